What follows belongs to an exercise in optimizing a design on an open flow for small area, a short achievable clock period and few clock cycles; a production flow would make more cautious choices. Where RTL was checked, it was by simulation tests only, not by an equivalence proof against the original. Runs are listed by start time; runs that overlapped did not see each other's results, and the first one shown may already differ from the original design. The series may have gaps, and a smaller design here may also do less where the tests do not look. Function not checked in runs 7, 8, 13, 15, 16 and 18: the RTL went through the layout flow alone.

<file path="flow/design.v">
module relu_32b4 (a, b);
input [31:0] a;
output [31:0] b;
wire signed [31:0] a;
wire signed [31:0] b;
reg signed [31:0] f;
always @(*) begin
    if (a < 0) begin
      f <= 32'd0;
    end
    else begin
      f <= a;
    end
end
assign b = f;
endmodule
module neuron_4input_baseline (x1, x2, x3, x4,
                               w1, w2, w3, w4,
                               b, f);
input [31:0] x1, x2, x3, x4, w1, w2, w3, w4, b;
output [31:0] f;
wire signed [31:0] x1, x2, x3, x4, w1, w2, w3, w4, b;
wire signed [31:0] f;
wire signed [31:0] w1x1, w2x2, w3x3, w4x4;
assign w1x1 = w1 * x1;
assign w2x2 = w2 * x2; 
assign w3x3 = w3 * x3; 
assign w4x4 = w4 * x4;
wire signed [31:0] output_x1x2, output_x3x4;
assign output_x1x2 = w1x1 + w2x2;
assign output_x3x4 = w3x3 + w4x4;
wire signed [31:0] output_before_bias;
assign output_before_bias = output_x1x2 + output_x3x4;
wire signed [31:0] output_bias;
assign output_bias = output_before_bias + b;
wire signed [31:0] output_relu;
relu_32b4 RELU (output_bias, output_relu);
assign f = output_relu;
endmodule
module mux2to1_128b (a0, b1, s, out);
parameter bitsize = 128;
input [bitsize-1:0] a0, b1;
input s;
output [bitsize-1:0] out;
wire [bitsize-1:0] a0, b1;
wire s;
reg [bitsize-1:0] out;
always @(*)
begin
    if (s == 1'b0) begin
      out <= a0;
    end
    else begin
      out <= b1;
    end
end
endmodule
module weight_mem (En_w_mem, Addr_mem_w, Res, Clock, 
                   w_l1_11, w_l1_12, w_l1_13, w_l1_14, w_l1_21, w_l1_22, w_l1_23, w_l1_24, w_l1_31, w_l1_32, w_l1_33, w_l1_34, w_l1_41, w_l1_42, w_l1_43, w_l1_44,
                   w_l2_11, w_l2_12, w_l2_21, w_l2_22, w_l2_31, w_l2_32, w_l2_41, w_l2_42,
                   w_l3_11, w_l3_21,
                   w_l4_11,
                   w_l5_11,
                   w_l6_11, w_l6_12, b_l6_1, b_l6_2,
                   w_l7_11, w_l7_12, w_l7_13, w_l7_14, w_l7_21, w_l7_22, w_l7_23, w_l7_24,
                   w_l8_11, w_l8_12, w_l8_13, w_l8_14, w_l8_21, w_l8_22, w_l8_23, w_l8_24, w_l8_31, w_l8_32, w_l8_33, w_l8_34, w_l8_41, w_l8_42, w_l8_43, w_l8_44,
                   mem_out);
input En_w_mem, Res, Clock;
input [4:0] Addr_mem_w;
input [31:0] w_l1_11, w_l1_12, w_l1_13, w_l1_14, w_l1_21, w_l1_22, w_l1_23, w_l1_24, w_l1_31, w_l1_32, w_l1_33, w_l1_34, w_l1_41, w_l1_42, w_l1_43, w_l1_44,
             w_l2_11, w_l2_12, w_l2_21, w_l2_22, w_l2_31, w_l2_32, w_l2_41, w_l2_42,
             w_l3_11, w_l3_21,
             w_l4_11,
             w_l5_11,
             w_l6_11, w_l6_12, b_l6_1, b_l6_2,
             w_l7_11, w_l7_12, w_l7_13, w_l7_14, w_l7_21, w_l7_22, w_l7_23, w_l7_24,
             w_l8_11, w_l8_12, w_l8_13, w_l8_14, w_l8_21, w_l8_22, w_l8_23, w_l8_24, w_l8_31, w_l8_32, w_l8_33, w_l8_34, w_l8_41, w_l8_42, w_l8_43, w_l8_44;
output [127:0] mem_out;
wire En_w_mem, Res, Clock;
wire [4:0] Addr_mem_w;
wire signed [31:0] w_l1_11, w_l1_12, w_l1_13, w_l1_14, w_l1_21, w_l1_22, w_l1_23, w_l1_24, w_l1_31, w_l1_32, w_l1_33, w_l1_34, w_l1_41, w_l1_42, w_l1_43, w_l1_44,
             w_l2_11, w_l2_12, w_l2_21, w_l2_22, w_l2_31, w_l2_32, w_l2_41, w_l2_42,
             w_l3_11, w_l3_21,
             w_l4_11,
             w_l5_11,
             w_l6_11, w_l6_12, b_l6_1, b_l6_2,
             w_l7_11, w_l7_12, w_l7_13, w_l7_14, w_l7_21, w_l7_22, w_l7_23, w_l7_24,
             w_l8_11, w_l8_12, w_l8_13, w_l8_14, w_l8_21, w_l8_22, w_l8_23, w_l8_24, w_l8_31, w_l8_32, w_l8_33, w_l8_34, w_l8_41, w_l8_42, w_l8_43, w_l8_44;
wire [127:0] mem_out;
reg [127:0] mem_block [0:18];
integer i;
always @(posedge Clock) begin
    if(!Res) begin
      for (i=0; i<19; i=i+1) begin  
        mem_block[i] <= 128'd0;
      end
    end
    else begin
      if (En_w_mem) begin  
        mem_block[0] <= {w_l1_11, w_l1_21, w_l1_31, w_l1_41};  
        mem_block[1] <= {w_l1_12, w_l1_22, w_l1_32, w_l1_42};
        mem_block[2] <= {w_l1_13, w_l1_23, w_l1_33, w_l1_43};
        mem_block[3] <= {w_l1_14, w_l1_24, w_l1_34, w_l1_44};
        mem_block[4] <= {w_l2_11, w_l2_21, w_l2_31, w_l2_41};  
        mem_block[5] <= {w_l2_12, w_l2_22, w_l2_32, w_l2_42};
        mem_block[6] <= {w_l3_11, w_l3_21, 32'd0, 32'd0};  
        mem_block[7] <= {w_l4_11, 32'd0, 32'd0, 32'd0};  
        mem_block[8] <= {w_l5_11, 32'd0, 32'd0, 32'd0};  
        mem_block[9] <= {w_l6_11, 32'd0, 32'd0, 32'd0};  
        mem_block[10] <= {w_l6_12, 32'd0, 32'd0, 32'd0}; 
        mem_block[11] <= {w_l7_11, w_l7_21, 32'd0, 32'd0};  
        mem_block[12] <= {w_l7_12, w_l7_22, 32'd0, 32'd0};
        mem_block[13] <= {w_l7_13, w_l7_23, 32'd0, 32'd0};
        mem_block[14] <= {w_l7_14, w_l7_24, 32'd0, 32'd0};
        mem_block[15] <= {w_l8_11, w_l8_21, w_l8_31, w_l8_41};  
        mem_block[16] <= {w_l8_12, w_l8_22, w_l8_32, w_l8_42};
        mem_block[17] <= {w_l8_13, w_l8_23, w_l8_33, w_l8_43};
        mem_block[18] <= {w_l8_14, w_l8_24, w_l8_34, w_l8_44};
      end
      else begin
        mem_block[0] <= mem_block[0];  
        mem_block[1] <= mem_block[1];
        mem_block[2] <= mem_block[2];
        mem_block[3] <= mem_block[3];
        mem_block[4] <= mem_block[4];  
        mem_block[5] <= mem_block[5];
        mem_block[6] <= mem_block[6];  
        mem_block[7] <= mem_block[7];  
        mem_block[8] <= mem_block[8];  
        mem_block[9] <= mem_block[9];  
        mem_block[10] <= mem_block[10]; 
        mem_block[11] <= mem_block[11];  
        mem_block[12] <= mem_block[12];
        mem_block[13] <= mem_block[13];
        mem_block[14] <= mem_block[14];
        mem_block[15] <= mem_block[15];  
        mem_block[16] <= mem_block[16];
        mem_block[17] <= mem_block[17];
        mem_block[18] <= mem_block[18];
      end
    end
end
assign mem_out = mem_block[Addr_mem_w];
endmodule
module bias_mem (En_b_mem, Addr_mem_b, Res, Clock,
                 b_l1_1, b_l1_2, b_l1_3, b_l1_4,
                 b_l2_1, b_l2_2,
                 b_l3_1,
                 b_l4_1,
                 b_l5_1,
                 b_l6_1, b_l6_2,
                 b_l7_1, b_l7_2, b_l7_3, b_l7_4,
                 b_l8_1, b_l8_2, b_l8_3, b_l8_4,
                 mem_out);
input En_b_mem, Res, Clock;
input [4:0] Addr_mem_b;
input [31:0] b_l1_1, b_l1_2, b_l1_3, b_l1_4,
             b_l2_1, b_l2_2,
             b_l3_1,
             b_l4_1,
             b_l5_1,
             b_l6_1, b_l6_2,
             b_l7_1, b_l7_2, b_l7_3, b_l7_4,
             b_l8_1, b_l8_2, b_l8_3, b_l8_4;
output [31:0] mem_out;
wire En_b_mem, Res, Clock;
wire [4:0] Addr_mem_b;
wire signed [31:0] b_l1_1, b_l1_2, b_l1_3, b_l1_4,
                   b_l2_1, b_l2_2,
                   b_l3_1,
                   b_l4_1,
                   b_l5_1,
                   b_l6_1, b_l6_2,
                   b_l7_1, b_l7_2, b_l7_3, b_l7_4,
                   b_l8_1, b_l8_2, b_l8_3, b_l8_4;
wire [31:0] mem_out;
reg [31:0] mem_block [0:18];
integer i;
always @(posedge Clock) begin
    if(!Res) begin
      for (i=0; i<19; i=i+1) begin  
        mem_block[i] <= 32'd0;
      end
    end
    else begin
      if (En_b_mem) begin  
        mem_block[0] <= b_l1_1;  
        mem_block[1] <= b_l1_2;
        mem_block[2] <= b_l1_3;
        mem_block[3] <= b_l1_4;
        mem_block[4] <= b_l2_1;  
        mem_block[5] <= b_l2_2;
        mem_block[6] <= b_l3_1;  
        mem_block[7] <= b_l4_1;  
        mem_block[8] <= b_l5_1;  
        mem_block[9] <= b_l6_1;  
        mem_block[10] <= b_l6_2; 
        mem_block[11] <= b_l7_1;  
        mem_block[12] <= b_l7_2;
        mem_block[13] <= b_l7_3;
        mem_block[14] <= b_l7_4;
        mem_block[15] <= b_l8_1;  
        mem_block[16] <= b_l8_2;
        mem_block[17] <= b_l8_3;
        mem_block[18] <= b_l8_4;
      end
      else begin
        mem_block[0] <= mem_block[0];  
        mem_block[1] <= mem_block[1];
        mem_block[2] <= mem_block[2];
        mem_block[3] <= mem_block[3];
        mem_block[4] <= mem_block[4];  
        mem_block[5] <= mem_block[5];
        mem_block[6] <= mem_block[6];  
        mem_block[7] <= mem_block[7];  
        mem_block[8] <= mem_block[8];  
        mem_block[9] <= mem_block[9];  
        mem_block[10] <= mem_block[10]; 
        mem_block[11] <= mem_block[11];  
        mem_block[12] <= mem_block[12];
        mem_block[13] <= mem_block[13];
        mem_block[14] <= mem_block[14];
        mem_block[15] <= mem_block[15];  
        mem_block[16] <= mem_block[16];
        mem_block[17] <= mem_block[17];
        mem_block[18] <= mem_block[18];
      end
    end
end
assign mem_out = mem_block[Addr_mem_b];
endmodule
module output_mem (En_out_mem, Addr_mem_o, Res, Clock,
                   in_data, out_data);
input En_out_mem, Res, Clock;
input [2:0] Addr_mem_o;
input [31:0] in_data;
output [127:0] out_data;
wire En_out_mem, Res, Clock;
wire [2:0] Addr_mem_o;
wire [31:0] in_data;
wire [127:0] out_data;
reg [31:0] mem_block [0:3];
integer i;
always @(posedge Clock) begin
    if(!Res) begin
      for (i=0; i<4; i=i+1) begin
        mem_block[i] <= 32'd0;
      end
    end
    else begin
      if (En_out_mem) begin
        mem_block[Addr_mem_o] <= in_data;
      end
      else begin
        mem_block[Addr_mem_o] <= mem_block[Addr_mem_o];
      end
    end
end
wire [127:0] mem_out;
assign mem_out = {mem_block[0], mem_block[1], mem_block[2], mem_block[3]};
assign out_data = mem_out;
endmodule
module wb_counter (En_wb_count, Res_wb_count, Clock, wb_count_out);
input En_wb_count, Res_wb_count, Clock;
output [4:0] wb_count_out;
wire En_wb_count, Res_wb_count, Clock;
reg [4:0] wb_count_out;
always @(posedge Clock) begin
    if (!Res_wb_count) begin
      wb_count_out <= 5'd0;
    end
    else begin
      if (En_wb_count) begin
        wb_count_out <= wb_count_out + 1;
      end
      else begin
        wb_count_out <= wb_count_out;
      end
    end
end
endmodule
module output_counter (En_o_count, Res_o_count, Clock, o_count_out);
input En_o_count, Res_o_count, Clock;
output [2:0] o_count_out;
wire En_o_count, Res_o_count, Clock;
reg [2:0] o_count_out;
always @(posedge Clock) begin
    if (!Res_o_count) begin
      o_count_out <= 3'd0;
    end
    else begin
      if (En_o_count) begin
        o_count_out <= o_count_out + 1;
      end
      else begin
        o_count_out <= o_count_out;
      end
    end
end
endmodule
module GAN_control_unit (Reset, Start, Wb_count, Clock,
                         Output, Done);
input Reset, Start, Clock;
input [4:0] Wb_count;
output [9:0] Output;
output Done;
wire Reset, Start, Clock;
wire [4:0] Wb_count;
reg [9:0] Output;
parameter state_size = 3;
parameter S1 = 3'b000;
parameter S2 = 3'b001;
parameter S3 = 3'b010;
parameter S4 = 3'b011;
parameter S5 = 3'b100;
parameter S6 = 3'b101;
reg [state_size-1:0] state;
assign Done = (state == S6);
always @(posedge Clock) begin
    if(!Reset) begin
      state <= S1;
    end
    else begin
      case (state)
      S1: begin
        if (Start) begin
          state <= S2;
        end
        else begin
          state <= S1;
        end
      end
      S2: begin
        state <= S3;
      end
      S3: begin
        state <= S4;
      end
      S4: begin
        case (Wb_count)
            3, 5, 6, 7, 8, 10, 14: begin
              state <= S5;
            end
            18: begin
              state <= S6;
            end
            default: begin
              state <= S4;
            end
        endcase   
      end
      S5: begin
        state <= S4;
      end
      S6: begin
        state <= S6;
      end
      default: begin
        state <= S1;
      end
      endcase
    end
end
always @(state) begin
    case (state)
      S1: begin
        Output <= 10'b1000000000;
      end
      S2: begin
        Output <= 10'b1111110011;
      end
      S3: begin
        Output <= 10'b0100011111;
      end
      S4: begin
        Output <= 10'b0100011111;
      end
      S5: begin
        Output <= 10'b0110010110;
      end
      S6: begin
        Output <= 10'b0100000011;
      end
      default:
        Output <= 10'b0000000000;
    endcase
end
endmodule
module GAN_shared_hw (x1, x2, x3, x4,
                     w_l1_11, w_l1_12, w_l1_13, w_l1_14, w_l1_21, w_l1_22, w_l1_23, w_l1_24, w_l1_31, w_l1_32, w_l1_33, w_l1_34, w_l1_41, w_l1_42, w_l1_43, w_l1_44, b_l1_1, b_l1_2, b_l1_3, b_l1_4,
                     w_l2_11, w_l2_12, w_l2_21, w_l2_22, w_l2_31, w_l2_32, w_l2_41, w_l2_42, b_l2_1, b_l2_2,
                     w_l3_11, w_l3_21, b_l3_1,
                     w_l4_11, b_l4_1,
                     w_l5_11, b_l5_1,
                     w_l6_11, w_l6_12, b_l6_1, b_l6_2,
                     w_l7_11, w_l7_12, w_l7_13, w_l7_14, w_l7_21, w_l7_22, w_l7_23, w_l7_24, b_l7_1, b_l7_2, b_l7_3, b_l7_4,
                     w_l8_11, w_l8_12, w_l8_13, w_l8_14, w_l8_21, w_l8_22, w_l8_23, w_l8_24, w_l8_31, w_l8_32, w_l8_33, w_l8_34, w_l8_41, w_l8_42, w_l8_43, w_l8_44, b_l8_1, b_l8_2, b_l8_3, b_l8_4,
                     f1, f2, f3, f4, Done, Start, Reset, Clock);
input Start, Reset, Clock;
input [5:0] x1, x2, x3, x4,
            w_l1_11, w_l1_12, w_l1_13, w_l1_14, w_l1_21, w_l1_22, w_l1_23, w_l1_24, w_l1_31, w_l1_32, w_l1_33, w_l1_34, w_l1_41, w_l1_42, w_l1_43, w_l1_44, b_l1_1, b_l1_2, b_l1_3, b_l1_4,
            w_l2_11, w_l2_12, w_l2_21, w_l2_22, w_l2_31, w_l2_32, w_l2_41, w_l2_42, b_l2_1, b_l2_2,
            w_l3_11, w_l3_21, b_l3_1,
            w_l4_11, b_l4_1,
            w_l5_11, b_l5_1,
            w_l6_11, w_l6_12, b_l6_1, b_l6_2,
            w_l7_11, w_l7_12, w_l7_13, w_l7_14, w_l7_21, w_l7_22, w_l7_23, w_l7_24, b_l7_1, b_l7_2, b_l7_3, b_l7_4,
            w_l8_11, w_l8_12, w_l8_13, w_l8_14, w_l8_21, w_l8_22, w_l8_23, w_l8_24, w_l8_31, w_l8_32, w_l8_33, w_l8_34, w_l8_41, w_l8_42, w_l8_43, w_l8_44, b_l8_1, b_l8_2, b_l8_3, b_l8_4;
output [31:0] f1, f2, f3, f4;
output Done;
wire Start, Reset, Clock;
wire signed [5:0] x1, x2, x3, x4,
            w_l1_11, w_l1_12, w_l1_13, w_l1_14, w_l1_21, w_l1_22, w_l1_23, w_l1_24, w_l1_31, w_l1_32, w_l1_33, w_l1_34, w_l1_41, w_l1_42, w_l1_43, w_l1_44, b_l1_1, b_l1_2, b_l1_3, b_l1_4,
            w_l2_11, w_l2_12, w_l2_21, w_l2_22, w_l2_31, w_l2_32, w_l2_41, w_l2_42, b_l2_1, b_l2_2,
            w_l3_11, w_l3_21, b_l3_1,
            w_l4_11, b_l4_1,
            w_l5_11, b_l5_1,
            w_l6_11, w_l6_12, b_l6_1, b_l6_2,
            w_l7_11, w_l7_12, w_l7_13, w_l7_14, w_l7_21, w_l7_22, w_l7_23, w_l7_24, b_l7_1, b_l7_2, b_l7_3, b_l7_4,
            w_l8_11, w_l8_12, w_l8_13, w_l8_14, w_l8_21, w_l8_22, w_l8_23, w_l8_24, w_l8_31, w_l8_32, w_l8_33, w_l8_34, w_l8_41, w_l8_42, w_l8_43, w_l8_44, b_l8_1, b_l8_2, b_l8_3, b_l8_4;
wire signed [31:0] f1, f2, f3, f4;
wire [9:0] control_signals;
GAN_control_unit CONTROL (
    .Reset(Reset),
    .Start(Start),
    .Clock(Clock),
    .Wb_count(wb_count_out),
    .Output(control_signals),
    .Done(Done)
);
wire [4:0] wb_count_out;
wb_counter WB_COUNT (
    .En_wb_count(control_signals[3]),
    .Res_wb_count(control_signals[1]),
    .Clock(Clock),
    .wb_count_out(wb_count_out)
);
wire [2:0] o_count_out;
output_counter OUTPUT_COUNTER (
    .En_o_count(control_signals[2]),
    .Res_o_count(control_signals[0]),
    .Clock(Clock),
    .o_count_out(o_count_out)
);
wire signed [31:0] x1_concat, x2_concat, x3_concat, x4_concat;
assign x1_concat = x1;
assign x2_concat = x2;
assign x3_concat = x3;
assign x4_concat = x4;
wire signed [127:0] input_concat;
assign input_concat = {x1_concat, x2_concat, x3_concat, x4_concat};
wire [127:0] mux_out;
mux2to1_128b mux_input (
    .a0(output_mem_out),
    .b1(input_concat),
    .s(control_signals[9]),  
    .out(mux_out)
);
reg [127:0] input_reg;
always @(posedge Clock) begin
    if(!control_signals[8]) begin  
      input_reg <= 128'd0;
    end
    else begin
      if (control_signals[7]) begin  
        input_reg <= mux_out;
      end
      else begin
        input_reg <= input_reg;
      end
    end
end
wire [127:0] weight_mem_out;
weight_mem WEIGHT_MEM (
    .En_w_mem(control_signals[6]),
    .Addr_mem_w(wb_count_out),
    .Res(control_signals[8]),
    .Clock(Clock),
    .w_l1_11(w_l1_11), .w_l1_12(w_l1_12), .w_l1_13(w_l1_13), .w_l1_14(w_l1_14), .w_l1_21(w_l1_21), .w_l1_22(w_l1_22), .w_l1_23(w_l1_23), .w_l1_24(w_l1_24), .w_l1_31(w_l1_31), .w_l1_32(w_l1_32), .w_l1_33(w_l1_33), .w_l1_34(w_l1_34), .w_l1_41(w_l1_41), .w_l1_42(w_l1_42), .w_l1_43(w_l1_43), .w_l1_44(w_l1_44),
    .w_l2_11(w_l2_11), .w_l2_12(w_l2_12), .w_l2_21(w_l2_21), .w_l2_22(w_l2_22), .w_l2_31(w_l2_31), .w_l2_32(w_l2_32), .w_l2_41(w_l2_41), .w_l2_42(w_l2_42),
    .w_l3_11(w_l3_11), .w_l3_21(w_l3_21),
    .w_l4_11(w_l4_11),
    .w_l5_11(w_l5_11),
    .w_l6_11(w_l6_11), .w_l6_12(w_l6_12),
    .w_l7_11(w_l7_11), .w_l7_12(w_l7_12), .w_l7_13(w_l7_13), .w_l7_14(w_l7_14), .w_l7_21(w_l7_21), .w_l7_22(w_l7_22), .w_l7_23(w_l7_23), .w_l7_24(w_l7_24),
    .w_l8_11(w_l8_11), .w_l8_12(w_l8_12), .w_l8_13(w_l8_13), .w_l8_14(w_l8_14), .w_l8_21(w_l8_21), .w_l8_22(w_l8_22), .w_l8_23(w_l8_23), .w_l8_24(w_l8_24), .w_l8_31(w_l8_31), .w_l8_32(w_l8_32), .w_l8_33(w_l8_33), .w_l8_34(w_l8_34), .w_l8_41(w_l8_41), .w_l8_42(w_l8_42), .w_l8_43(w_l8_43), .w_l8_44(w_l8_44),
    .mem_out(weight_mem_out)
);
wire [31:0] bias_mem_out;
bias_mem BIAS_MEM (
    .En_b_mem(control_signals[5]),
    .Addr_mem_b(wb_count_out),
    .Res(control_signals[8]),
    .Clock(Clock),
    .b_l1_1(b_l1_1), .b_l1_2(b_l1_2), .b_l1_3(b_l1_3), .b_l1_4(b_l1_4),
    .b_l2_1(b_l2_1), .b_l2_2(b_l2_2),
    .b_l3_1(b_l3_1),
    .b_l4_1(b_l4_1),
    .b_l5_1(b_l5_1),
    .b_l6_1(b_l6_1), .b_l6_2(b_l6_2),
    .b_l7_1(b_l7_1), .b_l7_2(b_l7_2), .b_l7_3(b_l7_3), .b_l7_4(b_l7_4),
    .b_l8_1(b_l8_1), .b_l8_2(b_l8_2), .b_l8_3(b_l8_3), .b_l8_4(b_l8_4),
    .mem_out(bias_mem_out)
);
wire [127:0] output_mem_out;
output_mem OUTPUT_MEM(
    .En_out_mem(control_signals[4]),
    .Addr_mem_o(o_count_out),
    .Res(control_signals[8]),
    .Clock(Clock),
    .in_data(neuron_out),
    .out_data(output_mem_out)
);
wire signed [31:0] neuron_out;
neuron_4input_baseline NEURON (
    .x1(input_reg[127:96]),
    .x2(input_reg[95:64]),
    .x3(input_reg[63:32]),
    .x4(input_reg[31:0]),
    .w1(weight_mem_out[127:96]),
    .w2(weight_mem_out[95:64]),
    .w3(weight_mem_out[63:32]),
    .w4(weight_mem_out[31:0]),
    .b(bias_mem_out),
    .f(neuron_out)
);
assign f1 = output_mem_out[127:96];
assign f2 = output_mem_out[95:64];
assign f3 = output_mem_out[63:32];
assign f4 = output_mem_out[31:0];
endmodule
</file>
<file path="flow/run.sh">
#!/bin/bash
# synth_recipe.tcl (not shown) runs the flow's synth.tcl, then flattens the netlist and writes it again
# the make line also repeats each setting of config.mk as NAME=value (left out here)
make -C /OpenROAD-flow-scripts/flow DESIGN_CONFIG=/design/flow/config.mk WORK_HOME=/design/flow/orfs CLKGATE_MAP_FILE= SYNTH_SCRIPT=/design/flow/synth_recipe.tcl finish
</file>
<file path="flow/config.mk">
export PLATFORM = sky130hd
export DESIGN_NAME = GAN_shared_hw
export DESIGN_NICKNAME = GAN_shared_hw
export VERILOG_FILES = /design/flow/design.v
export SDC_FILE = /design/flow/constraint.sdc
export NUM_CORES = 4
export LEC_CHECK = 0
export CAP_MARGIN = 20
export CORE_MARGIN = 2
export CORE_UTILIZATION = 40
export SLEW_MARGIN = 20
</file>
<file path="flow/constraint.sdc">
create_clock -name core_clock -period 12.5 [get_ports {Clock}]
set_input_delay 2.5000 -clock core_clock [delete_from_list [all_inputs] [get_ports {Clock}]]
set_output_delay 2.5000 -clock core_clock [all_outputs]
set_load 0.01 [all_outputs]
</file>
==> flow_summary_export.csv, run 1 <==
group,metric,value,unit
outcome,status,"complete, no violations",
timing,period_needed,12040,ps
critical_path,r2r-end,"OUTPUT_MEM.mem_block[1][16]",
logic_synthesis,synth_top_area_share,32.1,%
floorplanning,core,169000,sq um
logic_synthesis,synth_cells,7367,
routing,viasPerCell,5.25,
floorplanning,fp.dieH,416,um
logic_synthesis,synthTopCellsByArea,"fa_1, dfxtp_1, ha_1",
critical_path,crit_path_start_kind,"flop",
critical_path,crit_type,"flop to flop",
placed_design,gp_congestion,0.974,
critical_path,crit_path_end,"OUTPUT_MEM.mem_block[1][16]",
cts,clk_pin_slew_worst_paths,60,ps
grt,track_usage,29.8,%
logic_synthesis,ys.flop_type,"dfxtp_1",
critical_path,r2r_slack,460,ps
logic_synthesis,synth-seq-cells,703,
cts,cts_tree,"yes",
placed_design,place.port_buffers,589,
critical_path,slowest_delay,580,ps
routing,via_count,53400,
logic_synthesis,postSynthAreaPerCell,9.23,sq um
critical_path,critPathBufInv,11,
logic_synthesis,synth_top_cells_by_count,"inv_1, nand2_1, fa_1, a21oi_1, dfxtp_1",
critical_path,r2r-start,"WB_COUNT.wb_count_out[0]",
critical_path,cp.required,12890,ps
logic_synthesis,seq_area_frac_synth,22.5,%
routing,ant_nets,0,
grt,antenna_found_initial,24,
timing,rsz0062_at_grt,"no",
critical_path,path_depth,39,
timing,slew_violations,0,
cts,cts_buffers,82,
timing,skew,94.1,ps
min_path,holdCritPathClass,"flop to flop",
grt,grt_overflow,0,
routing,wl,257000,um
timing,setup_viol,0,
routing,first_pass_iters,6,
grt,grt_pass1_vias,55800,
routing,drc_errors,0,
grt,grt_max_degree,227,
logic_synthesis,synth-edff-count,124,
timing,setup_tns,0,ps
critical_path,cp_slowest_cell,"nor4bb_4",
timing,fmax,83.1,MHz
floorplanning,start_util,40.2,%
final_layout,drive_gt1_share,4.99,%
critical_path,critical_path.endpoint_type,"flop",
critical_path,crit_family,"adder cells",
cts,clock_tree.root_cell,"clkbuf_16",
routing,post_drt_wl_per_cell,25.3,um
logic_synthesis,ys_warn_count,84,
logic_synthesis,async_reset_ff_share,0,%
cts,clk_path_buf_depth,3,
timing,max-slew-margin-rel,11.9,%
critical_path,cp.arrival,12430,ps
floorplanning,die_w,416,um
cts,h-tree-depth,3,
timing,worstMarginPinSlew,1320,ps
floorplanning,rows,151,
cts,insertion_delay,770,ps
cts,ctsHoldBuffers,0,
routing,drtIter0Drc,4405,
final_layout,largest_reg_flops,324,
critical_path,critPathLaunch,"WB_COUNT.wb_count_out[0]",
critical_path,path_max_fanout,35,
critical_path,reg2reg_depth,39,
grt,grt_pass1_wl,376000,um
logic_synthesis,yosys.area.top_type,"fa_1",
logic_synthesis,synthMostInstantiatedCell,"inv_1",
final_layout,layout-area-overhead-vs-synth,17.4,%
critical_path,cp_common_cell,"fa_1",
floorplanning,pin_count,594,
timing,period_share,96.3,%
placed_design,hpwl,214000,um
logic_synthesis,netlist_area,68000,sq um
floorplanning,dieArea,173000,sq um
logic_synthesis,synth.distinct_cells,91,
timing,hold_violations,0,
final_layout,num-nets-final,9934,
cts,cts_sinks,703,
job,cap_violations,0,
## per-layer routing
| metal | vias up | part of all wire, % | routed length (um) | track usage (%) |
|---|---|---|---|---|
| met5 | - | 0.047 | 121 | 0 |
| met4 | 18 | 6.1 | 15700 | 15.3 |
| met3 | 469 | 6.4 | 16500 | 4.93 |
| met2 | 1974 | 48 | 122000 | 49.7 |
| met1 | 27000 | 40 | 102000 | 37.1 |
| li1 | 23900 | - | - | - |
## placed cells by master (no fill, tap or decap), drive strengths merged, types with 25 or more instances in the layout
master and count:
inv 1386, nand2 1358, fa 1092, clkdlybuf4s50 589
a21oi 586, dfxtp 579, ha 506, and2 384
buf 198, o21ai 153, nor3 138, edfxtp 124
clkbuf 121, xnor2 113, a22oi 73, nor2 47
mux2i 35, a22o 31, a21o 27, xor2 25
## worst min-delay path: cells and delay by family (launching register included)
| family | cells | cell delay [ps] |
|---|---|---|
| flip-flops | 1 | 310 |
| AND/OR/NAND/NOR | 1 | 50 |
| AO/OA/AOI/OAI | 1 | 50 |
## worst min path at each step
| stage | end | slack, ps | from | cells after the start |
|---|---|---|---|---|
| floorplan | input_reg[30] | 430 | input_reg[30] | 2 |
| global placement | WEIGHT_MEM.mem_block[9][98] | 440 | WEIGHT_MEM.mem_block[9][98] | 2 |
| detailed placement | WEIGHT_MEM.mem_block[9][98] | 440 | WEIGHT_MEM.mem_block[9][98] | 2 |
| CTS | WEIGHT_MEM.mem_block[9][98] | 450 | WEIGHT_MEM.mem_block[9][98] | 2 |
| global route | BIAS_MEM.mem_block[9][3] | 460 | BIAS_MEM.mem_block[9][3] | 2 |
| finish | WEIGHT_MEM.mem_block[9][98] | 450 | WEIGHT_MEM.mem_block[9][98] | 2 |
## layout make-up
class | count | area (sq um)
diodes | 14 | 35.0
clock buffers | 121 | 2340
clock inverters | 26 | 314
fillers | 16200 | 89300
inverters | 1381 | 5180
multi-input cells | 4916 | 46200
flip-flops and latches | 703 | 15300
well taps | 2218 | 2780
repair buffers | 787 | 7670
## cells by family after synthesis
family                     Yosys count  synth area share (%)
AOI/OAI and AO/OA                 1028                  9.03
DFF                                703                  22.5
and+or+nand+nor                   2089                  14.1
other                                1               0.00551
buffers and inverters             1751                  9.93
xor gates and xnor gates           154                  2.34
adders and majority gates         1599                  41.5
muxes                               42                 0.631
## what timing repair did
item | in CTS | in global routing
buffers inserted | 0 | 1
setup endpoints to repair | 0 | 124
gates resized for setup | 0 | 4
## metrics by stage
step	setup WS (ps)	area, sq um	instances	utilization, %	hold WS [ps]
2_1_floorplan	108	68000	7370	-	431
5_1_grt	8.69	79800	10200	47.2	465
3_3_place_gp	330	77100	10000	45.6	440
3_5_place_dp	195	77100	10000	45.6	445
4_1_cts	121	79800	10200	47.2	453
6_report	460	79800	10200	47.2	452
Testbench counts, summed over its fixed seeds: cycles 9,280.
Power of run 1 is not shown: default switching activity piles up to over one toggle a cycle in this logic, so the estimate is an artifact.
## Run 2: large edit since run 1, in outline
flow/design.v: 531 -> 1634 lines; modules unchanged: 0
  booth_pp: new, 5 lines
  csa_fa: new, 6 lines
  csa_ha: new, 6 lines
  gan_nu: new, 1417 lines, shown in part
  GAN_shared_hw: edited, 143 -> 200 lines
  removed: relu_32b4, neuron_4input_baseline, mux2to1_128b, weight_mem, bias_mem, output_mem, wb_counter, output_counter, GAN_control_unit
==> module booth_pp as of run 2 <==
module booth_pp (one, two, neg, a, am1, pp);
input one, two, neg, a, am1;
output pp;
assign pp = ((one & a) | (two & am1)) ^ neg;
endmodule
==> module csa_fa as of run 2 <==
module csa_fa (a, b, c, s, co);
input a, b, c;
output s, co;
assign s = a ^ b ^ c;
assign co = (a & b) | (a & c) | (b & c);
endmodule
==> module csa_ha as of run 2 <==
module csa_ha (a, b, s, co);
input a, b;
output s, co;
assign s = a ^ b;
assign co = a & b;
endmodule
==> module gan_nu as of run 2, first 22 of 1417 lines <==
module gan_nu (a0, a1, a2, a3, e0, e1, e2, e3, k, r);
input [31:0] a0, a1, a2, a3;
input [8:0] e0, e1, e2, e3;
input [7:0] k;
output [30:0] r;
wire [31:0] pp0_0;
booth_pp b0_0_0 (.one(e0[0]), .two(e0[3]), .neg(e0[6]), .a(a0[0]), .am1(1'b0), .pp(pp0_0[0]));
booth_pp b0_0_1 (.one(e0[0]), .two(e0[3]), .neg(e0[6]), .a(a0[1]), .am1(a0[0]), .pp(pp0_0[1]));
booth_pp b0_0_2 (.one(e0[0]), .two(e0[3]), .neg(e0[6]), .a(a0[2]), .am1(a0[1]), .pp(pp0_0[2]));
booth_pp b0_0_3 (.one(e0[0]), .two(e0[3]), .neg(e0[6]), .a(a0[3]), .am1(a0[2]), .pp(pp0_0[3]));
booth_pp b0_0_4 (.one(e0[0]), .two(e0[3]), .neg(e0[6]), .a(a0[4]), .am1(a0[3]), .pp(pp0_0[4]));
booth_pp b0_0_5 (.one(e0[0]), .two(e0[3]), .neg(e0[6]), .a(a0[5]), .am1(a0[4]), .pp(pp0_0[5]));
booth_pp b0_0_6 (.one(e0[0]), .two(e0[3]), .neg(e0[6]), .a(a0[6]), .am1(a0[5]), .pp(pp0_0[6]));
booth_pp b0_0_7 (.one(e0[0]), .two(e0[3]), .neg(e0[6]), .a(a0[7]), .am1(a0[6]), .pp(pp0_0[7]));
booth_pp b0_0_8 (.one(e0[0]), .two(e0[3]), .neg(e0[6]), .a(a0[8]), .am1(a0[7]), .pp(pp0_0[8]));
booth_pp b0_0_9 (.one(e0[0]), .two(e0[3]), .neg(e0[6]), .a(a0[9]), .am1(a0[8]), .pp(pp0_0[9]));
booth_pp b0_0_10 (.one(e0[0]), .two(e0[3]), .neg(e0[6]), .a(a0[10]), .am1(a0[9]), .pp(pp0_0[10]));
booth_pp b0_0_11 (.one(e0[0]), .two(e0[3]), .neg(e0[6]), .a(a0[11]), .am1(a0[10]), .pp(pp0_0[11]));
booth_pp b0_0_12 (.one(e0[0]), .two(e0[3]), .neg(e0[6]), .a(a0[12]), .am1(a0[11]), .pp(pp0_0[12]));
booth_pp b0_0_13 (.one(e0[0]), .two(e0[3]), .neg(e0[6]), .a(a0[13]), .am1(a0[12]), .pp(pp0_0[13]));
booth_pp b0_0_14 (.one(e0[0]), .two(e0[3]), .neg(e0[6]), .a(a0[14]), .am1(a0[13]), .pp(pp0_0[14]));
booth_pp b0_0_15 (.one(e0[0]), .two(e0[3]), .neg(e0[6]), .a(a0[15]), .am1(a0[14]), .pp(pp0_0[15]));
==> module GAN_shared_hw as of run 2 <==
module GAN_shared_hw (x1, x2, x3, x4,
                     w_l1_11, w_l1_12, w_l1_13, w_l1_14, w_l1_21, w_l1_22, w_l1_23, w_l1_24, w_l1_31, w_l1_32, w_l1_33, w_l1_34, w_l1_41, w_l1_42, w_l1_43, w_l1_44, b_l1_1, b_l1_2, b_l1_3, b_l1_4,
                     w_l2_11, w_l2_12, w_l2_21, w_l2_22, w_l2_31, w_l2_32, w_l2_41, w_l2_42, b_l2_1, b_l2_2,
                     w_l3_11, w_l3_21, b_l3_1,
                     w_l4_11, b_l4_1,
                     w_l5_11, b_l5_1,
                     w_l6_11, w_l6_12, b_l6_1, b_l6_2,
                     w_l7_11, w_l7_12, w_l7_13, w_l7_14, w_l7_21, w_l7_22, w_l7_23, w_l7_24, b_l7_1, b_l7_2, b_l7_3, b_l7_4,
                     w_l8_11, w_l8_12, w_l8_13, w_l8_14, w_l8_21, w_l8_22, w_l8_23, w_l8_24, w_l8_31, w_l8_32, w_l8_33, w_l8_34, w_l8_41, w_l8_42, w_l8_43, w_l8_44, b_l8_1, b_l8_2, b_l8_3, b_l8_4,
                     f1, f2, f3, f4, Done, Start, Reset, Clock);
input Start, Reset, Clock;
input [5:0] x1, x2, x3, x4,
            w_l1_11, w_l1_12, w_l1_13, w_l1_14, w_l1_21, w_l1_22, w_l1_23, w_l1_24, w_l1_31, w_l1_32, w_l1_33, w_l1_34, w_l1_41, w_l1_42, w_l1_43, w_l1_44, b_l1_1, b_l1_2, b_l1_3, b_l1_4,
            w_l2_11, w_l2_12, w_l2_21, w_l2_22, w_l2_31, w_l2_32, w_l2_41, w_l2_42, b_l2_1, b_l2_2,
            w_l3_11, w_l3_21, b_l3_1,
            w_l4_11, b_l4_1,
            w_l5_11, b_l5_1,
            w_l6_11, w_l6_12, b_l6_1, b_l6_2,
            w_l7_11, w_l7_12, w_l7_13, w_l7_14, w_l7_21, w_l7_22, w_l7_23, w_l7_24, b_l7_1, b_l7_2, b_l7_3, b_l7_4,
            w_l8_11, w_l8_12, w_l8_13, w_l8_14, w_l8_21, w_l8_22, w_l8_23, w_l8_24, w_l8_31, w_l8_32, w_l8_33, w_l8_34, w_l8_41, w_l8_42, w_l8_43, w_l8_44, b_l8_1, b_l8_2, b_l8_3, b_l8_4;
output [31:0] f1, f2, f3, f4;
output Done;
wire Start, Reset, Clock;
wire [5:0] x1, x2, x3, x4,
            w_l1_11, w_l1_12, w_l1_13, w_l1_14, w_l1_21, w_l1_22, w_l1_23, w_l1_24, w_l1_31, w_l1_32, w_l1_33, w_l1_34, w_l1_41, w_l1_42, w_l1_43, w_l1_44, b_l1_1, b_l1_2, b_l1_3, b_l1_4,
            w_l2_11, w_l2_12, w_l2_21, w_l2_22, w_l2_31, w_l2_32, w_l2_41, w_l2_42, b_l2_1, b_l2_2,
            w_l3_11, w_l3_21, b_l3_1,
            w_l4_11, b_l4_1,
            w_l5_11, b_l5_1,
            w_l6_11, w_l6_12, b_l6_1, b_l6_2,
            w_l7_11, w_l7_12, w_l7_13, w_l7_14, w_l7_21, w_l7_22, w_l7_23, w_l7_24, b_l7_1, b_l7_2, b_l7_3, b_l7_4,
            w_l8_11, w_l8_12, w_l8_13, w_l8_14, w_l8_21, w_l8_22, w_l8_23, w_l8_24, w_l8_31, w_l8_32, w_l8_33, w_l8_34, w_l8_41, w_l8_42, w_l8_43, w_l8_44, b_l8_1, b_l8_2, b_l8_3, b_l8_4;
wire [31:0] f1, f2, f3, f4;
reg [3:0] cyc;      
reg done_r;
wire idle = (cyc == 4'd0) & ~done_r;
assign Done = done_r;
always @(posedge Clock) begin
  if (!Reset) begin
    cyc <= 4'd0;
    done_r <= 1'b0;
  end else if (idle) begin
    if (Start) cyc <= 4'd1;
  end else if (cyc == 4'd11) begin
    cyc <= 4'd0;
    done_r <= 1'b1;
  end else if (cyc != 4'd0) begin
    cyc <= cyc + 4'd1;
  end
end
reg [5:0] s_w2_11, s_w2_12, s_w2_21, s_w2_22, s_w2_31, s_w2_32, s_w2_41, s_w2_42, s_b2_1, s_b2_2;
reg [5:0] s_w3_11, s_w3_21, s_b3_1, s_w4_11, s_b4_1, s_w5_11, s_b5_1;
reg [5:0] s_w6_11, s_w6_12, s_b6_1, s_b6_2;
reg [5:0] s_w7_11, s_w7_12, s_w7_13, s_w7_14, s_w7_21, s_w7_22, s_w7_23, s_w7_24;
reg [5:0] s_b7_1, s_b7_2, s_b7_3, s_b7_4;
reg [5:0] s_w8_11, s_w8_12, s_w8_13, s_w8_14, s_w8_21, s_w8_22, s_w8_23, s_w8_24;
reg [5:0] s_w8_31, s_w8_32, s_w8_33, s_w8_34, s_w8_41, s_w8_42, s_w8_43, s_w8_44;
reg [5:0] s_b8_1, s_b8_2, s_b8_3, s_b8_4;
always @(posedge Clock) begin
  if (idle) begin
    s_w2_11 <= w_l2_11; s_w2_12 <= w_l2_12; s_w2_21 <= w_l2_21; s_w2_22 <= w_l2_22;
    s_w2_31 <= w_l2_31; s_w2_32 <= w_l2_32; s_w2_41 <= w_l2_41; s_w2_42 <= w_l2_42;
    s_b2_1 <= b_l2_1; s_b2_2 <= b_l2_2;
    s_w3_11 <= w_l3_11; s_w3_21 <= w_l3_21; s_b3_1 <= b_l3_1;
    s_w4_11 <= w_l4_11; s_b4_1 <= b_l4_1; s_w5_11 <= w_l5_11; s_b5_1 <= b_l5_1;
    s_w6_11 <= w_l6_11; s_w6_12 <= w_l6_12; s_b6_1 <= b_l6_1; s_b6_2 <= b_l6_2;
    s_w7_11 <= w_l7_11; s_w7_12 <= w_l7_12; s_w7_13 <= w_l7_13; s_w7_14 <= w_l7_14;
    s_w7_21 <= w_l7_21; s_w7_22 <= w_l7_22; s_w7_23 <= w_l7_23; s_w7_24 <= w_l7_24;
    s_b7_1 <= b_l7_1; s_b7_2 <= b_l7_2; s_b7_3 <= b_l7_3; s_b7_4 <= b_l7_4;
    s_w8_11 <= w_l8_11; s_w8_12 <= w_l8_12; s_w8_13 <= w_l8_13; s_w8_14 <= w_l8_14;
    s_w8_21 <= w_l8_21; s_w8_22 <= w_l8_22; s_w8_23 <= w_l8_23; s_w8_24 <= w_l8_24;
    s_w8_31 <= w_l8_31; s_w8_32 <= w_l8_32; s_w8_33 <= w_l8_33; s_w8_34 <= w_l8_34;
    s_w8_41 <= w_l8_41; s_w8_42 <= w_l8_42; s_w8_43 <= w_l8_43; s_w8_44 <= w_l8_44;
    s_b8_1 <= b_l8_1; s_b8_2 <= b_l8_2; s_b8_3 <= b_l8_3; s_b8_4 <= b_l8_4;
  end
end
reg [5:0] n00, n01, n02, n03, nb0, n10, n11, n12, n13, nb1;
always @(*) begin
  case (cyc)
    4'd1: begin  
      n00 = w_l1_13; n01 = w_l1_23; n02 = w_l1_33; n03 = w_l1_43; nb0 = b_l1_3;
      n10 = w_l1_14; n11 = w_l1_24; n12 = w_l1_34; n13 = w_l1_44; nb1 = b_l1_4;
    end
    4'd2: begin  
      n00 = s_w2_11; n01 = s_w2_21; n02 = s_w2_31; n03 = s_w2_41; nb0 = s_b2_1;
      n10 = s_w2_12; n11 = s_w2_22; n12 = s_w2_32; n13 = s_w2_42; nb1 = s_b2_2;
    end
    4'd3: begin  
      n00 = s_w3_11; n01 = s_w3_21; n02 = s_w8_31; n03 = s_w8_41; nb0 = s_b3_1;
      n10 = s_w6_12; n11 = s_w7_22; n12 = s_w8_32; n13 = s_w8_42; nb1 = s_b6_2;
    end
    4'd4: begin  
      n00 = s_w4_11; n01 = s_w7_21; n02 = s_w8_31; n03 = s_w8_41; nb0 = s_b4_1;
      n10 = s_w6_12; n11 = s_w7_22; n12 = s_w8_32; n13 = s_w8_42; nb1 = s_b6_2;
    end
    4'd5: begin  
      n00 = s_w5_11; n01 = s_w7_21; n02 = s_w8_31; n03 = s_w8_41; nb0 = s_b5_1;
      n10 = s_w6_12; n11 = s_w7_22; n12 = s_w8_32; n13 = s_w8_42; nb1 = s_b6_2;
    end
    4'd6: begin  
      n00 = s_w6_11; n01 = s_w7_21; n02 = s_w8_31; n03 = s_w8_41; nb0 = s_b6_1;
      n10 = s_w6_12; n11 = s_w7_22; n12 = s_w8_32; n13 = s_w8_42; nb1 = s_b6_2;
    end
    4'd7: begin  
      n00 = s_w7_11; n01 = s_w7_21; n02 = s_w8_31; n03 = s_w8_41; nb0 = s_b7_1;
      n10 = s_w7_12; n11 = s_w7_22; n12 = s_w8_32; n13 = s_w8_42; nb1 = s_b7_2;
    end
    4'd8: begin  
      n00 = s_w7_13; n01 = s_w7_23; n02 = s_w8_31; n03 = s_w8_41; nb0 = s_b7_3;
      n10 = s_w7_14; n11 = s_w7_24; n12 = s_w8_32; n13 = s_w8_42; nb1 = s_b7_4;
    end
    4'd9: begin  
      n00 = s_w8_11; n01 = s_w8_21; n02 = s_w8_31; n03 = s_w8_41; nb0 = s_b8_1;
      n10 = s_w8_12; n11 = s_w8_22; n12 = s_w8_32; n13 = s_w8_42; nb1 = s_b8_2;
    end
    4'd10: begin  
      n00 = s_w8_13; n01 = s_w8_23; n02 = s_w8_33; n03 = s_w8_43; nb0 = s_b8_3;
      n10 = s_w8_14; n11 = s_w8_24; n12 = s_w8_34; n13 = s_w8_44; nb1 = s_b8_4;
    end
    default: begin  
      n00 = w_l1_11; n01 = w_l1_21; n02 = w_l1_31; n03 = w_l1_41; nb0 = b_l1_1;
      n10 = w_l1_12; n11 = w_l1_22; n12 = w_l1_32; n13 = w_l1_42; nb1 = b_l1_2;
    end
  endcase
end
function [8:0] benc;
  input [5:0] w;
  reg [6:0] x;
  integer d;
  begin
    x = {w, 1'b0};
    for (d = 0; d < 3; d = d + 1) begin
      benc[d]     = x[2*d+1] ^ x[2*d];
      benc[3 + d] = (x[2*d+2] & ~x[2*d+1] & ~x[2*d]) | (~x[2*d+2] & x[2*d+1] & x[2*d]);
      benc[6 + d] = x[2*d+2];
    end
  end
endfunction
function [7:0] negs;
  input [8:0] e;
  begin
    negs = {7'd0, e[6]} + {5'd0, e[7], 2'd0} + {3'd0, e[8], 4'd0};
  end
endfunction
wire [8:0] q00 = benc(n00), q01 = benc(n01), q02 = benc(n02), q03 = benc(n03);
wire [8:0] q10 = benc(n10), q11 = benc(n11), q12 = benc(n12), q13 = benc(n13);
wire [7:0] qk0 = {{2{nb0[5]}}, nb0} + negs(q00) + negs(q01) + negs(q02) + negs(q03);
wire [7:0] qk1 = {{2{nb1[5]}}, nb1} + negs(q10) + negs(q11) + negs(q12) + negs(q13);
reg [8:0] e00, e01, e02, e03, e10, e11, e12, e13;
reg [7:0] k0, k1;
always @(posedge Clock) begin
  e00 <= q00; e01 <= q01; e02 <= q02; e03 <= q03;
  e10 <= q10; e11 <= q11; e12 <= q12; e13 <= q13;
  k0 <= qk0; k1 <= qk1;
end
reg [31:0] act0, act1, act2, act3;
reg [30:0] o0, o1;
wire [30:0] r0, r1;
gan_nu NU0 (.a0(act0), .a1(act1), .a2(act2), .a3(act3),
            .e0(e00), .e1(e01), .e2(e02), .e3(e03), .k(k0), .r(r0));
gan_nu NU1 (.a0(act0), .a1(act1), .a2(act2), .a3(act3),
            .e0(e10), .e1(e11), .e2(e12), .e3(e13), .k(k1), .r(r1));
always @(posedge Clock) begin
  if (idle) begin
    act0 <= {{26{x1[5]}}, x1};
    act1 <= {{26{x2[5]}}, x2};
    act2 <= {{26{x3[5]}}, x3};
    act3 <= {{26{x4[5]}}, x4};
  end else begin
    case (cyc)
      4'd2, 4'd9: begin
        act0 <= {1'b0, o0}; act1 <= {1'b0, o1}; act2 <= {1'b0, r0}; act3 <= {1'b0, r1};
      end
      4'd3: begin
        act0 <= {1'b0, r0}; act1 <= {1'b0, r1}; act2 <= 32'd0; act3 <= 32'd0;
      end
      4'd4: begin
        act0 <= {1'b0, r0}; act1 <= 32'd0;
      end
      4'd5, 4'd6: begin
        act0 <= {1'b0, r0};
      end
      4'd7, 4'd11: begin
        act0 <= {1'b0, r0}; act1 <= {1'b0, r1};
      end
      default: ;
    endcase
  end
end
always @(posedge Clock) begin
  if (cyc == 4'd1 || cyc == 4'd8 || cyc == 4'd10) begin
    o0 <= r0;
    o1 <= r1;
  end
end
assign f1 = {1'b0, o0};
assign f2 = {1'b0, o1};
assign f3 = act0;
assign f4 = act1;
endmodule
--- a/flow/config.mk
+++ b/flow/config.mk
@@ -9,3 +9,4 @@
 export CORE_MARGIN = 2
 export CORE_UTILIZATION = 40
 export SLEW_MARGIN = 20
+export SYNTH_HIERARCHICAL = 1
==> run 2 against run 1 <==
Effect of this change: still clean; worst hold slack improved by 94 ps; register-to-register slack better by 4100 ps; clock skew down 47 ps; synthesized cell count is 43% lower; maximum frequency rose by 52%; via count shrank 24%; non-clock buffer count is 90 lower; final cell count down 34%; core utilization is 1.1 points higher; first-iteration DRC count fell by 17%; critical endpoint is now act0[24].
==> flow_summary_export.csv, run 2 <==
group,metric,value,unit
logic_synthesis,ys.flop_type,"edfxtp_1",
routing,drc_errors,0,
routing,drtIter0Drc,3645,
grt,grt-busiest-layer,"met2",
cts,clk_path_buf_depth,3,
logic_synthesis,netlist_area,55700,sq um
cts,cts_buffers,71,
grt,grt_pass1_vias,41900,
floorplanning,pin_count,594,
min_path,holdCritPathClass,"flop to flop",
grt,antenna_found_initial,36,
critical_path,slowest_delay,1040,ps
logic_synthesis,seq_area_frac_synth,30.7,%
critical_path,path_cells,"a22oi_2 > xnor2_1 > fa_1 > fa_1 > fa_1 > fa_1 > fa_1 > ha_1 > and2_1 > nand3_1 > nor3_1 > o211ai_1 > a21oi_1 > o211ai_4 > nor3b_1 > nand2_1 > a31oi_1",
cts,clk_pin_slew_worst_paths,60,ps
floorplanning,core,138000,sq um
critical_path,crit_type,"flop to flop",
routing,first_pass_iters,6,
cts,cts_sinks,601,
logic_synthesis,synth_cells,4217,
outcome,status,"complete, no violations",
timing,max-slew-margin-rel,15.2,%
job,cap_violations,0,
cts,cts_tree,"yes",
timing,period_share,63.4,%
placed_design,hpwl,160000,um
timing,skew,47.5,ps
floorplanning,rows,136,
final_layout,layout-area-overhead-vs-synth,19.6,%
cts,cts_resized,0,
grt,track_usage,29.3,%
final_layout,num-nets-final,6108,
placed_design,place.port_buffers,591,
final_layout,most-common-layout-cells,"xnor2_1, a22oi_2, fa_1, clkdlybuf4s50_1, edfxtp_1",
logic_synthesis,ys_warn_count,7,
grt,grt_overflow,0,
floorplanning,start_util,40.4,%
timing,slew_violations,0,
final_layout,drive_gt1_share,21.5,%
critical_path,r2r_slack,4580,ps
grt,grt_use_met1,35.8,%
critical_path,crit_path_start_kind,"flop",
grt,grt_pass1_wl,305000,um
floorplanning,dieArea,142000,sq um
routing,wl,209000,um
logic_synthesis,postSynthAreaPerCell,13.2,sq um
floorplanning,fp.dieH,377,um
critical_path,cp.required,13020,ps
routing,viasPerCell,5.99,
timing,rsz0062_at_grt,"no",
logic_synthesis,synth_top_cells_by_count,"xnor2_1, a22oi_2, fa_1, edfxtp_1, nand2_1",
logic_synthesis,synth-seq-cells,601,
cts,ctsHoldBuffers,0,
critical_path,path_max_fanout,32,
cts,cts_setup_buffers,0,
logic_synthesis,synth-edff-count,508,
cts,clock_tree.root_cell,"clkbuf_16",
timing,period_needed,7920,ps
routing,ant_nets,0,
critical_path,critPathBufInv,0,
final_layout,final_common_cell,"xnor2_1",
logic_synthesis,synth.distinct_cells,87,
timing,setup_viol,0,
timing,hold_violations,0,
critical_path,crit_family,"adder cells",
logic_synthesis,synth_top_area_share,27.4,%
timing,fmax,126,MHz
cts,h-tree-depth,3,
grt,use_met2,51.2,%
grt,grt_use_met3,4.79,%
critical_path,critical_path.endpoint_type,"flop",
logic_synthesis,synthMostInstantiatedCell,"xnor2_1",
floorplanning,die_w,377,um
critical_path,cp.arrival,8450,ps
grt,grt_max_degree,175,
critical_path,cp_slowest_cell,"dfxtp_2",
logic_synthesis,async_reset_ff_share,0,%
placed_design,gp_congestion,0.920,
timing,setup_tns,0,ps
logic_synthesis,synthTopCellsByArea,"edfxtp_1, fa_1, a22oi_2",
cts,insertion_delay,690,ps
logic_synthesis,yosys.area.top_type,"edfxtp_1",
critical_path,cp_common_cell,"fa_1",
routing,post_drt_wl_per_cell,31.0,um
timing,worstMarginPinSlew,1260,ps
routing,via_count,40400,
[run 2: per-module statistics from Yosys (local to each module, per instance)]
module,copies in the design,cells inside
csa_fa,634,1
booth_pp,720,2
csa_ha,14,1
gan_nu,2,303
GAN_shared_hw,1,1523
[run 2: worst paths after layout]
check          from  endpoint  cells after the start
max reg2reg  e01[0]  act0[24]                     17
max          e01[0]  act0[24]                     17
min          done_r    done_r                      2
min reg2reg  done_r    done_r                      2
[run 2: worst register-to-register path, stage by stage, from the launching register on]
cell	delay, ps
dfxtp_2	1040
a22oi_2	260
xnor2_1	200
fa_1	680
fa_1	470
fa_1	550
fa_1	600
fa_1	440
ha_1	470
and2_1	210
nand3_1	160
nor3_1	480
o211ai_1	380
a21oi_1	350
o211ai_4	360
nor3b_1	830
nand2_1	110
a31oi_1	190
[run 2: cell type report]
cell class,instances,area [sq um]
fillers,12400,71300
flip-flops and latches,601,17200
multi-input cells,3461,37800
inverters,51,199
clock buffers,81,1860
repair buffers,697,6740
well taps,1794,2240
diodes,15,37.5
clock inverters,47,529
[run 2: metrics by stage]
| step | cell area (sq um) | std cells | hold WS [ps] | setup slack [ps] | util, % |
|---|---|---|---|---|---|
| after floorplan | 55800 | 4240 | 473 | 5850 | - |
| after CTS | 66500 | 6732 | 542 | 4710 | 48.3 |
| after detailed placement | 64200 | 6604 | 522 | 4800 | 46.5 |
| final | 66600 | 6747 | 546 | 4580 | 48.3 |
| after global routing | 66600 | 6741 | 571 | 4270 | 48.3 |
| after global placement | 64100 | 6603 | 507 | 4700 | 46.5 |
[run 2: cells by family (layout without fill, tap and decap cells)]
group	Yosys count	count (layout)	synth area share, %
xor+xnor	782	782	12.3
mux	14	14	0.258
fa+ha+maj	760	760	25.8
flops	601	601	30.7
buf+inv	178	876	1.64
simple gates	544	544	4.47
other cells	3	41	0.0202
compound gates	1335	1335	24.8
[run 2: metal layers]
metal	vias to the layer above	wire [um]	share of wire (%)
met1	21100	79700	38
met4	26	8610	4.1
li1	17300	-	-
met5	-	158	0.076
met2	1691	107000	51
met3	325	13200	6.3
Testbench counts for the RTL of run 2, summed over its fixed seeds: cycles 4,160.
Power of run 2 is left out for the same reason.
==> run 3, diff against run 2 <==
--- a/flow/config.mk
+++ b/flow/config.mk
@@ -9,4 +9,3 @@
 export CORE_MARGIN = 2
 export CORE_UTILIZATION = 40
 export SLEW_MARGIN = 20
-export SYNTH_HIERARCHICAL = 1
==> run 3 against run 2 <==
Effect of this change: sequential share of layout area rose by 1.3 points; critical path depth grew 5; cell area is 5.1% lower; maximum frequency is 2.9% lower; clock skew up 13 ps; non-clock buffer count down 9; via count increased by 2.6%; register-to-register slack lost 240 ps; count of clock-buffer cells in the layout decreased by 2; worst hold slack better by 18 ps; critical endpoint is now act3[30]; largest cell class unchanged; highest routed layer unchanged.
==> flow_summary_export.csv, run 3 <==
group,metric,value,unit
critical_path,r2r-start,"e10[2]",
logic_synthesis,synthXorXnorAreaFrac,13.7,%
outcome,status,"complete, no violations",
timing,setup_viol,0,
final_layout,num-nets-final,6506,
cts,insertion_delay,670,ps
logic_synthesis,seq_area_frac_synth,31.5,%
timing,period_share,65.3,%
final_layout,drive_gt1_share,4.87,%
logic_synthesis,synth.distinct_cells,71,
placed_design,placed_cells,7022,
timing,worstMarginPinSlew,1180,ps
cts,cts_resized,0,
floorplanning,pin_count,594,
logic_synthesis,synth_compound_area_share,17.1,%
cts,cts_sinks,601,
cts,ctsHoldBuffers,0,
cts,h-tree-depth,2,
cts,clk_path_buf_depth,3,
critical_path,cp.arrival,8490,ps
logic_synthesis,synth_top_area_share,28.0,%
timing,skew,60.4,ps
cts,cts_tree,"yes",
routing,first_pass_iters,7,
critical_path,crit_type,"flop to flop",
min_path,holdPathEnd,"act0[23]",
routing,wl,202000,um
critical_path,r2r-end,"act3[30]",
cts,cts_setup_buffers,0,
final_layout,final_common_cell,"a22oi_1",
logic_synthesis,yosys.area.top_type,"edfxtp_1",
cts,cts_buffers,60,
routing,drtIter0Drc,4576,
routing,viasPerCell,5.81,
critical_path,critPathLaunch,"e10[2]",
timing,max-slew-margin-rel,21.0,%
timing,rsz0062_at_grt,"no",
grt,grt_pass1_wl,294000,um
grt,grt_max_degree,155,
final_layout,most-common-layout-cells,"a22oi_1, fa_1, inv_1, clkdlybuf4s50_1, edfxtp_1",
floorplanning,fp.dieH,373,um
routing,post_drt_wl_per_cell,28.3,um
critical_path,reg2reg_depth,22,
grt,antenna_found_initial,27,
final_layout,layout-area-overhead-vs-synth,16.1,%
min_path,min_from,"o0[23]",
critical_path,critical_path.endpoint_type,"flop",
logic_synthesis,synthSimpleGateAreaFrac,3.82,%
timing,hold_ws,564,ps
floorplanning,die_w,373,um
timing,period_needed,8160,ps
placed_design,hpwl,151000,um
final_layout,layout.cells.non_filler,7142,
logic_synthesis,synth_cells,5071,
floorplanning,rows,135,
timing,hold_violations,0,
logic_synthesis,muxShareOfSynthArea,0.0966,%
logic_synthesis,synth_fa_ha_area_share,25.5,%
critical_path,cp_common_cell,"fa_1",
job,cap_violations,0,
grt,grt_pass1_vias,42600,
min_path,holdCritPathClass,"flop to flop",
logic_synthesis,netlist_area,54400,sq um
grt,grt_overflow,0,
logic_synthesis,synthTopCellsByArea,"edfxtp_1, fa_1, a22oi_1",
cts,clk_pin_slew_worst_paths,70,ps
critical_path,cp.required,12830,ps
placed_design,place.port_buffers,591,
placed_design,gp_congestion,0.921,
logic_synthesis,synthMostInstantiatedCell,"a22oi_1",
critical_path,crit_path_start_kind,"flop",
grt,track_usage,28.5,%
critical_path,slowest_delay,1100,ps
timing,slew_violations,0,
logic_synthesis,ys_warn_count,1,
logic_synthesis,postSynthAreaPerCell,10.7,sq um
critical_path,r2r_slack,4340,ps
critical_path,path_max_fanout,40,
routing,ant_nets,0,
logic_synthesis,ys.flop_type,"edfxtp_1",
final_layout,fill_cells,12500,
cts,clock_tree.root_cell,"clkbuf_16",
logic_synthesis,synth_top_cells_by_count,"a22oi_1, fa_1, inv_1, edfxtp_1, xor2_1",
routing,via_count,41500,
final_layout,multi_input_area,32900,sq um
logic_synthesis,synth_top_family_by_area,"adder cells",
critical_path,cp_slowest_cell,"dfxtp_1",
logic_synthesis,async_reset_ff_share,0,%
final_layout,ff_latch_area,17200,sq um
floorplanning,start_util,40.2,%
timing,fmax,123,MHz
logic_synthesis,synth-edff-count,508,
routing,drc_errors,0,
min_path,hold_path_depth,2,
floorplanning,dieArea,139000,sq um
critical_path,path_cells,"a22oi_1 > xnor2_1 > fa_1 > inv_1 > fa_1 > inv_1 > fa_1 > inv_1 > fa_1 > inv_1 > fa_1 > ha_1 > a211oi_1 > o211ai_1 > a31oi_1 > o211ai_1 > nand2_1 > o21ai_0 > xnor2_2 > buf_4 > nand2b_1 > o21ai_0",
timing,setup_tns,0,ps
logic_synthesis,synth-seq-cells,601,
floorplanning,core,135000,sq um
-- run 3: changes by cell type after synthesis, sizes merged, moves of 28 or more --
| cell | change |
|---|---|
| a21o | -64 |
| a21oi | +57 |
| a221oi | -39 |
| a31oi | -36 |
| buf | +89 |
| clkbuf | +303 |
| fa | -28 |
| inv | +546 |
| nand2 | -49 |
| nor2 | -29 |
| o21ai | +136 |
| xnor2 | -396 |
| xor2 | +467 |
-- run 3: cells by family after synthesis --
logic type	count (synthesis)
AO/OA/AOI/OAI	1314
buffers and inverters	1114
XOR/XNOR	853
adder cells (fa/ha/maj)	738
flip-flops	601
AND/OR/NAND/NOR	446
multiplexers	4
other	1
-- run 3: how the worst max path moves through the flow --
| stage | slack [ps] | cells after the start | to |
|---|---|---|---|
| 6_report | 4340 | 22 | act3[30] |
| 5_1_grt | 3820 | 22 | act3[14] |
| 4_1_cts | 4350 | 19 | act2[17] |
| 3_5_place_dp | 4390 | 19 | act2[17] |
| 3_3_place_gp | 4520 | 22 | act3[18] |
| 2_1_floorplan | 1560 | 7 | s_b2_1[0] |
-- run 3: cell type report --
cell class / instances / share of cell area [%]
clock buffers: 79 / 2.69
flip-flops and latches: 601 / 27.1
multi-input cells: 3357 / 52.0
repair buffers: 688 / 10.5
clock inverters: 35 / 0.523
diodes: 6 / 0.0238
well taps: 1781 / 3.53
inverters: 595 / 3.55
-- run 3: worst max-delay path: cells and delay by family (launching register included) --
kind	cells	cell delay, ps
AOI/OAI and AO/OA	7	1700
xor gates and xnor gates	2	380
adders and majority gates	6	2930
buffers and inverters	5	650
DFF	1	1100
and+or+nand+nor	2	980
-- run 3: metrics by stage --
step | setup slack (ps) | area, sq um | util, %
final | 4340 | 63200 | 46.7
after global routing | 3820 | 63200 | 46.7
after CTS | 4350 | 63200 | 46.7
after detailed placement | 4390 | 61100 | 45.2
after global placement | 4520 | 61100 | 45.2
after floorplan | 1560 | 54400 | -
-- run 3: layer usage --
metal | vias up | wire length [um] | track usage, %
li1 | 17800 | - | -
met1 | 20800 | 71800 | 33.6
met2 | 2328 | 101000 | 48.8
met3 | 512 | 15600 | 4.90
met4 | 30 | 13800 | 16.6
met5 | - | 207 | 0
Power of run 3 is left out for the same reason.
==> run 4, diff against run 3 <==
--- a/flow/config.mk
+++ b/flow/config.mk
@@ -5,7 +5,9 @@
 export SDC_FILE = /design/flow/constraint.sdc
 export NUM_CORES = 4
 export LEC_CHECK = 0
+export ABC_CLOCK_PERIOD_IN_PS = 4000
 export CAP_MARGIN = 20
 export CORE_MARGIN = 2
 export CORE_UTILIZATION = 40
-export SLEW_MARGIN = 20
+export SETUP_SLACK_MARGIN = 5
+export SLEW_MARGIN = 60
==> run 4 against run 3 <==
Effect of this change: highest routed layer unchanged; synthesized area stayed put; cell area rose by 2.7%; global-route usage increased by 0.33 points; still clean on timing, DRC and antenna; die area unchanged; final cell count increased by 2.2%; critical path depth is 1 lower; critical endpoint is now act2[5]; non-clock buffer count increased by 147.
==> flow_summary_export.csv, run 4 <==
group,metric,value,unit
outcome,status,"complete, no violations",
grt,antenna_found_initial,29,
critical_path,critical_path.endpoint_type,"flop",
logic_synthesis,synth-edff-count,508,
critical_path,critPathBufInv,4,
logic_synthesis,ys_warn_count,1,
logic_synthesis,seq_area_frac_synth,31.5,%
grt,track_usage,28.8,%
timing,period_share,56.9,%
placed_design,place.port_buffers,591,
timing,skew,36.0,ps
timing,slew_violations,0,
timing,hold_violations,0,
cts,clock_tree.root_cell,"clkbuf_16",
routing,drc_errors,0,
cts,cts_tree,"yes",
final_layout,final_common_cell,"a22oi_1",
logic_synthesis,synth_top_cells_by_count,"a22oi_1, fa_1, inv_1, edfxtp_1, xor2_1",
final_layout,fill_cells,12300,
critical_path,crit_path_start_kind,"flop",
logic_synthesis,synth_top_area_share,28.0,%
routing,viasPerCell,5.78,
grt,grt_overflow,0,
critical_path,cp.arrival,7460,ps
cts,ctsHoldBuffers,0,
critical_path,path_cells,"buf_4 > buf_4 > a22oi_1 > xor2_1 > fa_1 > inv_1 > fa_1 > fa_1 > fa_1 > fa_1 > ha_1 > and3_1 > and3_1 > nand4_1 > a21oi_1 > a31oi_1 > o41a_1 > xnor2_2 > buf_6 > nand2b_4 > o21ai_0",
grt,grt_pass1_vias,43300,
floorplanning,start_util,40.2,%
final_layout,num-nets-final,6659,
logic_synthesis,yosys.area.top_type,"edfxtp_1",
placed_design,dp_slack,5040,ps
routing,drtIter0Drc,4662,
logic_synthesis,synth_cells,5071,
logic_synthesis,synthMostInstantiatedCell,"a22oi_1",
cts,h-tree-depth,3,
timing,setup_tns,0,ps
critical_path,crit_family,"adder cells",
cts,cts_sinks,601,
timing,hold_ws,552,ps
critical_path,slowest_delay,590,ps
routing,first_pass_iters,7,
timing,setup_viol,0,
job,cap_violations,0,
floorplanning,fp.dieH,373,um
floorplanning,rows,135,
timing,period_needed,7120,ps
final_layout,layout-area-overhead-vs-synth,19.2,%
timing,fin_ws,5380,ps
final_layout,utilization,47.9,%
critical_path,cp_slowest_cell,"fa_1",
logic_synthesis,ys.flop_type,"edfxtp_1",
floorplanning,dieArea,139000,sq um
grt,grt_max_degree,73,
logic_synthesis,netlist_area,54400,sq um
timing,rsz0062_at_grt,"no",
placed_design,hpwl,157000,um
critical_path,cp.required,12840,ps
cts,clk_path_buf_depth,3,
timing,max-slew-margin-rel,58.4,%
placed_design,gp_congestion,0.921,
critical_path,path_max_fanout,38,
floorplanning,pin_count,594,
cts,cts_setup_buffers,0,
routing,via_count,42200,
routing,post_drt_wl_per_cell,27.9,um
logic_synthesis,postSynthAreaPerCell,10.7,sq um
cts,cts_buffers,66,
final_layout,most-common-layout-cells,"a22oi_1, fa_1, inv_1, clkdlybuf4s50_1, edfxtp_1",
logic_synthesis,async_reset_ff_share,0,%
routing,wl,204000,um
cts,insertion_delay,650,ps
logic_synthesis,synth.distinct_cells,71,
critical_path,cp_common_cell,"fa_1",
floorplanning,die_w,373,um
routing,ant_nets,0,
critical_path,crit_type,"flop to flop",
timing,fmax,141,MHz
cts,clk_pin_slew_worst_paths,60,ps
logic_synthesis,synthTopCellsByArea,"edfxtp_1, fa_1, a22oi_1",
timing,worstMarginPinSlew,624,ps
final_layout,drive_gt1_share,8.01,%
grt,grt_pass1_wl,297000,um
logic_synthesis,synth-seq-cells,601,
min_path,holdCritPathClass,"flop to flop",
floorplanning,core,135000,sq um
[run 4: cell counts after synthesis]
Identical to the previous run, type by type.
[run 4: path summary, 6_finish.rpt]
check	slack [ps]	to	from	cells past startpoint
setup / recovery	5380	act2[5]	act1[9]	21
hold / removal	550	e02[0]	s_w8_31[0]	1
setup reg to reg	5380	act2[5]	act1[9]	21
hold reg to reg	550	e02[0]	s_w8_31[0]	1
[run 4: timing repair]
item | 4_1_cts | 5_1_grt
endpoints found under the setup margin | 2 | 76
endpoints found under the hold margin | 0 | 0
cloned | 0 | 0
pin swaps | 0 | 1
gates resized for setup | 1 | 3
[run 4: final cells by class]
class	instances	area, sq um	share of cell area [%]
timing repair buffer	835	7970	12.3
antenna	9	22.5	0.0347
multi-input combinational	3357	33000	50.9
inverter	595	2240	3.45
tap	1781	2230	3.44
clock buffer	84	1760	2.71
sequential	601	17200	26.5
clock inverter	37	430	0.664
[run 4: cell families after synthesis]
| group | after synthesis | share of synthesized area (%) |
|---|---|---|
| mux | 4 | 0.0966 |
| simple gates | 446 | 3.82 |
| flops | 601 | 31.5 |
| xor+xnor | 853 | 13.7 |
| fa+ha+maj | 738 | 25.5 |
| buf+inv | 1114 | 8.26 |
| other cells | 1 | 0.00689 |
| compound gates | 1314 | 17.1 |
[run 4: metal layers]
| metal | part of all wire (%) | global-route usage (%) | up-vias |
|---|---|---|---|
| met5 | 0.061 | 0 | - |
| met4 | 6.4 | 15.4 | 18 |
| met3 | 8.0 | 4.82 | 478 |
| met2 | 50 | 49.7 | 2430 |
| met1 | 36 | 34.4 | 21200 |
| li1 | - | - | 18100 |
[run 4: per-stage QoR]
step	instance area, sq um	instances
after CTS	64600	7281
after global routing	64900	7296
after global placement	61100	7023
final	64900	7299
after floorplan	54400	5072
after detailed placement	62400	7160
Power of run 4 is left out for the same reason.
==> run 5, diff against run 4 <==
--- a/flow/config.mk
+++ b/flow/config.mk
@@ -5,7 +5,6 @@
 export SDC_FILE = /design/flow/constraint.sdc
 export NUM_CORES = 4
 export LEC_CHECK = 0
-export ABC_CLOCK_PERIOD_IN_PS = 4000
 export CAP_MARGIN = 20
 export CORE_MARGIN = 2
 export CORE_UTILIZATION = 40
==> run 5 against run 4 <==
Effect of this change: sequential share of layout area stayed put; critical path depth stayed put; cell area stayed put; global-route usage stayed put; register-to-register slack hardly changed; largest cell class unchanged; sequential cell count stayed put; routed wire length stayed put; critical endpoint unchanged.
==> flow_summary_export.csv, run 5 <==
group,metric,value,unit
critical_path,crit_path_start_kind,"flop",
grt,track_usage,28.8,%
critical_path,cp_common_cell,"fa_1",
placed_design,hpwl,157000,um
job,cap_violations,0,
cts,cts_buffers,66,
logic_synthesis,async_reset_ff_share,0,%
final_layout,final_common_cell,"a22oi_1",
final_layout,most-common-layout-cells,"a22oi_1, fa_1, inv_1, clkdlybuf4s50_1, edfxtp_1",
timing,fmax,141,MHz
floorplanning,fp.dieH,373,um
floorplanning,core,135000,sq um
timing,slew_violations,0,
floorplanning,rows,135,
floorplanning,die_w,373,um
final_layout,fill_cells,12300,
cts,cts_tree,"yes",
timing,rsz0062_at_grt,"no",
cts,h-tree-depth,3,
routing,viasPerCell,5.78,
timing,setup_viol,0,
timing,period_share,56.9,%
routing,via_count,42200,
floorplanning,start_util,40.2,%
critical_path,critical_path.endpoint_type,"flop",
timing,hold_ws,552,ps
logic_synthesis,synth.distinct_cells,71,
timing,fin_ws,5380,ps
outcome,status,"complete, no violations",
critical_path,path_max_fanout,38,
final_layout,num-nets-final,6659,
routing,first_pass_iters,7,
cts,insertion_delay,650,ps
grt,grt_pass1_vias,43300,
timing,skew,36.0,ps
logic_synthesis,ys.flop_type,"edfxtp_1",
timing,worstMarginPinSlew,624,ps
final_layout,drive_gt1_share,8.01,%
cts,clk_path_buf_depth,3,
grt,grt_max_degree,73,
floorplanning,pin_count,594,
critical_path,cp_slowest_cell,"fa_1",
critical_path,crit_family,"adder cells",
logic_synthesis,synthTopCellsByArea,"edfxtp_1, fa_1, a22oi_1",
final_layout,layout-area-overhead-vs-synth,19.2,%
cts,clock_tree.root_cell,"clkbuf_16",
timing,setup_tns,0,ps
logic_synthesis,synth-edff-count,508,
timing,period_needed,7120,ps
logic_synthesis,synth-seq-cells,601,
final_layout,ff_latch_area,17200,sq um
min_path,holdCritPathClass,"flop to flop",
timing,hold_violations,0,
critical_path,cp.arrival,7460,ps
routing,ant_nets,0,
critical_path,path_cells,"buf_4 > buf_4 > a22oi_1 > xor2_1 > fa_1 > inv_1 > fa_1 > fa_1 > fa_1 > fa_1 > ha_1 > and3_1 > and3_1 > nand4_1 > a21oi_1 > a31oi_1 > o41a_1 > xnor2_2 > buf_6 > nand2b_4 > o21ai_0",
routing,drc_errors,0,
timing,max-slew-margin-rel,58.4,%
logic_synthesis,synth_top_cells_by_count,"a22oi_1, fa_1, inv_1, edfxtp_1, xor2_1",
placed_design,gp_congestion,0.921,
logic_synthesis,netlist_area,54400,sq um
placed_design,dp_slack,5040,ps
critical_path,crit_type,"flop to flop",
grt,antenna_found_initial,29,
floorplanning,dieArea,139000,sq um
logic_synthesis,synth_cells,5071,
routing,post_drt_wl_per_cell,27.9,um
critical_path,critPathBufInv,4,
logic_synthesis,ys_warn_count,1,
placed_design,placed_cells,7160,
final_layout,layout.cells.non_filler,7299,
routing,drtIter0Drc,4662,
logic_synthesis,synthMostInstantiatedCell,"a22oi_1",
critical_path,slowest_delay,590,ps
routing,wl,204000,um
grt,grt_pass1_wl,297000,um
logic_synthesis,yosys.area.top_type,"edfxtp_1",
critical_path,cp.required,12840,ps
final_layout,multi_input_area,33000,sq um
logic_synthesis,synth_top_area_share,28.0,%
logic_synthesis,seq_area_frac_synth,31.5,%
placed_design,place.port_buffers,591,
logic_synthesis,postSynthAreaPerCell,10.7,sq um
cts,cts_sinks,601,
cts,clk_pin_slew_worst_paths,60,ps
grt,grt_overflow,0,
## run 5: area by class of cell
cell class	count	share of cell area (%)
multi-input combinational	3357	50.9
sequential	601	26.5
timing repair buffer	835	12.3
inverter	595	3.45
tap	1781	3.44
clock buffer	84	2.71
clock inverter	37	0.664
antenna	9	0.0347
## run 5: metrics by stage
stage | cell area, sq um | utilization, %
after global placement | 61100 | 45.2
final | 64900 | 47.9
after CTS | 64600 | 47.8
after floorplan | 54400 | -
after global routing | 64900 | 47.9
after detailed placement | 62400 | 46.1
## run 5: metal layers
| layer | GRT usage [%] | wire length [um] |
|---|---|---|
| met1 | 34.4 | 72300 |
| met2 | 49.7 | 102000 |
| met5 | 0 | 124 |
| met4 | 15.4 | 12900 |
| met3 | 4.82 | 16300 |
## run 5: cells by family after synthesis
| logic type | Yosys count | share of synthesized area (%) |
|---|---|---|
| AO/OA/AOI/OAI | 1314 | 17.1 |
| buffers and inverters | 1114 | 8.26 |
| XOR/XNOR | 853 | 13.7 |
| adder cells (fa/ha/maj) | 738 | 25.5 |
| flip-flops | 601 | 31.5 |
| AND/OR/NAND/NOR | 446 | 3.82 |
| multiplexers | 4 | 0.0966 |
| other | 1 | 0.00689 |
## run 5: worst paths after layout
check                           cells past startpoint  endpoint        from  slack [ps]
worst max register to register                     21   act2[5]     act1[9]        5380
worst min-delay path                                1    e02[0]  s_w8_31[0]         550
worst max-delay path                               21   act2[5]     act1[9]        5380
worst min register to register                      1    e02[0]  s_w8_31[0]         550
## run 5: what timing repair did
item,in CTS,in global routing
setup endpoints to repair,2,76
resized for setup,1,3
hold buffers,0,0
setup buffers,0,0
pin swaps,0,1
Power of run 5 is left out for the same reason.
==> run 6, diff against run 5 <==
==> flow/flow/run.sh (new file) <==
#!/bin/bash
set -euo pipefail
bash standard.sh SETUP_SLACK_MARGIN=7 finish > standard_flow.log 2>&1
==> flow/standard.sh (new file) <==
#!/bin/bash
# synth_recipe.tcl (not shown) runs the flow's synth.tcl, then flattens the netlist and writes it again
# the make line also repeats each setting of config.mk as NAME=value (left out here)
make -C /OpenROAD-flow-scripts/flow DESIGN_CONFIG=/design/flow/config.mk WORK_HOME=/design/flow/orfs CLKGATE_MAP_FILE= SYNTH_SCRIPT=/design/flow/synth_recipe.tcl "${@:-finish}"
--- a/flow/config.mk
+++ b/flow/config.mk
@@ -8,5 +8,4 @@
 export CAP_MARGIN = 20
 export CORE_MARGIN = 2
 export CORE_UTILIZATION = 40
-export SETUP_SLACK_MARGIN = 5
 export SLEW_MARGIN = 60
removed: flow/run.sh
==> run 6 against run 5 <==
Effect of this change: first-iteration DRC count rose by 4.0%; worst setup slack improved by 570 ps; core utilization rose by 3.8 points; global-route usage rose by 1.6 points; die area did not move; synthesized area did not move; maximum frequency rose by 8.7%; critical endpoint is now act2[24]; non-clock buffer count rose by 241; sequential cell count did not move.
==> flow_summary_export.csv, run 6 <==
group,metric,value,unit
floorplanning,rows,135,
timing,hold_violations,0,
grt,antenna_found_initial,19,
critical_path,cp.arrival,6960,ps
routing,post_drt_wl_per_cell,28.7,um
critical_path,r2r-end,"act2[24]",
job,cap_violations,0,
cts,h-tree-depth,2,
final_layout,most-common-layout-cells,"a22oi_1, fa_1, clkdlybuf4s50_1, inv_1, edfxtp_1",
cts,cts_buffers,60,
timing,period_share,52.4,%
min_path,holdCritPathClass,"flop to flop",
cts,cts_tree,"yes",
timing,max-slew-margin-rel,54.7,%
routing,drtIter0Drc,4849,
floorplanning,die_w,373,um
logic_synthesis,async_reset_ff_share,0,%
grt,grt_max_degree,76,
final_layout,num-nets-final,6908,
outcome,status,"complete, no violations",
floorplanning,start_util,40.2,%
placed_design,dp_slack,5400,ps
floorplanning,core,135000,sq um
cts,clk_path_buf_depth,3,
logic_synthesis,synth_top_cells_by_count,"a22oi_1, fa_1, inv_1, edfxtp_1, xor2_1",
critical_path,crit_type,"flop to flop",
logic_synthesis,synth_top_area_share,28.0,%
routing,via_count,44000,
floorplanning,pin_count,594,
critical_path,critical_path.endpoint_type,"flop",
logic_synthesis,synth-edff-count,508,
timing,fin_ws,5950,ps
grt,grt_pass1_vias,45500,
final_layout,final_common_cell,"a22oi_1",
logic_synthesis,synth-seq-cells,601,
min_path,min_from,"s_w8_31[0]",
placed_design,place.port_buffers,591,
logic_synthesis,yosys.area.top_type,"edfxtp_1",
cts,cts_sinks,601,
timing,setup_viol,0,
critical_path,r2r_slack,5950,ps
floorplanning,dieArea,139000,sq um
critical_path,r2r-start,"act1[14]",
grt,grt_pass1_wl,313000,um
critical_path,cp.required,12910,ps
logic_synthesis,netlist_area,54400,sq um
logic_synthesis,synth.distinct_cells,71,
grt,track_usage,30.5,%
floorplanning,fp.dieH,373,um
final_layout,drive_gt1_share,18.6,%
timing,fmax,153,MHz
min_path,hold_path_depth,1,
cts,ctsHoldBuffers,0,
placed_design,hpwl,157000,um
routing,wl,217000,um
placed_design,placed_cells,7159,
timing,period_needed,6550,ps
cts,clk_pin_slew_worst_paths,60,ps
timing,worstMarginPinSlew,679,ps
routing,drc_errors,0,
critical_path,path_max_fanout,8,
logic_synthesis,seq_area_frac_synth,31.5,%
routing,viasPerCell,5.83,
placed_design,gp_congestion,0.911,
logic_synthesis,synthTopCellsByArea,"edfxtp_1, fa_1, a22oi_1",
routing,ant_nets,0,
logic_synthesis,ys_warn_count,1,
logic_synthesis,postSynthAreaPerCell,10.7,sq um
logic_synthesis,ys.flop_type,"edfxtp_1",
final_layout,layout-area-overhead-vs-synth,28.6,%
logic_synthesis,synth_cells,5071,
cts,clock_tree.root_cell,"clkbuf_16",
logic_synthesis,synthMostInstantiatedCell,"a22oi_1",
timing,slew_violations,0,
routing,first_pass_iters,7,
grt,grt_overflow,0,
timing,hold_ws,542,ps
timing,rsz0062_at_grt,"yes",
timing,skew,63.8,ps
critical_path,crit_path_start_kind,"flop",
critical_path,reg2reg_depth,21,
timing,setup_tns,0,ps
final_layout,layout.cells.non_filler,7543,
cts,insertion_delay,690,ps
min_path,holdPathEnd,"e02[0]",
[run 6: cell types whose count changed in the layout (fill, tap and decap cells not counted), sizes merged, moves of 3 or more]
cell	change
buf	+233
diode	-3
clkinvlp	+4
dlymetal6s2s	+4
clkdlybuf4s50	-8
clkinv	+6
inv	-6
clkbuf	-8
dlygate4sd2	+3
or3	+7
nand2b	+6
[run 6: repair_timing]
| action | 4_1_cts | 5_1_grt |
|---|---|---|
| buffers inserted | 183 | 46 |
| pin swaps | 149 | 131 |
| gates resized for setup | 376 | 192 |
| setup endpoints to repair | 199 | 192 |
| cloned | 25 | 3 |
[run 6: worst max path at each step]
stage | from | end | slack [ps]
floorplan | act2[5] | act0[23] | 6660
global placement | act1[14] | act0[19] | 4970
detailed placement | act1[14] | act0[9] | 5400
CTS | act3[6] | act2[23] | 6060
global route | act0[2] | act3[25] | 5790
finish | act1[14] | act2[24] | 5950
[run 6: cell type report]
| class | count | area [sq um] |
|---|---|---|
| tap | 1781 | 2230 |
| multi-input combinational | 3371 | 35400 |
| inverter | 595 | 2250 |
| clock inverter | 43 | 483 |
| antenna | 6 | 15.0 |
| clock buffer | 70 | 1560 |
| fill | 11900 | 65300 |
| sequential | 601 | 17200 |
| timing repair buffer | 1076 | 10800 |
[run 6: per-layer routing]
metal,track usage (%),wire [um],vias up
li1,-,-,18600
met2,52.0,106000,2587
met5,0,126,-
met1,35.6,76100,22100
met3,5.41,17700,628
met4,18.9,17300,20
[run 6: cell families (layout without fill, tap and decap cells)]
family                     Yosys count  after routing  share of synthesized area [%]
AOI/OAI and AO/OA                 1314           1315                           17.1
xor gates and xnor gates           853            853                           13.7
adders and majority gates          738            738                           25.5
buffers and inverters             1114           1784                           8.26
DFF                                601            601                           31.5
muxes                                4              4                         0.0966
other                                1              8                        0.00689
and+or+nand+nor                    446            459                           3.82
[run 6: critical path, cell delays in order (launching register included)]
cell      delay (ps)
edfxtp_1         440
buf_6            180
buf_4            200
a22oi_2          220
xor2_1           220
fa_1             450
inv_1            100
fa_1             480
fa_1             590
fa_1             480
fa_1             550
ha_4             300
and2_4           170
nand4_1          200
a21oi_4          260
a31oi_4          120
o41a_1           400
xnor2_4          330
buf_6            180
buf_16           110
nand2b_4         250
o21ai_2           90
[run 6: per-stage QoR]
step / util (%) / cell area (sq um)
floorplan: - / 55800
global placement: 45.5 / 61600
detailed placement: 46.5 / 62900
CTS: 50.6 / 68500
global route: 51.7 / 70000
finish: 51.7 / 70000
Power of run 6 is left out for the same reason.
==> run 7, diff against run 6 <==
--- a/flow/design.v
+++ b/flow/design.v
@@ -19,7 +19,7 @@
 input [31:0] a0, a1, a2, a3;
 input [8:0] e0, e1, e2, e3;
 input [7:0] k;
-output [30:0] r;
+output [31:0] r;
 wire [31:0] pp0_0;
 booth_pp b0_0_0 (.one(e0[0]), .two(e0[3]), .neg(e0[6]), .a(a0[0]), .am1(1'b0), .pp(pp0_0[0]));
 booth_pp b0_0_1 (.one(e0[0]), .two(e0[3]), .neg(e0[6]), .a(a0[1]), .am1(a0[0]), .pp(pp0_0[1]));
@@ -1429,8 +1429,7 @@
 assign s1[30] = t644;
 assign s0[31] = t647;
 assign s1[31] = t646;
-wire [31:0] sum = s0 + s1;
-assign r = sum[31] ? 31'd0 : sum[30:0];
+assign r = s0 + s1;
 endmodule
 module GAN_shared_hw (x1, x2, x3, x4,
                      w_l1_11, w_l1_12, w_l1_13, w_l1_14, w_l1_21, w_l1_22, w_l1_23, w_l1_24, w_l1_31, w_l1_32, w_l1_33, w_l1_34, w_l1_41, w_l1_42, w_l1_43, w_l1_44, b_l1_1, b_l1_2, b_l1_3, b_l1_4,
@@ -1582,40 +1581,53 @@
 wire [7:0] qk1 = {{2{nb1[5]}}, nb1} + negs(q10) + negs(q11) + negs(q12) + negs(q13);
 reg [8:0] e00, e01, e02, e03, e10, e11, e12, e13;
 reg [7:0] k0, k1;
+reg rmode;    
 always @(posedge Clock) begin
   e00 <= q00; e01 <= q01; e02 <= q02; e03 <= q03;
   e10 <= q10; e11 <= q11; e12 <= q12; e13 <= q13;
   k0 <= qk0; k1 <= qk1;
+  if (idle) rmode <= 1'b0;
+  else if (cyc == 4'd2) rmode <= 1'b1;
 end
-reg [31:0] act0, act1, act2, act3;
-reg [30:0] o0, o1;
-wire [30:0] r0, r1;
+wire [31:0] act0, act1, act2, act3;
+wire z0 = rmode & act0[31], z1 = rmode & act1[31], z2 = rmode & act2[31], z3 = rmode & act3[31];
+wire [8:0] d00 = {e00[8:6], e00[5:0] & {6{~z0}}}, d01 = {e01[8:6], e01[5:0] & {6{~z1}}};
+wire [8:0] d02 = {e02[8:6], e02[5:0] & {6{~z2}}}, d03 = {e03[8:6], e03[5:0] & {6{~z3}}};
+wire [8:0] d10 = {e10[8:6], e10[5:0] & {6{~z0}}}, d11 = {e11[8:6], e11[5:0] & {6{~z1}}};
+wire [8:0] d12 = {e12[8:6], e12[5:0] & {6{~z2}}}, d13 = {e13[8:6], e13[5:0] & {6{~z3}}};
+reg [31:0] a0_r, a1_r, a2_r, a3_r;
+reg [31:0] o0, o1;
+wire [31:0] r0, r1;
+assign act0 = a0_r;
+assign act1 = a1_r;
+assign act2 = a2_r;
+assign act3 = a3_r;
 gan_nu NU0 (.a0(act0), .a1(act1), .a2(act2), .a3(act3),
-            .e0(e00), .e1(e01), .e2(e02), .e3(e03), .k(k0), .r(r0));
+            .e0(d00), .e1(d01), .e2(d02), .e3(d03), .k(k0), .r(r0));
 gan_nu NU1 (.a0(act0), .a1(act1), .a2(act2), .a3(act3),
-            .e0(e10), .e1(e11), .e2(e12), .e3(e13), .k(k1), .r(r1));
+            .e0(d10), .e1(d11), .e2(d12), .e3(d13), .k(k1), .r(r1));
 always @(posedge Clock) begin
   if (idle) begin
-    act0 <= {{26{x1[5]}}, x1};
-    act1 <= {{26{x2[5]}}, x2};
-    act2 <= {{26{x3[5]}}, x3};
-    act3 <= {{26{x4[5]}}, x4};
+    a0_r <= {{26{x1[5]}}, x1};
+    a1_r <= {{26{x2[5]}}, x2};
+    a2_r <= {{26{x3[5]}}, x3};
+    a3_r <= {{26{x4[5]}}, x4};
   end else begin
     case (cyc)
       4'd2, 4'd9: begin
-        act0 <= {1'b0, o0}; act1 <= {1'b0, o1}; act2 <= {1'b0, r0}; act3 <= {1'b0, r1};
+        a0_r <= o0; a1_r <= o1; a2_r <= r0; a3_r <= r1;
       end
       4'd3: begin
-        act0 <= {1'b0, r0}; act1 <= {1'b0, r1}; act2 <= 32'd0; act3 <= 32'd0;
+        a0_r <= r0; a1_r <= r1; a2_r <= 32'd0; a3_r <= 32'd0;
       end
       4'd4: begin
-        act0 <= {1'b0, r0}; act1 <= 32'd0;
+        a0_r <= r0; a1_r <= 32'd0;
       end
       4'd5, 4'd6: begin
-        act0 <= {1'b0, r0};
+        a0_r <= r0;
       end
       4'd7, 4'd11: begin
-        act0 <= {1'b0, r0}; act1 <= {1'b0, r1};
+        a0_r <= r0; a1_r <= r1;
       end
       default: ;
     endcase
@@ -1627,8 +1639,8 @@
     o1 <= r1;
   end
 end
-assign f1 = {1'b0, o0};
-assign f2 = {1'b0, o1};
-assign f3 = act0;
-assign f4 = act1;
+assign f1 = {1'b0, o0[30:0] & {31{~o0[31]}}};
+assign f2 = {1'b0, o1[30:0] & {31{~o1[31]}}};
+assign f3 = {1'b0, act0[30:0] & {31{~act0[31]}}};
+assign f4 = {1'b0, act1[30:0] & {31{~act1[31]}}};
 endmodule
==> flow/run.sh (new file) <==
#!/bin/bash
# synth_recipe.tcl (not shown) runs the flow's synth.tcl, then flattens the netlist and writes it again
# the make line also repeats each setting of config.mk as NAME=value (left out here)
make -C /OpenROAD-flow-scripts/flow DESIGN_CONFIG=/design/flow/config.mk WORK_HOME=/design/flow/orfs CLKGATE_MAP_FILE= SYNTH_SCRIPT=/design/flow/synth_recipe.tcl finish
--- a/flow/config.mk
+++ b/flow/config.mk
@@ -8,4 +8,5 @@
 export CAP_MARGIN = 20
 export CORE_MARGIN = 2
 export CORE_UTILIZATION = 40
+export SETUP_SLACK_MARGIN = 5
 export SLEW_MARGIN = 60
removed: flow/flow/run.sh
removed: flow/standard.sh
==> run 7 against run 6 <==
Effect of this change: synthesized cell count is 2.1% higher; final cell count is 0.38% lower; first-iteration DRC count is 0.72% lower; critical path type unchanged; critical endpoint is now a1_r[20]; highest routed layer unchanged.
==> flow_summary_export.csv, run 7 <==
group,metric,value,unit
cts,clk_pin_slew_worst_paths,60,ps
cts,insertion_delay,670,ps
critical_path,slowest_delay,630,ps
timing,setup_viol,0,
logic_synthesis,seq_area_frac_synth,31.3,%
cts,clk_path_buf_depth,3,
min_path,holdCritPathClass,"flop to flop",
final_layout,drive_gt1_share,8.22,%
cts,h-tree-depth,3,
logic_synthesis,ys_warn_count,1,
floorplanning,die_w,375,um
floorplanning,rows,136,
final_layout,layout-area-overhead-vs-synth,21.2,%
logic_synthesis,yosys.area.top_type,"edfxtp_1",
critical_path,crit_family,"adder cells",
floorplanning,fp.dieH,375,um
timing,skew,36.2,ps
logic_synthesis,synth_top_cells_by_count,"a22oi_1, inv_1, fa_1, edfxtp_1, xor2_1",
min_path,min_from,"s_w8_31[5]",
logic_synthesis,synth_top_area_share,27.9,%
logic_synthesis,synth.distinct_cells,65,
cts,cts_tree,"yes",
routing,via_count,43200,
timing,rsz0062_at_grt,"no",
logic_synthesis,netlist_area,55000,sq um
routing,post_drt_wl_per_cell,28.0,um
placed_design,place.port_buffers,589,
timing,worstMarginPinSlew,628,ps
critical_path,r2r_slack,5170,ps
critical_path,reg2reg_depth,22,
min_path,holdPathEnd,"e02[8]",
logic_synthesis,async_reset_ff_share,0,%
cts,cts_buffers,67,
final_layout,most-common-layout-cells,"a22oi_1, inv_1, fa_1, clkdlybuf4s50_1, edfxtp_1",
logic_synthesis,synth-edff-count,510,
critical_path,r2r-start,"a0_r[31]",
routing,drc_errors,0,
timing,slew_violations,0,
timing,period_needed,7330,ps
critical_path,cp.arrival,7740,ps
critical_path,crit_path_start_kind,"flop",
cts,cts_sinks,604,
grt,grt_overflow,0,
routing,ant_nets,0,
critical_path,path_cells,"nand2_4 > and2_1 > buf_6 > a22oi_1 > xor2_1 > fa_1 > inv_1 > fa_1 > fa_1 > fa_1 > inv_1 > fa_1 > inv_1 > ha_1 > or4_1 > o32a_4 > a21oi_4 > o211ai_1 > a31o_2 > a21oi_1 > xnor2_2 > a221o_1",
timing,max-slew-margin-rel,58.1,%
job,cap_violations,0,
grt,grt_pass1_wl,304000,um
logic_synthesis,synthMostInstantiatedCell,"a22oi_1",
routing,wl,210000,um
routing,viasPerCell,5.75,
timing,hold_violations,0,
routing,first_pass_iters,9,
grt,antenna_found_initial,22,
logic_synthesis,synth_cells,5179,
logic_synthesis,synth-seq-cells,604,
logic_synthesis,synthTopCellsByArea,"edfxtp_1, fa_1, a22oi_1",
grt,grt_pass1_vias,43700,
floorplanning,dieArea,140000,sq um
min_path,hold_path_depth,1,
critical_path,cp.required,12910,ps
critical_path,r2r-end,"a1_r[20]",
floorplanning,pin_count,594,
critical_path,cp_slowest_cell,"fa_1",
critical_path,critPathBufInv,4,
timing,setup_tns,0,ps
critical_path,critical_path.endpoint_type,"flop",
final_layout,num-nets-final,6858,
routing,drtIter0Drc,4814,
final_layout,final_common_cell,"a22oi_1",
critical_path,path_max_fanout,28,
grt,track_usage,29.6,%
critical_path,cp_common_cell,"fa_1",
timing,period_share,58.6,%
floorplanning,core,137000,sq um
floorplanning,start_util,40.1,%
timing,fmax,136,MHz
grt,grt_max_degree,73,
logic_synthesis,ys.flop_type,"edfxtp_1",
placed_design,hpwl,164000,um
outcome,status,"complete, no violations",
critical_path,crit_type,"flop to flop",
placed_design,gp_congestion,0.922,
logic_synthesis,postSynthAreaPerCell,10.6,sq um
cts,clock_tree.root_cell,"clkbuf_16",
run 7: repair_timing:
action / CTS / global route
setup endpoints to repair: 35 / 35
hold buffers: 0 / 0
resized for setup: 15 / 55
pin swaps: 0 / 4
setup buffers: 2 / 7
run 7: worst max-delay path by stage:
stage / start / end / cells past startpoint
floorplan: a1_r[31] / a1_r[31] / 25
detailed placement: rmode / a1_r[31] / 21
finish: a0_r[31] / a1_r[20] / 22
global route: a2_r[31] / a1_r[31] / 22
global placement: rmode / a2_r[30] / 25
CTS: a1_r[31] / a1_r[31] / 21
run 7: cell families after synthesis:
group                    count (synthesis)  synth area share, %
multiplexers                             3               0.0546
adder cells (fa/ha/maj)                738                 25.3
flip-flops                             604                 31.3
AO/OA/AOI/OAI                         1215                 16.4
other                                    1              0.00682
AND/OR/NAND/NOR                        661                 5.81
XOR/XNOR                               852                 13.6
buffers and inverters                 1105                 7.65
run 7: stage by stage:
stage	cell area, sq um	setup WS, ps	util (%)	std cells	hold slack (ps)
global route	66600	4990	48.6	7509	556
detailed placement	63700	4530	46.5	7362	520
finish	66600	5170	48.6	7514	537
floorplan	55000	5300	-	5182	467
CTS	66100	5000	48.3	7485	528
global placement	62300	4380	45.5	7218	513
run 7: layout make-up:
class / count / area (sq um)
Timing Repair Buffer: 880 / 8500
Multi-Input combinational cell: 3473 / 34000
Antenna cell: 13 / 32.5
Sequential cell: 604 / 17200
Inverter: 629 / 2370
Clock buffer: 78 / 1750
Fill cell: 12500 / 70400
Tap cell: 1794 / 2240
Clock inverter: 43 / 551
run 7: per-layer routing:
layer	global-route usage (%)	vias to the layer above	routed length (um)
met3	5.04	526	16700
met1	36.3	21600	77400
met4	16.5	16	13900
li1	-	18600	-
met5	0	-	103
met2	49.4	2454	102000
run 7: worst register-to-register path, cell delays in order, from the launching register on:
cell      delay (ps)
edfxtp_1         530
nand2_4          210
and2_1           160
buf_6            260
a22oi_1          190
xor2_1           180
fa_1             540
inv_1             70
fa_1             500
fa_1             550
fa_1             630
inv_1             90
fa_1             510
inv_1             40
ha_1             270
or4_1            580
o32a_4           390
a21oi_4          220
o211ai_1         180
a31o_2           270
a21oi_1          220
xnor2_2          170
a221o_1          340
Power of run 7 is left out for the same reason.
==> run 8, diff against run 7 <==
==> flow/flow/run.sh (new file) <==
#!/bin/bash
# The standard layout (synthesis included), with the port buffers made
# of the smallest buffer cell.
set -euo pipefail
export BUFFER_PORTS_ARGS="-buffer_cell sky130_fd_sc_hd__buf_1"
bash standard.sh finish > standard_flow.log 2>&1
==> flow/standard.sh (new file) <==
#!/bin/bash
# synth_recipe.tcl (not shown) runs the flow's synth.tcl, then flattens the netlist and writes it again
# the make line also repeats each setting of config.mk as NAME=value (left out here)
make -C /OpenROAD-flow-scripts/flow DESIGN_CONFIG=/design/flow/config.mk WORK_HOME=/design/flow/orfs CLKGATE_MAP_FILE= SYNTH_SCRIPT=/design/flow/synth_recipe.tcl "${@:-finish}"
removed: flow/run.sh
==> run 8 against run 7 <==
Effect of this change: critical path depth stayed put; worst setup slack better by 26 ps; register-to-register slack better by 30 ps; worst hold slack worse by 11 ps; core utilization is 2.8 points lower; synthesized cell count stayed put; critical path type unchanged.
==> flow_summary_export.csv, run 8 <==
group,metric,value,unit
floorplanning,core,137000,sq um
logic_synthesis,ys_warn_count,1,
routing,post_drt_wl_per_cell,27.7,um
cts,clock_tree.root_cell,"clkbuf_16",
floorplanning,die_w,375,um
cts,cts_buffers,67,
placed_design,hpwl,162000,um
grt,grt_overflow,0,
floorplanning,fp.dieH,375,um
critical_path,path_max_fanout,32,
critical_path,cp.arrival,7690,ps
timing,setup_tns,0,ps
floorplanning,rows,136,
grt,grt_max_degree,71,
timing,worstMarginPinSlew,627,ps
placed_design,gp_congestion,0.917,
final_layout,drive_gt1_share,8.13,%
logic_synthesis,seq_area_frac_synth,31.3,%
routing,first_pass_iters,6,
logic_synthesis,synth_top_area_share,27.9,%
cts,cts_sinks,604,
logic_synthesis,netlist_area,55000,sq um
final_layout,utilization,45.8,%
logic_synthesis,async_reset_ff_share,0,%
critical_path,cp_slowest_cell,"fa_1",
logic_synthesis,yosys.area.top_type,"edfxtp_1",
timing,period_share,58.4,%
logic_synthesis,synthTopCellsByArea,"edfxtp_1, fa_1, a22oi_1",
final_layout,num-nets-final,6848,
routing,viasPerCell,5.75,
final_layout,most-common-layout-cells,"a22oi_1, inv_1, fa_1, buf_1, edfxtp_1",
critical_path,crit_family,"adder cells",
cts,ctsHoldBuffers,0,
timing,fmax,137,MHz
cts,clk_pin_slew_worst_paths,60,ps
critical_path,path_cells,"nand2_4 > and2_1 > buf_8 > a22oi_1 > xnor2_1 > fa_1 > inv_1 > fa_1 > inv_1 > fa_1 > fa_1 > fa_1 > ha_2 > nand4_1 > or3_1 > or3_4 > a211oi_4 > nor2_1 > o211ai_1 > a21oi_1 > xnor2_1 > a221o_1",
final_layout,final_common_cell,"a22oi_1",
critical_path,critPathBufInv,3,
grt,antenna_found_initial,14,
job,cap_violations,0,
timing,period_needed,7300,ps
grt,use_met2,48.1,%
cts,clk_path_buf_depth,3,
routing,via_count,43100,
outcome,status,"complete, no violations",
critical_path,slowest_delay,640,ps
grt,grt_pass1_vias,43800,
timing,hold_violations,0,
critical_path,critical_path.endpoint_type,"flop",
routing,wl,208000,um
min_path,holdCritPathClass,"flop to flop",
final_layout,layout-area-overhead-vs-synth,14.2,%
final_layout,fill_cells,12900,
timing,rsz0062_at_grt,"no",
logic_synthesis,synth_cells,5179,
grt,grt_use_met1,35.5,%
logic_synthesis,synth_top_cells_by_count,"a22oi_1, inv_1, fa_1, edfxtp_1, xor2_1",
critical_path,cp_common_cell,"fa_1",
logic_synthesis,synth-edff-count,510,
logic_synthesis,synth-seq-cells,604,
routing,drc_errors,0,
grt,track_usage,29.2,%
floorplanning,dieArea,140000,sq um
timing,skew,68.1,ps
grt,grt_use_met3,5.42,%
routing,drtIter0Drc,4470,
critical_path,cp.required,12890,ps
floorplanning,start_util,40.1,%
grt,grt_pass1_wl,301000,um
cts,cts_tree,"yes",
timing,slew_violations,0,
cts,h-tree-depth,3,
floorplanning,pin_count,594,
cts,insertion_delay,700,ps
critical_path,crit_type,"flop to flop",
routing,ant_nets,0,
logic_synthesis,synthMostInstantiatedCell,"a22oi_1",
timing,setup_viol,0,
critical_path,crit_path_start_kind,"flop",
placed_design,place.port_buffers,589,
logic_synthesis,postSynthAreaPerCell,10.6,sq um
logic_synthesis,ys.flop_type,"edfxtp_1",
grt,grt-busiest-layer,"met2",
timing,max-slew-margin-rel,58.0,%
logic_synthesis,synth.distinct_cells,65,
## run 8: cell counts after synthesis
Identical to the previous run, type by type.
## run 8: routing by layer
metal / part of all wire [%] / vias to the layer above
li1: - / 18600
met1: 37 / 21500
met2: 48 / 2516
met3: 8.0 / 560
met4: 7.2 / 18
met5: 0.063 / -
## run 8: kinds of logic after synthesis
| family | Yosys count | synth area share [%] |
|---|---|---|
| and+or+nand+nor | 661 | 5.81 |
| adders and majority gates | 738 | 25.3 |
| DFF | 604 | 31.3 |
| buffers and inverters | 1105 | 7.65 |
| xor gates and xnor gates | 852 | 13.6 |
| AOI/OAI and AO/OA | 1215 | 16.4 |
| other | 1 | 0.00682 |
| muxes | 3 | 0.0546 |
## run 8: timing repair
| item | 4_1_cts | 5_1_grt |
|---|---|---|
| endpoints found under the setup margin | 47 | 38 |
| pin swaps | 0 | 3 |
| gates cloned | 0 | 1 |
| gates resized for setup | 20 | 67 |
| buffers inserted | 2 | 7 |
## run 8: stage by stage
step	worst slack, ps	hold WS, ps	std cells	instance area, sq um
6_report	5200	526	7498	62800
5_1_grt	4980	557	7493	62800
4_1_cts	4990	530	7477	62300
3_5_place_dp	4410	510	7355	60000
3_3_place_gp	4280	507	7215	58600
2_1_floorplan	5300	467	5182	55000
## run 8: final cells by class
| cell class | count | area, sq um | share of cell area, % |
|---|---|---|---|
| tap | 1794 | 2240 | 3.57 |
| clock buffer | 87 | 1760 | 2.81 |
| clock inverter | 33 | 398 | 0.634 |
| timing repair buffer | 870 | 4780 | 7.61 |
| antenna | 8 | 20.0 | 0.0319 |
| multi-input combinational | 3473 | 34000 | 54.2 |
| inverter | 629 | 2370 | 3.77 |
| sequential | 604 | 17200 | 27.4 |
## run 8: final timing paths
path	startpoint	end	slack (ps)	depth (start not counted)
max	a2_r[31]	a1_r[31]	5200	22
min	s_w8_31[5]	e02[8]	530	1
max reg2reg	a2_r[31]	a1_r[31]	5200	22
min reg2reg	s_w8_31[5]	e02[8]	530	1
Power of run 8 is left out for the same reason.
==> run 9, diff against run 8 <==
==> flow/design.v: back to that of run 2 <==
==> run 9 against run 8 <==
Effect of this change: clock skew down 7.8 ps; count of clock-buffer cells in the layout down 5; final cell count shrank 2.7%; non-clock buffer count decreased by 24; critical path depth up 1; sequential share of layout area grew 0.73 points; register-to-register slack improved by 120 ps; critical endpoint is now act1[13]; maximum frequency increased by 1.6%; still clean; worst hold slack improved by 53 ps; sequential cell count decreased by 3; synthesized area down 1.0%; highest routed layer unchanged.
==> flow_summary_export.csv, run 9 <==
group,metric,value,unit
final_layout,drive_gt1_share,7.81,%
final_layout,fill_cells,12700,
logic_synthesis,synth.distinct_cells,71,
final_layout,most-common-layout-cells,"a22oi_1, fa_1, inv_1, buf_1, edfxtp_1",
critical_path,crit_family,"adder cells",
logic_synthesis,synth_cells,5071,
timing,fin_ws,5310,ps
floorplanning,start_util,40.2,%
grt,antenna_found_initial,9,
routing,wl,205000,um
logic_synthesis,ys_warn_count,1,
critical_path,r2r_slack,5310,ps
final_layout,ff_latch_area,17200,sq um
logic_synthesis,async_reset_ff_share,0,%
logic_synthesis,synth_top_cells_by_count,"a22oi_1, fa_1, inv_1, edfxtp_1, xor2_1",
routing,first_pass_iters,9,
critical_path,cp_slowest_cell,"fa_1",
critical_path,cp.arrival,7620,ps
critical_path,crit_path_start_kind,"flop",
final_layout,multi_input_area,33000,sq um
floorplanning,core,135000,sq um
cts,ctsHoldBuffers,0,
timing,period_needed,7190,ps
logic_synthesis,seq_area_frac_synth,31.5,%
critical_path,path_max_fanout,40,
placed_design,gp_congestion,0.934,
grt,grt_max_degree,71,
critical_path,r2r-start,"act0[5]",
logic_synthesis,postSynthAreaPerCell,10.7,sq um
logic_synthesis,synth-edff-count,508,
logic_synthesis,synthMostInstantiatedCell,"a22oi_1",
timing,fmax,139,MHz
outcome,status,"complete, no violations",
grt,grt_pass1_vias,43600,
grt,track_usage,28.8,%
timing,rsz0062_at_grt,"no",
logic_synthesis,ys.flop_type,"edfxtp_1",
floorplanning,pin_count,594,
logic_synthesis,synthTopCellsByArea,"edfxtp_1, fa_1, a22oi_1",
logic_synthesis,yosys.area.top_type,"edfxtp_1",
cts,clk_pin_slew_worst_paths,70,ps
logic_synthesis,synth_top_area_share,28.0,%
timing,slew_violations,0,
critical_path,critical_path.endpoint_type,"flop",
final_layout,num-nets-final,6663,
routing,via_count,42500,
timing,setup_viol,0,
grt,grt_pass1_wl,298000,um
cts,clk_path_buf_depth,3,
timing,skew,60.3,ps
routing,ant_nets,0,
timing,hold_violations,0,
grt,grt_overflow,0,
logic_synthesis,synth-seq-cells,601,
critical_path,reg2reg_depth,23,
critical_path,cp_common_cell,"fa_1",
final_layout,layout-area-overhead-vs-synth,12.1,%
routing,viasPerCell,5.83,
job,cap_violations,0,
logic_synthesis,netlist_area,54400,sq um
timing,max-slew-margin-rel,58.0,%
placed_design,hpwl,158000,um
critical_path,critPathLaunch,"act0[5]",
cts,cts_buffers,58,
critical_path,path_depth,23,
cts,insertion_delay,690,ps
floorplanning,die_w,373,um
placed_design,dp_slack,4980,ps
critical_path,critPathBufInv,6,
critical_path,crit_type,"flop to flop",
critical_path,slowest_delay,590,ps
critical_path,cp.required,12940,ps
timing,setup_tns,0,ps
floorplanning,rows,135,
routing,drtIter0Drc,4766,
routing,post_drt_wl_per_cell,28.0,um
cts,cts_sinks,601,
cts,cts_tree,"yes",
critical_path,crit_path_end,"act1[13]",
final_layout,final_common_cell,"a22oi_1",
min_path,hold_path_depth,2,
timing,worstMarginPinSlew,630,ps
critical_path,path_cells,"buf_4 > a22oi_1 > xnor2_1 > fa_1 > inv_1 > fa_1 > inv_1 > fa_1 > inv_1 > fa_1 > inv_1 > fa_1 > ha_1 > a211oi_1 > o211ai_1 > a31oi_2 > o211ai_1 > nand2_1 > o21ai_0 > xnor2_2 > buf_4 > or3_4 > o21ai_0",
cts,h-tree-depth,2,
min_path,holdCritPathClass,"flop to flop",
cts,clock_tree.root_cell,"clkbuf_16",
placed_design,place.port_buffers,591,
critical_path,r2r-end,"act1[13]",
timing,period_share,57.5,%
floorplanning,fp.dieH,373,um
floorplanning,dieArea,139000,sq um
routing,drc_errors,0,
[run 9: cell count changes after synthesis, moves of 20 or more]
cell / change
a21oi_1: +48
a221o_1: -36
a22o_1: -20
and2_1: -39
buf_1: +29
buf_4: +62
clkbuf_1: -57
inv_1: -33
nand2_1: -123
nor2_1: +45
nor2b_1: -115
o21ai_0: +105
[run 9: tightest hold or removal path: stages, from the launching register on]
cell and delay [ps]:
edfxtp_1 340, a21oi_1 70, o21ai_0 60
[run 9: cells by family (layout without fill, tap and decap cells)]
kind of cell,after synthesis,after routing,synth area share (%)
AOI/OAI and AO/OA,1314,1314,17.1
buffers and inverters,1114,1550,8.26
xor gates and xnor gates,853,853,13.7
adders and majority gates,738,738,25.5
DFF,601,601,31.5
and+or+nand+nor,446,447,3.82
muxes,4,4,0.0966
other,1,6,0.00689
[run 9: per-stage QoR]
step / hold WS (ps) / std cells / util, % / cell area [sq um]
floorplan: 472 / 5072 / - / 54400
global placement: 544 / 7028 / 42.5 / 57500
detailed placement: 547 / 7164 / 43.4 / 58800
CTS: 574 / 7277 / 44.9 / 60700
global route: 605 / 7291 / 45.1 / 61000
finish: 579 / 7294 / 45.1 / 61000
[run 9: cell type report]
cell class                      count  area share [%]
Multi-Input combinational cell   3358            54.2
Sequential cell                   601            28.1
Timing Repair Buffer              846            7.19
Inverter                          595            3.68
Tap cell                         1781            3.65
Clock buffer                       82            2.62
Clock inverter                     27           0.521
Antenna cell                        4          0.0164
[run 9: how the worst min path moves through the flow]
stage	endpoint	startpoint
final	act1[15]	o1[15]
after global routing	e11[6]	s_w7_22[1]
after CTS	act1[15]	o1[15]
after detailed placement	e02[0]	s_w8_31[0]
after global placement	act0[26]	o0[26]
after floorplan	e11[6]	s_w7_22[1]
[run 9: routing by layer]
metal / global-route usage, % / up-vias / wire length (um)
li1: - / 18100 / -
met1: 34.2 / 21400 / 72800
met2: 49.8 / 2423 / 102000
met3: 3.96 / 569 / 14800
met4: 17.1 / 10 / 15100
met5: 0 / - / 58
[run 9: timing repair]
action	in CTS	in global routing
endpoints found under the hold margin	0	0
gates resized for setup	1	7
setup buffers	4	0
cloned	0	1
endpoints found under the setup margin	16	84
Testbench counts for the RTL of run 9, summed over its fixed seeds: cycles 4,160.
Power of run 9 is left out for the same reason.
==> run 10, diff against run 9 <==
--- a/flow/config.mk
+++ b/flow/config.mk
@@ -5,6 +5,7 @@
 export SDC_FILE = /design/flow/constraint.sdc
 export NUM_CORES = 4
 export LEC_CHECK = 0
+export ABC_AREA = 1
 export CAP_MARGIN = 20
 export CORE_MARGIN = 2
 export CORE_UTILIZATION = 40
==> run 10 against run 9 <==
Effect of this change: synthesized cell count increased by 19%; largest cell class unchanged; core utilization decreased by 0.71 points; cell area increased by 2.6%; critical path type unchanged; final cell count increased by 13%; still clean; clock skew increased by 5.0 ps; global-route usage increased by 0.42 points; count of clock-buffer cells in the layout unchanged; sequential cell count unchanged; critical path depth unchanged; critical endpoint is now act3[26].
==> flow_summary_export.csv, run 10 <==
group,metric,value,unit
grt,grt_max_degree,77,
floorplanning,die_w,380,um
logic_synthesis,synth.distinct_cells,61,
timing,hold_ws,540,ps
final_layout,layout-area-overhead-vs-synth,10.5,%
logic_synthesis,synthMostInstantiatedCell,"inv_1",
logic_synthesis,synth-seq-cells,601,
critical_path,cp_slowest_cell,"fa_1",
final_layout,ff_latch_area,17100,sq um
routing,first_pass_iters,8,
timing,period_share,58.5,%
timing,max-slew-margin-rel,57.5,%
timing,hold_violations,0,
logic_synthesis,synth_cells,6019,
timing,rsz0062_at_grt,"yes",
routing,viasPerCell,5.57,
final_layout,fill_cells,13700,
cts,insertion_delay,690,ps
cts,cts_tree,"yes",
timing,period_needed,7320,ps
grt,grt_pass1_wl,313000,um
critical_path,slowest_delay,550,ps
final_layout,most-common-layout-cells,"inv_1, nand2_1, xor2_1, o22ai_1, fa_1",
timing,worstMarginPinSlew,636,ps
routing,drtIter0Drc,5128,
routing,drc_errors,0,
routing,wl_met2,103000,um
cts,clk_pin_slew_worst_paths,60,ps
cts,clk_path_buf_depth,3,
routing,via_count,46100,
logic_synthesis,async_reset_ff_share,0,%
critical_path,cp.required,13010,ps
routing,wl_met1,79200,um
routing,post_drt_wl_per_cell,26.0,um
timing,setup_tns,0,ps
floorplanning,start_util,40.1,%
critical_path,crit_path_start_kind,"flop",
logic_synthesis,netlist_area,56600,sq um
job,cap_violations,0,
logic_synthesis,synth-edff-count,508,
grt,track_usage,29.2,%
final_layout,layout.cells.non_filler,8265,
logic_synthesis,ys_warn_count,1,
logic_synthesis,synth_top_cells_by_count,"inv_1, nand2_1, xor2_1, o22ai_1, fa_1",
floorplanning,dieArea,145000,sq um
routing,route.met3.wl,16500,um
floorplanning,core,141000,sq um
critical_path,path_cells,"clkinv_1 > o22ai_1 > xor2_1 > fa_1 > inv_1 > fa_1 > inv_1 > fa_1 > fa_1 > fa_1 > ha_1 > a21oi_1 > nor2_1 > nor2_1 > o21ai_0 > a21o_1 > a21oi_1 > inv_1 > nand2_4 > nand2_8 > a21oi_1 > nand2_1 > nand2_1",
logic_synthesis,postSynthAreaPerCell,9.41,sq um
timing,setup_viol,0,
placed_design,place.port_buffers,591,
placed_design,gp_congestion,0.947,
cts,cts_setup_buffers,0,
grt,grt_overflow,0,
min_path,holdCritPathClass,"flop to flop",
floorplanning,fp.dieH,380,um
final_layout,final_common_cell,"inv_1",
critical_path,critical_path.endpoint_type,"flop",
final_layout,utilization,44.4,%
cts,h-tree-depth,3,
timing,fmax,137,MHz
floorplanning,pin_count,594,
logic_synthesis,yosys.area.top_type,"edfxtp_1",
critical_path,cp.arrival,7820,ps
placed_design,hpwl,166000,um
routing,highest_layer,"met5",
cts,cts_buffers,67,
cts,ctsHoldBuffers,0,
logic_synthesis,synth_top_area_share,26.9,%
timing,slew_violations,0,
grt,grt_pass1_vias,46100,
routing,ant_nets,0,
final_layout,multi_input_area,33600,sq um
grt,antenna_found_initial,9,
cts,clock_tree.root_cell,"clkbuf_16",
routing,wl,215000,um
final_layout,drive_gt1_share,6.47,%
logic_synthesis,ys.flop_type,"edfxtp_1",
final_layout,num-nets-final,7520,
cts,cts_resized,0,
critical_path,cp_common_cell,"fa_1",
critical_path,crit_type,"flop to flop",
cts,cts_sinks,601,
timing,skew,65.3,ps
placed_design,placed_cells,8131,
critical_path,path_max_fanout,36,
logic_synthesis,seq_area_frac_synth,30.2,%
outcome,status,"complete, no violations",
logic_synthesis,synthTopCellsByArea,"edfxtp_1, fa_1, xor2_1",
floorplanning,rows,138,
## run 10: changes by cell type in the layout (fill, tap and decap cells not counted), sizes merged, moves of 272 or more
cell / change
inv: +457
o22ai: +670
a22oi: -760
xnor2: -332
nand2: +631
xor2: +272
## run 10: routing by layer
metal  up-vias  track usage, %
met5         -               0
met4         8            18.0
met3       526            4.46
met2      2703            48.5
met1     22600            35.8
li1      20200               -
## run 10: logic make-up after synthesis
kind of cell / synth area share [%]
fa+ha+maj: 24.5
flops: 30.2
simple gates: 9.55
xor+xnor: 12.3
mux: 0.0707
compound gates: 12.5
other cells: 0.00662
buf+inv: 10.9
## run 10: worst paths after layout
kind         slack, ps  cells after the start        from       end
max               5180                     23    act2[11]  act3[26]
min                540                      2  s_w8_33[5]    e02[8]
max reg2reg       5180                     23    act2[11]  act3[26]
min reg2reg        540                      2  s_w8_33[5]    e02[8]
## run 10: area by class of cell
| cell class | count | area share (%) |
|---|---|---|
| clock inverter | 38 | 0.888 |
| sequential | 601 | 27.4 |
| multi-input combinational | 3882 | 53.6 |
| tap | 1890 | 3.78 |
| clock buffer | 82 | 2.84 |
| antenna | 7 | 0.0280 |
| timing repair buffer | 675 | 4.79 |
| inverter | 1090 | 6.68 |
## run 10: worst max-delay path: cells and delay by family (launching register included)
family	cells	cell delay [ps]
buf+inv	4	800
fa+ha+maj	6	2970
flops	1	390
compound gates	6	1740
xor+xnor	1	130
simple gates	6	1050
## run 10: metrics by stage
stage	instance area [sq um]	setup WS, ps
floorplan	56600	6380
global placement	59700	4430
detailed placement	60100	5250
CTS	62400	5220
global route	62600	5010
finish	62600	5180
Power of run 10 is left out for the same reason.
==> run 11, diff against run 10 <==
--- a/flow/design.v
+++ b/flow/design.v
@@ -1,8 +1,3 @@
-module booth_pp (one, two, neg, a, am1, pp);
-input one, two, neg, a, am1;
-output pp;
-assign pp = ((one & a) | (two & am1)) ^ neg;
-endmodule
 module csa_fa (a, b, c, s, co);
 input a, b, c;
 output s, co;
@@ -21,377 +16,377 @@
 input [7:0] k;
 output [30:0] r;
 wire [31:0] pp0_0;
-booth_pp b0_0_0 (.one(e0[0]), .two(e0[3]), .neg(e0[6]), .a(a0[0]), .am1(1'b0), .pp(pp0_0[0]));
-booth_pp b0_0_1 (.one(e0[0]), .two(e0[3]), .neg(e0[6]), .a(a0[1]), .am1(a0[0]), .pp(pp0_0[1]));
-booth_pp b0_0_2 (.one(e0[0]), .two(e0[3]), .neg(e0[6]), .a(a0[2]), .am1(a0[1]), .pp(pp0_0[2]));
-booth_pp b0_0_3 (.one(e0[0]), .two(e0[3]), .neg(e0[6]), .a(a0[3]), .am1(a0[2]), .pp(pp0_0[3]));
-booth_pp b0_0_4 (.one(e0[0]), .two(e0[3]), .neg(e0[6]), .a(a0[4]), .am1(a0[3]), .pp(pp0_0[4]));
-booth_pp b0_0_5 (.one(e0[0]), .two(e0[3]), .neg(e0[6]), .a(a0[5]), .am1(a0[4]), .pp(pp0_0[5]));
-booth_pp b0_0_6 (.one(e0[0]), .two(e0[3]), .neg(e0[6]), .a(a0[6]), .am1(a0[5]), .pp(pp0_0[6]));
-booth_pp b0_0_7 (.one(e0[0]), .two(e0[3]), .neg(e0[6]), .a(a0[7]), .am1(a0[6]), .pp(pp0_0[7]));
-booth_pp b0_0_8 (.one(e0[0]), .two(e0[3]), .neg(e0[6]), .a(a0[8]), .am1(a0[7]), .pp(pp0_0[8]));
-booth_pp b0_0_9 (.one(e0[0]), .two(e0[3]), .neg(e0[6]), .a(a0[9]), .am1(a0[8]), .pp(pp0_0[9]));
-booth_pp b0_0_10 (.one(e0[0]), .two(e0[3]), .neg(e0[6]), .a(a0[10]), .am1(a0[9]), .pp(pp0_0[10]));
-booth_pp b0_0_11 (.one(e0[0]), .two(e0[3]), .neg(e0[6]), .a(a0[11]), .am1(a0[10]), .pp(pp0_0[11]));
-booth_pp b0_0_12 (.one(e0[0]), .two(e0[3]), .neg(e0[6]), .a(a0[12]), .am1(a0[11]), .pp(pp0_0[12]));
-booth_pp b0_0_13 (.one(e0[0]), .two(e0[3]), .neg(e0[6]), .a(a0[13]), .am1(a0[12]), .pp(pp0_0[13]));
-booth_pp b0_0_14 (.one(e0[0]), .two(e0[3]), .neg(e0[6]), .a(a0[14]), .am1(a0[13]), .pp(pp0_0[14]));
-booth_pp b0_0_15 (.one(e0[0]), .two(e0[3]), .neg(e0[6]), .a(a0[15]), .am1(a0[14]), .pp(pp0_0[15]));
-booth_pp b0_0_16 (.one(e0[0]), .two(e0[3]), .neg(e0[6]), .a(a0[16]), .am1(a0[15]), .pp(pp0_0[16]));
-booth_pp b0_0_17 (.one(e0[0]), .two(e0[3]), .neg(e0[6]), .a(a0[17]), .am1(a0[16]), .pp(pp0_0[17]));
-booth_pp b0_0_18 (.one(e0[0]), .two(e0[3]), .neg(e0[6]), .a(a0[18]), .am1(a0[17]), .pp(pp0_0[18]));
-booth_pp b0_0_19 (.one(e0[0]), .two(e0[3]), .neg(e0[6]), .a(a0[19]), .am1(a0[18]), .pp(pp0_0[19]));
-booth_pp b0_0_20 (.one(e0[0]), .two(e0[3]), .neg(e0[6]), .a(a0[20]), .am1(a0[19]), .pp(pp0_0[20]));
-booth_pp b0_0_21 (.one(e0[0]), .two(e0[3]), .neg(e0[6]), .a(a0[21]), .am1(a0[20]), .pp(pp0_0[21]));
-booth_pp b0_0_22 (.one(e0[0]), .two(e0[3]), .neg(e0[6]), .a(a0[22]), .am1(a0[21]), .pp(pp0_0[22]));
-booth_pp b0_0_23 (.one(e0[0]), .two(e0[3]), .neg(e0[6]), .a(a0[23]), .am1(a0[22]), .pp(pp0_0[23]));
-booth_pp b0_0_24 (.one(e0[0]), .two(e0[3]), .neg(e0[6]), .a(a0[24]), .am1(a0[23]), .pp(pp0_0[24]));
-booth_pp b0_0_25 (.one(e0[0]), .two(e0[3]), .neg(e0[6]), .a(a0[25]), .am1(a0[24]), .pp(pp0_0[25]));
-booth_pp b0_0_26 (.one(e0[0]), .two(e0[3]), .neg(e0[6]), .a(a0[26]), .am1(a0[25]), .pp(pp0_0[26]));
-booth_pp b0_0_27 (.one(e0[0]), .two(e0[3]), .neg(e0[6]), .a(a0[27]), .am1(a0[26]), .pp(pp0_0[27]));
-booth_pp b0_0_28 (.one(e0[0]), .two(e0[3]), .neg(e0[6]), .a(a0[28]), .am1(a0[27]), .pp(pp0_0[28]));
-booth_pp b0_0_29 (.one(e0[0]), .two(e0[3]), .neg(e0[6]), .a(a0[29]), .am1(a0[28]), .pp(pp0_0[29]));
-booth_pp b0_0_30 (.one(e0[0]), .two(e0[3]), .neg(e0[6]), .a(a0[30]), .am1(a0[29]), .pp(pp0_0[30]));
-booth_pp b0_0_31 (.one(e0[0]), .two(e0[3]), .neg(e0[6]), .a(a0[31]), .am1(a0[30]), .pp(pp0_0[31]));
+assign pp0_0[0] = ((e0[0] & a0[0]) | (e0[3] & 1'b0)) ^ e0[6];
+assign pp0_0[1] = ((e0[0] & a0[1]) | (e0[3] & a0[0])) ^ e0[6];
+assign pp0_0[2] = ((e0[0] & a0[2]) | (e0[3] & a0[1])) ^ e0[6];
+assign pp0_0[3] = ((e0[0] & a0[3]) | (e0[3] & a0[2])) ^ e0[6];
+assign pp0_0[4] = ((e0[0] & a0[4]) | (e0[3] & a0[3])) ^ e0[6];
+assign pp0_0[5] = ((e0[0] & a0[5]) | (e0[3] & a0[4])) ^ e0[6];
+assign pp0_0[6] = ((e0[0] & a0[6]) | (e0[3] & a0[5])) ^ e0[6];
+assign pp0_0[7] = ((e0[0] & a0[7]) | (e0[3] & a0[6])) ^ e0[6];
+assign pp0_0[8] = ((e0[0] & a0[8]) | (e0[3] & a0[7])) ^ e0[6];
+assign pp0_0[9] = ((e0[0] & a0[9]) | (e0[3] & a0[8])) ^ e0[6];
+assign pp0_0[10] = ((e0[0] & a0[10]) | (e0[3] & a0[9])) ^ e0[6];
+assign pp0_0[11] = ((e0[0] & a0[11]) | (e0[3] & a0[10])) ^ e0[6];
+assign pp0_0[12] = ((e0[0] & a0[12]) | (e0[3] & a0[11])) ^ e0[6];
+assign pp0_0[13] = ((e0[0] & a0[13]) | (e0[3] & a0[12])) ^ e0[6];
+assign pp0_0[14] = ((e0[0] & a0[14]) | (e0[3] & a0[13])) ^ e0[6];
+assign pp0_0[15] = ((e0[0] & a0[15]) | (e0[3] & a0[14])) ^ e0[6];
+assign pp0_0[16] = ((e0[0] & a0[16]) | (e0[3] & a0[15])) ^ e0[6];
+assign pp0_0[17] = ((e0[0] & a0[17]) | (e0[3] & a0[16])) ^ e0[6];
+assign pp0_0[18] = ((e0[0] & a0[18]) | (e0[3] & a0[17])) ^ e0[6];
+assign pp0_0[19] = ((e0[0] & a0[19]) | (e0[3] & a0[18])) ^ e0[6];
+assign pp0_0[20] = ((e0[0] & a0[20]) | (e0[3] & a0[19])) ^ e0[6];
+assign pp0_0[21] = ((e0[0] & a0[21]) | (e0[3] & a0[20])) ^ e0[6];
+assign pp0_0[22] = ((e0[0] & a0[22]) | (e0[3] & a0[21])) ^ e0[6];
+assign pp0_0[23] = ((e0[0] & a0[23]) | (e0[3] & a0[22])) ^ e0[6];
+assign pp0_0[24] = ((e0[0] & a0[24]) | (e0[3] & a0[23])) ^ e0[6];
+assign pp0_0[25] = ((e0[0] & a0[25]) | (e0[3] & a0[24])) ^ e0[6];
+assign pp0_0[26] = ((e0[0] & a0[26]) | (e0[3] & a0[25])) ^ e0[6];
+assign pp0_0[27] = ((e0[0] & a0[27]) | (e0[3] & a0[26])) ^ e0[6];
+assign pp0_0[28] = ((e0[0] & a0[28]) | (e0[3] & a0[27])) ^ e0[6];
+assign pp0_0[29] = ((e0[0] & a0[29]) | (e0[3] & a0[28])) ^ e0[6];
+assign pp0_0[30] = ((e0[0] & a0[30]) | (e0[3] & a0[29])) ^ e0[6];
+assign pp0_0[31] = ((e0[0] & a0[31]) | (e0[3] & a0[30])) ^ e0[6];
 wire [29:0] pp0_1;
-booth_pp b0_1_0 (.one(e0[1]), .two(e0[4]), .neg(e0[7]), .a(a0[0]), .am1(1'b0), .pp(pp0_1[0]));
-booth_pp b0_1_1 (.one(e0[1]), .two(e0[4]), .neg(e0[7]), .a(a0[1]), .am1(a0[0]), .pp(pp0_1[1]));
-booth_pp b0_1_2 (.one(e0[1]), .two(e0[4]), .neg(e0[7]), .a(a0[2]), .am1(a0[1]), .pp(pp0_1[2]));
-booth_pp b0_1_3 (.one(e0[1]), .two(e0[4]), .neg(e0[7]), .a(a0[3]), .am1(a0[2]), .pp(pp0_1[3]));
-booth_pp b0_1_4 (.one(e0[1]), .two(e0[4]), .neg(e0[7]), .a(a0[4]), .am1(a0[3]), .pp(pp0_1[4]));
-booth_pp b0_1_5 (.one(e0[1]), .two(e0[4]), .neg(e0[7]), .a(a0[5]), .am1(a0[4]), .pp(pp0_1[5]));
-booth_pp b0_1_6 (.one(e0[1]), .two(e0[4]), .neg(e0[7]), .a(a0[6]), .am1(a0[5]), .pp(pp0_1[6]));
-booth_pp b0_1_7 (.one(e0[1]), .two(e0[4]), .neg(e0[7]), .a(a0[7]), .am1(a0[6]), .pp(pp0_1[7]));
-booth_pp b0_1_8 (.one(e0[1]), .two(e0[4]), .neg(e0[7]), .a(a0[8]), .am1(a0[7]), .pp(pp0_1[8]));
-booth_pp b0_1_9 (.one(e0[1]), .two(e0[4]), .neg(e0[7]), .a(a0[9]), .am1(a0[8]), .pp(pp0_1[9]));
-booth_pp b0_1_10 (.one(e0[1]), .two(e0[4]), .neg(e0[7]), .a(a0[10]), .am1(a0[9]), .pp(pp0_1[10]));
-booth_pp b0_1_11 (.one(e0[1]), .two(e0[4]), .neg(e0[7]), .a(a0[11]), .am1(a0[10]), .pp(pp0_1[11]));
-booth_pp b0_1_12 (.one(e0[1]), .two(e0[4]), .neg(e0[7]), .a(a0[12]), .am1(a0[11]), .pp(pp0_1[12]));
-booth_pp b0_1_13 (.one(e0[1]), .two(e0[4]), .neg(e0[7]), .a(a0[13]), .am1(a0[12]), .pp(pp0_1[13]));
-booth_pp b0_1_14 (.one(e0[1]), .two(e0[4]), .neg(e0[7]), .a(a0[14]), .am1(a0[13]), .pp(pp0_1[14]));
-booth_pp b0_1_15 (.one(e0[1]), .two(e0[4]), .neg(e0[7]), .a(a0[15]), .am1(a0[14]), .pp(pp0_1[15]));
-booth_pp b0_1_16 (.one(e0[1]), .two(e0[4]), .neg(e0[7]), .a(a0[16]), .am1(a0[15]), .pp(pp0_1[16]));
-booth_pp b0_1_17 (.one(e0[1]), .two(e0[4]), .neg(e0[7]), .a(a0[17]), .am1(a0[16]), .pp(pp0_1[17]));
-booth_pp b0_1_18 (.one(e0[1]), .two(e0[4]), .neg(e0[7]), .a(a0[18]), .am1(a0[17]), .pp(pp0_1[18]));
-booth_pp b0_1_19 (.one(e0[1]), .two(e0[4]), .neg(e0[7]), .a(a0[19]), .am1(a0[18]), .pp(pp0_1[19]));
-booth_pp b0_1_20 (.one(e0[1]), .two(e0[4]), .neg(e0[7]), .a(a0[20]), .am1(a0[19]), .pp(pp0_1[20]));
-booth_pp b0_1_21 (.one(e0[1]), .two(e0[4]), .neg(e0[7]), .a(a0[21]), .am1(a0[20]), .pp(pp0_1[21]));
-booth_pp b0_1_22 (.one(e0[1]), .two(e0[4]), .neg(e0[7]), .a(a0[22]), .am1(a0[21]), .pp(pp0_1[22]));
-booth_pp b0_1_23 (.one(e0[1]), .two(e0[4]), .neg(e0[7]), .a(a0[23]), .am1(a0[22]), .pp(pp0_1[23]));
-booth_pp b0_1_24 (.one(e0[1]), .two(e0[4]), .neg(e0[7]), .a(a0[24]), .am1(a0[23]), .pp(pp0_1[24]));
-booth_pp b0_1_25 (.one(e0[1]), .two(e0[4]), .neg(e0[7]), .a(a0[25]), .am1(a0[24]), .pp(pp0_1[25]));
-booth_pp b0_1_26 (.one(e0[1]), .two(e0[4]), .neg(e0[7]), .a(a0[26]), .am1(a0[25]), .pp(pp0_1[26]));
-booth_pp b0_1_27 (.one(e0[1]), .two(e0[4]), .neg(e0[7]), .a(a0[27]), .am1(a0[26]), .pp(pp0_1[27]));
-booth_pp b0_1_28 (.one(e0[1]), .two(e0[4]), .neg(e0[7]), .a(a0[28]), .am1(a0[27]), .pp(pp0_1[28]));
-booth_pp b0_1_29 (.one(e0[1]), .two(e0[4]), .neg(e0[7]), .a(a0[29]), .am1(a0[28]), .pp(pp0_1[29]));
+assign pp0_1[0] = ((e0[1] & a0[0]) | (e0[4] & 1'b0)) ^ e0[7];
+assign pp0_1[1] = ((e0[1] & a0[1]) | (e0[4] & a0[0])) ^ e0[7];
+assign pp0_1[2] = ((e0[1] & a0[2]) | (e0[4] & a0[1])) ^ e0[7];
+assign pp0_1[3] = ((e0[1] & a0[3]) | (e0[4] & a0[2])) ^ e0[7];
+assign pp0_1[4] = ((e0[1] & a0[4]) | (e0[4] & a0[3])) ^ e0[7];
+assign pp0_1[5] = ((e0[1] & a0[5]) | (e0[4] & a0[4])) ^ e0[7];
+assign pp0_1[6] = ((e0[1] & a0[6]) | (e0[4] & a0[5])) ^ e0[7];
+assign pp0_1[7] = ((e0[1] & a0[7]) | (e0[4] & a0[6])) ^ e0[7];
+assign pp0_1[8] = ((e0[1] & a0[8]) | (e0[4] & a0[7])) ^ e0[7];
+assign pp0_1[9] = ((e0[1] & a0[9]) | (e0[4] & a0[8])) ^ e0[7];
+assign pp0_1[10] = ((e0[1] & a0[10]) | (e0[4] & a0[9])) ^ e0[7];
+assign pp0_1[11] = ((e0[1] & a0[11]) | (e0[4] & a0[10])) ^ e0[7];
+assign pp0_1[12] = ((e0[1] & a0[12]) | (e0[4] & a0[11])) ^ e0[7];
+assign pp0_1[13] = ((e0[1] & a0[13]) | (e0[4] & a0[12])) ^ e0[7];
+assign pp0_1[14] = ((e0[1] & a0[14]) | (e0[4] & a0[13])) ^ e0[7];
+assign pp0_1[15] = ((e0[1] & a0[15]) | (e0[4] & a0[14])) ^ e0[7];
+assign pp0_1[16] = ((e0[1] & a0[16]) | (e0[4] & a0[15])) ^ e0[7];
+assign pp0_1[17] = ((e0[1] & a0[17]) | (e0[4] & a0[16])) ^ e0[7];
+assign pp0_1[18] = ((e0[1] & a0[18]) | (e0[4] & a0[17])) ^ e0[7];
+assign pp0_1[19] = ((e0[1] & a0[19]) | (e0[4] & a0[18])) ^ e0[7];
+assign pp0_1[20] = ((e0[1] & a0[20]) | (e0[4] & a0[19])) ^ e0[7];
+assign pp0_1[21] = ((e0[1] & a0[21]) | (e0[4] & a0[20])) ^ e0[7];
+assign pp0_1[22] = ((e0[1] & a0[22]) | (e0[4] & a0[21])) ^ e0[7];
+assign pp0_1[23] = ((e0[1] & a0[23]) | (e0[4] & a0[22])) ^ e0[7];
+assign pp0_1[24] = ((e0[1] & a0[24]) | (e0[4] & a0[23])) ^ e0[7];
+assign pp0_1[25] = ((e0[1] & a0[25]) | (e0[4] & a0[24])) ^ e0[7];
+assign pp0_1[26] = ((e0[1] & a0[26]) | (e0[4] & a0[25])) ^ e0[7];
+assign pp0_1[27] = ((e0[1] & a0[27]) | (e0[4] & a0[26])) ^ e0[7];
+assign pp0_1[28] = ((e0[1] & a0[28]) | (e0[4] & a0[27])) ^ e0[7];
+assign pp0_1[29] = ((e0[1] & a0[29]) | (e0[4] & a0[28])) ^ e0[7];
 wire [27:0] pp0_2;
-booth_pp b0_2_0 (.one(e0[2]), .two(e0[5]), .neg(e0[8]), .a(a0[0]), .am1(1'b0), .pp(pp0_2[0]));
-booth_pp b0_2_1 (.one(e0[2]), .two(e0[5]), .neg(e0[8]), .a(a0[1]), .am1(a0[0]), .pp(pp0_2[1]));
-booth_pp b0_2_2 (.one(e0[2]), .two(e0[5]), .neg(e0[8]), .a(a0[2]), .am1(a0[1]), .pp(pp0_2[2]));
-booth_pp b0_2_3 (.one(e0[2]), .two(e0[5]), .neg(e0[8]), .a(a0[3]), .am1(a0[2]), .pp(pp0_2[3]));
-booth_pp b0_2_4 (.one(e0[2]), .two(e0[5]), .neg(e0[8]), .a(a0[4]), .am1(a0[3]), .pp(pp0_2[4]));
-booth_pp b0_2_5 (.one(e0[2]), .two(e0[5]), .neg(e0[8]), .a(a0[5]), .am1(a0[4]), .pp(pp0_2[5]));
-booth_pp b0_2_6 (.one(e0[2]), .two(e0[5]), .neg(e0[8]), .a(a0[6]), .am1(a0[5]), .pp(pp0_2[6]));
-booth_pp b0_2_7 (.one(e0[2]), .two(e0[5]), .neg(e0[8]), .a(a0[7]), .am1(a0[6]), .pp(pp0_2[7]));
-booth_pp b0_2_8 (.one(e0[2]), .two(e0[5]), .neg(e0[8]), .a(a0[8]), .am1(a0[7]), .pp(pp0_2[8]));
-booth_pp b0_2_9 (.one(e0[2]), .two(e0[5]), .neg(e0[8]), .a(a0[9]), .am1(a0[8]), .pp(pp0_2[9]));
-booth_pp b0_2_10 (.one(e0[2]), .two(e0[5]), .neg(e0[8]), .a(a0[10]), .am1(a0[9]), .pp(pp0_2[10]));
-booth_pp b0_2_11 (.one(e0[2]), .two(e0[5]), .neg(e0[8]), .a(a0[11]), .am1(a0[10]), .pp(pp0_2[11]));
-booth_pp b0_2_12 (.one(e0[2]), .two(e0[5]), .neg(e0[8]), .a(a0[12]), .am1(a0[11]), .pp(pp0_2[12]));
-booth_pp b0_2_13 (.one(e0[2]), .two(e0[5]), .neg(e0[8]), .a(a0[13]), .am1(a0[12]), .pp(pp0_2[13]));
-booth_pp b0_2_14 (.one(e0[2]), .two(e0[5]), .neg(e0[8]), .a(a0[14]), .am1(a0[13]), .pp(pp0_2[14]));
-booth_pp b0_2_15 (.one(e0[2]), .two(e0[5]), .neg(e0[8]), .a(a0[15]), .am1(a0[14]), .pp(pp0_2[15]));
-booth_pp b0_2_16 (.one(e0[2]), .two(e0[5]), .neg(e0[8]), .a(a0[16]), .am1(a0[15]), .pp(pp0_2[16]));
-booth_pp b0_2_17 (.one(e0[2]), .two(e0[5]), .neg(e0[8]), .a(a0[17]), .am1(a0[16]), .pp(pp0_2[17]));
-booth_pp b0_2_18 (.one(e0[2]), .two(e0[5]), .neg(e0[8]), .a(a0[18]), .am1(a0[17]), .pp(pp0_2[18]));
-booth_pp b0_2_19 (.one(e0[2]), .two(e0[5]), .neg(e0[8]), .a(a0[19]), .am1(a0[18]), .pp(pp0_2[19]));
-booth_pp b0_2_20 (.one(e0[2]), .two(e0[5]), .neg(e0[8]), .a(a0[20]), .am1(a0[19]), .pp(pp0_2[20]));
-booth_pp b0_2_21 (.one(e0[2]), .two(e0[5]), .neg(e0[8]), .a(a0[21]), .am1(a0[20]), .pp(pp0_2[21]));
-booth_pp b0_2_22 (.one(e0[2]), .two(e0[5]), .neg(e0[8]), .a(a0[22]), .am1(a0[21]), .pp(pp0_2[22]));
-booth_pp b0_2_23 (.one(e0[2]), .two(e0[5]), .neg(e0[8]), .a(a0[23]), .am1(a0[22]), .pp(pp0_2[23]));
-booth_pp b0_2_24 (.one(e0[2]), .two(e0[5]), .neg(e0[8]), .a(a0[24]), .am1(a0[23]), .pp(pp0_2[24]));
-booth_pp b0_2_25 (.one(e0[2]), .two(e0[5]), .neg(e0[8]), .a(a0[25]), .am1(a0[24]), .pp(pp0_2[25]));
-booth_pp b0_2_26 (.one(e0[2]), .two(e0[5]), .neg(e0[8]), .a(a0[26]), .am1(a0[25]), .pp(pp0_2[26]));
-booth_pp b0_2_27 (.one(e0[2]), .two(e0[5]), .neg(e0[8]), .a(a0[27]), .am1(a0[26]), .pp(pp0_2[27]));
+assign pp0_2[0] = ((e0[2] & a0[0]) | (e0[5] & 1'b0)) ^ e0[8];
+assign pp0_2[1] = ((e0[2] & a0[1]) | (e0[5] & a0[0])) ^ e0[8];
+assign pp0_2[2] = ((e0[2] & a0[2]) | (e0[5] & a0[1])) ^ e0[8];
+assign pp0_2[3] = ((e0[2] & a0[3]) | (e0[5] & a0[2])) ^ e0[8];
+assign pp0_2[4] = ((e0[2] & a0[4]) | (e0[5] & a0[3])) ^ e0[8];
+assign pp0_2[5] = ((e0[2] & a0[5]) | (e0[5] & a0[4])) ^ e0[8];
+assign pp0_2[6] = ((e0[2] & a0[6]) | (e0[5] & a0[5])) ^ e0[8];
+assign pp0_2[7] = ((e0[2] & a0[7]) | (e0[5] & a0[6])) ^ e0[8];
+assign pp0_2[8] = ((e0[2] & a0[8]) | (e0[5] & a0[7])) ^ e0[8];
+assign pp0_2[9] = ((e0[2] & a0[9]) | (e0[5] & a0[8])) ^ e0[8];
+assign pp0_2[10] = ((e0[2] & a0[10]) | (e0[5] & a0[9])) ^ e0[8];
+assign pp0_2[11] = ((e0[2] & a0[11]) | (e0[5] & a0[10])) ^ e0[8];
+assign pp0_2[12] = ((e0[2] & a0[12]) | (e0[5] & a0[11])) ^ e0[8];
+assign pp0_2[13] = ((e0[2] & a0[13]) | (e0[5] & a0[12])) ^ e0[8];
+assign pp0_2[14] = ((e0[2] & a0[14]) | (e0[5] & a0[13])) ^ e0[8];
+assign pp0_2[15] = ((e0[2] & a0[15]) | (e0[5] & a0[14])) ^ e0[8];
+assign pp0_2[16] = ((e0[2] & a0[16]) | (e0[5] & a0[15])) ^ e0[8];
+assign pp0_2[17] = ((e0[2] & a0[17]) | (e0[5] & a0[16])) ^ e0[8];
+assign pp0_2[18] = ((e0[2] & a0[18]) | (e0[5] & a0[17])) ^ e0[8];
+assign pp0_2[19] = ((e0[2] & a0[19]) | (e0[5] & a0[18])) ^ e0[8];
+assign pp0_2[20] = ((e0[2] & a0[20]) | (e0[5] & a0[19])) ^ e0[8];
+assign pp0_2[21] = ((e0[2] & a0[21]) | (e0[5] & a0[20])) ^ e0[8];
+assign pp0_2[22] = ((e0[2] & a0[22]) | (e0[5] & a0[21])) ^ e0[8];
+assign pp0_2[23] = ((e0[2] & a0[23]) | (e0[5] & a0[22])) ^ e0[8];
+assign pp0_2[24] = ((e0[2] & a0[24]) | (e0[5] & a0[23])) ^ e0[8];
+assign pp0_2[25] = ((e0[2] & a0[25]) | (e0[5] & a0[24])) ^ e0[8];
+assign pp0_2[26] = ((e0[2] & a0[26]) | (e0[5] & a0[25])) ^ e0[8];
+assign pp0_2[27] = ((e0[2] & a0[27]) | (e0[5] & a0[26])) ^ e0[8];
 wire [31:0] pp1_0;
-booth_pp b1_0_0 (.one(e1[0]), .two(e1[3]), .neg(e1[6]), .a(a1[0]), .am1(1'b0), .pp(pp1_0[0]));
-booth_pp b1_0_1 (.one(e1[0]), .two(e1[3]), .neg(e1[6]), .a(a1[1]), .am1(a1[0]), .pp(pp1_0[1]));
-booth_pp b1_0_2 (.one(e1[0]), .two(e1[3]), .neg(e1[6]), .a(a1[2]), .am1(a1[1]), .pp(pp1_0[2]));
-booth_pp b1_0_3 (.one(e1[0]), .two(e1[3]), .neg(e1[6]), .a(a1[3]), .am1(a1[2]), .pp(pp1_0[3]));
-booth_pp b1_0_4 (.one(e1[0]), .two(e1[3]), .neg(e1[6]), .a(a1[4]), .am1(a1[3]), .pp(pp1_0[4]));
-booth_pp b1_0_5 (.one(e1[0]), .two(e1[3]), .neg(e1[6]), .a(a1[5]), .am1(a1[4]), .pp(pp1_0[5]));
-booth_pp b1_0_6 (.one(e1[0]), .two(e1[3]), .neg(e1[6]), .a(a1[6]), .am1(a1[5]), .pp(pp1_0[6]));
-booth_pp b1_0_7 (.one(e1[0]), .two(e1[3]), .neg(e1[6]), .a(a1[7]), .am1(a1[6]), .pp(pp1_0[7]));
-booth_pp b1_0_8 (.one(e1[0]), .two(e1[3]), .neg(e1[6]), .a(a1[8]), .am1(a1[7]), .pp(pp1_0[8]));
-booth_pp b1_0_9 (.one(e1[0]), .two(e1[3]), .neg(e1[6]), .a(a1[9]), .am1(a1[8]), .pp(pp1_0[9]));
-booth_pp b1_0_10 (.one(e1[0]), .two(e1[3]), .neg(e1[6]), .a(a1[10]), .am1(a1[9]), .pp(pp1_0[10]));
-booth_pp b1_0_11 (.one(e1[0]), .two(e1[3]), .neg(e1[6]), .a(a1[11]), .am1(a1[10]), .pp(pp1_0[11]));
-booth_pp b1_0_12 (.one(e1[0]), .two(e1[3]), .neg(e1[6]), .a(a1[12]), .am1(a1[11]), .pp(pp1_0[12]));
-booth_pp b1_0_13 (.one(e1[0]), .two(e1[3]), .neg(e1[6]), .a(a1[13]), .am1(a1[12]), .pp(pp1_0[13]));
-booth_pp b1_0_14 (.one(e1[0]), .two(e1[3]), .neg(e1[6]), .a(a1[14]), .am1(a1[13]), .pp(pp1_0[14]));
-booth_pp b1_0_15 (.one(e1[0]), .two(e1[3]), .neg(e1[6]), .a(a1[15]), .am1(a1[14]), .pp(pp1_0[15]));
-booth_pp b1_0_16 (.one(e1[0]), .two(e1[3]), .neg(e1[6]), .a(a1[16]), .am1(a1[15]), .pp(pp1_0[16]));
-booth_pp b1_0_17 (.one(e1[0]), .two(e1[3]), .neg(e1[6]), .a(a1[17]), .am1(a1[16]), .pp(pp1_0[17]));
-booth_pp b1_0_18 (.one(e1[0]), .two(e1[3]), .neg(e1[6]), .a(a1[18]), .am1(a1[17]), .pp(pp1_0[18]));
-booth_pp b1_0_19 (.one(e1[0]), .two(e1[3]), .neg(e1[6]), .a(a1[19]), .am1(a1[18]), .pp(pp1_0[19]));
-booth_pp b1_0_20 (.one(e1[0]), .two(e1[3]), .neg(e1[6]), .a(a1[20]), .am1(a1[19]), .pp(pp1_0[20]));
-booth_pp b1_0_21 (.one(e1[0]), .two(e1[3]), .neg(e1[6]), .a(a1[21]), .am1(a1[20]), .pp(pp1_0[21]));
-booth_pp b1_0_22 (.one(e1[0]), .two(e1[3]), .neg(e1[6]), .a(a1[22]), .am1(a1[21]), .pp(pp1_0[22]));
-booth_pp b1_0_23 (.one(e1[0]), .two(e1[3]), .neg(e1[6]), .a(a1[23]), .am1(a1[22]), .pp(pp1_0[23]));
-booth_pp b1_0_24 (.one(e1[0]), .two(e1[3]), .neg(e1[6]), .a(a1[24]), .am1(a1[23]), .pp(pp1_0[24]));
-booth_pp b1_0_25 (.one(e1[0]), .two(e1[3]), .neg(e1[6]), .a(a1[25]), .am1(a1[24]), .pp(pp1_0[25]));
-booth_pp b1_0_26 (.one(e1[0]), .two(e1[3]), .neg(e1[6]), .a(a1[26]), .am1(a1[25]), .pp(pp1_0[26]));
-booth_pp b1_0_27 (.one(e1[0]), .two(e1[3]), .neg(e1[6]), .a(a1[27]), .am1(a1[26]), .pp(pp1_0[27]));
-booth_pp b1_0_28 (.one(e1[0]), .two(e1[3]), .neg(e1[6]), .a(a1[28]), .am1(a1[27]), .pp(pp1_0[28]));
-booth_pp b1_0_29 (.one(e1[0]), .two(e1[3]), .neg(e1[6]), .a(a1[29]), .am1(a1[28]), .pp(pp1_0[29]));
-booth_pp b1_0_30 (.one(e1[0]), .two(e1[3]), .neg(e1[6]), .a(a1[30]), .am1(a1[29]), .pp(pp1_0[30]));
-booth_pp b1_0_31 (.one(e1[0]), .two(e1[3]), .neg(e1[6]), .a(a1[31]), .am1(a1[30]), .pp(pp1_0[31]));
+assign pp1_0[0] = ((e1[0] & a1[0]) | (e1[3] & 1'b0)) ^ e1[6];
+assign pp1_0[1] = ((e1[0] & a1[1]) | (e1[3] & a1[0])) ^ e1[6];
+assign pp1_0[2] = ((e1[0] & a1[2]) | (e1[3] & a1[1])) ^ e1[6];
+assign pp1_0[3] = ((e1[0] & a1[3]) | (e1[3] & a1[2])) ^ e1[6];
+assign pp1_0[4] = ((e1[0] & a1[4]) | (e1[3] & a1[3])) ^ e1[6];
+assign pp1_0[5] = ((e1[0] & a1[5]) | (e1[3] & a1[4])) ^ e1[6];
+assign pp1_0[6] = ((e1[0] & a1[6]) | (e1[3] & a1[5])) ^ e1[6];
+assign pp1_0[7] = ((e1[0] & a1[7]) | (e1[3] & a1[6])) ^ e1[6];
+assign pp1_0[8] = ((e1[0] & a1[8]) | (e1[3] & a1[7])) ^ e1[6];
+assign pp1_0[9] = ((e1[0] & a1[9]) | (e1[3] & a1[8])) ^ e1[6];
+assign pp1_0[10] = ((e1[0] & a1[10]) | (e1[3] & a1[9])) ^ e1[6];
+assign pp1_0[11] = ((e1[0] & a1[11]) | (e1[3] & a1[10])) ^ e1[6];
+assign pp1_0[12] = ((e1[0] & a1[12]) | (e1[3] & a1[11])) ^ e1[6];
+assign pp1_0[13] = ((e1[0] & a1[13]) | (e1[3] & a1[12])) ^ e1[6];
+assign pp1_0[14] = ((e1[0] & a1[14]) | (e1[3] & a1[13])) ^ e1[6];
+assign pp1_0[15] = ((e1[0] & a1[15]) | (e1[3] & a1[14])) ^ e1[6];
+assign pp1_0[16] = ((e1[0] & a1[16]) | (e1[3] & a1[15])) ^ e1[6];
+assign pp1_0[17] = ((e1[0] & a1[17]) | (e1[3] & a1[16])) ^ e1[6];
+assign pp1_0[18] = ((e1[0] & a1[18]) | (e1[3] & a1[17])) ^ e1[6];
+assign pp1_0[19] = ((e1[0] & a1[19]) | (e1[3] & a1[18])) ^ e1[6];
+assign pp1_0[20] = ((e1[0] & a1[20]) | (e1[3] & a1[19])) ^ e1[6];
+assign pp1_0[21] = ((e1[0] & a1[21]) | (e1[3] & a1[20])) ^ e1[6];
+assign pp1_0[22] = ((e1[0] & a1[22]) | (e1[3] & a1[21])) ^ e1[6];
+assign pp1_0[23] = ((e1[0] & a1[23]) | (e1[3] & a1[22])) ^ e1[6];
+assign pp1_0[24] = ((e1[0] & a1[24]) | (e1[3] & a1[23])) ^ e1[6];
+assign pp1_0[25] = ((e1[0] & a1[25]) | (e1[3] & a1[24])) ^ e1[6];
+assign pp1_0[26] = ((e1[0] & a1[26]) | (e1[3] & a1[25])) ^ e1[6];
+assign pp1_0[27] = ((e1[0] & a1[27]) | (e1[3] & a1[26])) ^ e1[6];
+assign pp1_0[28] = ((e1[0] & a1[28]) | (e1[3] & a1[27])) ^ e1[6];
+assign pp1_0[29] = ((e1[0] & a1[29]) | (e1[3] & a1[28])) ^ e1[6];
+assign pp1_0[30] = ((e1[0] & a1[30]) | (e1[3] & a1[29])) ^ e1[6];
+assign pp1_0[31] = ((e1[0] & a1[31]) | (e1[3] & a1[30])) ^ e1[6];
 wire [29:0] pp1_1;
-booth_pp b1_1_0 (.one(e1[1]), .two(e1[4]), .neg(e1[7]), .a(a1[0]), .am1(1'b0), .pp(pp1_1[0]));
-booth_pp b1_1_1 (.one(e1[1]), .two(e1[4]), .neg(e1[7]), .a(a1[1]), .am1(a1[0]), .pp(pp1_1[1]));
-booth_pp b1_1_2 (.one(e1[1]), .two(e1[4]), .neg(e1[7]), .a(a1[2]), .am1(a1[1]), .pp(pp1_1[2]));
-booth_pp b1_1_3 (.one(e1[1]), .two(e1[4]), .neg(e1[7]), .a(a1[3]), .am1(a1[2]), .pp(pp1_1[3]));
-booth_pp b1_1_4 (.one(e1[1]), .two(e1[4]), .neg(e1[7]), .a(a1[4]), .am1(a1[3]), .pp(pp1_1[4]));
-booth_pp b1_1_5 (.one(e1[1]), .two(e1[4]), .neg(e1[7]), .a(a1[5]), .am1(a1[4]), .pp(pp1_1[5]));
-booth_pp b1_1_6 (.one(e1[1]), .two(e1[4]), .neg(e1[7]), .a(a1[6]), .am1(a1[5]), .pp(pp1_1[6]));
-booth_pp b1_1_7 (.one(e1[1]), .two(e1[4]), .neg(e1[7]), .a(a1[7]), .am1(a1[6]), .pp(pp1_1[7]));
-booth_pp b1_1_8 (.one(e1[1]), .two(e1[4]), .neg(e1[7]), .a(a1[8]), .am1(a1[7]), .pp(pp1_1[8]));
-booth_pp b1_1_9 (.one(e1[1]), .two(e1[4]), .neg(e1[7]), .a(a1[9]), .am1(a1[8]), .pp(pp1_1[9]));
-booth_pp b1_1_10 (.one(e1[1]), .two(e1[4]), .neg(e1[7]), .a(a1[10]), .am1(a1[9]), .pp(pp1_1[10]));
-booth_pp b1_1_11 (.one(e1[1]), .two(e1[4]), .neg(e1[7]), .a(a1[11]), .am1(a1[10]), .pp(pp1_1[11]));
-booth_pp b1_1_12 (.one(e1[1]), .two(e1[4]), .neg(e1[7]), .a(a1[12]), .am1(a1[11]), .pp(pp1_1[12]));
-booth_pp b1_1_13 (.one(e1[1]), .two(e1[4]), .neg(e1[7]), .a(a1[13]), .am1(a1[12]), .pp(pp1_1[13]));
-booth_pp b1_1_14 (.one(e1[1]), .two(e1[4]), .neg(e1[7]), .a(a1[14]), .am1(a1[13]), .pp(pp1_1[14]));
-booth_pp b1_1_15 (.one(e1[1]), .two(e1[4]), .neg(e1[7]), .a(a1[15]), .am1(a1[14]), .pp(pp1_1[15]));
-booth_pp b1_1_16 (.one(e1[1]), .two(e1[4]), .neg(e1[7]), .a(a1[16]), .am1(a1[15]), .pp(pp1_1[16]));
-booth_pp b1_1_17 (.one(e1[1]), .two(e1[4]), .neg(e1[7]), .a(a1[17]), .am1(a1[16]), .pp(pp1_1[17]));
-booth_pp b1_1_18 (.one(e1[1]), .two(e1[4]), .neg(e1[7]), .a(a1[18]), .am1(a1[17]), .pp(pp1_1[18]));
-booth_pp b1_1_19 (.one(e1[1]), .two(e1[4]), .neg(e1[7]), .a(a1[19]), .am1(a1[18]), .pp(pp1_1[19]));
-booth_pp b1_1_20 (.one(e1[1]), .two(e1[4]), .neg(e1[7]), .a(a1[20]), .am1(a1[19]), .pp(pp1_1[20]));
-booth_pp b1_1_21 (.one(e1[1]), .two(e1[4]), .neg(e1[7]), .a(a1[21]), .am1(a1[20]), .pp(pp1_1[21]));
-booth_pp b1_1_22 (.one(e1[1]), .two(e1[4]), .neg(e1[7]), .a(a1[22]), .am1(a1[21]), .pp(pp1_1[22]));
-booth_pp b1_1_23 (.one(e1[1]), .two(e1[4]), .neg(e1[7]), .a(a1[23]), .am1(a1[22]), .pp(pp1_1[23]));
-booth_pp b1_1_24 (.one(e1[1]), .two(e1[4]), .neg(e1[7]), .a(a1[24]), .am1(a1[23]), .pp(pp1_1[24]));
-booth_pp b1_1_25 (.one(e1[1]), .two(e1[4]), .neg(e1[7]), .a(a1[25]), .am1(a1[24]), .pp(pp1_1[25]));
-booth_pp b1_1_26 (.one(e1[1]), .two(e1[4]), .neg(e1[7]), .a(a1[26]), .am1(a1[25]), .pp(pp1_1[26]));
-booth_pp b1_1_27 (.one(e1[1]), .two(e1[4]), .neg(e1[7]), .a(a1[27]), .am1(a1[26]), .pp(pp1_1[27]));
-booth_pp b1_1_28 (.one(e1[1]), .two(e1[4]), .neg(e1[7]), .a(a1[28]), .am1(a1[27]), .pp(pp1_1[28]));
-booth_pp b1_1_29 (.one(e1[1]), .two(e1[4]), .neg(e1[7]), .a(a1[29]), .am1(a1[28]), .pp(pp1_1[29]));
+assign pp1_1[0] = ((e1[1] & a1[0]) | (e1[4] & 1'b0)) ^ e1[7];
+assign pp1_1[1] = ((e1[1] & a1[1]) | (e1[4] & a1[0])) ^ e1[7];
+assign pp1_1[2] = ((e1[1] & a1[2]) | (e1[4] & a1[1])) ^ e1[7];
+assign pp1_1[3] = ((e1[1] & a1[3]) | (e1[4] & a1[2])) ^ e1[7];
+assign pp1_1[4] = ((e1[1] & a1[4]) | (e1[4] & a1[3])) ^ e1[7];
+assign pp1_1[5] = ((e1[1] & a1[5]) | (e1[4] & a1[4])) ^ e1[7];
+assign pp1_1[6] = ((e1[1] & a1[6]) | (e1[4] & a1[5])) ^ e1[7];
+assign pp1_1[7] = ((e1[1] & a1[7]) | (e1[4] & a1[6])) ^ e1[7];
+assign pp1_1[8] = ((e1[1] & a1[8]) | (e1[4] & a1[7])) ^ e1[7];
+assign pp1_1[9] = ((e1[1] & a1[9]) | (e1[4] & a1[8])) ^ e1[7];
+assign pp1_1[10] = ((e1[1] & a1[10]) | (e1[4] & a1[9])) ^ e1[7];
+assign pp1_1[11] = ((e1[1] & a1[11]) | (e1[4] & a1[10])) ^ e1[7];
+assign pp1_1[12] = ((e1[1] & a1[12]) | (e1[4] & a1[11])) ^ e1[7];
+assign pp1_1[13] = ((e1[1] & a1[13]) | (e1[4] & a1[12])) ^ e1[7];
+assign pp1_1[14] = ((e1[1] & a1[14]) | (e1[4] & a1[13])) ^ e1[7];
+assign pp1_1[15] = ((e1[1] & a1[15]) | (e1[4] & a1[14])) ^ e1[7];
+assign pp1_1[16] = ((e1[1] & a1[16]) | (e1[4] & a1[15])) ^ e1[7];
+assign pp1_1[17] = ((e1[1] & a1[17]) | (e1[4] & a1[16])) ^ e1[7];
+assign pp1_1[18] = ((e1[1] & a1[18]) | (e1[4] & a1[17])) ^ e1[7];
+assign pp1_1[19] = ((e1[1] & a1[19]) | (e1[4] & a1[18])) ^ e1[7];
+assign pp1_1[20] = ((e1[1] & a1[20]) | (e1[4] & a1[19])) ^ e1[7];
+assign pp1_1[21] = ((e1[1] & a1[21]) | (e1[4] & a1[20])) ^ e1[7];
+assign pp1_1[22] = ((e1[1] & a1[22]) | (e1[4] & a1[21])) ^ e1[7];
+assign pp1_1[23] = ((e1[1] & a1[23]) | (e1[4] & a1[22])) ^ e1[7];
+assign pp1_1[24] = ((e1[1] & a1[24]) | (e1[4] & a1[23])) ^ e1[7];
+assign pp1_1[25] = ((e1[1] & a1[25]) | (e1[4] & a1[24])) ^ e1[7];
+assign pp1_1[26] = ((e1[1] & a1[26]) | (e1[4] & a1[25])) ^ e1[7];
+assign pp1_1[27] = ((e1[1] & a1[27]) | (e1[4] & a1[26])) ^ e1[7];
+assign pp1_1[28] = ((e1[1] & a1[28]) | (e1[4] & a1[27])) ^ e1[7];
+assign pp1_1[29] = ((e1[1] & a1[29]) | (e1[4] & a1[28])) ^ e1[7];
 wire [27:0] pp1_2;
-booth_pp b1_2_0 (.one(e1[2]), .two(e1[5]), .neg(e1[8]), .a(a1[0]), .am1(1'b0), .pp(pp1_2[0]));
-booth_pp b1_2_1 (.one(e1[2]), .two(e1[5]), .neg(e1[8]), .a(a1[1]), .am1(a1[0]), .pp(pp1_2[1]));
-booth_pp b1_2_2 (.one(e1[2]), .two(e1[5]), .neg(e1[8]), .a(a1[2]), .am1(a1[1]), .pp(pp1_2[2]));
-booth_pp b1_2_3 (.one(e1[2]), .two(e1[5]), .neg(e1[8]), .a(a1[3]), .am1(a1[2]), .pp(pp1_2[3]));
-booth_pp b1_2_4 (.one(e1[2]), .two(e1[5]), .neg(e1[8]), .a(a1[4]), .am1(a1[3]), .pp(pp1_2[4]));
-booth_pp b1_2_5 (.one(e1[2]), .two(e1[5]), .neg(e1[8]), .a(a1[5]), .am1(a1[4]), .pp(pp1_2[5]));
-booth_pp b1_2_6 (.one(e1[2]), .two(e1[5]), .neg(e1[8]), .a(a1[6]), .am1(a1[5]), .pp(pp1_2[6]));
-booth_pp b1_2_7 (.one(e1[2]), .two(e1[5]), .neg(e1[8]), .a(a1[7]), .am1(a1[6]), .pp(pp1_2[7]));
-booth_pp b1_2_8 (.one(e1[2]), .two(e1[5]), .neg(e1[8]), .a(a1[8]), .am1(a1[7]), .pp(pp1_2[8]));
-booth_pp b1_2_9 (.one(e1[2]), .two(e1[5]), .neg(e1[8]), .a(a1[9]), .am1(a1[8]), .pp(pp1_2[9]));
-booth_pp b1_2_10 (.one(e1[2]), .two(e1[5]), .neg(e1[8]), .a(a1[10]), .am1(a1[9]), .pp(pp1_2[10]));
-booth_pp b1_2_11 (.one(e1[2]), .two(e1[5]), .neg(e1[8]), .a(a1[11]), .am1(a1[10]), .pp(pp1_2[11]));
-booth_pp b1_2_12 (.one(e1[2]), .two(e1[5]), .neg(e1[8]), .a(a1[12]), .am1(a1[11]), .pp(pp1_2[12]));
-booth_pp b1_2_13 (.one(e1[2]), .two(e1[5]), .neg(e1[8]), .a(a1[13]), .am1(a1[12]), .pp(pp1_2[13]));
-booth_pp b1_2_14 (.one(e1[2]), .two(e1[5]), .neg(e1[8]), .a(a1[14]), .am1(a1[13]), .pp(pp1_2[14]));
-booth_pp b1_2_15 (.one(e1[2]), .two(e1[5]), .neg(e1[8]), .a(a1[15]), .am1(a1[14]), .pp(pp1_2[15]));
-booth_pp b1_2_16 (.one(e1[2]), .two(e1[5]), .neg(e1[8]), .a(a1[16]), .am1(a1[15]), .pp(pp1_2[16]));
-booth_pp b1_2_17 (.one(e1[2]), .two(e1[5]), .neg(e1[8]), .a(a1[17]), .am1(a1[16]), .pp(pp1_2[17]));
-booth_pp b1_2_18 (.one(e1[2]), .two(e1[5]), .neg(e1[8]), .a(a1[18]), .am1(a1[17]), .pp(pp1_2[18]));
-booth_pp b1_2_19 (.one(e1[2]), .two(e1[5]), .neg(e1[8]), .a(a1[19]), .am1(a1[18]), .pp(pp1_2[19]));
-booth_pp b1_2_20 (.one(e1[2]), .two(e1[5]), .neg(e1[8]), .a(a1[20]), .am1(a1[19]), .pp(pp1_2[20]));
-booth_pp b1_2_21 (.one(e1[2]), .two(e1[5]), .neg(e1[8]), .a(a1[21]), .am1(a1[20]), .pp(pp1_2[21]));
-booth_pp b1_2_22 (.one(e1[2]), .two(e1[5]), .neg(e1[8]), .a(a1[22]), .am1(a1[21]), .pp(pp1_2[22]));
-booth_pp b1_2_23 (.one(e1[2]), .two(e1[5]), .neg(e1[8]), .a(a1[23]), .am1(a1[22]), .pp(pp1_2[23]));
-booth_pp b1_2_24 (.one(e1[2]), .two(e1[5]), .neg(e1[8]), .a(a1[24]), .am1(a1[23]), .pp(pp1_2[24]));
-booth_pp b1_2_25 (.one(e1[2]), .two(e1[5]), .neg(e1[8]), .a(a1[25]), .am1(a1[24]), .pp(pp1_2[25]));
-booth_pp b1_2_26 (.one(e1[2]), .two(e1[5]), .neg(e1[8]), .a(a1[26]), .am1(a1[25]), .pp(pp1_2[26]));
-booth_pp b1_2_27 (.one(e1[2]), .two(e1[5]), .neg(e1[8]), .a(a1[27]), .am1(a1[26]), .pp(pp1_2[27]));
+assign pp1_2[0] = ((e1[2] & a1[0]) | (e1[5] & 1'b0)) ^ e1[8];
+assign pp1_2[1] = ((e1[2] & a1[1]) | (e1[5] & a1[0])) ^ e1[8];
+assign pp1_2[2] = ((e1[2] & a1[2]) | (e1[5] & a1[1])) ^ e1[8];
+assign pp1_2[3] = ((e1[2] & a1[3]) | (e1[5] & a1[2])) ^ e1[8];
+assign pp1_2[4] = ((e1[2] & a1[4]) | (e1[5] & a1[3])) ^ e1[8];
+assign pp1_2[5] = ((e1[2] & a1[5]) | (e1[5] & a1[4])) ^ e1[8];
+assign pp1_2[6] = ((e1[2] & a1[6]) | (e1[5] & a1[5])) ^ e1[8];
+assign pp1_2[7] = ((e1[2] & a1[7]) | (e1[5] & a1[6])) ^ e1[8];
+assign pp1_2[8] = ((e1[2] & a1[8]) | (e1[5] & a1[7])) ^ e1[8];
+assign pp1_2[9] = ((e1[2] & a1[9]) | (e1[5] & a1[8])) ^ e1[8];
+assign pp1_2[10] = ((e1[2] & a1[10]) | (e1[5] & a1[9])) ^ e1[8];
+assign pp1_2[11] = ((e1[2] & a1[11]) | (e1[5] & a1[10])) ^ e1[8];
+assign pp1_2[12] = ((e1[2] & a1[12]) | (e1[5] & a1[11])) ^ e1[8];
+assign pp1_2[13] = ((e1[2] & a1[13]) | (e1[5] & a1[12])) ^ e1[8];
+assign pp1_2[14] = ((e1[2] & a1[14]) | (e1[5] & a1[13])) ^ e1[8];
+assign pp1_2[15] = ((e1[2] & a1[15]) | (e1[5] & a1[14])) ^ e1[8];
+assign pp1_2[16] = ((e1[2] & a1[16]) | (e1[5] & a1[15])) ^ e1[8];
+assign pp1_2[17] = ((e1[2] & a1[17]) | (e1[5] & a1[16])) ^ e1[8];
+assign pp1_2[18] = ((e1[2] & a1[18]) | (e1[5] & a1[17])) ^ e1[8];
+assign pp1_2[19] = ((e1[2] & a1[19]) | (e1[5] & a1[18])) ^ e1[8];
+assign pp1_2[20] = ((e1[2] & a1[20]) | (e1[5] & a1[19])) ^ e1[8];
+assign pp1_2[21] = ((e1[2] & a1[21]) | (e1[5] & a1[20])) ^ e1[8];
+assign pp1_2[22] = ((e1[2] & a1[22]) | (e1[5] & a1[21])) ^ e1[8];
+assign pp1_2[23] = ((e1[2] & a1[23]) | (e1[5] & a1[22])) ^ e1[8];
+assign pp1_2[24] = ((e1[2] & a1[24]) | (e1[5] & a1[23])) ^ e1[8];
+assign pp1_2[25] = ((e1[2] & a1[25]) | (e1[5] & a1[24])) ^ e1[8];
+assign pp1_2[26] = ((e1[2] & a1[26]) | (e1[5] & a1[25])) ^ e1[8];
+assign pp1_2[27] = ((e1[2] & a1[27]) | (e1[5] & a1[26])) ^ e1[8];
 wire [31:0] pp2_0;
-booth_pp b2_0_0 (.one(e2[0]), .two(e2[3]), .neg(e2[6]), .a(a2[0]), .am1(1'b0), .pp(pp2_0[0]));
-booth_pp b2_0_1 (.one(e2[0]), .two(e2[3]), .neg(e2[6]), .a(a2[1]), .am1(a2[0]), .pp(pp2_0[1]));
-booth_pp b2_0_2 (.one(e2[0]), .two(e2[3]), .neg(e2[6]), .a(a2[2]), .am1(a2[1]), .pp(pp2_0[2]));
-booth_pp b2_0_3 (.one(e2[0]), .two(e2[3]), .neg(e2[6]), .a(a2[3]), .am1(a2[2]), .pp(pp2_0[3]));
-booth_pp b2_0_4 (.one(e2[0]), .two(e2[3]), .neg(e2[6]), .a(a2[4]), .am1(a2[3]), .pp(pp2_0[4]));
-booth_pp b2_0_5 (.one(e2[0]), .two(e2[3]), .neg(e2[6]), .a(a2[5]), .am1(a2[4]), .pp(pp2_0[5]));
-booth_pp b2_0_6 (.one(e2[0]), .two(e2[3]), .neg(e2[6]), .a(a2[6]), .am1(a2[5]), .pp(pp2_0[6]));
-booth_pp b2_0_7 (.one(e2[0]), .two(e2[3]), .neg(e2[6]), .a(a2[7]), .am1(a2[6]), .pp(pp2_0[7]));
-booth_pp b2_0_8 (.one(e2[0]), .two(e2[3]), .neg(e2[6]), .a(a2[8]), .am1(a2[7]), .pp(pp2_0[8]));
-booth_pp b2_0_9 (.one(e2[0]), .two(e2[3]), .neg(e2[6]), .a(a2[9]), .am1(a2[8]), .pp(pp2_0[9]));
-booth_pp b2_0_10 (.one(e2[0]), .two(e2[3]), .neg(e2[6]), .a(a2[10]), .am1(a2[9]), .pp(pp2_0[10]));
-booth_pp b2_0_11 (.one(e2[0]), .two(e2[3]), .neg(e2[6]), .a(a2[11]), .am1(a2[10]), .pp(pp2_0[11]));
-booth_pp b2_0_12 (.one(e2[0]), .two(e2[3]), .neg(e2[6]), .a(a2[12]), .am1(a2[11]), .pp(pp2_0[12]));
-booth_pp b2_0_13 (.one(e2[0]), .two(e2[3]), .neg(e2[6]), .a(a2[13]), .am1(a2[12]), .pp(pp2_0[13]));
-booth_pp b2_0_14 (.one(e2[0]), .two(e2[3]), .neg(e2[6]), .a(a2[14]), .am1(a2[13]), .pp(pp2_0[14]));
-booth_pp b2_0_15 (.one(e2[0]), .two(e2[3]), .neg(e2[6]), .a(a2[15]), .am1(a2[14]), .pp(pp2_0[15]));
-booth_pp b2_0_16 (.one(e2[0]), .two(e2[3]), .neg(e2[6]), .a(a2[16]), .am1(a2[15]), .pp(pp2_0[16]));
-booth_pp b2_0_17 (.one(e2[0]), .two(e2[3]), .neg(e2[6]), .a(a2[17]), .am1(a2[16]), .pp(pp2_0[17]));
-booth_pp b2_0_18 (.one(e2[0]), .two(e2[3]), .neg(e2[6]), .a(a2[18]), .am1(a2[17]), .pp(pp2_0[18]));
-booth_pp b2_0_19 (.one(e2[0]), .two(e2[3]), .neg(e2[6]), .a(a2[19]), .am1(a2[18]), .pp(pp2_0[19]));
-booth_pp b2_0_20 (.one(e2[0]), .two(e2[3]), .neg(e2[6]), .a(a2[20]), .am1(a2[19]), .pp(pp2_0[20]));
-booth_pp b2_0_21 (.one(e2[0]), .two(e2[3]), .neg(e2[6]), .a(a2[21]), .am1(a2[20]), .pp(pp2_0[21]));
-booth_pp b2_0_22 (.one(e2[0]), .two(e2[3]), .neg(e2[6]), .a(a2[22]), .am1(a2[21]), .pp(pp2_0[22]));
-booth_pp b2_0_23 (.one(e2[0]), .two(e2[3]), .neg(e2[6]), .a(a2[23]), .am1(a2[22]), .pp(pp2_0[23]));
-booth_pp b2_0_24 (.one(e2[0]), .two(e2[3]), .neg(e2[6]), .a(a2[24]), .am1(a2[23]), .pp(pp2_0[24]));
-booth_pp b2_0_25 (.one(e2[0]), .two(e2[3]), .neg(e2[6]), .a(a2[25]), .am1(a2[24]), .pp(pp2_0[25]));
-booth_pp b2_0_26 (.one(e2[0]), .two(e2[3]), .neg(e2[6]), .a(a2[26]), .am1(a2[25]), .pp(pp2_0[26]));
-booth_pp b2_0_27 (.one(e2[0]), .two(e2[3]), .neg(e2[6]), .a(a2[27]), .am1(a2[26]), .pp(pp2_0[27]));
-booth_pp b2_0_28 (.one(e2[0]), .two(e2[3]), .neg(e2[6]), .a(a2[28]), .am1(a2[27]), .pp(pp2_0[28]));
-booth_pp b2_0_29 (.one(e2[0]), .two(e2[3]), .neg(e2[6]), .a(a2[29]), .am1(a2[28]), .pp(pp2_0[29]));
-booth_pp b2_0_30 (.one(e2[0]), .two(e2[3]), .neg(e2[6]), .a(a2[30]), .am1(a2[29]), .pp(pp2_0[30]));
-booth_pp b2_0_31 (.one(e2[0]), .two(e2[3]), .neg(e2[6]), .a(a2[31]), .am1(a2[30]), .pp(pp2_0[31]));
+assign pp2_0[0] = ((e2[0] & a2[0]) | (e2[3] & 1'b0)) ^ e2[6];
+assign pp2_0[1] = ((e2[0] & a2[1]) | (e2[3] & a2[0])) ^ e2[6];
+assign pp2_0[2] = ((e2[0] & a2[2]) | (e2[3] & a2[1])) ^ e2[6];
+assign pp2_0[3] = ((e2[0] & a2[3]) | (e2[3] & a2[2])) ^ e2[6];
+assign pp2_0[4] = ((e2[0] & a2[4]) | (e2[3] & a2[3])) ^ e2[6];
+assign pp2_0[5] = ((e2[0] & a2[5]) | (e2[3] & a2[4])) ^ e2[6];
+assign pp2_0[6] = ((e2[0] & a2[6]) | (e2[3] & a2[5])) ^ e2[6];
+assign pp2_0[7] = ((e2[0] & a2[7]) | (e2[3] & a2[6])) ^ e2[6];
+assign pp2_0[8] = ((e2[0] & a2[8]) | (e2[3] & a2[7])) ^ e2[6];
+assign pp2_0[9] = ((e2[0] & a2[9]) | (e2[3] & a2[8])) ^ e2[6];
+assign pp2_0[10] = ((e2[0] & a2[10]) | (e2[3] & a2[9])) ^ e2[6];
+assign pp2_0[11] = ((e2[0] & a2[11]) | (e2[3] & a2[10])) ^ e2[6];
+assign pp2_0[12] = ((e2[0] & a2[12]) | (e2[3] & a2[11])) ^ e2[6];
+assign pp2_0[13] = ((e2[0] & a2[13]) | (e2[3] & a2[12])) ^ e2[6];
+assign pp2_0[14] = ((e2[0] & a2[14]) | (e2[3] & a2[13])) ^ e2[6];
+assign pp2_0[15] = ((e2[0] & a2[15]) | (e2[3] & a2[14])) ^ e2[6];
+assign pp2_0[16] = ((e2[0] & a2[16]) | (e2[3] & a2[15])) ^ e2[6];
+assign pp2_0[17] = ((e2[0] & a2[17]) | (e2[3] & a2[16])) ^ e2[6];
+assign pp2_0[18] = ((e2[0] & a2[18]) | (e2[3] & a2[17])) ^ e2[6];
+assign pp2_0[19] = ((e2[0] & a2[19]) | (e2[3] & a2[18])) ^ e2[6];
+assign pp2_0[20] = ((e2[0] & a2[20]) | (e2[3] & a2[19])) ^ e2[6];
+assign pp2_0[21] = ((e2[0] & a2[21]) | (e2[3] & a2[20])) ^ e2[6];
+assign pp2_0[22] = ((e2[0] & a2[22]) | (e2[3] & a2[21])) ^ e2[6];
+assign pp2_0[23] = ((e2[0] & a2[23]) | (e2[3] & a2[22])) ^ e2[6];
+assign pp2_0[24] = ((e2[0] & a2[24]) | (e2[3] & a2[23])) ^ e2[6];
+assign pp2_0[25] = ((e2[0] & a2[25]) | (e2[3] & a2[24])) ^ e2[6];
+assign pp2_0[26] = ((e2[0] & a2[26]) | (e2[3] & a2[25])) ^ e2[6];
+assign pp2_0[27] = ((e2[0] & a2[27]) | (e2[3] & a2[26])) ^ e2[6];
+assign pp2_0[28] = ((e2[0] & a2[28]) | (e2[3] & a2[27])) ^ e2[6];
+assign pp2_0[29] = ((e2[0] & a2[29]) | (e2[3] & a2[28])) ^ e2[6];
+assign pp2_0[30] = ((e2[0] & a2[30]) | (e2[3] & a2[29])) ^ e2[6];
+assign pp2_0[31] = ((e2[0] & a2[31]) | (e2[3] & a2[30])) ^ e2[6];
 wire [29:0] pp2_1;
-booth_pp b2_1_0 (.one(e2[1]), .two(e2[4]), .neg(e2[7]), .a(a2[0]), .am1(1'b0), .pp(pp2_1[0]));
-booth_pp b2_1_1 (.one(e2[1]), .two(e2[4]), .neg(e2[7]), .a(a2[1]), .am1(a2[0]), .pp(pp2_1[1]));
-booth_pp b2_1_2 (.one(e2[1]), .two(e2[4]), .neg(e2[7]), .a(a2[2]), .am1(a2[1]), .pp(pp2_1[2]));
-booth_pp b2_1_3 (.one(e2[1]), .two(e2[4]), .neg(e2[7]), .a(a2[3]), .am1(a2[2]), .pp(pp2_1[3]));
-booth_pp b2_1_4 (.one(e2[1]), .two(e2[4]), .neg(e2[7]), .a(a2[4]), .am1(a2[3]), .pp(pp2_1[4]));
-booth_pp b2_1_5 (.one(e2[1]), .two(e2[4]), .neg(e2[7]), .a(a2[5]), .am1(a2[4]), .pp(pp2_1[5]));
-booth_pp b2_1_6 (.one(e2[1]), .two(e2[4]), .neg(e2[7]), .a(a2[6]), .am1(a2[5]), .pp(pp2_1[6]));
-booth_pp b2_1_7 (.one(e2[1]), .two(e2[4]), .neg(e2[7]), .a(a2[7]), .am1(a2[6]), .pp(pp2_1[7]));
-booth_pp b2_1_8 (.one(e2[1]), .two(e2[4]), .neg(e2[7]), .a(a2[8]), .am1(a2[7]), .pp(pp2_1[8]));
-booth_pp b2_1_9 (.one(e2[1]), .two(e2[4]), .neg(e2[7]), .a(a2[9]), .am1(a2[8]), .pp(pp2_1[9]));
-booth_pp b2_1_10 (.one(e2[1]), .two(e2[4]), .neg(e2[7]), .a(a2[10]), .am1(a2[9]), .pp(pp2_1[10]));
-booth_pp b2_1_11 (.one(e2[1]), .two(e2[4]), .neg(e2[7]), .a(a2[11]), .am1(a2[10]), .pp(pp2_1[11]));
-booth_pp b2_1_12 (.one(e2[1]), .two(e2[4]), .neg(e2[7]), .a(a2[12]), .am1(a2[11]), .pp(pp2_1[12]));
-booth_pp b2_1_13 (.one(e2[1]), .two(e2[4]), .neg(e2[7]), .a(a2[13]), .am1(a2[12]), .pp(pp2_1[13]));
-booth_pp b2_1_14 (.one(e2[1]), .two(e2[4]), .neg(e2[7]), .a(a2[14]), .am1(a2[13]), .pp(pp2_1[14]));
-booth_pp b2_1_15 (.one(e2[1]), .two(e2[4]), .neg(e2[7]), .a(a2[15]), .am1(a2[14]), .pp(pp2_1[15]));
-booth_pp b2_1_16 (.one(e2[1]), .two(e2[4]), .neg(e2[7]), .a(a2[16]), .am1(a2[15]), .pp(pp2_1[16]));
-booth_pp b2_1_17 (.one(e2[1]), .two(e2[4]), .neg(e2[7]), .a(a2[17]), .am1(a2[16]), .pp(pp2_1[17]));
-booth_pp b2_1_18 (.one(e2[1]), .two(e2[4]), .neg(e2[7]), .a(a2[18]), .am1(a2[17]), .pp(pp2_1[18]));
-booth_pp b2_1_19 (.one(e2[1]), .two(e2[4]), .neg(e2[7]), .a(a2[19]), .am1(a2[18]), .pp(pp2_1[19]));
-booth_pp b2_1_20 (.one(e2[1]), .two(e2[4]), .neg(e2[7]), .a(a2[20]), .am1(a2[19]), .pp(pp2_1[20]));
-booth_pp b2_1_21 (.one(e2[1]), .two(e2[4]), .neg(e2[7]), .a(a2[21]), .am1(a2[20]), .pp(pp2_1[21]));
-booth_pp b2_1_22 (.one(e2[1]), .two(e2[4]), .neg(e2[7]), .a(a2[22]), .am1(a2[21]), .pp(pp2_1[22]));
-booth_pp b2_1_23 (.one(e2[1]), .two(e2[4]), .neg(e2[7]), .a(a2[23]), .am1(a2[22]), .pp(pp2_1[23]));
-booth_pp b2_1_24 (.one(e2[1]), .two(e2[4]), .neg(e2[7]), .a(a2[24]), .am1(a2[23]), .pp(pp2_1[24]));
-booth_pp b2_1_25 (.one(e2[1]), .two(e2[4]), .neg(e2[7]), .a(a2[25]), .am1(a2[24]), .pp(pp2_1[25]));
-booth_pp b2_1_26 (.one(e2[1]), .two(e2[4]), .neg(e2[7]), .a(a2[26]), .am1(a2[25]), .pp(pp2_1[26]));
-booth_pp b2_1_27 (.one(e2[1]), .two(e2[4]), .neg(e2[7]), .a(a2[27]), .am1(a2[26]), .pp(pp2_1[27]));
-booth_pp b2_1_28 (.one(e2[1]), .two(e2[4]), .neg(e2[7]), .a(a2[28]), .am1(a2[27]), .pp(pp2_1[28]));
-booth_pp b2_1_29 (.one(e2[1]), .two(e2[4]), .neg(e2[7]), .a(a2[29]), .am1(a2[28]), .pp(pp2_1[29]));
+assign pp2_1[0] = ((e2[1] & a2[0]) | (e2[4] & 1'b0)) ^ e2[7];
+assign pp2_1[1] = ((e2[1] & a2[1]) | (e2[4] & a2[0])) ^ e2[7];
+assign pp2_1[2] = ((e2[1] & a2[2]) | (e2[4] & a2[1])) ^ e2[7];
+assign pp2_1[3] = ((e2[1] & a2[3]) | (e2[4] & a2[2])) ^ e2[7];
+assign pp2_1[4] = ((e2[1] & a2[4]) | (e2[4] & a2[3])) ^ e2[7];
+assign pp2_1[5] = ((e2[1] & a2[5]) | (e2[4] & a2[4])) ^ e2[7];
+assign pp2_1[6] = ((e2[1] & a2[6]) | (e2[4] & a2[5])) ^ e2[7];
+assign pp2_1[7] = ((e2[1] & a2[7]) | (e2[4] & a2[6])) ^ e2[7];
+assign pp2_1[8] = ((e2[1] & a2[8]) | (e2[4] & a2[7])) ^ e2[7];
+assign pp2_1[9] = ((e2[1] & a2[9]) | (e2[4] & a2[8])) ^ e2[7];
+assign pp2_1[10] = ((e2[1] & a2[10]) | (e2[4] & a2[9])) ^ e2[7];
+assign pp2_1[11] = ((e2[1] & a2[11]) | (e2[4] & a2[10])) ^ e2[7];
+assign pp2_1[12] = ((e2[1] & a2[12]) | (e2[4] & a2[11])) ^ e2[7];
+assign pp2_1[13] = ((e2[1] & a2[13]) | (e2[4] & a2[12])) ^ e2[7];
+assign pp2_1[14] = ((e2[1] & a2[14]) | (e2[4] & a2[13])) ^ e2[7];
+assign pp2_1[15] = ((e2[1] & a2[15]) | (e2[4] & a2[14])) ^ e2[7];
+assign pp2_1[16] = ((e2[1] & a2[16]) | (e2[4] & a2[15])) ^ e2[7];
+assign pp2_1[17] = ((e2[1] & a2[17]) | (e2[4] & a2[16])) ^ e2[7];
+assign pp2_1[18] = ((e2[1] & a2[18]) | (e2[4] & a2[17])) ^ e2[7];
+assign pp2_1[19] = ((e2[1] & a2[19]) | (e2[4] & a2[18])) ^ e2[7];
+assign pp2_1[20] = ((e2[1] & a2[20]) | (e2[4] & a2[19])) ^ e2[7];
+assign pp2_1[21] = ((e2[1] & a2[21]) | (e2[4] & a2[20])) ^ e2[7];
+assign pp2_1[22] = ((e2[1] & a2[22]) | (e2[4] & a2[21])) ^ e2[7];
+assign pp2_1[23] = ((e2[1] & a2[23]) | (e2[4] & a2[22])) ^ e2[7];
+assign pp2_1[24] = ((e2[1] & a2[24]) | (e2[4] & a2[23])) ^ e2[7];
+assign pp2_1[25] = ((e2[1] & a2[25]) | (e2[4] & a2[24])) ^ e2[7];
+assign pp2_1[26] = ((e2[1] & a2[26]) | (e2[4] & a2[25])) ^ e2[7];
+assign pp2_1[27] = ((e2[1] & a2[27]) | (e2[4] & a2[26])) ^ e2[7];
+assign pp2_1[28] = ((e2[1] & a2[28]) | (e2[4] & a2[27])) ^ e2[7];
+assign pp2_1[29] = ((e2[1] & a2[29]) | (e2[4] & a2[28])) ^ e2[7];
 wire [27:0] pp2_2;
-booth_pp b2_2_0 (.one(e2[2]), .two(e2[5]), .neg(e2[8]), .a(a2[0]), .am1(1'b0), .pp(pp2_2[0]));
-booth_pp b2_2_1 (.one(e2[2]), .two(e2[5]), .neg(e2[8]), .a(a2[1]), .am1(a2[0]), .pp(pp2_2[1]));
-booth_pp b2_2_2 (.one(e2[2]), .two(e2[5]), .neg(e2[8]), .a(a2[2]), .am1(a2[1]), .pp(pp2_2[2]));
-booth_pp b2_2_3 (.one(e2[2]), .two(e2[5]), .neg(e2[8]), .a(a2[3]), .am1(a2[2]), .pp(pp2_2[3]));
-booth_pp b2_2_4 (.one(e2[2]), .two(e2[5]), .neg(e2[8]), .a(a2[4]), .am1(a2[3]), .pp(pp2_2[4]));
-booth_pp b2_2_5 (.one(e2[2]), .two(e2[5]), .neg(e2[8]), .a(a2[5]), .am1(a2[4]), .pp(pp2_2[5]));
-booth_pp b2_2_6 (.one(e2[2]), .two(e2[5]), .neg(e2[8]), .a(a2[6]), .am1(a2[5]), .pp(pp2_2[6]));
-booth_pp b2_2_7 (.one(e2[2]), .two(e2[5]), .neg(e2[8]), .a(a2[7]), .am1(a2[6]), .pp(pp2_2[7]));
-booth_pp b2_2_8 (.one(e2[2]), .two(e2[5]), .neg(e2[8]), .a(a2[8]), .am1(a2[7]), .pp(pp2_2[8]));
-booth_pp b2_2_9 (.one(e2[2]), .two(e2[5]), .neg(e2[8]), .a(a2[9]), .am1(a2[8]), .pp(pp2_2[9]));
-booth_pp b2_2_10 (.one(e2[2]), .two(e2[5]), .neg(e2[8]), .a(a2[10]), .am1(a2[9]), .pp(pp2_2[10]));
-booth_pp b2_2_11 (.one(e2[2]), .two(e2[5]), .neg(e2[8]), .a(a2[11]), .am1(a2[10]), .pp(pp2_2[11]));
-booth_pp b2_2_12 (.one(e2[2]), .two(e2[5]), .neg(e2[8]), .a(a2[12]), .am1(a2[11]), .pp(pp2_2[12]));
-booth_pp b2_2_13 (.one(e2[2]), .two(e2[5]), .neg(e2[8]), .a(a2[13]), .am1(a2[12]), .pp(pp2_2[13]));
-booth_pp b2_2_14 (.one(e2[2]), .two(e2[5]), .neg(e2[8]), .a(a2[14]), .am1(a2[13]), .pp(pp2_2[14]));
-booth_pp b2_2_15 (.one(e2[2]), .two(e2[5]), .neg(e2[8]), .a(a2[15]), .am1(a2[14]), .pp(pp2_2[15]));
-booth_pp b2_2_16 (.one(e2[2]), .two(e2[5]), .neg(e2[8]), .a(a2[16]), .am1(a2[15]), .pp(pp2_2[16]));
-booth_pp b2_2_17 (.one(e2[2]), .two(e2[5]), .neg(e2[8]), .a(a2[17]), .am1(a2[16]), .pp(pp2_2[17]));
-booth_pp b2_2_18 (.one(e2[2]), .two(e2[5]), .neg(e2[8]), .a(a2[18]), .am1(a2[17]), .pp(pp2_2[18]));
-booth_pp b2_2_19 (.one(e2[2]), .two(e2[5]), .neg(e2[8]), .a(a2[19]), .am1(a2[18]), .pp(pp2_2[19]));
-booth_pp b2_2_20 (.one(e2[2]), .two(e2[5]), .neg(e2[8]), .a(a2[20]), .am1(a2[19]), .pp(pp2_2[20]));
-booth_pp b2_2_21 (.one(e2[2]), .two(e2[5]), .neg(e2[8]), .a(a2[21]), .am1(a2[20]), .pp(pp2_2[21]));
-booth_pp b2_2_22 (.one(e2[2]), .two(e2[5]), .neg(e2[8]), .a(a2[22]), .am1(a2[21]), .pp(pp2_2[22]));
-booth_pp b2_2_23 (.one(e2[2]), .two(e2[5]), .neg(e2[8]), .a(a2[23]), .am1(a2[22]), .pp(pp2_2[23]));
-booth_pp b2_2_24 (.one(e2[2]), .two(e2[5]), .neg(e2[8]), .a(a2[24]), .am1(a2[23]), .pp(pp2_2[24]));
-booth_pp b2_2_25 (.one(e2[2]), .two(e2[5]), .neg(e2[8]), .a(a2[25]), .am1(a2[24]), .pp(pp2_2[25]));
-booth_pp b2_2_26 (.one(e2[2]), .two(e2[5]), .neg(e2[8]), .a(a2[26]), .am1(a2[25]), .pp(pp2_2[26]));
-booth_pp b2_2_27 (.one(e2[2]), .two(e2[5]), .neg(e2[8]), .a(a2[27]), .am1(a2[26]), .pp(pp2_2[27]));
+assign pp2_2[0] = ((e2[2] & a2[0]) | (e2[5] & 1'b0)) ^ e2[8];
+assign pp2_2[1] = ((e2[2] & a2[1]) | (e2[5] & a2[0])) ^ e2[8];
+assign pp2_2[2] = ((e2[2] & a2[2]) | (e2[5] & a2[1])) ^ e2[8];
+assign pp2_2[3] = ((e2[2] & a2[3]) | (e2[5] & a2[2])) ^ e2[8];
+assign pp2_2[4] = ((e2[2] & a2[4]) | (e2[5] & a2[3])) ^ e2[8];
+assign pp2_2[5] = ((e2[2] & a2[5]) | (e2[5] & a2[4])) ^ e2[8];
+assign pp2_2[6] = ((e2[2] & a2[6]) | (e2[5] & a2[5])) ^ e2[8];
+assign pp2_2[7] = ((e2[2] & a2[7]) | (e2[5] & a2[6])) ^ e2[8];
+assign pp2_2[8] = ((e2[2] & a2[8]) | (e2[5] & a2[7])) ^ e2[8];
+assign pp2_2[9] = ((e2[2] & a2[9]) | (e2[5] & a2[8])) ^ e2[8];
+assign pp2_2[10] = ((e2[2] & a2[10]) | (e2[5] & a2[9])) ^ e2[8];
+assign pp2_2[11] = ((e2[2] & a2[11]) | (e2[5] & a2[10])) ^ e2[8];
+assign pp2_2[12] = ((e2[2] & a2[12]) | (e2[5] & a2[11])) ^ e2[8];
+assign pp2_2[13] = ((e2[2] & a2[13]) | (e2[5] & a2[12])) ^ e2[8];
+assign pp2_2[14] = ((e2[2] & a2[14]) | (e2[5] & a2[13])) ^ e2[8];
+assign pp2_2[15] = ((e2[2] & a2[15]) | (e2[5] & a2[14])) ^ e2[8];
+assign pp2_2[16] = ((e2[2] & a2[16]) | (e2[5] & a2[15])) ^ e2[8];
+assign pp2_2[17] = ((e2[2] & a2[17]) | (e2[5] & a2[16])) ^ e2[8];
+assign pp2_2[18] = ((e2[2] & a2[18]) | (e2[5] & a2[17])) ^ e2[8];
+assign pp2_2[19] = ((e2[2] & a2[19]) | (e2[5] & a2[18])) ^ e2[8];
+assign pp2_2[20] = ((e2[2] & a2[20]) | (e2[5] & a2[19])) ^ e2[8];
+assign pp2_2[21] = ((e2[2] & a2[21]) | (e2[5] & a2[20])) ^ e2[8];
+assign pp2_2[22] = ((e2[2] & a2[22]) | (e2[5] & a2[21])) ^ e2[8];
+assign pp2_2[23] = ((e2[2] & a2[23]) | (e2[5] & a2[22])) ^ e2[8];
+assign pp2_2[24] = ((e2[2] & a2[24]) | (e2[5] & a2[23])) ^ e2[8];
+assign pp2_2[25] = ((e2[2] & a2[25]) | (e2[5] & a2[24])) ^ e2[8];
+assign pp2_2[26] = ((e2[2] & a2[26]) | (e2[5] & a2[25])) ^ e2[8];
+assign pp2_2[27] = ((e2[2] & a2[27]) | (e2[5] & a2[26])) ^ e2[8];
 wire [31:0] pp3_0;
-booth_pp b3_0_0 (.one(e3[0]), .two(e3[3]), .neg(e3[6]), .a(a3[0]), .am1(1'b0), .pp(pp3_0[0]));
-booth_pp b3_0_1 (.one(e3[0]), .two(e3[3]), .neg(e3[6]), .a(a3[1]), .am1(a3[0]), .pp(pp3_0[1]));
-booth_pp b3_0_2 (.one(e3[0]), .two(e3[3]), .neg(e3[6]), .a(a3[2]), .am1(a3[1]), .pp(pp3_0[2]));
-booth_pp b3_0_3 (.one(e3[0]), .two(e3[3]), .neg(e3[6]), .a(a3[3]), .am1(a3[2]), .pp(pp3_0[3]));
-booth_pp b3_0_4 (.one(e3[0]), .two(e3[3]), .neg(e3[6]), .a(a3[4]), .am1(a3[3]), .pp(pp3_0[4]));
-booth_pp b3_0_5 (.one(e3[0]), .two(e3[3]), .neg(e3[6]), .a(a3[5]), .am1(a3[4]), .pp(pp3_0[5]));
-booth_pp b3_0_6 (.one(e3[0]), .two(e3[3]), .neg(e3[6]), .a(a3[6]), .am1(a3[5]), .pp(pp3_0[6]));
-booth_pp b3_0_7 (.one(e3[0]), .two(e3[3]), .neg(e3[6]), .a(a3[7]), .am1(a3[6]), .pp(pp3_0[7]));
-booth_pp b3_0_8 (.one(e3[0]), .two(e3[3]), .neg(e3[6]), .a(a3[8]), .am1(a3[7]), .pp(pp3_0[8]));
-booth_pp b3_0_9 (.one(e3[0]), .two(e3[3]), .neg(e3[6]), .a(a3[9]), .am1(a3[8]), .pp(pp3_0[9]));
-booth_pp b3_0_10 (.one(e3[0]), .two(e3[3]), .neg(e3[6]), .a(a3[10]), .am1(a3[9]), .pp(pp3_0[10]));
-booth_pp b3_0_11 (.one(e3[0]), .two(e3[3]), .neg(e3[6]), .a(a3[11]), .am1(a3[10]), .pp(pp3_0[11]));
-booth_pp b3_0_12 (.one(e3[0]), .two(e3[3]), .neg(e3[6]), .a(a3[12]), .am1(a3[11]), .pp(pp3_0[12]));
-booth_pp b3_0_13 (.one(e3[0]), .two(e3[3]), .neg(e3[6]), .a(a3[13]), .am1(a3[12]), .pp(pp3_0[13]));
-booth_pp b3_0_14 (.one(e3[0]), .two(e3[3]), .neg(e3[6]), .a(a3[14]), .am1(a3[13]), .pp(pp3_0[14]));
-booth_pp b3_0_15 (.one(e3[0]), .two(e3[3]), .neg(e3[6]), .a(a3[15]), .am1(a3[14]), .pp(pp3_0[15]));
-booth_pp b3_0_16 (.one(e3[0]), .two(e3[3]), .neg(e3[6]), .a(a3[16]), .am1(a3[15]), .pp(pp3_0[16]));
-booth_pp b3_0_17 (.one(e3[0]), .two(e3[3]), .neg(e3[6]), .a(a3[17]), .am1(a3[16]), .pp(pp3_0[17]));
-booth_pp b3_0_18 (.one(e3[0]), .two(e3[3]), .neg(e3[6]), .a(a3[18]), .am1(a3[17]), .pp(pp3_0[18]));
-booth_pp b3_0_19 (.one(e3[0]), .two(e3[3]), .neg(e3[6]), .a(a3[19]), .am1(a3[18]), .pp(pp3_0[19]));
-booth_pp b3_0_20 (.one(e3[0]), .two(e3[3]), .neg(e3[6]), .a(a3[20]), .am1(a3[19]), .pp(pp3_0[20]));
-booth_pp b3_0_21 (.one(e3[0]), .two(e3[3]), .neg(e3[6]), .a(a3[21]), .am1(a3[20]), .pp(pp3_0[21]));
-booth_pp b3_0_22 (.one(e3[0]), .two(e3[3]), .neg(e3[6]), .a(a3[22]), .am1(a3[21]), .pp(pp3_0[22]));
-booth_pp b3_0_23 (.one(e3[0]), .two(e3[3]), .neg(e3[6]), .a(a3[23]), .am1(a3[22]), .pp(pp3_0[23]));
-booth_pp b3_0_24 (.one(e3[0]), .two(e3[3]), .neg(e3[6]), .a(a3[24]), .am1(a3[23]), .pp(pp3_0[24]));
-booth_pp b3_0_25 (.one(e3[0]), .two(e3[3]), .neg(e3[6]), .a(a3[25]), .am1(a3[24]), .pp(pp3_0[25]));
-booth_pp b3_0_26 (.one(e3[0]), .two(e3[3]), .neg(e3[6]), .a(a3[26]), .am1(a3[25]), .pp(pp3_0[26]));
-booth_pp b3_0_27 (.one(e3[0]), .two(e3[3]), .neg(e3[6]), .a(a3[27]), .am1(a3[26]), .pp(pp3_0[27]));
-booth_pp b3_0_28 (.one(e3[0]), .two(e3[3]), .neg(e3[6]), .a(a3[28]), .am1(a3[27]), .pp(pp3_0[28]));
-booth_pp b3_0_29 (.one(e3[0]), .two(e3[3]), .neg(e3[6]), .a(a3[29]), .am1(a3[28]), .pp(pp3_0[29]));
-booth_pp b3_0_30 (.one(e3[0]), .two(e3[3]), .neg(e3[6]), .a(a3[30]), .am1(a3[29]), .pp(pp3_0[30]));
-booth_pp b3_0_31 (.one(e3[0]), .two(e3[3]), .neg(e3[6]), .a(a3[31]), .am1(a3[30]), .pp(pp3_0[31]));
+assign pp3_0[0] = ((e3[0] & a3[0]) | (e3[3] & 1'b0)) ^ e3[6];
+assign pp3_0[1] = ((e3[0] & a3[1]) | (e3[3] & a3[0])) ^ e3[6];
+assign pp3_0[2] = ((e3[0] & a3[2]) | (e3[3] & a3[1])) ^ e3[6];
+assign pp3_0[3] = ((e3[0] & a3[3]) | (e3[3] & a3[2])) ^ e3[6];
+assign pp3_0[4] = ((e3[0] & a3[4]) | (e3[3] & a3[3])) ^ e3[6];
+assign pp3_0[5] = ((e3[0] & a3[5]) | (e3[3] & a3[4])) ^ e3[6];
+assign pp3_0[6] = ((e3[0] & a3[6]) | (e3[3] & a3[5])) ^ e3[6];
+assign pp3_0[7] = ((e3[0] & a3[7]) | (e3[3] & a3[6])) ^ e3[6];
+assign pp3_0[8] = ((e3[0] & a3[8]) | (e3[3] & a3[7])) ^ e3[6];
+assign pp3_0[9] = ((e3[0] & a3[9]) | (e3[3] & a3[8])) ^ e3[6];
+assign pp3_0[10] = ((e3[0] & a3[10]) | (e3[3] & a3[9])) ^ e3[6];
+assign pp3_0[11] = ((e3[0] & a3[11]) | (e3[3] & a3[10])) ^ e3[6];
+assign pp3_0[12] = ((e3[0] & a3[12]) | (e3[3] & a3[11])) ^ e3[6];
+assign pp3_0[13] = ((e3[0] & a3[13]) | (e3[3] & a3[12])) ^ e3[6];
+assign pp3_0[14] = ((e3[0] & a3[14]) | (e3[3] & a3[13])) ^ e3[6];
+assign pp3_0[15] = ((e3[0] & a3[15]) | (e3[3] & a3[14])) ^ e3[6];
+assign pp3_0[16] = ((e3[0] & a3[16]) | (e3[3] & a3[15])) ^ e3[6];
+assign pp3_0[17] = ((e3[0] & a3[17]) | (e3[3] & a3[16])) ^ e3[6];
+assign pp3_0[18] = ((e3[0] & a3[18]) | (e3[3] & a3[17])) ^ e3[6];
+assign pp3_0[19] = ((e3[0] & a3[19]) | (e3[3] & a3[18])) ^ e3[6];
+assign pp3_0[20] = ((e3[0] & a3[20]) | (e3[3] & a3[19])) ^ e3[6];
+assign pp3_0[21] = ((e3[0] & a3[21]) | (e3[3] & a3[20])) ^ e3[6];
+assign pp3_0[22] = ((e3[0] & a3[22]) | (e3[3] & a3[21])) ^ e3[6];
+assign pp3_0[23] = ((e3[0] & a3[23]) | (e3[3] & a3[22])) ^ e3[6];
+assign pp3_0[24] = ((e3[0] & a3[24]) | (e3[3] & a3[23])) ^ e3[6];
+assign pp3_0[25] = ((e3[0] & a3[25]) | (e3[3] & a3[24])) ^ e3[6];
+assign pp3_0[26] = ((e3[0] & a3[26]) | (e3[3] & a3[25])) ^ e3[6];
+assign pp3_0[27] = ((e3[0] & a3[27]) | (e3[3] & a3[26])) ^ e3[6];
+assign pp3_0[28] = ((e3[0] & a3[28]) | (e3[3] & a3[27])) ^ e3[6];
+assign pp3_0[29] = ((e3[0] & a3[29]) | (e3[3] & a3[28])) ^ e3[6];
+assign pp3_0[30] = ((e3[0] & a3[30]) | (e3[3] & a3[29])) ^ e3[6];
+assign pp3_0[31] = ((e3[0] & a3[31]) | (e3[3] & a3[30])) ^ e3[6];
 wire [29:0] pp3_1;
-booth_pp b3_1_0 (.one(e3[1]), .two(e3[4]), .neg(e3[7]), .a(a3[0]), .am1(1'b0), .pp(pp3_1[0]));
-booth_pp b3_1_1 (.one(e3[1]), .two(e3[4]), .neg(e3[7]), .a(a3[1]), .am1(a3[0]), .pp(pp3_1[1]));
-booth_pp b3_1_2 (.one(e3[1]), .two(e3[4]), .neg(e3[7]), .a(a3[2]), .am1(a3[1]), .pp(pp3_1[2]));
-booth_pp b3_1_3 (.one(e3[1]), .two(e3[4]), .neg(e3[7]), .a(a3[3]), .am1(a3[2]), .pp(pp3_1[3]));
-booth_pp b3_1_4 (.one(e3[1]), .two(e3[4]), .neg(e3[7]), .a(a3[4]), .am1(a3[3]), .pp(pp3_1[4]));
-booth_pp b3_1_5 (.one(e3[1]), .two(e3[4]), .neg(e3[7]), .a(a3[5]), .am1(a3[4]), .pp(pp3_1[5]));
-booth_pp b3_1_6 (.one(e3[1]), .two(e3[4]), .neg(e3[7]), .a(a3[6]), .am1(a3[5]), .pp(pp3_1[6]));
-booth_pp b3_1_7 (.one(e3[1]), .two(e3[4]), .neg(e3[7]), .a(a3[7]), .am1(a3[6]), .pp(pp3_1[7]));
-booth_pp b3_1_8 (.one(e3[1]), .two(e3[4]), .neg(e3[7]), .a(a3[8]), .am1(a3[7]), .pp(pp3_1[8]));
-booth_pp b3_1_9 (.one(e3[1]), .two(e3[4]), .neg(e3[7]), .a(a3[9]), .am1(a3[8]), .pp(pp3_1[9]));
-booth_pp b3_1_10 (.one(e3[1]), .two(e3[4]), .neg(e3[7]), .a(a3[10]), .am1(a3[9]), .pp(pp3_1[10]));
-booth_pp b3_1_11 (.one(e3[1]), .two(e3[4]), .neg(e3[7]), .a(a3[11]), .am1(a3[10]), .pp(pp3_1[11]));
-booth_pp b3_1_12 (.one(e3[1]), .two(e3[4]), .neg(e3[7]), .a(a3[12]), .am1(a3[11]), .pp(pp3_1[12]));
-booth_pp b3_1_13 (.one(e3[1]), .two(e3[4]), .neg(e3[7]), .a(a3[13]), .am1(a3[12]), .pp(pp3_1[13]));
-booth_pp b3_1_14 (.one(e3[1]), .two(e3[4]), .neg(e3[7]), .a(a3[14]), .am1(a3[13]), .pp(pp3_1[14]));
-booth_pp b3_1_15 (.one(e3[1]), .two(e3[4]), .neg(e3[7]), .a(a3[15]), .am1(a3[14]), .pp(pp3_1[15]));
-booth_pp b3_1_16 (.one(e3[1]), .two(e3[4]), .neg(e3[7]), .a(a3[16]), .am1(a3[15]), .pp(pp3_1[16]));
-booth_pp b3_1_17 (.one(e3[1]), .two(e3[4]), .neg(e3[7]), .a(a3[17]), .am1(a3[16]), .pp(pp3_1[17]));
-booth_pp b3_1_18 (.one(e3[1]), .two(e3[4]), .neg(e3[7]), .a(a3[18]), .am1(a3[17]), .pp(pp3_1[18]));
-booth_pp b3_1_19 (.one(e3[1]), .two(e3[4]), .neg(e3[7]), .a(a3[19]), .am1(a3[18]), .pp(pp3_1[19]));
-booth_pp b3_1_20 (.one(e3[1]), .two(e3[4]), .neg(e3[7]), .a(a3[20]), .am1(a3[19]), .pp(pp3_1[20]));
-booth_pp b3_1_21 (.one(e3[1]), .two(e3[4]), .neg(e3[7]), .a(a3[21]), .am1(a3[20]), .pp(pp3_1[21]));
-booth_pp b3_1_22 (.one(e3[1]), .two(e3[4]), .neg(e3[7]), .a(a3[22]), .am1(a3[21]), .pp(pp3_1[22]));
-booth_pp b3_1_23 (.one(e3[1]), .two(e3[4]), .neg(e3[7]), .a(a3[23]), .am1(a3[22]), .pp(pp3_1[23]));
-booth_pp b3_1_24 (.one(e3[1]), .two(e3[4]), .neg(e3[7]), .a(a3[24]), .am1(a3[23]), .pp(pp3_1[24]));
-booth_pp b3_1_25 (.one(e3[1]), .two(e3[4]), .neg(e3[7]), .a(a3[25]), .am1(a3[24]), .pp(pp3_1[25]));
-booth_pp b3_1_26 (.one(e3[1]), .two(e3[4]), .neg(e3[7]), .a(a3[26]), .am1(a3[25]), .pp(pp3_1[26]));
-booth_pp b3_1_27 (.one(e3[1]), .two(e3[4]), .neg(e3[7]), .a(a3[27]), .am1(a3[26]), .pp(pp3_1[27]));
-booth_pp b3_1_28 (.one(e3[1]), .two(e3[4]), .neg(e3[7]), .a(a3[28]), .am1(a3[27]), .pp(pp3_1[28]));
-booth_pp b3_1_29 (.one(e3[1]), .two(e3[4]), .neg(e3[7]), .a(a3[29]), .am1(a3[28]), .pp(pp3_1[29]));
+assign pp3_1[0] = ((e3[1] & a3[0]) | (e3[4] & 1'b0)) ^ e3[7];
+assign pp3_1[1] = ((e3[1] & a3[1]) | (e3[4] & a3[0])) ^ e3[7];
+assign pp3_1[2] = ((e3[1] & a3[2]) | (e3[4] & a3[1])) ^ e3[7];
+assign pp3_1[3] = ((e3[1] & a3[3]) | (e3[4] & a3[2])) ^ e3[7];
+assign pp3_1[4] = ((e3[1] & a3[4]) | (e3[4] & a3[3])) ^ e3[7];
+assign pp3_1[5] = ((e3[1] & a3[5]) | (e3[4] & a3[4])) ^ e3[7];
+assign pp3_1[6] = ((e3[1] & a3[6]) | (e3[4] & a3[5])) ^ e3[7];
+assign pp3_1[7] = ((e3[1] & a3[7]) | (e3[4] & a3[6])) ^ e3[7];
+assign pp3_1[8] = ((e3[1] & a3[8]) | (e3[4] & a3[7])) ^ e3[7];
+assign pp3_1[9] = ((e3[1] & a3[9]) | (e3[4] & a3[8])) ^ e3[7];
+assign pp3_1[10] = ((e3[1] & a3[10]) | (e3[4] & a3[9])) ^ e3[7];
+assign pp3_1[11] = ((e3[1] & a3[11]) | (e3[4] & a3[10])) ^ e3[7];
+assign pp3_1[12] = ((e3[1] & a3[12]) | (e3[4] & a3[11])) ^ e3[7];
+assign pp3_1[13] = ((e3[1] & a3[13]) | (e3[4] & a3[12])) ^ e3[7];
+assign pp3_1[14] = ((e3[1] & a3[14]) | (e3[4] & a3[13])) ^ e3[7];
+assign pp3_1[15] = ((e3[1] & a3[15]) | (e3[4] & a3[14])) ^ e3[7];
+assign pp3_1[16] = ((e3[1] & a3[16]) | (e3[4] & a3[15])) ^ e3[7];
+assign pp3_1[17] = ((e3[1] & a3[17]) | (e3[4] & a3[16])) ^ e3[7];
+assign pp3_1[18] = ((e3[1] & a3[18]) | (e3[4] & a3[17])) ^ e3[7];
+assign pp3_1[19] = ((e3[1] & a3[19]) | (e3[4] & a3[18])) ^ e3[7];
+assign pp3_1[20] = ((e3[1] & a3[20]) | (e3[4] & a3[19])) ^ e3[7];
+assign pp3_1[21] = ((e3[1] & a3[21]) | (e3[4] & a3[20])) ^ e3[7];
+assign pp3_1[22] = ((e3[1] & a3[22]) | (e3[4] & a3[21])) ^ e3[7];
+assign pp3_1[23] = ((e3[1] & a3[23]) | (e3[4] & a3[22])) ^ e3[7];
+assign pp3_1[24] = ((e3[1] & a3[24]) | (e3[4] & a3[23])) ^ e3[7];
+assign pp3_1[25] = ((e3[1] & a3[25]) | (e3[4] & a3[24])) ^ e3[7];
+assign pp3_1[26] = ((e3[1] & a3[26]) | (e3[4] & a3[25])) ^ e3[7];
+assign pp3_1[27] = ((e3[1] & a3[27]) | (e3[4] & a3[26])) ^ e3[7];
+assign pp3_1[28] = ((e3[1] & a3[28]) | (e3[4] & a3[27])) ^ e3[7];
+assign pp3_1[29] = ((e3[1] & a3[29]) | (e3[4] & a3[28])) ^ e3[7];
 wire [27:0] pp3_2;
-booth_pp b3_2_0 (.one(e3[2]), .two(e3[5]), .neg(e3[8]), .a(a3[0]), .am1(1'b0), .pp(pp3_2[0]));
-booth_pp b3_2_1 (.one(e3[2]), .two(e3[5]), .neg(e3[8]), .a(a3[1]), .am1(a3[0]), .pp(pp3_2[1]));
-booth_pp b3_2_2 (.one(e3[2]), .two(e3[5]), .neg(e3[8]), .a(a3[2]), .am1(a3[1]), .pp(pp3_2[2]));
-booth_pp b3_2_3 (.one(e3[2]), .two(e3[5]), .neg(e3[8]), .a(a3[3]), .am1(a3[2]), .pp(pp3_2[3]));
-booth_pp b3_2_4 (.one(e3[2]), .two(e3[5]), .neg(e3[8]), .a(a3[4]), .am1(a3[3]), .pp(pp3_2[4]));
-booth_pp b3_2_5 (.one(e3[2]), .two(e3[5]), .neg(e3[8]), .a(a3[5]), .am1(a3[4]), .pp(pp3_2[5]));
-booth_pp b3_2_6 (.one(e3[2]), .two(e3[5]), .neg(e3[8]), .a(a3[6]), .am1(a3[5]), .pp(pp3_2[6]));
-booth_pp b3_2_7 (.one(e3[2]), .two(e3[5]), .neg(e3[8]), .a(a3[7]), .am1(a3[6]), .pp(pp3_2[7]));
-booth_pp b3_2_8 (.one(e3[2]), .two(e3[5]), .neg(e3[8]), .a(a3[8]), .am1(a3[7]), .pp(pp3_2[8]));
-booth_pp b3_2_9 (.one(e3[2]), .two(e3[5]), .neg(e3[8]), .a(a3[9]), .am1(a3[8]), .pp(pp3_2[9]));
-booth_pp b3_2_10 (.one(e3[2]), .two(e3[5]), .neg(e3[8]), .a(a3[10]), .am1(a3[9]), .pp(pp3_2[10]));
-booth_pp b3_2_11 (.one(e3[2]), .two(e3[5]), .neg(e3[8]), .a(a3[11]), .am1(a3[10]), .pp(pp3_2[11]));
-booth_pp b3_2_12 (.one(e3[2]), .two(e3[5]), .neg(e3[8]), .a(a3[12]), .am1(a3[11]), .pp(pp3_2[12]));
-booth_pp b3_2_13 (.one(e3[2]), .two(e3[5]), .neg(e3[8]), .a(a3[13]), .am1(a3[12]), .pp(pp3_2[13]));
-booth_pp b3_2_14 (.one(e3[2]), .two(e3[5]), .neg(e3[8]), .a(a3[14]), .am1(a3[13]), .pp(pp3_2[14]));
-booth_pp b3_2_15 (.one(e3[2]), .two(e3[5]), .neg(e3[8]), .a(a3[15]), .am1(a3[14]), .pp(pp3_2[15]));
-booth_pp b3_2_16 (.one(e3[2]), .two(e3[5]), .neg(e3[8]), .a(a3[16]), .am1(a3[15]), .pp(pp3_2[16]));
-booth_pp b3_2_17 (.one(e3[2]), .two(e3[5]), .neg(e3[8]), .a(a3[17]), .am1(a3[16]), .pp(pp3_2[17]));
-booth_pp b3_2_18 (.one(e3[2]), .two(e3[5]), .neg(e3[8]), .a(a3[18]), .am1(a3[17]), .pp(pp3_2[18]));
-booth_pp b3_2_19 (.one(e3[2]), .two(e3[5]), .neg(e3[8]), .a(a3[19]), .am1(a3[18]), .pp(pp3_2[19]));
-booth_pp b3_2_20 (.one(e3[2]), .two(e3[5]), .neg(e3[8]), .a(a3[20]), .am1(a3[19]), .pp(pp3_2[20]));
-booth_pp b3_2_21 (.one(e3[2]), .two(e3[5]), .neg(e3[8]), .a(a3[21]), .am1(a3[20]), .pp(pp3_2[21]));
-booth_pp b3_2_22 (.one(e3[2]), .two(e3[5]), .neg(e3[8]), .a(a3[22]), .am1(a3[21]), .pp(pp3_2[22]));
-booth_pp b3_2_23 (.one(e3[2]), .two(e3[5]), .neg(e3[8]), .a(a3[23]), .am1(a3[22]), .pp(pp3_2[23]));
-booth_pp b3_2_24 (.one(e3[2]), .two(e3[5]), .neg(e3[8]), .a(a3[24]), .am1(a3[23]), .pp(pp3_2[24]));
-booth_pp b3_2_25 (.one(e3[2]), .two(e3[5]), .neg(e3[8]), .a(a3[25]), .am1(a3[24]), .pp(pp3_2[25]));
-booth_pp b3_2_26 (.one(e3[2]), .two(e3[5]), .neg(e3[8]), .a(a3[26]), .am1(a3[25]), .pp(pp3_2[26]));
-booth_pp b3_2_27 (.one(e3[2]), .two(e3[5]), .neg(e3[8]), .a(a3[27]), .am1(a3[26]), .pp(pp3_2[27]));
+assign pp3_2[0] = ((e3[2] & a3[0]) | (e3[5] & 1'b0)) ^ e3[8];
+assign pp3_2[1] = ((e3[2] & a3[1]) | (e3[5] & a3[0])) ^ e3[8];
+assign pp3_2[2] = ((e3[2] & a3[2]) | (e3[5] & a3[1])) ^ e3[8];
+assign pp3_2[3] = ((e3[2] & a3[3]) | (e3[5] & a3[2])) ^ e3[8];
+assign pp3_2[4] = ((e3[2] & a3[4]) | (e3[5] & a3[3])) ^ e3[8];
+assign pp3_2[5] = ((e3[2] & a3[5]) | (e3[5] & a3[4])) ^ e3[8];
+assign pp3_2[6] = ((e3[2] & a3[6]) | (e3[5] & a3[5])) ^ e3[8];
+assign pp3_2[7] = ((e3[2] & a3[7]) | (e3[5] & a3[6])) ^ e3[8];
+assign pp3_2[8] = ((e3[2] & a3[8]) | (e3[5] & a3[7])) ^ e3[8];
+assign pp3_2[9] = ((e3[2] & a3[9]) | (e3[5] & a3[8])) ^ e3[8];
+assign pp3_2[10] = ((e3[2] & a3[10]) | (e3[5] & a3[9])) ^ e3[8];
+assign pp3_2[11] = ((e3[2] & a3[11]) | (e3[5] & a3[10])) ^ e3[8];
+assign pp3_2[12] = ((e3[2] & a3[12]) | (e3[5] & a3[11])) ^ e3[8];
+assign pp3_2[13] = ((e3[2] & a3[13]) | (e3[5] & a3[12])) ^ e3[8];
+assign pp3_2[14] = ((e3[2] & a3[14]) | (e3[5] & a3[13])) ^ e3[8];
+assign pp3_2[15] = ((e3[2] & a3[15]) | (e3[5] & a3[14])) ^ e3[8];
+assign pp3_2[16] = ((e3[2] & a3[16]) | (e3[5] & a3[15])) ^ e3[8];
+assign pp3_2[17] = ((e3[2] & a3[17]) | (e3[5] & a3[16])) ^ e3[8];
+assign pp3_2[18] = ((e3[2] & a3[18]) | (e3[5] & a3[17])) ^ e3[8];
+assign pp3_2[19] = ((e3[2] & a3[19]) | (e3[5] & a3[18])) ^ e3[8];
+assign pp3_2[20] = ((e3[2] & a3[20]) | (e3[5] & a3[19])) ^ e3[8];
+assign pp3_2[21] = ((e3[2] & a3[21]) | (e3[5] & a3[20])) ^ e3[8];
+assign pp3_2[22] = ((e3[2] & a3[22]) | (e3[5] & a3[21])) ^ e3[8];
+assign pp3_2[23] = ((e3[2] & a3[23]) | (e3[5] & a3[22])) ^ e3[8];
+assign pp3_2[24] = ((e3[2] & a3[24]) | (e3[5] & a3[23])) ^ e3[8];
+assign pp3_2[25] = ((e3[2] & a3[25]) | (e3[5] & a3[24])) ^ e3[8];
+assign pp3_2[26] = ((e3[2] & a3[26]) | (e3[5] & a3[25])) ^ e3[8];
+assign pp3_2[27] = ((e3[2] & a3[27]) | (e3[5] & a3[26])) ^ e3[8];
 wire t1;
 wire t2;
 csa_fa ft1 (.a(pp0_0[4]), .b(pp0_1[2]), .c(pp0_2[0]), .s(t1), .co(t2));
--- a/flow/config.mk
+++ b/flow/config.mk
@@ -5,9 +5,9 @@
 export SDC_FILE = /design/flow/constraint.sdc
 export NUM_CORES = 4
 export LEC_CHECK = 0
-export ABC_AREA = 1
 export CAP_MARGIN = 20
 export CORE_MARGIN = 2
 export CORE_UTILIZATION = 40
 export SETUP_SLACK_MARGIN = 5
 export SLEW_MARGIN = 60
+export SYNTH_HIERARCHICAL = 1
==> run 11 against run 10 <==
Effect of this change: die area shrank 7.2%; highest routed layer unchanged; via count shrank 10%; synthesized area shrank 7.3%; sequential cell count is the same.
==> flow_summary_export.csv, run 11 <==
group,metric,value,unit
routing,first_pass_iters,7,
placed_design,gp_congestion,0.916,
logic_synthesis,seq_area_frac_synth,32.6,%
critical_path,crit_path_start_kind,"flop",
logic_synthesis,synth.distinct_cells,81,
critical_path,critical_path.endpoint_type,"flop",
cts,ctsHoldBuffers,0,
routing,wl,197000,um
logic_synthesis,synthSimpleGateAreaFrac,4.76,%
cts,clk_path_buf_depth,3,
logic_synthesis,yosys.area.top_type,"edfxtp_1",
timing,period_share,57.3,%
placed_design,dp_slack,5340,ps
floorplanning,core,130000,sq um
logic_synthesis,synth_compound_area_share,18.7,%
logic_synthesis,synth_top_family_by_area,"adder cells",
placed_design,place.port_buffers,591,
final_layout,layout.cells.non_filler,6803,
final_layout,utilization,46.4,%
grt,grt_pass1_vias,42200,
timing,max-slew-margin-rel,60.2,%
timing,setup_viol,0,
grt,grt_max_degree,92,
cts,h-tree-depth,3,
routing,via_count,41300,
logic_synthesis,synth-edff-count,508,
timing,skew,68.0,ps
routing,drtIter0Drc,4601,
critical_path,cp.required,12890,ps
routing,viasPerCell,6.07,
logic_synthesis,synth_top_area_share,29.1,%
cts,clock_tree.root_cell,"clkbuf_16",
final_layout,drive_gt1_share,9.55,%
logic_synthesis,synth_cells,4425,
placed_design,placed_cells,6647,
cts,clk_pin_slew_worst_paths,60,ps
cts,cts_setup_buffers,0,
logic_synthesis,postSynthAreaPerCell,11.9,sq um
critical_path,cp.arrival,7550,ps
logic_synthesis,netlist_area,52500,sq um
timing,fmax,140,MHz
cts,cts_sinks,601,
floorplanning,fp.dieH,366,um
logic_synthesis,synthXorXnorAreaFrac,13.1,%
grt,grt_pass1_wl,289000,um
final_layout,layout-area-overhead-vs-synth,14.9,%
logic_synthesis,synthMostInstantiatedCell,"a22oi_1",
timing,rsz0062_at_grt,"no",
timing,worstMarginPinSlew,596,ps
job,cap_violations,0,
final_layout,fill_cells,12200,
floorplanning,dieArea,134000,sq um
grt,grt_overflow,0,
placed_design,hpwl,156000,um
logic_synthesis,muxShareOfSynthArea,0.319,%
logic_synthesis,synth_top_cells_by_count,"a22oi_1, xnor2_1, fa_1, edfxtp_1, nand2_1",
timing,hold_violations,0,
final_layout,num-nets-final,6225,
timing,fin_ws,5340,ps
cts,cts_buffers,72,
final_layout,final_common_cell,"a22oi_1",
floorplanning,rows,132,
timing,slew_violations,0,
final_layout,most-common-layout-cells,"a22oi_1, xnor2_1, fa_1, buf_1, edfxtp_1",
cts,cts_tree,"yes",
routing,post_drt_wl_per_cell,29.0,um
logic_synthesis,synth-seq-cells,601,
critical_path,path_max_fanout,12,
logic_synthesis,ys_warn_count,7,
critical_path,crit_type,"flop to flop",
routing,ant_nets,0,
logic_synthesis,ys.flop_type,"edfxtp_1",
floorplanning,die_w,366,um
min_path,holdCritPathClass,"flop to flop",
logic_synthesis,async_reset_ff_share,0,%
routing,drc_errors,0,
cts,insertion_delay,710,ps
grt,antenna_found_initial,23,
outcome,status,"complete, no violations",
timing,setup_tns,0,ps
floorplanning,start_util,40.4,%
floorplanning,pin_count,594,
grt,track_usage,29.1,%
logic_synthesis,synth_fa_ha_area_share,27.4,%
logic_synthesis,synthTopCellsByArea,"edfxtp_1, fa_1, xnor2_1",
timing,period_needed,7160,ps
run 11: cell types whose count changed after synthesis, moves of 46 or more:
cell	before	now
nand2_1	781	220
inv_1	1029	50
o22ai_1	672	13
nand4_1	78	2
nand3_1	121	50
a21o_1	11	79
a21oi_1	136	89
a31oi_1	2	48
xor2_1	764	26
o21ai_0	113	34
buf_4	76	6
a22oi_1	20	776
xnor2_1	29	757
run 11: cell families (layout without fill, tap and decap cells):
group,count (synthesis),count (layout)
AO/OA/AOI/OAI,1308,1308
XOR/XNOR,783,783
adder cells (fa/ha/maj),760,760
buffers and inverters,406,1038
flip-flops,601,601
multiplexers,15,15
other,1,5
AND/OR/NAND/NOR,551,551
run 11: timing repair:
action / CTS / global route
gates resized for setup: 0 / 2
hold endpoints to repair: 0 / 0
setup endpoints to repair: 0 / 12
run 11: worst max-delay path: stages (launching register included):
cell,delay (ps)
edfxtp_1,460
buf_4,210
buf_4,180
a22oi_1,210
xnor2_1,120
fa_1,590
fa_1,450
fa_1,520
fa_1,570
fa_1,450
ha_1,480
and2_1,210
nand3_1,170
nor3_2,350
o211ai_1,320
a211o_1,410
o211ai_4,190
buf_6,230
buf_4,230
nor3_1,100
a221oi_1,290
nor2_1,70
run 11: cell type report:
cell class | count | area [sq um] | share of cell area (%)
repair buffers | 852 | 4360 | 7.23
multi-input cells | 3419 | 34000 | 56.3
inverters | 54 | 215 | 0.357
flip-flops and latches | 601 | 17100 | 28.4
clock inverters | 42 | 469 | 0.778
well taps | 1742 | 2180 | 3.61
clock buffers | 90 | 1960 | 3.24
diodes | 3 | 7.51 | 0.0124
run 11: stage by stage:
stage	cell area, sq um	hold WS [ps]
finish	60300	544
global route	60300	595
CTS	60000	551
detailed placement	57600	538
global placement	56400	533
floorplan	52500	473
run 11: Yosys stat by module, one instance, submodules excluded:
module,cell area (sq um),times used
csa_fa,20.0,634
GAN_shared_hw,23100,1
gan_nu,8280,2
csa_ha,12.5,14
run 11: routing by layer:
| layer | wire (um) | up-vias | GRT usage, % |
|---|---|---|---|
| met3 | 14200 | 435 | 4.86 |
| li1 | - | 17400 | - |
| met1 | 73100 | 21200 | 36.1 |
| met5 | 198 | - | 0 |
| met4 | 9970 | 28 | 12.4 |
| met2 | 99700 | 2227 | 50.1 |
run 11: final timing paths:
| kind | from | end | slack [ps] | cells after the start |
|---|---|---|---|---|
| max | act0[25] | act1[5] | 5340 | 21 |
| min | s_w8_42[0] | e13[0] | 540 | 2 |
| max reg2reg | act0[25] | act1[5] | 5340 | 21 |
| min reg2reg | s_w8_42[0] | e13[0] | 540 | 2 |
Testbench counts for the RTL of run 11, summed over its fixed seeds: cycles 4,160.
Power of run 11 is left out for the same reason.
==> run 12, diff against run 11 <==
==> flow/design.v: back to that of run 2 <==
--- a/flow/config.mk
+++ b/flow/config.mk
@@ -7,7 +7,7 @@
 export LEC_CHECK = 0
 export CAP_MARGIN = 20
 export CORE_MARGIN = 2
-export CORE_UTILIZATION = 40
+export CORE_UTILIZATION = 60
+export CTS_BUF_LIST = sky130_fd_sc_hd__clkbuf_8
 export SETUP_SLACK_MARGIN = 5
 export SLEW_MARGIN = 60
-export SYNTH_HIERARCHICAL = 1
==> run 12 against run 11 <==
Effect of this change: cell area decreased by 0.56%; critical endpoint is now act2[6]; routed wire length fell by 3.3%; maximum frequency increased by 0.57%; largest cell class unchanged; register-to-register slack gained 40 ps; worst hold slack worse by 13 ps; critical path depth is the same; count of clock-buffer cells in the layout increased by 18; still clean.
==> flow_summary_export.csv, run 12 <==
group,metric,value,unit
outcome,status,"complete, no violations",
grt,grt_overflow,0,
cts,clock_tree.root_cell,"clkbuf_8",
final_layout,most-common-layout-cells,"a22oi_1, fa_1, inv_1, buf_1, edfxtp_1",
timing,period_share,57.0,%
timing,setup_viol,0,
final_layout,final_common_cell,"a22oi_1",
floorplanning,start_util,60.5,%
min_path,holdCritPathClass,"flop to flop",
min_path,holdPathEnd,"e03[0]",
critical_path,slowest_delay,590,ps
critical_path,path_cells,"buf_4 > a22oi_1 > xnor2_1 > fa_1 > inv_1 > fa_1 > inv_1 > fa_1 > fa_1 > fa_1 > ha_1 > and3_1 > and3_1 > nand4_1 > a21oi_1 > a31oi_1 > o41a_1 > xnor2_2 > buf_6 > nand2b_2 > o21ai_0",
timing,fin_ws,5380,ps
grt,grt_pass1_wl,282000,um
critical_path,r2r-end,"act2[6]",
grt,track_usage,40.9,%
logic_synthesis,synthMostInstantiatedCell,"a22oi_1",
logic_synthesis,synthTopCellsByArea,"edfxtp_1, fa_1, a22oi_1",
timing,max-slew-margin-rel,59.1,%
routing,ant_nets,0,
final_layout,drive_gt1_share,7.94,%
final_layout,final_area,60000,sq um
critical_path,cp.required,12940,ps
timing,hold_violations,0,
cts,cts_tree,"yes",
job,cap_violations,0,
floorplanning,core,89900,sq um
timing,setup_tns,0,ps
timing,fmax,140,MHz
floorplanning,pin_count,594,
cts,clk_pin_slew_worst_paths,60,ps
grt,grt_max_degree,79,
logic_synthesis,synth-seq-cells,601,
placed_design,dpl_cell_area,57700,sq um
timing,period_needed,7120,ps
final_layout,layout.cells.non_filler,6731,
critical_path,critPathLaunch,"e02[1]",
critical_path,crit_path_start_kind,"flop",
critical_path,crit_family,"adder cells",
routing,viasPerCell,6.35,
placed_design,place.port_buffers,591,
logic_synthesis,synth_cells,5071,
logic_synthesis,synth.distinct_cells,71,
routing,via_count,42800,
placed_design,gp_congestion,0.965,
grt,grt_pass1_vias,43100,
placed_design,placed_cells,6523,
logic_synthesis,seq_area_frac_synth,31.5,%
cts,cts_buffers,99,
timing,slew_violations,0,
floorplanning,rows,110,
routing,drtIter0Drc,5446,
critical_path,critPathBufInv,4,
routing,drc_errors,0,
grt,antenna_found_initial,18,
logic_synthesis,synth_top_area_share,28.0,%
cts,clk_path_buf_depth,3,
placed_design,dp_slack,5140,ps
critical_path,critical_path.endpoint_type,"flop",
final_layout,num-nets-final,6665,
logic_synthesis,yosys.area.top_type,"edfxtp_1",
logic_synthesis,synth-edff-count,508,
floorplanning,fp.dieH,305,um
min_path,min_from,"s_w8_41[0]",
timing,skew,73.1,ps
logic_synthesis,async_reset_ff_share,0,%
routing,first_pass_iters,8,
logic_synthesis,ys_warn_count,1,
placed_design,hpwl,144000,um
floorplanning,die_w,305,um
timing,worstMarginPinSlew,613,ps
min_path,hold_path_depth,1,
timing,rsz0062_at_grt,"yes",
logic_synthesis,netlist_area,54400,sq um
critical_path,cp_common_cell,"fa_1",
cts,h-tree-depth,3,
critical_path,r2r_slack,5380,ps
critical_path,crit_type,"flop to flop",
logic_synthesis,postSynthAreaPerCell,10.7,sq um
cts,cts_sinks,601,
critical_path,reg2reg_depth,21,
logic_synthesis,ys.flop_type,"edfxtp_1",
final_layout,layout-area-overhead-vs-synth,10.3,%
critical_path,path_max_fanout,39,
critical_path,r2r-start,"e02[1]",
logic_synthesis,synth_top_cells_by_count,"a22oi_1, fa_1, inv_1, edfxtp_1, xor2_1",
critical_path,cp_slowest_cell,"fa_1",
cts,ctsHoldBuffers,0,
routing,wl,191000,um
floorplanning,dieArea,93100,sq um
routing,post_drt_wl_per_cell,28.3,um
cts,insertion_delay,790,ps
critical_path,cp.arrival,7560,ps
## run 12: how the worst max path moves through the flow
stage	slack (ps)	depth (start not counted)	to
after floorplan	5750	21	act1[22]
after global placement	4700	20	act2[14]
after detailed placement	5140	20	act0[21]
after CTS	5080	23	act1[6]
after global routing	4950	23	act1[6]
final	5380	21	act2[6]
## run 12: layout make-up
| class | instances | area [sq um] |
|---|---|---|
| antenna | 15 | 37.5 |
| clock buffer | 108 | 1490 |
| clock inverter | 71 | 474 |
| fill | 7279 | 29900 |
| inverter | 595 | 2250 |
| multi-input combinational | 3358 | 33000 |
| sequential | 601 | 17200 |
| tap | 1176 | 1470 |
| timing repair buffer | 807 | 4100 |
## run 12: routing by layer
metal	GRT usage, %	vias up	part of all wire, %
met1	52.4	21100	36
met2	64.9	2966	47
met3	7.27	598	9.6
met4	25.5	4	7.6
met5	0	-	0.014
li1	-	18100	-
## run 12: kinds of logic (layout without fill, tap and decap cells)
group | Yosys count | count (layout) | share of synthesized area (%)
buffers and inverters | 1114 | 1581 | 8.26
xor gates and xnor gates | 853 | 853 | 13.7
and+or+nand+nor | 446 | 447 | 3.82
AOI/OAI and AO/OA | 1314 | 1314 | 17.1
other | 1 | 17 | 0.00689
muxes | 4 | 4 | 0.0966
adders and majority gates | 738 | 738 | 25.5
DFF | 601 | 601 | 31.5
## run 12: metrics by stage
step | util [%] | hold WS, ps
2_1_floorplan | - | 472
3_3_place_gp | 63.2 | 531
3_5_place_dp | 64.2 | 519
4_1_cts | 66.4 | 528
5_1_grt | 66.7 | 537
6_report | 66.8 | 532
## run 12: what timing repair did
action                     CTS  global route
gates resized for setup      0             4
setup endpoints to repair    0            82
setup buffers                0             0
Testbench counts for the RTL of run 12, summed over its fixed seeds: cycles 4,160.
Power of run 12 is left out for the same reason.
==> run 13: too many edits to list; what changed since run 12 <==
flow/design.v: 1634 -> 1641 lines; modules unchanged: 2
  gan_nu: edited, 1417 -> 1416 lines, shown in part
  GAN_shared_hw: edited, 200 -> 213 lines
  removed: booth_pp
==> module gan_nu as of run 13, first 31 of 1416 lines <==
module gan_nu (a0, a1, a2, a3, e0, e1, e2, e3, k, r);
input [31:0] a0, a1, a2, a3;
input [8:0] e0, e1, e2, e3;
input [7:0] k;
output [31:0] r;
wire [31:0] pp0_0;
assign pp0_0[0] = ((e0[0] & a0[0]) | (e0[3] & 1'b0)) ^ e0[6];
assign pp0_0[1] = ((e0[0] & a0[1]) | (e0[3] & a0[0])) ^ e0[6];
assign pp0_0[2] = ((e0[0] & a0[2]) | (e0[3] & a0[1])) ^ e0[6];
assign pp0_0[3] = ((e0[0] & a0[3]) | (e0[3] & a0[2])) ^ e0[6];
assign pp0_0[4] = ((e0[0] & a0[4]) | (e0[3] & a0[3])) ^ e0[6];
assign pp0_0[5] = ((e0[0] & a0[5]) | (e0[3] & a0[4])) ^ e0[6];
assign pp0_0[6] = ((e0[0] & a0[6]) | (e0[3] & a0[5])) ^ e0[6];
assign pp0_0[7] = ((e0[0] & a0[7]) | (e0[3] & a0[6])) ^ e0[6];
assign pp0_0[8] = ((e0[0] & a0[8]) | (e0[3] & a0[7])) ^ e0[6];
assign pp0_0[9] = ((e0[0] & a0[9]) | (e0[3] & a0[8])) ^ e0[6];
assign pp0_0[10] = ((e0[0] & a0[10]) | (e0[3] & a0[9])) ^ e0[6];
assign pp0_0[11] = ((e0[0] & a0[11]) | (e0[3] & a0[10])) ^ e0[6];
assign pp0_0[12] = ((e0[0] & a0[12]) | (e0[3] & a0[11])) ^ e0[6];
assign pp0_0[13] = ((e0[0] & a0[13]) | (e0[3] & a0[12])) ^ e0[6];
assign pp0_0[14] = ((e0[0] & a0[14]) | (e0[3] & a0[13])) ^ e0[6];
assign pp0_0[15] = ((e0[0] & a0[15]) | (e0[3] & a0[14])) ^ e0[6];
assign pp0_0[16] = ((e0[0] & a0[16]) | (e0[3] & a0[15])) ^ e0[6];
assign pp0_0[17] = ((e0[0] & a0[17]) | (e0[3] & a0[16])) ^ e0[6];
assign pp0_0[18] = ((e0[0] & a0[18]) | (e0[3] & a0[17])) ^ e0[6];
assign pp0_0[19] = ((e0[0] & a0[19]) | (e0[3] & a0[18])) ^ e0[6];
assign pp0_0[20] = ((e0[0] & a0[20]) | (e0[3] & a0[19])) ^ e0[6];
assign pp0_0[21] = ((e0[0] & a0[21]) | (e0[3] & a0[20])) ^ e0[6];
assign pp0_0[22] = ((e0[0] & a0[22]) | (e0[3] & a0[21])) ^ e0[6];
assign pp0_0[23] = ((e0[0] & a0[23]) | (e0[3] & a0[22])) ^ e0[6];
assign pp0_0[24] = ((e0[0] & a0[24]) | (e0[3] & a0[23])) ^ e0[6];
==> module GAN_shared_hw, changes in run 13 <==
@@ -148,40 +148,53 @@
 wire [7:0] qk1 = {{2{nb1[5]}}, nb1} + negs(q10) + negs(q11) + negs(q12) + negs(q13);
 reg [8:0] e00, e01, e02, e03, e10, e11, e12, e13;
 reg [7:0] k0, k1;
+reg rmode;    
 always @(posedge Clock) begin
   e00 <= q00; e01 <= q01; e02 <= q02; e03 <= q03;
   e10 <= q10; e11 <= q11; e12 <= q12; e13 <= q13;
   k0 <= qk0; k1 <= qk1;
-end
-reg [31:0] act0, act1, act2, act3;
-reg [30:0] o0, o1;
-wire [30:0] r0, r1;
+  if (idle) rmode <= 1'b0;
+  else if (cyc == 4'd2) rmode <= 1'b1;
+end
+wire [31:0] act0, act1, act2, act3;
+wire z0 = rmode & act0[31], z1 = rmode & act1[31], z2 = rmode & act2[31], z3 = rmode & act3[31];
+wire [8:0] d00 = {e00[8:6], e00[5:0] & {6{~z0}}}, d01 = {e01[8:6], e01[5:0] & {6{~z1}}};
+wire [8:0] d02 = {e02[8:6], e02[5:0] & {6{~z2}}}, d03 = {e03[8:6], e03[5:0] & {6{~z3}}};
+wire [8:0] d10 = {e10[8:6], e10[5:0] & {6{~z0}}}, d11 = {e11[8:6], e11[5:0] & {6{~z1}}};
+wire [8:0] d12 = {e12[8:6], e12[5:0] & {6{~z2}}}, d13 = {e13[8:6], e13[5:0] & {6{~z3}}};
+reg [31:0] a0_r, a1_r, a2_r, a3_r;
+reg [31:0] o0, o1;
+wire [31:0] r0, r1;
+assign act0 = a0_r;
+assign act1 = a1_r;
+assign act2 = a2_r;
+assign act3 = a3_r;
 gan_nu NU0 (.a0(act0), .a1(act1), .a2(act2), .a3(act3),
-            .e0(e00), .e1(e01), .e2(e02), .e3(e03), .k(k0), .r(r0));
+            .e0(d00), .e1(d01), .e2(d02), .e3(d03), .k(k0), .r(r0));
 gan_nu NU1 (.a0(act0), .a1(act1), .a2(act2), .a3(act3),
-            .e0(e10), .e1(e11), .e2(e12), .e3(e13), .k(k1), .r(r1));
+            .e0(d10), .e1(d11), .e2(d12), .e3(d13), .k(k1), .r(r1));
 always @(posedge Clock) begin
   if (idle) begin
-    act0 <= {{26{x1[5]}}, x1};
-    act1 <= {{26{x2[5]}}, x2};
-    act2 <= {{26{x3[5]}}, x3};
-    act3 <= {{26{x4[5]}}, x4};
+    a0_r <= {{26{x1[5]}}, x1};
+    a1_r <= {{26{x2[5]}}, x2};
+    a2_r <= {{26{x3[5]}}, x3};
+    a3_r <= {{26{x4[5]}}, x4};
   end else begin
     case (cyc)
       4'd2, 4'd9: begin
-        act0 <= {1'b0, o0}; act1 <= {1'b0, o1}; act2 <= {1'b0, r0}; act3 <= {1'b0, r1};
+        a0_r <= o0; a1_r <= o1; a2_r <= r0; a3_r <= r1;
       end
       4'd3: begin
-        act0 <= {1'b0, r0}; act1 <= {1'b0, r1}; act2 <= 32'd0; act3 <= 32'd0;
+        a0_r <= r0; a1_r <= r1; a2_r <= 32'd0; a3_r <= 32'd0;
       end
       4'd4: begin
-        act0 <= {1'b0, r0}; act1 <= 32'd0;
+        a0_r <= r0; a1_r <= 32'd0;
       end
       4'd5, 4'd6: begin
-        act0 <= {1'b0, r0};
+        a0_r <= r0;
       end
       4'd7, 4'd11: begin
-        act0 <= {1'b0, r0}; act1 <= {1'b0, r1};
+        a0_r <= r0; a1_r <= r1;
       end
       default: ;
     endcase
@@ -193,8 +206,8 @@
     o1 <= r1;
   end
 end
-assign f1 = {1'b0, o0};
-assign f2 = {1'b0, o1};
-assign f3 = act0;
-assign f4 = act1;
+assign f1 = {1'b0, o0[30:0] & {31{~o0[31]}}};
+assign f2 = {1'b0, o1[30:0] & {31{~o1[31]}}};
+assign f3 = {1'b0, act0[30:0] & {31{~act0[31]}}};
+assign f4 = {1'b0, act1[30:0] & {31{~act1[31]}}};
 endmodule
--- a/flow/config.mk
+++ b/flow/config.mk
@@ -7,7 +7,7 @@
 export LEC_CHECK = 0
 export CAP_MARGIN = 20
 export CORE_MARGIN = 2
-export CORE_UTILIZATION = 60
-export CTS_BUF_LIST = sky130_fd_sc_hd__clkbuf_8
+export CORE_UTILIZATION = 40
 export SETUP_SLACK_MARGIN = 5
 export SLEW_MARGIN = 60
+export SYNTH_HIERARCHICAL = 1
==> run 13 against run 12 <==
Effect of this change: register-to-register slack got worse by 100 ps; sequential cell count rose by 3; highest routed layer unchanged; cell area rose by 2.0%; critical path depth fell by 2; sequential share of layout area fell by 0.47 points; final cell count rose by 3.0%.
==> flow_summary_export.csv, run 13 <==
group,metric,value,unit
timing,period_needed,7230,ps
cts,cts_setup_buffers,0,
logic_synthesis,synth-seq-cells,604,
logic_synthesis,netlist_area,53400,sq um
critical_path,critical_path.endpoint_type,"flop",
logic_synthesis,synth_top_cells_by_count,"xnor2_1, a22oi_1, fa_1, edfxtp_1, nand2_1",
logic_synthesis,synth.distinct_cells,91,
cts,cts_sinks,604,
grt,grt_pass1_wl,304000,um
routing,wl,211000,um
placed_design,hpwl,162000,um
routing,via_count,42300,
floorplanning,pin_count,594,
logic_synthesis,synthMostInstantiatedCell,"xnor2_1",
cts,ctsHoldBuffers,0,
cts,clk_path_buf_depth,3,
grt,grt_use_met1,37.6,%
logic_synthesis,synth-edff-count,510,
placed_design,place.port_buffers,589,
grt,grt_use_met3,6.15,%
floorplanning,core,133000,sq um
critical_path,cp.required,12910,ps
final_layout,layout.cells.non_filler,6932,
final_layout,most-common-layout-cells,"xnor2_1, a22oi_1, fa_1, buf_1, edfxtp_1",
critical_path,crit_type,"flop to flop",
floorplanning,dieArea,137000,sq um
final_layout,drive_gt1_share,9.82,%
final_layout,final_common_cell,"xnor2_1",
critical_path,cp.arrival,7630,ps
outcome,status,"complete, no violations",
logic_synthesis,synth_cells,4512,
routing,ant_nets,0,
placed_design,placed_cells,6779,
logic_synthesis,synthTopCellsByArea,"edfxtp_1, fa_1, xnor2_1",
min_path,holdCritPathClass,"flop to flop",
grt,track_usage,30.5,%
final_layout,num-nets-final,6314,
routing,viasPerCell,6.10,
routing,drc_errors,0,
cts,clk_pin_slew_worst_paths,70,ps
cts,cts_buffers,66,
routing,post_drt_wl_per_cell,30.4,um
cts,cts_tree,"yes",
logic_synthesis,async_reset_ff_share,0,%
routing,drtIter0Drc,5272,
timing,slew_violations,0,
grt,grt_pass1_vias,42500,
floorplanning,start_util,40.2,%
timing,fmax,138,MHz
critical_path,crit_path_start_kind,"flop",
critical_path,path_max_fanout,31,
placed_design,gp_congestion,0.946,
logic_synthesis,synth_top_area_share,28.7,%
job,cap_violations,0,
cts,insertion_delay,690,ps
grt,use_met2,49.6,%
routing,first_pass_iters,7,
floorplanning,die_w,370,um
cts,h-tree-depth,3,
cts,clock_tree.root_cell,"clkbuf_16",
timing,max-slew-margin-rel,55.4,%
logic_synthesis,ys_warn_count,7,
timing,skew,57.0,ps
cts,cts_resized,0,
grt,grt_overflow,0,
timing,worstMarginPinSlew,665,ps
timing,setup_viol,0,
grt,antenna_found_initial,28,
timing,period_share,57.8,%
final_layout,layout-area-overhead-vs-synth,14.5,%
timing,setup_tns,0,ps
logic_synthesis,postSynthAreaPerCell,11.8,sq um
grt,grt-busiest-layer,"met2",
logic_synthesis,yosys.area.top_type,"edfxtp_1",
grt,grt_max_degree,70,
logic_synthesis,ys.flop_type,"edfxtp_1",
logic_synthesis,seq_area_frac_synth,32.2,%
timing,rsz0062_at_grt,"no",
floorplanning,rows,134,
timing,hold_violations,0,
floorplanning,fp.dieH,370,um
-- run 13: logic make-up (layout without fill, tap and decap cells) --
group / after synthesis / in the layout / synth area share, %
adder cells (fa/ha/maj): 760 / 760 / 26.9
flip-flops: 604 / 604 / 32.2
AND/OR/NAND/NOR: 642 / 642 / 5.99
buffers and inverters: 419 / 1046 / 3.36
AO/OA/AOI/OAI: 1275 / 1275 / 18.2
multiplexers: 11 / 11 / 0.218
other: 1 / 26 / 0.00702
XOR/XNOR: 800 / 800 / 13.1
-- run 13: worst paths after layout --
check / startpoint / endpoint / slack [ps] / depth (start not counted)
worst max register to register: a0_r[31] / a1_r[25] / 5270 / 19
worst min-delay path: rmode / rmode / 540 / 2
worst min register to register: rmode / rmode / 540 / 2
worst max-delay path: a0_r[31] / a1_r[25] / 5270 / 19
-- run 13: layout make-up --
class / instances / area [sq um]
clock buffers: 76 / 1730
repair buffers: 866 / 4560
well taps: 1768 / 2210
multi-input cells: 3492 / 34600
fillers: 12300 / 71800
flip-flops and latches: 604 / 17200
clock inverters: 45 / 547
inverters: 59 / 229
diodes: 22 / 55.1
-- run 13: routing by layer --
| layer | part of all wire, % | vias up |
|---|---|---|
| met3 | 9.4 | 511 |
| met2 | 47 | 2914 |
| met5 | 0.032 | - |
| li1 | - | 17600 |
| met1 | 36 | 21200 |
| met4 | 7.0 | 10 |
-- run 13: worst max-delay path, stage by stage, from the launching register on --
cell	delay [ps]
edfxtp_1	560
nand2_1	470
and2_1	200
buf_4	390
a22oi_1	200
xnor2_1	180
fa_1	630
fa_1	470
fa_1	550
fa_1	580
fa_1	470
ha_1	390
a21oi_1	190
o21ai_0	160
a2bb2oi_1	310
o311ai_4	210
o2bb2ai_2	290
o21ai_0	160
xor2_1	200
a221o_1	350
-- run 13: Yosys stat by module (local to each module, per instance) --
module	times used	cell area, sq um	flops+latches
GAN_shared_hw	1	24600	604
gan_nu	2	8000	0
csa_fa	634	20.0	0
csa_ha	14	12.5	0
-- run 13: through the flow --
stage | cell area, sq um | worst slack, ps | util, % | hold WS, ps
4_1_cts | 61000 | 5350 | 45.9 | 535
5_1_grt | 61100 | 5040 | 46.0 | 566
3_5_place_dp | 58700 | 5380 | 44.2 | 528
6_report | 61200 | 5270 | 46.0 | 537
2_1_floorplan | 53500 | 6150 | - | 454
3_3_place_gp | 57200 | 5270 | 43.0 | 517
Power of run 13 is left out for the same reason.
==> run 14, diff against run 13 <==
==> flow/design.v: back to that of run 11 <==
--- a/flow/config.mk
+++ b/flow/config.mk
@@ -7,7 +7,8 @@
 export LEC_CHECK = 0
 export CAP_MARGIN = 20
 export CORE_MARGIN = 2
-export CORE_UTILIZATION = 40
+export CORE_UTILIZATION = 60
+export CTS_BUF_LIST = sky130_fd_sc_hd__clkbuf_8
 export SETUP_SLACK_MARGIN = 5
 export SLEW_MARGIN = 60
 export SYNTH_HIERARCHICAL = 1
==> run 14 against run 13 <==
Effect of this change: cell area is 2.9% lower; final cell count decreased by 9.1%; worst setup slack got worse by 130 ps; clock skew decreased by 3.9 ps; via count rose by 0.55%; synthesized area shrank 1.7%; sequential cell count is 3 lower; routed wire length decreased by 6.4%; sequential share of layout area up 0.74 points; maximum frequency down 1.8%.
==> flow_summary_export.csv, run 14 <==
group,metric,value,unit
logic_synthesis,postSynthAreaPerCell,11.9,sq um
grt,track_usage,44.0,%
timing,rsz0062_at_grt,"no",
logic_synthesis,synth_compound_area_share,18.7,%
routing,via_count,42500,
placed_design,gp_congestion,0.983,
cts,h-tree-depth,3,
logic_synthesis,synth_fa_ha_area_share,27.4,%
routing,viasPerCell,6.75,
logic_synthesis,async_reset_ff_share,0,%
routing,drtIter0Drc,6010,
cts,clk_path_buf_depth,3,
logic_synthesis,synth-edff-count,508,
floorplanning,fp.dieH,300,um
critical_path,path_max_fanout,32,
grt,antenna_found_initial,19,
floorplanning,dieArea,89900,sq um
final_layout,fill_cells,6670,
placed_design,place.port_buffers,591,
outcome,status,"complete, no violations",
logic_synthesis,ys.flop_type,"edfxtp_1",
job,cap_violations,0,
logic_synthesis,synthTopCellsByArea,"edfxtp_1, fa_1, xnor2_1",
logic_synthesis,yosys.area.top_type,"edfxtp_1",
timing,period_share,58.8,%
critical_path,cp.required,13120,ps
logic_synthesis,synth-seq-cells,601,
cts,clk_pin_slew_worst_paths,70,ps
logic_synthesis,synthMostInstantiatedCell,"a22oi_1",
timing,setup_viol,0,
timing,period_needed,7360,ps
final_layout,num-nets-final,6266,
timing,hold_violations,0,
critical_path,crit_type,"flop to flop",
placed_design,hpwl,149000,um
cts,cts_buffers,100,
logic_synthesis,synth_top_family_by_area,"adder cells",
routing,wl,198000,um
critical_path,crit_path_start_kind,"flop",
timing,worstMarginPinSlew,614,ps
logic_synthesis,ys_warn_count,7,
logic_synthesis,synth.distinct_cells,81,
timing,setup_tns,0,ps
critical_path,cp.arrival,7970,ps
timing,max-slew-margin-rel,58.7,%
timing,slew_violations,0,
logic_synthesis,muxShareOfSynthArea,0.319,%
cts,cts_tree,"yes",
logic_synthesis,synth_cells,4425,
grt,grt_overflow,0,
logic_synthesis,synthXorXnorAreaFrac,13.1,%
logic_synthesis,synth_top_cells_by_count,"a22oi_1, xnor2_1, fa_1, edfxtp_1, nand2_1",
final_layout,most-common-layout-cells,"a22oi_1, xnor2_1, fa_1, buf_1, edfxtp_1",
cts,insertion_delay,790,ps
critical_path,critical_path.endpoint_type,"flop",
grt,grt_max_degree,96,
routing,ant_nets,0,
floorplanning,die_w,300,um
grt,grt_pass1_wl,289000,um
logic_synthesis,netlist_area,52500,sq um
grt,grt_pass1_vias,42900,
cts,cts_setup_buffers,0,
final_layout,final_common_cell,"a22oi_1",
floorplanning,core,86800,sq um
floorplanning,start_util,60.5,%
min_path,holdCritPathClass,"flop to flop",
routing,drc_errors,0,
logic_synthesis,synth_top_area_share,29.1,%
final_layout,ff_latch_area,17200,sq um
logic_synthesis,synthSimpleGateAreaFrac,4.76,%
floorplanning,pin_count,594,
final_layout,multi_input_area,34000,sq um
cts,clock_tree.root_cell,"clkbuf_8",
floorplanning,rows,108,
final_layout,layout-area-overhead-vs-synth,13.2,%
final_layout,drive_gt1_share,9.99,%
timing,fmax,136,MHz
timing,skew,53.1,ps
cts,cts_sinks,601,
routing,post_drt_wl_per_cell,31.4,um
cts,ctsHoldBuffers,0,
logic_synthesis,seq_area_frac_synth,32.6,%
routing,first_pass_iters,12,
-- run 14: cell count changes in the layout (fill, tap and decap cells not counted), moves of 27 or more --
| cell | previous run | this run |
|---|---|---|
| nor2b_1 | 137 | 11 |
| clkbuf_8 | 1 | 112 |
| nor2_1 | 76 | 147 |
| clkbuf_16 | 67 | 0 |
| inv_1 | 54 | 85 |
| a221oi_1 | 20 | 47 |
-- run 14: repair_timing --
action	in CTS	in global routing
hold endpoints to repair	0	0
gates resized for setup	0	1
endpoints found under the setup margin	0	1
-- run 14: per-layer routing --
metal | vias up | wire length (um) | GRT usage (%)
met5 | - | 46 | 0
met4 | 8 | 13700 | 25.1
met3 | 665 | 23800 | 11.9
met2 | 3358 | 90700 | 67.8
met1 | 20900 | 69300 | 56.5
li1 | 17500 | - | -
-- run 14: worst paths after layout --
| kind | from | endpoint | slack [ps] | cells past startpoint |
|---|---|---|---|---|
| setup / recovery | e00[0] | act0[15] | 5150 | 20 |
| hold / removal | s_w6_12[0] | e10[0] | 520 | 1 |
| setup reg to reg | e00[0] | act0[15] | 5150 | 20 |
| hold reg to reg | s_w6_12[0] | e10[0] | 520 | 1 |
-- run 14: stage by stage --
step	cell area, sq um	hold WS, ps	worst slack [ps]	util, %	cells
6_report	59400	525	5150	68.5	6299
2_1_floorplan	52500	473	5250	-	4426
3_5_place_dp	57100	511	5430	65.8	6073
4_1_cts	59000	519	5380	68.0	6260
3_3_place_gp	55700	507	5290	64.2	5934
5_1_grt	59400	531	5010	68.5	6294
-- run 14: cell families (layout without fill, tap and decap cells) --
group                      count (synthesis)  in the layout
xor gates and xnor gates                 783            783
DFF                                      601            601
and+or+nand+nor                          551            551
muxes                                     15             15
AOI/OAI and AO/OA                       1308           1308
other                                      1             20
adders and majority gates                760            760
buffers and inverters                    406           1106
-- run 14: final cells by class --
| type | instances | area share (%) |
|---|---|---|
| clock inverters | 77 | 0.718 |
| repair buffers | 865 | 7.78 |
| well taps | 1155 | 2.43 |
| clock buffers | 110 | 2.55 |
| inverters | 54 | 0.362 |
| multi-input cells | 3419 | 57.2 |
| flip-flops and latches | 601 | 28.9 |
| diodes | 18 | 0.0758 |
-- run 14: critical path: stages (launching register included) --
cell,delay [ps]
dfxtp_1,310
buf_4,500
a22oi_1,210
xnor2_1,190
fa_1,720
fa_1,490
fa_1,520
fa_1,510
fa_1,540
ha_1,460
a21o_1,230
o21bai_1,210
a211oi_2,360
a2bb2oi_1,380
a211o_1,230
o211ai_4,150
buf_6,190
buf_4,200
nor3_1,510
nand2_1,110
a31oi_1,170
-- run 14: Yosys stat by module, one instance, submodules excluded --
module / times used / cells inside
csa_fa: 634 / 1
gan_nu: 2 / 1138
GAN_shared_hw: 1 / 1501
csa_ha: 14 / 1
Testbench counts for the RTL of run 14, summed over its fixed seeds: cycles 4,160.
Power of run 14 is left out for the same reason.
==> run 15, diff against run 14 <==
--- a/flow/design.v
+++ b/flow/design.v
@@ -14,7 +14,7 @@
 input [31:0] a0, a1, a2, a3;
 input [8:0] e0, e1, e2, e3;
 input [7:0] k;
-output [30:0] r;
+output [31:0] r;
 wire [31:0] pp0_0;
 assign pp0_0[0] = ((e0[0] & a0[0]) | (e0[3] & 1'b0)) ^ e0[6];
 assign pp0_0[1] = ((e0[0] & a0[1]) | (e0[3] & a0[0])) ^ e0[6];
@@ -1424,8 +1424,7 @@
 assign s1[30] = t644;
 assign s0[31] = t647;
 assign s1[31] = t646;
-wire [31:0] sum = s0 + s1;
-assign r = sum[31] ? 31'd0 : sum[30:0];
+assign r = s0 + s1;
 endmodule
 module GAN_shared_hw (x1, x2, x3, x4,
                      w_l1_11, w_l1_12, w_l1_13, w_l1_14, w_l1_21, w_l1_22, w_l1_23, w_l1_24, w_l1_31, w_l1_32, w_l1_33, w_l1_34, w_l1_41, w_l1_42, w_l1_43, w_l1_44, b_l1_1, b_l1_2, b_l1_3, b_l1_4,
@@ -1575,55 +1574,62 @@
 wire [8:0] q10 = benc(n10), q11 = benc(n11), q12 = benc(n12), q13 = benc(n13);
 wire [7:0] qk0 = {{2{nb0[5]}}, nb0} + negs(q00) + negs(q01) + negs(q02) + negs(q03);
 wire [7:0] qk1 = {{2{nb1[5]}}, nb1} + negs(q10) + negs(q11) + negs(q12) + negs(q13);
-reg [8:0] e00, e01, e02, e03, e10, e11, e12, e13;
-reg [7:0] k0, k1;
-always @(posedge Clock) begin
-  e00 <= q00; e01 <= q01; e02 <= q02; e03 <= q03;
-  e10 <= q10; e11 <= q11; e12 <= q12; e13 <= q13;
-  k0 <= qk0; k1 <= qk1;
-end
 reg [31:0] act0, act1, act2, act3;
-reg [30:0] o0, o1;
-wire [30:0] r0, r1;
+reg [31:0] o0, o1;
+wire [31:0] r0, r1;
 gan_nu NU0 (.a0(act0), .a1(act1), .a2(act2), .a3(act3),
             .e0(e00), .e1(e01), .e2(e02), .e3(e03), .k(k0), .r(r0));
 gan_nu NU1 (.a0(act0), .a1(act1), .a2(act2), .a3(act3),
             .e0(e10), .e1(e11), .e2(e12), .e3(e13), .k(k1), .r(r1));
-always @(posedge Clock) begin
+reg [31:0] an0, an1, an2, an3;    
+always @(*) begin
+  an0 = act0; an1 = act1; an2 = act2; an3 = act3;
   if (idle) begin
-    act0 <= {{26{x1[5]}}, x1};
-    act1 <= {{26{x2[5]}}, x2};
-    act2 <= {{26{x3[5]}}, x3};
-    act3 <= {{26{x4[5]}}, x4};
+    an0 = {{26{x1[5]}}, x1};
+    an1 = {{26{x2[5]}}, x2};
+    an2 = {{26{x3[5]}}, x3};
+    an3 = {{26{x4[5]}}, x4};
   end else begin
     case (cyc)
       4'd2, 4'd9: begin
-        act0 <= {1'b0, o0}; act1 <= {1'b0, o1}; act2 <= {1'b0, r0}; act3 <= {1'b0, r1};
+        an0 = o0; an1 = o1; an2 = r0; an3 = r1;
       end
       4'd3: begin
-        act0 <= {1'b0, r0}; act1 <= {1'b0, r1}; act2 <= 32'd0; act3 <= 32'd0;
+        an0 = r0; an1 = r1; an2 = 32'd0; an3 = 32'd0;
       end
       4'd4: begin
-        act0 <= {1'b0, r0}; act1 <= 32'd0;
+        an0 = r0; an1 = 32'd0;
       end
       4'd5, 4'd6: begin
-        act0 <= {1'b0, r0};
+        an0 = r0;
       end
       4'd7, 4'd11: begin
-        act0 <= {1'b0, r0}; act1 <= {1'b0, r1};
+        an0 = r0; an1 = r1;
       end
       default: ;
     endcase
   end
 end
+wire sums = (cyc >= 4'd2);
+wire zn0 = sums & an0[31], zn1 = sums & an1[31], zn2 = sums & an2[31], zn3 = sums & an3[31];
+reg [8:0] e00, e01, e02, e03, e10, e11, e12, e13;
+reg [7:0] k0, k1;
+always @(posedge Clock) begin
+  act0 <= an0; act1 <= an1; act2 <= an2; act3 <= an3;
+  e00 <= {q00[8:6], q00[5:0] & {6{~zn0}}}; e01 <= {q01[8:6], q01[5:0] & {6{~zn1}}};
+  e02 <= {q02[8:6], q02[5:0] & {6{~zn2}}}; e03 <= {q03[8:6], q03[5:0] & {6{~zn3}}};
+  e10 <= {q10[8:6], q10[5:0] & {6{~zn0}}}; e11 <= {q11[8:6], q11[5:0] & {6{~zn1}}};
+  e12 <= {q12[8:6], q12[5:0] & {6{~zn2}}}; e13 <= {q13[8:6], q13[5:0] & {6{~zn3}}};
+  k0 <= qk0; k1 <= qk1;
+end
 always @(posedge Clock) begin
   if (cyc == 4'd1 || cyc == 4'd8 || cyc == 4'd10) begin
     o0 <= r0;
     o1 <= r1;
   end
 end
-assign f1 = {1'b0, o0};
-assign f2 = {1'b0, o1};
-assign f3 = act0;
-assign f4 = act1;
+assign f1 = {1'b0, o0[30:0] & {31{~o0[31]}}};
+assign f2 = {1'b0, o1[30:0] & {31{~o1[31]}}};
+assign f3 = {1'b0, act0[30:0] & {31{~act0[31]}}};
+assign f4 = {1'b0, act1[30:0] & {31{~act1[31]}}};
 endmodule
--- a/flow/config.mk
+++ b/flow/config.mk
@@ -7,8 +7,7 @@
 export LEC_CHECK = 0
 export CAP_MARGIN = 20
 export CORE_MARGIN = 2
-export CORE_UTILIZATION = 60
-export CTS_BUF_LIST = sky130_fd_sc_hd__clkbuf_8
+export CORE_UTILIZATION = 40
 export SETUP_SLACK_MARGIN = 5
 export SLEW_MARGIN = 60
 export SYNTH_HIERARCHICAL = 1
==> run 15 against run 14 <==
Effect of this change: clock skew is 2.7 ps lower; maximum frequency is 1.5% higher; sequential share of layout area is 0.92 points lower; count of clock-buffer cells in the layout is 22 lower; routed wire length is 2.2% higher; via count is 0.93% lower; core utilization is 22 points lower; critical endpoint is now e00[5]; highest routed layer unchanged.
==> flow_summary_export.csv, run 15 <==
group,metric,value,unit
routing,drc_errors,0,
timing,period_needed,7250,ps
timing,max-slew-margin-rel,57.7,%
logic_synthesis,netlist_area,53300,sq um
routing,drtIter0Drc,4349,
critical_path,path_max_fanout,32,
timing,fmax,138,MHz
grt,grt-busiest-layer,"met2",
timing,slew_violations,0,
floorplanning,core,132000,sq um
placed_design,hpwl,156000,um
cts,h-tree-depth,3,
routing,viasPerCell,6.08,
logic_synthesis,synth_top_area_share,28.5,%
placed_design,gp_congestion,0.934,
logic_synthesis,seq_area_frac_synth,32.1,%
timing,hold_violations,0,
critical_path,cp.arrival,7840,ps
grt,grt_use_met3,5.71,%
logic_synthesis,synth_cells,4544,
timing,skew,50.4,ps
logic_synthesis,ys_warn_count,7,
timing,worstMarginPinSlew,634,ps
floorplanning,dieArea,136000,sq um
grt,track_usage,29.4,%
grt,grt_max_degree,126,
timing,rsz0062_at_grt,"no",
grt,grt_overflow,0,
timing,setup_viol,0,
logic_synthesis,postSynthAreaPerCell,11.7,sq um
final_layout,most-common-layout-cells,"xnor2_1, a22oi_1, fa_1, buf_1, edfxtp_1",
logic_synthesis,synthMostInstantiatedCell,"xnor2_1",
final_layout,final_common_cell,"xnor2_1",
cts,clk_path_buf_depth,3,
routing,via_count,42100,
floorplanning,rows,133,
floorplanning,start_util,40.4,%
logic_synthesis,ys.flop_type,"edfxtp_1",
placed_design,place.port_buffers,589,
final_layout,drive_gt1_share,9.45,%
cts,clock_tree.root_cell,"clkbuf_16",
cts,clk_pin_slew_worst_paths,60,ps
logic_synthesis,async_reset_ff_share,0,%
floorplanning,die_w,369,um
logic_synthesis,synth_top_cells_by_count,"xnor2_1, a22oi_1, fa_1, edfxtp_1, clkbuf_1",
floorplanning,fp.dieH,369,um
floorplanning,pin_count,594,
logic_synthesis,yosys.area.top_type,"edfxtp_1",
routing,first_pass_iters,11,
timing,period_share,58.0,%
min_path,holdCritPathClass,"flop to flop",
grt,grt_pass1_vias,43200,
grt,antenna_found_initial,23,
logic_synthesis,synth.distinct_cells,84,
cts,cts_tree,"yes",
cts,insertion_delay,710,ps
critical_path,crit_path_start_kind,"flop",
logic_synthesis,synthTopCellsByArea,"edfxtp_1, fa_1, xnor2_1",
final_layout,num-nets-final,6333,
critical_path,cp.required,13090,ps
logic_synthesis,synth-seq-cells,603,
critical_path,crit_type,"flop to flop",
cts,ctsHoldBuffers,0,
outcome,status,"complete, no violations",
grt,use_met2,50.6,%
critical_path,critical_path.endpoint_type,"flop",
grt,grt_use_met1,35.0,%
cts,cts_buffers,72,
routing,wl,202000,um
routing,ant_nets,0,
timing,setup_tns,0,ps
cts,cts_sinks,603,
logic_synthesis,synth-edff-count,506,
grt,grt_pass1_wl,295000,um
job,cap_violations,0,
routing,post_drt_wl_per_cell,29.1,um
final_layout,layout-area-overhead-vs-synth,15.4,%
[run 15: changes by cell type in the layout (fill, tap and decap cells not counted), sizes merged, moves of 25 or more]
cell,delta
nor2b,+132
nand2,-70
a21oi,+51
inv,-35
a31oi,-31
a221oi,+26
a22oi,-25
[run 15: what timing repair did]
action                     4_1_cts  5_1_grt
hold endpoints to repair         0        0
setup buffers                    0        0
resized for setup                0        2
setup endpoints to repair        0        6
[run 15: critical path, cell delays in order (launching register included)]
cell	delay (ps)
dfxtp_1	310
buf_4	460
a22oi_1	220
xnor2_1	200
fa_1	600
fa_1	450
fa_1	540
fa_1	580
fa_1	450
ha_1	450
nand4_1	400
nor4_4	520
nand2_1	120
o21bai_2	310
o311ai_2	270
a221oi_2	490
a211oi_4	200
or4b_1	490
o31ai_1	80
[run 15: cell families (layout without fill, tap and decap cells)]
kind of cell               count (synthesis)  count (layout)  share of synthesized area, %
AOI/OAI and AO/OA                       1326            1326                          18.6
xor gates and xnor gates                 802             802                          13.2
adders and majority gates                763             763                          27.0
and+or+nand+nor                          616             616                          5.67
DFF                                      603             603                          32.1
buffers and inverters                    421            1037                          3.15
muxes                                     12              12                         0.244
other                                      1              17                       0.00703
[run 15: layout make-up]
type	instances	area (sq um)
repair buffers	854	4490
clock inverters	44	634
flip-flops and latches	603	17200
clock buffers	88	1890
diodes	13	32.5
well taps	1755	2200
multi-input cells	3523	34900
inverters	51	218
fillers	12200	70400
[run 15: routing by layer]
metal | wire, um | up-vias | part of all wire, %
met4 | 12100 | 12 | 6.0
met5 | 81 | - | 0.040
met1 | 72700 | 21500 | 36
met3 | 15900 | 483 | 7.9
li1 | - | 17800 | -
met2 | 101000 | 2329 | 50
[run 15: modules after synthesis, one instance, submodules excluded]
module | times used | cell area (sq um) | flip-flops and latches | cells
csa_fa | 634 | 20.0 | 0 | 1
gan_nu | 2 | 8000 | 0 | 1079
GAN_shared_hw | 1 | 24500 | 603 | 1738
csa_ha | 14 | 12.5 | 0 | 1
[run 15: metrics by stage]
| stage | util (%) | cell area [sq um] | std cells | setup slack, ps | hold slack [ps] |
|---|---|---|---|---|---|
| floorplan | - | 53400 | 4547 | 6300 | 495 |
| finish | 46.6 | 61600 | 6931 | 5250 | 551 |
| global route | 46.6 | 61500 | 6926 | 5080 | 620 |
| CTS | 46.4 | 61300 | 6907 | 5110 | 544 |
| detailed placement | 44.5 | 58700 | 6775 | 5160 | 531 |
| global placement | 43.4 | 57200 | 6630 | 4280 | 515 |
[run 15: final timing paths]
| check | start | end | slack, ps | cells past startpoint |
|---|---|---|---|---|
| max reg2reg | e00[0] | e00[5] | 5250 | 18 |
| max | e00[0] | e00[5] | 5250 | 18 |
| min | done_r | done_r | 550 | 2 |
| min reg2reg | done_r | done_r | 550 | 2 |
Power of run 15 is left out for the same reason.
==> run 16, diff against run 15 <==
==> flow/flow/run.sh (replaced) <==
#!/bin/bash
set -euo pipefail
export BUFFER_PORTS_ARGS="-buffer_cell sky130_fd_sc_hd__buf_1"
bash standard.sh SETUP_SLACK_MARGIN=8 finish > standard_flow.log 2>&1
--- a/flow/config.mk
+++ b/flow/config.mk
@@ -7,7 +7,7 @@
 export LEC_CHECK = 0
 export CAP_MARGIN = 20
 export CORE_MARGIN = 2
-export CORE_UTILIZATION = 40
-export SETUP_SLACK_MARGIN = 5
+export CORE_UTILIZATION = 60
+export CTS_BUF_LIST = sky130_fd_sc_hd__clkbuf_8
 export SLEW_MARGIN = 60
 export SYNTH_HIERARCHICAL = 1
==> run 16 against run 15 <==
Effect of this change: non-clock buffer count increased by 456; critical path type unchanged; final cell count decreased by 1.1%; still clean on timing, DRC and antenna; sequential share of layout area shrank 3.4 points.
==> flow_summary_export.csv, run 16 <==
group,metric,value,unit
logic_synthesis,synthMostInstantiatedCell,"xnor2_1",
timing,setup_tns,0,ps
grt,grt_use_met3,11.4,%
floorplanning,die_w,302,um
grt,grt_pass1_vias,46400,
logic_synthesis,async_reset_ff_share,0,%
timing,rsz0062_at_grt,"yes",
critical_path,crit_path_end,"e00[5]",
critical_path,critical_path.endpoint_type,"flop",
logic_synthesis,yosys.area.top_type,"edfxtp_1",
floorplanning,start_util,60.5,%
logic_synthesis,synth-edff-count,506,
cts,cts_tree,"yes",
grt,use_met2,70.7,%
final_layout,drive_gt1_share,29.8,%
routing,via_count,46700,
logic_synthesis,ys.flop_type,"edfxtp_1",
grt,grt_max_degree,67,
job,cap_violations,0,
timing,hold_violations,0,
grt,grt_overflow,0,
timing,fin_ws,5990,ps
critical_path,path_max_fanout,7,
logic_synthesis,postSynthAreaPerCell,11.7,sq um
cts,clock_tree.root_cell,"clkbuf_8",
cts,clk_pin_slew_worst_paths,70,ps
logic_synthesis,seq_area_frac_synth,32.1,%
critical_path,r2r-start,"act1[14]",
logic_synthesis,netlist_area,53300,sq um
placed_design,hpwl,146000,um
critical_path,crit_path_start_kind,"flop",
critical_path,r2r_slack,5990,ps
grt,track_usage,45.0,%
floorplanning,fp.dieH,302,um
final_layout,most-common-layout-cells,"xnor2_1, fa_1, buf_1, a22oi_1, edfxtp_1",
final_layout,layout-area-overhead-vs-synth,31.6,%
min_path,hold_path_depth,2,
logic_synthesis,synthTopCellsByArea,"edfxtp_1, fa_1, xnor2_1",
placed_design,place.port_buffers,589,
logic_synthesis,synth.distinct_cells,84,
routing,post_drt_wl_per_cell,31.2,um
grt,grt_use_met1,52.3,%
routing,drtIter0Drc,6069,
placed_design,dp_slack,5660,ps
logic_synthesis,ys_warn_count,7,
critical_path,crit_type,"flop to flop",
floorplanning,rows,109,
critical_path,critPathLaunch,"act1[14]",
cts,insertion_delay,830,ps
timing,setup_viol,0,
timing,period_needed,6510,ps
timing,fmax,154,MHz
placed_design,gp_congestion,0.953,
logic_synthesis,synth_cells,4544,
timing,slew_violations,0,
critical_path,reg2reg_depth,21,
outcome,status,"complete, no violations",
cts,h-tree-depth,3,
routing,wl,214000,um
cts,cts_buffers,101,
cts,ctsHoldBuffers,0,
floorplanning,pin_count,594,
floorplanning,core,88200,sq um
floorplanning,dieArea,91300,sq um
cts,cts_sinks,603,
grt,grt_pass1_wl,300000,um
grt,grt-busiest-layer,"met2",
cts,clk_path_buf_depth,3,
timing,max-slew-margin-rel,41.2,%
routing,drc_errors,0,
routing,first_pass_iters,8,
critical_path,cp.required,13200,ps
final_layout,final_common_cell,"xnor2_1",
routing,ant_nets,0,
routing,viasPerCell,6.82,
timing,worstMarginPinSlew,877,ps
final_layout,num-nets-final,6819,
critical_path,cp.arrival,7210,ps
min_path,holdCritPathClass,"flop to flop",
logic_synthesis,synth_top_cells_by_count,"xnor2_1, a22oi_1, fa_1, edfxtp_1, clkbuf_1",
timing,skew,90.3,ps
grt,antenna_found_initial,19,
critical_path,r2r-end,"e00[5]",
logic_synthesis,synth_top_area_share,28.5,%
logic_synthesis,synth-seq-cells,603,
timing,period_share,52.0,%
run 16: metrics by stage:
step                      util, %  instances  hold slack (ps)  instance area, sq um
after floorplan                 -       4547              495                 55700
after global routing         79.5       6846              614                 70200
final                        79.6       6852              593                 70200
after global placement       65.9       6033              544                 58100
after detailed placement     67.3       6160              580                 59400
after CTS                    76.0       6670              565                 67000
run 16: worst min-delay path by stage:
| stage | from | to |
|---|---|---|
| after floorplan | s_w8_31[3] | e02[7] |
| after global placement | s_w8_31[3] | e02[7] |
| after detailed placement | s_w7_22[0] | e11[3] |
| after CTS | s_w7_22[0] | e11[3] |
| after global routing | o0[18] | act0[18] |
| final | o0[18] | act0[18] |
run 16: layout make-up:
class	instances	area [sq um]
diodes	17	42.5
clock buffers	106	1460
clock inverters	76	549
fillers	5378	18000
inverters	51	208
multi-input cells	3524	39700
flip-flops and latches	603	17200
well taps	1165	1460
repair buffers	1310	9500
run 16: per-layer routing:
| metal | wire length (um) | share of wire (%) |
|---|---|---|
| met1 | 69000 | 32 |
| met2 | 99600 | 47 |
| met3 | 23200 | 11 |
| met4 | 22100 | 10 |
| met5 | 18 | 0.0084 |
run 16: critical path, stage by stage, from the launching register on:
cell and delay, ps:
edfxtp_1 480, buf_4 240, a22oi_1 230, xnor2_1 220
fa_2 530, fa_1 500, fa_2 580, fa_1 420
fa_1 510, ha_4 310, nand4_1 210, nor4_4 340
buf_4 170, and3_4 160, o21bai_4 160, o311ai_4 140
buf_12 170, a221oi_4 240, a211oi_2 110, buf_4 170
or4b_1 460, o31ai_1 80
run 16: cells by family after synthesis:
logic type	after synthesis	synth area share [%]
multiplexers	12	0.244
buffers and inverters	421	3.15
adder cells (fa/ha/maj)	763	27.0
other	1	0.00703
flip-flops	603	32.1
AO/OA/AOI/OAI	1326	18.6
XOR/XNOR	802	13.2
AND/OR/NAND/NOR	616	5.67
run 16: what timing repair did:
| action | CTS | global route |
|---|---|---|
| hold endpoints to repair | 0 | 0 |
| endpoints found under the setup margin | 399 | 304 |
| buffers inserted | 324 | 159 |
| gates resized for setup | 536 | 336 |
| pin swaps | 292 | 305 |
| cloned | 4 | 3 |
run 16: modules after synthesis, one instance, submodules excluded:
module         cell area (sq um)  times used  cells  flip-flops and latches
gan_nu                      8000           2   1079                       0
csa_fa                      20.0         634      1                       0
GAN_shared_hw              24500           1   1738                     603
csa_ha                      12.5          14      1                       0
Power of run 16 is left out for the same reason.
==> run 17, diff against run 16 <==
==> flow/design.v: back to that of run 11 <==
==> flow/flow/run.sh (replaced) <==
#!/bin/bash
set -euo pipefail
export BUFFER_PORTS_ARGS="-buffer_cell sky130_fd_sc_hd__buf_1"
bash standard.sh SETUP_SLACK_MARGIN=9 finish > standard_flow.log 2>&1
==> run 17 against run 16 <==
Effect of this change: count of clock-buffer cells in the layout decreased by 4; worst setup slack better by 120 ps; final cell count shrank 3.1%; die area shrank 1.5%; maximum frequency rose by 1.9%; register-to-register slack better by 120 ps; routed wire length fell by 3.4%; cell area shrank 4.9%; non-clock buffer count is 95 lower; global-route usage about the same.
==> flow_summary_export.csv, run 17 <==
group,metric,value,unit
outcome,status,"complete, no violations",
routing,drc_errors,0,
logic_synthesis,postSynthAreaPerCell,11.9,sq um
logic_synthesis,ys_warn_count,7,
cts,cts_buffers,95,
routing,post_drt_wl_per_cell,31.1,um
final_layout,drive_gt1_share,26.2,%
grt,grt_max_degree,78,
logic_synthesis,synthMostInstantiatedCell,"a22oi_1",
floorplanning,pin_count,594,
logic_synthesis,synth_top_cells_by_count,"a22oi_1, xnor2_1, fa_1, edfxtp_1, nand2_1",
cts,cts_tree,"yes",
grt,grt_use_met1,57.8,%
floorplanning,die_w,300,um
logic_synthesis,synth.distinct_cells,81,
grt,grt_pass1_wl,299000,um
timing,period_share,51.1,%
logic_synthesis,netlist_area,52500,sq um
timing,period_needed,6390,ps
grt,grt_use_met3,8.52,%
timing,fmax,157,MHz
floorplanning,start_util,60.5,%
grt,track_usage,45.1,%
placed_design,gp_congestion,0.969,
timing,skew,63.7,ps
final_layout,most-common-layout-cells,"xnor2_1, a22oi_1, fa_1, edfxtp_1, buf_1",
final_layout,final_common_cell,"xnor2_1",
grt,grt-busiest-layer,"met2",
placed_design,place.port_buffers,591,
min_path,holdCritPathClass,"flop to flop",
routing,ant_nets,0,
floorplanning,core,86800,sq um
routing,drtIter0Drc,6375,
placed_design,hpwl,145000,um
logic_synthesis,synthTopCellsByArea,"edfxtp_1, fa_1, xnor2_1",
critical_path,critical_path.endpoint_type,"flop",
routing,via_count,45500,
logic_synthesis,seq_area_frac_synth,32.6,%
timing,hold_violations,0,
critical_path,cp.arrival,6850,ps
logic_synthesis,synth-seq-cells,601,
logic_synthesis,synth_top_area_share,29.1,%
logic_synthesis,async_reset_ff_share,0,%
critical_path,crit_type,"flop to flop",
cts,cts_sinks,601,
grt,grt_overflow,0,
logic_synthesis,ys.flop_type,"edfxtp_1",
grt,use_met2,69.9,%
grt,grt_pass1_vias,45500,
timing,slew_violations,0,
timing,setup_tns,0,ps
logic_synthesis,yosys.area.top_type,"edfxtp_1",
timing,worstMarginPinSlew,628,ps
cts,h-tree-depth,3,
final_layout,layout-area-overhead-vs-synth,27.1,%
logic_synthesis,synth-edff-count,508,
routing,first_pass_iters,8,
final_layout,num-nets-final,6611,
placed_design,placed_cells,6071,
floorplanning,fp.dieH,300,um
job,cap_violations,0,
final_layout,layout.cells.non_filler,6643,
timing,max-slew-margin-rel,58.1,%
timing,rsz0062_at_grt,"yes",
floorplanning,rows,108,
floorplanning,dieArea,89900,sq um
grt,antenna_found_initial,24,
cts,clk_path_buf_depth,3,
cts,clk_pin_slew_worst_paths,60,ps
timing,setup_viol,0,
logic_synthesis,synth_cells,4425,
routing,wl,207000,um
routing,viasPerCell,6.85,
cts,clock_tree.root_cell,"clkbuf_8",
final_layout,utilization,76.9,%
cts,insertion_delay,780,ps
critical_path,path_max_fanout,8,
critical_path,cp.required,12970,ps
critical_path,crit_path_start_kind,"flop",
-- run 17: cell types whose count changed after synthesis, sizes merged, moves of 9 or more --
cell and delta:
or3 -10, xnor2 -15, nand3 +9, nor2 -19
a221oi -26, nor2b -132, a22oi +25, a31oi +31
and2 +15, buf -14, o21bai -13, nand4 -13
a21oi -51, nand2 +70
-- run 17: Yosys stat by module (local to each module, per instance) --
| module | times used | flops+latches | cells inside | cell area (sq um) |
|---|---|---|---|---|
| csa_fa | 634 | 0 | 1 | 20.0 |
| GAN_shared_hw | 1 | 601 | 1501 | 23100 |
| gan_nu | 2 | 0 | 1138 | 8280 |
| csa_ha | 14 | 0 | 1 | 12.5 |
-- run 17: routing by layer --
metal	routed length [um]	vias to the layer above	share of wire [%]
met5	65	-	0.031
met4	18100	10	8.7
met3	23000	925	11
met2	95000	3868	46
met1	70500	22400	34
li1	-	18300	-
-- run 17: final cells by class --
| cell class | instances | area, sq um |
|---|---|---|
| Antenna cell | 23 | 57.6 |
| Clock buffer | 102 | 1400 |
| Clock inverter | 74 | 478 |
| Fill cell | 5719 | 20000 |
| Inverter | 54 | 234 |
| Multi-Input combinational cell | 3419 | 37000 |
| Sequential cell | 601 | 17200 |
| Tap cell | 1155 | 1450 |
| Timing Repair Buffer | 1215 | 9010 |
-- run 17: worst max-delay path, cell delays in order (launching register included) --
cell and delay (ps):
edfxtp_1 480, buf_6 190, a22oi_1 260, xnor2_1 190, fa_1 500, fa_1 590, fa_2 470, fa_1 580
fa_2 480, ha_4 330, and3_4 220, nand2_4 60, nor3_4 220, buf_6 130, a2bb2oi_4 60, a211o_1 350
o211ai_4 120, buf_12 160, buf_12 100, buf_16 160, nor2_4 70, a221oi_2 290, nor2_1 80
-- run 17: final timing paths --
check	startpoint	endpoint	slack [ps]	cells past startpoint
worst min-delay path	s_w8_42[0]	e13[0]	540	2
worst max-delay path	act3[15]	act1[6]	6110	22
worst max register to register	act3[15]	act1[6]	6110	22
worst min register to register	s_w8_42[0]	e13[0]	540	2
-- run 17: logic make-up (layout without fill, tap and decap cells) --
kind of cell / Yosys count / in the layout / share of synthesized area [%]
AOI/OAI and AO/OA: 1308 / 1308 / 18.7
xor gates and xnor gates: 783 / 783 / 13.1
adders and majority gates: 760 / 760 / 27.4
buffers and inverters: 406 / 1445 / 3.18
DFF: 601 / 601 / 32.6
muxes: 15 / 15 / 0.319
other: 1 / 25 / 0.00714
and+or+nand+nor: 551 / 551 / 4.76
-- run 17: timing repair --
action                                  4_1_cts  5_1_grt
hold endpoints to repair                      0        0
buffers inserted                            272       88
pin swaps                                   265      142
cloned                                        7        1
endpoints found under the setup margin      565      415
resized for setup                           687      256
hold buffers                                  0        0
-- run 17: per-stage QoR --
| stage | hold slack (ps) | area (sq um) | setup slack (ps) |
|---|---|---|---|
| global placement | 531 | 56400 | 5420 |
| detailed placement | 500 | 57700 | 5630 |
| global route | 582 | 66700 | 5970 |
| floorplan | 473 | 53600 | 6760 |
| finish | 543 | 66800 | 6110 |
| CTS | 535 | 64900 | 6260 |
Testbench counts for the RTL of run 17, summed over its fixed seeds: cycles 4,160.
Power of run 17 is left out for the same reason.
==> run 18, diff against run 17 <==
==> flow/design.v (replaced) <==
module csa_fa (a, b, c, s, co);
input a, b, c;
output s, co;
assign s = a ^ b ^ c;
assign co = (a & b) | (a & c) | (b & c);
endmodule
module csa_ha (a, b, s, co);
input a, b;
output s, co;
assign s = a ^ b;
assign co = a & b;
endmodule
module gan_nu (a0, a1, a2, a3, e0, e1, e2, e3, h0, h1, h2, h3, k, kh, simd, r);
input [31:0] a0, a1, a2, a3;
input [8:0] e0, e1, e2, e3, h0, h1, h2, h3;
input [7:0] k, kh;
input simd;
output [31:0] r;
wire ns = ~simd;
wire a0_15g = a0[15] & ns;
wire [8:0] g0_1 = h0 & {9{ns}};
wire [8:0] g0_2 = h0 & {9{ns}};
wire [31:0] pp0_0;
assign pp0_0[0] = ((e0[0] & a0[0]) | (e0[3] & 1'b0)) ^ e0[6];
assign pp0_0[1] = ((e0[0] & a0[1]) | (e0[3] & a0[0])) ^ e0[6];
assign pp0_0[2] = ((e0[0] & a0[2]) | (e0[3] & a0[1])) ^ e0[6];
assign pp0_0[3] = ((e0[0] & a0[3]) | (e0[3] & a0[2])) ^ e0[6];
assign pp0_0[4] = ((e0[0] & a0[4]) | (e0[3] & a0[3])) ^ e0[6];
assign pp0_0[5] = ((e0[0] & a0[5]) | (e0[3] & a0[4])) ^ e0[6];
assign pp0_0[6] = ((e0[0] & a0[6]) | (e0[3] & a0[5])) ^ e0[6];
assign pp0_0[7] = ((e0[0] & a0[7]) | (e0[3] & a0[6])) ^ e0[6];
assign pp0_0[8] = ((e0[0] & a0[8]) | (e0[3] & a0[7])) ^ e0[6];
assign pp0_0[9] = ((e0[0] & a0[9]) | (e0[3] & a0[8])) ^ e0[6];
assign pp0_0[10] = ((e0[0] & a0[10]) | (e0[3] & a0[9])) ^ e0[6];
assign pp0_0[11] = ((e0[0] & a0[11]) | (e0[3] & a0[10])) ^ e0[6];
assign pp0_0[12] = ((e0[0] & a0[12]) | (e0[3] & a0[11])) ^ e0[6];
assign pp0_0[13] = ((e0[0] & a0[13]) | (e0[3] & a0[12])) ^ e0[6];
assign pp0_0[14] = ((e0[0] & a0[14]) | (e0[3] & a0[13])) ^ e0[6];
assign pp0_0[15] = ((e0[0] & a0[15]) | (e0[3] & a0[14])) ^ e0[6];
assign pp0_0[16] = ((h0[0] & a0[16]) | (h0[3] & a0_15g)) ^ h0[6];
assign pp0_0[17] = ((h0[0] & a0[17]) | (h0[3] & a0[16])) ^ h0[6];
assign pp0_0[18] = ((h0[0] & a0[18]) | (h0[3] & a0[17])) ^ h0[6];
assign pp0_0[19] = ((h0[0] & a0[19]) | (h0[3] & a0[18])) ^ h0[6];
assign pp0_0[20] = ((h0[0] & a0[20]) | (h0[3] & a0[19])) ^ h0[6];
assign pp0_0[21] = ((h0[0] & a0[21]) | (h0[3] & a0[20])) ^ h0[6];
assign pp0_0[22] = ((h0[0] & a0[22]) | (h0[3] & a0[21])) ^ h0[6];
assign pp0_0[23] = ((h0[0] & a0[23]) | (h0[3] & a0[22])) ^ h0[6];
assign pp0_0[24] = ((h0[0] & a0[24]) | (h0[3] & a0[23])) ^ h0[6];
assign pp0_0[25] = ((h0[0] & a0[25]) | (h0[3] & a0[24])) ^ h0[6];
assign pp0_0[26] = ((h0[0] & a0[26]) | (h0[3] & a0[25])) ^ h0[6];
assign pp0_0[27] = ((h0[0] & a0[27]) | (h0[3] & a0[26])) ^ h0[6];
assign pp0_0[28] = ((h0[0] & a0[28]) | (h0[3] & a0[27])) ^ h0[6];
assign pp0_0[29] = ((h0[0] & a0[29]) | (h0[3] & a0[28])) ^ h0[6];
assign pp0_0[30] = ((h0[0] & a0[30]) | (h0[3] & a0[29])) ^ h0[6];
assign pp0_0[31] = ((h0[0] & a0[31]) | (h0[3] & a0[30])) ^ h0[6];
wire [29:0] pp0_1;
assign pp0_1[0] = ((e0[1] & a0[0]) | (e0[4] & 1'b0)) ^ e0[7];
assign pp0_1[1] = ((e0[1] & a0[1]) | (e0[4] & a0[0])) ^ e0[7];
assign pp0_1[2] = ((e0[1] & a0[2]) | (e0[4] & a0[1])) ^ e0[7];
assign pp0_1[3] = ((e0[1] & a0[3]) | (e0[4] & a0[2])) ^ e0[7];
assign pp0_1[4] = ((e0[1] & a0[4]) | (e0[4] & a0[3])) ^ e0[7];
assign pp0_1[5] = ((e0[1] & a0[5]) | (e0[4] & a0[4])) ^ e0[7];
assign pp0_1[6] = ((e0[1] & a0[6]) | (e0[4] & a0[5])) ^ e0[7];
assign pp0_1[7] = ((e0[1] & a0[7]) | (e0[4] & a0[6])) ^ e0[7];
assign pp0_1[8] = ((e0[1] & a0[8]) | (e0[4] & a0[7])) ^ e0[7];
assign pp0_1[9] = ((e0[1] & a0[9]) | (e0[4] & a0[8])) ^ e0[7];
assign pp0_1[10] = ((e0[1] & a0[10]) | (e0[4] & a0[9])) ^ e0[7];
assign pp0_1[11] = ((e0[1] & a0[11]) | (e0[4] & a0[10])) ^ e0[7];
assign pp0_1[12] = ((e0[1] & a0[12]) | (e0[4] & a0[11])) ^ e0[7];
assign pp0_1[13] = ((e0[1] & a0[13]) | (e0[4] & a0[12])) ^ e0[7];
assign pp0_1[14] = ((g0_1[1] & a0[14]) | (g0_1[4] & a0[13])) ^ g0_1[7];
assign pp0_1[15] = ((g0_1[1] & a0[15]) | (g0_1[4] & a0[14])) ^ g0_1[7];
assign pp0_1[16] = ((h0[1] & a0[16]) | (h0[4] & a0_15g)) ^ h0[7];
assign pp0_1[17] = ((h0[1] & a0[17]) | (h0[4] & a0[16])) ^ h0[7];
assign pp0_1[18] = ((h0[1] & a0[18]) | (h0[4] & a0[17])) ^ h0[7];
assign pp0_1[19] = ((h0[1] & a0[19]) | (h0[4] & a0[18])) ^ h0[7];
assign pp0_1[20] = ((h0[1] & a0[20]) | (h0[4] & a0[19])) ^ h0[7];
assign pp0_1[21] = ((h0[1] & a0[21]) | (h0[4] & a0[20])) ^ h0[7];
assign pp0_1[22] = ((h0[1] & a0[22]) | (h0[4] & a0[21])) ^ h0[7];
assign pp0_1[23] = ((h0[1] & a0[23]) | (h0[4] & a0[22])) ^ h0[7];
assign pp0_1[24] = ((h0[1] & a0[24]) | (h0[4] & a0[23])) ^ h0[7];
assign pp0_1[25] = ((h0[1] & a0[25]) | (h0[4] & a0[24])) ^ h0[7];
assign pp0_1[26] = ((h0[1] & a0[26]) | (h0[4] & a0[25])) ^ h0[7];
assign pp0_1[27] = ((h0[1] & a0[27]) | (h0[4] & a0[26])) ^ h0[7];
assign pp0_1[28] = ((h0[1] & a0[28]) | (h0[4] & a0[27])) ^ h0[7];
assign pp0_1[29] = ((h0[1] & a0[29]) | (h0[4] & a0[28])) ^ h0[7];
wire [27:0] pp0_2;
assign pp0_2[0] = ((e0[2] & a0[0]) | (e0[5] & 1'b0)) ^ e0[8];
assign pp0_2[1] = ((e0[2] & a0[1]) | (e0[5] & a0[0])) ^ e0[8];
assign pp0_2[2] = ((e0[2] & a0[2]) | (e0[5] & a0[1])) ^ e0[8];
assign pp0_2[3] = ((e0[2] & a0[3]) | (e0[5] & a0[2])) ^ e0[8];
assign pp0_2[4] = ((e0[2] & a0[4]) | (e0[5] & a0[3])) ^ e0[8];
assign pp0_2[5] = ((e0[2] & a0[5]) | (e0[5] & a0[4])) ^ e0[8];
assign pp0_2[6] = ((e0[2] & a0[6]) | (e0[5] & a0[5])) ^ e0[8];
assign pp0_2[7] = ((e0[2] & a0[7]) | (e0[5] & a0[6])) ^ e0[8];
assign pp0_2[8] = ((e0[2] & a0[8]) | (e0[5] & a0[7])) ^ e0[8];
assign pp0_2[9] = ((e0[2] & a0[9]) | (e0[5] & a0[8])) ^ e0[8];
assign pp0_2[10] = ((e0[2] & a0[10]) | (e0[5] & a0[9])) ^ e0[8];
assign pp0_2[11] = ((e0[2] & a0[11]) | (e0[5] & a0[10])) ^ e0[8];
assign pp0_2[12] = ((g0_2[2] & a0[12]) | (g0_2[5] & a0[11])) ^ g0_2[8];
assign pp0_2[13] = ((g0_2[2] & a0[13]) | (g0_2[5] & a0[12])) ^ g0_2[8];
assign pp0_2[14] = ((g0_2[2] & a0[14]) | (g0_2[5] & a0[13])) ^ g0_2[8];
assign pp0_2[15] = ((g0_2[2] & a0[15]) | (g0_2[5] & a0[14])) ^ g0_2[8];
assign pp0_2[16] = ((h0[2] & a0[16]) | (h0[5] & a0_15g)) ^ h0[8];
assign pp0_2[17] = ((h0[2] & a0[17]) | (h0[5] & a0[16])) ^ h0[8];
assign pp0_2[18] = ((h0[2] & a0[18]) | (h0[5] & a0[17])) ^ h0[8];
assign pp0_2[19] = ((h0[2] & a0[19]) | (h0[5] & a0[18])) ^ h0[8];
assign pp0_2[20] = ((h0[2] & a0[20]) | (h0[5] & a0[19])) ^ h0[8];
assign pp0_2[21] = ((h0[2] & a0[21]) | (h0[5] & a0[20])) ^ h0[8];
assign pp0_2[22] = ((h0[2] & a0[22]) | (h0[5] & a0[21])) ^ h0[8];
assign pp0_2[23] = ((h0[2] & a0[23]) | (h0[5] & a0[22])) ^ h0[8];
assign pp0_2[24] = ((h0[2] & a0[24]) | (h0[5] & a0[23])) ^ h0[8];
assign pp0_2[25] = ((h0[2] & a0[25]) | (h0[5] & a0[24])) ^ h0[8];
assign pp0_2[26] = ((h0[2] & a0[26]) | (h0[5] & a0[25])) ^ h0[8];
assign pp0_2[27] = ((h0[2] & a0[27]) | (h0[5] & a0[26])) ^ h0[8];
wire a1_15g = a1[15] & ns;
wire [8:0] g1_1 = h1 & {9{ns}};
wire [8:0] g1_2 = h1 & {9{ns}};
wire [31:0] pp1_0;
assign pp1_0[0] = ((e1[0] & a1[0]) | (e1[3] & 1'b0)) ^ e1[6];
assign pp1_0[1] = ((e1[0] & a1[1]) | (e1[3] & a1[0])) ^ e1[6];
assign pp1_0[2] = ((e1[0] & a1[2]) | (e1[3] & a1[1])) ^ e1[6];
assign pp1_0[3] = ((e1[0] & a1[3]) | (e1[3] & a1[2])) ^ e1[6];
assign pp1_0[4] = ((e1[0] & a1[4]) | (e1[3] & a1[3])) ^ e1[6];
assign pp1_0[5] = ((e1[0] & a1[5]) | (e1[3] & a1[4])) ^ e1[6];
assign pp1_0[6] = ((e1[0] & a1[6]) | (e1[3] & a1[5])) ^ e1[6];
assign pp1_0[7] = ((e1[0] & a1[7]) | (e1[3] & a1[6])) ^ e1[6];
assign pp1_0[8] = ((e1[0] & a1[8]) | (e1[3] & a1[7])) ^ e1[6];
assign pp1_0[9] = ((e1[0] & a1[9]) | (e1[3] & a1[8])) ^ e1[6];
assign pp1_0[10] = ((e1[0] & a1[10]) | (e1[3] & a1[9])) ^ e1[6];
assign pp1_0[11] = ((e1[0] & a1[11]) | (e1[3] & a1[10])) ^ e1[6];
assign pp1_0[12] = ((e1[0] & a1[12]) | (e1[3] & a1[11])) ^ e1[6];
assign pp1_0[13] = ((e1[0] & a1[13]) | (e1[3] & a1[12])) ^ e1[6];
assign pp1_0[14] = ((e1[0] & a1[14]) | (e1[3] & a1[13])) ^ e1[6];
assign pp1_0[15] = ((e1[0] & a1[15]) | (e1[3] & a1[14])) ^ e1[6];
assign pp1_0[16] = ((h1[0] & a1[16]) | (h1[3] & a1_15g)) ^ h1[6];
assign pp1_0[17] = ((h1[0] & a1[17]) | (h1[3] & a1[16])) ^ h1[6];
assign pp1_0[18] = ((h1[0] & a1[18]) | (h1[3] & a1[17])) ^ h1[6];
assign pp1_0[19] = ((h1[0] & a1[19]) | (h1[3] & a1[18])) ^ h1[6];
assign pp1_0[20] = ((h1[0] & a1[20]) | (h1[3] & a1[19])) ^ h1[6];
assign pp1_0[21] = ((h1[0] & a1[21]) | (h1[3] & a1[20])) ^ h1[6];
assign pp1_0[22] = ((h1[0] & a1[22]) | (h1[3] & a1[21])) ^ h1[6];
assign pp1_0[23] = ((h1[0] & a1[23]) | (h1[3] & a1[22])) ^ h1[6];
assign pp1_0[24] = ((h1[0] & a1[24]) | (h1[3] & a1[23])) ^ h1[6];
assign pp1_0[25] = ((h1[0] & a1[25]) | (h1[3] & a1[24])) ^ h1[6];
assign pp1_0[26] = ((h1[0] & a1[26]) | (h1[3] & a1[25])) ^ h1[6];
assign pp1_0[27] = ((h1[0] & a1[27]) | (h1[3] & a1[26])) ^ h1[6];
assign pp1_0[28] = ((h1[0] & a1[28]) | (h1[3] & a1[27])) ^ h1[6];
assign pp1_0[29] = ((h1[0] & a1[29]) | (h1[3] & a1[28])) ^ h1[6];
assign pp1_0[30] = ((h1[0] & a1[30]) | (h1[3] & a1[29])) ^ h1[6];
assign pp1_0[31] = ((h1[0] & a1[31]) | (h1[3] & a1[30])) ^ h1[6];
wire [29:0] pp1_1;
assign pp1_1[0] = ((e1[1] & a1[0]) | (e1[4] & 1'b0)) ^ e1[7];
assign pp1_1[1] = ((e1[1] & a1[1]) | (e1[4] & a1[0])) ^ e1[7];
assign pp1_1[2] = ((e1[1] & a1[2]) | (e1[4] & a1[1])) ^ e1[7];
assign pp1_1[3] = ((e1[1] & a1[3]) | (e1[4] & a1[2])) ^ e1[7];
assign pp1_1[4] = ((e1[1] & a1[4]) | (e1[4] & a1[3])) ^ e1[7];
assign pp1_1[5] = ((e1[1] & a1[5]) | (e1[4] & a1[4])) ^ e1[7];
assign pp1_1[6] = ((e1[1] & a1[6]) | (e1[4] & a1[5])) ^ e1[7];
assign pp1_1[7] = ((e1[1] & a1[7]) | (e1[4] & a1[6])) ^ e1[7];
assign pp1_1[8] = ((e1[1] & a1[8]) | (e1[4] & a1[7])) ^ e1[7];
assign pp1_1[9] = ((e1[1] & a1[9]) | (e1[4] & a1[8])) ^ e1[7];
assign pp1_1[10] = ((e1[1] & a1[10]) | (e1[4] & a1[9])) ^ e1[7];
assign pp1_1[11] = ((e1[1] & a1[11]) | (e1[4] & a1[10])) ^ e1[7];
assign pp1_1[12] = ((e1[1] & a1[12]) | (e1[4] & a1[11])) ^ e1[7];
assign pp1_1[13] = ((e1[1] & a1[13]) | (e1[4] & a1[12])) ^ e1[7];
assign pp1_1[14] = ((g1_1[1] & a1[14]) | (g1_1[4] & a1[13])) ^ g1_1[7];
assign pp1_1[15] = ((g1_1[1] & a1[15]) | (g1_1[4] & a1[14])) ^ g1_1[7];
assign pp1_1[16] = ((h1[1] & a1[16]) | (h1[4] & a1_15g)) ^ h1[7];
assign pp1_1[17] = ((h1[1] & a1[17]) | (h1[4] & a1[16])) ^ h1[7];
assign pp1_1[18] = ((h1[1] & a1[18]) | (h1[4] & a1[17])) ^ h1[7];
assign pp1_1[19] = ((h1[1] & a1[19]) | (h1[4] & a1[18])) ^ h1[7];
assign pp1_1[20] = ((h1[1] & a1[20]) | (h1[4] & a1[19])) ^ h1[7];
assign pp1_1[21] = ((h1[1] & a1[21]) | (h1[4] & a1[20])) ^ h1[7];
assign pp1_1[22] = ((h1[1] & a1[22]) | (h1[4] & a1[21])) ^ h1[7];
assign pp1_1[23] = ((h1[1] & a1[23]) | (h1[4] & a1[22])) ^ h1[7];
assign pp1_1[24] = ((h1[1] & a1[24]) | (h1[4] & a1[23])) ^ h1[7];
assign pp1_1[25] = ((h1[1] & a1[25]) | (h1[4] & a1[24])) ^ h1[7];
assign pp1_1[26] = ((h1[1] & a1[26]) | (h1[4] & a1[25])) ^ h1[7];
assign pp1_1[27] = ((h1[1] & a1[27]) | (h1[4] & a1[26])) ^ h1[7];
assign pp1_1[28] = ((h1[1] & a1[28]) | (h1[4] & a1[27])) ^ h1[7];
assign pp1_1[29] = ((h1[1] & a1[29]) | (h1[4] & a1[28])) ^ h1[7];
wire [27:0] pp1_2;
assign pp1_2[0] = ((e1[2] & a1[0]) | (e1[5] & 1'b0)) ^ e1[8];
assign pp1_2[1] = ((e1[2] & a1[1]) | (e1[5] & a1[0])) ^ e1[8];
assign pp1_2[2] = ((e1[2] & a1[2]) | (e1[5] & a1[1])) ^ e1[8];
assign pp1_2[3] = ((e1[2] & a1[3]) | (e1[5] & a1[2])) ^ e1[8];
assign pp1_2[4] = ((e1[2] & a1[4]) | (e1[5] & a1[3])) ^ e1[8];
assign pp1_2[5] = ((e1[2] & a1[5]) | (e1[5] & a1[4])) ^ e1[8];
assign pp1_2[6] = ((e1[2] & a1[6]) | (e1[5] & a1[5])) ^ e1[8];
assign pp1_2[7] = ((e1[2] & a1[7]) | (e1[5] & a1[6])) ^ e1[8];
assign pp1_2[8] = ((e1[2] & a1[8]) | (e1[5] & a1[7])) ^ e1[8];
assign pp1_2[9] = ((e1[2] & a1[9]) | (e1[5] & a1[8])) ^ e1[8];
assign pp1_2[10] = ((e1[2] & a1[10]) | (e1[5] & a1[9])) ^ e1[8];
assign pp1_2[11] = ((e1[2] & a1[11]) | (e1[5] & a1[10])) ^ e1[8];
assign pp1_2[12] = ((g1_2[2] & a1[12]) | (g1_2[5] & a1[11])) ^ g1_2[8];
assign pp1_2[13] = ((g1_2[2] & a1[13]) | (g1_2[5] & a1[12])) ^ g1_2[8];
assign pp1_2[14] = ((g1_2[2] & a1[14]) | (g1_2[5] & a1[13])) ^ g1_2[8];
assign pp1_2[15] = ((g1_2[2] & a1[15]) | (g1_2[5] & a1[14])) ^ g1_2[8];
assign pp1_2[16] = ((h1[2] & a1[16]) | (h1[5] & a1_15g)) ^ h1[8];
assign pp1_2[17] = ((h1[2] & a1[17]) | (h1[5] & a1[16])) ^ h1[8];
assign pp1_2[18] = ((h1[2] & a1[18]) | (h1[5] & a1[17])) ^ h1[8];
assign pp1_2[19] = ((h1[2] & a1[19]) | (h1[5] & a1[18])) ^ h1[8];
assign pp1_2[20] = ((h1[2] & a1[20]) | (h1[5] & a1[19])) ^ h1[8];
assign pp1_2[21] = ((h1[2] & a1[21]) | (h1[5] & a1[20])) ^ h1[8];
assign pp1_2[22] = ((h1[2] & a1[22]) | (h1[5] & a1[21])) ^ h1[8];
assign pp1_2[23] = ((h1[2] & a1[23]) | (h1[5] & a1[22])) ^ h1[8];
assign pp1_2[24] = ((h1[2] & a1[24]) | (h1[5] & a1[23])) ^ h1[8];
assign pp1_2[25] = ((h1[2] & a1[25]) | (h1[5] & a1[24])) ^ h1[8];
assign pp1_2[26] = ((h1[2] & a1[26]) | (h1[5] & a1[25])) ^ h1[8];
assign pp1_2[27] = ((h1[2] & a1[27]) | (h1[5] & a1[26])) ^ h1[8];
wire a2_15g = a2[15] & ns;
wire [8:0] g2_1 = h2 & {9{ns}};
wire [8:0] g2_2 = h2 & {9{ns}};
wire [31:0] pp2_0;
assign pp2_0[0] = ((e2[0] & a2[0]) | (e2[3] & 1'b0)) ^ e2[6];
assign pp2_0[1] = ((e2[0] & a2[1]) | (e2[3] & a2[0])) ^ e2[6];
assign pp2_0[2] = ((e2[0] & a2[2]) | (e2[3] & a2[1])) ^ e2[6];
assign pp2_0[3] = ((e2[0] & a2[3]) | (e2[3] & a2[2])) ^ e2[6];
assign pp2_0[4] = ((e2[0] & a2[4]) | (e2[3] & a2[3])) ^ e2[6];
assign pp2_0[5] = ((e2[0] & a2[5]) | (e2[3] & a2[4])) ^ e2[6];
assign pp2_0[6] = ((e2[0] & a2[6]) | (e2[3] & a2[5])) ^ e2[6];
assign pp2_0[7] = ((e2[0] & a2[7]) | (e2[3] & a2[6])) ^ e2[6];
assign pp2_0[8] = ((e2[0] & a2[8]) | (e2[3] & a2[7])) ^ e2[6];
assign pp2_0[9] = ((e2[0] & a2[9]) | (e2[3] & a2[8])) ^ e2[6];
assign pp2_0[10] = ((e2[0] & a2[10]) | (e2[3] & a2[9])) ^ e2[6];
assign pp2_0[11] = ((e2[0] & a2[11]) | (e2[3] & a2[10])) ^ e2[6];
assign pp2_0[12] = ((e2[0] & a2[12]) | (e2[3] & a2[11])) ^ e2[6];
assign pp2_0[13] = ((e2[0] & a2[13]) | (e2[3] & a2[12])) ^ e2[6];
assign pp2_0[14] = ((e2[0] & a2[14]) | (e2[3] & a2[13])) ^ e2[6];
assign pp2_0[15] = ((e2[0] & a2[15]) | (e2[3] & a2[14])) ^ e2[6];
assign pp2_0[16] = ((h2[0] & a2[16]) | (h2[3] & a2_15g)) ^ h2[6];
assign pp2_0[17] = ((h2[0] & a2[17]) | (h2[3] & a2[16])) ^ h2[6];
assign pp2_0[18] = ((h2[0] & a2[18]) | (h2[3] & a2[17])) ^ h2[6];
assign pp2_0[19] = ((h2[0] & a2[19]) | (h2[3] & a2[18])) ^ h2[6];
assign pp2_0[20] = ((h2[0] & a2[20]) | (h2[3] & a2[19])) ^ h2[6];
assign pp2_0[21] = ((h2[0] & a2[21]) | (h2[3] & a2[20])) ^ h2[6];
assign pp2_0[22] = ((h2[0] & a2[22]) | (h2[3] & a2[21])) ^ h2[6];
assign pp2_0[23] = ((h2[0] & a2[23]) | (h2[3] & a2[22])) ^ h2[6];
assign pp2_0[24] = ((h2[0] & a2[24]) | (h2[3] & a2[23])) ^ h2[6];
assign pp2_0[25] = ((h2[0] & a2[25]) | (h2[3] & a2[24])) ^ h2[6];
assign pp2_0[26] = ((h2[0] & a2[26]) | (h2[3] & a2[25])) ^ h2[6];
assign pp2_0[27] = ((h2[0] & a2[27]) | (h2[3] & a2[26])) ^ h2[6];
assign pp2_0[28] = ((h2[0] & a2[28]) | (h2[3] & a2[27])) ^ h2[6];
assign pp2_0[29] = ((h2[0] & a2[29]) | (h2[3] & a2[28])) ^ h2[6];
assign pp2_0[30] = ((h2[0] & a2[30]) | (h2[3] & a2[29])) ^ h2[6];
assign pp2_0[31] = ((h2[0] & a2[31]) | (h2[3] & a2[30])) ^ h2[6];
wire [29:0] pp2_1;
assign pp2_1[0] = ((e2[1] & a2[0]) | (e2[4] & 1'b0)) ^ e2[7];
assign pp2_1[1] = ((e2[1] & a2[1]) | (e2[4] & a2[0])) ^ e2[7];
assign pp2_1[2] = ((e2[1] & a2[2]) | (e2[4] & a2[1])) ^ e2[7];
assign pp2_1[3] = ((e2[1] & a2[3]) | (e2[4] & a2[2])) ^ e2[7];
assign pp2_1[4] = ((e2[1] & a2[4]) | (e2[4] & a2[3])) ^ e2[7];
assign pp2_1[5] = ((e2[1] & a2[5]) | (e2[4] & a2[4])) ^ e2[7];
assign pp2_1[6] = ((e2[1] & a2[6]) | (e2[4] & a2[5])) ^ e2[7];
assign pp2_1[7] = ((e2[1] & a2[7]) | (e2[4] & a2[6])) ^ e2[7];
assign pp2_1[8] = ((e2[1] & a2[8]) | (e2[4] & a2[7])) ^ e2[7];
assign pp2_1[9] = ((e2[1] & a2[9]) | (e2[4] & a2[8])) ^ e2[7];
assign pp2_1[10] = ((e2[1] & a2[10]) | (e2[4] & a2[9])) ^ e2[7];
assign pp2_1[11] = ((e2[1] & a2[11]) | (e2[4] & a2[10])) ^ e2[7];
assign pp2_1[12] = ((e2[1] & a2[12]) | (e2[4] & a2[11])) ^ e2[7];
assign pp2_1[13] = ((e2[1] & a2[13]) | (e2[4] & a2[12])) ^ e2[7];
assign pp2_1[14] = ((g2_1[1] & a2[14]) | (g2_1[4] & a2[13])) ^ g2_1[7];
assign pp2_1[15] = ((g2_1[1] & a2[15]) | (g2_1[4] & a2[14])) ^ g2_1[7];
assign pp2_1[16] = ((h2[1] & a2[16]) | (h2[4] & a2_15g)) ^ h2[7];
assign pp2_1[17] = ((h2[1] & a2[17]) | (h2[4] & a2[16])) ^ h2[7];
assign pp2_1[18] = ((h2[1] & a2[18]) | (h2[4] & a2[17])) ^ h2[7];
assign pp2_1[19] = ((h2[1] & a2[19]) | (h2[4] & a2[18])) ^ h2[7];
assign pp2_1[20] = ((h2[1] & a2[20]) | (h2[4] & a2[19])) ^ h2[7];
assign pp2_1[21] = ((h2[1] & a2[21]) | (h2[4] & a2[20])) ^ h2[7];
assign pp2_1[22] = ((h2[1] & a2[22]) | (h2[4] & a2[21])) ^ h2[7];
assign pp2_1[23] = ((h2[1] & a2[23]) | (h2[4] & a2[22])) ^ h2[7];
assign pp2_1[24] = ((h2[1] & a2[24]) | (h2[4] & a2[23])) ^ h2[7];
assign pp2_1[25] = ((h2[1] & a2[25]) | (h2[4] & a2[24])) ^ h2[7];
assign pp2_1[26] = ((h2[1] & a2[26]) | (h2[4] & a2[25])) ^ h2[7];
assign pp2_1[27] = ((h2[1] & a2[27]) | (h2[4] & a2[26])) ^ h2[7];
assign pp2_1[28] = ((h2[1] & a2[28]) | (h2[4] & a2[27])) ^ h2[7];
assign pp2_1[29] = ((h2[1] & a2[29]) | (h2[4] & a2[28])) ^ h2[7];
wire [27:0] pp2_2;
assign pp2_2[0] = ((e2[2] & a2[0]) | (e2[5] & 1'b0)) ^ e2[8];
assign pp2_2[1] = ((e2[2] & a2[1]) | (e2[5] & a2[0])) ^ e2[8];
assign pp2_2[2] = ((e2[2] & a2[2]) | (e2[5] & a2[1])) ^ e2[8];
assign pp2_2[3] = ((e2[2] & a2[3]) | (e2[5] & a2[2])) ^ e2[8];
assign pp2_2[4] = ((e2[2] & a2[4]) | (e2[5] & a2[3])) ^ e2[8];
assign pp2_2[5] = ((e2[2] & a2[5]) | (e2[5] & a2[4])) ^ e2[8];
assign pp2_2[6] = ((e2[2] & a2[6]) | (e2[5] & a2[5])) ^ e2[8];
assign pp2_2[7] = ((e2[2] & a2[7]) | (e2[5] & a2[6])) ^ e2[8];
assign pp2_2[8] = ((e2[2] & a2[8]) | (e2[5] & a2[7])) ^ e2[8];
assign pp2_2[9] = ((e2[2] & a2[9]) | (e2[5] & a2[8])) ^ e2[8];
assign pp2_2[10] = ((e2[2] & a2[10]) | (e2[5] & a2[9])) ^ e2[8];
assign pp2_2[11] = ((e2[2] & a2[11]) | (e2[5] & a2[10])) ^ e2[8];
assign pp2_2[12] = ((g2_2[2] & a2[12]) | (g2_2[5] & a2[11])) ^ g2_2[8];
assign pp2_2[13] = ((g2_2[2] & a2[13]) | (g2_2[5] & a2[12])) ^ g2_2[8];
assign pp2_2[14] = ((g2_2[2] & a2[14]) | (g2_2[5] & a2[13])) ^ g2_2[8];
assign pp2_2[15] = ((g2_2[2] & a2[15]) | (g2_2[5] & a2[14])) ^ g2_2[8];
assign pp2_2[16] = ((h2[2] & a2[16]) | (h2[5] & a2_15g)) ^ h2[8];
assign pp2_2[17] = ((h2[2] & a2[17]) | (h2[5] & a2[16])) ^ h2[8];
assign pp2_2[18] = ((h2[2] & a2[18]) | (h2[5] & a2[17])) ^ h2[8];
assign pp2_2[19] = ((h2[2] & a2[19]) | (h2[5] & a2[18])) ^ h2[8];
assign pp2_2[20] = ((h2[2] & a2[20]) | (h2[5] & a2[19])) ^ h2[8];
assign pp2_2[21] = ((h2[2] & a2[21]) | (h2[5] & a2[20])) ^ h2[8];
assign pp2_2[22] = ((h2[2] & a2[22]) | (h2[5] & a2[21])) ^ h2[8];
assign pp2_2[23] = ((h2[2] & a2[23]) | (h2[5] & a2[22])) ^ h2[8];
assign pp2_2[24] = ((h2[2] & a2[24]) | (h2[5] & a2[23])) ^ h2[8];
assign pp2_2[25] = ((h2[2] & a2[25]) | (h2[5] & a2[24])) ^ h2[8];
assign pp2_2[26] = ((h2[2] & a2[26]) | (h2[5] & a2[25])) ^ h2[8];
assign pp2_2[27] = ((h2[2] & a2[27]) | (h2[5] & a2[26])) ^ h2[8];
wire a3_15g = a3[15] & ns;
wire [8:0] g3_1 = h3 & {9{ns}};
wire [8:0] g3_2 = h3 & {9{ns}};
wire [31:0] pp3_0;
assign pp3_0[0] = ((e3[0] & a3[0]) | (e3[3] & 1'b0)) ^ e3[6];
assign pp3_0[1] = ((e3[0] & a3[1]) | (e3[3] & a3[0])) ^ e3[6];
assign pp3_0[2] = ((e3[0] & a3[2]) | (e3[3] & a3[1])) ^ e3[6];
assign pp3_0[3] = ((e3[0] & a3[3]) | (e3[3] & a3[2])) ^ e3[6];
assign pp3_0[4] = ((e3[0] & a3[4]) | (e3[3] & a3[3])) ^ e3[6];
assign pp3_0[5] = ((e3[0] & a3[5]) | (e3[3] & a3[4])) ^ e3[6];
assign pp3_0[6] = ((e3[0] & a3[6]) | (e3[3] & a3[5])) ^ e3[6];
assign pp3_0[7] = ((e3[0] & a3[7]) | (e3[3] & a3[6])) ^ e3[6];
assign pp3_0[8] = ((e3[0] & a3[8]) | (e3[3] & a3[7])) ^ e3[6];
assign pp3_0[9] = ((e3[0] & a3[9]) | (e3[3] & a3[8])) ^ e3[6];
assign pp3_0[10] = ((e3[0] & a3[10]) | (e3[3] & a3[9])) ^ e3[6];
assign pp3_0[11] = ((e3[0] & a3[11]) | (e3[3] & a3[10])) ^ e3[6];
assign pp3_0[12] = ((e3[0] & a3[12]) | (e3[3] & a3[11])) ^ e3[6];
assign pp3_0[13] = ((e3[0] & a3[13]) | (e3[3] & a3[12])) ^ e3[6];
assign pp3_0[14] = ((e3[0] & a3[14]) | (e3[3] & a3[13])) ^ e3[6];
assign pp3_0[15] = ((e3[0] & a3[15]) | (e3[3] & a3[14])) ^ e3[6];
assign pp3_0[16] = ((h3[0] & a3[16]) | (h3[3] & a3_15g)) ^ h3[6];
assign pp3_0[17] = ((h3[0] & a3[17]) | (h3[3] & a3[16])) ^ h3[6];
assign pp3_0[18] = ((h3[0] & a3[18]) | (h3[3] & a3[17])) ^ h3[6];
assign pp3_0[19] = ((h3[0] & a3[19]) | (h3[3] & a3[18])) ^ h3[6];
assign pp3_0[20] = ((h3[0] & a3[20]) | (h3[3] & a3[19])) ^ h3[6];
assign pp3_0[21] = ((h3[0] & a3[21]) | (h3[3] & a3[20])) ^ h3[6];
assign pp3_0[22] = ((h3[0] & a3[22]) | (h3[3] & a3[21])) ^ h3[6];
assign pp3_0[23] = ((h3[0] & a3[23]) | (h3[3] & a3[22])) ^ h3[6];
assign pp3_0[24] = ((h3[0] & a3[24]) | (h3[3] & a3[23])) ^ h3[6];
assign pp3_0[25] = ((h3[0] & a3[25]) | (h3[3] & a3[24])) ^ h3[6];
assign pp3_0[26] = ((h3[0] & a3[26]) | (h3[3] & a3[25])) ^ h3[6];
assign pp3_0[27] = ((h3[0] & a3[27]) | (h3[3] & a3[26])) ^ h3[6];
assign pp3_0[28] = ((h3[0] & a3[28]) | (h3[3] & a3[27])) ^ h3[6];
assign pp3_0[29] = ((h3[0] & a3[29]) | (h3[3] & a3[28])) ^ h3[6];
assign pp3_0[30] = ((h3[0] & a3[30]) | (h3[3] & a3[29])) ^ h3[6];
assign pp3_0[31] = ((h3[0] & a3[31]) | (h3[3] & a3[30])) ^ h3[6];
wire [29:0] pp3_1;
assign pp3_1[0] = ((e3[1] & a3[0]) | (e3[4] & 1'b0)) ^ e3[7];
assign pp3_1[1] = ((e3[1] & a3[1]) | (e3[4] & a3[0])) ^ e3[7];
assign pp3_1[2] = ((e3[1] & a3[2]) | (e3[4] & a3[1])) ^ e3[7];
assign pp3_1[3] = ((e3[1] & a3[3]) | (e3[4] & a3[2])) ^ e3[7];
assign pp3_1[4] = ((e3[1] & a3[4]) | (e3[4] & a3[3])) ^ e3[7];
assign pp3_1[5] = ((e3[1] & a3[5]) | (e3[4] & a3[4])) ^ e3[7];
assign pp3_1[6] = ((e3[1] & a3[6]) | (e3[4] & a3[5])) ^ e3[7];
assign pp3_1[7] = ((e3[1] & a3[7]) | (e3[4] & a3[6])) ^ e3[7];
assign pp3_1[8] = ((e3[1] & a3[8]) | (e3[4] & a3[7])) ^ e3[7];
assign pp3_1[9] = ((e3[1] & a3[9]) | (e3[4] & a3[8])) ^ e3[7];
assign pp3_1[10] = ((e3[1] & a3[10]) | (e3[4] & a3[9])) ^ e3[7];
assign pp3_1[11] = ((e3[1] & a3[11]) | (e3[4] & a3[10])) ^ e3[7];
assign pp3_1[12] = ((e3[1] & a3[12]) | (e3[4] & a3[11])) ^ e3[7];
assign pp3_1[13] = ((e3[1] & a3[13]) | (e3[4] & a3[12])) ^ e3[7];
assign pp3_1[14] = ((g3_1[1] & a3[14]) | (g3_1[4] & a3[13])) ^ g3_1[7];
assign pp3_1[15] = ((g3_1[1] & a3[15]) | (g3_1[4] & a3[14])) ^ g3_1[7];
assign pp3_1[16] = ((h3[1] & a3[16]) | (h3[4] & a3_15g)) ^ h3[7];
assign pp3_1[17] = ((h3[1] & a3[17]) | (h3[4] & a3[16])) ^ h3[7];
assign pp3_1[18] = ((h3[1] & a3[18]) | (h3[4] & a3[17])) ^ h3[7];
assign pp3_1[19] = ((h3[1] & a3[19]) | (h3[4] & a3[18])) ^ h3[7];
assign pp3_1[20] = ((h3[1] & a3[20]) | (h3[4] & a3[19])) ^ h3[7];
assign pp3_1[21] = ((h3[1] & a3[21]) | (h3[4] & a3[20])) ^ h3[7];
assign pp3_1[22] = ((h3[1] & a3[22]) | (h3[4] & a3[21])) ^ h3[7];
assign pp3_1[23] = ((h3[1] & a3[23]) | (h3[4] & a3[22])) ^ h3[7];
assign pp3_1[24] = ((h3[1] & a3[24]) | (h3[4] & a3[23])) ^ h3[7];
assign pp3_1[25] = ((h3[1] & a3[25]) | (h3[4] & a3[24])) ^ h3[7];
assign pp3_1[26] = ((h3[1] & a3[26]) | (h3[4] & a3[25])) ^ h3[7];
assign pp3_1[27] = ((h3[1] & a3[27]) | (h3[4] & a3[26])) ^ h3[7];
assign pp3_1[28] = ((h3[1] & a3[28]) | (h3[4] & a3[27])) ^ h3[7];
assign pp3_1[29] = ((h3[1] & a3[29]) | (h3[4] & a3[28])) ^ h3[7];
wire [27:0] pp3_2;
assign pp3_2[0] = ((e3[2] & a3[0]) | (e3[5] & 1'b0)) ^ e3[8];
assign pp3_2[1] = ((e3[2] & a3[1]) | (e3[5] & a3[0])) ^ e3[8];
assign pp3_2[2] = ((e3[2] & a3[2]) | (e3[5] & a3[1])) ^ e3[8];
assign pp3_2[3] = ((e3[2] & a3[3]) | (e3[5] & a3[2])) ^ e3[8];
assign pp3_2[4] = ((e3[2] & a3[4]) | (e3[5] & a3[3])) ^ e3[8];
assign pp3_2[5] = ((e3[2] & a3[5]) | (e3[5] & a3[4])) ^ e3[8];
assign pp3_2[6] = ((e3[2] & a3[6]) | (e3[5] & a3[5])) ^ e3[8];
assign pp3_2[7] = ((e3[2] & a3[7]) | (e3[5] & a3[6])) ^ e3[8];
assign pp3_2[8] = ((e3[2] & a3[8]) | (e3[5] & a3[7])) ^ e3[8];
assign pp3_2[9] = ((e3[2] & a3[9]) | (e3[5] & a3[8])) ^ e3[8];
assign pp3_2[10] = ((e3[2] & a3[10]) | (e3[5] & a3[9])) ^ e3[8];
assign pp3_2[11] = ((e3[2] & a3[11]) | (e3[5] & a3[10])) ^ e3[8];
assign pp3_2[12] = ((g3_2[2] & a3[12]) | (g3_2[5] & a3[11])) ^ g3_2[8];
assign pp3_2[13] = ((g3_2[2] & a3[13]) | (g3_2[5] & a3[12])) ^ g3_2[8];
assign pp3_2[14] = ((g3_2[2] & a3[14]) | (g3_2[5] & a3[13])) ^ g3_2[8];
assign pp3_2[15] = ((g3_2[2] & a3[15]) | (g3_2[5] & a3[14])) ^ g3_2[8];
assign pp3_2[16] = ((h3[2] & a3[16]) | (h3[5] & a3_15g)) ^ h3[8];
assign pp3_2[17] = ((h3[2] & a3[17]) | (h3[5] & a3[16])) ^ h3[8];
assign pp3_2[18] = ((h3[2] & a3[18]) | (h3[5] & a3[17])) ^ h3[8];
assign pp3_2[19] = ((h3[2] & a3[19]) | (h3[5] & a3[18])) ^ h3[8];
assign pp3_2[20] = ((h3[2] & a3[20]) | (h3[5] & a3[19])) ^ h3[8];
assign pp3_2[21] = ((h3[2] & a3[21]) | (h3[5] & a3[20])) ^ h3[8];
assign pp3_2[22] = ((h3[2] & a3[22]) | (h3[5] & a3[21])) ^ h3[8];
assign pp3_2[23] = ((h3[2] & a3[23]) | (h3[5] & a3[22])) ^ h3[8];
assign pp3_2[24] = ((h3[2] & a3[24]) | (h3[5] & a3[23])) ^ h3[8];
assign pp3_2[25] = ((h3[2] & a3[25]) | (h3[5] & a3[24])) ^ h3[8];
assign pp3_2[26] = ((h3[2] & a3[26]) | (h3[5] & a3[25])) ^ h3[8];
assign pp3_2[27] = ((h3[2] & a3[27]) | (h3[5] & a3[26])) ^ h3[8];
wire t1;
wire t2;
csa_fa ft1 (.a(pp0_0[4]), .b(pp0_1[2]), .c(pp0_2[0]), .s(t1), .co(t2));
wire t3;
wire t4;
csa_fa ft3 (.a(pp1_0[4]), .b(pp1_1[2]), .c(pp1_2[0]), .s(t3), .co(t4));
wire t5;
wire t6;
csa_fa ft5 (.a(pp0_0[5]), .b(pp0_1[3]), .c(pp0_2[1]), .s(t5), .co(t6));
wire t7;
wire t8;
csa_fa ft7 (.a(pp1_0[5]), .b(pp1_1[3]), .c(pp1_2[1]), .s(t7), .co(t8));
wire t9;
wire t10;
csa_fa ft9 (.a(pp2_0[5]), .b(pp2_1[3]), .c(pp2_2[1]), .s(t9), .co(t10));
wire t11;
wire t12;
csa_fa ft11 (.a(pp0_0[6]), .b(pp0_1[4]), .c(pp0_2[2]), .s(t11), .co(t12));
wire t13;
wire t14;
csa_fa ft13 (.a(pp1_0[6]), .b(pp1_1[4]), .c(pp1_2[2]), .s(t13), .co(t14));
wire t15;
wire t16;
csa_fa ft15 (.a(pp2_0[6]), .b(pp2_1[4]), .c(pp2_2[2]), .s(t15), .co(t16));
wire t17;
wire t18;
csa_ha ht17 (.a(pp3_0[6]), .b(pp3_1[4]), .s(t17), .co(t18));
wire t19;
wire t20;
csa_fa ft19 (.a(pp0_0[7]), .b(pp0_1[5]), .c(pp0_2[3]), .s(t19), .co(t20));
wire t21;
wire t22;
csa_fa ft21 (.a(pp1_0[7]), .b(pp1_1[5]), .c(pp1_2[3]), .s(t21), .co(t22));
wire t23;
wire t24;
csa_fa ft23 (.a(pp2_0[7]), .b(pp2_1[5]), .c(pp2_2[3]), .s(t23), .co(t24));
wire t25;
wire t26;
csa_fa ft25 (.a(pp3_0[7]), .b(pp3_1[5]), .c(pp3_2[3]), .s(t25), .co(t26));
wire t27;
wire t28;
csa_fa ft27 (.a(pp0_0[8]), .b(pp0_1[6]), .c(pp0_2[4]), .s(t27), .co(t28));
wire t29;
wire t30;
csa_fa ft29 (.a(pp1_0[8]), .b(pp1_1[6]), .c(pp1_2[4]), .s(t29), .co(t30));
wire t31;
wire t32;
csa_fa ft31 (.a(pp2_0[8]), .b(pp2_1[6]), .c(pp2_2[4]), .s(t31), .co(t32));
wire t33;
wire t34;
csa_fa ft33 (.a(pp3_0[8]), .b(pp3_1[6]), .c(pp3_2[4]), .s(t33), .co(t34));
wire t35;
wire t36;
csa_fa ft35 (.a(pp0_0[9]), .b(pp0_1[7]), .c(pp0_2[5]), .s(t35), .co(t36));
wire t37;
wire t38;
csa_fa ft37 (.a(pp1_0[9]), .b(pp1_1[7]), .c(pp1_2[5]), .s(t37), .co(t38));
wire t39;
wire t40;
csa_fa ft39 (.a(pp2_0[9]), .b(pp2_1[7]), .c(pp2_2[5]), .s(t39), .co(t40));
wire t41;
wire t42;
csa_fa ft41 (.a(pp3_0[9]), .b(pp3_1[7]), .c(pp3_2[5]), .s(t41), .co(t42));
wire t43;
wire t44;
csa_fa ft43 (.a(pp0_0[10]), .b(pp0_1[8]), .c(pp0_2[6]), .s(t43), .co(t44));
wire t45;
wire t46;
csa_fa ft45 (.a(pp1_0[10]), .b(pp1_1[8]), .c(pp1_2[6]), .s(t45), .co(t46));
wire t47;
wire t48;
csa_fa ft47 (.a(pp2_0[10]), .b(pp2_1[8]), .c(pp2_2[6]), .s(t47), .co(t48));
wire t49;
wire t50;
csa_fa ft49 (.a(pp3_0[10]), .b(pp3_1[8]), .c(pp3_2[6]), .s(t49), .co(t50));
wire t51;
wire t52;
csa_fa ft51 (.a(pp0_0[11]), .b(pp0_1[9]), .c(pp0_2[7]), .s(t51), .co(t52));
wire t53;
wire t54;
csa_fa ft53 (.a(pp1_0[11]), .b(pp1_1[9]), .c(pp1_2[7]), .s(t53), .co(t54));
wire t55;
wire t56;
csa_fa ft55 (.a(pp2_0[11]), .b(pp2_1[9]), .c(pp2_2[7]), .s(t55), .co(t56));
wire t57;
wire t58;
csa_fa ft57 (.a(pp3_0[11]), .b(pp3_1[9]), .c(pp3_2[7]), .s(t57), .co(t58));
wire t59;
wire t60;
csa_fa ft59 (.a(pp0_0[12]), .b(pp0_1[10]), .c(pp0_2[8]), .s(t59), .co(t60));
wire t61;
wire t62;
csa_fa ft61 (.a(pp1_0[12]), .b(pp1_1[10]), .c(pp1_2[8]), .s(t61), .co(t62));
wire t63;
wire t64;
csa_fa ft63 (.a(pp2_0[12]), .b(pp2_1[10]), .c(pp2_2[8]), .s(t63), .co(t64));
wire t65;
wire t66;
csa_fa ft65 (.a(pp3_0[12]), .b(pp3_1[10]), .c(pp3_2[8]), .s(t65), .co(t66));
wire t67;
wire t68;
csa_fa ft67 (.a(pp0_0[13]), .b(pp0_1[11]), .c(pp0_2[9]), .s(t67), .co(t68));
wire t69;
wire t70;
csa_fa ft69 (.a(pp1_0[13]), .b(pp1_1[11]), .c(pp1_2[9]), .s(t69), .co(t70));
wire t71;
wire t72;
csa_fa ft71 (.a(pp2_0[13]), .b(pp2_1[11]), .c(pp2_2[9]), .s(t71), .co(t72));
wire t73;
wire t74;
csa_fa ft73 (.a(pp3_0[13]), .b(pp3_1[11]), .c(pp3_2[9]), .s(t73), .co(t74));
wire t75;
wire t76;
csa_fa ft75 (.a(pp0_0[14]), .b(pp0_1[12]), .c(pp0_2[10]), .s(t75), .co(t76));
wire t77;
wire t78;
csa_fa ft77 (.a(pp1_0[14]), .b(pp1_1[12]), .c(pp1_2[10]), .s(t77), .co(t78));
wire t79;
wire t80;
csa_fa ft79 (.a(pp2_0[14]), .b(pp2_1[12]), .c(pp2_2[10]), .s(t79), .co(t80));
wire t81;
wire t82;
csa_fa ft81 (.a(pp3_0[14]), .b(pp3_1[12]), .c(pp3_2[10]), .s(t81), .co(t82));
wire t83;
wire t84;
csa_fa ft83 (.a(pp0_0[15]), .b(pp0_1[13]), .c(pp0_2[11]), .s(t83), .co(t84));
wire t85;
assign t85 = t84 & ns;
wire t86;
wire t87;
csa_fa ft86 (.a(pp1_0[15]), .b(pp1_1[13]), .c(pp1_2[11]), .s(t86), .co(t87));
wire t88;
assign t88 = t87 & ns;
wire t89;
wire t90;
csa_fa ft89 (.a(pp2_0[15]), .b(pp2_1[13]), .c(pp2_2[11]), .s(t89), .co(t90));
wire t91;
assign t91 = t90 & ns;
wire t92;
wire t93;
csa_fa ft92 (.a(pp3_0[15]), .b(pp3_1[13]), .c(pp3_2[11]), .s(t92), .co(t93));
wire t94;
assign t94 = t93 & ns;
wire t95;
wire t96;
csa_fa ft95 (.a(pp0_0[16]), .b(pp0_1[14]), .c(pp0_2[12]), .s(t95), .co(t96));
wire t97;
wire t98;
csa_fa ft97 (.a(pp1_0[16]), .b(pp1_1[14]), .c(pp1_2[12]), .s(t97), .co(t98));
wire t99;
wire t100;
csa_fa ft99 (.a(pp2_0[16]), .b(pp2_1[14]), .c(pp2_2[12]), .s(t99), .co(t100));
wire t101;
wire t102;
csa_fa ft101 (.a(pp3_0[16]), .b(pp3_1[14]), .c(pp3_2[12]), .s(t101), .co(t102));
wire t103;
wire t104;
csa_fa ft103 (.a(pp0_0[17]), .b(pp0_1[15]), .c(pp0_2[13]), .s(t103), .co(t104));
wire t105;
wire t106;
csa_fa ft105 (.a(pp1_0[17]), .b(pp1_1[15]), .c(pp1_2[13]), .s(t105), .co(t106));
wire t107;
wire t108;
csa_fa ft107 (.a(pp2_0[17]), .b(pp2_1[15]), .c(pp2_2[13]), .s(t107), .co(t108));
wire t109;
wire t110;
csa_fa ft109 (.a(pp3_0[17]), .b(pp3_1[15]), .c(pp3_2[13]), .s(t109), .co(t110));
wire t111;
wire t112;
csa_fa ft111 (.a(pp0_0[18]), .b(pp0_1[16]), .c(pp0_2[14]), .s(t111), .co(t112));
wire t113;
wire t114;
csa_fa ft113 (.a(pp1_0[18]), .b(pp1_1[16]), .c(pp1_2[14]), .s(t113), .co(t114));
wire t115;
wire t116;
csa_fa ft115 (.a(pp2_0[18]), .b(pp2_1[16]), .c(pp2_2[14]), .s(t115), .co(t116));
wire t117;
wire t118;
csa_fa ft117 (.a(pp3_0[18]), .b(pp3_1[16]), .c(pp3_2[14]), .s(t117), .co(t118));
wire t119;
wire t120;
csa_fa ft119 (.a(pp0_0[19]), .b(pp0_1[17]), .c(pp0_2[15]), .s(t119), .co(t120));
wire t121;
wire t122;
csa_fa ft121 (.a(pp1_0[19]), .b(pp1_1[17]), .c(pp1_2[15]), .s(t121), .co(t122));
wire t123;
wire t124;
csa_fa ft123 (.a(pp2_0[19]), .b(pp2_1[17]), .c(pp2_2[15]), .s(t123), .co(t124));
wire t125;
wire t126;
csa_fa ft125 (.a(pp3_0[19]), .b(pp3_1[17]), .c(pp3_2[15]), .s(t125), .co(t126));
wire t127;
wire t128;
csa_fa ft127 (.a(pp0_0[20]), .b(pp0_1[18]), .c(pp0_2[16]), .s(t127), .co(t128));
wire t129;
wire t130;
csa_fa ft129 (.a(pp1_0[20]), .b(pp1_1[18]), .c(pp1_2[16]), .s(t129), .co(t130));
wire t131;
wire t132;
csa_fa ft131 (.a(pp2_0[20]), .b(pp2_1[18]), .c(pp2_2[16]), .s(t131), .co(t132));
wire t133;
wire t134;
csa_fa ft133 (.a(pp3_0[20]), .b(pp3_1[18]), .c(pp3_2[16]), .s(t133), .co(t134));
wire t135;
wire t136;
csa_fa ft135 (.a(pp0_0[21]), .b(pp0_1[19]), .c(pp0_2[17]), .s(t135), .co(t136));
wire t137;
wire t138;
csa_fa ft137 (.a(pp1_0[21]), .b(pp1_1[19]), .c(pp1_2[17]), .s(t137), .co(t138));
wire t139;
wire t140;
csa_fa ft139 (.a(pp2_0[21]), .b(pp2_1[19]), .c(pp2_2[17]), .s(t139), .co(t140));
wire t141;
wire t142;
csa_fa ft141 (.a(pp3_0[21]), .b(pp3_1[19]), .c(pp3_2[17]), .s(t141), .co(t142));
wire t143;
wire t144;
csa_fa ft143 (.a(pp0_0[22]), .b(pp0_1[20]), .c(pp0_2[18]), .s(t143), .co(t144));
wire t145;
wire t146;
csa_fa ft145 (.a(pp1_0[22]), .b(pp1_1[20]), .c(pp1_2[18]), .s(t145), .co(t146));
wire t147;
wire t148;
csa_fa ft147 (.a(pp2_0[22]), .b(pp2_1[20]), .c(pp2_2[18]), .s(t147), .co(t148));
wire t149;
wire t150;
csa_fa ft149 (.a(pp3_0[22]), .b(pp3_1[20]), .c(pp3_2[18]), .s(t149), .co(t150));
wire t151;
wire t152;
csa_fa ft151 (.a(pp0_0[23]), .b(pp0_1[21]), .c(pp0_2[19]), .s(t151), .co(t152));
wire t153;
wire t154;
csa_fa ft153 (.a(pp1_0[23]), .b(pp1_1[21]), .c(pp1_2[19]), .s(t153), .co(t154));
wire t155;
wire t156;
csa_fa ft155 (.a(pp2_0[23]), .b(pp2_1[21]), .c(pp2_2[19]), .s(t155), .co(t156));
wire t157;
wire t158;
csa_fa ft157 (.a(pp3_0[23]), .b(pp3_1[21]), .c(pp3_2[19]), .s(t157), .co(t158));
wire t159;
wire t160;
csa_fa ft159 (.a(pp0_0[24]), .b(pp0_1[22]), .c(pp0_2[20]), .s(t159), .co(t160));
wire t161;
wire t162;
csa_fa ft161 (.a(pp1_0[24]), .b(pp1_1[22]), .c(pp1_2[20]), .s(t161), .co(t162));
wire t163;
wire t164;
csa_fa ft163 (.a(pp2_0[24]), .b(pp2_1[22]), .c(pp2_2[20]), .s(t163), .co(t164));
wire t165;
wire t166;
csa_fa ft165 (.a(pp3_0[24]), .b(pp3_1[22]), .c(pp3_2[20]), .s(t165), .co(t166));
wire t167;
wire t168;
csa_fa ft167 (.a(pp0_0[25]), .b(pp0_1[23]), .c(pp0_2[21]), .s(t167), .co(t168));
wire t169;
wire t170;
csa_fa ft169 (.a(pp1_0[25]), .b(pp1_1[23]), .c(pp1_2[21]), .s(t169), .co(t170));
wire t171;
wire t172;
csa_fa ft171 (.a(pp2_0[25]), .b(pp2_1[23]), .c(pp2_2[21]), .s(t171), .co(t172));
wire t173;
wire t174;
csa_fa ft173 (.a(pp3_0[25]), .b(pp3_1[23]), .c(pp3_2[21]), .s(t173), .co(t174));
wire t175;
wire t176;
csa_fa ft175 (.a(pp0_0[26]), .b(pp0_1[24]), .c(pp0_2[22]), .s(t175), .co(t176));
wire t177;
wire t178;
csa_fa ft177 (.a(pp1_0[26]), .b(pp1_1[24]), .c(pp1_2[22]), .s(t177), .co(t178));
wire t179;
wire t180;
csa_fa ft179 (.a(pp2_0[26]), .b(pp2_1[24]), .c(pp2_2[22]), .s(t179), .co(t180));
wire t181;
wire t182;
csa_fa ft181 (.a(pp3_0[26]), .b(pp3_1[24]), .c(pp3_2[22]), .s(t181), .co(t182));
wire t183;
wire t184;
csa_fa ft183 (.a(pp0_0[27]), .b(pp0_1[25]), .c(pp0_2[23]), .s(t183), .co(t184));
wire t185;
wire t186;
csa_fa ft185 (.a(pp1_0[27]), .b(pp1_1[25]), .c(pp1_2[23]), .s(t185), .co(t186));
wire t187;
wire t188;
csa_fa ft187 (.a(pp2_0[27]), .b(pp2_1[25]), .c(pp2_2[23]), .s(t187), .co(t188));
wire t189;
wire t190;
csa_fa ft189 (.a(pp3_0[27]), .b(pp3_1[25]), .c(pp3_2[23]), .s(t189), .co(t190));
wire t191;
wire t192;
csa_fa ft191 (.a(pp0_0[28]), .b(pp0_1[26]), .c(pp0_2[24]), .s(t191), .co(t192));
wire t193;
wire t194;
csa_fa ft193 (.a(pp1_0[28]), .b(pp1_1[26]), .c(pp1_2[24]), .s(t193), .co(t194));
wire t195;
wire t196;
csa_fa ft195 (.a(pp2_0[28]), .b(pp2_1[26]), .c(pp2_2[24]), .s(t195), .co(t196));
wire t197;
wire t198;
csa_fa ft197 (.a(pp3_0[28]), .b(pp3_1[26]), .c(pp3_2[24]), .s(t197), .co(t198));
wire t199;
wire t200;
csa_fa ft199 (.a(pp0_0[29]), .b(pp0_1[27]), .c(pp0_2[25]), .s(t199), .co(t200));
wire t201;
wire t202;
csa_fa ft201 (.a(pp1_0[29]), .b(pp1_1[27]), .c(pp1_2[25]), .s(t201), .co(t202));
wire t203;
wire t204;
csa_fa ft203 (.a(pp2_0[29]), .b(pp2_1[27]), .c(pp2_2[25]), .s(t203), .co(t204));
wire t205;
wire t206;
csa_fa ft205 (.a(pp3_0[29]), .b(pp3_1[27]), .c(pp3_2[25]), .s(t205), .co(t206));
wire t207;
wire t208;
csa_fa ft207 (.a(pp0_0[30]), .b(pp0_1[28]), .c(pp0_2[26]), .s(t207), .co(t208));
wire t209;
wire t210;
csa_fa ft209 (.a(pp1_0[30]), .b(pp1_1[28]), .c(pp1_2[26]), .s(t209), .co(t210));
wire t211;
wire t212;
csa_fa ft211 (.a(pp2_0[30]), .b(pp2_1[28]), .c(pp2_2[26]), .s(t211), .co(t212));
wire t213;
wire t214;
csa_fa ft213 (.a(pp3_0[30]), .b(pp3_1[28]), .c(pp3_2[26]), .s(t213), .co(t214));
wire t215;
wire t216;
csa_fa ft215 (.a(pp0_0[31]), .b(pp0_1[29]), .c(pp0_2[27]), .s(t215), .co(t216));
wire t217;
wire t218;
csa_fa ft217 (.a(pp1_0[31]), .b(pp1_1[29]), .c(pp1_2[27]), .s(t217), .co(t218));
wire t219;
wire t220;
csa_fa ft219 (.a(pp2_0[31]), .b(pp2_1[29]), .c(pp2_2[27]), .s(t219), .co(t220));
wire t221;
wire t222;
csa_fa ft221 (.a(pp3_0[31]), .b(pp3_1[29]), .c(pp3_2[27]), .s(t221), .co(t222));
wire t223;
wire t224;
csa_fa ft223 (.a(pp0_0[2]), .b(pp0_1[0]), .c(pp1_0[2]), .s(t223), .co(t224));
wire t225;
wire t226;
csa_ha ht225 (.a(pp1_1[0]), .b(pp2_0[2]), .s(t225), .co(t226));
wire t227;
wire t228;
csa_fa ft227 (.a(pp0_0[3]), .b(pp0_1[1]), .c(pp1_0[3]), .s(t227), .co(t228));
wire t229;
wire t230;
csa_fa ft229 (.a(pp1_1[1]), .b(pp2_0[3]), .c(pp2_1[1]), .s(t229), .co(t230));
wire t231;
wire t232;
csa_ha ht231 (.a(pp3_0[3]), .b(pp3_1[1]), .s(t231), .co(t232));
wire t233;
wire t234;
csa_fa ft233 (.a(pp2_0[4]), .b(pp2_1[2]), .c(pp2_2[0]), .s(t233), .co(t234));
wire t235;
wire t236;
csa_fa ft235 (.a(pp3_0[4]), .b(pp3_1[2]), .c(pp3_2[0]), .s(t235), .co(t236));
wire t237;
wire t238;
csa_fa ft237 (.a(k[4]), .b(t1), .c(t3), .s(t237), .co(t238));
wire t239;
wire t240;
csa_fa ft239 (.a(pp3_0[5]), .b(pp3_1[3]), .c(pp3_2[1]), .s(t239), .co(t240));
wire t241;
wire t242;
csa_fa ft241 (.a(k[5]), .b(t5), .c(t7), .s(t241), .co(t242));
wire t243;
wire t244;
csa_fa ft243 (.a(t9), .b(t2), .c(t4), .s(t243), .co(t244));
wire t245;
wire t246;
csa_fa ft245 (.a(pp3_2[2]), .b(k[6]), .c(t11), .s(t245), .co(t246));
wire t247;
wire t248;
csa_fa ft247 (.a(t13), .b(t15), .c(t17), .s(t247), .co(t248));
wire t249;
wire t250;
csa_fa ft249 (.a(t6), .b(t8), .c(t10), .s(t249), .co(t250));
wire t251;
wire t252;
csa_fa ft251 (.a(k[7]), .b(t19), .c(t21), .s(t251), .co(t252));
wire t253;
wire t254;
csa_fa ft253 (.a(t23), .b(t25), .c(t12), .s(t253), .co(t254));
wire t255;
wire t256;
csa_fa ft255 (.a(t14), .b(t16), .c(t18), .s(t255), .co(t256));
wire t257;
wire t258;
csa_fa ft257 (.a(k[7]), .b(t27), .c(t29), .s(t257), .co(t258));
wire t259;
wire t260;
csa_fa ft259 (.a(t31), .b(t33), .c(t20), .s(t259), .co(t260));
wire t261;
wire t262;
csa_fa ft261 (.a(t22), .b(t24), .c(t26), .s(t261), .co(t262));
wire t263;
wire t264;
csa_fa ft263 (.a(k[7]), .b(t35), .c(t37), .s(t263), .co(t264));
wire t265;
wire t266;
csa_fa ft265 (.a(t39), .b(t41), .c(t28), .s(t265), .co(t266));
wire t267;
wire t268;
csa_fa ft267 (.a(t30), .b(t32), .c(t34), .s(t267), .co(t268));
wire t269;
wire t270;
csa_fa ft269 (.a(k[7]), .b(t43), .c(t45), .s(t269), .co(t270));
wire t271;
wire t272;
csa_fa ft271 (.a(t47), .b(t49), .c(t36), .s(t271), .co(t272));
wire t273;
wire t274;
csa_fa ft273 (.a(t38), .b(t40), .c(t42), .s(t273), .co(t274));
wire t275;
wire t276;
csa_fa ft275 (.a(k[7]), .b(t51), .c(t53), .s(t275), .co(t276));
wire t277;
wire t278;
csa_fa ft277 (.a(t55), .b(t57), .c(t44), .s(t277), .co(t278));
wire t279;
wire t280;
csa_fa ft279 (.a(t46), .b(t48), .c(t50), .s(t279), .co(t280));
wire t281;
wire t282;
csa_fa ft281 (.a(k[7]), .b(t59), .c(t61), .s(t281), .co(t282));
wire t283;
wire t284;
csa_fa ft283 (.a(t63), .b(t65), .c(t52), .s(t283), .co(t284));
wire t285;
wire t286;
csa_fa ft285 (.a(t54), .b(t56), .c(t58), .s(t285), .co(t286));
wire t287;
wire t288;
csa_fa ft287 (.a(k[7]), .b(t67), .c(t69), .s(t287), .co(t288));
wire t289;
wire t290;
csa_fa ft289 (.a(t71), .b(t73), .c(t60), .s(t289), .co(t290));
wire t291;
wire t292;
csa_fa ft291 (.a(t62), .b(t64), .c(t66), .s(t291), .co(t292));
wire t293;
wire t294;
csa_fa ft293 (.a(k[7]), .b(t75), .c(t77), .s(t293), .co(t294));
wire t295;
wire t296;
csa_fa ft295 (.a(t79), .b(t81), .c(t68), .s(t295), .co(t296));
wire t297;
wire t298;
csa_fa ft297 (.a(t70), .b(t72), .c(t74), .s(t297), .co(t298));
wire t299;
wire t300;
csa_fa ft299 (.a(k[7]), .b(t83), .c(t86), .s(t299), .co(t300));
wire t301;
assign t301 = t300 & ns;
wire t302;
wire t303;
csa_fa ft302 (.a(t89), .b(t92), .c(t76), .s(t302), .co(t303));
wire t304;
assign t304 = t303 & ns;
wire t305;
wire t306;
csa_fa ft305 (.a(t78), .b(t80), .c(t82), .s(t305), .co(t306));
wire t307;
assign t307 = t306 & ns;
wire t308;
wire t309;
csa_fa ft308 (.a(kh[0]), .b(t95), .c(t97), .s(t308), .co(t309));
wire t310;
wire t311;
csa_fa ft310 (.a(t99), .b(t101), .c(t85), .s(t310), .co(t311));
wire t312;
wire t313;
csa_fa ft312 (.a(t88), .b(t91), .c(t94), .s(t312), .co(t313));
wire t314;
wire t315;
csa_fa ft314 (.a(kh[1]), .b(t103), .c(t105), .s(t314), .co(t315));
wire t316;
wire t317;
csa_fa ft316 (.a(t107), .b(t109), .c(t96), .s(t316), .co(t317));
wire t318;
wire t319;
csa_fa ft318 (.a(t98), .b(t100), .c(t102), .s(t318), .co(t319));
wire t320;
wire t321;
csa_fa ft320 (.a(kh[2]), .b(t111), .c(t113), .s(t320), .co(t321));
wire t322;
wire t323;
csa_fa ft322 (.a(t115), .b(t117), .c(t104), .s(t322), .co(t323));
wire t324;
wire t325;
csa_fa ft324 (.a(t106), .b(t108), .c(t110), .s(t324), .co(t325));
wire t326;
wire t327;
csa_fa ft326 (.a(kh[3]), .b(t119), .c(t121), .s(t326), .co(t327));
wire t328;
wire t329;
csa_fa ft328 (.a(t123), .b(t125), .c(t112), .s(t328), .co(t329));
wire t330;
wire t331;
csa_fa ft330 (.a(t114), .b(t116), .c(t118), .s(t330), .co(t331));
wire t332;
wire t333;
csa_fa ft332 (.a(kh[4]), .b(t127), .c(t129), .s(t332), .co(t333));
wire t334;
wire t335;
csa_fa ft334 (.a(t131), .b(t133), .c(t120), .s(t334), .co(t335));
wire t336;
wire t337;
csa_fa ft336 (.a(t122), .b(t124), .c(t126), .s(t336), .co(t337));
wire t338;
wire t339;
csa_fa ft338 (.a(kh[5]), .b(t135), .c(t137), .s(t338), .co(t339));
wire t340;
wire t341;
csa_fa ft340 (.a(t139), .b(t141), .c(t128), .s(t340), .co(t341));
wire t342;
wire t343;
csa_fa ft342 (.a(t130), .b(t132), .c(t134), .s(t342), .co(t343));
wire t344;
wire t345;
csa_fa ft344 (.a(kh[6]), .b(t143), .c(t145), .s(t344), .co(t345));
wire t346;
wire t347;
csa_fa ft346 (.a(t147), .b(t149), .c(t136), .s(t346), .co(t347));
wire t348;
wire t349;
csa_fa ft348 (.a(t138), .b(t140), .c(t142), .s(t348), .co(t349));
wire t350;
wire t351;
csa_fa ft350 (.a(kh[7]), .b(t151), .c(t153), .s(t350), .co(t351));
wire t352;
wire t353;
csa_fa ft352 (.a(t155), .b(t157), .c(t144), .s(t352), .co(t353));
wire t354;
wire t355;
csa_fa ft354 (.a(t146), .b(t148), .c(t150), .s(t354), .co(t355));
wire t356;
wire t357;
csa_fa ft356 (.a(kh[7]), .b(t159), .c(t161), .s(t356), .co(t357));
wire t358;
wire t359;
csa_fa ft358 (.a(t163), .b(t165), .c(t152), .s(t358), .co(t359));
wire t360;
wire t361;
csa_fa ft360 (.a(t154), .b(t156), .c(t158), .s(t360), .co(t361));
wire t362;
wire t363;
csa_fa ft362 (.a(kh[7]), .b(t167), .c(t169), .s(t362), .co(t363));
wire t364;
wire t365;
csa_fa ft364 (.a(t171), .b(t173), .c(t160), .s(t364), .co(t365));
wire t366;
wire t367;
csa_fa ft366 (.a(t162), .b(t164), .c(t166), .s(t366), .co(t367));
wire t368;
wire t369;
csa_fa ft368 (.a(kh[7]), .b(t175), .c(t177), .s(t368), .co(t369));
wire t370;
wire t371;
csa_fa ft370 (.a(t179), .b(t181), .c(t168), .s(t370), .co(t371));
wire t372;
wire t373;
csa_fa ft372 (.a(t170), .b(t172), .c(t174), .s(t372), .co(t373));
wire t374;
wire t375;
csa_fa ft374 (.a(kh[7]), .b(t183), .c(t185), .s(t374), .co(t375));
wire t376;
wire t377;
csa_fa ft376 (.a(t187), .b(t189), .c(t176), .s(t376), .co(t377));
wire t378;
wire t379;
csa_fa ft378 (.a(t178), .b(t180), .c(t182), .s(t378), .co(t379));
wire t380;
wire t381;
csa_fa ft380 (.a(kh[7]), .b(t191), .c(t193), .s(t380), .co(t381));
wire t382;
wire t383;
csa_fa ft382 (.a(t195), .b(t197), .c(t184), .s(t382), .co(t383));
wire t384;
wire t385;
csa_fa ft384 (.a(t186), .b(t188), .c(t190), .s(t384), .co(t385));
wire t386;
wire t387;
csa_fa ft386 (.a(kh[7]), .b(t199), .c(t201), .s(t386), .co(t387));
wire t388;
wire t389;
csa_fa ft388 (.a(t203), .b(t205), .c(t192), .s(t388), .co(t389));
wire t390;
wire t391;
csa_fa ft390 (.a(t194), .b(t196), .c(t198), .s(t390), .co(t391));
wire t392;
wire t393;
csa_fa ft392 (.a(kh[7]), .b(t207), .c(t209), .s(t392), .co(t393));
wire t394;
wire t395;
csa_fa ft394 (.a(t211), .b(t213), .c(t200), .s(t394), .co(t395));
wire t396;
wire t397;
csa_fa ft396 (.a(t202), .b(t204), .c(t206), .s(t396), .co(t397));
wire t398;
wire t399;
csa_fa ft398 (.a(kh[7]), .b(t215), .c(t217), .s(t398), .co(t399));
wire t400;
wire t401;
csa_fa ft400 (.a(t219), .b(t221), .c(t208), .s(t400), .co(t401));
wire t402;
wire t403;
csa_fa ft402 (.a(t210), .b(t212), .c(t214), .s(t402), .co(t403));
wire t404;
wire t405;
csa_ha ht404 (.a(pp0_0[0]), .b(pp1_0[0]), .s(t404), .co(t405));
wire t406;
wire t407;
csa_fa ft406 (.a(pp0_0[1]), .b(pp1_0[1]), .c(pp2_0[1]), .s(t406), .co(t407));
wire t408;
wire t409;
csa_fa ft408 (.a(pp2_1[0]), .b(pp3_0[2]), .c(pp3_1[0]), .s(t408), .co(t409));
wire t410;
wire t411;
csa_ha ht410 (.a(k[2]), .b(t223), .s(t410), .co(t411));
wire t412;
wire t413;
csa_fa ft412 (.a(k[3]), .b(t227), .c(t229), .s(t412), .co(t413));
wire t414;
wire t415;
csa_fa ft414 (.a(t231), .b(t224), .c(t226), .s(t414), .co(t415));
wire t416;
wire t417;
csa_fa ft416 (.a(t233), .b(t235), .c(t237), .s(t416), .co(t417));
wire t418;
wire t419;
csa_fa ft418 (.a(t228), .b(t230), .c(t232), .s(t418), .co(t419));
wire t420;
wire t421;
csa_fa ft420 (.a(t239), .b(t241), .c(t243), .s(t420), .co(t421));
wire t422;
wire t423;
csa_fa ft422 (.a(t234), .b(t236), .c(t238), .s(t422), .co(t423));
wire t424;
wire t425;
csa_fa ft424 (.a(t245), .b(t247), .c(t249), .s(t424), .co(t425));
wire t426;
wire t427;
csa_fa ft426 (.a(t240), .b(t242), .c(t244), .s(t426), .co(t427));
wire t428;
wire t429;
csa_fa ft428 (.a(t251), .b(t253), .c(t255), .s(t428), .co(t429));
wire t430;
wire t431;
csa_fa ft430 (.a(t246), .b(t248), .c(t250), .s(t430), .co(t431));
wire t432;
wire t433;
csa_fa ft432 (.a(t257), .b(t259), .c(t261), .s(t432), .co(t433));
wire t434;
wire t435;
csa_fa ft434 (.a(t252), .b(t254), .c(t256), .s(t434), .co(t435));
wire t436;
wire t437;
csa_fa ft436 (.a(t263), .b(t265), .c(t267), .s(t436), .co(t437));
wire t438;
wire t439;
csa_fa ft438 (.a(t258), .b(t260), .c(t262), .s(t438), .co(t439));
wire t440;
wire t441;
csa_fa ft440 (.a(t269), .b(t271), .c(t273), .s(t440), .co(t441));
wire t442;
wire t443;
csa_fa ft442 (.a(t264), .b(t266), .c(t268), .s(t442), .co(t443));
wire t444;
wire t445;
csa_fa ft444 (.a(t275), .b(t277), .c(t279), .s(t444), .co(t445));
wire t446;
wire t447;
csa_fa ft446 (.a(t270), .b(t272), .c(t274), .s(t446), .co(t447));
wire t448;
wire t449;
csa_fa ft448 (.a(t281), .b(t283), .c(t285), .s(t448), .co(t449));
wire t450;
wire t451;
csa_fa ft450 (.a(t276), .b(t278), .c(t280), .s(t450), .co(t451));
wire t452;
wire t453;
csa_fa ft452 (.a(t287), .b(t289), .c(t291), .s(t452), .co(t453));
wire t454;
wire t455;
csa_fa ft454 (.a(t282), .b(t284), .c(t286), .s(t454), .co(t455));
wire t456;
wire t457;
csa_fa ft456 (.a(t293), .b(t295), .c(t297), .s(t456), .co(t457));
wire t458;
wire t459;
csa_fa ft458 (.a(t288), .b(t290), .c(t292), .s(t458), .co(t459));
wire t460;
wire t461;
csa_fa ft460 (.a(t299), .b(t302), .c(t305), .s(t460), .co(t461));
wire t462;
assign t462 = t461 & ns;
wire t463;
wire t464;
csa_fa ft463 (.a(t294), .b(t296), .c(t298), .s(t463), .co(t464));
wire t465;
assign t465 = t464 & ns;
wire t466;
wire t467;
csa_fa ft466 (.a(t308), .b(t310), .c(t312), .s(t466), .co(t467));
wire t468;
wire t469;
csa_fa ft468 (.a(t301), .b(t304), .c(t307), .s(t468), .co(t469));
wire t470;
wire t471;
csa_fa ft470 (.a(t314), .b(t316), .c(t318), .s(t470), .co(t471));
wire t472;
wire t473;
csa_fa ft472 (.a(t309), .b(t311), .c(t313), .s(t472), .co(t473));
wire t474;
wire t475;
csa_fa ft474 (.a(t320), .b(t322), .c(t324), .s(t474), .co(t475));
wire t476;
wire t477;
csa_fa ft476 (.a(t315), .b(t317), .c(t319), .s(t476), .co(t477));
wire t478;
wire t479;
csa_fa ft478 (.a(t326), .b(t328), .c(t330), .s(t478), .co(t479));
wire t480;
wire t481;
csa_fa ft480 (.a(t321), .b(t323), .c(t325), .s(t480), .co(t481));
wire t482;
wire t483;
csa_fa ft482 (.a(t332), .b(t334), .c(t336), .s(t482), .co(t483));
wire t484;
wire t485;
csa_fa ft484 (.a(t327), .b(t329), .c(t331), .s(t484), .co(t485));
wire t486;
wire t487;
csa_fa ft486 (.a(t338), .b(t340), .c(t342), .s(t486), .co(t487));
wire t488;
wire t489;
csa_fa ft488 (.a(t333), .b(t335), .c(t337), .s(t488), .co(t489));
wire t490;
wire t491;
csa_fa ft490 (.a(t344), .b(t346), .c(t348), .s(t490), .co(t491));
wire t492;
wire t493;
csa_fa ft492 (.a(t339), .b(t341), .c(t343), .s(t492), .co(t493));
wire t494;
wire t495;
csa_fa ft494 (.a(t350), .b(t352), .c(t354), .s(t494), .co(t495));
wire t496;
wire t497;
csa_fa ft496 (.a(t345), .b(t347), .c(t349), .s(t496), .co(t497));
wire t498;
wire t499;
csa_fa ft498 (.a(t356), .b(t358), .c(t360), .s(t498), .co(t499));
wire t500;
wire t501;
csa_fa ft500 (.a(t351), .b(t353), .c(t355), .s(t500), .co(t501));
wire t502;
wire t503;
csa_fa ft502 (.a(t362), .b(t364), .c(t366), .s(t502), .co(t503));
wire t504;
wire t505;
csa_fa ft504 (.a(t357), .b(t359), .c(t361), .s(t504), .co(t505));
wire t506;
wire t507;
csa_fa ft506 (.a(t368), .b(t370), .c(t372), .s(t506), .co(t507));
wire t508;
wire t509;
csa_fa ft508 (.a(t363), .b(t365), .c(t367), .s(t508), .co(t509));
wire t510;
wire t511;
csa_fa ft510 (.a(t374), .b(t376), .c(t378), .s(t510), .co(t511));
wire t512;
wire t513;
csa_fa ft512 (.a(t369), .b(t371), .c(t373), .s(t512), .co(t513));
wire t514;
wire t515;
csa_fa ft514 (.a(t380), .b(t382), .c(t384), .s(t514), .co(t515));
wire t516;
wire t517;
csa_fa ft516 (.a(t375), .b(t377), .c(t379), .s(t516), .co(t517));
wire t518;
wire t519;
csa_fa ft518 (.a(t386), .b(t388), .c(t390), .s(t518), .co(t519));
wire t520;
wire t521;
csa_fa ft520 (.a(t381), .b(t383), .c(t385), .s(t520), .co(t521));
wire t522;
wire t523;
csa_fa ft522 (.a(t392), .b(t394), .c(t396), .s(t522), .co(t523));
wire t524;
wire t525;
csa_fa ft524 (.a(t387), .b(t389), .c(t391), .s(t524), .co(t525));
wire t526;
wire t527;
csa_fa ft526 (.a(t398), .b(t400), .c(t402), .s(t526), .co(t527));
wire t528;
wire t529;
csa_fa ft528 (.a(t393), .b(t395), .c(t397), .s(t528), .co(t529));
wire t530;
wire t531;
csa_ha ht530 (.a(pp2_0[0]), .b(pp3_0[0]), .s(t530), .co(t531));
wire t532;
wire t533;
csa_fa ft532 (.a(pp3_0[1]), .b(k[1]), .c(t406), .s(t532), .co(t533));
wire t534;
wire t535;
csa_fa ft534 (.a(t225), .b(t408), .c(t410), .s(t534), .co(t535));
wire t536;
wire t537;
csa_fa ft536 (.a(t412), .b(t414), .c(t409), .s(t536), .co(t537));
wire t538;
wire t539;
csa_fa ft538 (.a(t416), .b(t418), .c(t413), .s(t538), .co(t539));
wire t540;
wire t541;
csa_fa ft540 (.a(t420), .b(t422), .c(t417), .s(t540), .co(t541));
wire t542;
wire t543;
csa_fa ft542 (.a(t424), .b(t426), .c(t421), .s(t542), .co(t543));
wire t544;
wire t545;
csa_fa ft544 (.a(t428), .b(t430), .c(t425), .s(t544), .co(t545));
wire t546;
wire t547;
csa_fa ft546 (.a(t432), .b(t434), .c(t429), .s(t546), .co(t547));
wire t548;
wire t549;
csa_fa ft548 (.a(t436), .b(t438), .c(t433), .s(t548), .co(t549));
wire t550;
wire t551;
csa_fa ft550 (.a(t440), .b(t442), .c(t437), .s(t550), .co(t551));
wire t552;
wire t553;
csa_fa ft552 (.a(t444), .b(t446), .c(t441), .s(t552), .co(t553));
wire t554;
wire t555;
csa_fa ft554 (.a(t448), .b(t450), .c(t445), .s(t554), .co(t555));
wire t556;
wire t557;
csa_fa ft556 (.a(t452), .b(t454), .c(t449), .s(t556), .co(t557));
wire t558;
wire t559;
csa_fa ft558 (.a(t456), .b(t458), .c(t453), .s(t558), .co(t559));
wire t560;
wire t561;
csa_fa ft560 (.a(t460), .b(t463), .c(t457), .s(t560), .co(t561));
wire t562;
assign t562 = t561 & ns;
wire t563;
wire t564;
csa_fa ft563 (.a(t466), .b(t468), .c(t462), .s(t563), .co(t564));
wire t565;
wire t566;
csa_fa ft565 (.a(t470), .b(t472), .c(t467), .s(t565), .co(t566));
wire t567;
wire t568;
csa_fa ft567 (.a(t474), .b(t476), .c(t471), .s(t567), .co(t568));
wire t569;
wire t570;
csa_fa ft569 (.a(t478), .b(t480), .c(t475), .s(t569), .co(t570));
wire t571;
wire t572;
csa_fa ft571 (.a(t482), .b(t484), .c(t479), .s(t571), .co(t572));
wire t573;
wire t574;
csa_fa ft573 (.a(t486), .b(t488), .c(t483), .s(t573), .co(t574));
wire t575;
wire t576;
csa_fa ft575 (.a(t490), .b(t492), .c(t487), .s(t575), .co(t576));
wire t577;
wire t578;
csa_fa ft577 (.a(t494), .b(t496), .c(t491), .s(t577), .co(t578));
wire t579;
wire t580;
csa_fa ft579 (.a(t498), .b(t500), .c(t495), .s(t579), .co(t580));
wire t581;
wire t582;
csa_fa ft581 (.a(t502), .b(t504), .c(t499), .s(t581), .co(t582));
wire t583;
wire t584;
csa_fa ft583 (.a(t506), .b(t508), .c(t503), .s(t583), .co(t584));
wire t585;
wire t586;
csa_fa ft585 (.a(t510), .b(t512), .c(t507), .s(t585), .co(t586));
wire t587;
wire t588;
csa_fa ft587 (.a(t514), .b(t516), .c(t511), .s(t587), .co(t588));
wire t589;
wire t590;
csa_fa ft589 (.a(t518), .b(t520), .c(t515), .s(t589), .co(t590));
wire t591;
wire t592;
csa_fa ft591 (.a(t522), .b(t524), .c(t519), .s(t591), .co(t592));
wire t593;
wire t594;
csa_fa ft593 (.a(t526), .b(t528), .c(t523), .s(t593), .co(t594));
wire t595;
wire t596;
csa_ha ht595 (.a(k[0]), .b(t404), .s(t595), .co(t596));
wire t597;
wire t598;
csa_fa ft597 (.a(t405), .b(t532), .c(t531), .s(t597), .co(t598));
wire t599;
wire t600;
csa_fa ft599 (.a(t407), .b(t534), .c(t533), .s(t599), .co(t600));
wire t601;
wire t602;
csa_fa ft601 (.a(t411), .b(t536), .c(t535), .s(t601), .co(t602));
wire t603;
wire t604;
csa_fa ft603 (.a(t415), .b(t538), .c(t537), .s(t603), .co(t604));
wire t605;
wire t606;
csa_fa ft605 (.a(t419), .b(t540), .c(t539), .s(t605), .co(t606));
wire t607;
wire t608;
csa_fa ft607 (.a(t423), .b(t542), .c(t541), .s(t607), .co(t608));
wire t609;
wire t610;
csa_fa ft609 (.a(t427), .b(t544), .c(t543), .s(t609), .co(t610));
wire t611;
wire t612;
csa_fa ft611 (.a(t431), .b(t546), .c(t545), .s(t611), .co(t612));
wire t613;
wire t614;
csa_fa ft613 (.a(t435), .b(t548), .c(t547), .s(t613), .co(t614));
wire t615;
wire t616;
csa_fa ft615 (.a(t439), .b(t550), .c(t549), .s(t615), .co(t616));
wire t617;
wire t618;
csa_fa ft617 (.a(t443), .b(t552), .c(t551), .s(t617), .co(t618));
wire t619;
wire t620;
csa_fa ft619 (.a(t447), .b(t554), .c(t553), .s(t619), .co(t620));
wire t621;
wire t622;
csa_fa ft621 (.a(t451), .b(t556), .c(t555), .s(t621), .co(t622));
wire t623;
wire t624;
csa_fa ft623 (.a(t455), .b(t558), .c(t557), .s(t623), .co(t624));
wire t625;
wire t626;
csa_fa ft625 (.a(t459), .b(t560), .c(t559), .s(t625), .co(t626));
wire t627;
assign t627 = t626 & ns;
wire t628;
wire t629;
csa_fa ft628 (.a(t465), .b(t563), .c(t562), .s(t628), .co(t629));
wire t630;
wire t631;
csa_fa ft630 (.a(t469), .b(t565), .c(t564), .s(t630), .co(t631));
wire t632;
wire t633;
csa_fa ft632 (.a(t473), .b(t567), .c(t566), .s(t632), .co(t633));
wire t634;
wire t635;
csa_fa ft634 (.a(t477), .b(t569), .c(t568), .s(t634), .co(t635));
wire t636;
wire t637;
csa_fa ft636 (.a(t481), .b(t571), .c(t570), .s(t636), .co(t637));
wire t638;
wire t639;
csa_fa ft638 (.a(t485), .b(t573), .c(t572), .s(t638), .co(t639));
wire t640;
wire t641;
csa_fa ft640 (.a(t489), .b(t575), .c(t574), .s(t640), .co(t641));
wire t642;
wire t643;
csa_fa ft642 (.a(t493), .b(t577), .c(t576), .s(t642), .co(t643));
wire t644;
wire t645;
csa_fa ft644 (.a(t497), .b(t579), .c(t578), .s(t644), .co(t645));
wire t646;
wire t647;
csa_fa ft646 (.a(t501), .b(t581), .c(t580), .s(t646), .co(t647));
wire t648;
wire t649;
csa_fa ft648 (.a(t505), .b(t583), .c(t582), .s(t648), .co(t649));
wire t650;
wire t651;
csa_fa ft650 (.a(t509), .b(t585), .c(t584), .s(t650), .co(t651));
wire t652;
wire t653;
csa_fa ft652 (.a(t513), .b(t587), .c(t586), .s(t652), .co(t653));
wire t654;
wire t655;
csa_fa ft654 (.a(t517), .b(t589), .c(t588), .s(t654), .co(t655));
wire t656;
wire t657;
csa_fa ft656 (.a(t521), .b(t591), .c(t590), .s(t656), .co(t657));
wire t658;
wire t659;
csa_fa ft658 (.a(t525), .b(t593), .c(t592), .s(t658), .co(t659));
wire [31:0] s0, s1;
assign s0[0] = t530;
assign s1[0] = t595;
assign s0[1] = t597;
assign s1[1] = t596;
assign s0[2] = t599;
assign s1[2] = t598;
assign s0[3] = t601;
assign s1[3] = t600;
assign s0[4] = t603;
assign s1[4] = t602;
assign s0[5] = t605;
assign s1[5] = t604;
assign s0[6] = t607;
assign s1[6] = t606;
assign s0[7] = t609;
assign s1[7] = t608;
assign s0[8] = t611;
assign s1[8] = t610;
assign s0[9] = t613;
assign s1[9] = t612;
assign s0[10] = t615;
assign s1[10] = t614;
assign s0[11] = t617;
assign s1[11] = t616;
assign s0[12] = t619;
assign s1[12] = t618;
assign s0[13] = t621;
assign s1[13] = t620;
assign s0[14] = t623;
assign s1[14] = t622;
assign s0[15] = t625;
assign s1[15] = t624;
assign s0[16] = t628;
assign s1[16] = t627;
assign s0[17] = t630;
assign s1[17] = t629;
assign s0[18] = t632;
assign s1[18] = t631;
assign s0[19] = t634;
assign s1[19] = t633;
assign s0[20] = t636;
assign s1[20] = t635;
assign s0[21] = t638;
assign s1[21] = t637;
assign s0[22] = t640;
assign s1[22] = t639;
assign s0[23] = t642;
assign s1[23] = t641;
assign s0[24] = t644;
assign s1[24] = t643;
assign s0[25] = t646;
assign s1[25] = t645;
assign s0[26] = t648;
assign s1[26] = t647;
assign s0[27] = t650;
assign s1[27] = t649;
assign s0[28] = t652;
assign s1[28] = t651;
assign s0[29] = t654;
assign s1[29] = t653;
assign s0[30] = t656;
assign s1[30] = t655;
assign s0[31] = t658;
assign s1[31] = t657;
wire [32:0] sum = {s0[31:16], ns, s0[15:0]} + {s1[31:16], 1'b0, s1[15:0]};
assign r = {sum[32:17], sum[15:0]};
endmodule
module GAN_shared_hw (x1, x2, x3, x4,
                     w_l1_11, w_l1_12, w_l1_13, w_l1_14, w_l1_21, w_l1_22, w_l1_23, w_l1_24, w_l1_31, w_l1_32, w_l1_33, w_l1_34, w_l1_41, w_l1_42, w_l1_43, w_l1_44, b_l1_1, b_l1_2, b_l1_3, b_l1_4,
                     w_l2_11, w_l2_12, w_l2_21, w_l2_22, w_l2_31, w_l2_32, w_l2_41, w_l2_42, b_l2_1, b_l2_2,
                     w_l3_11, w_l3_21, b_l3_1,
                     w_l4_11, b_l4_1,
                     w_l5_11, b_l5_1,
                     w_l6_11, w_l6_12, b_l6_1, b_l6_2,
                     w_l7_11, w_l7_12, w_l7_13, w_l7_14, w_l7_21, w_l7_22, w_l7_23, w_l7_24, b_l7_1, b_l7_2, b_l7_3, b_l7_4,
                     w_l8_11, w_l8_12, w_l8_13, w_l8_14, w_l8_21, w_l8_22, w_l8_23, w_l8_24, w_l8_31, w_l8_32, w_l8_33, w_l8_34, w_l8_41, w_l8_42, w_l8_43, w_l8_44, b_l8_1, b_l8_2, b_l8_3, b_l8_4,
                     f1, f2, f3, f4, Done, Start, Reset, Clock);
input Start, Reset, Clock;
input [5:0] x1, x2, x3, x4,
            w_l1_11, w_l1_12, w_l1_13, w_l1_14, w_l1_21, w_l1_22, w_l1_23, w_l1_24, w_l1_31, w_l1_32, w_l1_33, w_l1_34, w_l1_41, w_l1_42, w_l1_43, w_l1_44, b_l1_1, b_l1_2, b_l1_3, b_l1_4,
            w_l2_11, w_l2_12, w_l2_21, w_l2_22, w_l2_31, w_l2_32, w_l2_41, w_l2_42, b_l2_1, b_l2_2,
            w_l3_11, w_l3_21, b_l3_1,
            w_l4_11, b_l4_1,
            w_l5_11, b_l5_1,
            w_l6_11, w_l6_12, b_l6_1, b_l6_2,
            w_l7_11, w_l7_12, w_l7_13, w_l7_14, w_l7_21, w_l7_22, w_l7_23, w_l7_24, b_l7_1, b_l7_2, b_l7_3, b_l7_4,
            w_l8_11, w_l8_12, w_l8_13, w_l8_14, w_l8_21, w_l8_22, w_l8_23, w_l8_24, w_l8_31, w_l8_32, w_l8_33, w_l8_34, w_l8_41, w_l8_42, w_l8_43, w_l8_44, b_l8_1, b_l8_2, b_l8_3, b_l8_4;
output [31:0] f1, f2, f3, f4;
output Done;
wire Start, Reset, Clock;
wire [5:0] x1, x2, x3, x4,
            w_l1_11, w_l1_12, w_l1_13, w_l1_14, w_l1_21, w_l1_22, w_l1_23, w_l1_24, w_l1_31, w_l1_32, w_l1_33, w_l1_34, w_l1_41, w_l1_42, w_l1_43, w_l1_44, b_l1_1, b_l1_2, b_l1_3, b_l1_4,
            w_l2_11, w_l2_12, w_l2_21, w_l2_22, w_l2_31, w_l2_32, w_l2_41, w_l2_42, b_l2_1, b_l2_2,
            w_l3_11, w_l3_21, b_l3_1,
            w_l4_11, b_l4_1,
            w_l5_11, b_l5_1,
            w_l6_11, w_l6_12, b_l6_1, b_l6_2,
            w_l7_11, w_l7_12, w_l7_13, w_l7_14, w_l7_21, w_l7_22, w_l7_23, w_l7_24, b_l7_1, b_l7_2, b_l7_3, b_l7_4,
            w_l8_11, w_l8_12, w_l8_13, w_l8_14, w_l8_21, w_l8_22, w_l8_23, w_l8_24, w_l8_31, w_l8_32, w_l8_33, w_l8_34, w_l8_41, w_l8_42, w_l8_43, w_l8_44, b_l8_1, b_l8_2, b_l8_3, b_l8_4;
wire [31:0] f1, f2, f3, f4;
reg [3:0] cyc;      
reg done_r;
wire idle = (cyc == 4'd0) & ~done_r;
assign Done = done_r;
always @(posedge Clock) begin
  if (!Reset) begin
    cyc <= 4'd0;
    done_r <= 1'b0;
  end else if (idle) begin
    if (Start) cyc <= 4'd1;
  end else if (cyc == 4'd10) begin
    cyc <= 4'd0;
    done_r <= 1'b1;
  end else if (cyc != 4'd0) begin
    cyc <= cyc + 4'd1;
  end
end
reg [5:0] s_w3_11, s_w3_21, s_b3_1, s_w4_11, s_b4_1, s_w5_11, s_b5_1;
reg [5:0] s_w6_11, s_w6_12, s_b6_1, s_b6_2;
reg [5:0] s_w7_11, s_w7_12, s_w7_13, s_w7_14, s_w7_21, s_w7_22, s_w7_23, s_w7_24;
reg [5:0] s_b7_1, s_b7_2, s_b7_3, s_b7_4;
reg [5:0] s_w8_11, s_w8_12, s_w8_13, s_w8_14, s_w8_21, s_w8_22, s_w8_23, s_w8_24;
reg [5:0] s_w8_31, s_w8_32, s_w8_33, s_w8_34, s_w8_41, s_w8_42, s_w8_43, s_w8_44;
reg [5:0] s_b8_1, s_b8_2, s_b8_3, s_b8_4;
always @(posedge Clock) begin
  if (idle) begin
    s_w3_11 <= w_l3_11; s_w3_21 <= w_l3_21; s_b3_1 <= b_l3_1;
    s_w4_11 <= w_l4_11; s_b4_1 <= b_l4_1; s_w5_11 <= w_l5_11; s_b5_1 <= b_l5_1;
    s_w6_11 <= w_l6_11; s_w6_12 <= w_l6_12; s_b6_1 <= b_l6_1; s_b6_2 <= b_l6_2;
    s_w7_11 <= w_l7_11; s_w7_12 <= w_l7_12; s_w7_13 <= w_l7_13; s_w7_14 <= w_l7_14;
    s_w7_21 <= w_l7_21; s_w7_22 <= w_l7_22; s_w7_23 <= w_l7_23; s_w7_24 <= w_l7_24;
    s_b7_1 <= b_l7_1; s_b7_2 <= b_l7_2; s_b7_3 <= b_l7_3; s_b7_4 <= b_l7_4;
    s_w8_11 <= w_l8_11; s_w8_12 <= w_l8_12; s_w8_13 <= w_l8_13; s_w8_14 <= w_l8_14;
    s_w8_21 <= w_l8_21; s_w8_22 <= w_l8_22; s_w8_23 <= w_l8_23; s_w8_24 <= w_l8_24;
    s_w8_31 <= w_l8_31; s_w8_32 <= w_l8_32; s_w8_33 <= w_l8_33; s_w8_34 <= w_l8_34;
    s_w8_41 <= w_l8_41; s_w8_42 <= w_l8_42; s_w8_43 <= w_l8_43; s_w8_44 <= w_l8_44;
    s_b8_1 <= b_l8_1; s_b8_2 <= b_l8_2; s_b8_3 <= b_l8_3; s_b8_4 <= b_l8_4;
  end
end
reg [5:0] n00, n01, n02, n03, nb0, n10, n11, n12, n13, nb1;
always @(*) begin
  case (cyc)
    4'd1: begin  
      n00 = w_l2_11; n01 = w_l2_21; n02 = w_l2_31; n03 = w_l2_41; nb0 = b_l2_1;
      n10 = w_l2_12; n11 = w_l2_22; n12 = w_l2_32; n13 = w_l2_42; nb1 = b_l2_2;
    end
    4'd2: begin  
      n00 = s_w3_11; n01 = s_w3_21; n02 = s_w8_31; n03 = s_w8_41; nb0 = s_b3_1;
      n10 = s_w6_12; n11 = s_w7_22; n12 = s_w8_32; n13 = s_w8_42; nb1 = s_b6_2;
    end
    4'd3: begin  
      n00 = s_w4_11; n01 = s_w7_21; n02 = s_w8_31; n03 = s_w8_41; nb0 = s_b4_1;
      n10 = s_w6_12; n11 = s_w7_22; n12 = s_w8_32; n13 = s_w8_42; nb1 = s_b6_2;
    end
    4'd4: begin  
      n00 = s_w5_11; n01 = s_w7_21; n02 = s_w8_31; n03 = s_w8_41; nb0 = s_b5_1;
      n10 = s_w6_12; n11 = s_w7_22; n12 = s_w8_32; n13 = s_w8_42; nb1 = s_b6_2;
    end
    4'd5: begin  
      n00 = s_w6_11; n01 = s_w7_21; n02 = s_w8_31; n03 = s_w8_41; nb0 = s_b6_1;
      n10 = s_w6_12; n11 = s_w7_22; n12 = s_w8_32; n13 = s_w8_42; nb1 = s_b6_2;
    end
    4'd6: begin  
      n00 = s_w7_11; n01 = s_w7_21; n02 = s_w8_31; n03 = s_w8_41; nb0 = s_b7_1;
      n10 = s_w7_12; n11 = s_w7_22; n12 = s_w8_32; n13 = s_w8_42; nb1 = s_b7_2;
    end
    4'd7: begin  
      n00 = s_w7_13; n01 = s_w7_23; n02 = s_w8_31; n03 = s_w8_41; nb0 = s_b7_3;
      n10 = s_w7_14; n11 = s_w7_24; n12 = s_w8_32; n13 = s_w8_42; nb1 = s_b7_4;
    end
    4'd8: begin  
      n00 = s_w8_11; n01 = s_w8_21; n02 = s_w8_31; n03 = s_w8_41; nb0 = s_b8_1;
      n10 = s_w8_12; n11 = s_w8_22; n12 = s_w8_32; n13 = s_w8_42; nb1 = s_b8_2;
    end
    4'd9: begin  
      n00 = s_w8_13; n01 = s_w8_23; n02 = s_w8_33; n03 = s_w8_43; nb0 = s_b8_3;
      n10 = s_w8_14; n11 = s_w8_24; n12 = s_w8_34; n13 = s_w8_44; nb1 = s_b8_4;
    end
    default: begin  
      n00 = w_l1_11; n01 = w_l1_21; n02 = w_l1_31; n03 = w_l1_41; nb0 = b_l1_1;
      n10 = w_l1_13; n11 = w_l1_23; n12 = w_l1_33; n13 = w_l1_43; nb1 = b_l1_3;
    end
  endcase
end
function [8:0] benc;
  input [5:0] w;
  reg [6:0] x;
  integer d;
  begin
    x = {w, 1'b0};
    for (d = 0; d < 3; d = d + 1) begin
      benc[d]     = x[2*d+1] ^ x[2*d];
      benc[3 + d] = (x[2*d+2] & ~x[2*d+1] & ~x[2*d]) | (~x[2*d+2] & x[2*d+1] & x[2*d]);
      benc[6 + d] = x[2*d+2];
    end
  end
endfunction
function [7:0] negs;
  input [8:0] e;
  begin
    negs = {7'd0, e[6]} + {5'd0, e[7], 2'd0} + {3'd0, e[8], 4'd0};
  end
endfunction
wire [8:0] q00 = benc(n00), q01 = benc(n01), q02 = benc(n02), q03 = benc(n03);
wire [8:0] q10 = benc(n10), q11 = benc(n11), q12 = benc(n12), q13 = benc(n13);
wire [7:0] qk0 = {{2{nb0[5]}}, nb0} + negs(q00) + negs(q01) + negs(q02) + negs(q03);
wire [7:0] qk1 = {{2{nb1[5]}}, nb1} + negs(q10) + negs(q11) + negs(q12) + negs(q13);
wire [8:0] p00 = benc(w_l1_12), p01 = benc(w_l1_22), p02 = benc(w_l1_32), p03 = benc(w_l1_42);
wire [8:0] p10 = benc(w_l1_14), p11 = benc(w_l1_24), p12 = benc(w_l1_34), p13 = benc(w_l1_44);
wire [7:0] pk0 = {{2{b_l1_2[5]}}, b_l1_2} + negs(p00) + negs(p01) + negs(p02) + negs(p03);
wire [7:0] pk1 = {{2{b_l1_4[5]}}, b_l1_4} + negs(p10) + negs(p11) + negs(p12) + negs(p13);
reg [8:0] e00, e01, e02, e03, e10, e11, e12, e13;
reg [8:0] h00, h01, h02, h03, h10, h11, h12, h13;
reg [7:0] k0, k1, kh0, kh1;
reg simd;
always @(posedge Clock) begin
  e00 <= q00; e01 <= q01; e02 <= q02; e03 <= q03;
  e10 <= q10; e11 <= q11; e12 <= q12; e13 <= q13;
  k0 <= qk0; k1 <= qk1;
  simd <= idle;
  if (idle) begin
    h00 <= p00; h01 <= p01; h02 <= p02; h03 <= p03;
    h10 <= p10; h11 <= p11; h12 <= p12; h13 <= p13;
    kh0 <= pk0; kh1 <= pk1;
  end else begin
    h00 <= q00; h01 <= q01; h02 <= q02; h03 <= q03;
    h10 <= q10; h11 <= q11; h12 <= q12; h13 <= q13;
    kh0 <= {8{qk0[7]}}; kh1 <= {8{qk1[7]}};
  end
end
reg [31:0] act0, act1, act2, act3;
reg [30:0] o0, o1;
wire [31:0] r0, r1;
gan_nu NU0 (.a0(act0), .a1(act1), .a2(act2), .a3(act3),
            .e0(e00), .e1(e01), .e2(e02), .e3(e03), .h0(h00), .h1(h01), .h2(h02), .h3(h03),
            .k(k0), .kh(kh0), .simd(simd), .r(r0));
gan_nu NU1 (.a0(act0), .a1(act1), .a2(act2), .a3(act3),
            .e0(e10), .e1(e11), .e2(e12), .e3(e13), .h0(h10), .h1(h11), .h2(h12), .h3(h13),
            .k(k1), .kh(kh1), .simd(simd), .r(r1));
wire [30:0] u0 = r0[31] ? 31'd0 : r0[30:0];
wire [30:0] u1 = r1[31] ? 31'd0 : r1[30:0];
wire [14:0] l0 = r0[15] ? 15'd0 : r0[14:0];
wire [14:0] m0 = r0[31] ? 15'd0 : r0[30:16];
wire [14:0] l1 = r1[15] ? 15'd0 : r1[14:0];
wire [14:0] m1 = r1[31] ? 15'd0 : r1[30:16];
always @(posedge Clock) begin
  if (idle) begin
    act0 <= {{10{x1[5]}}, x1, {10{x1[5]}}, x1};
    act1 <= {{10{x2[5]}}, x2, {10{x2[5]}}, x2};
    act2 <= {{10{x3[5]}}, x3, {10{x3[5]}}, x3};
    act3 <= {{10{x4[5]}}, x4, {10{x4[5]}}, x4};
  end else begin
    case (cyc)
      4'd1: begin
        act0 <= {17'd0, l0}; act1 <= {17'd0, m0}; act2 <= {17'd0, l1}; act3 <= {17'd0, m1};
      end
      4'd2: begin
        act0 <= {1'b0, u0}; act1 <= {1'b0, u1}; act2 <= 32'd0; act3 <= 32'd0;
      end
      4'd3: begin
        act0 <= {1'b0, u0}; act1 <= 32'd0;
      end
      4'd4, 4'd5: begin
        act0 <= {1'b0, u0};
      end
      4'd6, 4'd10: begin
        act0 <= {1'b0, u0}; act1 <= {1'b0, u1};
      end
      4'd8: begin
        act0 <= {1'b0, o0}; act1 <= {1'b0, o1}; act2 <= {1'b0, u0}; act3 <= {1'b0, u1};
      end
      default: ;
    endcase
  end
end
always @(posedge Clock) begin
  if (cyc == 4'd7 || cyc == 4'd9) begin
    o0 <= u0;
    o1 <= u1;
  end
end
assign f1 = {1'b0, o0};
assign f2 = {1'b0, o1};
assign f3 = act0;
assign f4 = act1;
endmodule
==> flow/flow/run.sh (replaced) <==
#!/bin/bash
set -euo pipefail
export BUFFER_PORTS_ARGS="-buffer_cell sky130_fd_sc_hd__buf_1"
bash standard.sh SETUP_SLACK_MARGIN=7 finish > standard_flow.log 2>&1
==> run 18 against run 17 <==
Effect of this change: still clean on timing, DRC and antenna; worst hold slack gained 48 ps; worst setup slack worse by 530 ps; register-to-register slack worse by 530 ps; die area grew 6.1%; cell area is 0.23% higher; critical path depth rose by 2; synthesized area rose by 6.1%; final cell count rose by 5.3%; sequential cell count up 29; core utilization down 4.1 points; via count grew 5.8%; synthesized cell count increased by 12%; critical endpoint is now act1[5].
==> flow_summary_export.csv, run 18 <==
group,metric,value,unit
logic_synthesis,synth_top_family_by_area,"adder cells",
critical_path,cp.arrival,7550,ps
placed_design,hpwl,178000,um
grt,grt_pass1_wl,332000,um
logic_synthesis,synth_top_area_share,24.1,%
logic_synthesis,yosys.area.top_type,"edfxtp_1",
floorplanning,pin_count,594,
logic_synthesis,synth_fa_ha_area_share,26.9,%
floorplanning,die_w,309,um
min_path,holdCritPathClass,"flop to flop",
timing,setup_tns,0,ps
logic_synthesis,synth_top_cells_by_count,"a22oi_1, xnor2_1, fa_1, edfxtp_1, clkbuf_1",
timing,slew_violations,0,
critical_path,reg2reg_depth,24,
final_layout,fill_cells,6641,
logic_synthesis,synth-edff-count,448,
routing,via_count,48100,
logic_synthesis,ys_warn_count,7,
critical_path,crit_type,"flop to flop",
cts,clk_pin_slew_worst_paths,60,ps
logic_synthesis,synth-seq-cells,630,
timing,hold_violations,0,
cts,cts_buffers,107,
timing,max-slew-margin-rel,46.0,%
final_layout,final_common_cell,"xnor2_1",
job,cap_violations,0,
floorplanning,fp.dieH,309,um
floorplanning,rows,111,
cts,clock_tree.root_cell,"clkbuf_8",
timing,worstMarginPinSlew,808,ps
critical_path,cp.required,13130,ps
critical_path,critical_path.endpoint_type,"flop",
floorplanning,start_util,60.7,%
final_layout,drive_gt1_share,19.6,%
grt,grt_overflow,0,
cts,cts_sinks,630,
logic_synthesis,synthSimpleGateAreaFrac,6.46,%
final_layout,multi_input_area,39200,sq um
final_layout,layout-area-overhead-vs-synth,20.0,%
timing,period_share,55.3,%
timing,setup_viol,0,
logic_synthesis,seq_area_frac_synth,30.7,%
logic_synthesis,netlist_area,55700,sq um
placed_design,place.port_buffers,591,
routing,first_pass_iters,7,
logic_synthesis,synthMostInstantiatedCell,"a22oi_1",
logic_synthesis,async_reset_ff_share,0,%
logic_synthesis,synth_compound_area_share,18.2,%
logic_synthesis,synthTopCellsByArea,"edfxtp_1, fa_1, xnor2_1",
grt,track_usage,48.7,%
grt,antenna_found_initial,30,
logic_synthesis,synth.distinct_cells,86,
logic_synthesis,muxShareOfSynthArea,1.46,%
routing,drtIter0Drc,6795,
floorplanning,dieArea,95300,sq um
routing,ant_nets,0,
min_path,hold_path_depth,1,
logic_synthesis,ys.flop_type,"edfxtp_1",
placed_design,gp_congestion,1.01,
cts,insertion_delay,830,ps
cts,h-tree-depth,3,
cts,clk_path_buf_depth,3,
grt,grt_pass1_vias,48500,
grt,grt_max_degree,78,
logic_synthesis,postSynthAreaPerCell,11.3,sq um
critical_path,crit_path_start_kind,"flop",
floorplanning,core,91800,sq um
routing,viasPerCell,6.88,
timing,skew,40.9,ps
timing,fmax,145,MHz
logic_synthesis,synthXorXnorAreaFrac,12.9,%
final_layout,most-common-layout-cells,"xnor2_1, a22oi_1, fa_1, buf_1, edfxtp_1",
routing,wl,233000,um
cts,ctsHoldBuffers,0,
timing,period_needed,6920,ps
logic_synthesis,synth_cells,4934,
final_layout,ff_latch_area,17300,sq um
routing,drc_errors,0,
routing,post_drt_wl_per_cell,33.2,um
final_layout,num-nets-final,6905,
cts,cts_tree,"yes",
timing,rsz0062_at_grt,"yes",
outcome,status,"complete, no violations",
critical_path,path_max_fanout,6,
## run 18: final timing paths
path | start | endpoint | slack, ps
min reg2reg | o1[30] | act1[30] | 590
max | act0[13] | act1[5] | 5580
min | o1[30] | act1[30] | 590
max reg2reg | act0[13] | act1[5] | 5580
## run 18: critical path, cell delays in order (launching register included)
cell and delay, ps:
edfxtp_1 390, buf_6 160, buf_4 170, a22oi_2 220, xnor2_2 100, fa_1 610, fa_2 480, fa_2 400
nor2b_2 180, fa_1 500, fa_1 570, ha_4 220, nand4b_1 130, o32ai_2 100, a311o_1 360, a311oi_4 430
o22ai_2 170, a221oi_4 340, xnor2_4 150, buf_12 170, buf_6 110, buf_8 110, nor2b_4 210, nand2_1 160
a21oi_2 280
## run 18: logic make-up (layout without fill, tap and decap cells)
group,after synthesis,in the layout
and+or+nand+nor,757,757
AOI/OAI and AO/OA,1375,1375
adders and majority gates,802,802
muxes,74,74
other,1,28
xor gates and xnor gates,821,821
buffers and inverters,474,1267
DFF,630,630
## run 18: metrics by stage
| stage | setup slack [ps] | std cells | cell area, sq um | utilization, % | hold slack, ps |
|---|---|---|---|---|---|
| global route | 5530 | 6992 | 66900 | 72.9 | 607 |
| CTS | 5780 | 6927 | 65900 | 71.8 | 587 |
| detailed placement | 4440 | 6571 | 61200 | 66.7 | 574 |
| finish | 5580 | 6997 | 66900 | 72.9 | 591 |
| floorplan | 6310 | 4935 | 57000 | - | 495 |
| global placement | 4030 | 6455 | 59600 | 64.9 | 573 |
## run 18: layout make-up
class,count,share of cell area [%]
clock inverter,80,1.01
sequential,630,25.9
clock buffer,119,2.45
timing repair buffer,975,9.11
antenna,26,0.0972
multi-input combinational,3831,58.6
tap,1243,2.32
inverter,93,0.576
## run 18: timing repair
action / CTS / global route
gates cloned: 7 / 1
resized for setup: 225 / 105
endpoints found under the hold margin: 0 / 0
setup buffers: 150 / 33
pin swaps: 112 / 113
setup endpoints to repair: 207 / 203
## run 18: per-module statistics from Yosys (local to each module, per instance)
| module | area, sq um | cells inside | flops+latches |
|---|---|---|---|
| GAN_shared_hw | 26700 | 2084 | 630 |
| csa_fa | 20.0 | 1 | 0 |
| csa_ha | 12.5 | 1 | 0 |
| gan_nu | 8090 | 1101 | 0 |
## run 18: layer usage
metal / routed length (um) / part of all wire, % / track usage [%] / vias to the layer above
li1: - / - / - / 19300
met1: 78700 / 34 / 59.3 / 23600
met2: 100000 / 43 / 71.8 / 4198
met3: 35000 / 15 / 18.9 / 1023
met4: 18700 / 8.0 / 32.6 / 16
met5: 234 / 0.10 / 1.16 / -
Power of run 18 is left out for the same reason.
==> run 19, diff against run 18 <==
==> flow/design.v: back to that of run 11 <==
==> run 19 against run 18 <==
Effect of this change: synthesized cell count decreased by 10%; register-to-register slack better by 540 ps; routed wire length fell by 12%; global-route usage is 3.6 points lower; sequential cell count decreased by 29; cell area decreased by 4.1%; via count down 7.6%; highest routed layer is now met4; critical path depth fell by 4; critical endpoint is now act1[8]; worst setup slack improved by 540 ps.
==> flow_summary_export.csv, run 19 <==
group,metric,value,unit
outcome,status,"complete, no violations",
cts,h-tree-depth,3,
grt,antenna_found_initial,17,
floorplanning,dieArea,89900,sq um
cts,clock_tree.root_cell,"clkbuf_8",
logic_synthesis,synth_fa_ha_area_share,27.4,%
logic_synthesis,netlist_area,52500,sq um
final_layout,num-nets-final,6488,
floorplanning,fp.dieH,300,um
min_path,holdCritPathClass,"flop to flop",
logic_synthesis,synth_top_area_share,29.1,%
logic_synthesis,synthTopCellsByArea,"edfxtp_1, fa_1, xnor2_1",
final_layout,multi_input_area,36400,sq um
timing,rsz0062_at_grt,"yes",
logic_synthesis,postSynthAreaPerCell,11.9,sq um
grt,track_usage,45.1,%
cts,ctsHoldBuffers,0,
job,cap_violations,0,
routing,ant_nets,0,
timing,fin_ws,6120,ps
critical_path,crit_type,"flop to flop",
routing,post_drt_wl_per_cell,31.4,um
timing,hold_violations,0,
placed_design,gp_congestion,0.967,
logic_synthesis,muxShareOfSynthArea,0.319,%
timing,period_needed,6380,ps
routing,first_pass_iters,10,
grt,grt_pass1_wl,298000,um
critical_path,critical_path.endpoint_type,"flop",
placed_design,hpwl,147000,um
timing,setup_viol,0,
critical_path,path_max_fanout,8,
timing,setup_tns,0,ps
timing,slew_violations,0,
critical_path,cp.required,12970,ps
grt,grt_pass1_vias,44800,
critical_path,cp.arrival,6850,ps
logic_synthesis,synth_top_family_by_area,"adder cells",
timing,period_share,51.1,%
logic_synthesis,synthXorXnorAreaFrac,13.1,%
cts,clk_pin_slew_worst_paths,70,ps
routing,drc_errors,0,
logic_synthesis,async_reset_ff_share,0,%
floorplanning,core,86800,sq um
cts,cts_tree,"yes",
grt,grt_overflow,0,
logic_synthesis,synthMostInstantiatedCell,"a22oi_1",
final_layout,final_common_cell,"xnor2_1",
placed_design,place.port_buffers,591,
timing,skew,60.3,ps
final_layout,layout-area-overhead-vs-synth,22.2,%
final_layout,ff_latch_area,17200,sq um
floorplanning,pin_count,594,
logic_synthesis,synth_compound_area_share,18.7,%
logic_synthesis,synth-seq-cells,601,
cts,cts_buffers,98,
critical_path,crit_path_start_kind,"flop",
placed_design,dp_slack,5500,ps
floorplanning,start_util,60.5,%
final_layout,drive_gt1_share,20.8,%
routing,via_count,44500,
logic_synthesis,synth_cells,4425,
cts,cts_sinks,601,
logic_synthesis,synth.distinct_cells,81,
logic_synthesis,seq_area_frac_synth,32.6,%
routing,wl,205000,um
cts,clk_path_buf_depth,3,
cts,insertion_delay,780,ps
timing,fmax,157,MHz
logic_synthesis,yosys.area.top_type,"edfxtp_1",
timing,max-slew-margin-rel,60.1,%
logic_synthesis,ys_warn_count,7,
routing,drtIter0Drc,6316,
logic_synthesis,synth_top_cells_by_count,"a22oi_1, xnor2_1, fa_1, edfxtp_1, nand2_1",
final_layout,fill_cells,6104,
logic_synthesis,synth-edff-count,508,
logic_synthesis,ys.flop_type,"edfxtp_1",
floorplanning,die_w,300,um
final_layout,most-common-layout-cells,"xnor2_1, a22oi_1, fa_1, buf_1, edfxtp_1",
logic_synthesis,synthSimpleGateAreaFrac,4.76,%
routing,viasPerCell,6.83,
grt,grt_max_degree,90,
floorplanning,rows,108,
timing,worstMarginPinSlew,598,ps
-- run 19: layout make-up --
| cell class | count | share of cell area (%) |
|---|---|---|
| Clock buffer | 109 | 2.34 |
| Tap cell | 1155 | 2.25 |
| Clock inverter | 68 | 0.618 |
| Sequential cell | 601 | 26.7 |
| Multi-Input combinational cell | 3419 | 56.8 |
| Timing Repair Buffer | 1089 | 10.8 |
| Inverter | 54 | 0.335 |
| Antenna cell | 19 | 0.0741 |
-- run 19: logic make-up after synthesis --
family                   count (synthesis)
multiplexers                            15
other                                    1
buffers and inverters                  406
flip-flops                             601
XOR/XNOR                               783
adder cells (fa/ha/maj)                760
AND/OR/NAND/NOR                        551
AO/OA/AOI/OAI                         1308
-- run 19: timing repair --
| action | in CTS | in global routing |
|---|---|---|
| hold endpoints to repair | 0 | 0 |
| pin swaps | 222 | 108 |
| cloned | 6 | 3 |
| setup endpoints to repair | 191 | 189 |
| setup buffers | 184 | 46 |
| gates resized for setup | 290 | 90 |
-- run 19: path summary, 6_finish.rpt --
kind                              start      end  slack (ps)  cells past startpoint
worst max-delay path            act0[2]  act1[8]        6120                     20
worst min-delay path             done_r   done_r         550                      2
worst max register to register  act0[2]  act1[8]        6120                     20
worst min register to register   done_r   done_r         550                      2
-- run 19: per-layer routing --
layer / vias up / track usage, % / wire length [um]
li1: 18000 / - / -
met5: - / 0 / 0
met2: 3724 / 70.8 / 95000
met1: 22000 / 58.0 / 70600
met4: 0 / 28.5 / 16600
met3: 794 / 8.61 / 22500
-- run 19: Yosys stat by module, one instance, submodules excluded --
| module | flops+latches | area, sq um | cells | times used |
|---|---|---|---|---|
| gan_nu | 0 | 8280 | 1138 | 2 |
| GAN_shared_hw | 601 | 23100 | 1501 | 1 |
| csa_ha | 0 | 12.5 | 1 | 14 |
| csa_fa | 0 | 20.0 | 1 | 634 |
-- run 19: critical path, stage by stage, from the launching register on --
cell,delay (ps)
edfxtp_1,530
buf_6,210
a22oi_2,180
xnor2_1,180
fa_1,530
fa_1,580
fa_2,480
fa_1,540
fa_1,470
ha_4,320
nand2_4,60
nor4bb_4,420
or2_1,230
o211ai_1,160
a211o_1,360
o211ai_4,120
buf_12,160
buf_16,170
nor2_4,60
a221oi_2,260
nor2_1,70
-- run 19: through the flow --
stage	hold slack, ps	cell area, sq um	utilization [%]	std cells
2_1_floorplan	473	54200	-	4426
3_3_place_gp	528	56900	65.6	5937
3_5_place_dp	535	58200	67.1	6071
4_1_cts	545	63100	72.8	6438
5_1_grt	572	64100	73.9	6511
6_report	547	64100	73.9	6514
Testbench counts for the RTL of run 19, summed over its fixed seeds: cycles 4,160.
Power of run 19 is left out for the same reason.
==> run 20, diff against run 19 <==
==> flow/flow/run.sh (replaced) <==
#!/bin/bash
set -euo pipefail
export BUFFER_PORTS_ARGS="-buffer_cell sky130_fd_sc_hd__buf_1"
bash standard.sh SETUP_SLACK_MARGIN=6 finish > standard_flow.log 2>&1
--- a/flow/config.mk
+++ b/flow/config.mk
@@ -9,5 +9,5 @@
 export CORE_MARGIN = 2
 export CORE_UTILIZATION = 60
 export CTS_BUF_LIST = sky130_fd_sc_hd__clkbuf_8
-export SLEW_MARGIN = 60
+export SLEW_MARGIN = 30
 export SYNTH_HIERARCHICAL = 1
==> run 20 against run 19 <==
Effect of this change: count of clock-buffer cells in the layout decreased by 2; first-iteration DRC count increased by 8.6%; die area unchanged; global-route usage increased by 0.96 points; largest cell class unchanged.
==> flow_summary_export.csv, run 20 <==
group,metric,value,unit
cts,insertion_delay,810,ps
grt,grt_max_degree,116,
cts,cts_buffers,98,
grt,grt_pass1_wl,299000,um
logic_synthesis,synthSimpleGateAreaFrac,4.76,%
logic_synthesis,seq_area_frac_synth,32.6,%
final_layout,final_area,63200,sq um
logic_synthesis,ys_warn_count,7,
final_layout,most-common-layout-cells,"xnor2_1, a22oi_1, fa_1, buf_1, edfxtp_1",
final_layout,num-nets-final,6435,
grt,grt-busiest-layer,"met2",
critical_path,cp.arrival,6980,ps
timing,slew_violations,0,
timing,fmax,155,MHz
placed_design,hpwl,147000,um
cts,clock_tree.root_cell,"clkbuf_8",
floorplanning,pin_count,594,
routing,wl,212000,um
final_layout,final_common_cell,"xnor2_1",
placed_design,place.port_buffers,591,
critical_path,crit_type,"flop to flop",
cts,clk_path_buf_depth,3,
cts,cts_sinks,601,
cts,clk_pin_slew_worst_paths,80,ps
logic_synthesis,muxShareOfSynthArea,0.319,%
timing,period_needed,6460,ps
critical_path,slowest_delay,630,ps
logic_synthesis,netlist_area,52500,sq um
final_layout,utilization,72.8,%
critical_path,critPathBufInv,5,
logic_synthesis,synth_top_area_share,29.1,%
routing,via_count,44800,
final_layout,drive_gt1_share,17.5,%
logic_synthesis,synthTopCellsByArea,"edfxtp_1, fa_1, xnor2_1",
logic_synthesis,async_reset_ff_share,0,%
timing,skew,78.1,ps
routing,drc_errors,0,
outcome,status,"complete, no violations",
critical_path,path_cells,"buf_4 > buf_12 > a22oi_1 > xnor2_1 > fa_1 > fa_1 > fa_1 > fa_2 > fa_1 > ha_4 > and3_4 > nand2_1 > nor3_4 > buf_4 > a2bb2oi_4 > a211o_1 > o211ai_4 > buf_12 > clkbuf_16 > a2111oi_4 > a221oi_1 > nor2_1",
logic_synthesis,synth_fa_ha_area_share,27.4,%
timing,fin_ws,6040,ps
critical_path,cp_common_cell,"fa_1",
floorplanning,rows,108,
critical_path,path_max_fanout,7,
timing,setup_tns,0,ps
job,cap_violations,0,
routing,first_pass_iters,8,
logic_synthesis,ys.flop_type,"edfxtp_1",
critical_path,cp_slowest_cell,"fa_1",
logic_synthesis,synth.distinct_cells,81,
timing,period_share,51.7,%
critical_path,crit_path_start_kind,"flop",
min_path,holdCritPathClass,"flop to flop",
logic_synthesis,synthMostInstantiatedCell,"a22oi_1",
cts,h-tree-depth,3,
logic_synthesis,synth_top_family_by_area,"adder cells",
grt,grt_use_met3,10.4,%
grt,antenna_found_initial,14,
floorplanning,fp.dieH,300,um
timing,hold_violations,0,
timing,worstMarginPinSlew,1090,ps
logic_synthesis,synthXorXnorAreaFrac,13.1,%
logic_synthesis,synth_cells,4425,
logic_synthesis,synth_top_cells_by_count,"a22oi_1, xnor2_1, fa_1, edfxtp_1, nand2_1",
logic_synthesis,synth-edff-count,508,
routing,drtIter0Drc,6859,
routing,ant_nets,0,
routing,viasPerCell,6.93,
grt,track_usage,46.0,%
timing,setup_viol,0,
logic_synthesis,yosys.area.top_type,"edfxtp_1",
floorplanning,core,86800,sq um
critical_path,critical_path.endpoint_type,"flop",
timing,rsz0062_at_grt,"yes",
final_layout,layout-area-overhead-vs-synth,20.4,%
placed_design,dpl_cell_area,55800,sq um
cts,ctsHoldBuffers,0,
timing,max-slew-margin-rel,27.3,%
cts,cts_tree,"yes",
grt,use_met2,70.1,%
routing,post_drt_wl_per_cell,32.8,um
logic_synthesis,synth_compound_area_share,18.7,%
grt,grt_overflow,0,
grt,grt_use_met1,58.4,%
floorplanning,dieArea,89900,sq um
grt,grt_pass1_vias,43400,
logic_synthesis,synth-seq-cells,601,
logic_synthesis,postSynthAreaPerCell,11.9,sq um
critical_path,cp.required,13010,ps
floorplanning,die_w,300,um
floorplanning,start_util,60.5,%
placed_design,dp_slack,4820,ps
critical_path,crit_family,"adder cells",
critical_path,r2r_slack,6040,ps
placed_design,gp_congestion,0.966,
==> run 20: cell types whose count changed in the layout (fill, tap and decap cells not counted), sizes merged <==
cell,delta
clkinv,+11
buf,-51
clkbuf,-1
inv,-3
clkinvlp,-1
dlymetal6s2s,-3
diode,-3
==> run 20: area by class of cell <==
class,instances,area (sq um)
antenna,16,40.0
clock buffer,107,1470
clock inverter,75,463
fill,6293,23600
inverter,54,210
multi-input combinational,3419,35400
sequential,601,17200
tap,1155,1450
timing repair buffer,1036,7000
==> run 20: metal layers <==
layer | wire [um] | vias up
met4 | 20500 | 0
li1 | - | 17900
met5 | 0 | -
met2 | 94800 | 3912
met3 | 25300 | 908
met1 | 71300 | 22100
==> run 20: kinds of logic (layout without fill, tap and decap cells) <==
group	after synthesis	count (layout)
flops	601	601
mux	15	15
buf+inv	406	1272
xor+xnor	783	783
compound gates	1308	1308
fa+ha+maj	760	760
simple gates	551	551
other cells	1	18
==> run 20: worst paths after layout <==
kind	endpoint	from	cells past startpoint
worst max-delay path	act1[20]	act2[13]	22
worst min-delay path	e10[0]	s_w6_12[0]	1
worst max register to register	act1[20]	act2[13]	22
worst min register to register	e10[0]	s_w6_12[0]	1
==> run 20: what timing repair did <==
item | 4_1_cts | 5_1_grt
pin swaps | 6 | 126
buffers inserted | 248 | 60
endpoints found under the setup margin | 186 | 168
cloned | 0 | 7
gates resized for setup | 77 | 324
==> run 20: metrics by stage <==
step	hold WS, ps	instances
final	546	6463
after CTS	543	6380
after floorplan	473	4426
after global routing	575	6458
after detailed placement	511	5950
after global placement	511	5945
==> run 20: per-module statistics from Yosys (local to each module, per instance) <==
module,times used,flops+latches,area (sq um)
GAN_shared_hw,1,601,23100
csa_fa,634,0,20.0
csa_ha,14,0,12.5
gan_nu,2,0,8280
Power of run 20 is left out for the same reason.
==> run 21, diff against run 20 <==
--- a/flow/config.mk
+++ b/flow/config.mk
@@ -9,5 +9,5 @@
 export CORE_MARGIN = 2
 export CORE_UTILIZATION = 60
 export CTS_BUF_LIST = sky130_fd_sc_hd__clkbuf_8
-export SLEW_MARGIN = 30
+export SLEW_MARGIN = 60
 export SYNTH_HIERARCHICAL = 1
==> run 21 against run 20 <==
Effect of this change: still clean on timing, DRC and antenna; worst hold slack worse by 19 ps; synthesized cell count stayed put; sequential cell count stayed put; critical path depth is 1 lower; first-iteration DRC count is 3.2% lower; sequential share of layout area is 0.57 points higher; worst setup slack better by 17 ps; routed wire length is 3.1% lower; critical path type unchanged; via count is 2.0% lower; clock skew is 12 ps lower.
==> flow_summary_export.csv, run 21 <==
group,metric,value,unit
outcome,status,"complete, no violations",
floorplanning,dieArea,89900,sq um
routing,ant_nets,0,
final_layout,utilization,71.3,%
logic_synthesis,ys_warn_count,7,
logic_synthesis,synthTopCellsByArea,"edfxtp_1, fa_1, xnor2_1",
routing,wl,205000,um
cts,cts_sinks,601,
final_layout,multi_input_area,35200,sq um
timing,slew_violations,0,
placed_design,dpl_cell_area,56800,sq um
logic_synthesis,netlist_area,52500,sq um
final_layout,final_area,61900,sq um
grt,grt_pass1_vias,42500,
grt,track_usage,45.0,%
floorplanning,start_util,60.5,%
logic_synthesis,async_reset_ff_share,0,%
logic_synthesis,synth_top_area_share,29.1,%
placed_design,place.port_buffers,591,
grt,antenna_found_initial,14,
final_layout,num-nets-final,6377,
cts,cts_tree,"yes",
logic_synthesis,synth-seq-cells,601,
cts,ctsHoldBuffers,0,
routing,post_drt_wl_per_cell,32.1,um
cts,clk_pin_slew_worst_paths,70,ps
timing,hold_ws,527,ps
cts,cts_buffers,99,
routing,via_count,43900,
routing,drc_errors,0,
placed_design,gp_congestion,0.966,
routing,drtIter0Drc,6640,
critical_path,crit_type,"flop to flop",
timing,setup_viol,0,
cts,clock_tree.root_cell,"clkbuf_8",
grt,grt_pass1_wl,294000,um
critical_path,path_max_fanout,8,
logic_synthesis,postSynthAreaPerCell,11.9,sq um
floorplanning,rows,108,
timing,hold_violations,0,
logic_synthesis,synthMostInstantiatedCell,"a22oi_1",
cts,insertion_delay,800,ps
critical_path,cp.arrival,7000,ps
timing,setup_tns,0,ps
cts,h-tree-depth,3,
timing,period_share,51.6,%
routing,viasPerCell,6.86,
logic_synthesis,synth-edff-count,508,
final_layout,most-common-layout-cells,"xnor2_1, a22oi_1, fa_1, buf_1, edfxtp_1",
logic_synthesis,seq_area_frac_synth,32.6,%
logic_synthesis,synth_cells,4425,
critical_path,cp.required,13050,ps
final_layout,ff_latch_area,17200,sq um
critical_path,critical_path.endpoint_type,"flop",
floorplanning,pin_count,594,
timing,worstMarginPinSlew,617,ps
logic_synthesis,ys.flop_type,"edfxtp_1",
placed_design,hpwl,151000,um
floorplanning,fp.dieH,300,um
min_path,holdCritPathClass,"flop to flop",
grt,grt_overflow,0,
timing,max-slew-margin-rel,58.9,%
floorplanning,die_w,300,um
floorplanning,core,86800,sq um
timing,skew,66.5,ps
logic_synthesis,yosys.area.top_type,"edfxtp_1",
final_layout,fill_cells,6394,
timing,rsz0062_at_grt,"yes",
final_layout,drive_gt1_share,15.6,%
job,cap_violations,0,
cts,clk_path_buf_depth,3,
timing,fmax,155,MHz
grt,grt_max_degree,116,
final_layout,layout-area-overhead-vs-synth,17.9,%
critical_path,crit_path_start_kind,"flop",
routing,first_pass_iters,7,
logic_synthesis,synth_top_cells_by_count,"a22oi_1, xnor2_1, fa_1, edfxtp_1, nand2_1",
final_layout,final_common_cell,"xnor2_1",
logic_synthesis,synth.distinct_cells,81,
min_path,hold_path_depth,1,
critical_path,reg2reg_depth,21,
timing,period_needed,6450,ps
[run 21: final cells by class]
| class | instances | share of cell area, % |
|---|---|---|
| sequential | 601 | 27.7 |
| clock inverter | 63 | 0.760 |
| clock buffer | 114 | 2.54 |
| timing repair buffer | 977 | 9.32 |
| antenna | 16 | 0.0647 |
| multi-input combinational | 3419 | 56.9 |
| inverter | 54 | 0.354 |
| tap | 1155 | 2.33 |
[run 21: per-layer routing]
layer | up-vias | GRT usage (%) | part of all wire [%]
li1 | 17800 | - | -
met1 | 21700 | 58.4 | 35
met2 | 3669 | 70.3 | 46
met3 | 737 | 9.34 | 12
met4 | 4 | 26.7 | 8.1
met5 | - | 0 | 0.015
[run 21: worst paths after layout]
kind | start | to | slack [ps]
worst min register to register | s_w6_12[0] | e10[0] | 530
worst min-delay path | s_w6_12[0] | e10[0] | 530
worst max-delay path | act1[5] | act1[4] | 6050
worst max register to register | act1[5] | act1[4] | 6050
[run 21: worst max-delay path, cell delays in order (launching register included)]
cell      delay, ps
edfxtp_1        480
buf_4           190
buf_4           130
a22oi_1         190
xnor2_1         140
fa_2            610
fa_1            440
fa_1            510
fa_1            530
fa_2            480
ha_4            320
nand3_1          80
a21oi_1         390
or2_1           210
o211ai_1        170
a211o_1         370
o211ai_4        170
buf_8           170
buf_6           150
nor2_1           90
a221oi_2        310
nor2_1           60
[run 21: stage by stage]
step	setup WS (ps)	std cells
floorplan	6210	4426
global placement	4850	5945
detailed placement	5310	6036
CTS	6000	6310
global route	5890	6392
finish	6050	6399
[run 21: modules after synthesis, one instance, submodules excluded]
module / cells inside / copies in the design / flip-flops and latches / area (sq um)
csa_fa: 1 / 634 / 0 / 20.0
gan_nu: 1138 / 2 / 0 / 8280
GAN_shared_hw: 1501 / 1 / 601 / 23100
csa_ha: 1 / 14 / 0 / 12.5
[run 21: cells by family (layout without fill, tap and decap cells)]
group / Yosys count / in the layout / share of synthesized area, %
adders and majority gates: 760 / 760 / 27.4
xor gates and xnor gates: 783 / 783 / 13.1
and+or+nand+nor: 551 / 551 / 4.76
muxes: 15 / 15 / 0.319
AOI/OAI and AO/OA: 1308 / 1308 / 18.7
DFF: 601 / 601 / 32.6
other: 1 / 18 / 0.00714
buffers and inverters: 406 / 1208 / 3.18
[run 21: repair_timing]
item / CTS / global route
pin swaps: 10 / 89
resized for setup: 79 / 222
setup endpoints to repair: 169 / 161
setup buffers: 96 / 64
cloned: 1 / 2
Power of run 21 is left out for the same reason.
==> run 22, diff against run 21 <==
--- a/flow/config.mk
+++ b/flow/config.mk
@@ -7,7 +7,7 @@
 export LEC_CHECK = 0
 export CAP_MARGIN = 20
 export CORE_MARGIN = 2
-export CORE_UTILIZATION = 60
+export CORE_UTILIZATION = 70
 export CTS_BUF_LIST = sky130_fd_sc_hd__clkbuf_8
 export SLEW_MARGIN = 60
 export SYNTH_HIERARCHICAL = 1
==> run 22 against run 21 <==
Effect of this change: die area is 14% lower; via count up 10%; count of clock-buffer cells in the layout fell by 15; final cell count down 2.5%.
==> flow_summary_export.csv, run 22 <==
group,metric,value,unit
outcome,status,"complete, no violations",
final_layout,num-nets-final,6389,
logic_synthesis,synth-seq-cells,601,
routing,first_pass_iters,21,
grt,grt-busiest-layer,"met2",
cts,cts_sinks,601,
routing,ant_nets,0,
critical_path,path_max_fanout,31,
grt,use_met2,77.5,%
floorplanning,core,74300,sq um
logic_synthesis,seq_area_frac_synth,32.6,%
logic_synthesis,ys.flop_type,"edfxtp_1",
final_layout,layout-area-overhead-vs-synth,17.8,%
job,cap_violations,0,
min_path,holdCritPathClass,"flop to flop",
cts,insertion_delay,810,ps
final_layout,most-common-layout-cells,"xnor2_1, a22oi_1, fa_1, buf_1, edfxtp_1",
floorplanning,fp.dieH,278,um
final_layout,final_common_cell,"xnor2_1",
timing,slew_violations,0,
final_layout,final_area,61900,sq um
cts,cts_buffers,95,
timing,rsz0062_at_grt,"yes",
final_layout,drive_gt1_share,16.3,%
routing,viasPerCell,7.77,
placed_design,gp_congestion,1.00,
grt,grt_use_met3,16.3,%
logic_synthesis,synth.distinct_cells,81,
logic_synthesis,synth_top_area_share,29.1,%
timing,skew,76.4,ps
timing,fmax,131,MHz
critical_path,cp.arrival,8130,ps
logic_synthesis,synth_top_cells_by_count,"a22oi_1, xnor2_1, fa_1, edfxtp_1, nand2_1",
logic_synthesis,yosys.area.top_type,"edfxtp_1",
critical_path,crit_path_start_kind,"flop",
timing,worstMarginPinSlew,1470,ps
logic_synthesis,synth_cells,4425,
routing,wl,221000,um
cts,clock_tree.root_cell,"clkbuf_8",
grt,antenna_found_initial,28,
grt,grt_overflow,0,
critical_path,cp.required,13010,ps
routing,drc_errors,0,
logic_synthesis,postSynthAreaPerCell,11.9,sq um
grt,grt_pass1_wl,300000,um
grt,grt_max_degree,115,
cts,clk_path_buf_depth,3,
placed_design,place.port_buffers,591,
logic_synthesis,synth-edff-count,508,
floorplanning,start_util,70.7,%
routing,via_count,48500,
critical_path,crit_type,"flop to flop",
timing,setup_tns,0,ps
critical_path,critical_path.endpoint_type,"flop",
timing,period_needed,7620,ps
floorplanning,rows,100,
timing,period_share,61.0,%
floorplanning,dieArea,77200,sq um
timing,setup_viol,0,
logic_synthesis,synthMostInstantiatedCell,"a22oi_1",
grt,track_usage,52.8,%
timing,max-slew-margin-rel,1.45,%
logic_synthesis,async_reset_ff_share,0,%
logic_synthesis,netlist_area,52500,sq um
routing,drtIter0Drc,10000,
placed_design,hpwl,146000,um
placed_design,dpl_cell_area,56600,sq um
cts,h-tree-depth,3,
logic_synthesis,ys_warn_count,7,
cts,cts_tree,"yes",
grt,grt_use_met1,64.9,%
logic_synthesis,synthTopCellsByArea,"edfxtp_1, fa_1, xnor2_1",
grt,grt_pass1_vias,46000,
routing,post_drt_wl_per_cell,35.5,um
cts,clk_pin_slew_worst_paths,70,ps
timing,hold_violations,0,
floorplanning,die_w,278,um
floorplanning,pin_count,594,
## run 22: cell counts after synthesis
Identical to the previous run, type by type.
## run 22: worst paths after layout
check | from | to | slack, ps | depth (start not counted)
worst max-delay path | e11[3] | act1[0] | 4880 | 20
worst min-delay path | s_w6_12[0] | e10[0] | 550 | 1
worst max register to register | e11[3] | act1[0] | 4880 | 20
worst min register to register | s_w6_12[0] | e10[0] | 550 | 1
## run 22: Yosys stat by module (local to each module, per instance)
| module | cell area, sq um | cells inside | flops+latches |
|---|---|---|---|
| csa_ha | 12.5 | 1 | 0 |
| GAN_shared_hw | 23100 | 1501 | 601 |
| gan_nu | 8280 | 1138 | 0 |
| csa_fa | 20.0 | 1 | 0 |
## run 22: critical path, stage by stage, from the launching register on
cell	delay [ps]
dfxtp_1	340
buf_6	310
a22oi_2	150
xnor2_1	1160
fa_1	670
fa_1	590
fa_1	500
fa_1	600
fa_1	460
ha_4	340
nand3_2	140
nor4bb_4	400
or2_4	220
o211ai_1	140
a211o_1	330
o211ai_4	100
buf_12	160
clkbuf_16	150
nor2b_1	70
a221oi_1	350
nor2_1	140
## run 22: routing by layer
| layer | vias to the layer above | wire (um) |
|---|---|---|
| met5 | - | 196 |
| met4 | 16 | 28000 |
| met3 | 1891 | 36300 |
| met2 | 6042 | 91900 |
| met1 | 22700 | 64900 |
| li1 | 17800 | - |
## run 22: final cells by class
class	instances	area, sq um
multi-input combinational	3419	35400
sequential	601	17200
fill	3820	12400
timing repair buffer	993	5910
clock buffer	99	1360
tap	969	1210
clock inverter	77	538
inverter	54	219
antenna	28	70.1
## run 22: through the flow
step | hold slack, ps | setup slack (ps) | cells | util, %
after global routing | 575 | 4840 | 6235 | 83.2
after CTS | 542 | 5980 | 6071 | 79.4
after detailed placement | 499 | 5520 | 5863 | 76.2
final | 555 | 4880 | 6240 | 83.3
after floorplan | 473 | 6210 | 4426 | -
after global placement | 487 | 4860 | 5741 | 74.5
## run 22: cells by family after synthesis
logic type                 synth area share (%)
AOI/OAI and AO/OA                          18.7
xor gates and xnor gates                   13.1
adders and majority gates                  27.4
DFF                                        32.6
and+or+nand+nor                            4.76
buffers and inverters                      3.18
muxes                                     0.319
other                                   0.00714
## run 22: repair_timing
item / in CTS / in global routing
hold endpoints to repair: 0 / 0
buffers inserted: 32 / 123
resized for setup: 51 / 295
pin swaps: 4 / 130
setup endpoints to repair: 151 / 157
hold buffers: 0 / 0
cloned: 0 / 1
Power of run 22 is left out for the same reason.
==> run 23, diff against run 22 <==
--- a/flow/config.mk
+++ b/flow/config.mk
@@ -5,9 +5,10 @@
 export SDC_FILE = /design/flow/constraint.sdc
 export NUM_CORES = 4
 export LEC_CHECK = 0
+export ABC_AREA = 1
 export CAP_MARGIN = 20
 export CORE_MARGIN = 2
-export CORE_UTILIZATION = 70
+export CORE_UTILIZATION = 60
 export CTS_BUF_LIST = sky130_fd_sc_hd__clkbuf_8
 export SLEW_MARGIN = 60
 export SYNTH_HIERARCHICAL = 1
==> run 23 against run 22 <==
Effect of this change: synthesized cell count up 30%; first-iteration DRC count down 42%; non-clock buffer count down 290; routed wire length down 5.8%; count of clock-buffer cells in the layout up 6; critical path depth unchanged; final cell count up 21%; worst setup slack better by 1200 ps.
==> flow_summary_export.csv, run 23 <==
group,metric,value,unit
critical_path,r2r-start,"e03[5]",
min_path,hold_path_depth,2,
logic_synthesis,synth_top_cells_by_count,"nand2_1, xor2_1, o22ai_1, inv_1, fa_1",
critical_path,r2r_slack,6110,ps
floorplanning,start_util,60.7,%
routing,drtIter0Drc,5856,
placed_design,placed_cells,7291,
final_layout,num-nets-final,7482,
cts,h-tree-depth,3,
critical_path,cp.arrival,6940,ps
timing,hold_violations,0,
timing,setup_viol,0,
logic_synthesis,synth_top_family_by_area,"adder cells",
grt,grt_overflow,0,
critical_path,critical_path.endpoint_type,"flop",
placed_design,gp_congestion,1.05,
logic_synthesis,synth_fa_ha_area_share,26.2,%
timing,worstMarginPinSlew,618,ps
job,cap_violations,0,
grt,grt_max_degree,125,
routing,first_pass_iters,6,
placed_design,place.port_buffers,591,
floorplanning,core,90300,sq um
logic_synthesis,async_reset_ff_share,0,%
final_layout,final_common_cell,"nand2_1",
routing,wl,208000,um
final_layout,layout.cells.non_filler,7540,
logic_synthesis,synthSimpleGateAreaFrac,12.8,%
critical_path,r2r-end,"act0[15]",
critical_path,crit_type,"flop to flop",
timing,skew,63.4,ps
floorplanning,pin_count,594,
grt,track_usage,44.2,%
routing,ant_nets,0,
cts,cts_buffers,98,
cts,clk_pin_slew_worst_paths,60,ps
logic_synthesis,synth-seq-cells,601,
floorplanning,fp.dieH,306,um
critical_path,crit_path_start_kind,"flop",
timing,period_share,51.1,%
logic_synthesis,seq_area_frac_synth,31.2,%
logic_synthesis,synth_top_area_share,27.8,%
floorplanning,dieArea,93800,sq um
critical_path,path_cells,"clkinv_2 > o22ai_1 > xor2_1 > fa_1 > fa_1 > fa_1 > fa_1 > fa_1 > ha_1 > nand2_1 > a21oi_1 > nor2_1 > nand2_1 > a21oi_1 > nand2_1 > nand2_1 > nand2_8 > nor2_2 > o21ai_0 > o21ai_0",
cts,insertion_delay,770,ps
routing,viasPerCell,6.16,
critical_path,cp_slowest_cell,"fa_1",
routing,drc_errors,0,
placed_design,dpl_cell_area,58000,sq um
cts,clk_path_buf_depth,3,
logic_synthesis,ys.flop_type,"edfxtp_1",
logic_synthesis,synthXorXnorAreaFrac,12.3,%
timing,slew_violations,0,
final_layout,layout-area-overhead-vs-synth,10.7,%
logic_synthesis,synth_compound_area_share,10.3,%
critical_path,slowest_delay,600,ps
logic_synthesis,muxShareOfSynthArea,0,%
cts,cts_tree,"yes",
logic_synthesis,yosys.area.top_type,"edfxtp_1",
logic_synthesis,synth_cells,5753,
critical_path,cp.required,13050,ps
timing,hold_ws,557,ps
timing,period_needed,6390,ps
logic_synthesis,synth-edff-count,508,
final_layout,most-common-layout-cells,"nand2_1, xor2_1, o22ai_1, inv_1, fa_1",
final_layout,drive_gt1_share,6.20,%
floorplanning,rows,110,
logic_synthesis,postSynthAreaPerCell,9.53,sq um
logic_synthesis,synthMostInstantiatedCell,"nand2_1",
cts,clock_tree.root_cell,"clkbuf_8",
logic_synthesis,synthTopCellsByArea,"edfxtp_1, fa_1, xor2_1",
routing,via_count,46400,
floorplanning,die_w,306,um
min_path,holdCritPathClass,"flop to flop",
critical_path,cp_common_cell,"fa_1",
grt,antenna_found_initial,35,
outcome,status,"complete, no violations",
logic_synthesis,ys_warn_count,7,
timing,fmax,157,MHz
routing,post_drt_wl_per_cell,27.6,um
final_layout,final_area,60700,sq um
min_path,holdPathEnd,"e00[0]",
cts,cts_sinks,601,
timing,max-slew-margin-rel,58.5,%
critical_path,path_max_fanout,31,
final_layout,fill_cells,7472,
logic_synthesis,synth.distinct_cells,41,
critical_path,reg2reg_depth,20,
grt,grt_pass1_vias,45100,
placed_design,hpwl,165000,um
min_path,min_from,"s_w2_11[0]",
timing,setup_tns,0,ps
timing,rsz0062_at_grt,"yes",
grt,grt_pass1_wl,301000,um
logic_synthesis,netlist_area,54800,sq um
## run 23: cell count changes in the layout (fill, tap and decap cells not counted), sizes merged, moves of 40 or more
cell / change
a21o: -82
buf: -283
a22oi: -775
o21ai: +71
inv: +621
nor2: +171
nand3: +129
a221oi: -62
o22ai: +675
nand4: +40
xnor2: -694
nand2: +904
xor2: +684
## run 23: worst max-delay path: cells and delay by family (launching register included)
family	cells	cell delay [ps]
XOR/XNOR	1	220
flip-flops	1	320
buffers and inverters	1	360
AND/OR/NAND/NOR	7	1340
adder cells (fa/ha/maj)	6	2990
AO/OA/AOI/OAI	5	940
## run 23: logic make-up after synthesis
kind of cell | Yosys count
simple gates | 1697
buf+inv | 983
compound gates | 938
xor+xnor | 773
fa+ha+maj | 760
flops | 601
other cells | 1
## run 23: Yosys stat by module (local to each module, per instance)
module         cells  area [sq um]  times used
GAN_shared_hw   2109         24200           1
csa_fa             1          20.0         634
csa_ha             1          12.5          14
gan_nu          1498          8890           2
## run 23: worst max-delay path by stage
stage              from  endpoint  slack [ps]  cells after the start
4_1_cts        act0[24]  act1[28]        5960                     21
2_1_floorplan    e12[1]  act1[15]        7060                     26
3_3_place_gp     e00[2]   act0[5]        5350                     19
5_1_grt        act0[21]  act0[16]        5940                     23
3_5_place_dp   act0[23]  act3[16]        5820                     19
6_report         e03[5]  act0[15]        6110                     20
## run 23: repair_timing
| action | 4_1_cts | 5_1_grt |
|---|---|---|
| endpoints found under the setup margin | 7 | 140 |
| buffers inserted | 1 | 28 |
| pin swaps | 0 | 1 |
| hold buffers | 0 | 0 |
| gates cloned | 0 | 2 |
| resized for setup | 1 | 46 |
## run 23: metrics by stage
| step | util, % | setup WS [ps] |
|---|---|---|
| detailed placement | 64.2 | 5820 |
| CTS | 66.4 | 5960 |
| global placement | 64.0 | 5350 |
| floorplan | - | 7060 |
| global route | 67.2 | 5940 |
| finish | 67.3 | 6110 |
## run 23: layout make-up
type                       instances  area (sq um)  area share, %
clock buffer                     105          1450           2.38
multi-input combinational       4172         34100           56.2
inverter                         681          2630           4.33
sequential                       601         17100           28.2
antenna                           29          72.6          0.120
tap                             1176          1470           2.42
clock inverter                    73           504          0.830
timing repair buffer             703          3350           5.51
## run 23: per-layer routing
layer / share of wire, % / up-vias / GRT usage [%]
met5: 0.0096 / - / 0
met4: 10 / 4 / 36.7
met3: 11 / 771 / 10.7
met1: 35 / 22200 / 53.7
met2: 45 / 3391 / 67.0
li1: - / 20100 / -
Power of run 23 is left out for the same reason.
==> run 24, diff against run 23 <==
==> flow/flow/run.sh (replaced) <==
#!/bin/bash
set -euo pipefail
export BUFFER_PORTS_ARGS="-buffer_cell sky130_fd_sc_hd__buf_1"
bash standard.sh SETUP_SLACK_MARGIN=7 finish > standard_flow.log 2>&1
==> run 24 against run 23 <==
Effect of this change: worst hold slack worse by 7.2 ps; cell area rose by 12%; non-clock buffer count rose by 230; clock skew up 16 ps; final cell count increased by 3.2%; synthesized area did not move; routed wire length up 6.4%; highest routed layer is now met4; sequential share of layout area fell by 2.9 points; still clean on timing, DRC and antenna; worst setup slack improved by 460 ps; die area unchanged; register-to-register slack better by 460 ps; critical path depth increased by 3.
==> flow_summary_export.csv, run 24 <==
group,metric,value,unit
timing,fmax,169,MHz
floorplanning,fp.dieH,306,um
floorplanning,dieArea,93800,sq um
routing,viasPerCell,6.26,
logic_synthesis,async_reset_ff_share,0,%
timing,worstMarginPinSlew,604,ps
placed_design,place.port_buffers,591,
final_layout,ff_latch_area,17200,sq um
logic_synthesis,yosys.area.top_type,"edfxtp_1",
cts,insertion_delay,790,ps
routing,first_pass_iters,8,
logic_synthesis,ys.flop_type,"edfxtp_1",
cts,cts_sinks,601,
final_layout,layout-area-overhead-vs-synth,23.6,%
final_layout,drive_gt1_share,21.2,%
placed_design,hpwl,165000,um
logic_synthesis,synth_top_cells_by_count,"nand2_1, xor2_1, o22ai_1, inv_1, fa_1",
final_layout,utilization,75.1,%
floorplanning,die_w,306,um
cts,ctsHoldBuffers,0,
timing,skew,79.8,ps
routing,drc_errors,0,
floorplanning,core,90300,sq um
logic_synthesis,synth_top_area_share,27.8,%
floorplanning,start_util,60.7,%
timing,rsz0062_at_grt,"yes",
placed_design,gp_congestion,1.05,
logic_synthesis,seq_area_frac_synth,31.2,%
timing,period_needed,5930,ps
final_layout,final_common_cell,"nand2_1",
timing,slew_violations,0,
logic_synthesis,synth-edff-count,508,
logic_synthesis,synth.distinct_cells,41,
final_layout,fill_cells,6502,
routing,wl,222000,um
final_layout,most-common-layout-cells,"nand2_1, xor2_1, fa_1, buf_1, inv_1",
routing,drtIter0Drc,6593,
routing,via_count,48700,
timing,hold_violations,0,
critical_path,cp.arrival,6380,ps
routing,post_drt_wl_per_cell,28.5,um
critical_path,crit_path_start_kind,"flop",
logic_synthesis,postSynthAreaPerCell,9.53,sq um
routing,ant_nets,0,
logic_synthesis,synth-seq-cells,601,
critical_path,path_max_fanout,7,
critical_path,cp.required,12950,ps
logic_synthesis,synthTopCellsByArea,"edfxtp_1, fa_1, xor2_1",
logic_synthesis,synthMostInstantiatedCell,"nand2_1",
outcome,status,"complete, no violations",
grt,grt_overflow,0,
timing,setup_viol,0,
grt,grt_pass1_wl,318000,um
logic_synthesis,ys_warn_count,7,
timing,period_share,47.5,%
final_layout,num-nets-final,7727,
logic_synthesis,netlist_area,54800,sq um
placed_design,dp_slack,5820,ps
floorplanning,rows,110,
timing,hold_ws,550,ps
grt,antenna_found_initial,34,
min_path,holdCritPathClass,"flop to flop",
cts,h-tree-depth,3,
cts,cts_buffers,98,
grt,grt_max_degree,125,
cts,cts_tree,"yes",
timing,max-slew-margin-rel,59.4,%
floorplanning,pin_count,594,
cts,clock_tree.root_cell,"clkbuf_8",
logic_synthesis,synth_cells,5753,
job,cap_violations,0,
critical_path,crit_type,"flop to flop",
final_layout,multi_input_area,38100,sq um
grt,track_usage,46.7,%
timing,fin_ws,6570,ps
timing,setup_tns,0,ps
cts,clk_pin_slew_worst_paths,60,ps
grt,grt_pass1_vias,47500,
critical_path,critical_path.endpoint_type,"flop",
cts,clk_path_buf_depth,3,
[run 24: cell families after synthesis]
group	share of synthesized area, %
AOI/OAI and AO/OA	10.3
xor gates and xnor gates	12.3
adders and majority gates	26.2
buffers and inverters	7.12
DFF	31.2
other	0.00684
and+or+nand+nor	12.8
[run 24: timing repair]
item | CTS | global route
cloned | 20 | 0
buffers inserted | 202 | 62
pin swaps | 346 | 227
endpoints found under the hold margin | 0 | 0
resized for setup | 835 | 360
setup endpoints to repair | 191 | 192
[run 24: area by class of cell]
| type | instances | area share, % |
|---|---|---|
| antenna | 29 | 0.107 |
| clock buffer | 105 | 2.13 |
| clock inverter | 73 | 0.744 |
| inverter | 681 | 4.30 |
| multi-input combinational | 4176 | 56.2 |
| sequential | 601 | 25.4 |
| tap | 1176 | 2.17 |
| timing repair buffer | 933 | 8.79 |
| timing repair inverter | 11 | 0.157 |
[run 24: path summary, 6_finish.rpt]
path,from,endpoint,slack [ps],cells past startpoint
setup / recovery,act3[17],act0[25],6570,23
hold reg to reg,s_w2_11[0],e00[0],550,2
hold / removal,s_w2_11[0],e00[0],550,2
setup reg to reg,act3[17],act0[25],6570,23
[run 24: worst max-delay path, stage by stage, from the launching register on]
cell,delay (ps)
edfxtp_1,480
buf_12,160
clkinvlp_4,200
o22ai_2,230
xor2_1,220
fa_1,490
fa_1,500
fa_1,510
fa_1,580
fa_1,460
ha_4,270
nand2_4,90
inv_1,40
nand2_1,80
nand2_2,60
nand2_1,70
nand2_2,80
a21oi_4,190
nand3_4,240
buf_12,220
nand2_8,150
nor2_4,100
o21ai_1,120
o21ai_1,90
[run 24: metrics by stage]
step	std cells	cell area [sq um]
after CTS	7691	65500
final	7785	67800
after detailed placement	7291	58000
after floorplan	5754	54900
after global routing	7781	67800
after global placement	7288	57800
[run 24: layer usage]
layer	vias up	wire length (um)	global-route usage, %
met5	-	0	0
met4	0	23100	39.6
met3	929	26000	12.8
met2	3762	98100	70.0
met1	23500	74300	56.2
li1	20600	-	-
[run 24: modules after synthesis, one instance, submodules excluded]
| module | cells | cell area, sq um | flops+latches | times used |
|---|---|---|---|---|
| GAN_shared_hw | 2109 | 24200 | 601 | 1 |
| gan_nu | 1498 | 8890 | 0 | 2 |
| csa_fa | 1 | 20.0 | 0 | 634 |
| csa_ha | 1 | 12.5 | 0 | 14 |
Power of run 24 is left out for the same reason.
==> run 25, diff against run 24 <==
==> flow/flow/run.sh (replaced) <==
#!/bin/bash
set -euo pipefail
export BUFFER_PORTS_ARGS="-buffer_cell sky130_fd_sc_hd__buf_1"
bash standard.sh SETUP_SLACK_MARGIN=6.5 finish > standard_flow.log 2>&1
==> run 25 against run 24 <==
Effect of this change: critical endpoint is now act0[15]; critical path type unchanged; first-iteration DRC count down 0.32%; register-to-register slack worse by 60 ps; cell area down 3.5%; highest routed layer is now met5; sequential share of layout area up 0.89 points.
==> flow_summary_export.csv, run 25 <==
group,metric,value,unit
outcome,status,"complete, no violations",
min_path,hold_path_depth,2,
logic_synthesis,synth.distinct_cells,41,
grt,antenna_found_initial,35,
placed_design,gp_congestion,1.05,
floorplanning,die_w,306,um
critical_path,critPathBufInv,2,
logic_synthesis,synthMostInstantiatedCell,"nand2_1",
timing,fmax,167,MHz
logic_synthesis,synth_top_family_by_area,"adder cells",
critical_path,crit_path_start_kind,"flop",
placed_design,placed_cells,7291,
logic_synthesis,postSynthAreaPerCell,9.53,sq um
logic_synthesis,seq_area_frac_synth,31.2,%
logic_synthesis,synth_top_cells_by_count,"nand2_1, xor2_1, o22ai_1, inv_1, fa_1",
floorplanning,fp.dieH,306,um
logic_synthesis,synth_fa_ha_area_share,26.2,%
timing,worstMarginPinSlew,638,ps
routing,ant_nets,0,
critical_path,r2r-end,"act0[15]",
critical_path,crit_family,"adder cells",
timing,period_share,47.9,%
min_path,holdCritPathClass,"flop to flop",
final_layout,most-common-layout-cells,"nand2_1, xor2_1, fa_1, buf_1, inv_1",
grt,grt_pass1_wl,305000,um
grt,grt_overflow,0,
critical_path,slowest_delay,590,ps
logic_synthesis,synthSimpleGateAreaFrac,12.8,%
final_layout,layout-area-overhead-vs-synth,19.3,%
critical_path,r2r-start,"act3[18]",
timing,period_needed,5990,ps
floorplanning,dieArea,93800,sq um
grt,track_usage,44.8,%
critical_path,crit_type,"flop to flop",
logic_synthesis,muxShareOfSynthArea,0,%
logic_synthesis,yosys.area.top_type,"edfxtp_1",
logic_synthesis,synthTopCellsByArea,"edfxtp_1, fa_1, xor2_1",
cts,ctsHoldBuffers,0,
timing,skew,81.9,ps
grt,grt_pass1_vias,45800,
floorplanning,core,90300,sq um
routing,drtIter0Drc,6572,
logic_synthesis,synth-edff-count,508,
final_layout,layout.cells.non_filler,7682,
timing,slew_violations,0,
timing,fin_ws,6510,ps
logic_synthesis,netlist_area,54800,sq um
critical_path,cp_common_cell,"fa_1",
critical_path,cp.required,13060,ps
critical_path,reg2reg_depth,20,
logic_synthesis,ys_warn_count,7,
floorplanning,pin_count,594,
min_path,min_from,"s_w2_11[0]",
routing,first_pass_iters,8,
critical_path,path_max_fanout,8,
cts,clock_tree.root_cell,"clkbuf_8",
placed_design,hpwl,165000,um
logic_synthesis,ys.flop_type,"edfxtp_1",
routing,via_count,47800,
logic_synthesis,synth-seq-cells,601,
critical_path,critical_path.endpoint_type,"flop",
cts,cts_sinks,601,
cts,clk_pin_slew_worst_paths,60,ps
cts,h-tree-depth,3,
critical_path,cp_slowest_cell,"fa_1",
logic_synthesis,synthXorXnorAreaFrac,12.3,%
floorplanning,rows,110,
timing,hold_violations,0,
critical_path,path_cells,"buf_4 > clkinvlp_4 > o22ai_2 > xor2_1 > fa_2 > fa_1 > fa_1 > fa_1 > fa_1 > ha_4 > nand2_1 > nor2_2 > nand2_1 > nor2_2 > nand2_4 > nand3_4 > nand2_8 > nor2_4 > o21ai_0 > o21ai_0",
final_layout,drive_gt1_share,16.1,%
timing,rsz0062_at_grt,"yes",
routing,wl,216000,um
logic_synthesis,synth_cells,5753,
min_path,holdPathEnd,"e00[0]",
cts,cts_tree,"yes",
cts,cts_buffers,98,
grt,grt_max_degree,125,
placed_design,place.port_buffers,591,
placed_design,dp_slack,5820,ps
final_layout,final_common_cell,"nand2_1",
timing,setup_tns,0,ps
routing,post_drt_wl_per_cell,28.2,um
logic_synthesis,synth_top_area_share,27.8,%
logic_synthesis,synth_compound_area_share,10.3,%
floorplanning,start_util,60.7,%
final_layout,num-nets-final,7624,
timing,max-slew-margin-rel,57.1,%
critical_path,cp.arrival,6550,ps
cts,clk_path_buf_depth,3,
routing,viasPerCell,6.23,
critical_path,r2r_slack,6510,ps
routing,drc_errors,0,
job,cap_violations,0,
timing,setup_viol,0,
cts,insertion_delay,790,ps
logic_synthesis,async_reset_ff_share,0,%
[run 25: layout make-up]
| cell class | count | area (sq um) |
|---|---|---|
| antenna | 29 | 72.6 |
| timing repair buffer | 835 | 4810 |
| sequential | 601 | 17200 |
| fill | 6853 | 24900 |
| timing repair inverter | 6 | 36.3 |
| clock buffer | 105 | 1450 |
| clock inverter | 73 | 504 |
| tap | 1176 | 1470 |
| inverter | 681 | 2920 |
| multi-input combinational | 4176 | 37000 |
[run 25: worst max-delay path by stage]
| stage | cells after the start | end | slack, ps | start |
|---|---|---|---|---|
| after floorplan | 26 | act1[15] | 7060 | e12[1] |
| after global placement | 19 | act0[5] | 5350 | e00[2] |
| after detailed placement | 19 | act3[16] | 5820 | act0[23] |
| after CTS | 25 | act1[26] | 6500 | e10[0] |
| after global routing | 23 | act0[26] | 6320 | act0[3] |
| final | 20 | act0[15] | 6510 | act3[18] |
[run 25: per-stage QoR]
step / hold WS [ps] / area [sq um] / utilization, %
finish: 537 / 65400 / 72.5
global route: 595 / 65400 / 72.5
CTS: 559 / 61600 / 68.2
detailed placement: 558 / 58000 / 64.2
global placement: 522 / 57800 / 64.0
floorplan: 442 / 54900 / -
[run 25: Yosys stat by module, one instance, submodules excluded]
module,cells,flip-flops and latches
csa_fa,1,0
GAN_shared_hw,2109,601
csa_ha,1,0
gan_nu,1498,0
[run 25: worst reg2reg max path: stages, from the launching register on]
cell        delay, ps
edfxtp_1          380
buf_4             180
clkinvlp_4        250
o22ai_2           270
xor2_1            210
fa_2              530
fa_1              560
fa_1              450
fa_1              590
fa_1              470
ha_4              310
nand2_1            90
nor2_2            140
nand2_1           110
nor2_2            160
nand2_4            80
nand3_4           210
nand2_8           190
nor2_4            330
o21ai_0           140
o21ai_0           180
[run 25: metal layers]
layer	GRT usage (%)	wire length (um)	part of all wire [%]
met5	0	11	0.0051
met3	10.9	25900	12
met1	54.3	72500	33
met2	67.9	95500	44
met4	37.5	22500	10
[run 25: cells by family after synthesis]
group	count (synthesis)
DFF	601
buffers and inverters	983
AOI/OAI and AO/OA	938
and+or+nand+nor	1697
xor gates and xnor gates	773
adders and majority gates	760
other	1
[run 25: repair_timing]
action                                 4_1_cts  5_1_grt
pin swaps                                   25      227
endpoints found under the hold margin        0        0
gates cloned                                 5        7
setup endpoints to repair                  186      152
resized for setup                          168      591
buffers inserted                            94       69
Power of run 25 is left out for the same reason.
==> run 26, diff against run 25 <==
==> flow/flow/run.sh (replaced) <==
#!/bin/bash
set -euo pipefail
export BUFFER_PORTS_ARGS="-buffer_cell sky130_fd_sc_hd__buf_1"
bash standard.sh SETUP_SLACK_MARGIN=5.5 finish > standard_flow.log 2>&1
==> run 26 against run 25 <==
Effect of this change: count of clock-buffer cells in the layout unchanged; first-iteration DRC count decreased by 3.1%; critical path depth decreased by 1; critical path type unchanged; critical endpoint is now act0[6]; largest cell class unchanged.
==> flow_summary_export.csv, run 26 <==
group,metric,value,unit
timing,fin_ws,5700,ps
final_layout,ff_latch_area,17100,sq um
final_layout,num-nets-final,7450,
logic_synthesis,postSynthAreaPerCell,9.53,sq um
critical_path,slowest_delay,630,ps
logic_synthesis,synth-seq-cells,601,
final_layout,most-common-layout-cells,"nand2_1, xor2_1, o22ai_1, inv_1, fa_1",
logic_synthesis,seq_area_frac_synth,31.2,%
grt,antenna_found_initial,34,
timing,max-slew-margin-rel,57.0,%
floorplanning,die_w,306,um
logic_synthesis,synthMostInstantiatedCell,"nand2_1",
floorplanning,rows,110,
routing,via_count,46200,
routing,wl,207000,um
cts,cts_buffers,98,
min_path,hold_path_depth,2,
timing,setup_viol,0,
logic_synthesis,netlist_area,54800,sq um
routing,ant_nets,0,
critical_path,crit_path_start_kind,"flop",
cts,h-tree-depth,3,
logic_synthesis,synthTopCellsByArea,"edfxtp_1, fa_1, xor2_1",
critical_path,cp_common_cell,"fa_1",
floorplanning,pin_count,594,
timing,worstMarginPinSlew,645,ps
timing,period_share,54.4,%
job,cap_violations,0,
critical_path,r2r-end,"act0[6]",
final_layout,fill_cells,7517,
timing,period_needed,6800,ps
critical_path,path_max_fanout,31,
min_path,min_from,"s_w2_11[0]",
critical_path,r2r-start,"e02[0]",
floorplanning,dieArea,93800,sq um
min_path,holdPathEnd,"e00[0]",
cts,insertion_delay,780,ps
placed_design,dp_slack,5820,ps
routing,viasPerCell,6.16,
grt,grt_pass1_wl,301000,um
placed_design,gp_congestion,1.05,
critical_path,cp.arrival,7370,ps
cts,cts_sinks,601,
timing,fmax,147,MHz
logic_synthesis,yosys.area.top_type,"edfxtp_1",
grt,grt_overflow,0,
logic_synthesis,synth-edff-count,508,
logic_synthesis,ys_warn_count,7,
timing,skew,68.8,ps
cts,cts_resized,0,
outcome,status,"complete, no violations",
logic_synthesis,synth_top_area_share,27.8,%
placed_design,place.port_buffers,591,
critical_path,critical_path.endpoint_type,"flop",
routing,post_drt_wl_per_cell,27.6,um
cts,clk_pin_slew_worst_paths,70,ps
logic_synthesis,async_reset_ff_share,0,%
placed_design,hpwl,165000,um
critical_path,r2r_slack,5700,ps
logic_synthesis,synth_top_cells_by_count,"nand2_1, xor2_1, o22ai_1, inv_1, fa_1",
critical_path,cp_slowest_cell,"fa_1",
cts,ctsHoldBuffers,0,
timing,setup_tns,0,ps
grt,grt_pass1_vias,45100,
timing,hold_violations,0,
critical_path,reg2reg_depth,19,
floorplanning,fp.dieH,306,um
critical_path,crit_type,"flop to flop",
min_path,holdCritPathClass,"flop to flop",
grt,track_usage,44.2,%
final_layout,multi_input_area,34000,sq um
logic_synthesis,ys.flop_type,"edfxtp_1",
critical_path,cp.required,13070,ps
final_layout,final_common_cell,"nand2_1",
final_layout,layout-area-overhead-vs-synth,9.88,%
grt,grt_max_degree,125,
final_layout,drive_gt1_share,5.54,%
routing,first_pass_iters,9,
timing,rsz0062_at_grt,"no",
cts,clock_tree.root_cell,"clkbuf_8",
cts,cts_tree,"yes",
logic_synthesis,synth_cells,5753,
routing,drtIter0Drc,6367,
timing,slew_violations,0,
floorplanning,start_util,60.7,%
critical_path,path_cells,"clkinv_2 > o22ai_1 > xor2_1 > fa_1 > fa_1 > fa_1 > fa_1 > fa_1 > ha_1 > a21o_1 > nor2_1 > nand2_1 > a21oi_1 > nand2_1 > nand2_1 > nand2_4 > nor2_1 > o21ai_0 > o21ai_0",
cts,clk_path_buf_depth,3,
floorplanning,core,90300,sq um
cts,cts_setup_buffers,0,
logic_synthesis,synth.distinct_cells,41,
routing,drc_errors,0,
[run 26: layout make-up]
type / count / area share [%]
Antenna cell: 30 / 0.125
Clock buffer: 105 / 2.40
Clock inverter: 73 / 0.837
Inverter: 681 / 4.33
Multi-Input combinational cell: 4170 / 56.4
Sequential cell: 601 / 28.4
Tap cell: 1176 / 2.44
Timing Repair Buffer: 673 / 5.05
[run 26: cells by family after synthesis]
| logic type | after synthesis | share of synthesized area [%] |
|---|---|---|
| other | 1 | 0.00684 |
| and+or+nand+nor | 1697 | 12.8 |
| AOI/OAI and AO/OA | 938 | 10.3 |
| buffers and inverters | 983 | 7.12 |
| adders and majority gates | 760 | 26.2 |
| DFF | 601 | 31.2 |
| xor gates and xnor gates | 773 | 12.3 |
[run 26: how the worst max path moves through the flow]
stage / cells after the start / from / slack (ps) / end
after global routing: 22 / act0[20] / 5530 / act3[16]
after CTS: 19 / act0[23] / 5780 / act3[16]
after global placement: 19 / e00[2] / 5350 / act0[5]
after floorplan: 26 / e12[1] / 7060 / act1[15]
final: 19 / e02[0] / 5700 / act0[6]
after detailed placement: 19 / act0[23] / 5820 / act3[16]
[run 26: Yosys stat by module, one instance, submodules excluded]
module         times used  cells inside  cell area, sq um  flip-flops and latches
GAN_shared_hw           1          2109             24200                     601
gan_nu                  2          1498              8890                       0
csa_fa                634             1              20.0                       0
csa_ha                 14             1              12.5                       0
[run 26: worst max-delay path: cells and delay by family (launching register included)]
| family | cells | cell delay (ps) |
|---|---|---|
| flip-flops | 1 | 370 |
| AND/OR/NAND/NOR | 6 | 1400 |
| adder cells (fa/ha/maj) | 6 | 2950 |
| AO/OA/AOI/OAI | 5 | 1140 |
| buffers and inverters | 1 | 420 |
| XOR/XNOR | 1 | 260 |
[run 26: layer usage]
layer,vias to the layer above,part of all wire (%),track usage [%]
met3,802,11,10.6
met5,-,0.0058,0
li1,20000,-,-
met2,3300,44,66.9
met4,2,10,36.9
met1,22100,34,53.7
[run 26: metrics by stage]
step	utilization [%]	area, sq um	instances	hold WS (ps)
floorplan	-	54900	5754	442
global placement	64.0	57800	7288	522
detailed placement	64.2	58000	7291	558
CTS	66.4	59900	7469	559
global route	66.7	60300	7503	595
finish	66.8	60300	7509	543
Power of run 26 is left out for the same reason.

==> re-timing with driven ports <==
The flow's constraints put no driver on any port. The routed layouts listed below were extracted and timed again, unchanged, in two steps.
Step 1 assumes that a clkbuf_16 drives the clock port and a buf_2 every other input.
Step 2 also shifts input and output timing later by t, the mid clock arrival at the registers, as if the neighbouring blocks saw the same clock.
Three values: ideal ports, drivers, drivers and shift; two values: the first two.
run | t, ns | setup slack, ns | worst setup path at the end | worst register clock-pin slew, ns
run 1 | 0.814 | 0.460 / 0.460 / 0.460 | register to register | 0.08 / 0.08
run 2 | 0.744 | 4.578 / 4.578 / 4.578 | register to register | 0.07 / 0.07
run 3 | 0.728 | 4.340 / 4.340 / 4.340 | register to register | 0.07 / 0.07
run 4 | 0.715 | 5.383 / 5.383 / 5.383 | register to register | 0.07 / 0.07
run 5 | 0.715 | 5.383 / 5.383 / 5.383 | register to register | 0.07 / 0.07
run 6 | 0.740 | 5.951 / 5.951 / 5.951 | register to register | 0.10 / 0.10
run 7 | 0.734 | 5.171 / 5.171 / 5.171 | register to register | 0.06 / 0.06
run 8 | 0.743 | 5.197 / 5.197 / 5.197 | register to register | 0.07 / 0.07
run 9 | 0.736 | 5.314 / 5.314 / 5.314 | register to register | 0.07 / 0.07
run 10 | 0.740 | 5.184 / 5.184 / 5.184 | register to register | 0.07 / 0.07
run 11 | 0.760 | 5.337 / 5.337 / 5.337 | register to register | 0.08 / 0.08
run 12 | 0.833 | 5.378 / 5.378 / 5.378 | register to register | 0.09 / 0.09
run 13 | 0.738 | 5.275 / 5.275 / 5.275 | register to register | 0.09 / 0.09
run 14 | 0.833 | 5.145 / 5.145 / 5.145 | register to register | 0.08 / 0.08
run 15 | 0.770 | 5.253 / 5.253 / 5.253 | register to register | 0.07 / 0.07
run 16 | 0.859 | 5.994 / 5.994 / 5.994 | register to register | 0.08 / 0.08
run 17 | 0.828 | 6.113 / 6.113 / 6.113 | register to register | 0.07 / 0.07
run 18 | 0.875 | 5.582 / 5.582 / 5.582 | register to register | 0.08 / 0.08
run 19 | 0.829 | 6.118 / 6.118 / 6.118 | register to register | 0.09 / 0.09
run 20 | 0.841 | 6.035 / 6.035 / 6.035 | register to register | 0.08 / 0.08
run 21 | 0.852 | 6.052 / 6.052 / 5.980 | input to register | 0.08 / 0.08
run 22 | 0.848 | 4.881 / 4.881 / 4.881 | register to register | 0.09 / 0.09
run 23 | 0.817 | 6.112 / 6.112 / 6.112 | register to register | 0.07 / 0.07
run 24 | 0.821 | 6.567 / 6.567 / 6.567 | register to register | 0.07 / 0.07
run 25 | 0.824 | 6.511 / 6.511 / 6.487 | input to register | 0.07 / 0.07
run 26 | 0.821 | 5.702 / 5.702 / 5.702 | register to register | 0.07 / 0.07
After both steps every run listed still meets setup and hold. The setup slack of run 21, which loses most, moves by 0.000 ns with the drivers and by -0.072 ns with both steps.
